What follows belongs to an exercise in optimizing a design on an open flow for small area; a production flow would make more cautious choices.
At most, simulation tests tie the RTL to the original design; equivalence was not proved.
Runs are listed by start time; runs that overlapped did not see each other's results, and the first one shown may already differ from the original design.
Not every run is shown, and edits may drop behaviour that the tests do not exercise.
The RTL of runs 6 to 9 was laid out without a check of its function.
Power and IR drop assume default switching activity. The flow treats the clock pin as an ideal source, which a real chip does not have.

### flow/run.sh
#!/bin/bash
# synth_recipe.tcl (not shown) runs the flow's synth.tcl, then flattens the netlist and writes it again
# the make line also repeats each setting of config.mk as NAME=value (left out here)
make -C /OpenROAD-flow-scripts/flow DESIGN_CONFIG=/design/flow/config.mk WORK_HOME=/design/flow/orfs CLKGATE_MAP_FILE= SYNTH_SCRIPT=/design/flow/synth_recipe.tcl finish
### flow/design.v
`timescale 1ns / 1ps
module VGA(
    input wire CLK25,
    input wire rst,
    input wire rez_160x120,
    input wire rez_320x240,
    output reg hsync,
    output reg vsync,
    output wire nblank,
    output reg activeArea,
    output wire nsync,
    output wire [11:0] hcnt_out,
    output wire [11:0] vcnt_out
    );
    localparam HM = 799;
    localparam HD = 640;
    localparam HF = 16;
    localparam HB = 48;
    localparam HR = 96;
    localparam VM = 524;
    localparam VD = 480;
    localparam VF = 10;
    localparam VB = 33;
    localparam VR = 2;
    localparam POS_X = 240;
    localparam POS_Y = 180;
    localparam WIDTH = 160;
    localparam HEIGHT = 120;
    reg [9:0] Hcnt;
    reg [9:0] Vcnt;
    wire video;
    assign hcnt_out = {2'b00, Hcnt};
    assign vcnt_out = {2'b00, Vcnt};
    always @(posedge CLK25) begin
        if (rst) begin
            Hcnt <= 10'b0000000000;
            Vcnt <= 10'b1000001000;
        end
        else if (Hcnt == HM) begin
            Hcnt <= 10'b0000000000;
            if (Vcnt == VM)
                Vcnt <= 10'b0000000000;
            else
                Vcnt <= Vcnt + 1;
        end
        else begin
            Hcnt <= Hcnt + 1;
        end
        if ((Hcnt >= POS_X) && (Hcnt < POS_X + WIDTH) && (Vcnt >= POS_Y) && (Vcnt < POS_Y + HEIGHT))
            activeArea <= 1'b1;
        else
            activeArea <= 1'b0;
    end
    always @(posedge CLK25) begin
        if (rst)
            hsync <= 1'b0;
        else if (Hcnt >= (HD + HF) && Hcnt <= (HD + HF + HR - 1))
            hsync <= 1'b0;
        else
            hsync <= 1'b1;
    end
    always @(posedge CLK25) begin
        if (rst)
            vsync <= 1'b0;
        else if (Vcnt >= (VD + VF) && Vcnt <= (VD + VF + VR - 1))
            vsync <= 1'b0;
        else
            vsync <= 1'b1;
    end
    assign nsync = 1'b1;
    assign video = (Hcnt < HD) && (Vcnt < VD);
    assign nblank = video;
endmodule
`timescale 1ns / 1ps
module integral_image_display(
        input rst,
        input clk_vga,
        output vga_hsync,
        output vsync_out,
        output nblank,
        output nsync,
        output [11:0] rgb,
        output [14:0] rd_addr,
        input  [19:0] ii_rddata,
        output [11:0] hcnt_out,
        output [11:0] vcnt_out
    );
    localparam
    II_WIDTH = 160,
    II_HEIGHT = 120;
    reg [14:0] ii_address;  
    reg [3:0] ii_z_buff [II_WIDTH - 1 : 0];  
    integer i;
    reg [3:0] row_buff;
    reg [7:0] col_ctr;
    reg [3:0] bw_reg;
    wire active_area;
    wire vsync;
    reg vsync_z, vsync_z_z, vsync_z_z_z, active_area_z, active_area_z_z, active_area_z_z_z;
    assign rd_addr = ii_address;
    assign rgb = {bw_reg[3:0], bw_reg[3:0], bw_reg[3:0]};
    assign vsync_out = vsync_z_z;
    VGA u1_VGA(
        .rst(rst),
        .CLK25(clk_vga),
        .rez_160x120(1),
        .rez_320x240(0),
        .hsync(vga_hsync),
        .vsync(vsync),
        .nblank(nblank),
        .nsync(nsync),
        .activeArea(active_area),
        .hcnt_out(hcnt_out),
        .vcnt_out(vcnt_out)
    );
    always @(posedge clk_vga) begin
        if (rst) begin
            ii_address <= 0;
        end
        else begin
            if (vsync == 0) begin
                ii_address <= 0;
            end
            else if(active_area) begin
                ii_address <= ii_address + 1;
            end
            vsync_z <= vsync;
            vsync_z_z <= vsync_z;
            vsync_z_z_z <= vsync_z_z;
            active_area_z <= active_area;
            active_area_z_z <= active_area_z;
            active_area_z_z_z <= active_area_z_z;
        end
    end
    always @(posedge clk_vga) begin
        if (rst) begin
            for (i = 0 ; i < II_WIDTH ; i = i + 1) begin
                ii_z_buff[i] <= 0;
            end
            row_buff <= 0;
            col_ctr <= 0;
        end
        else begin
            if (vsync_z_z_z == 0) begin  
                for (i = 0 ; i < II_WIDTH ; i = i + 1) begin
                    ii_z_buff[i] <= 0;
                end
                row_buff <= 0;
                    col_ctr <= 0;
            end
            else if(active_area_z_z_z) begin
                if (col_ctr == II_WIDTH - 1) begin
                    row_buff <=  ii_rddata - ii_z_buff[II_WIDTH - 1];
                    bw_reg <= ii_rddata - ii_z_buff[II_WIDTH - 1] - row_buff;
                    for (i = II_WIDTH - 1; i > 0 ; i = i - 1) begin
                        ii_z_buff[i] <= ii_z_buff[i - 1];
                    end
                    ii_z_buff[0] <= ii_rddata;
                    col_ctr <= 0;
                end
                else begin
                    bw_reg <= ii_rddata - ii_z_buff[II_WIDTH - 1] - row_buff;  
                    row_buff <= ii_rddata - ii_z_buff[II_WIDTH - 1];  
                    for (i = II_WIDTH - 1; i > 0 ; i = i - 1) begin
                        ii_z_buff[i] <= ii_z_buff[i - 1];
                    end
                    ii_z_buff[0] <= ii_rddata;
                    col_ctr <= col_ctr + 1;
                end
            end
            else begin
                bw_reg <= 0;
            end
        end
    end
endmodule
`timescale 1ns / 1ps
module draw(
    input wire rst,
    input wire pclk,
    input wire [11:0] hcount_in,
    input wire hsync_in,
    input wire hblnk_in,
    input wire [11:0] vcount_in,
    input wire vsync_in,
    input wire vblnk_in,
    input wire [11:0] rgb_in,
    input wire detected_flag,
    input wire continuous,
    output reg [11:0] hcount_out,
    output reg hsync_out,
    output reg hblnk_out,
    output reg [11:0] vcount_out,
    output reg vsync_out,
    output reg vblnk_out,
    output reg [11:0] rgb_out,
    output reg nblank_out
    );
    reg [11:0] rgb_out_nxt;
    localparam RECTANGLE_X_POSITION = 100;
    localparam RECTANGLE_Y_POSITION = 100;
    localparam RECTANGLE_HEIGHT = 100;
    localparam RECTANGLE_WIDTH = 100;
    localparam RECTANGLE_COLOUR_NOT_CONTINUOUS = 12'hf_f_0;
    localparam RECTANGLE_COLOUR_CONTINUOUS = 12'h0_0_f;
    localparam CIRCLE_X_POSITION = 500;
    localparam CIRCLE_Y_POSITION = 150;
    localparam CIRCLE_RADIUS = 50;
    localparam CIRCLE_COLOUR_DETECTED = 12'h0_f_0;
    localparam CIRCLE_COLOUR_NOT_DETECTED = 12'hf_0_0;
    always @(posedge pclk) begin
        if (rst) begin
        hcount_out <= 0;
        hsync_out <= 0;
        hblnk_out <= 0;
        vcount_out <= 0;
        vsync_out <= 0;
        vblnk_out <= 0;
        rgb_out <= 0;
        nblank_out <= 0;
        end
        else begin
        hcount_out <= hcount_in;
        hsync_out <= hsync_in;
        hblnk_out <= hblnk_in;
        vcount_out <= vcount_in;
        vsync_out <= vsync_in;
        vblnk_out <= vblnk_in;
        rgb_out <= rgb_out_nxt;
        nblank_out <= !(hblnk_in || vblnk_in);
        end        
    end
    always @* begin
        if (hcount_in >= RECTANGLE_X_POSITION
            && hcount_in < (RECTANGLE_X_POSITION + RECTANGLE_WIDTH)
            && vcount_in >= RECTANGLE_Y_POSITION
            && vcount_in <= (RECTANGLE_Y_POSITION+RECTANGLE_HEIGHT)) begin 
            if (continuous) begin
                rgb_out_nxt = RECTANGLE_COLOUR_CONTINUOUS;         
            end
            else begin
                rgb_out_nxt = RECTANGLE_COLOUR_NOT_CONTINUOUS;
            end
        end
        else if ((hcount_in-CIRCLE_X_POSITION)*(hcount_in-CIRCLE_X_POSITION) + (vcount_in-CIRCLE_Y_POSITION)*(vcount_in-CIRCLE_Y_POSITION) <= CIRCLE_RADIUS) begin
            if (detected_flag) begin
                rgb_out_nxt = CIRCLE_COLOUR_DETECTED;
            end
            else begin
                rgb_out_nxt = CIRCLE_COLOUR_NOT_DETECTED;
            end
        end
        else begin
            rgb_out_nxt = rgb_in;  
        end
    end
endmodule
`timescale 1ns / 1ps
module facedet_display(
    input wire clk,
    input wire rst,
    output wire [14:0] rd_addr,
    input wire [19:0] ii_rddata,
    input wire detected_flag,
    input wire continuous,
    output wire vga_hsync,
    output wire vga_vsync,
    output wire [3:0] vga_r,
    output wire [3:0] vga_g,
    output wire [3:0] vga_b
    );
    wire [11:0] disp2draw_hcnt;
    wire disp2draw_nblank;
    wire [11:0] disp2draw_rgb;
    wire [11:0] disp2draw_vcnt;
    wire disp2draw_hsync;
    wire disp2draw_vsync;
    wire [11:0] draw2rgb_data;
    wire draw2RGB_nblank;
    integral_image_display u1_integral_image_display(
        .rst(rst),
        .clk_vga(clk),
        .vga_hsync(disp2draw_hsync),
        .vsync_out(disp2draw_vsync),
        .nblank(disp2draw_nblank),
        .nsync(),
        .rgb(disp2draw_rgb),
        .rd_addr(rd_addr),
        .ii_rddata(ii_rddata),
        .hcnt_out(disp2draw_hcnt),
        .vcnt_out(disp2draw_vcnt)
    );
    draw ul_draw(
        .rst(rst),
        .pclk(clk),
        .hcount_in(disp2draw_hcnt),
        .vcount_in(disp2draw_vcnt),
        .hsync_in(disp2draw_hsync),
        .vsync_in(disp2draw_vsync),
        .hblnk_in(!disp2draw_nblank),
        .vblnk_in(!disp2draw_nblank),
        .rgb_in(disp2draw_rgb),
        .hsync_out(vga_hsync),
        .vsync_out(vga_vsync),
        .rgb_out(draw2rgb_data),
        .nblank_out(draw2RGB_nblank),
        .detected_flag(detected_flag),
        .continuous(continuous),
        .hblnk_out(),
        .vblnk_out(),
        .vcount_out(),
        .hcount_out()
    );
    assign vga_r = draw2RGB_nblank ? draw2rgb_data[11:8] : 4'b0000;
    assign vga_g = draw2RGB_nblank ? draw2rgb_data[7:4] : 4'b0000;
    assign vga_b = draw2RGB_nblank ? draw2rgb_data[3:0] : 4'b0000;
endmodule
### flow/constraint.sdc
create_clock -name core_clock -period 12.0 [get_ports {clk}]
set_input_delay 2.4000 -clock core_clock [delete_from_list [all_inputs] [get_ports {clk}]]
set_output_delay 2.4000 -clock core_clock [all_outputs]
set_load 0.01 [all_outputs]
### flow/config.mk
export PLATFORM = sky130hd
export DESIGN_NAME = facedet_display
export DESIGN_NICKNAME = facedet_display
export VERILOG_FILES = /design/flow/design.v
export SDC_FILE = /design/flow/constraint.sdc
export NUM_CORES = 4
export LEC_CHECK = 0
export CAP_MARGIN = 20
export CORE_MARGIN = 2
export CORE_UTILIZATION = 45
export PLACE_DENSITY = 0.6
export SLEW_MARGIN = 20
==> Flow_metrics.wiki, run 1 <==
{| class="wikitable"
! Metric !! Value
|-
| Result of the run || timing/DRC/antenna clean
|-
| Share of synthesized registers carrying an async set or reset || 0%
|-
| Cell type group with the largest total delay on the critical path || adder cells
|-
| Multi-input gate area || roughly 26,000 sq um
|-
| Number of placement rows || about 110
|-
| CP Capture Type || flip-flop
|-
| GRT overflow || 0
|-
| Most instantiated cells after synthesis || nor2_1, dfxtp_1, mux2i_1
|-
| Required time worst endpoint || between 10,000 and 15,000 ps
|-
| WP data arrival || between 10,000 and 15,000 ps
|-
| Area growth from synthesis to layout || 10.1%
|-
| Number of pins exceeding their max-slew limit in the final report || 0
|-
| CP Launch Type || flip-flop
|-
| Area used by sequential logic in the layout || approximately 14,000 sq um
|-
| Maximum number of pins on one net before global-route repair || around 250
|-
| Sinks on the clock net || a little over 700
|-
| DRC Markers || 0
|-
| CTS tree || built
|-
| Fraction of the yosys area taken by sequential cells || 32.9%
|-
| Floorplan die area || approximately 99,000 sq um
|-
| Hold crit path type || reg -> reg
|-
| Final net count || roughly 5,000
|-
| Shortest period the worst path allows || 11,430 ps
|-
| Avg Inst Size Synth || 10.3 sq um
|-
| Most numerous cell in the Yosys netlist || nor2_1
|-
| Relative slew slack || 21.4%
|-
| Number of DRC violations after detailed-routing iteration 0 || around 1,600
|-
| Number of setup violations in the final report || 0
|-
| Number of synthesis warnings || 6
|-
| Register bank with the most flops || u1_integral_image_display.ii_z_buff
|-
| Actual slew at the worst max-slew pin || between 1000 and 1500 ps
|-
| Worst path most repeated cell || fa_1
|-
| First-pass GRT wire length || ~140,000 um
|-
| Count of vias placed by the detailed router || 26,694
|-
| Total I/O pin count || 53
|-
| Library cell contributing the largest single delay on the critical path || fa_2
|-
| Net count after synthesis || a little under 5,000
|-
| Antenna violations before repair || 0
|-
| Count of buffering cells on the critical path with inverters included || 10
|-
| Max reg flops || between 600 and 700
|-
| Routed Wire Length || roughly 83,000 um
|-
| Classification of the worst setup path || reg -> reg
|-
| Critical path fanouts, max || 12
|-
| Fin. Hold Viols || 0
|-
| Synthesized instance count || between 4,000 and 5,000
|-
| Final clock skew || ~45 ps
|-
| Layout cells sized above 1 || slightly above 5%
|-
| Detailed-router iteration count before antenna repair || 5
|-
| Setup repair after global routing missed its margin || false
|-
| Post-synthesis register bit count || around 710
|-
| Die X || between 300 and 400 um
|-
| Initial core utilization || roughly 45%
|-
| Chip height || between 300 and 400 um
|-
| Global-route total usage across every layer || between 10% and 20%
|-
| Largest stage delay on the critical path || 680 ps
|-
| Most instantiated flip-flop cell in the synthesis netlist || dfxtp_1
|-
| Final GP Congestion || slightly above 0.9
|-
| Via density per instance || 4.83
|-
| Detail Route Antenna Nets || 0
|-
| Biggest registers after layout || u1_integral_image_display.ii_z_buff x640, u1_integral_image_display.ii_address x15, ul_draw.rgb_out x12
|-
| Sum of negative setup slack || 0 ps
|-
| Maximum clock path buffer count || 3
|-
| CTS Hold Buffers Added || 0
|-
| Share of Yosys cell area claimed by the top area cell type || between 30% and 40%
|-
| Quantity of I/O buffers inserted on ports || 36
|-
| Worst-skew pair later-pin latency || 640 ps
|-
| Master cell of the clock root buffer || clkbuf_16
|-
| Final Cycle Share || between 90% and 100%
|-
| Number of buffers created by CTS || between 70 and 80
|-
| Top cells by area in the synthesized netlist || dfxtp_1, fa_1, mux2i_1
|-
| Core area || 95,200 sq um
|-
| Routed wirelength normalized by instance count || between 15 and 20 um
|-
| Number of flops mapped to enable cells by yosys || 10
|-
| Area of the mapped netlist || around 43,000 sq um
|-
| Detail Placement HPWL || about 62,000 um
|-
| Post-synthesis cell type with the largest combined area || dfxtp_1
|-
| Fill count || 8,781
|-
| Via count of the first global-routing pass || 26,381
|-
| Max-capacitance violation count || 0
|-
| CTS HTree Levels || 3
|-
| Clock-pin transition on the worst setup and hold timing paths || around 60 ps
|-
| Synth unique cells || slightly below 80
|-
| Highest achievable clock rate || slightly below 0.09 GHz
|}
## final cells by class
type,count,area share (%)
repair buffers,100,1.93
inverters,618,4.88
clock inverters,29,0.877
well taps,1265,3.32
clock buffers,110,4.53
diodes,1,0.00525
flip-flops and latches,707,29.9
multi-input cells,2692,54.5
## repair_timing
| action | in CTS | in global routing |
|---|---|---|
| gates resized for setup | 0 | 4 |
| setup buffers | 0 | 3 |
| setup endpoints to repair | 0 | 12 |
## routing by layer
metal	up-vias	track usage (%)	part of all wire, %
met5	-	0	0
met1	12944	25.2	48
met3	96	3.25	5.0
li1	13236	-	-
met2	418	26.4	45
met4	0	4.02	1.7
## logic make-up after synthesis
kind of cell	after synthesis	share of synthesized area (%)
AO/OA/AOI/OAI	187	2.99
flip-flops	707	32.9
AND/OR/NAND/NOR	996	9.35
XOR/XNOR	114	2.34
buffers and inverters	801	7.09
adder cells (fa/ha/maj)	743	30.2
multiplexers	652	15.1
## path summary, 6_finish.rpt
kind | from | endpoint | slack (ps) | cells after the start
worst min register to register | u1_integral_image_display.active_area_z_z | u1_integral_image_display.active_area_z_z_z | 420 | 0
worst max-delay path | u1_integral_image_display.u1_VGA.Vcnt[1] | ul_draw.rgb_out[2] | 570 | 38
worst min-delay path | u1_integral_image_display.active_area_z_z | u1_integral_image_display.active_area_z_z_z | 420 | 0
worst max register to register | u1_integral_image_display.u1_VGA.Vcnt[1] | ul_draw.rgb_out[2] | 570 | 38
## metrics by stage
step / instances / util (%) / hold WS [ps] / setup slack, ps / area, sq um
floorplan: 4200 / - / 400 / 1110 / 43300
global placement: 5377 / 47.2 / 406 / 655 / 45000
detailed placement: 5377 / 47.2 / 406 / 548 / 45000
CTS: 5516 / 50.0 / 417 / 512 / 47500
global route: 5521 / 50.1 / 422 / 63.0 / 47600
finish: 5522 / 50.1 / 417 / 573 / 47600
## worst register-to-register path: cells and delay by family (launching register included)
family	cells	cell delay, ps
adder cells (fa/ha/maj)	12	5910
AND/OR/NAND/NOR	9	2290
AO/OA/AOI/OAI	6	1370
flip-flops	1	310
buffers and inverters	10	1120
XOR/XNOR	1	300
## cell usage in the layout (no fill, tap or decap), drive strengths merged, types with 5 or more instances in the layout
master	n
buf	64
fa	503
clkdlybuf4s50	36
nand2	110
mux2i	651
a21o	22
o21a	9
a21oi	47
xor2	40
nand4	13
ha	240
clkinv	25
nor4	5
clkbuf	110
o21ai	42
and3	9
xnor2	73
o211ai	5
a31oi	13
nor3	15
or2	11
nand2b	11
dfxtp	697
nor2b	6
edfxtp	10
a211oi	9
inv	617
or3	10
and2	19
nor2	769
nand3	7
Power of run 1 is left out: the tool's default activity adds up to more than one toggle a clock period on the data nets, which glitch-free logic cannot reach.
==> inputs of run 2 (changes only) <==
==> flow/design.v (replaced) <==
`timescale 1ns / 1ps
module facedet_display(
    input wire clk,
    input wire rst,
    output wire [14:0] rd_addr,
    input wire [19:0] ii_rddata,
    input wire detected_flag,
    input wire continuous,
    output wire vga_hsync,
    output wire vga_vsync,
    output wire [3:0] vga_r,
    output wire [3:0] vga_g,
    output wire [3:0] vga_b
    );
    reg [9:0] hcnt;
    reg [9:0] vcnt;
    always @(posedge clk) begin
        if (rst) begin
            hcnt <= 10'd0;
            vcnt <= 10'd520;
        end else if (hcnt == 10'd799) begin
            hcnt <= 10'd0;
            vcnt <= (vcnt == 10'd524) ? 10'd0 : vcnt + 10'd1;
        end else begin
            hcnt <= hcnt + 10'd1;
        end
    end
    wire rows = (vcnt >= 10'd180) && (vcnt < 10'd300);
    wire addr_en = rows && (hcnt >= 10'd241) && (hcnt <= 10'd400);
    wire data_en = rows && (hcnt >= 10'd244) && (hcnt <= 10'd403);
    wire addr_clr = ((vcnt == 10'd490) && (hcnt != 10'd0)) || (vcnt >= 10'd491);
    reg [14:0] ii_address;
    always @(posedge clk) begin
        if (addr_clr)
            ii_address <= 15'd0;
        else if (addr_en)
            ii_address <= ii_address + 15'd1;
    end
    assign rd_addr = ii_address;
    reg [639:0] ring;
    wire [3:0] above = ring[639:636];
    wire [3:0] feed = data_en ? ii_rddata[3:0] : (vcnt[9] ? 4'd0 : above);
    always @(posedge clk)
        ring <= {ring[635:0], feed};
    wire [3:0] diff = ii_rddata[3:0] - above;
    reg [3:0] row_buff;
    reg [3:0] bw_reg;
    always @(posedge clk) begin
        if (vcnt[9])
            row_buff <= 4'd0;
        else if (data_en)
            row_buff <= diff;
        bw_reg <= data_en ? diff - row_buff : 4'd0;
    end
    wire rect = (hcnt >= 10'd100) && (hcnt < 10'd200) && (vcnt >= 10'd100) && (vcnt <= 10'd200);
    wire [9:0] dx = hcnt - 10'd500;
    wire [9:0] dy = vcnt - 10'd150;
    wire near = ((dx <= 10'd7) || (dx >= 10'd1017)) && ((dy <= 10'd7) || (dy >= 10'd1017));
    wire [2:0] ax = dx[9] ? 3'd0 - dx[2:0] : dx[2:0];
    wire [2:0] ay = dy[9] ? 3'd0 - dy[2:0] : dy[2:0];
    wire [6:0] r2 = ax * ax + ay * ay;
    wire dot = near && (r2 <= 7'd50);
    reg xr, xg, xb;
    reg [3:0] grey;
    reg hs, vs;
    always @(posedge clk) begin
        xr <= (rect && !continuous) || (!rect && dot && !detected_flag);
        xg <= (rect && !continuous) || (!rect && dot && detected_flag);
        xb <= rect && continuous;
        grey <= bw_reg;
        hs <= !((hcnt >= 10'd657) && (hcnt <= 10'd752));
        vs <= !((vcnt == 10'd491) || ((vcnt == 10'd490) && (hcnt >= 10'd3)) ||
                ((vcnt == 10'd492) && (hcnt < 10'd3)));
    end
    assign vga_hsync = hs;
    assign vga_vsync = vs;
    assign vga_r = {4{xr}} | grey;
    assign vga_g = {4{xg}} | grey;
    assign vga_b = {4{xb}} | grey;
endmodule
==> Flow_metrics.wiki, run 2 <==
{| class="wikitable"
! Metric !! Value
|-
| Maximum clock path buffer count || 3
|-
| Antenna violations before repair || 0
|-
| Power share of the combinational group || less than 1%
|-
| Number of placement rows || 70
|-
| Buffers inserted by post-CTS timing repair || 0
|-
| Number of DRC violations after detailed-routing iteration 0 || 351
|-
| Post-synthesis cell type with the largest combined area || dfxtp_1
|-
| Via count of the first global-routing pass || around 7,000
|-
| Fin. Hold Viols || 0
|-
| Routed Wire Length || approximately 20,000 um
|-
| Share of total power consumed by net switching || a little under 20%
|-
| Sw power || about 0.82 mW
|-
| Hold path startpoint || ring[464]
|-
| Most instantiated flip-flop cell in the synthesis netlist || dfxtp_1
|-
| Most used cells in the layout excluding fill and tap cells || dfxtp_1, clkbuf_16, nor2_1
|-
| Share of total power in sequential cells || about 54%
|-
| DRC Markers || 0
|-
| Synthesized instance count || 1,083
|-
| Number of flops mapped to enable cells by yosys || 0
|-
| Biggest registers after layout || ring x640, ii_address x15
|-
| Static leakage || approximately 7.7 nW
|-
| Power Dens Cells || about 220 nW/um^2
|-
| Sinks on the clock net || a little under 700
|-
| Fill count || a little under 3,000
|-
| Critical path fanouts, max || 16
|-
| Sum of negative setup slack || 0 ps
|-
| Quantity of I/O buffers inserted on ports || 36
|-
| Final Cycle Share || 35.1%
|-
| Share of synthesized registers carrying an async set or reset || 0%
|-
| Chip height || slightly below 200 um
|-
| CP Launch Type || flip-flop
|-
| Synth unique cells || 60
|-
| Max reg flops || 640
|-
| Max IR drop VDD || ~0.00013 V
|-
| Total I/O pin count || 53
|-
| Die X || about 200 um
|-
| Register bank with the most flops || ring
|-
| CTS HTree Levels || 2
|-
| Initial core utilization || between 40% and 50%
|-
| Detailed-router iteration count before antenna repair || 5
|-
| Setup repair after global routing missed its margin || false
|-
| Worst reg2reg endpoint || xg
|-
| Worst-skew pair later-pin latency || roughly 600 ps
|-
| Routed wirelength normalized by instance count || between 10 and 15 um
|-
| Classification of the worst setup path || reg -> reg
|-
| Instance count along the most critical hold path || 0
|-
| Share of Yosys cell area claimed by the top area cell type || between 80% and 90%
|-
| Shortest period the worst path allows || approximately 4200 ps
|-
| Antenna diode instance count || 0
|-
| Number of buffers created by CTS || 60
|-
| Net count after synthesis || 1,139
|-
| Compound-gate portion of the synthesized area || roughly 3.8%
|-
| Global-route total usage across every layer || 11.2%
|-
| Required time worst endpoint || around 13,000 ps
|-
| Area of the mapped netlist || ~16,000 sq um
|-
| Number of synthesis warnings || 1
|-
| CTS tree || built
|-
| Largest family of logic cells by synthesized area || simple AND/OR/NAND/NOR gates
|-
| Post-synthesis register bit count || ~690
|-
| Number of setup violations in the final report || 0
|-
| CTS Hold Buffers Added || 0
|-
| GRT overflow || 0
|-
| Maximum number of pins on one net before global-route repair || 26
|-
| Count of vias placed by the detailed router || around 7,200
|-
| Detail Placement HPWL || ~11,000 um
|-
| Internal power || between 3 and 4 mW
|-
| Clock-pin transition on the worst setup and hold timing paths || approximately 60 ps
|-
| Detail Route Antenna Nets || 0
|-
| Layout cells sized above 1 || between 10% and 20%
|-
| Core area || ~36,000 sq um
|-
| First-pass GRT wire length || ~35,000 um
|-
| Most numerous cell in the Yosys netlist || dfxtp_1
|-
| Relative slew slack || between 50% and 60%
|-
| Simple-gate portion of the synthesized area || 5.66%
|-
| Master cell of the clock root buffer || clkbuf_16
|-
| WP data arrival || roughly 4700 ps
|-
| Final GP Congestion || 0.788
|-
| Most instantiated cells after synthesis || dfxtp_1, nor2_1, inv_1
|-
| Reg2Reg Depth || 15
|-
| Max-capacitance violation count || 0
|-
| Worst hold path endpoint || ring[468]
|-
| Post-synthesis share of cell area spent on xor and xnor gates || roughly 1.7%
|-
| Result of the run || timing/DRC/antenna clean
|-
| RR Startpoint || hcnt[4]
|-
| Floorplan die area || between 30,000 and 40,000 sq um
|-
| Fraction of the yosys area taken by sequential cells || approximately 84%
|-
| Multiplexer share of the synthesized area || less than 1%
|-
| Avg Inst Size Synth || 15.2 sq um
|-
| Register-to-register setup slack || between 7000 and 8000 ps
|-
| CP Capture Type || flip-flop
|-
| Leading cell type in the layout, fill and taps excluded || dfxtp_1
|-
| Final clock skew || roughly 19 ps
|-
| Placed standard-cell area || ~17,000 sq um
|-
| Resized cells post-CTS || 0
|-
| Final net count || about 1,200
|-
| Number of pins exceeding their max-slew limit in the final report || 0
|-
| Actual slew at the worst max-slew pin || 650 ps
|-
| Clock share of power || about 45%
|-
| Fraction of the mapped netlist area in adder cells || between 2 and 3%
|-
| Area growth from synthesis to layout || 17.5%
|-
| Area of all placed cells without fillers || 19,300 sq um
|-
| Via density per instance || roughly 4.3
|-
| Highest achievable clock rate || 0.238 GHz
|-
| Hold crit path type || reg -> reg
|-
| Top cells by area in the synthesized netlist || dfxtp_1, ha_1, nor2_1
|}
[run 2: layout make-up]
cell class | count | area, sq um | area share (%)
inverters | 31 | 116 | 0.602
well taps | 468 | 586 | 3.03
multi-input cells | 336 | 2350 | 12.1
flip-flops and latches | 692 | 13900 | 71.7
repair buffers | 38 | 375 | 1.94
clock buffers | 88 | 1750 | 9.05
clock inverters | 24 | 297 | 1.53
[run 2: worst max-delay path by stage]
stage	slack, ps	startpoint	to
after floorplan	7810	ii_rddata[0]	bw_reg[3]
after global placement	7170	ii_rddata[0]	bw_reg[3]
after detailed placement	7200	ii_rddata[0]	bw_reg[3]
after CTS	7760	hcnt[4]	xg
after global routing	7400	hcnt[4]	xg
final	7790	hcnt[4]	xg
[run 2: cell families after synthesis]
logic type | Yosys count
and+or+nand+nor | 176
xor gates and xnor gates | 31
AOI/OAI and AO/OA | 88
buffers and inverters | 55
muxes | 9
adders and majority gates | 32
DFF | 692
[run 2: stage by stage]
step,cells,setup slack (ps),power [mW],util (%),hold slack (ps)
floorplan,1083,7810,2.38,-,310
global placement,1565,7170,2.38,47.7,311
detailed placement,1565,7200,2.38,47.7,312
CTS,1677,7760,4.31,53.3,309
global route,1677,7400,4.41,53.3,321
finish,1677,7790,4.25,53.3,308
[run 2: power groups by stage]
stage | combinational, mW | sequential [mW] | clock (mW)
after floorplan | 0.0254 | 2.35 | 0
after global placement | 0.0337 | 2.35 | 0
after detailed placement | 0.0341 | 2.35 | 0
after CTS | 0.0343 | 2.30 | 1.98
after global routing | 0.0405 | 2.30 | 2.07
final | 0.0337 | 2.30 | 1.92
[run 2: worst max-delay path, stage by stage, from the launching register on]
cell and delay (ps):
dfxtp_1 660, nand4_1 370, nor3b_1 310, xnor2_1 270, mux2i_1 310, inv_1 80, ha_1 180, inv_1 50
o31ai_1 80, fa_1 460, ha_1 240, fa_1 380, xor2_1 150, o211ai_1 140, nand4_1 130, o32ai_1 280
[run 2: metal layers]
layer	GRT usage (%)	wire length, um	vias up
met5	0	0	-
met1	16.5	10900	3290
li1	-	-	3684
met3	3.78	1090	50
met2	14.8	7780	137
met4	5.15	644	0
==> inputs of run 3 (changes only) <==
--- a/flow/config.mk
+++ b/flow/config.mk
@@ -8,5 +8,7 @@
 export CAP_MARGIN = 20
 export CORE_MARGIN = 2
-export CORE_UTILIZATION = 45
-export PLACE_DENSITY = 0.6
+export CORE_UTILIZATION = 70
+export CTS_BUF_LIST = sky130_fd_sc_hd__clkbuf_8
+export CTS_CLUSTER_SIZE = 30
+export PLACE_DENSITY = 0.8
 export SLEW_MARGIN = 20
==> Flow_metrics.wiki, run 3 <==
{| class="wikitable"
! Metric !! Value
|-
| Master cell of the clock root buffer || clkbuf_8
|-
| Synth unique cells || 60
|-
| Share of synthesized registers carrying an async set or reset || 0%
|-
| Initial core utilization || between 70 and 80%
|-
| Net count after synthesis || 1,139
|-
| Static leakage || 7.83 nW
|-
| Antenna violations before repair || 1
|-
| Largest stage delay on the critical path || 480 ps
|-
| Global-route total usage across every layer || between 20% and 30%
|-
| Most numerous cell in the Yosys netlist || dfxtp_1
|-
| Cell type group with the largest total delay on the critical path || adder cells
|-
| Area of the mapped netlist || around 16,000 sq um
|-
| Max reg flops || 640
|-
| Shortest period the worst path allows || about 4300 ps
|-
| Die X || 157 um
|-
| Power Dens Cells || 221 nW/um^2
|-
| Highest achievable clock rate || approximately 0.23 GHz
|-
| Register-to-register setup slack || just under 8000 ps
|-
| Power share of the combinational group || less than 1%
|-
| Reg2Reg Depth || 15
|-
| Max IR drop VDD || approximately 0.00015 V
|-
| Final net count || about 1,200
|-
| Number of cells on the critical path || 11
|-
| Synthesized instance count || ~1,100
|-
| Layout cells sized above 1 || about 14%
|-
| Via density per instance || between 4 and 5
|-
| RR Startpoint || hcnt[4]
|-
| CTS Hold Buffers Added || 0
|-
| Number of setup violations in the final report || 0
|-
| Relative slew slack || between 50% and 60%
|-
| Biggest registers after layout || ring x640, ii_address x15
|-
| Share of total power consumed by net switching || 20.5%
|-
| Share of Yosys cell area claimed by the top area cell type || a little over four fifths
|-
| Number of buffers created by CTS || between 90 and 100
|-
| Final Cycle Share || around 36%
|-
| Hold crit path type || reg -> reg
|-
| Area growth from synthesis to layout || 16.7%
|-
| Register bank with the most flops || ring
|-
| Internal power || 3.37 mW
|-
| Worst setup path start || ii_rddata[0]
|-
| Chip height || ~160 um
|-
| Actual slew at the worst max-slew pin || ~720 ps
|-
| Classification of the worst setup path || in -> reg
|-
| Number of flops mapped to enable cells by yosys || 0
|-
| Number of synthesis warnings || 1
|-
| GRT overflow || 0
|-
| Critical path fanouts, max || 3
|-
| Routed Wire Length || between 20,000 and 30,000 um
|-
| Post-synthesis cell type with the largest combined area || dfxtp_1
|-
| WP data arrival || 4780 ps
|-
| First-pass GRT wire length || 42,700 um
|-
| Top cells by area in the synthesized netlist || dfxtp_1, ha_1, nor2_1
|-
| Avg Inst Size Synth || roughly 15 sq um
|-
| Fin. Hold Viols || 0
|-
| Minimum setup slack after placement || a little over 7000 ps
|-
| Maximum number of pins on one net before global-route repair || 26
|-
| Quantity of I/O buffers inserted on ports || 36
|-
| Via count of the first global-routing pass || 8,284
|-
| Placed standard-cell area || 17,100 sq um
|-
| Clock share of power || around 45%
|-
| Worst reg2reg endpoint || xg
|-
| CP Launch Type || input pin
|-
| Area of all placed cells without fillers || roughly 19,000 sq um
|-
| CTS HTree Levels || 3
|-
| Share of total power in sequential cells || around 54%
|-
| Maximum clock path buffer count || 3
|-
| Sum of negative setup slack || 0 ps
|-
| Most instantiated cells after synthesis || dfxtp_1, nor2_1, inv_1
|-
| Library cell contributing the largest single delay on the critical path || fa_1
|-
| Min setup slack post-route || 7720 ps
|-
| Capture point of the worst path || bw_reg[3]
|-
| Max-capacitance violation count || 0
|-
| Routed wirelength normalized by instance count || 16.7 um
|-
| Count of vias placed by the detailed router || around 7,700
|-
| DRC Markers || 0
|-
| Sw power || 0.867 mW
|-
| Detail Placement HPWL || roughly 12,000 um
|-
| Post-synthesis register bit count || between 600 and 700
|-
| Sinks on the clock net || ~690
|-
| Fraction of the yosys area taken by sequential cells || between 80% and 90%
|-
| CTS tree || built
|-
| Buffers inserted by post-CTS timing repair || 0
|-
| Core area || between 20,000 and 25,000 sq um
|-
| Worst-skew pair later-pin latency || around 600 ps
|-
| Number of DRC violations after detailed-routing iteration 0 || approximately 480
|-
| Count of buffering cells on the critical path with inverters included || 3
|-
| Total I/O pin count || 53
|-
| Cell breakdown of the critical path || clkdlybuf4s50_1 > inv_1 > ha_1 > inv_1 > fa_1 > ha_1 > a21o_1 > a21oi_1 > xnor2_1 > xnor2_1 > nor2_1
|-
| Most used cells in the layout excluding fill and tap cells || dfxtp_1, clkbuf_8, inv_1, nor2_1, clkdlybuf4s50_1
|-
| Detail Route Antenna Nets || 0
|-
| Number of pins exceeding their max-slew limit in the final report || 0
|-
| Number of placement rows || 56
|-
| Hold Slack || ~320 ps
|-
| Most instantiated flip-flop cell in the synthesis netlist || dfxtp_1
|-
| Clock-pin transition on the worst setup and hold timing paths || approximately 70 ps
|-
| Required time worst endpoint || roughly 13,000 ps
|-
| Floorplan die area || between 20,000 and 25,000 sq um
|-
| CP Capture Type || flip-flop
|-
| Final clock skew || 19.5 ps
|-
| Result of the run || timing/DRC/antenna clean
|-
| Resized cells post-CTS || 0
|-
| Detailed-router iteration count before antenna repair || 5
|-
| Setup repair after global routing missed its margin || false
|-
| Leading cell type in the layout, fill and taps excluded || dfxtp_1
|-
| Final GP Congestion || roughly 0.84
|}
==> run 3: cell counts after synthesis <==
Identical to the previous run, type by type.
==> run 3: how the worst min path moves through the flow <==
stage | to | cells past startpoint | startpoint | slack [ps]
floorplan | grey[0] | 0 | bw_reg[0] | 310
global placement | ring[636] | 0 | ring[632] | 310
detailed placement | ring[238] | 0 | ring[234] | 310
CTS | ring[43] | 0 | ring[39] | 310
global route | ring[611] | 0 | ring[607] | 320
finish | ring[581] | 0 | ring[577] | 320
==> run 3: area by class of cell <==
class                   instances  area, sq um
clock inverters                46          354
repair buffers                 38          375
clock buffers                 126         1730
inverters                      31          116
well taps                     319          399
multi-input cells             336         2350
diodes                          1         2.50
fillers                      1123         4080
flip-flops and latches        692        13900
==> run 3: stage by stage <==
step                cells  power [mW]  util (%)
detailed placement   1416        2.38      73.5
finish               1589        4.23      82.5
global placement     1416        2.38      73.5
CTS                  1588        4.27      82.4
floorplan            1083        2.38         -
global route         1588        4.37      82.4
==> run 3: cell families after synthesis <==
group	count (synthesis)	share of synthesized area, %
AOI/OAI and AO/OA	88	3.77
adders and majority gates	32	2.62
DFF	692	84.2
xor gates and xnor gates	31	1.65
and+or+nand+nor	176	5.66
muxes	9	0.578
buffers and inverters	55	1.48
==> run 3: layer usage <==
layer,routed length [um],vias up,part of all wire [%],GRT usage (%)
met5,0,-,0,0
met4,952,0,3.6,11.8
met3,1090,78,4.1,5.15
met2,13000,207,49,37.2
met1,11400,3657,43,27.9
li1,-,3777,-,-
==> run 3: worst reg2reg max path, cell delays in order (launching register included) <==
cell	delay (ps)
dfxtp_1	670
nand4_1	410
nor3b_1	360
xnor2_1	260
mux2i_1	300
inv_1	80
ha_1	180
inv_1	50
o31ai_1	80
fa_1	470
ha_1	230
fa_1	370
xor2_1	150
o211ai_1	110
nand4_1	120
o32ai_1	300
==> run 3: power groups by stage <==
| stage | combinational, mW | clock, mW | sequential [mW] |
|---|---|---|---|
| 6_report | 0.0351 | 1.90 | 2.30 |
| 5_1_grt | 0.0398 | 2.04 | 2.30 |
| 4_1_cts | 0.0353 | 1.94 | 2.30 |
| 3_5_place_dp | 0.0342 | 0 | 2.35 |
| 3_3_place_gp | 0.0329 | 0 | 2.35 |
| 2_1_floorplan | 0.0254 | 0 | 2.35 |
==> inputs of run 4 (changes only) <==
--- a/flow/config.mk
+++ b/flow/config.mk
@@ -8,7 +8,7 @@
 export CAP_MARGIN = 20
 export CORE_MARGIN = 2
-export CORE_UTILIZATION = 70
-export CTS_BUF_LIST = sky130_fd_sc_hd__clkbuf_8
-export CTS_CLUSTER_SIZE = 30
-export PLACE_DENSITY = 0.8
+export CORE_UTILIZATION = 45
+export CTS_CLUSTER_DIAMETER = 50
+export CTS_CLUSTER_SIZE = 40
+export PLACE_DENSITY = 0.6
 export SLEW_MARGIN = 20
==> Flow_metrics.wiki, run 4 <==
{| class="wikitable"
! Metric !! Value
|-
| Result of the run || timing/DRC/antenna clean
|-
| Count of vias placed by the detailed router || 7,009
|-
| Post-synthesis register bit count || 692
|-
| CTS HTree Levels || 2
|-
| Routed Wire Length || 19,400 um
|-
| Actual slew at the worst max-slew pin || ~650 ps
|-
| Max-capacitance violation count || 0
|-
| Number of setup violations in the final report || 0
|-
| First-pass GRT wire length || 33,600 um
|-
| Relative slew slack || between 50% and 60%
|-
| Fin. Hold Viols || 0
|-
| Number of flops mapped to enable cells by yosys || 0
|-
| Resized cells post-CTS || 0
|-
| Maximum number of pins on one net before global-route repair || 39
|-
| Required time worst endpoint || between 10,000 and 15,000 ps
|-
| Register bank with the most flops || ring
|-
| CTS tree || built
|-
| Power Dens Cells || about 210 nW/um^2
|-
| Number of DRC violations after detailed-routing iteration 0 || a little under 400
|-
| Avg Inst Size Synth || ~15 sq um
|-
| Hold crit path type || reg -> reg
|-
| Synth unique cells || 60
|-
| Top cells by area in the synthesized netlist || dfxtp_1, ha_1, nor2_1
|-
| Floorplan die area || 38,100 sq um
|-
| Final Cycle Share || a little over a third
|-
| Buffers inserted by post-CTS timing repair || 0
|-
| Die X || 195 um
|-
| Detailed-router iteration count before antenna repair || 4
|-
| Library cell contributing the largest single delay on the critical path || fa_1
|-
| Classification of the worst setup path || in -> reg
|-
| Largest family of logic cells by synthesized area || simple AND/OR/NAND/NOR gates
|-
| Antenna diode instance count || 0
|-
| GRT overflow || 0
|-
| Initial core utilization || 45.3%
|-
| Number of synthesis warnings || 1
|-
| Master cell of the clock root buffer || clkbuf_16
|-
| Area growth from synthesis to layout || 15.4%
|-
| Hold path startpoint || ring[0]
|-
| Number of buffers created by CTS || 40
|-
| Post-synthesis share of cell area spent on xor and xnor gates || ~1.7%
|-
| Sum of negative setup slack || 0 ps
|-
| Final net count || roughly 1,200
|-
| Antenna violations before repair || 0
|-
| Multiplexer share of the synthesized area || less than 1%
|-
| Critical path fanouts, max || 3
|-
| Layout cells sized above 1 || 8.71%
|-
| Routed wirelength normalized by instance count || ~12 um
|-
| Setup repair after global routing missed its margin || false
|-
| Synthesized instance count || approximately 1,100
|-
| Chip height || slightly below 200 um
|-
| Fraction of the yosys area taken by sequential cells || 84.2%
|-
| CP Capture Type || flip-flop
|-
| Quantity of I/O buffers inserted on ports || 36
|-
| Net count after synthesis || ~1,100
|-
| Detail Placement HPWL || 10,900 um
|-
| Worst-skew pair later-pin latency || between 500 and 600 ps
|-
| Global-route total usage across every layer || around a tenth
|-
| Share of synthesized registers carrying an async set or reset || 0%
|-
| Maximum clock path buffer count || 3
|-
| CTS Hold Buffers Added || 0
|-
| Final clock skew || around 45 ps
|-
| Most instantiated flip-flop cell in the synthesis netlist || dfxtp_1
|-
| Number of placement rows || 70
|-
| Register-to-register setup slack || 7790 ps
|-
| Area of the mapped netlist || roughly 16,000 sq um
|-
| Most instantiated cells after synthesis || dfxtp_1, nor2_1, inv_1
|-
| Most used cells in the layout excluding fill and tap cells || dfxtp_1, nor2_1, clkbuf_16
|-
| Cell breakdown of the critical path || clkdlybuf4s50_1 > inv_1 > ha_1 > inv_1 > fa_1 > ha_1 > a21o_1 > a21oi_1 > xnor2_1 > xnor2_1 > nor2_1
|-
| Clock-pin transition on the worst setup and hold timing paths || around 120 ps
|-
| Largest stage delay on the critical path || approximately 470 ps
|-
| Leading cell type in the layout, fill and taps excluded || dfxtp_1
|-
| Reg2Reg Depth || 15
|-
| Biggest registers after layout || ring x640, ii_address x15
|-
| Final GP Congestion || 0.788
|-
| Highest achievable clock rate || around 0.24 GHz
|-
| Shortest period the worst path allows || about 4200 ps
|-
| RR Startpoint || hcnt[4]
|-
| Max reg flops || 640
|-
| Max IR drop VDD || 0.000102 V
|-
| Detail Route Antenna Nets || 0
|-
| Total I/O pin count || 53
|-
| Capture point of the worst path || bw_reg[3]
|-
| Simple-gate portion of the synthesized area || between 5 and 6%
|-
| Compound-gate portion of the synthesized area || roughly 3.8%
|-
| Static leakage || around 7.5 nW
|-
| PnR Total Power || ~4 mW
|-
| Post-synthesis cell type with the largest combined area || dfxtp_1
|-
| Number of pins exceeding their max-slew limit in the final report || 0
|-
| Worst setup path start || ii_rddata[0]
|-
| WP data arrival || 4670 ps
|-
| DRC Markers || 0
|-
| Worst reg2reg endpoint || xg
|-
| Share of Yosys cell area claimed by the top area cell type || about 84%
|-
| Fraction of the mapped netlist area in adder cells || under 10%
|-
| CP Launch Type || input pin
|-
| Most numerous cell in the Yosys netlist || dfxtp_1
|-
| Via density per instance || 4.28
|-
| Core area || approximately 36,000 sq um
|-
| Via count of the first global-routing pass || ~6,700
|-
| Sinks on the clock net || 692
|}
-- run 4: cell types whose count changed in the layout (fill, tap and decap cells not counted), moves of 3 or more --
| cell | before | now |
|---|---|---|
| inv_1 | 55 | 31 |
| clkinv_16 | 0 | 11 |
| inv_16 | 0 | 7 |
| clkbuf_8 | 126 | 0 |
| inv_6 | 0 | 4 |
| clkbuf_16 | 0 | 41 |
| bufinv_16 | 5 | 2 |
| inv_12 | 1 | 4 |
| clkinv_2 | 12 | 2 |
-- run 4: worst min path at each step --
stage / to / slack [ps] / cells past startpoint
final: ring[4] / 300 / 0
after global routing: ring[4] / 300 / 0
after CTS: ring[4] / 310 / 0
after detailed placement: ring[129] / 310 / 0
after global placement: ring[636] / 310 / 0
after floorplan: grey[0] / 310 / 0
-- run 4: report_power, final --
group	internal, mW	total [mW]	switching (mW)
clock network	0.779	1.68	0.900
registers	2.30	2.30	0.00143
logic	0.0152	0.0336	0.0184
total	3.09	4.01	0.920
-- run 4: worst max-delay path, delay by kind of cell --
kind / cells / cell delay [ps]
buffers and inverters: 3 / 590
XOR/XNOR: 2 / 300
AO/OA/AOI/OAI: 2 / 360
AND/OR/NAND/NOR: 1 / 50
adder cells (fa/ha/maj): 3 / 960
-- run 4: final cells by class --
class | instances | area [sq um]
Clock buffer | 41 | 1030
Fill cell | 2976 | 17300
Multi-Input combinational cell | 336 | 2350
Sequential cell | 692 | 13900
Tap cell | 468 | 586
Inverter | 31 | 116
Clock inverter | 33 | 672
Timing Repair Buffer | 38 | 375
-- run 4: cells by family (layout without fill, tap and decap cells) --
group                    Yosys count  after routing
flip-flops                       692            692
AND/OR/NAND/NOR                  176            176
AO/OA/AOI/OAI                     88             88
buffers and inverters             55            143
adder cells (fa/ha/maj)           32             32
XOR/XNOR                          31             31
multiplexers                       9              9
-- run 4: routing by layer --
| metal | routed length [um] | part of all wire (%) | global-route usage [%] | vias up |
|---|---|---|---|---|
| li1 | - | - | - | 3630 |
| met1 | 10700 | 55 | 16.3 | 3236 |
| met4 | 547 | 2.8 | 4.18 | 0 |
| met5 | 0 | 0 | 0 | - |
| met3 | 840 | 4.3 | 2.57 | 41 |
| met2 | 7290 | 38 | 14.0 | 102 |
-- run 4: through the flow --
step / hold WS, ps / instance area (sq um) / setup slack (ps) / std cells / utilization, %
2_1_floorplan: 310 / 16400 / 7810 / 1083 / -
3_3_place_gp: 311 / 17300 / 7170 / 1565 / 47.7
3_5_place_dp: 312 / 17300 / 7200 / 1565 / 47.7
4_1_cts: 306 / 19000 / 7770 / 1639 / 52.3
5_1_grt: 303 / 19000 / 7410 / 1639 / 52.3
6_report: 303 / 19000 / 7780 / 1639 / 52.3
==> inputs of run 5 (changes only) <==
--- a/flow/config.mk
+++ b/flow/config.mk
@@ -9,6 +9,6 @@
 export CORE_MARGIN = 2
 export CORE_UTILIZATION = 45
-export CTS_CLUSTER_DIAMETER = 50
-export CTS_CLUSTER_SIZE = 40
+export CTS_CLUSTER_DIAMETER = 100
+export CTS_CLUSTER_SIZE = 30
 export PLACE_DENSITY = 0.6
 export SLEW_MARGIN = 20
==> Flow_metrics.wiki, run 5 <==
{| class="wikitable"
! Metric !! Value
|-
| Capture point of the worst path || xg
|-
| Sinks on the clock net || slightly below 700
|-
| Detailed-router iteration count before antenna repair || 5
|-
| Leading cell type in the layout, fill and taps excluded || dfxtp_1
|-
| Global-route total usage across every layer || about a tenth
|-
| Hold crit path type || reg -> reg
|-
| CP Launch Type || flip-flop
|-
| Chip height || approximately 200 um
|-
| Worst setup path start || hcnt[4]
|-
| Post-synthesis register bit count || between 600 and 700
|-
| Top cells by area in the synthesized netlist || dfxtp_1, ha_1, nor2_1
|-
| Initial core utilization || ~45%
|-
| Core area || 36,300 sq um
|-
| Placed standard-cell area || approximately 17,000 sq um
|-
| Actual slew at the worst max-slew pin || about 640 ps
|-
| Number of buffers created by CTS || 27
|-
| RR Startpoint || hcnt[4]
|-
| Largest stage delay on the critical path || about 680 ps
|-
| Power Dens Cells || around 190 nW/um^2
|-
| Master cell of the clock root buffer || clkbuf_16
|-
| Final GP Congestion || about 0.79
|-
| CTS tree || built
|-
| Via density per instance || approximately 4.3
|-
| CTS HTree Levels || 1
|-
| Die X || 195 um
|-
| Number of DRC violations after detailed-routing iteration 0 || 414
|-
| Maximum number of pins on one net before global-route repair || 31
|-
| Most numerous cell in the Yosys netlist || dfxtp_1
|-
| Number of synthesis warnings || 1
|-
| Final net count || between 1,000 and 1,500
|-
| Buffers inserted by post-CTS timing repair || 0
|-
| Most instantiated cells after synthesis || dfxtp_1, nor2_1, inv_1
|-
| Floorplan die area || about 38,000 sq um
|-
| Max IR drop VDD || ~0.00011 V
|-
| Total I/O pin count || 53
|-
| Share of synthesized registers carrying an async set or reset || 0%
|-
| Hold Slack || ~320 ps
|-
| Min setup slack post-route || about 7800 ps
|-
| Share of Yosys cell area claimed by the top area cell type || about 84%
|-
| Shortest period the worst path allows || about 4200 ps
|-
| Layout cells sized above 1 || under 10%
|-
| Final Cycle Share || a little over a third
|-
| CTS Hold Buffers Added || 0
|-
| Number of setup violations in the final report || 0
|-
| Synth unique cells || 60
|-
| Final clock skew || around 10 ps
|-
| Highest achievable clock rate || roughly 0.24 GHz
|-
| Reg2Reg Depth || 15
|-
| Quantity of I/O buffers inserted on ports || 36
|-
| CP Capture Type || flip-flop
|-
| Detail Placement HPWL || roughly 11,000 um
|-
| Static leakage || around 7.0 nW
|-
| Net count after synthesis || between 1,000 and 1,500
|-
| Routed Wire Length || roughly 19,000 um
|-
| Maximum clock path buffer count || 3
|-
| Library cell contributing the largest single delay on the critical path || dfxtp_1
|-
| Post-synthesis cell type with the largest combined area || dfxtp_1
|-
| Count of vias placed by the detailed router || ~7,000
|-
| Register-to-register setup slack || around 8000 ps
|-
| Classification of the worst setup path || reg -> reg
|-
| Most used cells in the layout excluding fill and tap cells || dfxtp_1, nor2_1, clkdlybuf4s50_1
|-
| Number of flops mapped to enable cells by yosys || 0
|-
| Area growth from synthesis to layout || 9.53%
|-
| Area of all placed cells without fillers || 18,000 sq um
|-
| First-pass GRT wire length || approximately 33,000 um
|-
| Detail Route Antenna Nets || 0
|-
| Sum of negative setup slack || 0 ps
|-
| GRT overflow || 0
|-
| Most instantiated flip-flop cell in the synthesis netlist || dfxtp_1
|-
| Minimum setup slack after placement || approximately 7200 ps
|-
| DRC Markers || 0
|-
| Register bank with the most flops || ring
|-
| Number of pins exceeding their max-slew limit in the final report || 0
|-
| Avg Inst Size Synth || around 15 sq um
|-
| Fraction of the yosys area taken by sequential cells || between 80% and 90%
|-
| Resized cells post-CTS || 0
|-
| WP data arrival || around 4700 ps
|-
| Result of the run || timing/DRC/antenna clean
|-
| Area of the mapped netlist || 16,400 sq um
|-
| Worst-skew pair later-pin latency || approximately 570 ps
|-
| Cell breakdown of the critical path || nand4_1 > nor3b_1 > xnor2_1 > mux2i_1 > inv_1 > ha_1 > inv_1 > o31ai_1 > fa_1 > ha_1 > fa_1 > xor2_1 > o211ai_1 > nand4_1 > o32ai_1
|-
| Antenna violations before repair || 0
|-
| Relative slew slack || a little under three fifths
|-
| Max reg flops || 640
|-
| Required time worst endpoint || between 10,000 and 15,000 ps
|-
| Hold path startpoint || ring[344]
|-
| Setup repair after global routing missed its margin || false
|-
| Worst reg2reg endpoint || xg
|-
| Antenna diode instance count || 0
|-
| Routed wirelength normalized by instance count || 11.9 um
|-
| Critical path fanouts, max || 16
|-
| Fin. Hold Viols || 0
|-
| Number of placement rows || 70
|-
| Max-capacitance violation count || 0
|-
| Clock-pin transition on the worst setup and hold timing paths || approximately 110 ps
|-
| Synthesized instance count || ~1,100
|-
| Biggest registers after layout || ring x640, ii_address x15
|-
| Via count of the first global-routing pass || approximately 6,600
|}
run 5: cell types whose count changed in the layout (fill, tap and decap cells not counted), moves of 4 or more:
cell / change
clkbuf_16: -14
clkinv_16: -11
inv_16: -5
inv_12: -4
inv_6: -4
run 5: how the worst min path moves through the flow:
stage | endpoint | slack [ps] | depth (start not counted)
floorplan | grey[0] | 310 | 0
global placement | ring[636] | 310 | 0
detailed placement | ring[129] | 310 | 0
CTS | ring[348] | 320 | 0
global route | ring[308] | 320 | 0
finish | ring[348] | 320 | 0
run 5: cell type report:
class	instances	area, sq um
inverter	31	116
sequential	692	13900
fill	3070	18300
clock inverter	3	56.3
tap	468	586
clock buffer	27	676
timing repair buffer	38	375
multi-input combinational	336	2350
run 5: power by group:
part	leakage [nW]	total, mW	internal, mW	switching [mW]
clock	0.359	1.04	0.416	0.627
combinational	1.08	0.0336	0.0152	0.0183
sequential	5.58	2.30	2.30	0.00141
total	7.02	3.37	2.73	0.646
run 5: stage by stage:
step	util, %	total power, mW	cells
finish	49.7	3.37	1595
global route	49.7	3.51	1595
CTS	49.7	3.42	1595
detailed placement	47.7	2.38	1565
global placement	47.7	2.38	1565
floorplan	-	2.38	1083
run 5: metal layers:
layer,GRT usage [%],up-vias,wire [um]
met3,2.12,36,790
met1,16.3,3180,10500
li1,-,3574,-
met2,13.9,108,7150
met5,0,-,0
met4,3.31,0,448
run 5: kinds of logic after synthesis:
group / share of synthesized area, %
AO/OA/AOI/OAI: 3.77
multiplexers: 0.578
buffers and inverters: 1.48
adder cells (fa/ha/maj): 2.62
flip-flops: 84.2
XOR/XNOR: 1.65
AND/OR/NAND/NOR: 5.66
run 5: critical path: cells and delay by family (launching register included):
family / cells / cell delay (ps)
compound gates: 3 / 490
flops: 1 / 680
xor+xnor: 2 / 420
buf+inv: 2 / 130
simple gates: 3 / 810
fa+ha+maj: 4 / 1260
mux: 1 / 310
==> inputs of run 6 (changes only) <==
==> flow/design.v (replaced) <==
`timescale 1ns / 1ps
module facedet_display(
    input wire clk,
    input wire rst,
    output wire [14:0] rd_addr,
    input wire [19:0] ii_rddata,
    input wire detected_flag,
    input wire continuous,
    output wire vga_hsync,
    output wire vga_vsync,
    output wire [3:0] vga_r,
    output wire [3:0] vga_g,
    output wire [3:0] vga_b
    );
    reg [9:0] hpos;
    reg [9:0] vcnt;
    always @(posedge clk) begin
        if (rst) begin
            hpos <= 10'd15;
            vcnt <= 10'd520;
        end else if (hpos == 10'd814) begin
            hpos <= 10'd15;
            vcnt <= (vcnt == 10'd524) ? 10'd0 : vcnt + 10'd1;
        end else begin
            hpos <= hpos + 10'd1;
        end
    end
    wire rows = ((vcnt >= 10'd180) && (vcnt <= 10'd299));
    wire addr_en = rows && ((hpos >= 10'd256) && (hpos <= 10'd415));
    wire data_en = rows && ((hpos >= 10'd259) && (hpos <= 10'd418));
    wire addr_clr = ((vcnt == 10'd490) && (hpos != 10'd15)) || ((vcnt >= 10'd491) && (vcnt <= 10'd524));
    reg [9:0] addr_hi;
    always @(posedge clk) begin
        if (addr_clr)
            addr_hi <= 10'd0;
        else if (addr_en && (hpos[4:0] == 5'd31))
            addr_hi <= addr_hi + 10'd1;
    end
    assign rd_addr = {addr_hi, addr_en ? hpos[4:0] : 5'd0};
    reg [639:0] ring;
    wire [3:0] above = ring[639:636];
    wire [3:0] feed = data_en ? ii_rddata[3:0] : (addr_clr ? 4'd0 : above);
    always @(posedge clk)
        ring <= {ring[635:0], feed};
    wire [3:0] diff = ii_rddata[3:0] - above;
    reg [3:0] row_buff;
    reg [3:0] bw_reg;
    reg [3:0] grey;
    always @(posedge clk) begin
        if (addr_clr)
            row_buff <= 4'd0;
        else if (data_en)
            row_buff <= diff;
        bw_reg <= data_en ? diff - row_buff : 4'd0;
        grey <= bw_reg;
    end
    reg cont_q, det_q;
    always @(posedge clk) begin
        cont_q <= continuous;
        det_q <= detected_flag;
    end
    wire rect = ((hpos >= 10'd116) && (hpos <= 10'd215)) && ((vcnt >= 10'd100) && (vcnt <= 10'd200));
    wire dot =
        ((vcnt == 10'd143) && ((hpos >= 10'd515) && (hpos <= 10'd517))) ||
        ((vcnt == 10'd144) && ((hpos >= 10'd513) && (hpos <= 10'd519))) ||
        ((vcnt == 10'd145) && ((hpos >= 10'd511) && (hpos <= 10'd521))) ||
        ((vcnt == 10'd146) && ((hpos >= 10'd511) && (hpos <= 10'd521))) ||
        ((vcnt == 10'd147) && ((hpos >= 10'd510) && (hpos <= 10'd522))) ||
        ((vcnt == 10'd148) && ((hpos >= 10'd510) && (hpos <= 10'd522))) ||
        ((vcnt == 10'd149) && ((hpos >= 10'd509) && (hpos <= 10'd523))) ||
        ((vcnt == 10'd150) && ((hpos >= 10'd509) && (hpos <= 10'd523))) ||
        ((vcnt == 10'd151) && ((hpos >= 10'd509) && (hpos <= 10'd523))) ||
        ((vcnt == 10'd152) && ((hpos >= 10'd510) && (hpos <= 10'd522))) ||
        ((vcnt == 10'd153) && ((hpos >= 10'd510) && (hpos <= 10'd522))) ||
        ((vcnt == 10'd154) && ((hpos >= 10'd511) && (hpos <= 10'd521))) ||
        ((vcnt == 10'd155) && ((hpos >= 10'd511) && (hpos <= 10'd521))) ||
        ((vcnt == 10'd156) && ((hpos >= 10'd513) && (hpos <= 10'd519))) ||
        ((vcnt == 10'd157) && ((hpos >= 10'd515) && (hpos <= 10'd517)));
    wire xr = (rect && !cont_q) || (dot && !det_q);
    wire xg = (rect && !cont_q) || (dot && det_q);
    wire xb = rect && cont_q;
    assign vga_hsync = !((hpos >= 10'd673) && (hpos <= 10'd768));
    assign vga_vsync = !((vcnt == 10'd491) || ((vcnt == 10'd490) && ((hpos >= 10'd19) && (hpos <= 10'd814))) ||
                         ((vcnt == 10'd492) && ((hpos >= 10'd15) && (hpos <= 10'd18))));
    assign vga_r = {4{xr}} | grey;
    assign vga_g = {4{xg}} | grey;
    assign vga_b = {4{xb}} | grey;
endmodule
--- a/flow/config.mk
+++ b/flow/config.mk
@@ -9,5 +9,5 @@
 export CORE_MARGIN = 2
 export CORE_UTILIZATION = 45
-export CTS_CLUSTER_DIAMETER = 100
+export CTS_CLUSTER_DIAMETER = 200
 export CTS_CLUSTER_SIZE = 30
 export PLACE_DENSITY = 0.6
==> Flow_metrics.wiki, run 6 <==
{| class="wikitable"
! Metric !! Value
|-
| Leading cell type in the layout, fill and taps excluded || dfxtp_1
|-
| Layout cells sized above 1 || 4.64%
|-
| Max reg flops || 640
|-
| Relative slew slack || approximately a third
|-
| Floorplan die area || 36,600 sq um
|-
| Maximum number of pins on one net before global-route repair || 31
|-
| Sum of negative setup slack || 0 ps
|-
| Detail Placement HPWL || roughly 10,000 um
|-
| Share of total power consumed by net switching || a little under a fifth
|-
| Avg Inst Size Synth || approximately 16 sq um
|-
| Sinks on the clock net || 684
|-
| Synth unique cells || 60
|-
| Result of the run || timing/DRC/antenna clean
|-
| Number of setup violations in the final report || 0
|-
| Static leakage || roughly 6.7 nW
|-
| Fill count || approximately 3,000
|-
| Setup repair after global routing missed its margin || false
|-
| Fraction of the yosys area taken by sequential cells || between 80 and 90%
|-
| Area growth from synthesis to layout || 9.57%
|-
| Number of pins exceeding their max-slew limit in the final report || 0
|-
| DRC Markers || 0
|-
| Critical path fanouts, max || 8
|-
| Power Dens Cells || around 190 nW/um^2
|-
| Share of total power in sequential cells || 68.6%
|-
| Via density per instance || between 4 and 5
|-
| Net count after synthesis || about 1,100
|-
| PnR Total Power || 3.33 mW
|-
| Global-route total usage across every layer || about a tenth
|-
| Synthesized instance count || 1,010
|-
| CP Capture Type || primary output
|-
| Number of synthesis warnings || 1
|-
| Die X || 191 um
|-
| Share of synthesized registers carrying an async set or reset || 0%
|-
| Hold Slack || a little over 300 ps
|-
| Final net count || approximately 1,100
|-
| Multi-input gate area || 1930 sq um
|-
| CP Launch Type || flip-flop
|-
| Resized cells post-CTS || 0
|-
| CTS tree || built
|-
| Fin. Hold Viols || 0
|-
| Non-Filler Instances || between 1,500 and 2,000
|-
| Total I/O pin count || 53
|-
| CTS HTree Levels || 1
|-
| Final Cycle Share || between 40% and 50%
|-
| Share of Yosys cell area claimed by the top area cell type || around 87%
|-
| Most numerous cell in the Yosys netlist || dfxtp_1
|-
| Buffers inserted by post-CTS timing repair || 0
|-
| Antenna diode instance count || 0
|-
| Clock share of power || a little under a third
|-
| Count of vias placed by the detailed router || approximately 6,500
|-
| Area used by sequential logic in the layout || around 14,000 sq um
|-
| Internal power || 2.69 mW
|-
| Number of buffers created by CTS || 26
|-
| Required time worst endpoint || roughly 9600 ps
|-
| GRT overflow || 0
|-
| Final clock skew || 28.7 ps
|-
| Shortest period the worst path allows || slightly below 6000 ps
|-
| Post-synthesis cell type with the largest combined area || dfxtp_1
|-
| Classification of the worst setup path || reg -> out
|-
| Highest achievable clock rate || 0.173 GHz
|-
| Register bank with the most flops || ring
|-
| Quantity of I/O buffers inserted on ports || 36
|-
| Actual slew at the worst max-slew pin || between 1000 and 1500 ps
|-
| Most instantiated cells after synthesis || dfxtp_1, nand2_1, nor2_1
|-
| Fraction of the core area covered by cells at the end of the flow || between 50 and 60%
|-
| Number of placement rows || 68
|-
| First-pass GRT wire length || between 30,000 and 40,000 um
|-
| Detail Route Antenna Nets || 0
|-
| Chip height || between 150 and 200 um
|-
| Max IR drop VDD || 0.000125 V
|-
| Most used cells in the layout excluding fill and tap cells || dfxtp_1, nand2_1, clkdlybuf4s50_1
|-
| Master cell of the clock root buffer || clkbuf_16
|-
| Antenna violations before repair || 0
|-
| Final GP Congestion || roughly 0.86
|-
| Clock-pin transition on the worst setup and hold timing paths || between 100 and 150 ps
|-
| Max-capacitance violation count || 0
|-
| Power share of the combinational group || ~1.1%
|-
| Initial core utilization || between 40 and 50%
|-
| Core area || ~35,000 sq um
|-
| Maximum clock path buffer count || 3
|-
| Post-synthesis register bit count || 684
|-
| Number of flops mapped to enable cells by yosys || 0
|-
| Most instantiated flip-flop cell in the synthesis netlist || dfxtp_1
|-
| Cell Count Post-Placement || about 1,500
|-
| Sw power || ~0.63 mW
|-
| Routed wirelength normalized by instance count || approximately 12 um
|-
| Top cells by area in the synthesized netlist || dfxtp_1, ha_1, nand2_1
|-
| Worst-skew pair later-pin latency || approximately 570 ps
|-
| CTS Hold Buffers Added || 0
|-
| Number of DRC violations after detailed-routing iteration 0 || between 400 and 500
|-
| Routed Wire Length || roughly 18,000 um
|-
| Hold crit path type || reg -> reg
|-
| WP data arrival || roughly 3400 ps
|-
| Detailed-router iteration count before antenna repair || 5
|-
| Via count of the first global-routing pass || roughly 6,000
|-
| Area of the mapped netlist || about 16,000 sq um
|}
## run 6: cell count changes in the layout (fill, tap and decap cells not counted), sizes merged, moves of 5 or more
cell   previous run  this run
a21oi            26        13
dfxtp           692       684
ha               28        16
inv              33        23
nand2            21        39
nand3            15        10
nand4            11         6
nor2             55        38
o21ai            12        19
o31ai            12         4
or4              13         1
xor2             14         9
## run 6: worst paths after layout
| kind | slack, ps | endpoint | startpoint | depth (start not counted) |
|---|---|---|---|---|
| worst min register to register | 310 | ring[101] | ring[97] | 0 |
| worst max register to register | 9170 | row_buff[3] | vcnt[2] | 6 |
| worst min-delay path | 310 | ring[101] | ring[97] | 0 |
| worst max-delay path | 6210 | vga_r[3] | hpos[0] | 8 |
## run 6: metal layers
metal | routed length (um) | vias up | track usage [%]
met5 | 0 | - | 0
met4 | 527 | 0 | 3.49
met3 | 852 | 35 | 1.95
met1 | 10300 | 2976 | 16.5
met2 | 6710 | 117 | 13.1
li1 | - | 3323 | -
## run 6: per-stage QoR
stage	worst slack [ps]	cell area, sq um
after floorplan	7680	15800
after global placement	6860	16600
after detailed placement	6840	16600
after CTS	6180	17300
after global routing	5940	17300
final	6210	17300
## run 6: logic make-up (layout without fill, tap and decap cells)
| kind of cell | count (synthesis) | count (layout) | share of synthesized area (%) |
|---|---|---|---|
| AO/OA/AOI/OAI | 74 | 74 | 3.27 |
| XOR/XNOR | 24 | 24 | 1.33 |
| adder cells (fa/ha/maj) | 18 | 18 | 1.52 |
| buffers and inverters | 41 | 87 | 1.19 |
| flip-flops | 684 | 684 | 86.6 |
| multiplexers | 7 | 7 | 0.459 |
| AND/OR/NAND/NOR | 162 | 162 | 5.62 |
## run 6: power by group through the flow
stage	combinational [mW]	clock, mW	sequential [mW]
2_1_floorplan	0.0298	0	2.33
3_3_place_gp	0.0343	0	2.33
3_5_place_dp	0.0345	0	2.33
4_1_cts	0.0349	1.05	2.28
5_1_grt	0.0390	1.13	2.28
6_report	0.0355	1.01	2.28
## run 6: worst max-delay path: stages, from the launching register on
cell             delay (ps)
dfxtp_1                 500
ha_1                    330
or3_1                   160
nand4_1                 100
a2111oi_0               540
nor4_2                   90
a41oi_1                 410
or2_1                   160
clkdlybuf4s50_1         530
## run 6: cell type report
cell class | count | area share (%)
sequential | 684 | 79.1
clock inverter | 1 | 0.0506
multi-input combinational | 285 | 11.1
inverter | 23 | 0.498
clock buffer | 27 | 3.90
tap | 455 | 3.29
timing repair buffer | 36 | 2.08
==> inputs of run 7 (changes only) <==
--- a/flow/config.mk
+++ b/flow/config.mk
@@ -9,6 +9,6 @@
 export CORE_MARGIN = 2
 export CORE_UTILIZATION = 45
-export CTS_CLUSTER_DIAMETER = 200
-export CTS_CLUSTER_SIZE = 30
+export CTS_CLUSTER_DIAMETER = 100
+export CTS_CLUSTER_SIZE = 36
 export PLACE_DENSITY = 0.6
 export SLEW_MARGIN = 20
==> Flow_metrics.wiki, run 7 <==
{| class="wikitable"
! Metric !! Value
|-
| Result of the run || timing/DRC/antenna clean
|-
| Clock-pin transition on the worst setup and hold timing paths || ~130 ps
|-
| Most used cells in the layout excluding fill and tap cells || dfxtp_1, nand2_1, clkdlybuf4s50_1
|-
| Post-synthesis cell type with the largest combined area || dfxtp_1
|-
| Highest achievable clock rate || ~0.17 GHz
|-
| Master cell of the clock root buffer || clkbuf_16
|-
| GRT overflow || 0
|-
| Number of synthesis warnings || 1
|-
| Cell Count Post-Placement || between 1,000 and 1,500
|-
| Avg Inst Size Synth || between 15 and 20 sq um
|-
| WP data arrival || ~3400 ps
|-
| CTS HTree Levels || 1
|-
| Detail Placement HPWL || between 10,000 and 15,000 um
|-
| Largest stage delay on the critical path || approximately 550 ps
|-
| Fin. Hold Viols || 0
|-
| Area growth from synthesis to layout || 9.22%
|-
| CP Capture Type || primary output
|-
| Worst-skew pair later-pin latency || 560 ps
|-
| Initial core utilization || between 40% and 50%
|-
| Actual slew at the worst max-slew pin || roughly 1000 ps
|-
| Leading cell type in the layout, fill and taps excluded || dfxtp_1
|-
| Max IR drop VDD || approximately 0.00013 V
|-
| Number of pins exceeding their max-slew limit in the final report || 0
|-
| Fraction of the yosys area taken by sequential cells || 86.6%
|-
| Non-Filler Instances || roughly 1,500
|-
| Final net count || between 1,000 and 1,500
|-
| Cell breakdown of the critical path || ha_1 > or3_1 > nand4_1 > a2111oi_0 > nor4_2 > a41oi_1 > or2_1 > clkdlybuf4s50_1
|-
| Library cell contributing the largest single delay on the critical path || a2111oi_0
|-
| Detail Route Antenna Nets || 0
|-
| Fraction of the core area covered by cells at the end of the flow || roughly 50%
|-
| Critical path fanouts, max || 8
|-
| Final clock skew || roughly 18 ps
|-
| Number of buffers created by CTS || 23
|-
| Most instantiated cells after synthesis || dfxtp_1, nand2_1, nor2_1
|-
| Maximum number of pins on one net before global-route repair || 37
|-
| CTS tree || built
|-
| Hold Slack || between 300 and 400 ps
|-
| Sinks on the clock net || 684
|-
| Placed standard-cell area || ~17,000 sq um
|-
| Number of DRC violations after detailed-routing iteration 0 || ~360
|-
| Cell type group with the largest total delay on the critical path || compound AO/OA/AOI/OAI gates
|-
| Power Dens Cells || between 150 and 200 nW/um^2
|-
| Number of flops mapped to enable cells by yosys || 0
|-
| Via count of the first global-routing pass || 5,923
|-
| Shortest period the worst path allows || approximately 5800 ps
|-
| Minimum setup slack after placement || 6840 ps
|-
| Setup repair after global routing missed its margin || false
|-
| Relative slew slack || a little under a third
|-
| Number of placement rows || 68
|-
| Antenna violations before repair || 0
|-
| Die X || 191 um
|-
| Total I/O pin count || 53
|-
| Most numerous cell in the Yosys netlist || dfxtp_1
|-
| Post-synthesis register bit count || between 600 and 700
|-
| Count of vias placed by the detailed router || about 6,500
|-
| Synth unique cells || 60
|-
| Register bank with the most flops || ring
|-
| Count of buffering cells on the critical path with inverters included || 1
|-
| Detailed-router iteration count before antenna repair || 7
|-
| Number of setup violations in the final report || 0
|-
| Static leakage || about 6.7 nW
|-
| Max reg flops || 640
|-
| Layout cells sized above 1 || under 10%
|-
| Quantity of I/O buffers inserted on ports || 36
|-
| CP Launch Type || flip-flop
|-
| Max-capacitance violation count || 0
|-
| PnR Total Power || roughly 3.3 mW
|-
| Hold crit path type || reg -> reg
|-
| Share of Yosys cell area claimed by the top area cell type || 86.6%
|-
| Required time worst endpoint || around 9600 ps
|-
| Area of all placed cells without fillers || between 15,000 and 20,000 sq um
|-
| Share of synthesized registers carrying an async set or reset || 0%
|-
| Fill count || between 2,000 and 3,000
|-
| DRC Markers || 0
|-
| Synthesized instance count || approximately 1,000
|-
| Via density per instance || roughly 4.3
|-
| Top cells by area in the synthesized netlist || dfxtp_1, ha_1, nand2_1
|-
| Chip height || around 190 um
|-
| Floorplan die area || approximately 37,000 sq um
|-
| Area of the mapped netlist || roughly 16,000 sq um
|-
| Routed Wire Length || 18,300 um
|-
| Classification of the worst setup path || reg -> out
|-
| Routed wirelength normalized by instance count || 12.1 um
|-
| Core area || about 35,000 sq um
|-
| Global-route total usage across every layer || around 10%
|-
| CTS Hold Buffers Added || 0
|-
| Final GP Congestion || 0.861
|-
| Final Cycle Share || approximately half
|-
| Maximum clock path buffer count || 3
|-
| First-pass GRT wire length || slightly above 30,000 um
|-
| Most instantiated flip-flop cell in the synthesis netlist || dfxtp_1
|-
| Resized cells post-CTS || 0
|-
| Buffers inserted by post-CTS timing repair || 0
|-
| Min setup slack post-route || 6210 ps
|-
| Net count after synthesis || 1,052
|-
| Sum of negative setup slack || 0 ps
|-
| Antenna diode instance count || 0
|}
-- run 7: cell counts after synthesis --
Identical to the previous run, type by type.
-- run 7: final timing paths --
path	start	endpoint	slack (ps)	cells past startpoint
hold reg to reg	ring[260]	ring[264]	320	0
setup / recovery	hpos[0]	vga_r[3]	6210	8
hold / removal	ring[260]	ring[264]	320	0
setup reg to reg	vcnt[2]	row_buff[3]	9180	6
-- run 7: logic make-up after synthesis --
kind of cell | Yosys count | synth area share, %
adders and majority gates | 18 | 1.52
xor gates and xnor gates | 24 | 1.33
and+or+nand+nor | 162 | 5.62
AOI/OAI and AO/OA | 74 | 3.27
DFF | 684 | 86.6
buffers and inverters | 41 | 1.19
muxes | 7 | 0.459
-- run 7: routing by layer --
| layer | vias up | share of wire (%) | global-route usage (%) |
|---|---|---|---|
| met5 | - | 0 | 0 |
| met4 | 0 | 3.4 | 3.73 |
| met3 | 43 | 4.2 | 1.62 |
| met2 | 122 | 36 | 12.7 |
| met1 | 2983 | 57 | 16.5 |
| li1 | 3314 | - | - |
-- run 7: area by class of cell --
type / count / area [sq um] / area share (%)
sequential: 684 / 13700 / 79.3
multi-input combinational: 285 / 1930 / 11.2
clock buffer: 24 / 589 / 3.41
tap: 455 / 569 / 3.30
timing repair buffer: 36 / 360 / 2.09
inverter: 23 / 86.3 / 0.500
clock inverter: 3 / 40.0 / 0.232
-- run 7: where the power goes --
| part | switching (mW) | internal [mW] |
|---|---|---|
| combinational | 0.0219 | 0.0137 |
| sequential | 0.00977 | 2.27 |
| clock | 0.608 | 0.365 |
| total | 0.640 | 2.65 |
-- run 7: worst reg2reg max path, delay by kind of cell, from the launching register on --
kind               cells  cell delay (ps)
AOI/OAI and AO/OA      4             1820
DFF                    1              520
muxes                  1              300
and+or+nand+nor        1               40
==> inputs of run 8 (changes only) <==
--- a/flow/config.mk
+++ b/flow/config.mk
@@ -8,7 +8,7 @@
 export CAP_MARGIN = 20
 export CORE_MARGIN = 2
-export CORE_UTILIZATION = 45
-export CTS_CLUSTER_DIAMETER = 100
-export CTS_CLUSTER_SIZE = 36
-export PLACE_DENSITY = 0.6
+export CORE_UTILIZATION = 65
+export CTS_CLUSTER_DIAMETER = 60
+export CTS_CLUSTER_SIZE = 40
+export PLACE_DENSITY = 0.7
 export SLEW_MARGIN = 20
==> Flow_metrics.wiki, run 8 <==
{| class="wikitable"
! Metric !! Value
|-
| Number of setup violations in the final report || 0
|-
| Register bank with the most flops || ring
|-
| Share of total power in sequential cells || 63.2%
|-
| Area of the mapped netlist || 15,800 sq um
|-
| Result of the run || timing/DRC/antenna clean
|-
| Avg Inst Size Synth || approximately 16 sq um
|-
| Number of pins exceeding their max-slew limit in the final report || 0
|-
| Top cells by area in the synthesized netlist || dfxtp_1, ha_1, nand2_1
|-
| Highest achievable clock rate || 0.173 GHz
|-
| PnR Total Power || approximately 3.6 mW
|-
| Most instantiated flip-flop cell in the synthesis netlist || dfxtp_1
|-
| Non-Filler Instances || around 1,400
|-
| Detail Placement HPWL || a little over 10,000 um
|-
| Shortest period the worst path allows || 5770 ps
|-
| CTS tree || built
|-
| Relative slew slack || between 30% and 40%
|-
| Clock share of power || 35.9%
|-
| Static leakage || 6.91 nW
|-
| Net count after synthesis || 1,052
|-
| Number of DRC violations after detailed-routing iteration 0 || around 400
|-
| CTS Hold Buffers Added || 0
|-
| Sw power || just under 0.8 mW
|-
| Core area || around 24,000 sq um
|-
| Count of vias placed by the detailed router || 6,454
|-
| CTS HTree Levels || 1
|-
| Initial core utilization || approximately two thirds
|-
| Number of synthesis warnings || 1
|-
| CP Launch Type || flip-flop
|-
| Buffers inserted by post-CTS timing repair || 0
|-
| Classification of the worst setup path || reg -> out
|-
| Actual slew at the worst max-slew pin || 1040 ps
|-
| Fin. Hold Viols || 0
|-
| Multiplexer share of the synthesized area || less than 1%
|-
| Power share of the combinational group || around 1.0%
|-
| Total I/O pin count || 53
|-
| Routed Wire Length || about 19,000 um
|-
| Layout cells sized above 1 || 6.85%
|-
| Max reg flops || 640
|-
| Number of buffers created by CTS || 29
|-
| Fill count || ~1,500
|-
| Number of placement rows || 57
|-
| Maximum number of pins on one net before global-route repair || 41
|-
| Final clock skew || approximately 36 ps
|-
| Leading cell type in the layout, fill and taps excluded || dfxtp_1
|-
| Via count of the first global-routing pass || 6,115
|-
| Die X || 160 um
|-
| Antenna violations before repair || 0
|-
| Master cell of the clock root buffer || clkbuf_16
|-
| Post-synthesis share of cell area spent on xor and xnor gates || approximately 1.3%
|-
| Most instantiated cells after synthesis || dfxtp_1, nand2_1, nor2_1
|-
| GRT overflow || 0
|-
| Power Dens Cells || roughly 210 nW/um^2
|-
| First-pass GRT wire length || around 32,000 um
|-
| Final Cycle Share || ~48%
|-
| Sinks on the clock net || slightly below 700
|-
| Largest family of logic cells by synthesized area || simple AND/OR/NAND/NOR gates
|-
| Chip height || between 150 and 200 um
|-
| Number of flops mapped to enable cells by yosys || 0
|-
| Register-to-register setup slack || a little over 9000 ps
|-
| Share of Yosys cell area claimed by the top area cell type || between 80 and 90%
|-
| Worst-skew pair later-pin latency || about 600 ps
|-
| Setup repair after global routing missed its margin || false
|-
| CP Capture Type || primary output
|-
| WP data arrival || about 3400 ps
|-
| Hold crit path type || reg -> reg
|-
| Resized cells post-CTS || 0
|-
| Synthesized instance count || just over 1,000
|-
| Compound-gate portion of the synthesized area || approximately 3.3%
|-
| Fraction of the mapped netlist area in adder cells || roughly 1.5%
|-
| Clock-pin transition on the worst setup and hold timing paths || about 120 ps
|-
| Global-route total usage across every layer || 15.1%
|-
| Critical path fanouts, max || 8
|-
| Final net count || between 1,000 and 1,500
|-
| Most numerous cell in the Yosys netlist || dfxtp_1
|-
| Share of synthesized registers carrying an async set or reset || 0%
|-
| Floorplan die area || roughly 26,000 sq um
|-
| Fraction of the yosys area taken by sequential cells || between 80% and 90%
|-
| Post-synthesis cell type with the largest combined area || dfxtp_1
|-
| Post-synthesis register bit count || about 680
|-
| Sum of negative setup slack || 0 ps
|-
| Detail Route Antenna Nets || 0
|-
| Quantity of I/O buffers inserted on ports || 36
|-
| Max IR drop VDD || around 0.00015 V
|-
| Cell Count Post-Placement || 1,352
|-
| Simple-gate portion of the synthesized area || roughly 5.6%
|-
| Antenna diode instance count || 0
|-
| Internal power || ~2.8 mW
|-
| Most used cells in the layout excluding fill and tap cells || dfxtp_1, nand2_1, clkdlybuf4s50_1
|-
| DRC Markers || 0
|-
| Final GP Congestion || 0.853
|-
| Detailed-router iteration count before antenna repair || 4
|-
| Routed wirelength normalized by instance count || ~13 um
|-
| Share of total power consumed by net switching || between 20% and 30%
|-
| Required time worst endpoint || 9600 ps
|-
| Via density per instance || between 4 and 5
|-
| Area growth from synthesis to layout || 11.5%
|-
| Synth unique cells || 60
|-
| Max-capacitance violation count || 0
|-
| Maximum clock path buffer count || 3
|}
run 8: cell counts after synthesis:
Identical to the previous run, type by type.
run 8: cells by family (layout without fill, tap and decap cells):
| family | count (synthesis) | after routing |
|---|---|---|
| simple gates | 162 | 162 |
| compound gates | 74 | 74 |
| buf+inv | 41 | 112 |
| xor+xnor | 24 | 24 |
| mux | 7 | 7 |
| fa+ha+maj | 18 | 18 |
| flops | 684 | 684 |
run 8: layout make-up:
type / count / area, sq um / share of cell area [%]
flip-flops and latches: 684 / 13700 / 77.7
well taps: 324 / 405 / 2.30
repair buffers: 36 / 360 / 2.04
clock buffers: 29 / 726 / 4.12
multi-input cells: 285 / 1930 / 10.9
clock inverters: 24 / 430 / 2.44
inverters: 23 / 86.3 / 0.490
run 8: through the flow:
step	hold WS (ps)	area (sq um)	utilization [%]	setup WS (ps)
floorplan	310	15800	-	7680
CTS	329	17600	73.1	6220
detailed placement	312	16500	68.3	6890
global route	331	17600	73.1	5980
finish	327	17600	73.1	6230
global placement	311	16500	68.3	6890
run 8: worst paths after layout:
| check | startpoint | end | depth (start not counted) |
|---|---|---|---|
| max | hpos[0] | vga_r[0] | 8 |
| min | ring[125] | ring[129] | 0 |
| max reg2reg | vcnt[2] | row_buff[3] | 6 |
| min reg2reg | ring[125] | ring[129] | 0 |
run 8: power by group through the flow:
stage	registers (mW)	logic (mW)	clock network, mW
floorplan	2.33	0.0298	0
CTS	2.28	0.0352	1.33
global route	2.28	0.0395	1.41
detailed placement	2.33	0.0341	0
global placement	2.33	0.0336	0
finish	2.28	0.0354	1.30
run 8: metal layers:
metal	wire length, um	vias up	GRT usage (%)
li1	-	3349	-
met1	10300	2946	25.1
met2	7320	125	20.2
met3	886	34	2.55
met4	435	0	4.71
met5	0	-	0
run 8: critical path: stages, from the launching register on:
cell	delay, ps
dfxtp_1	500
ha_1	330
or3_1	160
nand4_1	100
a2111oi_0	550
nor4_2	90
a41oi_1	380
or2_1	160
clkdlybuf4s50_1	530
==> inputs of run 9 (changes only) <==
==> flow/flow/run.sh (new file) <==
#!/bin/bash
# Standard layout with three changes: logic cells shrunk to their smallest
# drive after floorplanning, port buffers of the smallest buffer cell, and
# clock tree synthesis without dummy loads and with larger sink clusters.
set -euo pipefail
here=$(pwd)
export POST_FLOORPLAN_TCL=$here/flow/downsize.tcl
export BUFFER_PORTS_ARGS="-buffer_cell sky130_fd_sc_hd__buf_1"
export CTS_ARGS="-sink_clustering_enable -repair_clock_nets -dont_use_dummy_load -sink_clustering_size 36 -sink_clustering_max_diameter 100"
bash standard.sh > $here/standard.log 2>&1
==> flow/flow/downsize.tcl (new file) <==
# Shrink each logic cell to the smallest drive strength of its family. The
# design has several ns of slack at its period; the resizer's later
# repair_design restores drive wherever a slew or load limit needs it.
set dont_use [split $::env(DONT_USE_CELLS)]
set n 0
set saved 0.0
foreach inst [get_cells *] {
  set master [get_property $inst ref_name]
  if { ![regexp {^(sky130_fd_sc_hd__[a-z0-9]+)_([0-9]+)$} $master -> base sz] } { continue }
  if { [regexp {^sky130_fd_sc_hd__(df|ed|sd|dl|tap|fill|decap|conb|clk|probe|lpflow)} $master] } { continue }
  set cur [lindex [get_lib_cells */$master] 0]
  set best $master
  set best_area [get_property $cur area]
  set area0 $best_area
  foreach lc [get_lib_cells */${base}_*] {
    set name [get_property $lc name]
    if { ![regexp "^${base}_\[0-9\]+\$" $name] } { continue }
    if { [lsearch -exact $dont_use $name] >= 0 } { continue }
    set a [get_property $lc area]
    if { $a < $best_area } {
      set best $name
      set best_area $a
    }
  }
  if { $best ne $master } {
    replace_cell $inst $best
    incr n
    set saved [expr {$saved + $area0 - $best_area}]
  }
}
puts "downsize.tcl: replaced $n cells, [format %.1f $saved] um2 less"
==> flow/standard.sh (new file) <==
#!/bin/bash
# synth_recipe.tcl (not shown) runs the flow's synth.tcl, then flattens the netlist and writes it again
# the make line also repeats each setting of config.mk as NAME=value (left out here)
make -C /OpenROAD-flow-scripts/flow DESIGN_CONFIG=/design/flow/config.mk WORK_HOME=/design/flow/orfs CLKGATE_MAP_FILE= SYNTH_SCRIPT=/design/flow/synth_recipe.tcl "${@:-finish}"
--- a/flow/config.mk
+++ b/flow/config.mk
@@ -8,7 +8,5 @@
 export CAP_MARGIN = 20
 export CORE_MARGIN = 2
-export CORE_UTILIZATION = 65
-export CTS_CLUSTER_DIAMETER = 60
-export CTS_CLUSTER_SIZE = 40
-export PLACE_DENSITY = 0.7
+export CORE_UTILIZATION = 45
+export PLACE_DENSITY = 0.6
 export SLEW_MARGIN = 20
removed: flow/run.sh
==> Flow_metrics.wiki, run 9 <==
{| class="wikitable"
! Metric !! Value
|-
| Result of the run || timing/DRC/antenna clean
|-
| CP Launch Type || flip-flop
|-
| Number of DRC violations after detailed-routing iteration 0 || ~340
|-
| Post-synthesis cell type with the largest combined area || dfxtp_1
|-
| Final GP Congestion || ~0.86
|-
| Detail Placement HPWL || approximately 9900 um
|-
| Number of synthesis warnings || 1
|-
| Core area || 34,500 sq um
|-
| Die X || 191 um
|-
| Max reg flops || 640
|-
| Library cell contributing the largest single delay on the critical path || nor3_1
|-
| Via density per instance || roughly 4.2
|-
| Sinks on the clock net || approximately 680
|-
| Relative slew slack || between 30% and 40%
|-
| Initial core utilization || a little under half
|-
| Actual slew at the worst max-slew pin || between 900 and 1000 ps
|-
| Resized cells post-CTS || 0
|-
| Detail Route Antenna Nets || 0
|-
| Number of pins exceeding their max-slew limit in the final report || 0
|-
| Max IR drop VDD || 0.000147 V
|-
| CTS Hold Buffers Added || 0
|-
| CP Capture Type || primary output
|-
| Net count after synthesis || roughly 1,100
|-
| Static leakage || 6.53 nW
|-
| Antenna violations before repair || 0
|-
| Buffers inserted by post-CTS timing repair || 0
|-
| Power Dens Cells || roughly 190 nW/um^2
|-
| Most numerous cell in the Yosys netlist || dfxtp_1
|-
| Via count of the first global-routing pass || around 6,100
|-
| Maximum clock path buffer count || 3
|-
| Largest stage delay on the critical path || approximately 670 ps
|-
| Critical path fanouts, max || 10
|-
| Cell breakdown of the critical path || nor3_1 > nand3_1 > a2111oi_0 > o21bai_1 > a41oi_1 > or2_1 > buf_1
|-
| Simple-gate portion of the synthesized area || 5.62%
|-
| First-pass GRT wire length || roughly 31,000 um
|-
| Master cell of the clock root buffer || clkbuf_16
|-
| Layout cells sized above 1 || 3.13%
|-
| Largest family of logic cells by synthesized area || simple AND/OR/NAND/NOR gates
|-
| Floorplan die area || 36,600 sq um
|-
| Multiplexer share of the synthesized area || 0.459%
|-
| Area of the mapped netlist || about 16,000 sq um
|-
| Number of placement rows || 68
|-
| Quantity of I/O buffers inserted on ports || 36
|-
| Avg Inst Size Synth || roughly 16 sq um
|-
| Global-route total usage across every layer || between 10% and 20%
|-
| CTS tree || built
|-
| Shortest period the worst path allows || roughly 5600 ps
|-
| Highest achievable clock rate || around 0.18 GHz
|-
| Final Cycle Share || between 40% and 50%
|-
| Area growth from synthesis to layout || 6.95%
|-
| WP data arrival || approximately 3200 ps
|-
| Register-to-register setup slack || approximately 9200 ps
|-
| Worst-skew pair later-pin latency || about 550 ps
|-
| Max-capacitance violation count || 0
|-
| Top cells by area in the synthesized netlist || dfxtp_1, ha_1, nand2_1
|-
| Routed Wire Length || roughly 18,000 um
|-
| Post-synthesis share of cell area spent on xor and xnor gates || ~1.3%
|-
| GRT overflow || 0
|-
| PnR Total Power || between 3 and 4 mW
|-
| Most used cells in the layout excluding fill and tap cells || dfxtp_1, nand2_1, nor2_1
|-
| Share of Yosys cell area claimed by the top area cell type || between 80% and 90%
|-
| Most instantiated flip-flop cell in the synthesis netlist || dfxtp_1
|-
| Detailed-router iteration count before antenna repair || 5
|-
| Final clock skew || between 40 and 50 ps
|-
| Most instantiated cells after synthesis || dfxtp_1, nand2_1, nor2_1
|-
| Chip height || 191 um
|-
| Number of flops mapped to enable cells by yosys || 0
|-
| Count of buffering cells on the critical path with inverters included || 1
|-
| Clock-pin transition on the worst setup and hold timing paths || ~120 ps
|-
| Antenna diode instance count || 0
|-
| Register bank with the most flops || ring
|-
| Count of vias placed by the detailed router || ~6,400
|-
| Required time worst endpoint || about 9600 ps
|-
| Fraction of the yosys area taken by sequential cells || slightly below 90%
|-
| Synth unique cells || 60
|-
| Compound-gate portion of the synthesized area || approximately 3.3%
|-
| Number of buffers created by CTS || 23
|-
| Synthesized instance count || 1,010
|-
| Sum of negative setup slack || 0 ps
|-
| CTS HTree Levels || 1
|-
| Share of synthesized registers carrying an async set or reset || 0%
|-
| Routed wirelength normalized by instance count || approximately 12 um
|-
| Final net count || ~1,100
|-
| Fraction of the mapped netlist area in adder cells || 1.52%
|-
| Hold crit path type || reg -> reg
|-
| Number of setup violations in the final report || 0
|-
| Maximum number of pins on one net before global-route repair || 37
|-
| Total I/O pin count || 53
|-
| Post-synthesis register bit count || ~680
|-
| Classification of the worst setup path || reg -> out
|-
| Setup repair after global routing missed its margin || false
|-
| Fin. Hold Viols || 0
|-
| DRC Markers || 0
|-
| Leading cell type in the layout, fill and taps excluded || dfxtp_1
|-
| Cell type group with the largest total delay on the critical path || simple AND/OR/NAND/NOR gates
|}
-- run 9: worst paths after layout --
path | startpoint | endpoint | depth (start not counted)
setup reg to reg | vcnt[3] | addr_hi[3] | 6
hold / removal | ring[312] | ring[316] | 0
setup / recovery | hpos[7] | vga_r[0] | 7
hold reg to reg | ring[312] | ring[316] | 0
-- run 9: where the power goes --
part / switching [mW] / internal [mW] / leakage [nW]
registers: 0.00977 / 2.27 / 5.51
clock network: 0.586 / 0.349 / 0.283
logic: 0.0206 / 0.0118 / 0.731
total: 0.617 / 2.63 / 6.53
-- run 9: final cells by class --
class	instances	area (sq um)
well taps	455	569
clock buffers	23	576
inverters	23	86.3
flip-flops and latches	684	13700
fillers	2980	17600
repair buffers	38	150
multi-input cells	285	1830
-- run 9: logic make-up after synthesis --
family,Yosys count
mux,7
flops,684
buf+inv,41
simple gates,162
compound gates,74
xor+xnor,24
fa+ha+maj,18
-- run 9: per-stage QoR --
stage	instances	setup WS (ps)	hold WS [ps]	cell area [sq um]	util, %
6_report	1508	6400	287	16900	48.9
5_1_grt	1508	6130	294	16900	48.9
4_1_cts	1508	6410	296	16900	48.9
3_5_place_dp	1485	7010	312	16300	47.3
3_3_place_gp	1485	7050	310	16300	47.3
2_1_floorplan	1010	7680	310	15800	-
-- run 9: metal layers --
metal  up-vias  GRT usage, %  part of all wire, %
li1       3314             -                    -
met1      2935          16.5                   57
met2       111          13.0                   36
met3        28          1.82                  4.5
met4         0          3.49                  2.8
met5         -             0                    0
==> inputs of run 10 (changes only) <==
==> flow/design.v (replaced) <==
`timescale 1ns / 1ps
module facedet_display(
    input wire clk,
    input wire rst,
    output wire [14:0] rd_addr,
    input wire [19:0] ii_rddata,
    input wire detected_flag,
    input wire continuous,
    output wire vga_hsync,
    output wire vga_vsync,
    output wire [3:0] vga_r,
    output wire [3:0] vga_g,
    output wire [3:0] vga_b
    );
    reg [9:0] hpos;
    reg [9:0] vcnt;
    always @(posedge clk) begin
        if (rst) begin
            hpos <= 10'd623;
            vcnt <= 10'd160;
        end else if (hpos == 10'd398) begin
            hpos <= 10'd623;
            vcnt <= (vcnt == 10'd164) ? 10'd664 : vcnt + 10'd1;
        end else begin
            hpos <= hpos + 10'd1;
        end
    end
    wire rows = ((vcnt >= 10'd844) && (vcnt <= 10'd963));
    wire addr_en = rows && ((hpos >= 10'd864));
    wire data_en = rows && ((hpos >= 10'd867) || (hpos <= 10'd2));
    wire addr_clr = ((vcnt == 10'd130) && (hpos != 10'd623)) || ((vcnt >= 10'd131) && (vcnt <= 10'd164));
    reg [9:0] addr_hi;
    always @(posedge clk) begin
        if (addr_clr)
            addr_hi <= 10'd0;
        else if (addr_en && (hpos[4:0] == 5'd31))
            addr_hi <= addr_hi + 10'd1;
    end
    assign rd_addr = {addr_hi, addr_en ? hpos[4:0] : 5'd0};
    reg [639:0] ring;
    wire [3:0] above = ring[639:636];
    wire [3:0] feed = data_en ? ii_rddata[3:0] : (addr_clr ? 4'd0 : above);
    always @(posedge clk)
        ring <= {ring[635:0], feed};
    wire [3:0] diff = ii_rddata[3:0] - above;
    reg [3:0] row_buff;
    reg [3:0] bw_reg;
    reg [3:0] grey;
    always @(posedge clk) begin
        if (addr_clr)
            row_buff <= 4'd0;
        else if (data_en)
            row_buff <= diff;
        bw_reg <= data_en ? diff - row_buff : 4'd0;
        grey <= bw_reg;
    end
    reg cont_q, det_q;
    always @(posedge clk) begin
        cont_q <= continuous;
        det_q <= detected_flag;
    end
    wire rect = ((hpos >= 10'd724) && (hpos <= 10'd823)) && ((vcnt >= 10'd764) && (vcnt <= 10'd864));
    wire dot =
        ((vcnt == 10'd807) && ((hpos >= 10'd99) && (hpos <= 10'd101))) ||
        ((vcnt == 10'd808) && ((hpos >= 10'd97) && (hpos <= 10'd103))) ||
        ((vcnt == 10'd809) && ((hpos >= 10'd95) && (hpos <= 10'd105))) ||
        ((vcnt == 10'd810) && ((hpos >= 10'd95) && (hpos <= 10'd105))) ||
        ((vcnt == 10'd811) && ((hpos >= 10'd94) && (hpos <= 10'd106))) ||
        ((vcnt == 10'd812) && ((hpos >= 10'd94) && (hpos <= 10'd106))) ||
        ((vcnt == 10'd813) && ((hpos >= 10'd93) && (hpos <= 10'd107))) ||
        ((vcnt == 10'd814) && ((hpos >= 10'd93) && (hpos <= 10'd107))) ||
        ((vcnt == 10'd815) && ((hpos >= 10'd93) && (hpos <= 10'd107))) ||
        ((vcnt == 10'd816) && ((hpos >= 10'd94) && (hpos <= 10'd106))) ||
        ((vcnt == 10'd817) && ((hpos >= 10'd94) && (hpos <= 10'd106))) ||
        ((vcnt == 10'd818) && ((hpos >= 10'd95) && (hpos <= 10'd105))) ||
        ((vcnt == 10'd819) && ((hpos >= 10'd95) && (hpos <= 10'd105))) ||
        ((vcnt == 10'd820) && ((hpos >= 10'd97) && (hpos <= 10'd103))) ||
        ((vcnt == 10'd821) && ((hpos >= 10'd99) && (hpos <= 10'd101)));
    wire xr = (rect && !cont_q) || (dot && !det_q);
    wire xg = (rect && !cont_q) || (dot && det_q);
    wire xb = rect && cont_q;
    assign vga_hsync = !((hpos >= 10'd257) && (hpos <= 10'd352));
    assign vga_vsync = !((vcnt == 10'd131) || ((vcnt == 10'd130) && ((hpos >= 10'd627) || (hpos <= 10'd398))) ||
                         ((vcnt == 10'd132) && ((hpos >= 10'd623) && (hpos <= 10'd626))));
    assign vga_r = {4{xr}} | grey;
    assign vga_g = {4{xg}} | grey;
    assign vga_b = {4{xb}} | grey;
endmodule
==> Flow_metrics.wiki, run 10 <==
{| class="wikitable"
! Metric !! Value
|-
| Number of setup violations in the final report || 0
|-
| Sinks on the clock net || ~680
|-
| Highest achievable clock rate || between 0.15 and 0.2 GHz
|-
| Resized cells post-CTS || 0
|-
| Global routing usage on met1 || ~16%
|-
| Detail Route Antenna Nets || 0
|-
| Number of placement rows || just under 70
|-
| CP Capture Type || primary output
|-
| Detail Placement HPWL || slightly below 10,000 um
|-
| Critical path fanouts, max || 13
|-
| Post-synthesis register bit count || slightly below 700
|-
| Fin. Hold Viols || 0
|-
| Via density per instance || 4.22
|-
| Met2 track demand over resource in global routing || around 13%
|-
| Required time worst endpoint || ~9600 ps
|-
| Avg Inst Size Synth || approximately 16 sq um
|-
| Cell type group with the largest total delay on the critical path || simple AND/OR/NAND/NOR gates
|-
| Core area || ~34,000 sq um
|-
| Number of DRC violations after detailed-routing iteration 0 || a little over 300
|-
| CTS tree || built
|-
| Max-capacitance violation count || 0
|-
| Buffers inserted by post-CTS timing repair || 0
|-
| Most used cells in the layout excluding fill and tap cells || dfxtp_1, nor2_1, buf_1
|-
| CTS Hold Buffers Added || 0
|-
| Worst-skew pair later-pin latency || around 550 ps
|-
| Final Cycle Share || around 44%
|-
| Final GP Congestion || a little under 0.9
|-
| CP Launch Type || flip-flop
|-
| Total I/O pin count || 53
|-
| Actual slew at the worst max-slew pin || just under 800 ps
|-
| PnR Total Power || around 3.3 mW
|-
| Number of flops mapped to enable cells by yosys || 0
|-
| Maximum number of pins on one net before global-route repair || 37
|-
| Synth unique cells || 56
|-
| Area used by sequential logic in the layout || 13,700 sq um
|-
| Largest stage delay on the critical path || 640 ps
|-
| Initial core utilization || a little under half
|-
| Number of pins exceeding their max-slew limit in the final report || 0
|-
| Fraction of the yosys area taken by sequential cells || between 80% and 90%
|-
| Post-synthesis cell type with the largest combined area || dfxtp_1
|-
| Synthesized instance count || ~990
|-
| Master cell of the clock root buffer || clkbuf_16
|-
| Count of vias placed by the detailed router || 6,265
|-
| GRT Max-Usage Layer || met1
|-
| Power Dens Cells || 194 nW/um^2
|-
| Classification of the worst setup path || reg -> out
|-
| WP data arrival || 2930 ps
|-
| Cell breakdown of the critical path || nand4_1 > or3_1 > o21ai_0 > nor4bb_1 > and3b_1 > or3_1 > buf_1
|-
| Number of synthesis warnings || 1
|-
| Most instantiated flip-flop cell in the synthesis netlist || dfxtp_1
|-
| Share of Yosys cell area claimed by the top area cell type || between 80% and 90%
|-
| Quantity of I/O buffers inserted on ports || 36
|-
| Area of the mapped netlist || between 15,000 and 20,000 sq um
|-
| Worst path most repeated cell || or3_1
|-
| Library cell contributing the largest single delay on the critical path || dfxtp_1
|-
| Non-Filler Instances || around 1,500
|-
| Final net count || 1,074
|-
| Antenna diode instance count || 0
|-
| Chip height || 190 um
|-
| Detailed-router iteration count before antenna repair || 5
|-
| Clock-pin transition on the worst setup and hold timing paths || about 120 ps
|-
| Floorplan die area || ~36,000 sq um
|-
| Net count after synthesis || between 1,000 and 1,500
|-
| CTS HTree Levels || 1
|-
| Final clock skew || roughly 48 ps
|-
| First-pass GRT wire length || 29,400 um
|-
| GRT overflow || 0
|-
| Most instantiated cells after synthesis || dfxtp_1, nor2_1, nand2_1
|-
| Via count of the first global-routing pass || between 5,000 and 6,000
|-
| Register bank with the most flops || ring
|-
| Max reg flops || 640
|-
| Global-route total usage across every layer || 9.76%
|-
| Routed Wire Length || 17,500 um
|-
| Fill count || 2,909
|-
| Global-route met3 utilization || ~2%
|-
| Maximum clock path buffer count || 3
|-
| Most numerous cell in the Yosys netlist || dfxtp_1
|-
| Setup repair after global routing missed its margin || false
|-
| Share of synthesized registers carrying an async set or reset || 0%
|-
| Number of buffers created by CTS || 23
|-
| Hold crit path type || reg -> reg
|-
| Sum of negative setup slack || 0 ps
|-
| Layout cells sized above 1 || 2.81%
|-
| DRC Markers || 0
|-
| Multi-input gate area || ~1700 sq um
|-
| Count of buffering cells on the critical path with inverters included || 1
|-
| Die X || 190 um
|-
| Relative slew slack || between 40% and 50%
|-
| Antenna violations before repair || 0
|-
| Top cells by area in the synthesized netlist || dfxtp_1, ha_1, xor2_1
|-
| Area growth from synthesis to layout || 7.38%
|-
| Max IR drop VDD || approximately 0.00013 V
|-
| Fraction of the core area covered by cells at the end of the flow || between 40% and 50%
|-
| Routed wirelength normalized by instance count || 11.8 um
|-
| Cell Count Post-Placement || 1,463
|-
| Static leakage || about 6.5 nW
|-
| Shortest period the worst path allows || 5330 ps
|-
| Leading cell type in the layout, fill and taps excluded || dfxtp_1
|-
| Result of the run || timing/DRC/antenna clean
|}
run 10: report_power, final:
group / switching (mW) / total [mW] / internal, mW
Combinational: 0.0202 / 0.0347 / 0.0145
Clock: 0.583 / 0.932 / 0.349
Sequential: 0.0113 / 2.29 / 2.28
Total: 0.615 / 3.25 / 2.64
run 10: per-layer routing:
layer,share of wire (%),wire length [um]
met5,0,0
met4,3.1,546
met3,4.2,733
met2,36,6370
met1,56,9870
run 10: cells by family (layout without fill, tap and decap cells):
kind of cell	Yosys count	after routing	share of synthesized area [%]
flip-flops	684	684	87.6
adder cells (fa/ha/maj)	17	17	1.46
buffers and inverters	42	81	1.22
XOR/XNOR	25	25	1.40
AO/OA/AOI/OAI	62	62	2.56
multiplexers	4	4	0.256
AND/OR/NAND/NOR	158	158	5.46
run 10: worst paths after layout:
path | from | to | slack, ps | cells after the start
setup reg to reg | vcnt[4] | addr_hi[9] | 9090 | 6
hold reg to reg | ring[356] | ring[360] | 270 | 0
setup / recovery | vcnt[4] | vga_g[3] | 6670 | 7
hold / removal | ring[356] | ring[360] | 270 | 0
run 10: stage by stage:
stage / hold slack [ps] / instance area, sq um / setup WS [ps]
floorplan: 310 / 15600 / 7740
detailed placement: 312 / 16200 / 7280
finish: 273 / 16800 / 6670
global route: 276 / 16800 / 6410
CTS: 279 / 16800 / 6650
global placement: 311 / 16200 / 7320
run 10: cell type report:
type,instances,share of cell area (%)
sequential,684,81.6
clock buffer,23,3.43
multi-input combinational,266,10.2
tap,455,3.39
inverter,20,0.447
timing repair buffer,38,0.895
==> inputs of run 11 (changes only) <==
==> flow/design.v (replaced) <==
`timescale 1ns / 1ps
module facedet_display(
    input wire clk,
    input wire rst,
    output wire [14:0] rd_addr,
    input wire [19:0] ii_rddata,
    input wire detected_flag,
    input wire continuous,
    output wire vga_hsync,
    output wire vga_vsync,
    output wire [3:0] vga_r,
    output wire [3:0] vga_g,
    output wire [3:0] vga_b
    );
    reg [9:0] hpos;
    reg [9:0] vcnt;
    always @(posedge clk) begin
        if (rst) begin
            hpos <= 10'd623;
            vcnt <= 10'd730;
        end else if (hpos == 10'd398) begin
            hpos <= 10'd623;
            vcnt <= (vcnt == 10'd734) ? 10'd210 : vcnt + 10'd1;
        end else begin
            hpos <= hpos + 10'd1;
        end
    end
    wire rows = ((vcnt >= 10'd390) && (vcnt <= 10'd509));
    wire addr_en = rows && ((hpos >= 10'd864));
    wire data_en = rows && ((hpos >= 10'd867) || (hpos <= 10'd2));
    wire addr_clr = ((vcnt == 10'd700) && (hpos != 10'd623)) || ((vcnt >= 10'd701) && (vcnt <= 10'd734));
    reg [9:0] addr_hi;
    always @(posedge clk) begin
        if (addr_clr)
            addr_hi <= 10'd0;
        else if (addr_en && (hpos[4:0] == 5'd31))
            addr_hi <= addr_hi + 10'd1;
    end
    assign rd_addr = {addr_hi, addr_en ? hpos[4:0] : 5'd0};
    reg [639:0] ring;
    wire [3:0] above = ring[639:636];
    wire [3:0] feed = data_en ? ii_rddata[3:0] : (addr_clr ? 4'd0 : above);
    always @(posedge clk)
        ring <= {ring[635:0], feed};
    wire [3:0] diff = ii_rddata[3:0] - above;
    reg [3:0] row_buff;
    reg [3:0] bw_reg;
    reg [3:0] grey;
    always @(posedge clk) begin
        if (addr_clr)
            row_buff <= 4'd0;
        else if (data_en)
            row_buff <= diff;
        bw_reg <= data_en ? diff - row_buff : 4'd0;
        grey <= bw_reg;
    end
    reg cont_q, det_q;
    always @(posedge clk) begin
        cont_q <= continuous;
        det_q <= detected_flag;
    end
    wire rect = ((hpos >= 10'd724) && (hpos <= 10'd823)) && ((vcnt >= 10'd310) && (vcnt <= 10'd410));
    wire vwin = (vcnt[9:4] == 6'd22) && (vcnt[3:0] != 4'd0);
    wire [2:0] ady = vcnt[3] ? vcnt[2:0] : 3'd0 - vcnt[2:0];
    wire hin_a = (hpos[9:5] == 5'd3) && (hpos[4:0] <= 5'd11);
    wire hin_b = (hpos[9:5] == 5'd2) && (hpos[4:0] >= 5'd29);
    wire [2:0] adx = (hin_a && (hpos[4:2] != 3'd0)) ? hpos[2:0] - 3'd4 : 3'd4 - hpos[2:0];
    reg dot_t;
    always @* begin
        case ({adx, ady})
            6'd0: dot_t = 1'b1;
            6'd1: dot_t = 1'b1;
            6'd2: dot_t = 1'b1;
            6'd3: dot_t = 1'b1;
            6'd4: dot_t = 1'b1;
            6'd5: dot_t = 1'b1;
            6'd6: dot_t = 1'b1;
            6'd7: dot_t = 1'b1;
            6'd8: dot_t = 1'b1;
            6'd9: dot_t = 1'b1;
            6'd10: dot_t = 1'b1;
            6'd11: dot_t = 1'b1;
            6'd12: dot_t = 1'b1;
            6'd13: dot_t = 1'b1;
            6'd14: dot_t = 1'b1;
            6'd15: dot_t = 1'b1;
            6'd16: dot_t = 1'b1;
            6'd17: dot_t = 1'b1;
            6'd18: dot_t = 1'b1;
            6'd19: dot_t = 1'b1;
            6'd20: dot_t = 1'b1;
            6'd21: dot_t = 1'b1;
            6'd22: dot_t = 1'b1;
            6'd24: dot_t = 1'b1;
            6'd25: dot_t = 1'b1;
            6'd26: dot_t = 1'b1;
            6'd27: dot_t = 1'b1;
            6'd28: dot_t = 1'b1;
            6'd29: dot_t = 1'b1;
            6'd30: dot_t = 1'b1;
            6'd32: dot_t = 1'b1;
            6'd33: dot_t = 1'b1;
            6'd34: dot_t = 1'b1;
            6'd35: dot_t = 1'b1;
            6'd36: dot_t = 1'b1;
            6'd37: dot_t = 1'b1;
            6'd40: dot_t = 1'b1;
            6'd41: dot_t = 1'b1;
            6'd42: dot_t = 1'b1;
            6'd43: dot_t = 1'b1;
            6'd44: dot_t = 1'b1;
            6'd45: dot_t = 1'b1;
            6'd48: dot_t = 1'b1;
            6'd49: dot_t = 1'b1;
            6'd50: dot_t = 1'b1;
            6'd51: dot_t = 1'b1;
            6'd56: dot_t = 1'b1;
            6'd57: dot_t = 1'b1;
            default: dot_t = 1'b0;
        endcase
    end
    wire dot = vwin && (hin_a || hin_b) && dot_t;
    wire xr = (rect && !cont_q) || (dot && !det_q);
    wire xg = (rect && !cont_q) || (dot && det_q);
    wire xb = rect && cont_q;
    assign vga_hsync = !((hpos >= 10'd257) && (hpos <= 10'd352));
    assign vga_vsync = !((vcnt == 10'd701) || ((vcnt == 10'd700) && ((hpos >= 10'd627) || (hpos <= 10'd398))) ||
                         ((vcnt == 10'd702) && ((hpos >= 10'd623) && (hpos <= 10'd626))));
    assign vga_r = {4{xr}} | grey;
    assign vga_g = {4{xg}} | grey;
    assign vga_b = {4{xb}} | grey;
endmodule
==> Flow_metrics.wiki, run 11 <==
{| class="wikitable"
! Metric !! Value
|-
| Result of the run || timing/DRC/antenna clean
|-
| Actual slew at the worst max-slew pin || 835 ps
|-
| Routed Wire Length || 17,200 um
|-
| Classification of the worst setup path || reg -> out
|-
| Via density per instance || 4.18
|-
| Floorplan die area || 36,100 sq um
|-
| Share of Yosys cell area claimed by the top area cell type || roughly 88%
|-
| Static leakage || between 6 and 7 nW
|-
| Share of synthesized registers carrying an async set or reset || 0%
|-
| Final Cycle Share || 45.6%
|-
| Synth unique cells || 62
|-
| Fin. Hold Viols || 0
|-
| Number of DRC violations after detailed-routing iteration 0 || around 330
|-
| Detailed-router iteration count before antenna repair || 5
|-
| Antenna diode instance count || 0
|-
| Detail Route Antenna Nets || 0
|-
| GRT overflow || 0
|-
| Avg Inst Size Synth || between 15 and 20 sq um
|-
| Number of pins exceeding their max-slew limit in the final report || 0
|-
| CP Launch Type || flip-flop
|-
| Synthesized instance count || 982
|-
| Placed standard-cell area || ~16,000 sq um
|-
| Chip height || 190 um
|-
| Antenna violations before repair || 0
|-
| CP Capture Type || primary output
|-
| Relative slew slack || between 40% and 50%
|-
| Worst-skew pair later-pin latency || around 550 ps
|-
| CTS tree || built
|-
| Number of setup violations in the final report || 0
|-
| Final GP Congestion || a little over 0.8
|-
| Hold Slack || between 200 and 300 ps
|-
| DRC Markers || 0
|-
| Routed wirelength normalized by instance count || 11.6 um
|-
| Area of all placed cells without fillers || ~17,000 sq um
|-
| First-pass GRT wire length || 28,900 um
|-
| Detail Placement HPWL || 9330 um
|-
| Setup repair after global routing missed its margin || false
|-
| Layout cells sized above 1 || under 10%
|-
| Post-synthesis cell type with the largest combined area || dfxtp_1
|-
| Most instantiated cells after synthesis || dfxtp_1, nor2_1, nand2_1
|-
| Clock-pin transition on the worst setup and hold timing paths || 120 ps
|-
| Fraction of the yosys area taken by sequential cells || around 88%
|-
| Maximum number of pins on one net before global-route repair || 37
|-
| Highest achievable clock rate || approximately 0.18 GHz
|-
| Post-synthesis register bit count || 684
|-
| Sinks on the clock net || a little under 700
|-
| Die X || 190 um
|-
| Max IR drop VDD || 0.000106 V
|-
| Sum of negative setup slack || 0 ps
|-
| Global-route total usage across every layer || 9.56%
|-
| Area of the mapped netlist || 15,600 sq um
|-
| Required time worst endpoint || 9600 ps
|-
| WP data arrival || about 3100 ps
|-
| Top cells by area in the synthesized netlist || dfxtp_1, ha_1, nor2_1
|-
| Buffers inserted by post-CTS timing repair || 0
|-
| Max-capacitance violation count || 0
|-
| Resized cells post-CTS || 0
|-
| PnR Total Power || ~3.3 mW
|-
| Most numerous cell in the Yosys netlist || dfxtp_1
|-
| Initial core utilization || 45.5%
|-
| Final net count || about 1,100
|-
| Quantity of I/O buffers inserted on ports || 36
|-
| Hold crit path type || reg -> reg
|-
| Number of synthesis warnings || 1
|-
| Leading cell type in the layout, fill and taps excluded || dfxtp_1
|-
| Critical path fanouts, max || 7
|-
| CTS Hold Buffers Added || 0
|-
| Net count after synthesis || about 1,000
|-
| Maximum clock path buffer count || 3
|-
| Max reg flops || 640
|-
| Register bank with the most flops || ring
|-
| Count of vias placed by the detailed router || roughly 6,200
|-
| Final clock skew || ~43 ps
|-
| Core area || roughly 34,000 sq um
|-
| Power Dens Cells || 195 nW/um^2
|-
| CTS HTree Levels || 1
|-
| Number of placement rows || slightly below 70
|-
| Number of flops mapped to enable cells by yosys || 0
|-
| Via count of the first global-routing pass || roughly 5,800
|-
| Area growth from synthesis to layout || 7.59%
|-
| Most used cells in the layout excluding fill and tap cells || dfxtp_1, nor2_1, buf_1
|-
| Most instantiated flip-flop cell in the synthesis netlist || dfxtp_1
|-
| Total I/O pin count || 53
|-
| Master cell of the clock root buffer || clkbuf_16
|-
| Shortest period the worst path allows || 5470 ps
|-
| Number of buffers created by CTS || 23
|}
## run 11: logic make-up (layout without fill, tap and decap cells)
| group | count (synthesis) | count (layout) | synth area share, % |
|---|---|---|---|
| flops | 684 | 684 | 87.8 |
| buf+inv | 36 | 79 | 0.987 |
| xor+xnor | 26 | 26 | 1.46 |
| fa+ha+maj | 17 | 17 | 1.46 |
| simple gates | 159 | 159 | 5.41 |
| mux | 5 | 5 | 0.321 |
| compound gates | 55 | 55 | 2.51 |
## run 11: critical path, stage by stage, from the launching register on
cell and delay, ps:
dfxtp_1 490, inv_1 150, ha_1 360, or4b_2 620, a31oi_1 200, mux2i_1 130, o211ai_1 330, nand2_1 100
buf_1 130
## run 11: cell type report
| class | count | area [sq um] |
|---|---|---|
| fill | 2921 | 17500 |
| sequential | 684 | 13700 |
| multi-input combinational | 262 | 1720 |
| clock buffer | 23 | 576 |
| tap | 455 | 569 |
| timing repair buffer | 38 | 150 |
| inverter | 18 | 67.6 |
## run 11: per-stage QoR
stage / instances / worst slack, ps / util (%)
after detailed placement: 1457 / 7130 / 47.2
after global placement: 1457 / 7190 / 47.2
after CTS: 1480 / 6530 / 48.9
after global routing: 1480 / 6280 / 48.9
after floorplan: 982 / 7420 / -
final: 1480 / 6530 / 48.9
## run 11: path summary, 6_finish.rpt
check / endpoint / slack [ps] / from / depth (start not counted)
worst max-delay path: vga_r[1] / 6530 / vcnt[0] / 8
worst min-delay path: ring[456] / 290 / ring[452] / 0
worst max register to register: ring[0] / 9280 / vcnt[0] / 8
worst min register to register: ring[456] / 290 / ring[452] / 0
## run 11: layer usage
layer	wire, um	GRT usage [%]	vias up
li1	-	-	3210
met1	9770	15.6	2821
met3	757	1.72	39
met4	564	3.43	0
met2	6100	12.4	120
met5	0	0	-
## run 11: where the power goes
| part | total (mW) | internal (mW) | switching (mW) | leakage (nW) |
|---|---|---|---|---|
| clock network | 0.933 | 0.349 | 0.584 | 0.283 |
| logic | 0.0432 | 0.0193 | 0.0239 | 0.821 |
| registers | 2.29 | 2.27 | 0.0119 | 5.51 |
==> inputs of run 12 (changes only) <==
--- a/flow/flow/run.sh
+++ b/flow/flow/run.sh
@@ -7,4 +7,4 @@
 export POST_FLOORPLAN_TCL=$here/flow/downsize.tcl
 export BUFFER_PORTS_ARGS="-buffer_cell sky130_fd_sc_hd__buf_1"
-export CTS_ARGS="-sink_clustering_enable -repair_clock_nets -dont_use_dummy_load -sink_clustering_size 36 -sink_clustering_max_diameter 100"
+export CTS_ARGS="-sink_clustering_enable -repair_clock_nets -dont_use_dummy_load -sink_clustering_size 38 -sink_clustering_max_diameter 60"
 bash standard.sh > $here/standard.log 2>&1
--- a/flow/config.mk
+++ b/flow/config.mk
@@ -8,5 +8,5 @@
 export CAP_MARGIN = 20
 export CORE_MARGIN = 2
-export CORE_UTILIZATION = 45
-export PLACE_DENSITY = 0.6
+export CORE_UTILIZATION = 65
+export PLACE_DENSITY = 0.75
 export SLEW_MARGIN = 20
==> Flow_metrics.wiki, run 12 <==
{| class="wikitable"
! Metric !! Value
|-
| Result of the run || timing/DRC/antenna clean
|-
| Share of synthesized registers carrying an async set or reset || 0%
|-
| Synthesized instance count || 982
|-
| Classification of the worst setup path || reg -> out
|-
| Net count after synthesis || 1,023
|-
| Antenna diode instance count || 0
|-
| Most used cells in the layout excluding fill and tap cells || dfxtp_1, nor2_1, buf_1
|-
| Final clock skew || between 70 and 80 ps
|-
| Detail Route Antenna Nets || 0
|-
| Antenna violations before repair || 0
|-
| CP Capture Type || primary output
|-
| Quantity of I/O buffers inserted on ports || 36
|-
| CTS HTree Levels || 1
|-
| Fin. Hold Viols || 0
|-
| Register bank with the most flops || ring
|-
| Relative slew slack || 48.9%
|-
| WP data arrival || just over 3000 ps
|-
| Simple-gate portion of the synthesized area || 5.41%
|-
| Hold path startpoint || ring[381]
|-
| CP Launch Type || flip-flop
|-
| Static leakage || approximately 6.7 nW
|-
| Max reg flops || 640
|-
| Power Dens Cells || around 200 nW/um^2
|-
| Largest stage delay on the critical path || about 620 ps
|-
| Maximum clock path buffer count || 3
|-
| Die X || 159 um
|-
| Most instantiated cells after synthesis || dfxtp_1, nor2_1, nand2_1
|-
| Hold crit path type || reg -> reg
|-
| Number of placement rows || 56
|-
| Max IR drop VDD || between 0.0001 and 0.00015 V
|-
| Share of Yosys cell area claimed by the top area cell type || 87.8%
|-
| Cell type group with the largest total delay on the critical path || simple AND/OR/NAND/NOR gates
|-
| Most numerous cell in the Yosys netlist || dfxtp_1
|-
| Via density per instance || about 4.6
|-
| Cell breakdown of the critical path || inv_1 > ha_1 > or4b_2 > a31oi_1 > mux2i_1 > o211ai_1 > nand2_1 > buf_1
|-
| Fill count || 1,490
|-
| Core area || roughly 23,000 sq um
|-
| CTS tree || built
|-
| Number of pins exceeding their max-slew limit in the final report || 0
|-
| Final net count || 1,073
|-
| Final Cycle Share || roughly 45%
|-
| Required time worst endpoint || ~9600 ps
|-
| Compound-gate portion of the synthesized area || under 10%
|-
| Largest family of logic cells by synthesized area || simple AND/OR/NAND/NOR gates
|-
| Master cell of the clock root buffer || clkbuf_16
|-
| Post-synthesis share of cell area spent on xor and xnor gates || 1.46%
|-
| Register-to-register setup slack || 9300 ps
|-
| Leading cell type in the layout, fill and taps excluded || dfxtp_1
|-
| Setup repair after global routing missed its margin || false
|-
| Number of flops mapped to enable cells by yosys || 0
|-
| Reg2Reg Depth || 8
|-
| Critical path fanouts, max || 10
|-
| Buffers inserted by post-CTS timing repair || 0
|-
| Floorplan die area || 25,200 sq um
|-
| Sum of negative setup slack || 0 ps
|-
| Actual slew at the worst max-slew pin || 755 ps
|-
| Most instantiated flip-flop cell in the synthesis netlist || dfxtp_1
|-
| Routed Wire Length || ~20,000 um
|-
| Highest achievable clock rate || 0.184 GHz
|-
| Clock-pin transition on the worst setup and hold timing paths || around 120 ps
|-
| Hold Slack || 249 ps
|-
| Shortest period the worst path allows || approximately 5400 ps
|-
| Count of vias placed by the detailed router || ~6,200
|-
| Worst hold path endpoint || ring[385]
|-
| Initial core utilization || about two thirds
|-
| Maximum number of pins on one net before global-route repair || 39
|-
| Top cells by area in the synthesized netlist || dfxtp_1, ha_1, nor2_1
|-
| Multiplexer share of the synthesized area || less than 1%
|-
| Global-route total usage across every layer || roughly 16%
|-
| Detail Placement HPWL || between 10,000 and 15,000 um
|-
| First-pass GRT wire length || ~32,000 um
|-
| Fraction of the yosys area taken by sequential cells || between 80 and 90%
|-
| Post-synthesis cell type with the largest combined area || dfxtp_1
|-
| Fraction of the mapped netlist area in adder cells || about 1.5%
|-
| Max-capacitance violation count || 0
|-
| Number of DRC violations after detailed-routing iteration 0 || approximately 340
|-
| Final GP Congestion || roughly 0.84
|-
| Via count of the first global-routing pass || around 6,200
|-
| RR Startpoint || vcnt[1]
|-
| Layout cells sized above 1 || 3.40%
|-
| Count of buffering cells on the critical path with inverters included || 2
|-
| DRC Markers || 0
|-
| GRT overflow || 0
|-
| Sinks on the clock net || between 600 and 700
|-
| Post-synthesis register bit count || between 600 and 700
|-
| Number of buffers created by CTS || 28
|-
| Worst-skew pair later-pin latency || around 590 ps
|-
| Instance count along the most critical hold path || 0
|-
| Worst reg2reg endpoint || ring[0]
|-
| Area of the mapped netlist || around 16,000 sq um
|-
| Area growth from synthesis to layout || 7.30%
|-
| Chip height || approximately 160 um
|-
| Detailed-router iteration count before antenna repair || 4
|-
| Synth unique cells || 62
|-
| Total I/O pin count || 53
|-
| Routed wirelength normalized by instance count || approximately 14 um
|-
| Resized cells post-CTS || 0
|-
| Number of synthesis warnings || 1
|-
| CTS Hold Buffers Added || 0
|-
| Avg Inst Size Synth || between 15 and 20 sq um
|-
| Library cell contributing the largest single delay on the critical path || or4b_2
|-
| Number of setup violations in the final report || 0
|}
-- run 12: cell count changes in the layout (fill, tap and decap cells not counted), sizes merged --
cell	before	now
clkbuf	23	28
-- run 12: worst max path at each step --
stage	cells after the start	startpoint	to
2_1_floorplan	8	vcnt[1]	vga_r[3]
3_3_place_gp	8	vcnt[1]	vga_r[2]
3_5_place_dp	8	vcnt[1]	vga_g[0]
4_1_cts	8	vcnt[1]	vga_r[3]
5_1_grt	8	vcnt[1]	vga_g[0]
6_report	8	vcnt[1]	vga_r[3]
-- run 12: final cells by class --
class / instances / area (sq um) / share of cell area [%]
clock buffers: 28 / 701 / 4.19
inverters: 18 / 67.6 / 0.404
multi-input cells: 262 / 1720 / 10.3
flip-flops and latches: 684 / 13700 / 81.9
well taps: 319 / 399 / 2.39
repair buffers: 38 / 150 / 0.898
-- run 12: where the power goes --
group | total, mW | internal (mW) | switching, mW | leakage (nW)
sequential | 2.29 | 2.27 | 0.0118 | 5.51
combinational | 0.0432 | 0.0194 | 0.0238 | 0.821
clock | 1.03 | 0.418 | 0.612 | 0.345
total | 3.36 | 2.71 | 0.648 | 6.67
-- run 12: metrics by stage --
step	area (sq um)	worst slack, ps	instances	power [mW]	utilization (%)
detailed placement	16000	7180	1321	2.38	68.3
floorplan	15600	7420	982	2.37	-
CTS	16700	6550	1349	3.38	71.3
global placement	16000	7240	1321	2.38	68.3
global route	16700	6350	1349	3.47	71.3
finish	16700	6570	1349	3.36	71.3
-- run 12: routing by layer --
layer	vias to the layer above	GRT usage, %	wire, um
met5	-	0	0
met2	97	23.4	8100
li1	3209	-	-
met3	33	2.59	664
met1	2880	24.0	10300
met4	0	4.09	448
-- run 12: cell families after synthesis --
| group | after synthesis |
|---|---|
| buf+inv | 36 |
| mux | 5 |
| compound gates | 55 |
| fa+ha+maj | 17 |
| xor+xnor | 26 |
| flops | 684 |
| simple gates | 159 |
==> inputs of run 13 (changes only) <==
==> flow/flow/run.sh (replaced) <==
#!/bin/bash
# Standard layout with four changes: ABC maps the logic with an area-oriented
# script (the flip-flops and their names are those of the standard
# synthesis), logic cells are shrunk to their smallest drive after
# floorplanning, port buffers use the smallest buffer cell, and clock tree
# synthesis runs without dummy loads and with larger sink clusters.
set -euo pipefail
here=$(pwd)
cp -r "$FLOW_HOME/scripts" "$here/scripts"
cp "$here/flow/abc_area.script" "$here/scripts/abc_speed.script"
export SCRIPTS_DIR=$here/scripts
export POST_FLOORPLAN_TCL=$here/flow/downsize.tcl
export BUFFER_PORTS_ARGS="-buffer_cell sky130_fd_sc_hd__buf_1"
export CTS_ARGS="-sink_clustering_enable -repair_clock_nets -dont_use_dummy_load -sink_clustering_size 36 -sink_clustering_max_diameter 100"
bash standard.sh > $here/standard.log 2>&1
==> flow/flow/abc_area.script (new file) <==
&get -n
&st
&dch
&nf -p
&st
&syn2
&dch
&nf -p
&st
&syn2
&dch
&nf -p
&st
&syn2
&dch
&nf -p
&st
&dch
&nf -R 1000 -p
&put
--- a/flow/config.mk
+++ b/flow/config.mk
@@ -8,5 +8,5 @@
 export CAP_MARGIN = 20
 export CORE_MARGIN = 2
-export CORE_UTILIZATION = 65
-export PLACE_DENSITY = 0.75
+export CORE_UTILIZATION = 45
+export PLACE_DENSITY = 0.6
 export SLEW_MARGIN = 20
==> Flow_metrics.wiki, run 13 <==
{| class="wikitable"
! Metric !! Value
|-
| Result of the run || timing/DRC/antenna clean
|-
| Clock-pin transition on the worst setup and hold timing paths || 120 ps
|-
| CTS tree || built
|-
| Top cells by area in the synthesized netlist || dfxtp_1, ha_1, nand2_1
|-
| Multiplexer share of the synthesized area || 0.130%
|-
| Maximum number of pins on one net before global-route repair || 37
|-
| Buffers inserted by post-CTS timing repair || 0
|-
| Area growth from synthesis to layout || 8.38%
|-
| Floorplan die area || about 36,000 sq um
|-
| Die X || 189 um
|-
| Leading cell type in the layout, fill and taps excluded || dfxtp_1
|-
| Worst-skew pair later-pin latency || around 550 ps
|-
| Synth unique cells || 42
|-
| Resized cells post-CTS || 0
|-
| Fin. Hold Viols || 0
|-
| Antenna diode instance count || 0
|-
| Master cell of the clock root buffer || clkbuf_16
|-
| Number of synthesis warnings || 1
|-
| Via count of the first global-routing pass || ~5,700
|-
| DRC Markers || 0
|-
| GRT overflow || 0
|-
| Most used cells in the layout excluding fill and tap cells || dfxtp_1, nand2_1, buf_1
|-
| CP Launch Type || flip-flop
|-
| Fraction of the mapped netlist area in adder cells || 1.48%
|-
| Chip height || around 190 um
|-
| Non-Filler Instances || about 1,500
|-
| Fraction of the yosys area taken by sequential cells || between 80% and 90%
|-
| Met2 track demand over resource in global routing || between 10% and 20%
|-
| Register-to-register setup slack || a little over 9000 ps
|-
| Post-synthesis share of cell area spent on xor and xnor gates || less than 1%
|-
| Core area || between 30,000 and 40,000 sq um
|-
| Instance count along the most critical hold path || 0
|-
| Hold path startpoint || ring[422]
|-
| Number of pins exceeding their max-slew limit in the final report || 0
|-
| Number of setup violations in the final report || 0
|-
| Placed standard-cell area || 16,100 sq um
|-
| Share of Yosys cell area claimed by the top area cell type || between 80 and 90%
|-
| WP data arrival || ~3200 ps
|-
| Fill count || between 2,000 and 3,000
|-
| Global routing usage on met1 || between 10% and 20%
|-
| Critical path fanouts, max || 8
|-
| Max IR drop VDD || between 0.0001 and 0.00015 V
|-
| Multi-input gate area || around 1600 sq um
|-
| Maximum clock path buffer count || 3
|-
| Final net count || 1,062
|-
| Detail Route Antenna Nets || 0
|-
| CTS HTree Levels || 1
|-
| Most numerous cell in the Yosys netlist || dfxtp_1
|-
| Reg2Reg Depth || 11
|-
| Sinks on the clock net || a little under 700
|-
| Hold crit path type || reg -> reg
|-
| Actual slew at the worst max-slew pin || ~900 ps
|-
| Final Cycle Share || 46.6%
|-
| Share of synthesized registers carrying an async set or reset || 0%
|-
| Total I/O pin count || 53
|-
| Area used by sequential logic in the layout || ~14,000 sq um
|-
| Detailed-router iteration count before antenna repair || 4
|-
| CTS Hold Buffers Added || 0
|-
| Post-synthesis register bit count || 684
|-
| Routed Wire Length || 17,200 um
|-
| Power Dens Cells || about 200 nW/um^2
|-
| Via density per instance || between 4 and 5
|-
| Global-route met3 utilization || between 1.5 and 2%
|-
| Quantity of I/O buffers inserted on ports || 36
|-
| Post-synthesis cell type with the largest combined area || dfxtp_1
|-
| Count of vias placed by the detailed router || between 6,000 and 7,000
|-
| Layout cells sized above 1 || ~2.5%
|-
| Most instantiated cells after synthesis || dfxtp_1, nand2_1, nor2_1
|-
| Number of flops mapped to enable cells by yosys || 0
|-
| First-pass GRT wire length || 28,900 um
|-
| GRT Max-Usage Layer || met1
|-
| Most instantiated flip-flop cell in the synthesis netlist || dfxtp_1
|-
| Number of buffers created by CTS || 23
|-
| Area of all placed cells without fillers || about 17,000 sq um
|-
| Antenna violations before repair || 0
|-
| Largest family of logic cells by synthesized area || simple AND/OR/NAND/NOR gates
|-
| Final GP Congestion || 0.850
|-
| Register bank with the most flops || ring
|-
| Required time worst endpoint || ~9600 ps
|-
| Simple-gate portion of the synthesized area || approximately 4.7%
|-
| Initial core utilization || roughly 46%
|-
| Number of placement rows || 67
|-
| Classification of the worst setup path || reg -> out
|-
| Relative slew slack || about 40%
|-
| Detail Placement HPWL || between 9000 and 10,000 um
|-
| Avg Inst Size Synth || roughly 16 sq um
|-
| Minimum setup slack after placement || 7000 ps
|-
| Routed wirelength normalized by instance count || ~12 um
|-
| Cell Count Post-Placement || 1,444
|-
| Synthesized instance count || around 960
|-
| Number of DRC violations after detailed-routing iteration 0 || 323
|-
| Net count after synthesis || between 900 and 1,000
|-
| Shortest period the worst path allows || between 5000 and 6000 ps
|-
| Global-route total usage across every layer || 9.73%
|-
| CP Capture Type || primary output
|-
| Highest achievable clock rate || 0.179 GHz
|-
| RR Startpoint || vcnt[0]
|-
| Compound-gate portion of the synthesized area || 3.22%
|-
| Setup repair after global routing missed its margin || false
|-
| Max-capacitance violation count || 0
|-
| Area of the mapped netlist || ~15,000 sq um
|-
| Min setup slack post-route || ~6400 ps
|-
| Max reg flops || 640
|-
| Final clock skew || 54.3 ps
|-
| Fraction of the core area covered by cells at the end of the flow || 49.6%
|-
| Worst hold path endpoint || ring[426]
|-
| Sum of negative setup slack || 0 ps
|-
| Static leakage || 6.48 nW
|-
| Worst reg2reg endpoint || addr_hi[4]
|}
[run 13: metal layers]
layer | wire, um | part of all wire, %
met1 | 9770 | 57
met2 | 6200 | 36
met3 | 720 | 4.2
met4 | 507 | 2.9
met5 | 0 | 0
[run 13: critical path, stage by stage, from the launching register on]
cell	delay (ps)
dfxtp_1	490
and2_0	330
nand4_1	130
a21oi_1	280
nand2_1	110
mux2i_1	250
clkinv_1	150
o211ai_1	250
nand3_1	100
o21bai_1	240
or2_0	160
buf_1	160
[run 13: logic make-up (layout without fill, tap and decap cells)]
kind of cell             count (synthesis)  count (layout)
adder cells (fa/ha/maj)                 17              17
multiplexers                             2               2
AND/OR/NAND/NOR                        148             148
buffers and inverters                   16              77
AO/OA/AOI/OAI                           77              77
XOR/XNOR                                14              14
flip-flops                             684             684
[run 13: where the power goes]
group,leakage (nW),switching [mW],internal [mW]
clock network,0.283,0.585,0.349
logic,0.679,0.0211,0.0161
registers,5.52,0.0126,2.28
[run 13: through the flow]
step                      power [mW]  hold WS [ps]
after floorplan                 2.36           310
after global placement          2.38           311
after detailed placement        2.38           312
after CTS                       3.30           312
after global routing            3.38           311
final                           3.26           309
[run 13: how the worst max path moves through the flow]
stage                     startpoint       end  slack [ps]  cells after the start
after floorplan              hpos[0]  vga_r[0]        7630                     10
after global placement       hpos[6]  vga_r[2]        7010                     11
after detailed placement     hpos[6]  vga_r[2]        7000                     11
after CTS                    hpos[6]  vga_r[2]        6390                     11
after global routing         hpos[6]  vga_r[2]        6070                     11
final                        hpos[6]  vga_r[2]        6410                     11
[run 13: layout make-up]
| class | instances | share of cell area (%) |
|---|---|---|
| Clock buffer | 23 | 3.46 |
| Inverter | 16 | 0.361 |
| Multi-Input combinational cell | 258 | 9.57 |
| Sequential cell | 684 | 82.3 |
| Tap cell | 448 | 3.37 |
| Timing Repair Buffer | 38 | 0.903 |
==> inputs of run 14 (changes only) <==
--- a/flow/flow/run.sh
+++ b/flow/flow/run.sh
@@ -12,4 +12,4 @@
 export POST_FLOORPLAN_TCL=$here/flow/downsize.tcl
 export BUFFER_PORTS_ARGS="-buffer_cell sky130_fd_sc_hd__buf_1"
-export CTS_ARGS="-sink_clustering_enable -repair_clock_nets -dont_use_dummy_load -sink_clustering_size 36 -sink_clustering_max_diameter 100"
+export CTS_ARGS="-sink_clustering_enable -repair_clock_nets -dont_use_dummy_load -sink_clustering_size 40 -sink_clustering_max_diameter 50"
 bash standard.sh > $here/standard.log 2>&1
--- a/flow/config.mk
+++ b/flow/config.mk
@@ -8,5 +8,5 @@
 export CAP_MARGIN = 20
 export CORE_MARGIN = 2
-export CORE_UTILIZATION = 45
-export PLACE_DENSITY = 0.6
+export CORE_UTILIZATION = 70
+export PLACE_DENSITY = 0.85
 export SLEW_MARGIN = 20
==> Flow_metrics.wiki, run 14 <==
{| class="wikitable"
! Metric !! Value
|-
| Classification of the worst setup path || reg -> out
|-
| Initial core utilization || between 70% and 80%
|-
| Synth unique cells || 42
|-
| RR Startpoint || vcnt[0]
|-
| Maximum clock path buffer count || 3
|-
| Number of flops mapped to enable cells by yosys || 0
|-
| Instance count along the most critical hold path || 0
|-
| Synthesized instance count || approximately 960
|-
| Buffers inserted by post-CTS timing repair || 0
|-
| Post-synthesis cell type with the largest combined area || dfxtp_1
|-
| Worst hold path endpoint || ring[124]
|-
| DRC Markers || 0
|-
| Number of placement rows || 54
|-
| Die X || 152 um
|-
| Largest stage delay on the critical path || about 520 ps
|-
| Number of DRC violations after detailed-routing iteration 0 || 467
|-
| Worst reg2reg endpoint || addr_hi[6]
|-
| Final GP Congestion || 0.902
|-
| Count of vias placed by the detailed router || 6,501
|-
| Sinks on the clock net || roughly 680
|-
| Critical path fanouts, max || 8
|-
| Global-route total usage across every layer || between 20 and 25%
|-
| Share of Yosys cell area claimed by the top area cell type || 89.2%
|-
| Final clock skew || a little under 80 ps
|-
| Share of synthesized registers carrying an async set or reset || 0%
|-
| Placed standard-cell area || 15,800 sq um
|-
| Final net count || around 1,100
|-
| Leading cell type in the layout, fill and taps excluded || dfxtp_1
|-
| CTS tree || built
|-
| Routed wirelength normalized by instance count || around 18 um
|-
| Static leakage || around 6.6 nW
|-
| Sum of negative setup slack || 0 ps
|-
| Fraction of the yosys area taken by sequential cells || between 80% and 90%
|-
| Shortest period the worst path allows || roughly 5700 ps
|-
| CP Launch Type || flip-flop
|-
| Net count after synthesis || ~1,000
|-
| Reg2Reg Depth || 11
|-
| Floorplan die area || between 20,000 and 25,000 sq um
|-
| Fin. Hold Viols || 0
|-
| Layout cells sized above 1 || approximately 3.5%
|-
| Number of buffers created by CTS || 34
|-
| WP data arrival || 3280 ps
|-
| First-pass GRT wire length || 36,600 um
|-
| Minimum setup slack after placement || approximately 7000 ps
|-
| Area of the mapped netlist || ~15,000 sq um
|-
| Detail Route Antenna Nets || 0
|-
| Detail Placement HPWL || around 12,000 um
|-
| Hold Slack || around 290 ps
|-
| Maximum number of pins on one net before global-route repair || 38
|-
| Most instantiated cells after synthesis || dfxtp_1, nand2_1, nor2_1
|-
| Required time worst endpoint || roughly 9600 ps
|-
| Via count of the first global-routing pass || 6,626
|-
| Max reg flops || between 600 and 700
|-
| Post-synthesis register bit count || roughly 680
|-
| Library cell contributing the largest single delay on the critical path || dfxtp_1
|-
| CTS HTree Levels || 2
|-
| Via density per instance || around 5.0
|-
| Max-capacitance violation count || 0
|-
| Number of setup violations in the final report || 0
|-
| Quantity of I/O buffers inserted on ports || 36
|-
| Number of pins exceeding their max-slew limit in the final report || 0
|-
| Actual slew at the worst max-slew pin || around 900 ps
|-
| CP Capture Type || primary output
|-
| Power Dens Cells || around 210 nW/um^2
|-
| Detailed-router iteration count before antenna repair || 6
|-
| Number of synthesis warnings || 1
|-
| Result of the run || timing/DRC/antenna clean
|-
| Antenna violations before repair || 0
|-
| Fraction of the core area covered by cells at the end of the flow || about 77%
|-
| GRT overflow || 0
|-
| Final Cycle Share || approximately 47%
|-
| Chip height || approximately 150 um
|-
| Hold crit path type || reg -> reg
|-
| Most instantiated flip-flop cell in the synthesis netlist || dfxtp_1
|-
| Cell breakdown of the critical path || and2_0 > nand4_1 > a21oi_1 > nand2_1 > mux2i_1 > clkinv_1 > o211ai_1 > nand3_1 > o21bai_1 > or2_0 > buf_1
|-
| Relative slew slack || just under 40%
|-
| Highest achievable clock rate || 0.176 GHz
|-
| Resized cells post-CTS || 0
|-
| Cell Count Post-Placement || around 1,300
|-
| Max IR drop VDD || roughly 0.00016 V
|-
| Area growth from synthesis to layout || 8.81%
|-
| Non-Filler Instances || between 1,000 and 1,500
|-
| Master cell of the clock root buffer || clkbuf_16
|-
| Cell type group with the largest total delay on the critical path || simple AND/OR/NAND/NOR gates
|-
| Min setup slack post-route || about 6300 ps
|-
| Routed Wire Length || ~23,000 um
|-
| Worst-skew pair later-pin latency || 540 ps
|-
| Antenna diode instance count || 0
|-
| Top cells by area in the synthesized netlist || dfxtp_1, ha_1, nand2_1
|-
| Core area || between 20,000 and 25,000 sq um
|-
| Register bank with the most flops || ring
|-
| Register-to-register setup slack || 8930 ps
|-
| Most used cells in the layout excluding fill and tap cells || dfxtp_1, nand2_1, buf_1
|-
| Total I/O pin count || 53
|-
| CTS Hold Buffers Added || 0
|-
| Setup repair after global routing missed its margin || false
|-
| Area of all placed cells without fillers || 16,700 sq um
|-
| Avg Inst Size Synth || roughly 16 sq um
|-
| Hold path startpoint || ring[120]
|-
| Count of buffering cells on the critical path with inverters included || 2
|-
| Clock-pin transition on the worst setup and hold timing paths || roughly 110 ps
|-
| PnR Total Power || between 3 and 4 mW
|-
| Most numerous cell in the Yosys netlist || dfxtp_1
|-
| Fill count || approximately 1,100
|}
[run 14: area by class of cell]
type / count / area [sq um] / share of cell area [%]
clock buffers: 34 / 851 / 5.10
flip-flops and latches: 684 / 13700 / 82.0
repair buffers: 38 / 150 / 0.899
multi-input cells: 258 / 1590 / 9.53
inverters: 16 / 60.1 / 0.360
well taps: 280 / 350 / 2.10
[run 14: worst max path at each step]
stage            start  endpoint  slack, ps  cells after the start
4_1_cts        hpos[6]  vga_r[2]       6380                     11
5_1_grt        hpos[6]  vga_r[3]       6050                     11
3_3_place_gp   hpos[1]  vga_r[1]       7100                     11
3_5_place_dp   hpos[6]  vga_r[2]       7000                     11
6_report       hpos[6]  vga_r[2]       6320                     11
2_1_floorplan  hpos[0]  vga_r[0]       7630                     10
[run 14: kinds of logic (layout without fill, tap and decap cells)]
family / after synthesis / after routing / synth area share [%]
AO/OA/AOI/OAI: 77 / 77 / 3.22
XOR/XNOR: 14 / 14 / 0.799
adder cells (fa/ha/maj): 17 / 17 / 1.48
buffers and inverters: 16 / 88 / 0.391
flip-flops: 684 / 684 / 89.2
multiplexers: 2 / 2 / 0.130
AND/OR/NAND/NOR: 148 / 148 / 4.74
[run 14: power breakdown]
part           switching [mW]  internal (mW)
Combinational          0.0245         0.0165
Sequential             0.0133           2.27
Clock                   0.635          0.509
[run 14: per-layer routing]
layer,global-route usage (%),up-vias,part of all wire [%]
li1,-,3218,-
met1,27.9,3068,45
met2,33.5,166,48
met3,3.42,49,4.1
met4,5.83,0,2.4
met5,0,-,0
==> inputs of run 15 (changes only) <==
--- a/flow/design.v
+++ b/flow/design.v
@@ -18,16 +18,16 @@
         if (rst) begin
             hpos <= 10'd623;
-            vcnt <= 10'd730;
+            vcnt <= 10'd234;
         end else if (hpos == 10'd398) begin
             hpos <= 10'd623;
-            vcnt <= (vcnt == 10'd734) ? 10'd210 : vcnt + 10'd1;
+            vcnt <= (vcnt == 10'd238) ? 10'd738 : vcnt + 10'd1;
         end else begin
             hpos <= hpos + 10'd1;
         end
     end
-    wire rows = ((vcnt >= 10'd390) && (vcnt <= 10'd509));
+    wire rows = ((vcnt >= 10'd918) || (vcnt <= 10'd13));
     wire addr_en = rows && ((hpos >= 10'd864));
     wire data_en = rows && ((hpos >= 10'd867) || (hpos <= 10'd2));
-    wire addr_clr = ((vcnt == 10'd700) && (hpos != 10'd623)) || ((vcnt >= 10'd701) && (vcnt <= 10'd734));
+    wire addr_clr = ((vcnt == 10'd204) && (hpos != 10'd623)) || ((vcnt >= 10'd205) && (vcnt <= 10'd238));
     reg [9:0] addr_hi;
     always @(posedge clk) begin
@@ -60,6 +60,6 @@
         det_q <= detected_flag;
     end
-    wire rect = ((hpos >= 10'd724) && (hpos <= 10'd823)) && ((vcnt >= 10'd310) && (vcnt <= 10'd410));
-    wire vwin = (vcnt[9:4] == 6'd22) && (vcnt[3:0] != 4'd0);
+    wire rect = ((hpos >= 10'd724) && (hpos <= 10'd823)) && ((vcnt >= 10'd838) && (vcnt <= 10'd938));
+    wire vwin = (vcnt[9:4] == 6'd55) && (vcnt[3:0] != 4'd0);
     wire [2:0] ady = vcnt[3] ? vcnt[2:0] : 3'd0 - vcnt[2:0];
     wire hin_a = (hpos[9:5] == 5'd3) && (hpos[4:0] <= 5'd11);
@@ -125,6 +125,6 @@
     wire xb = rect && cont_q;
     assign vga_hsync = !((hpos >= 10'd257) && (hpos <= 10'd352));
-    assign vga_vsync = !((vcnt == 10'd701) || ((vcnt == 10'd700) && ((hpos >= 10'd627) || (hpos <= 10'd398))) ||
-                         ((vcnt == 10'd702) && ((hpos >= 10'd623) && (hpos <= 10'd626))));
+    assign vga_vsync = !((vcnt == 10'd205) || ((vcnt == 10'd204) && ((hpos >= 10'd627) || (hpos <= 10'd398))) ||
+                         ((vcnt == 10'd206) && ((hpos >= 10'd623) && (hpos <= 10'd626))));
     assign vga_r = {4{xr}} | grey;
     assign vga_g = {4{xg}} | grey;
--- a/flow/flow/run.sh
+++ b/flow/flow/run.sh
@@ -12,4 +12,4 @@
 export POST_FLOORPLAN_TCL=$here/flow/downsize.tcl
 export BUFFER_PORTS_ARGS="-buffer_cell sky130_fd_sc_hd__buf_1"
-export CTS_ARGS="-sink_clustering_enable -repair_clock_nets -dont_use_dummy_load -sink_clustering_size 40 -sink_clustering_max_diameter 50"
+export CTS_ARGS="-sink_clustering_enable -repair_clock_nets -dont_use_dummy_load -sink_clustering_size 20 -sink_clustering_max_diameter 100 -buf_list sky130_fd_sc_hd__clkbuf_8 -root_buf sky130_fd_sc_hd__clkbuf_16"
 bash standard.sh > $here/standard.log 2>&1
--- a/flow/config.mk
+++ b/flow/config.mk
@@ -8,5 +8,5 @@
 export CAP_MARGIN = 20
 export CORE_MARGIN = 2
-export CORE_UTILIZATION = 70
-export PLACE_DENSITY = 0.85
+export CORE_UTILIZATION = 45
+export PLACE_DENSITY = 0.6
 export SLEW_MARGIN = 20
==> Flow_metrics.wiki, run 15 <==
{| class="wikitable"
! Metric !! Value
|-
| Core area || roughly 34,000 sq um
|-
| CP Capture Type || primary output
|-
| Count of vias placed by the detailed router || 6,281
|-
| Net count after synthesis || ~990
|-
| Buffers inserted by post-CTS timing repair || 0
|-
| Largest stage delay on the critical path || roughly 570 ps
|-
| Maximum number of pins on one net before global-route repair || 21
|-
| Die X || roughly 190 um
|-
| Detail Route Antenna Nets || 0
|-
| Max-capacitance violation count || 0
|-
| Total I/O pin count || 53
|-
| Number of buffers created by CTS || 40
|-
| DRC Markers || 0
|-
| WP data arrival || about 3200 ps
|-
| Critical path fanouts, max || 11
|-
| Setup repair after global routing missed its margin || false
|-
| Required time worst endpoint || between 9000 and 10,000 ps
|-
| Detail Placement HPWL || a little under 10,000 um
|-
| Fill count || about 2,900
|-
| Clock-pin transition on the worst setup and hold timing paths || approximately 110 ps
|-
| Relative slew slack || 34.8%
|-
| Register bank with the most flops || ring
|-
| Sum of negative setup slack || 0 ps
|-
| Multi-input gate area || 1560 sq um
|-
| Classification of the worst setup path || reg -> out
|-
| Highest achievable clock rate || 0.180 GHz
|-
| Synthesized instance count || around 950
|-
| First-pass GRT wire length || 30,000 um
|-
| Static leakage || between 6 and 7 nW
|-
| Share of synthesized registers carrying an async set or reset || 0%
|-
| Hold crit path type || reg -> reg
|-
| Master cell of the clock root buffer || clkbuf_16
|-
| Most instantiated cells after synthesis || dfxtp_1, nor2_1, nand2_1
|-
| Shortest period the worst path allows || around 5600 ps
|-
| Post-synthesis cell type with the largest combined area || dfxtp_1
|-
| Leading cell type in the layout, fill and taps excluded || dfxtp_1
|-
| Library cell contributing the largest single delay on the critical path || dfxtp_1
|-
| Fin. Hold Viols || 0
|-
| Initial core utilization || a little under half
|-
| Antenna diode instance count || 0
|-
| Fraction of the yosys area taken by sequential cells || 89.4%
|-
| Final clock skew || 58.4 ps
|-
| Cell breakdown of the critical path || ha_1 > nand4b_1 > nand4_1 > nor2_1 > a21oi_1 > a31oi_1 > o2111ai_1 > nand4_1 > clkinv_1 > a21oi_1 > nand2b_1 > buf_1
|-
| Final net count || between 1,000 and 1,500
|-
| Final Cycle Share || approximately 46%
|-
| Global-route total usage across every layer || 10.1%
|-
| Number of pins exceeding their max-slew limit in the final report || 0
|-
| Via density per instance || ~4.3
|-
| Synth unique cells || 43
|-
| Quantity of I/O buffers inserted on ports || 36
|-
| Post-synthesis register bit count || 684
|-
| Avg Inst Size Synth || 16.2 sq um
|-
| Maximum clock path buffer count || 3
|-
| Area growth from synthesis to layout || 8.65%
|-
| Most used cells in the layout excluding fill and tap cells || dfxtp_1, buf_1, clkbuf_8
|-
| Layout cells sized above 1 || ~4.2%
|-
| Routed Wire Length || roughly 18,000 um
|-
| Actual slew at the worst max-slew pin || ~970 ps
|-
| CP Launch Type || flip-flop
|-
| CTS HTree Levels || 2
|-
| Most numerous cell in the Yosys netlist || dfxtp_1
|-
| Number of DRC violations after detailed-routing iteration 0 || 273
|-
| Number of synthesis warnings || 1
|-
| Number of setup violations in the final report || 0
|-
| Floorplan die area || around 36,000 sq um
|-
| Resized cells post-CTS || 0
|-
| Number of flops mapped to enable cells by yosys || 0
|-
| Chip height || between 150 and 200 um
|-
| Sinks on the clock net || about 680
|-
| Most instantiated flip-flop cell in the synthesis netlist || dfxtp_1
|-
| CTS Hold Buffers Added || 0
|-
| Worst-skew pair later-pin latency || 510 ps
|-
| CTS tree || built
|-
| Power Dens Cells || ~200 nW/um^2
|-
| Area used by sequential logic in the layout || around 14,000 sq um
|-
| Result of the run || timing/DRC/antenna clean
|-
| Routed wirelength normalized by instance count || around 12 um
|-
| Detailed-router iteration count before antenna repair || 4
|-
| Fraction of the core area covered by cells at the end of the flow || roughly half
|-
| GRT overflow || 0
|-
| Max reg flops || 640
|-
| Share of Yosys cell area claimed by the top area cell type || about nine tenths
|-
| Final GP Congestion || roughly 0.82
|-
| Top cells by area in the synthesized netlist || dfxtp_1, ha_1, a21oi_1
|-
| Max IR drop VDD || 0.000110 V
|-
| Area of the mapped netlist || around 15,000 sq um
|-
| Via count of the first global-routing pass || between 5,000 and 6,000
|-
| Number of placement rows || 67
|-
| Antenna violations before repair || 0
|}
run 15: routing by layer:
| metal | GRT usage, % | routed length [um] |
|---|---|---|
| met5 | 0 | 0 |
| met4 | 3.67 | 441 |
| met3 | 2.46 | 799 |
| met2 | 13.1 | 6390 |
| met1 | 16.0 | 10000 |
run 15: final cells by class:
class,count,share of cell area (%)
timing repair buffer,39,0.948
multi-input combinational,248,9.37
clock buffer,40,3.65
sequential,684,82.3
inverter,16,0.361
tap,448,3.37
run 15: final timing paths:
path,from,end,slack (ps),cells after the start
setup / recovery,hpos[0],vga_g[0],6440,12
hold / removal,ring[268],ring[272],260,0
setup reg to reg,vcnt[1],addr_hi[9],8970,9
hold reg to reg,ring[268],ring[272],260,0
run 15: where the power goes:
part,total [mW],leakage (nW),switching [mW],internal [mW]
Clock,0.939,0.313,0.598,0.341
Combinational,0.0351,0.678,0.0210,0.0141
Sequential,2.29,5.52,0.0117,2.27
Total,3.26,6.51,0.630,2.63
run 15: critical path, delay by kind of cell (launching register included):
| family | cells | cell delay, ps |
|---|---|---|
| simple gates | 5 | 770 |
| compound gates | 4 | 760 |
| flops | 1 | 570 |
| fa+ha+maj | 1 | 340 |
| buf+inv | 2 | 210 |
run 15: through the flow:
stage | total power [mW] | area [sq um] | setup WS, ps | hold slack [ps] | instances
floorplan | 2.36 | 15300 | 7490 | 310 | 948
global placement | 2.37 | 16000 | 7060 | 312 | 1435
detailed placement | 2.37 | 16000 | 7020 | 312 | 1435
CTS | 3.30 | 16600 | 6470 | 257 | 1475
global route | 3.39 | 16600 | 6120 | 265 | 1475
finish | 3.26 | 16600 | 6440 | 258 | 1475
run 15: logic make-up (layout without fill, tap and decap cells):
logic type,Yosys count,in the layout,share of synthesized area [%]
multiplexers,2,2,0.131
adder cells (fa/ha/maj),17,17,1.49
XOR/XNOR,10,10,0.572
AO/OA/AOI/OAI,81,81,3.29
AND/OR/NAND/NOR,138,138,4.70
buffers and inverters,16,95,0.392
flip-flops,684,684,89.4
==> inputs of run 16 (changes only) <==
--- a/flow/flow/run.sh
+++ b/flow/flow/run.sh
@@ -12,4 +12,4 @@
 export POST_FLOORPLAN_TCL=$here/flow/downsize.tcl
 export BUFFER_PORTS_ARGS="-buffer_cell sky130_fd_sc_hd__buf_1"
-export CTS_ARGS="-sink_clustering_enable -repair_clock_nets -dont_use_dummy_load -sink_clustering_size 20 -sink_clustering_max_diameter 100 -buf_list sky130_fd_sc_hd__clkbuf_8 -root_buf sky130_fd_sc_hd__clkbuf_16"
+export CTS_ARGS="-sink_clustering_enable -repair_clock_nets -dont_use_dummy_load -sink_clustering_size 36 -sink_clustering_max_diameter 100"
 bash standard.sh > $here/standard.log 2>&1
==> Flow_metrics.wiki, run 16 <==
{| class="wikitable"
! Metric !! Value
|-
| Final net count || 1,053
|-
| Clock share of power || between 20% and 30%
|-
| Sw power || approximately 0.62 mW
|-
| Number of setup violations in the final report || 0
|-
| Antenna diode instance count || 0
|-
| Minimum setup slack after placement || around 7000 ps
|-
| Relative slew slack || between 30 and 40%
|-
| Register bank with the most flops || ring
|-
| First-pass GRT wire length || about 30,000 um
|-
| CTS tree || built
|-
| Synth unique cells || between 40 and 50
|-
| Share of Yosys cell area claimed by the top area cell type || approximately 89%
|-
| Required time worst endpoint || between 9000 and 10,000 ps
|-
| Post-synthesis cell type with the largest combined area || dfxtp_1
|-
| Maximum number of pins on one net before global-route repair || 37
|-
| Leading cell type in the layout, fill and taps excluded || dfxtp_1
|-
| Avg Inst Size Synth || 16.2 sq um
|-
| Fraction of the yosys area taken by sequential cells || between 80% and 90%
|-
| Floorplan die area || 35,500 sq um
|-
| Result of the run || timing/DRC/antenna clean
|-
| Master cell of the clock root buffer || clkbuf_16
|-
| Most used cells in the layout excluding fill and tap cells || dfxtp_1, buf_1, nor2_1
|-
| Die X || around 190 um
|-
| Detailed-router iteration count before antenna repair || 4
|-
| Power share of the combinational group || under 10%
|-
| Most instantiated cells after synthesis || dfxtp_1, nor2_1, nand2_1
|-
| Core area || ~34,000 sq um
|-
| Reg2Reg Depth || 8
|-
| Final GP Congestion || 0.822
|-
| CP Launch Type || flip-flop
|-
| Number of flops mapped to enable cells by yosys || 0
|-
| GRT overflow || 0
|-
| DRC Markers || 0
|-
| Number of synthesis warnings || 1
|-
| Highest achievable clock rate || around 0.18 GHz
|-
| Number of DRC violations after detailed-routing iteration 0 || roughly 300
|-
| Fraction of the core area covered by cells at the end of the flow || roughly 50%
|-
| Area of the mapped netlist || 15,300 sq um
|-
| Initial core utilization || ~46%
|-
| Chip height || about 190 um
|-
| Most numerous cell in the Yosys netlist || dfxtp_1
|-
| Sum of negative setup slack || 0 ps
|-
| Share of total power consumed by net switching || approximately a fifth
|-
| Max IR drop VDD || 0.000100 V
|-
| Register-to-register setup slack || ~9000 ps
|-
| Routed wirelength normalized by instance count || approximately 12 um
|-
| Worst reg2reg endpoint || addr_hi[9]
|-
| Buffers inserted by post-CTS timing repair || 0
|-
| Critical path fanouts, max || 11
|-
| Final clock skew || roughly 48 ps
|-
| Worst setup path start || hpos[0]
|-
| Detail Placement HPWL || between 9000 and 10,000 um
|-
| Share of synthesized registers carrying an async set or reset || 0%
|-
| Quantity of I/O buffers inserted on ports || 36
|-
| Power Dens Cells || around 200 nW/um^2
|-
| CP Capture Type || primary output
|-
| Actual slew at the worst max-slew pin || between 900 and 1000 ps
|-
| Shortest period the worst path allows || approximately 5600 ps
|-
| Internal power || 2.64 mW
|-
| Detail Route Antenna Nets || 0
|-
| Number of placement rows || 67
|-
| Placed standard-cell area || 16,000 sq um
|-
| Resized cells post-CTS || 0
|-
| Hold crit path type || reg -> reg
|-
| Share of total power in sequential cells || 70.2%
|-
| Most instantiated flip-flop cell in the synthesis netlist || dfxtp_1
|-
| Via count of the first global-routing pass || slightly below 6,000
|-
| Capture point of the worst path || vga_g[0]
|-
| Static leakage || 6.48 nW
|-
| WP data arrival || 3200 ps
|-
| Area growth from synthesis to layout || 8.45%
|-
| Max-capacitance violation count || 0
|-
| Post-synthesis register bit count || 684
|-
| Net count after synthesis || between 900 and 1,000
|-
| Area of all placed cells without fillers || between 15,000 and 20,000 sq um
|-
| Number of buffers created by CTS || 23
|-
| Setup repair after global routing missed its margin || false
|-
| Clock-pin transition on the worst setup and hold timing paths || between 100 and 150 ps
|-
| Final Cycle Share || 46.7%
|-
| Fin. Hold Viols || 0
|-
| Maximum clock path buffer count || 3
|-
| RR Startpoint || vcnt[0]
|-
| Number of pins exceeding their max-slew limit in the final report || 0
|-
| Total I/O pin count || 53
|-
| Global-route total usage across every layer || approximately a tenth
|-
| Max reg flops || 640
|-
| CTS HTree Levels || 1
|-
| Via density per instance || 4.27
|-
| Top cells by area in the synthesized netlist || dfxtp_1, ha_1, a21oi_1
|-
| Sinks on the clock net || roughly 680
|-
| Routed Wire Length || around 17,000 um
|-
| Count of vias placed by the detailed router || approximately 6,200
|-
| Antenna violations before repair || 0
|-
| Worst-skew pair later-pin latency || between 500 and 600 ps
|-
| CTS Hold Buffers Added || 0
|-
| Classification of the worst setup path || reg -> out
|-
| Min setup slack post-route || between 6000 and 7000 ps
|-
| Synthesized instance count || about 950
|-
| Layout cells sized above 1 || ~2.6%
|}
run 16: worst max-delay path: stages, from the launching register on:
cell and delay, ps:
dfxtp_1 580, ha_1 350, nand4b_1 140, nand4_1 120, nor2_1 240, a21oi_1 100, a31oi_1 210, o2111ai_1 150
nand4_1 170, clkinv_1 80, a21oi_1 300, nand2b_1 100, buf_1 130
run 16: stage by stage:
step	hold WS (ps)	power [mW]	instances
after CTS	275	3.29	1458
after global placement	312	2.37	1435
after floorplan	310	2.36	948
after detailed placement	312	2.37	1435
after global routing	272	3.38	1458
final	278	3.26	1458
run 16: worst min path at each step:
stage | start | endpoint | slack, ps | depth (start not counted)
CTS | ring[272] | ring[276] | 270 | 0
finish | ring[272] | ring[276] | 280 | 0
global route | ring[284] | ring[288] | 270 | 0
detailed placement | ring[150] | ring[154] | 310 | 0
global placement | ring[135] | ring[139] | 310 | 0
floorplan | bw_reg[0] | grey[0] | 310 | 0
run 16: layer usage:
layer  part of all wire (%)  vias to the layer above  wire, um  track usage (%)
met4                    2.8                        0       492             3.13
met1                     57                     2881      9910             16.0
met3                    3.9                       38       684             1.83
met5                      0                        -         0                0
met2                     36                      111      6350             13.1
li1                       -                     3198         -                -
run 16: layout make-up:
cell class | instances | area (sq um)
multi-input cells | 248 | 1560
flip-flops and latches | 684 | 13700
repair buffers | 39 | 158
inverters | 16 | 60.1
well taps | 448 | 561
fillers | 2859 | 16900
clock buffers | 23 | 576
run 16: kinds of logic after synthesis:
logic type,share of synthesized area (%)
flops,89.4
xor+xnor,0.572
mux,0.131
buf+inv,0.392
compound gates,3.29
simple gates,4.70
fa+ha+maj,1.49
run 16: power groups by stage:
| stage | Combinational (mW) | Clock [mW] | Sequential [mW] |
|---|---|---|---|
| after global routing | 0.0399 | 1.05 | 2.29 |
| after global placement | 0.0345 | 0 | 2.34 |
| final | 0.0350 | 0.937 | 2.29 |
| after detailed placement | 0.0347 | 0 | 2.34 |
| after floorplan | 0.0267 | 0 | 2.33 |
| after CTS | 0.0350 | 0.972 | 2.29 |
==> inputs of run 17 (changes only) <==
--- a/flow/flow/run.sh
+++ b/flow/flow/run.sh
@@ -12,4 +12,4 @@
 export POST_FLOORPLAN_TCL=$here/flow/downsize.tcl
 export BUFFER_PORTS_ARGS="-buffer_cell sky130_fd_sc_hd__buf_1"
-export CTS_ARGS="-sink_clustering_enable -repair_clock_nets -dont_use_dummy_load -sink_clustering_size 36 -sink_clustering_max_diameter 100"
+export CTS_ARGS="-sink_clustering_enable -repair_clock_nets -dont_use_dummy_load -sink_clustering_size 36 -sink_clustering_max_diameter 100 -sink_clustering_buffer sky130_fd_sc_hd__clkbuf_16 -buf_list sky130_fd_sc_hd__clkbuf_4 -root_buf sky130_fd_sc_hd__clkbuf_8"
 bash standard.sh > $here/standard.log 2>&1
==> Flow_metrics.wiki, run 17 <==
{| class="wikitable"
! Metric !! Value
|-
| Result of the run || timing/DRC/antenna clean
|-
| Max reg flops || 640
|-
| Antenna violations before repair || 0
|-
| Chip height || about 190 um
|-
| Share of Yosys cell area claimed by the top area cell type || around nine tenths
|-
| Final clock skew || between 40 and 50 ps
|-
| Fill count || 2,863
|-
| Detail Route Antenna Nets || 0
|-
| Share of synthesized registers carrying an async set or reset || 0%
|-
| Detailed-router iteration count before antenna repair || 4
|-
| Avg Inst Size Synth || ~16 sq um
|-
| Sum of negative setup slack || 0 ps
|-
| Leading cell type in the layout, fill and taps excluded || dfxtp_1
|-
| Count of vias placed by the detailed router || approximately 6,200
|-
| Wire length on met1 || 9820 um
|-
| Most instantiated flip-flop cell in the synthesis netlist || dfxtp_1
|-
| Largest family of logic cells by synthesized area || simple AND/OR/NAND/NOR gates
|-
| Worst-skew pair later-pin latency || between 600 and 700 ps
|-
| Actual slew at the worst max-slew pin || a little under 1000 ps
|-
| Uppermost layer routed || met4
|-
| Hold Slack || 278 ps
|-
| Number of pins exceeding their max-slew limit in the final report || 0
|-
| Library cell contributing the largest single delay on the critical path || dfxtp_1
|-
| Largest stage delay on the critical path || between 500 and 600 ps
|-
| CP Capture Type || primary output
|-
| Classification of the worst setup path || reg -> out
|-
| Number of placement rows || 67
|-
| Number of DRC violations after detailed-routing iteration 0 || about 350
|-
| GRT overflow || 0
|-
| Highest achievable clock rate || 0.177 GHz
|-
| Shortest period the worst path allows || between 5000 and 6000 ps
|-
| Floorplan die area || around 36,000 sq um
|-
| Most used cells in the layout excluding fill and tap cells || dfxtp_1, buf_1, nor2_1
|-
| Multiplexer share of the synthesized area || less than 1%
|-
| Top cells by area in the synthesized netlist || dfxtp_1, ha_1, a21oi_1
|-
| Routed wirelength normalized by instance count || ~12 um
|-
| Final net count || roughly 1,100
|-
| Fraction of the yosys area taken by sequential cells || a little under 90%
|-
| Hold crit path type || reg -> reg
|-
| Register bank with the most flops || ring
|-
| CP Launch Type || flip-flop
|-
| Die X || around 190 um
|-
| Quantity of I/O buffers inserted on ports || 36
|-
| Via count of the first global-routing pass || between 5,000 and 6,000
|-
| Buffers inserted by post-CTS timing repair || 0
|-
| Post-synthesis cell type with the largest combined area || dfxtp_1
|-
| CTS Hold Buffers Added || 0
|-
| Setup repair after global routing missed its margin || false
|-
| Maximum clock path buffer count || 3
|-
| Most instantiated cells after synthesis || dfxtp_1, nor2_1, nand2_1
|-
| CTS HTree Levels || 1
|-
| Master cell of the clock root buffer || clkbuf_8
|-
| Global-route total usage across every layer || roughly 10%
|-
| Critical path fanouts, max || 11
|-
| Core area || ~34,000 sq um
|-
| Final GP Congestion || around 0.8
|-
| Resized cells post-CTS || 0
|-
| Max-capacitance violation count || 0
|-
| Fin. Hold Viols || 0
|-
| Most numerous cell in the Yosys netlist || dfxtp_1
|-
| Static leakage || roughly 6.5 nW
|-
| Net count after synthesis || a little under 1,000
|-
| Number of setup violations in the final report || 0
|-
| Via density per instance || ~4.3
|-
| Required time worst endpoint || ~9600 ps
|-
| Number of synthesis warnings || 1
|-
| Compound-gate portion of the synthesized area || 3.29%
|-
| Final Cycle Share || 47.2%
|-
| Met3 WL || between 600 and 700 um
|-
| Sinks on the clock net || slightly below 700
|-
| WP data arrival || between 3000 and 4000 ps
|-
| Relative slew slack || 34.6%
|-
| Clock-pin transition on the worst setup and hold timing paths || 110 ps
|-
| Total I/O pin count || 53
|-
| Simple-gate portion of the synthesized area || about 4.7%
|-
| DRC Markers || 0
|-
| Maximum number of pins on one net before global-route repair || 37
|-
| Area of the mapped netlist || approximately 15,000 sq um
|-
| Routed Wire Length || 17,400 um
|-
| Synthesized instance count || 948
|-
| Post-synthesis register bit count || between 600 and 700
|-
| Post-synthesis share of cell area spent on xor and xnor gates || 0.572%
|-
| Max IR drop VDD || between 0.00009 and 0.0001 V
|-
| Initial core utilization || between 40% and 50%
|-
| Number of flops mapped to enable cells by yosys || 0
|-
| First-pass GRT wire length || around 30,000 um
|-
| Area growth from synthesis to layout || 8.23%
|-
| Antenna diode instance count || 0
|-
| Synth unique cells || 43
|-
| Detail Route met2 WL || 6380 um
|-
| Power Dens Cells || 195 nW/um^2
|-
| Cell breakdown of the critical path || ha_1 > nand4b_1 > nand4_1 > nor2_1 > a21oi_1 > a31oi_1 > o2111ai_1 > nand4_1 > clkinv_1 > a21oi_1 > nand2b_1 > buf_1
|-
| Detail Placement HPWL || 9630 um
|-
| Number of buffers created by CTS || 23
|-
| Layout cells sized above 1 || roughly 2.6%
|-
| CTS tree || built
|-
| Fraction of the mapped netlist area in adder cells || between 1 and 1.5%
|}
==> run 17: cell counts after synthesis <==
Identical to the previous run, type by type.
==> run 17: where the power goes <==
part / internal [mW] / switching [mW] / leakage, nW
Sequential: 2.28 / 0.0116 / 5.52
Clock: 0.323 / 0.585 / 0.268
Combinational: 0.0141 / 0.0210 / 0.678
==> run 17: cell families after synthesis <==
logic type | after synthesis
xor+xnor | 10
fa+ha+maj | 17
simple gates | 138
compound gates | 81
buf+inv | 16
flops | 684
mux | 2
==> run 17: cell type report <==
| type | instances | area [sq um] | share of cell area [%] |
|---|---|---|---|
| repair buffers | 39 | 158 | 0.951 |
| clock buffers | 23 | 542 | 3.27 |
| multi-input cells | 248 | 1560 | 9.41 |
| well taps | 448 | 561 | 3.38 |
| flip-flops and latches | 684 | 13700 | 82.6 |
| inverters | 16 | 60.1 | 0.362 |
==> run 17: final timing paths <==
path                     end  startpoint  cells after the start  slack [ps]
hold / removal     ring[276]   ring[272]                      0         280
hold reg to reg    ring[276]   ring[272]                      0         280
setup / recovery    vga_g[0]     hpos[0]                     12        6340
setup reg to reg  addr_hi[9]     vcnt[0]                      8        8950
==> run 17: routing by layer <==
layer,vias to the layer above,global-route usage (%)
met4,0,3.22
met2,105,13.1
met5,-,0
li1,3193,-
met1,2886,16.0
met3,41,1.84
==> run 17: through the flow <==
step	setup WS [ps]	util, %	total power, mW	std cells	area [sq um]
floorplan	7490	-	2.36	948	15300
global placement	7060	47.8	2.37	1435	16000
detailed placement	7020	47.8	2.37	1435	16000
CTS	6330	49.4	3.27	1458	16600
global route	5990	49.4	3.35	1458	16600
finish	6340	49.4	3.23	1458	16600
==> run 17: critical path: cells and delay by family (launching register included) <==
| kind | cells | cell delay, ps |
|---|---|---|
| DFF | 1 | 570 |
| and+or+nand+nor | 5 | 760 |
| AOI/OAI and AO/OA | 4 | 760 |
| buffers and inverters | 2 | 210 |
| adders and majority gates | 1 | 350 |
==> inputs of run 18 (changes only) <==
--- a/flow/config.mk
+++ b/flow/config.mk
@@ -9,4 +9,5 @@
 export CORE_MARGIN = 2
 export CORE_UTILIZATION = 45
+export GPL_TIMING_DRIVEN = 0
 export PLACE_DENSITY = 0.6
 export SLEW_MARGIN = 20
==> Flow_metrics.wiki, run 18 <==
{| class="wikitable"
! Metric !! Value
|-
| Antenna diode instance count || 0
|-
| Synthesized instance count || ~950
|-
| Max IR drop VDD || 0.0000912 V
|-
| Post-synthesis cell type with the largest combined area || dfxtp_1
|-
| Quantity of I/O buffers inserted on ports || 36
|-
| Layout cells sized above 1 || under 10%
|-
| Reg2Reg Depth || 9
|-
| Critical path fanouts, max || 11
|-
| Most numerous cell in the Yosys netlist || dfxtp_1
|-
| Largest family of logic cells by synthesized area || simple AND/OR/NAND/NOR gates
|-
| Share of synthesized registers carrying an async set or reset || 0%
|-
| Most instantiated cells after synthesis || dfxtp_1, nor2_1, nand2_1
|-
| Total I/O pin count || between 50 and 60
|-
| Detailed-router iteration count before antenna repair || 7
|-
| Final Cycle Share || 47.0%
|-
| Global-route total usage across every layer || 9.64%
|-
| Post-synthesis share of cell area spent on xor and xnor gates || 0.572%
|-
| CTS Hold Buffers Added || 0
|-
| Number of setup violations in the final report || 0
|-
| Die X || around 190 um
|-
| Most instantiated flip-flop cell in the synthesis netlist || dfxtp_1
|-
| Area used by sequential logic in the layout || 13,700 sq um
|-
| Initial core utilization || 45.7%
|-
| Final clock skew || approximately 60 ps
|-
| Floorplan die area || between 30,000 and 40,000 sq um
|-
| Avg Inst Size Synth || 16.2 sq um
|-
| Leading cell type in the layout, fill and taps excluded || dfxtp_1
|-
| Master cell of the clock root buffer || clkbuf_8
|-
| Multi-input gate area || approximately 1600 sq um
|-
| WP data arrival || 3240 ps
|-
| Setup repair after global routing missed its margin || false
|-
| Actual slew at the worst max-slew pin || just over 800 ps
|-
| Post-synthesis register bit count || 684
|-
| CP Capture Type || primary output
|-
| GRT overflow || 0
|-
| Fraction of the yosys area taken by sequential cells || around nine tenths
|-
| Share of Yosys cell area claimed by the top area cell type || approximately 90%
|-
| Buffers inserted by post-CTS timing repair || 0
|-
| Final net count || approximately 1,100
|-
| Number of synthesis warnings || 1
|-
| Shortest period the worst path allows || about 5600 ps
|-
| First-pass GRT wire length || 28,700 um
|-
| Via count of the first global-routing pass || 5,697
|-
| Clock-pin transition on the worst setup and hold timing paths || between 100 and 150 ps
|-
| Static leakage || ~6.4 nW
|-
| Register bank with the most flops || ring
|-
| Worst-skew pair later-pin latency || about 630 ps
|-
| Number of placement rows || 67
|-
| Relative slew slack || 44.7%
|-
| Hold crit path type || reg -> reg
|-
| Resized cells post-CTS || 0
|-
| Required time worst endpoint || about 9600 ps
|-
| CTS HTree Levels || 1
|-
| Via density per instance || 4.24
|-
| Final GP Congestion || around 0.8
|-
| Net count after synthesis || 989
|-
| Max-capacitance violation count || 0
|-
| Detail Placement HPWL || between 9000 and 10,000 um
|-
| Count of vias placed by the detailed router || 6,170
|-
| DRC Markers || 0
|-
| Instance count along the most critical hold path || 0
|-
| Number of pins exceeding their max-slew limit in the final report || 0
|-
| Hold Slack || just under 300 ps
|-
| Synth unique cells || 43
|-
| Fill count || between 2,000 and 3,000
|-
| Compound-gate portion of the synthesized area || approximately 3.3%
|-
| Highest achievable clock rate || about 0.18 GHz
|-
| CTS tree || built
|-
| Area growth from synthesis to layout || 8.11%
|-
| Number of buffers created by CTS || 22
|-
| CP Launch Type || flip-flop
|-
| Maximum clock path buffer count || 3
|-
| Number of DRC violations after detailed-routing iteration 0 || roughly 310
|-
| Multiplexer share of the synthesized area || less than 1%
|-
| Routed Wire Length || between 15,000 and 20,000 um
|-
| Max reg flops || 640
|-
| Fin. Hold Viols || 0
|-
| Detail Route Antenna Nets || 0
|-
| Number of flops mapped to enable cells by yosys || 0
|-
| Maximum number of pins on one net before global-route repair || 37
|-
| Sinks on the clock net || 684
|-
| Fraction of the mapped netlist area in adder cells || around 1.5%
|-
| Classification of the worst setup path || reg -> out
|-
| Routed wirelength normalized by instance count || about 12 um
|-
| Simple-gate portion of the synthesized area || 4.70%
|-
| Most used cells in the layout excluding fill and tap cells || dfxtp_1, buf_1, nor2_1
|-
| Chip height || 188 um
|-
| Core area || about 34,000 sq um
|-
| Result of the run || timing/DRC/antenna clean
|-
| Power Dens Cells || about 190 nW/um^2
|-
| Sum of negative setup slack || 0 ps
|-
| Top cells by area in the synthesized netlist || dfxtp_1, ha_1, a21oi_1
|-
| Antenna violations before repair || 0
|-
| Area of the mapped netlist || roughly 15,000 sq um
|}
-- run 18: cell counts after synthesis --
No cell type changed its count.
-- run 18: through the flow --
step,setup WS (ps),utilization [%],std cells,power (mW),cell area [sq um]
after floorplan,7490,-,948,2.36,15300
after global placement,7060,47.7,1432,2.37,16000
after detailed placement,7010,47.8,1434,2.37,16000
after CTS,6330,49.4,1456,3.24,16600
after global routing,5980,49.4,1456,3.33,16600
final,6360,49.4,1456,3.21,16600
-- run 18: area by class of cell --
class                           count  share of cell area (%)
Inverter                           16                   0.363
Sequential cell                   684                    82.7
Clock buffer                       22                    3.12
Tap cell                          448                    3.39
Timing Repair Buffer               38                   0.915
Multi-Input combinational cell    248                    9.50
-- run 18: kinds of logic (layout without fill, tap and decap cells) --
family,count (synthesis),in the layout
xor gates and xnor gates,10,10
and+or+nand+nor,138,138
buffers and inverters,16,76
AOI/OAI and AO/OA,81,81
muxes,2,2
adders and majority gates,17,17
DFF,684,684
-- run 18: worst max-delay path, stage by stage (launching register included) --
cell       delay [ps]
dfxtp_1           590
ha_1              350
nand4b_1          140
nand4_1           120
nor2_1            230
a21oi_1           100
a31oi_1           220
o2111ai_1         150
nand4_1           180
clkinv_1           90
a21oi_1           280
nand2b_1           80
buf_1             130
-- run 18: worst paths after layout --
| check | start | endpoint | slack (ps) |
|---|---|---|---|
| setup / recovery | hpos[0] | vga_g[3] | 6360 |
| hold / removal | ring[484] | ring[488] | 290 |
| setup reg to reg | vcnt[1] | addr_hi[9] | 9070 |
| hold reg to reg | ring[484] | ring[488] | 290 |
-- run 18: routing by layer --
| metal | global-route usage (%) | wire [um] | vias up |
|---|---|---|---|
| met2 | 12.5 | 6140 | 126 |
| met3 | 1.88 | 784 | 29 |
| met4 | 2.85 | 400 | 0 |
| met1 | 15.9 | 9750 | 2821 |
| met5 | 0 | 0 | - |
| li1 | - | - | 3194 |
-- run 18: power breakdown --
part           internal, mW  switching (mW)
sequential             2.28          0.0117
combinational        0.0141          0.0212
clock                 0.310           0.576
==> inputs of run 19 (changes only) <==
--- a/flow/flow/run.sh
+++ b/flow/flow/run.sh
@@ -12,4 +12,4 @@
 export POST_FLOORPLAN_TCL=$here/flow/downsize.tcl
 export BUFFER_PORTS_ARGS="-buffer_cell sky130_fd_sc_hd__buf_1"
-export CTS_ARGS="-sink_clustering_enable -repair_clock_nets -dont_use_dummy_load -sink_clustering_size 36 -sink_clustering_max_diameter 100 -sink_clustering_buffer sky130_fd_sc_hd__clkbuf_16 -buf_list sky130_fd_sc_hd__clkbuf_4 -root_buf sky130_fd_sc_hd__clkbuf_8"
+export CTS_ARGS="-sink_clustering_enable -repair_clock_nets -dont_use_dummy_load -sink_clustering_size 36 -sink_clustering_max_diameter 80 -sink_clustering_buffer sky130_fd_sc_hd__clkbuf_16 -buf_list sky130_fd_sc_hd__clkbuf_4 -root_buf sky130_fd_sc_hd__clkbuf_8"
 bash standard.sh > $here/standard.log 2>&1
==> Flow_metrics.wiki, run 19 <==
{| class="wikitable"
! Metric !! Value
|-
| Most used cells in the layout excluding fill and tap cells || dfxtp_1, buf_1, nor2_1
|-
| Via density per instance || between 4 and 5
|-
| Floorplan die area || about 36,000 sq um
|-
| Net count after synthesis || 989
|-
| Final net count || 1,052
|-
| CP Launch Type || flip-flop
|-
| Core area || about 34,000 sq um
|-
| Final Cycle Share || a little under half
|-
| Power share of the combinational group || under 10%
|-
| Routed Wire Length || roughly 17,000 um
|-
| Number of buffers created by CTS || 23
|-
| Final clock skew || roughly 48 ps
|-
| GRT overflow || 0
|-
| Sum of negative setup slack || 0 ps
|-
| Detailed-router iteration count before antenna repair || 5
|-
| Area used by sequential logic in the layout || between 10,000 and 15,000 sq um
|-
| Maximum clock path buffer count || 3
|-
| First-pass GRT wire length || 28,700 um
|-
| Number of DRC violations after detailed-routing iteration 0 || between 300 and 400
|-
| Synthesized instance count || between 900 and 1,000
|-
| Fill count || between 2,000 and 3,000
|-
| Result of the run || timing/DRC/antenna clean
|-
| Max reg flops || 640
|-
| Register bank with the most flops || ring
|-
| Max-capacitance violation count || 0
|-
| Classification of the worst setup path || reg -> out
|-
| Number of pins exceeding their max-slew limit in the final report || 0
|-
| Worst-skew pair later-pin latency || around 630 ps
|-
| Most instantiated flip-flop cell in the synthesis netlist || dfxtp_1
|-
| Total I/O pin count || 53
|-
| Quantity of I/O buffers inserted on ports || 36
|-
| WP data arrival || ~3300 ps
|-
| Sw power || ~0.6 mW
|-
| Multi-input gate area || roughly 1600 sq um
|-
| Number of synthesis warnings || 1
|-
| CP Capture Type || primary output
|-
| Clock share of power || roughly 28%
|-
| Maximum number of pins on one net before global-route repair || 37
|-
| Count of buffering cells on the critical path with inverters included || 2
|-
| Most numerous cell in the Yosys netlist || dfxtp_1
|-
| Synth unique cells || 43
|-
| Share of Yosys cell area claimed by the top area cell type || 89.4%
|-
| Number of flops mapped to enable cells by yosys || 0
|-
| DRC Markers || 0
|-
| Post-synthesis register bit count || just under 700
|-
| Chip height || ~190 um
|-
| Relative slew slack || between 40% and 50%
|-
| Final GP Congestion || about 0.81
|-
| Highest achievable clock rate || between 0.15 and 0.2 GHz
|-
| Fraction of the yosys area taken by sequential cells || between 80% and 90%
|-
| Cell breakdown of the critical path || ha_1 > nand4b_1 > nand4_1 > nor2_1 > a21oi_1 > a31oi_1 > o2111ai_1 > nand4_1 > clkinv_1 > a21oi_1 > nand2b_1 > buf_1
|-
| Layout cells sized above 1 || 2.78%
|-
| CTS Hold Buffers Added || 0
|-
| Master cell of the clock root buffer || clkbuf_8
|-
| Power Dens Cells || around 190 nW/um^2
|-
| Avg Inst Size Synth || 16.2 sq um
|-
| Shortest period the worst path allows || 5690 ps
|-
| Die X || between 150 and 200 um
|-
| Actual slew at the worst max-slew pin || 812 ps
|-
| Share of total power in sequential cells || between 70% and 80%
|-
| Setup repair after global routing missed its margin || false
|-
| Library cell contributing the largest single delay on the critical path || dfxtp_1
|-
| Routed wirelength normalized by instance count || between 10 and 15 um
|-
| Detail Route Antenna Nets || 0
|-
| Critical path fanouts, max || 11
|-
| Detail Placement HPWL || about 9400 um
|-
| CTS tree || built
|-
| Resized cells post-CTS || 0
|-
| Max IR drop VDD || ~0.00009 V
|-
| CTS HTree Levels || 1
|-
| Initial core utilization || 45.7%
|-
| Antenna violations before repair || 0
|-
| Area of the mapped netlist || between 15,000 and 20,000 sq um
|-
| Cell type group with the largest total delay on the critical path || simple AND/OR/NAND/NOR gates
|-
| Number of setup violations in the final report || 0
|-
| Antenna diode instance count || 0
|-
| Clock-pin transition on the worst setup and hold timing paths || 120 ps
|-
| Hold crit path type || reg -> reg
|-
| Placed standard-cell area || 16,000 sq um
|-
| Share of synthesized registers carrying an async set or reset || 0%
|-
| Internal power || ~2.6 mW
|-
| Count of vias placed by the detailed router || between 6,000 and 7,000
|-
| Top cells by area in the synthesized netlist || dfxtp_1, ha_1, a21oi_1
|-
| Buffers inserted by post-CTS timing repair || 0
|-
| Share of total power consumed by net switching || about a fifth
|-
| Hold Slack || 273 ps
|-
| PnR Total Power || about 3.2 mW
|-
| Via count of the first global-routing pass || between 5,000 and 6,000
|-
| Required time worst endpoint || between 9000 and 10,000 ps
|-
| Fin. Hold Viols || 0
|-
| Largest stage delay on the critical path || ~590 ps
|-
| Global-route total usage across every layer || about a tenth
|-
| Leading cell type in the layout, fill and taps excluded || dfxtp_1
|-
| Number of placement rows || between 60 and 70
|-
| Sinks on the clock net || just under 700
|-
| Area of all placed cells without fillers || around 17,000 sq um
|-
| Static leakage || 6.46 nW
|-
| Most instantiated cells after synthesis || dfxtp_1, nor2_1, nand2_1
|-
| Post-synthesis cell type with the largest combined area || dfxtp_1
|-
| Area growth from synthesis to layout || 8.28%
|}
[run 19: cell count changes in the layout (fill, tap and decap cells not counted)]
cell,previous run,this run
clkbuf_16,19,20
[run 19: path summary, 6_finish.rpt]
check | start | end | slack (ps) | cells after the start
setup / recovery | hpos[0] | vga_g[3] | 6310 | 12
hold / removal | ring[244] | ring[248] | 270 | 0
setup reg to reg | vcnt[0] | addr_hi[9] | 9090 | 9
hold reg to reg | ring[244] | ring[248] | 270 | 0
[run 19: metal layers]
layer  vias up  part of all wire (%)  track usage, %
li1       3193                     -               -
met1      2803                    58            16.0
met2       117                    35            12.4
met3        38                   4.5            1.94
met4         0                   2.6            3.00
met5         -                     0               0
[run 19: kinds of logic (layout without fill, tap and decap cells)]
logic type,after synthesis,count (layout),synth area share (%)
buf+inv,16,77,0.392
fa+ha+maj,17,17,1.49
mux,2,2,0.131
xor+xnor,10,10,0.572
compound gates,81,81,3.29
simple gates,138,138,4.70
flops,684,684,89.4
[run 19: layout make-up]
type / count / area share, %
flip-flops and latches: 684 / 82.6
inverters: 16 / 0.362
repair buffers: 38 / 0.913
multi-input cells: 248 / 9.49
clock buffers: 23 / 3.27
well taps: 448 / 3.38
[run 19: metrics by stage]
stage | setup WS, ps | cells | utilization (%)
5_1_grt | 5960 | 1457 | 49.4
6_report | 6310 | 1457 | 49.4
3_3_place_gp | 7060 | 1432 | 47.7
2_1_floorplan | 7490 | 948 | -
3_5_place_dp | 7010 | 1434 | 47.8
4_1_cts | 6320 | 1457 | 49.4
[run 19: power groups by stage]
stage / Sequential, mW / Combinational [mW] / Clock, mW
after floorplan: 2.33 / 0.0267 / 0
after global placement: 2.34 / 0.0345 / 0
after detailed placement: 2.34 / 0.0348 / 0
after CTS: 2.29 / 0.0351 / 0.939
after global routing: 2.29 / 0.0396 / 1.02
final: 2.29 / 0.0353 / 0.906
==> inputs of run 20 (changes only) <==
--- a/flow/flow/run.sh
+++ b/flow/flow/run.sh
@@ -12,4 +12,4 @@
 export POST_FLOORPLAN_TCL=$here/flow/downsize.tcl
 export BUFFER_PORTS_ARGS="-buffer_cell sky130_fd_sc_hd__buf_1"
-export CTS_ARGS="-sink_clustering_enable -repair_clock_nets -dont_use_dummy_load -sink_clustering_size 36 -sink_clustering_max_diameter 80 -sink_clustering_buffer sky130_fd_sc_hd__clkbuf_16 -buf_list sky130_fd_sc_hd__clkbuf_4 -root_buf sky130_fd_sc_hd__clkbuf_8"
+export CTS_ARGS="-sink_clustering_enable -repair_clock_nets -dont_use_dummy_load -sink_clustering_size 36 -sink_clustering_max_diameter 100 -sink_clustering_buffer sky130_fd_sc_hd__clkbuf_16 -buf_list sky130_fd_sc_hd__clkbuf_4 -root_buf sky130_fd_sc_hd__clkbuf_8"
 bash standard.sh > $here/standard.log 2>&1
--- a/flow/config.mk
+++ b/flow/config.mk
@@ -8,6 +8,6 @@
 export CAP_MARGIN = 20
 export CORE_MARGIN = 2
-export CORE_UTILIZATION = 45
+export CORE_UTILIZATION = 50
 export GPL_TIMING_DRIVEN = 0
-export PLACE_DENSITY = 0.6
+export PLACE_DENSITY = 0.65
 export SLEW_MARGIN = 20
==> Flow_metrics.wiki, run 20 <==
{| class="wikitable"
! Metric !! Value
|-
| Floorplan die area || between 30,000 and 40,000 sq um
|-
| Share of Yosys cell area claimed by the top area cell type || roughly nine tenths
|-
| Sinks on the clock net || a little under 700
|-
| Final GP Congestion || ~0.9
|-
| Share of synthesized registers carrying an async set or reset || 0%
|-
| Fill count || about 2,400
|-
| Number of buffers created by CTS || 22
|-
| Highest achievable clock rate || 0.175 GHz
|-
| Min setup slack post-route || ~6300 ps
|-
| Met2 track demand over resource in global routing || between 10% and 20%
|-
| Most used cells in the layout excluding fill and tap cells || dfxtp_1, buf_1, nor2_1
|-
| Number of synthesis warnings || 1
|-
| Buffers inserted by post-CTS timing repair || 0
|-
| Chip height || approximately 180 um
|-
| WP data arrival || ~3300 ps
|-
| Resized cells post-CTS || 0
|-
| CP Capture Type || primary output
|-
| Total I/O pin count || 53
|-
| Final Cycle Share || roughly 48%
|-
| CP Launch Type || flip-flop
|-
| Shortest period the worst path allows || about 5700 ps
|-
| Max reg flops || 640
|-
| Maximum number of pins on one net before global-route repair || 37
|-
| Power Dens Cells || between 150 and 200 nW/um^2
|-
| Synth unique cells || 43
|-
| Setup repair after global routing missed its margin || false
|-
| Master cell of the clock root buffer || clkbuf_8
|-
| Minimum setup slack after placement || around 7000 ps
|-
| Post-synthesis register bit count || ~680
|-
| Worst-skew pair later-pin latency || approximately 640 ps
|-
| Max-capacitance violation count || 0
|-
| Detailed-router iteration count before antenna repair || 5
|-
| Most instantiated flip-flop cell in the synthesis netlist || dfxtp_1
|-
| Area growth from synthesis to layout || 7.71%
|-
| DRC Markers || 0
|-
| CTS HTree Levels || 1
|-
| Global routing usage on met1 || between 10% and 20%
|-
| GRT overflow || 0
|-
| Top cells by area in the synthesized netlist || dfxtp_1, ha_1, a21oi_1
|-
| Actual slew at the worst max-slew pin || roughly 1000 ps
|-
| Routed wirelength normalized by instance count || between 10 and 15 um
|-
| Maximum clock path buffer count || 3
|-
| Core area || between 30,000 and 40,000 sq um
|-
| GRT Max-Usage Layer || met1
|-
| Global-route met3 utilization || 1.93%
|-
| Via density per instance || around 4.4
|-
| Result of the run || timing/DRC/antenna clean
|-
| Fraction of the yosys area taken by sequential cells || approximately 89%
|-
| Final net count || ~1,100
|-
| Library cell contributing the largest single delay on the critical path || dfxtp_1
|-
| Via count of the first global-routing pass || ~5,700
|-
| Net count after synthesis || 989
|-
| Quantity of I/O buffers inserted on ports || 36
|-
| Most numerous cell in the Yosys netlist || dfxtp_1
|-
| Die X || between 150 and 200 um
|-
| Antenna diode instance count || 0
|-
| Sum of negative setup slack || 0 ps
|-
| Fin. Hold Viols || 0
|-
| Register bank with the most flops || ring
|-
| Relative slew slack || roughly 30%
|-
| Number of setup violations in the final report || 0
|-
| Routed Wire Length || about 17,000 um
|-
| CTS Hold Buffers Added || 0
|-
| Number of flops mapped to enable cells by yosys || 0
|-
| Critical path fanouts, max || 11
|-
| Static leakage || approximately 6.4 nW
|-
| Layout cells sized above 1 || 2.68%
|-
| Initial core utilization || 50.5%
|-
| Hold Slack || roughly 290 ps
|-
| Number of DRC violations after detailed-routing iteration 0 || 379
|-
| Largest stage delay on the critical path || ~600 ps
|-
| Multi-input gate area || 1570 sq um
|-
| Final clock skew || between 60 and 70 ps
|-
| Clock-pin transition on the worst setup and hold timing paths || roughly 120 ps
|-
| Number of pins exceeding their max-slew limit in the final report || 0
|-
| Count of vias placed by the detailed router || about 6,100
|-
| Avg Inst Size Synth || 16.2 sq um
|-
| Required time worst endpoint || about 9600 ps
|-
| Antenna violations before repair || 0
|-
| Number of placement rows || 64
|-
| Classification of the worst setup path || reg -> out
|-
| Area of the mapped netlist || ~15,000 sq um
|-
| Most instantiated cells after synthesis || dfxtp_1, nor2_1, nand2_1
|-
| Hold crit path type || reg -> reg
|-
| Area used by sequential logic in the layout || 13,700 sq um
|-
| Detail Placement HPWL || a little under 10,000 um
|-
| Max IR drop VDD || a little under 0.0001 V
|-
| Synthesized instance count || 948
|-
| First-pass GRT wire length || 28,500 um
|-
| Post-synthesis cell type with the largest combined area || dfxtp_1
|-
| Cell breakdown of the critical path || ha_1 > nand4b_1 > nand4_1 > nor2_1 > a21oi_1 > a31oi_1 > o2111ai_1 > nand4_1 > clkinv_1 > a21oi_1 > nand2b_1 > buf_1
|-
| Detail Route Antenna Nets || 0
|-
| CTS tree || built
|-
| Global-route total usage across every layer || 11.0%
|-
| Leading cell type in the layout, fill and taps excluded || dfxtp_1
|}
[run 20: area by class of cell]
cell class	instances	area share, %
repair buffers	38	0.933
multi-input cells	248	9.54
flip-flops and latches	684	83.0
well taps	396	3.00
inverters	16	0.364
clock buffers	22	3.13
[run 20: logic make-up after synthesis]
| group | synth area share [%] |
|---|---|
| muxes | 0.131 |
| DFF | 89.4 |
| AOI/OAI and AO/OA | 3.29 |
| buffers and inverters | 0.392 |
| xor gates and xnor gates | 0.572 |
| adders and majority gates | 1.49 |
| and+or+nand+nor | 4.70 |
[run 20: critical path: cells and delay by family, from the launching register on]
| family | cells | cell delay [ps] |
|---|---|---|
| compound gates | 4 | 790 |
| fa+ha+maj | 1 | 330 |
| buf+inv | 2 | 210 |
| flops | 1 | 600 |
| simple gates | 5 | 790 |
[run 20: final timing paths]
check / endpoint / slack [ps] / startpoint / depth (start not counted)
max reg2reg: addr_hi[9] / 8810 / vcnt[1] / 9
min: ring[538] / 290 / ring[534] / 0
min reg2reg: ring[538] / 290 / ring[534] / 0
max: vga_g[1] / 6290 / hpos[0] / 12
[run 20: per-layer routing]
metal	wire length, um	share of wire, %	vias up
met2	6360	37	108
li1	-	-	3205
met5	0	0	-
met4	433	2.5	0
met1	9690	56	2786
met3	772	4.5	33
[run 20: where the power goes]
part           leakage (nW)  switching (mW)  total (mW)  internal, mW
logic                 0.675          0.0210      0.0351        0.0141
clock network         0.256           0.578       0.888         0.309
registers              5.52          0.0118        2.29          2.28
[run 20: through the flow]
step	util (%)	total power, mW	std cells	instance area, sq um
floorplan	-	2.36	948	15300
global placement	52.5	2.37	1380	15900
detailed placement	52.6	2.37	1382	16000
CTS	54.3	3.24	1404	16500
global route	54.3	3.32	1404	16500
finish	54.3	3.21	1404	16500
==> inputs of run 21 (changes only) <==
--- a/flow/flow/run.sh
+++ b/flow/flow/run.sh
@@ -12,4 +12,4 @@
 export POST_FLOORPLAN_TCL=$here/flow/downsize.tcl
 export BUFFER_PORTS_ARGS="-buffer_cell sky130_fd_sc_hd__buf_1"
-export CTS_ARGS="-sink_clustering_enable -repair_clock_nets -dont_use_dummy_load -sink_clustering_size 36 -sink_clustering_max_diameter 100 -sink_clustering_buffer sky130_fd_sc_hd__clkbuf_16 -buf_list sky130_fd_sc_hd__clkbuf_4 -root_buf sky130_fd_sc_hd__clkbuf_8"
+export CTS_ARGS="-sink_clustering_enable -repair_clock_nets -dont_use_dummy_load -sink_clustering_size 35 -sink_clustering_max_diameter 100 -sink_clustering_buffer sky130_fd_sc_hd__clkbuf_16 -buf_list sky130_fd_sc_hd__clkbuf_4 -root_buf sky130_fd_sc_hd__clkbuf_8"
 bash standard.sh > $here/standard.log 2>&1
--- a/flow/config.mk
+++ b/flow/config.mk
@@ -8,6 +8,6 @@
 export CAP_MARGIN = 20
 export CORE_MARGIN = 2
-export CORE_UTILIZATION = 50
+export CORE_UTILIZATION = 45
 export GPL_TIMING_DRIVEN = 0
-export PLACE_DENSITY = 0.65
+export PLACE_DENSITY = 0.6
 export SLEW_MARGIN = 20
==> Flow_metrics.wiki, run 21 <==
{| class="wikitable"
! Metric !! Value
|-
| Result of the run || timing/DRC/antenna clean
|-
| Core area || ~34,000 sq um
|-
| CTS tree || built
|-
| Reg2Reg Depth || 9
|-
| Non-Filler Instances || ~1,500
|-
| Quantity of I/O buffers inserted on ports || 36
|-
| Number of flops mapped to enable cells by yosys || 0
|-
| Area of the mapped netlist || around 15,000 sq um
|-
| Shortest period the worst path allows || around 5700 ps
|-
| Sum of negative setup slack || 0 ps
|-
| Maximum number of pins on one net before global-route repair || 36
|-
| Worst hold path endpoint || ring[24]
|-
| Highest achievable clock rate || about 0.18 GHz
|-
| Number of synthesis warnings || 1
|-
| Final GP Congestion || 0.810
|-
| Synthesized instance count || between 900 and 1,000
|-
| Master cell of the clock root buffer || clkbuf_8
|-
| RR Startpoint || vcnt[1]
|-
| Via density per instance || between 4 and 5
|-
| Resized cells post-CTS || 0
|-
| Initial core utilization || around 46%
|-
| Setup repair after global routing missed its margin || false
|-
| Post-synthesis cell type with the largest combined area || dfxtp_1
|-
| Number of DRC violations after detailed-routing iteration 0 || 340
|-
| Clock-pin transition on the worst setup and hold timing paths || 120 ps
|-
| Floorplan die area || 35,500 sq um
|-
| CTS HTree Levels || 1
|-
| Detailed-router iteration count before antenna repair || 4
|-
| Instance count along the most critical hold path || 0
|-
| CP Capture Type || primary output
|-
| Top cells by area in the synthesized netlist || dfxtp_1, ha_1, a21oi_1
|-
| Global-route met3 utilization || ~1.8%
|-
| Hold path startpoint || ring[20]
|-
| Final clock skew || slightly below 40 ps
|-
| DRC Markers || 0
|-
| Routed Wire Length || approximately 17,000 um
|-
| Area growth from synthesis to layout || 8.28%
|-
| Power Dens Cells || ~200 nW/um^2
|-
| Antenna violations before repair || 0
|-
| Most instantiated cells after synthesis || dfxtp_1, nor2_1, nand2_1
|-
| Share of Yosys cell area claimed by the top area cell type || slightly below 90%
|-
| Met2 track demand over resource in global routing || about 12%
|-
| Worst-skew pair later-pin latency || 630 ps
|-
| Detail Placement HPWL || between 9000 and 10,000 um
|-
| CP Launch Type || flip-flop
|-
| Max reg flops || 640
|-
| Die X || 188 um
|-
| Leading cell type in the layout, fill and taps excluded || dfxtp_1
|-
| Net count after synthesis || a little under 1,000
|-
| Chip height || ~190 um
|-
| Maximum clock path buffer count || 3
|-
| Classification of the worst setup path || reg -> out
|-
| GRT Max-Usage Layer || met1
|-
| Register-to-register setup slack || 9070 ps
|-
| Share of synthesized registers carrying an async set or reset || 0%
|-
| Final Cycle Share || 47.1%
|-
| Total I/O pin count || 53
|-
| Via count of the first global-routing pass || around 5,700
|-
| Worst reg2reg endpoint || addr_hi[9]
|-
| Number of buffers created by CTS || 23
|-
| Antenna diode instance count || 0
|-
| Layout cells sized above 1 || under 10%
|-
| Global routing usage on met1 || between 15 and 20%
|-
| First-pass GRT wire length || around 29,000 um
|-
| Global-route total usage across every layer || 9.62%
|-
| Max-capacitance violation count || 0
|-
| Count of vias placed by the detailed router || between 6,000 and 7,000
|-
| Required time worst endpoint || ~9600 ps
|-
| Register bank with the most flops || ring
|-
| Post-synthesis register bit count || ~700
|-
| Most used cells in the layout excluding fill and tap cells || dfxtp_1, buf_1, nor2_1
|-
| Relative slew slack || 43.7%
|-
| Most numerous cell in the Yosys netlist || dfxtp_1
|-
| Number of placement rows || 67
|-
| WP data arrival || between 3000 and 4000 ps
|-
| Detail Route Antenna Nets || 0
|-
| Avg Inst Size Synth || about 16 sq um
|-
| Number of pins exceeding their max-slew limit in the final report || 0
|-
| CTS Hold Buffers Added || 0
|-
| Buffers inserted by post-CTS timing repair || 0
|-
| Number of setup violations in the final report || 0
|-
| Hold crit path type || reg -> reg
|-
| PnR Total Power || between 3 and 4 mW
|-
| Critical path fanouts, max || 11
|-
| Max IR drop VDD || ~0.000092 V
|-
| Static leakage || ~6.5 nW
|-
| Fraction of the yosys area taken by sequential cells || approximately nine tenths
|-
| Synth unique cells || 43
|-
| Cell Count Post-Placement || 1,434
|-
| GRT overflow || 0
|-
| Actual slew at the worst max-slew pin || 833 ps
|-
| Final net count || 1,052
|-
| Sinks on the clock net || around 680
|-
| Most instantiated flip-flop cell in the synthesis netlist || dfxtp_1
|-
| Routed wirelength normalized by instance count || about 12 um
|-
| Fin. Hold Viols || 0
|}
==> run 21: cell counts after synthesis <==
Identical to the previous run, type by type.
==> run 21: logic make-up (layout without fill, tap and decap cells) <==
kind of cell,Yosys count,count (layout),share of synthesized area [%]
adder cells (fa/ha/maj),17,17,1.49
flip-flops,684,684,89.4
multiplexers,2,2,0.131
AO/OA/AOI/OAI,81,81,3.29
XOR/XNOR,10,10,0.572
AND/OR/NAND/NOR,138,138,4.70
buffers and inverters,16,77,0.392
==> run 21: how the worst max path moves through the flow <==
stage	to	depth (start not counted)	start	slack, ps
CTS	vga_g[3]	12	hpos[0]	6320
detailed placement	vga_g[3]	12	hpos[0]	7010
floorplan	vga_g[0]	11	hpos[0]	7490
global placement	vga_g[0]	12	hpos[0]	7060
global route	vga_g[2]	12	hpos[0]	5970
finish	vga_g[3]	12	hpos[0]	6350
==> run 21: layout make-up <==
class	count	area (sq um)
repair buffers	38	151
inverters	16	60.1
well taps	448	561
flip-flops and latches	684	13700
fillers	2867	17000
clock buffers	23	542
multi-input cells	248	1570
==> run 21: critical path, stage by stage, from the launching register on <==
cell,delay [ps]
dfxtp_1,590
ha_1,350
nand4b_1,140
nand4_1,120
nor2_1,240
a21oi_1,100
a31oi_1,210
o2111ai_1,150
nand4_1,180
clkinv_1,90
a21oi_1,280
nand2b_1,80
buf_1,130
==> run 21: stage by stage <==
step           util, %  setup WS [ps]  instance area [sq um]  hold slack, ps
2_1_floorplan        -           7490                  15300             310
3_3_place_gp      47.7           7060                  16000             312
3_5_place_dp      47.8           7010                  16000             312
4_1_cts           49.4           6320                  16600             303
5_1_grt           49.4           5970                  16600             310
6_report          49.4           6350                  16600             305
==> run 21: routing by layer <==
layer  routed length [um]  part of all wire (%)  vias to the layer above
met4                  479                   2.8                        0
met1                 9850                    58                     2798
met3                  745                   4.4                       35
met2                 5960                    35                      123
met5                    0                     0                        -
li1                     -                     -                     3192
==> run 21: power breakdown <==
part	switching, mW	leakage, nW	internal, mW
clock network	0.583	0.268	0.323
registers	0.0116	5.52	2.27
logic	0.0211	0.675	0.0141
total	0.615	6.46	2.61
==> inputs of run 22 (changes only) <==
--- a/flow/flow/run.sh
+++ b/flow/flow/run.sh
@@ -12,4 +12,4 @@
 export POST_FLOORPLAN_TCL=$here/flow/downsize.tcl
 export BUFFER_PORTS_ARGS="-buffer_cell sky130_fd_sc_hd__buf_1"
-export CTS_ARGS="-sink_clustering_enable -repair_clock_nets -dont_use_dummy_load -sink_clustering_size 35 -sink_clustering_max_diameter 100 -sink_clustering_buffer sky130_fd_sc_hd__clkbuf_16 -buf_list sky130_fd_sc_hd__clkbuf_4 -root_buf sky130_fd_sc_hd__clkbuf_8"
+export CTS_ARGS="-sink_clustering_enable -repair_clock_nets -dont_use_dummy_load -sink_clustering_size 36 -sink_clustering_max_diameter 90 -sink_clustering_buffer sky130_fd_sc_hd__clkbuf_16 -buf_list sky130_fd_sc_hd__clkbuf_4 -root_buf sky130_fd_sc_hd__clkbuf_8"
 bash standard.sh > $here/standard.log 2>&1
==> Flow_metrics.wiki, run 22 <==
{| class="wikitable"
! Metric !! Value
|-
| Result of the run || timing/DRC/antenna clean
|-
| Via density per instance || 4.19
|-
| Area used by sequential logic in the layout || 13,700 sq um
|-
| Detail Placement HPWL || ~9400 um
|-
| Number of placement rows || 67
|-
| Antenna violations before repair || 0
|-
| CP Launch Type || flip-flop
|-
| Fraction of the yosys area taken by sequential cells || between 80% and 90%
|-
| Classification of the worst setup path || reg -> out
|-
| Multi-input gate area || between 1500 and 2000 sq um
|-
| Resized cells post-CTS || 0
|-
| Number of flops mapped to enable cells by yosys || 0
|-
| Max IR drop VDD || between 0.0001 and 0.00015 V
|-
| Number of DRC violations after detailed-routing iteration 0 || around 310
|-
| Highest achievable clock rate || roughly 0.18 GHz
|-
| Floorplan die area || between 30,000 and 40,000 sq um
|-
| DRC Markers || 0
|-
| Maximum clock path buffer count || 3
|-
| Hold Slack || approximately 270 ps
|-
| Quantity of I/O buffers inserted on ports || 36
|-
| Total I/O pin count || between 50 and 60
|-
| Sinks on the clock net || 684
|-
| Most used cells in the layout excluding fill and tap cells || dfxtp_1, buf_1, nor2_1
|-
| Buffers inserted by post-CTS timing repair || 0
|-
| Compound-gate portion of the synthesized area || about 3.3%
|-
| Number of setup violations in the final report || 0
|-
| Routed wirelength normalized by instance count || ~12 um
|-
| Required time worst endpoint || 9600 ps
|-
| CP Capture Type || primary output
|-
| Antenna diode instance count || 0
|-
| Leading cell type in the layout, fill and taps excluded || dfxtp_1
|-
| Top cells by area in the synthesized netlist || dfxtp_1, ha_1, a21oi_1
|-
| Most numerous cell in the Yosys netlist || dfxtp_1
|-
| Share of synthesized registers carrying an async set or reset || 0%
|-
| Share of Yosys cell area claimed by the top area cell type || about nine tenths
|-
| Largest stage delay on the critical path || approximately 580 ps
|-
| Sum of negative setup slack || 0 ps
|-
| Clock-pin transition on the worst setup and hold timing paths || about 120 ps
|-
| Area growth from synthesis to layout || 8.28%
|-
| Final GP Congestion || about 0.8
|-
| Library cell contributing the largest single delay on the critical path || dfxtp_1
|-
| Max-capacitance violation count || 0
|-
| Fraction of the core area covered by cells at the end of the flow || 49.4%
|-
| Maximum number of pins on one net before global-route repair || 37
|-
| Synthesized instance count || around 950
|-
| Setup repair after global routing missed its margin || false
|-
| Final clock skew || ~50 ps
|-
| Layout cells sized above 1 || 2.78%
|-
| Detailed-router iteration count before antenna repair || 5
|-
| Hold crit path type || reg -> reg
|-
| Number of pins exceeding their max-slew limit in the final report || 0
|-
| Critical path fanouts, max || 11
|-
| Cell breakdown of the critical path || ha_1 > nand4b_1 > nand4_1 > nor2_1 > a21oi_1 > a31oi_1 > o2111ai_1 > nand4_1 > clkinv_1 > a21oi_1 > nand2b_1 > buf_1
|-
| Net count after synthesis || between 900 and 1,000
|-
| First-pass GRT wire length || approximately 29,000 um
|-
| Power Dens Cells || a little under 200 nW/um^2
|-
| Number of synthesis warnings || 1
|-
| Max reg flops || 640
|-
| Final net count || around 1,100
|-
| Die X || approximately 190 um
|-
| Most instantiated cells after synthesis || dfxtp_1, nor2_1, nand2_1
|-
| Fill count || between 2,000 and 3,000
|-
| Core area || roughly 34,000 sq um
|-
| Fin. Hold Viols || 0
|-
| Register bank with the most flops || ring
|-
| GRT overflow || 0
|-
| WP data arrival || 3270 ps
|-
| Most instantiated flip-flop cell in the synthesis netlist || dfxtp_1
|-
| Number of buffers created by CTS || 23
|-
| Count of vias placed by the detailed router || between 6,000 and 7,000
|-
| Routed Wire Length || roughly 17,000 um
|-
| Simple-gate portion of the synthesized area || 4.70%
|-
| Post-synthesis share of cell area spent on xor and xnor gates || less than 1%
|-
| Global-route total usage across every layer || under 10%
|-
| Avg Inst Size Synth || between 15 and 20 sq um
|-
| Initial core utilization || 45.7%
|-
| Final Cycle Share || ~47%
|-
| Post-synthesis cell type with the largest combined area || dfxtp_1
|-
| Chip height || ~190 um
|-
| Static leakage || between 6 and 7 nW
|-
| Fraction of the mapped netlist area in adder cells || between 1 and 1.5%
|-
| Worst-skew pair later-pin latency || 630 ps
|-
| Actual slew at the worst max-slew pin || between 800 and 900 ps
|-
| Master cell of the clock root buffer || clkbuf_8
|-
| Minimum setup slack after placement || approximately 7000 ps
|-
| CTS tree || built
|-
| Area of the mapped netlist || about 15,000 sq um
|-
| Multiplexer share of the synthesized area || less than 1%
|-
| Post-synthesis register bit count || between 600 and 700
|-
| Largest family of logic cells by synthesized area || simple AND/OR/NAND/NOR gates
|-
| CTS Hold Buffers Added || 0
|-
| Shortest period the worst path allows || ~5700 ps
|-
| Via count of the first global-routing pass || between 5,000 and 6,000
|-
| Relative slew slack || ~44%
|-
| Detail Route Antenna Nets || 0
|-
| Synth unique cells || 43
|-
| CTS HTree Levels || 1
|-
| Min setup slack post-route || about 6300 ps
|}
## run 22: cell counts in the layout (fill, tap and decap cells not counted)
Identical to the previous run, type by type.
## run 22: area by class of cell
class / count / share of cell area [%]
clock buffer: 23 / 3.27
inverter: 16 / 0.362
multi-input combinational: 248 / 9.49
sequential: 684 / 82.6
tap: 448 / 3.38
timing repair buffer: 38 / 0.913
## run 22: per-layer routing
layer	vias to the layer above	routed length (um)	track usage [%]
li1	3200	-	-
met1	2775	9810	15.8
met2	106	6080	12.6
met3	27	707	1.77
met4	0	429	2.91
met5	-	0	0
## run 22: where the power goes
part | leakage, nW | internal [mW] | switching, mW
combinational | 0.675 | 0.0141 | 0.0212
clock | 0.268 | 0.323 | 0.580
sequential | 5.52 | 2.28 | 0.0115
total | 6.46 | 2.61 | 0.613
## run 22: cells by family (layout without fill, tap and decap cells)
logic type | Yosys count | in the layout
flip-flops | 684 | 684
buffers and inverters | 16 | 77
AND/OR/NAND/NOR | 138 | 138
XOR/XNOR | 10 | 10
adder cells (fa/ha/maj) | 17 | 17
multiplexers | 2 | 2
AO/OA/AOI/OAI | 81 | 81
## run 22: path summary, 6_finish.rpt
kind,cells past startpoint,slack [ps],start,to
max,12,6330,hpos[0],vga_g[3]
min,0,270,ring[220],ring[224]
max reg2reg,9,9090,vcnt[0],addr_hi[9]
min reg2reg,0,270,ring[220],ring[224]
## run 22: worst max-delay path, delay by kind of cell (launching register included)
family                     cells  cell delay [ps]
and+or+nand+nor                5              760
buffers and inverters          2              220
AOI/OAI and AO/OA              4              740
DFF                            1              580
adders and majority gates      1              350
## run 22: through the flow
stage / power [mW] / std cells / area (sq um)
global route: 3.35 / 1457 / 16600
floorplan: 2.36 / 948 / 15300
global placement: 2.37 / 1432 / 16000
finish: 3.23 / 1457 / 16600
detailed placement: 2.37 / 1434 / 16000
CTS: 3.26 / 1457 / 16600
==> inputs of run 23 (changes only) <==
==> flow/flow/run.sh (replaced) <==
#!/bin/bash
# Standard layout with four changes: ABC maps the logic with an area-oriented
# script (the flip-flops and their names are those of the standard
# synthesis), logic cells are shrunk to their smallest drive after
# floorplanning, port buffers use the smallest buffer cell, and clock tree
# synthesis runs without dummy loads, with larger sink clusters and with
# smaller buffers above the leaf level.
set -euo pipefail
here=$(pwd)
cp -r "$FLOW_HOME/scripts" "$here/scripts"
cp "$here/flow/abc_area.script" "$here/scripts/abc_speed.script"
export SCRIPTS_DIR=$here/scripts
export POST_FLOORPLAN_TCL=$here/flow/downsize.tcl
export BUFFER_PORTS_ARGS="-buffer_cell sky130_fd_sc_hd__buf_1"
export CTS_ARGS="-sink_clustering_enable -repair_clock_nets -dont_use_dummy_load -sink_clustering_size 36 -sink_clustering_max_diameter 100 -sink_clustering_buffer sky130_fd_sc_hd__clkbuf_16 -buf_list sky130_fd_sc_hd__clkbuf_4 -root_buf sky130_fd_sc_hd__clkbuf_8"
bash standard.sh > $here/standard.log 2>&1
==> Flow_metrics.wiki, run 23 <==
{| class="wikitable"
! Metric !! Value
|-
| Result of the run || timing/DRC/antenna clean
|-
| Number of flops mapped to enable cells by yosys || 0
|-
| Max reg flops || 640
|-
| Number of placement rows || 67
|-
| Most instantiated flip-flop cell in the synthesis netlist || dfxtp_1
|-
| Worst-skew pair later-pin latency || 630 ps
|-
| Share of Yosys cell area claimed by the top area cell type || between 80% and 90%
|-
| Number of setup violations in the final report || 0
|-
| Detail Route Antenna Nets || 0
|-
| Power share of the combinational group || under 10%
|-
| CTS HTree Levels || 1
|-
| Initial core utilization || a little under half
|-
| Max IR drop VDD || between 0.00009 and 0.0001 V
|-
| Hold Slack || ~290 ps
|-
| Share of total power consumed by net switching || a little under a fifth
|-
| CTS Hold Buffers Added || 0
|-
| Leading cell type in the layout, fill and taps excluded || dfxtp_1
|-
| Most instantiated cells after synthesis || dfxtp_1, nor2_1, nand2_1
|-
| Number of pins exceeding their max-slew limit in the final report || 0
|-
| Clock-pin transition on the worst setup and hold timing paths || 120 ps
|-
| Routed wirelength normalized by instance count || between 10 and 15 um
|-
| Cell breakdown of the critical path || ha_1 > nand4b_1 > nand4_1 > nor2_1 > a21oi_1 > a31oi_1 > o2111ai_1 > nand4_1 > clkinv_1 > a21oi_1 > nand2b_1 > buf_1
|-
| Detailed-router iteration count before antenna repair || 7
|-
| Avg Inst Size Synth || 16.2 sq um
|-
| Largest stage delay on the critical path || slightly below 600 ps
|-
| Library cell contributing the largest single delay on the critical path || dfxtp_1
|-
| Synth unique cells || 43
|-
| Final Cycle Share || 47.0%
|-
| Critical path fanouts, max || 11
|-
| Final GP Congestion || approximately 0.81
|-
| Area of the mapped netlist || around 15,000 sq um
|-
| Core area || about 34,000 sq um
|-
| Fin. Hold Viols || 0
|-
| Synthesized instance count || roughly 950
|-
| Number of DRC violations after detailed-routing iteration 0 || around 310
|-
| Area of all placed cells without fillers || around 17,000 sq um
|-
| Via density per instance || 4.24
|-
| Fill count || 2,869
|-
| First-pass GRT wire length || ~29,000 um
|-
| Fraction of the yosys area taken by sequential cells || 89.4%
|-
| Shortest period the worst path allows || between 5000 and 6000 ps
|-
| Area growth from synthesis to layout || 8.11%
|-
| Master cell of the clock root buffer || clkbuf_8
|-
| GRT overflow || 0
|-
| Power Dens Cells || between 150 and 200 nW/um^2
|-
| Via count of the first global-routing pass || about 5,700
|-
| Maximum number of pins on one net before global-route repair || 37
|-
| Static leakage || around 6.4 nW
|-
| Register bank with the most flops || ring
|-
| CP Capture Type || primary output
|-
| Max-capacitance violation count || 0
|-
| Chip height || 188 um
|-
| Maximum clock path buffer count || 3
|-
| Fraction of the core area covered by cells at the end of the flow || between 40% and 50%
|-
| Detail Placement HPWL || 9380 um
|-
| Post-synthesis register bit count || between 600 and 700
|-
| Most used cells in the layout excluding fill and tap cells || dfxtp_1, buf_1, nor2_1
|-
| Sw power || just over 0.6 mW
|-
| Hold crit path type || reg -> reg
|-
| Antenna diode instance count || 0
|-
| Placed standard-cell area || about 16,000 sq um
|-
| Antenna violations before repair || 0
|-
| Floorplan die area || roughly 36,000 sq um
|-
| WP data arrival || about 3200 ps
|-
| Layout cells sized above 1 || about 2.7%
|-
| Required time worst endpoint || roughly 9600 ps
|-
| Internal power || approximately 2.6 mW
|-
| Post-synthesis cell type with the largest combined area || dfxtp_1
|-
| Actual slew at the worst max-slew pin || around 800 ps
|-
| Relative slew slack || about 45%
|-
| Sinks on the clock net || just under 700
|-
| Quantity of I/O buffers inserted on ports || 36
|-
| CTS tree || built
|-
| Classification of the worst setup path || reg -> out
|-
| Setup repair after global routing missed its margin || false
|-
| Net count after synthesis || just under 1,000
|-
| CP Launch Type || flip-flop
|-
| Count of vias placed by the detailed router || 6,170
|-
| Final net count || 1,051
|-
| Buffers inserted by post-CTS timing repair || 0
|-
| Resized cells post-CTS || 0
|-
| Die X || 188 um
|-
| Most numerous cell in the Yosys netlist || dfxtp_1
|-
| Share of synthesized registers carrying an async set or reset || 0%
|-
| Clock share of power || between 20% and 30%
|-
| Global-route total usage across every layer || 9.64%
|-
| Share of total power in sequential cells || a little over 70%
|-
| Final clock skew || between 50 and 60 ps
|-
| Number of synthesis warnings || 1
|-
| Sum of negative setup slack || 0 ps
|-
| Highest achievable clock rate || ~0.18 GHz
|-
| Total I/O pin count || 53
|-
| Number of buffers created by CTS || 22
|-
| Top cells by area in the synthesized netlist || dfxtp_1, ha_1, a21oi_1
|-
| DRC Markers || 0
|-
| Routed Wire Length || approximately 17,000 um
|}
[run 23: cell types whose count changed in the layout (fill, tap and decap cells not counted), sizes merged]
cell,change
clkbuf,-1
[run 23: layer usage]
| metal | part of all wire [%] | track usage, % | vias up |
|---|---|---|---|
| met1 | 57 | 15.9 | 2821 |
| li1 | - | - | 3194 |
| met2 | 36 | 12.5 | 126 |
| met3 | 4.6 | 1.88 | 29 |
| met5 | 0 | 0 | - |
| met4 | 2.3 | 2.85 | 0 |
[run 23: logic make-up (layout without fill, tap and decap cells)]
group / count (synthesis) / count (layout) / share of synthesized area (%)
DFF: 684 / 684 / 89.4
and+or+nand+nor: 138 / 138 / 4.70
AOI/OAI and AO/OA: 81 / 81 / 3.29
adders and majority gates: 17 / 17 / 1.49
buffers and inverters: 16 / 76 / 0.392
xor gates and xnor gates: 10 / 10 / 0.572
muxes: 2 / 2 / 0.131
[run 23: power by group through the flow]
| stage | Clock (mW) | Combinational, mW | Sequential, mW |
|---|---|---|---|
| finish | 0.885 | 0.0353 | 2.29 |
| global route | 1.00 | 0.0396 | 2.29 |
| CTS | 0.923 | 0.0351 | 2.29 |
| detailed placement | 0 | 0.0348 | 2.34 |
| global placement | 0 | 0.0345 | 2.34 |
| floorplan | 0 | 0.0267 | 2.33 |
[run 23: cell type report]
type                       count  area (sq um)  area share, %
timing repair buffer          38           151          0.915
clock buffer                  22           517           3.12
sequential                   684         13700           82.7
multi-input combinational    248          1570           9.50
tap                          448           561           3.39
inverter                      16          60.1          0.363
[run 23: stage by stage]
stage                     power [mW]  setup slack, ps  std cells
after floorplan                 2.36             7490        948
after global placement          2.37             7060       1432
after detailed placement        2.37             7010       1434
after CTS                       3.24             6330       1456
after global routing            3.33             5980       1456
final                           3.21             6360       1456
[run 23: critical path, delay by kind of cell, from the launching register on]
kind,cells,cell delay [ps]
flip-flops,1,590
AO/OA/AOI/OAI,4,750
adder cells (fa/ha/maj),1,350
AND/OR/NAND/NOR,5,750
buffers and inverters,2,220
[run 23: worst paths after layout]
kind                                 from    endpoint  depth (start not counted)  slack [ps]
worst max-delay path              hpos[0]    vga_g[3]                         12        6360
worst min-delay path            ring[484]   ring[488]                          0         290
worst max register to register    vcnt[1]  addr_hi[9]                          9        9070
worst min register to register  ring[484]   ring[488]                          0         290
==> inputs of run 24 (changes only) <==
--- a/flow/design.v
+++ b/flow/design.v
@@ -15,19 +15,21 @@
     reg [9:0] hpos;
     reg [9:0] vcnt;
+    wire line_end = ((!hpos[9] && !hpos[8] && !hpos[7] && hpos[3] && hpos[2] && hpos[1]));      
+    wire frame_end = ((vcnt[9] && vcnt[3] && vcnt[2] && vcnt[1]));     
     always @(posedge clk) begin
         if (rst) begin
-            hpos <= 10'd623;
-            vcnt <= 10'd234;
-        end else if (hpos == 10'd398) begin
-            hpos <= 10'd623;
-            vcnt <= (vcnt == 10'd238) ? 10'd738 : vcnt + 10'd1;
+            hpos <= 10'd239;
+            vcnt <= 10'd522;
+        end else if (line_end) begin
+            hpos <= 10'd239;
+            vcnt <= frame_end ? 10'd2 : vcnt + 10'd1;
         end else begin
             hpos <= hpos + 10'd1;
         end
     end
-    wire rows = ((vcnt >= 10'd918) || (vcnt <= 10'd13));
-    wire addr_en = rows && ((hpos >= 10'd864));
-    wire data_en = rows && ((hpos >= 10'd867) || (hpos <= 10'd2));
-    wire addr_clr = ((vcnt == 10'd204) && (hpos != 10'd623)) || ((vcnt >= 10'd205) && (vcnt <= 10'd238));
+    wire rows = ((vcnt[8] && !vcnt[7] && !vcnt[6] && !vcnt[5]) || (vcnt[8] && !vcnt[7] && !vcnt[6] && !vcnt[4] && !vcnt[3]) || (vcnt[8] && !vcnt[7] && !vcnt[6] && !vcnt[4] && !vcnt[2]) || (vcnt[8] && !vcnt[7] && !vcnt[6] && !vcnt[4] && !vcnt[1]) || (!vcnt[8] && vcnt[7] && vcnt[5] && vcnt[4] && vcnt[2] && vcnt[1]) || (!vcnt[8] && vcnt[7] && vcnt[5] && vcnt[4] && vcnt[3]) || (!vcnt[8] && vcnt[7] && vcnt[6]));
+    wire addr_en = rows && ((hpos[9] && !hpos[8] && !hpos[7]) || (!hpos[9] && hpos[8] && hpos[7] && hpos[6] && hpos[5]));
+    wire data_en = rows && ((hpos[9] && !hpos[8] && !hpos[7]) || (!hpos[9] && hpos[8] && hpos[7] && hpos[6] && hpos[5] && hpos[4]) || (!hpos[9] && hpos[8] && hpos[7] && hpos[6] && hpos[5] && hpos[3]) || (!hpos[9] && hpos[8] && hpos[7] && hpos[6] && hpos[5] && hpos[2]) || (!hpos[8] && hpos[7] && !hpos[6] && !hpos[5] && !hpos[4] && !hpos[3] && !hpos[2] && !hpos[0]) || (!hpos[9] && hpos[8] && hpos[7] && hpos[6] && hpos[5] && hpos[1] && hpos[0]) || (!hpos[8] && hpos[7] && !hpos[6] && !hpos[5] && !hpos[4] && !hpos[3] && !hpos[2] && !hpos[1]));
+    wire addr_clr = (((vcnt[8] && vcnt[7] && vcnt[6] && vcnt[5] && !vcnt[4] && vcnt[3] && vcnt[2] && !vcnt[1] && !vcnt[0])) && !((!hpos[9] && !hpos[8] && hpos[7] && !hpos[4]))) || ((vcnt[9]) || (vcnt[8] && vcnt[7] && vcnt[6] && vcnt[5] && vcnt[3] && vcnt[2] && vcnt[0]) || (vcnt[8] && vcnt[7] && vcnt[6] && vcnt[5] && vcnt[3] && vcnt[2] && vcnt[1]) || (vcnt[8] && vcnt[7] && vcnt[6] && vcnt[5] && vcnt[4]));
     reg [9:0] addr_hi;
     always @(posedge clk) begin
@@ -60,10 +62,9 @@
         det_q <= detected_flag;
     end
-    wire rect = ((hpos >= 10'd724) && (hpos <= 10'd823)) && ((vcnt >= 10'd838) && (vcnt <= 10'd938));
-    wire vwin = (vcnt[9:4] == 6'd55) && (vcnt[3:0] != 4'd0);
+    wire rect = ((!hpos[9] && !hpos[7] && hpos[6] && hpos[4] && hpos[2]) || (!hpos[9] && !hpos[7] && hpos[6] && hpos[4] && hpos[3]) || (!hpos[9] && !hpos[7] && hpos[6] && hpos[5]) || (!hpos[9] && hpos[7] && !hpos[6] && !hpos[5]) || (!hpos[9] && hpos[7] && !hpos[6] && !hpos[4]) || (!hpos[9] && hpos[7] && !hpos[6] && !hpos[3])) && ((!vcnt[8] && !vcnt[7] && vcnt[6] && vcnt[5] && vcnt[2] && vcnt[1]) || (!vcnt[8] && !vcnt[7] && vcnt[6] && vcnt[5] && vcnt[3]) || (!vcnt[8] && !vcnt[7] && vcnt[6] && vcnt[5] && vcnt[4]) || (!vcnt[8] && vcnt[7] && !vcnt[6]) || (!vcnt[8] && vcnt[7] && !vcnt[5] && !vcnt[4] && !vcnt[3]) || (!vcnt[8] && vcnt[7] && !vcnt[5] && !vcnt[4] && !vcnt[2] && !vcnt[1]) || (!vcnt[8] && vcnt[7] && !vcnt[5] && !vcnt[4] && !vcnt[2] && !vcnt[0]));
+    wire vwin = ((!vcnt[8] && vcnt[7] && !vcnt[6] && !vcnt[5] && vcnt[4] && vcnt[0]) || (!vcnt[8] && vcnt[7] && !vcnt[6] && !vcnt[5] && vcnt[4] && vcnt[1]) || (!vcnt[8] && vcnt[7] && !vcnt[6] && !vcnt[5] && vcnt[4] && vcnt[2]) || (!vcnt[8] && vcnt[7] && !vcnt[6] && !vcnt[5] && vcnt[4] && vcnt[3]));
+    wire hwin = ((!hpos[8] && hpos[7] && hpos[6] && hpos[5] && !hpos[4] && !hpos[3]) || (!hpos[8] && hpos[7] && hpos[6] && hpos[5] && !hpos[4] && !hpos[2]) || (!hpos[8] && hpos[7] && hpos[6] && !hpos[5] && hpos[4] && hpos[3] && hpos[2] && hpos[0]) || (!hpos[8] && hpos[7] && hpos[6] && !hpos[5] && hpos[4] && hpos[3] && hpos[2] && hpos[1]));
     wire [2:0] ady = vcnt[3] ? vcnt[2:0] : 3'd0 - vcnt[2:0];
-    wire hin_a = (hpos[9:5] == 5'd3) && (hpos[4:0] <= 5'd11);
-    wire hin_b = (hpos[9:5] == 5'd2) && (hpos[4:0] >= 5'd29);
-    wire [2:0] adx = (hin_a && (hpos[4:2] != 3'd0)) ? hpos[2:0] - 3'd4 : 3'd4 - hpos[2:0];
+    wire [2:0] adx = (!hpos[4] && (hpos[3] || hpos[2])) ? hpos[2:0] - 3'd4 : 3'd4 - hpos[2:0];
     reg dot_t;
     always @* begin
@@ -120,11 +121,11 @@
         endcase
     end
-    wire dot = vwin && (hin_a || hin_b) && dot_t;
+    wire dot = vwin && hwin && dot_t;
     wire xr = (rect && !cont_q) || (dot && !det_q);
     wire xg = (rect && !cont_q) || (dot && det_q);
     wire xb = rect && cont_q;
-    assign vga_hsync = !((hpos >= 10'd257) && (hpos <= 10'd352));
-    assign vga_vsync = !((vcnt == 10'd205) || ((vcnt == 10'd204) && ((hpos >= 10'd627) || (hpos <= 10'd398))) ||
-                         ((vcnt == 10'd206) && ((hpos >= 10'd623) && (hpos <= 10'd626))));
+    assign vga_hsync = !((hpos[9] && hpos[8] && hpos[7] && !hpos[5] && hpos[2]) || (hpos[9] && hpos[8] && hpos[7] && !hpos[6] && hpos[5]) || (hpos[9] && hpos[8] && hpos[7] && !hpos[5] && hpos[1]) || (hpos[9] && hpos[8] && hpos[7] && !hpos[5] && hpos[4]) || (hpos[9] && hpos[8] && hpos[7] && hpos[6] && !hpos[5]) || (hpos[9] && hpos[8] && hpos[7] && !hpos[6] && hpos[3]) || (hpos[9] && hpos[8] && hpos[7] && !hpos[5] && hpos[0]) || (hpos[9] && hpos[8] && hpos[7] && hpos[6] && !hpos[4] && !hpos[3] && !hpos[2] && !hpos[1] && !hpos[0]));
+    assign vga_vsync = !(((vcnt[8] && vcnt[7] && vcnt[6] && vcnt[5] && !vcnt[4] && vcnt[3] && vcnt[2] && !vcnt[1] && vcnt[0])) || (((vcnt[8] && vcnt[7] && vcnt[6] && vcnt[5] && !vcnt[4] && vcnt[3] && vcnt[2] && !vcnt[1] && !vcnt[0])) && !((!hpos[9] && !hpos[8] && hpos[7] && !hpos[3] && !hpos[2] && !hpos[1]) || (!hpos[9] && !hpos[8] && hpos[7] && !hpos[4]) || (!hpos[9] && !hpos[8] && hpos[7] && !hpos[3] && !hpos[2] && !hpos[0]))) ||
+                         (((vcnt[8] && vcnt[7] && vcnt[6] && vcnt[5] && !vcnt[4] && vcnt[3] && vcnt[2] && vcnt[1] && !vcnt[0])) && ((!hpos[9] && !hpos[8] && hpos[7] && !hpos[3] && !hpos[2] && !hpos[1]) || (!hpos[9] && !hpos[8] && hpos[7] && !hpos[4]) || (!hpos[9] && !hpos[8] && hpos[7] && !hpos[3] && !hpos[2] && !hpos[0]))));
     assign vga_r = {4{xr}} | grey;
     assign vga_g = {4{xg}} | grey;
==> Flow_metrics.wiki, run 24 <==
{| class="wikitable"
! Metric !! Value
|-
| Result of the run || timing/DRC/antenna clean
|-
| Worst-skew pair later-pin latency || ~640 ps
|-
| Number of buffers created by CTS || 22
|-
| Power Dens Cells || about 200 nW/um^2
|-
| Share of total power in sequential cells || 70.5%
|-
| Max-capacitance violation count || 0
|-
| Largest stage delay on the critical path || ~490 ps
|-
| Maximum clock path buffer count || 3
|-
| Post-synthesis cell type with the largest combined area || dfxtp_1
|-
| Power share of the combinational group || 2.5%
|-
| Floorplan die area || between 30,000 and 40,000 sq um
|-
| Hold Slack || 282 ps
|-
| Routed Wire Length || 16,300 um
|-
| CTS Hold Buffers Added || 0
|-
| Master cell of the clock root buffer || clkbuf_8
|-
| Relative slew slack || between 40% and 50%
|-
| Fin. Hold Viols || 0
|-
| Sw power || between 0.6 and 0.7 mW
|-
| WP data arrival || roughly 3100 ps
|-
| Cell breakdown of the critical path || clkinv_1 > ha_1 > mux2i_1 > nor2_1 > or3b_1 > nor3b_1 > nor4_1 > or3_1 > buf_1
|-
| Leading cell type in the layout, fill and taps excluded || dfxtp_1
|-
| Detail Route Antenna Nets || 0
|-
| Most instantiated flip-flop cell in the synthesis netlist || dfxtp_1
|-
| Number of pins exceeding their max-slew limit in the final report || 0
|-
| Fill count || ~2,900
|-
| Die X || 188 um
|-
| Final clock skew || between 50 and 60 ps
|-
| Cell type group with the largest total delay on the critical path || simple AND/OR/NAND/NOR gates
|-
| Setup repair after global routing missed its margin || false
|-
| Most numerous cell in the Yosys netlist || dfxtp_1
|-
| CTS tree || built
|-
| Hold crit path type || reg -> reg
|-
| Fraction of the yosys area taken by sequential cells || 90.3%
|-
| Count of vias placed by the detailed router || 5,969
|-
| CP Capture Type || primary output
|-
| Static leakage || around 6.4 nW
|-
| Shortest period the worst path allows || roughly 5500 ps
|-
| Resized cells post-CTS || 0
|-
| Number of placement rows || 67
|-
| Via density per instance || between 4 and 5
|-
| Clock-pin transition on the worst setup and hold timing paths || 120 ps
|-
| Classification of the worst setup path || reg -> out
|-
| Multi-input gate area || ~1400 sq um
|-
| Routed wirelength normalized by instance count || roughly 11 um
|-
| Library cell contributing the largest single delay on the critical path || dfxtp_1
|-
| Net count after synthesis || 970
|-
| CP Launch Type || flip-flop
|-
| Core area || between 30,000 and 40,000 sq um
|-
| Reg2Reg Depth || 10
|-
| Quantity of I/O buffers inserted on ports || 36
|-
| Number of setup violations in the final report || 0
|-
| Number of flops mapped to enable cells by yosys || 0
|-
| Initial core utilization || between 40% and 50%
|-
| Area growth from synthesis to layout || 8.11%
|-
| Top cells by area in the synthesized netlist || dfxtp_1, ha_1, nor2_1
|-
| Most used cells in the layout excluding fill and tap cells || dfxtp_1, buf_1, nor2_1
|-
| Required time worst endpoint || between 9000 and 10,000 ps
|-
| Sinks on the clock net || just under 700
|-
| Antenna violations before repair || 0
|-
| Register bank with the most flops || ring
|-
| Worst reg2reg endpoint || addr_hi[9]
|-
| Number of synthesis warnings || 1
|-
| Via count of the first global-routing pass || around 5,500
|-
| Avg Inst Size Synth || around 16 sq um
|-
| GRT overflow || 0
|-
| First-pass GRT wire length || ~27,000 um
|-
| Max reg flops || 640
|-
| Area of the mapped netlist || around 15,000 sq um
|-
| Chip height || roughly 190 um
|-
| CTS HTree Levels || 1
|-
| Final GP Congestion || ~0.8
|-
| Share of Yosys cell area claimed by the top area cell type || 90.3%
|-
| Actual slew at the worst max-slew pin || between 800 and 900 ps
|-
| Share of total power consumed by net switching || 19.8%
|-
| Instance count along the most critical hold path || 0
|-
| Total I/O pin count || 53
|-
| Worst hold path endpoint || ring[586]
|-
| Most instantiated cells after synthesis || dfxtp_1, nor2_1, nand2_1
|-
| RR Startpoint || vcnt[3]
|-
| Highest achievable clock rate || about 0.18 GHz
|-
| Clock share of power || 27.1%
|-
| Critical path fanouts, max || 8
|-
| Max IR drop VDD || between 0.00009 and 0.0001 V
|-
| Detail Placement HPWL || 9070 um
|-
| Sum of negative setup slack || 0 ps
|-
| Register-to-register setup slack || 9070 ps
|-
| Area used by sequential logic in the layout || around 14,000 sq um
|-
| Number of DRC violations after detailed-routing iteration 0 || ~320
|-
| Synth unique cells || 38
|-
| Post-synthesis register bit count || approximately 680
|-
| Hold path startpoint || ring[582]
|-
| Maximum number of pins on one net before global-route repair || 37
|-
| Buffers inserted by post-CTS timing repair || 0
|-
| DRC Markers || 0
|-
| Global-route total usage across every layer || roughly 9%
|-
| Synthesized instance count || a little over 900
|-
| Detailed-router iteration count before antenna repair || 4
|-
| Share of synthesized registers carrying an async set or reset || 0%
|-
| Final net count || roughly 1,000
|-
| Final Cycle Share || ~46%
|-
| Antenna diode instance count || 0
|-
| Layout cells sized above 1 || 2.52%
|-
| Internal power || about 2.6 mW
|-
| Count of buffering cells on the critical path with inverters included || 2
|}
-- run 24: changes by cell type after synthesis, moves of 4 or more --
cell     delta
and3_1      -5
a21oi_1     -4
nor2b_1     +6
o21ai_0     -5
nor2_1      +4
-- run 24: worst reg2reg max path, stage by stage (launching register included) --
cell	delay, ps
dfxtp_1	550
a21o_1	170
a31oi_1	90
o21ai_0	280
o21ai_0	390
nor2b_1	440
nand4_1	170
nor2b_1	220
and3_1	280
and3_1	180
nor3_1	40
-- run 24: metal layers --
metal  GRT usage [%]  vias to the layer above  routed length (um)
li1                -                     3099                   -
met2            11.9                       89                5770
met5               0                        -                   0
met1            15.1                     2748                9370
met4            2.73                        0                 435
met3            1.95                       33                 710
-- run 24: worst max-delay path by stage --
stage / depth (start not counted) / startpoint / slack [ps] / to
floorplan: 8 / vcnt[1] / 7510 / vga_r[0]
global placement: 9 / vcnt[1] / 7190 / vga_r[2]
detailed placement: 9 / vcnt[1] / 7120 / vga_r[0]
CTS: 9 / vcnt[1] / 6420 / vga_r[0]
global route: 10 / vcnt[1] / 6250 / vga_g[0]
finish: 9 / vcnt[1] / 6470 / vga_r[0]
-- run 24: per-stage QoR --
step / utilization (%) / setup slack (ps) / std cells / cell area [sq um] / power, mW
4_1_cts: 49.1 / 6420 / 1439 / 16400 / 3.31
5_1_grt: 49.1 / 6250 / 1439 / 16400 / 3.40
3_3_place_gp: 47.5 / 7190 / 1416 / 15900 / 2.43
3_5_place_dp: 47.6 / 7120 / 1417 / 15900 / 2.44
2_1_floorplan: - / 7510 / 932 / 15200 / 2.41
6_report: 49.1 / 6470 / 1439 / 16400 / 3.27
-- run 24: cell families (layout without fill, tap and decap cells) --
group	Yosys count	after routing	share of synthesized area, %
DFF	684	684	90.3
and+or+nand+nor	140	140	4.62
xor gates and xnor gates	12	12	0.693
buffers and inverters	15	74	0.371
muxes	1	1	0.0660
adders and majority gates	14	14	1.25
AOI/OAI and AO/OA	66	66	2.69
-- run 24: power groups by stage --
stage	clock, mW	combinational (mW)	sequential [mW]
2_1_floorplan	0	0.0632	2.35
4_1_cts	0.928	0.0797	2.31
3_5_place_dp	0	0.0790	2.36
6_report	0.885	0.0801	2.31
5_1_grt	1.00	0.0910	2.31
3_3_place_gp	0	0.0775	2.36
-- run 24: layout make-up --
cell class,count,share of cell area (%)
sequential,684,83.5
inverter,15,0.343
clock buffer,22,3.15
multi-input combinational,233,8.69
tap,448,3.42
timing repair buffer,37,0.870
==> inputs of run 25 (changes only) <==
--- a/flow/flow/run.sh
+++ b/flow/flow/run.sh
@@ -4,6 +4,5 @@
 # synthesis), logic cells are shrunk to their smallest drive after
 # floorplanning, port buffers use the smallest buffer cell, and clock tree
-# synthesis runs without dummy loads, with larger sink clusters and with
-# smaller buffers above the leaf level.
+# synthesis runs without dummy loads and with larger sink clusters.
 set -euo pipefail
 here=$(pwd)
--- a/flow/config.mk
+++ b/flow/config.mk
@@ -9,5 +9,4 @@
 export CORE_MARGIN = 2
 export CORE_UTILIZATION = 45
-export GPL_TIMING_DRIVEN = 0
 export PLACE_DENSITY = 0.6
 export SLEW_MARGIN = 20
==> Flow_metrics.wiki, run 25 <==
{| class="wikitable"
! Metric !! Value
|-
| Result of the run || timing/DRC/antenna clean
|-
| Via density per instance || between 4 and 5
|-
| GRT Max-Usage Layer || met1
|-
| Number of setup violations in the final report || 0
|-
| Synth unique cells || 38
|-
| Net count after synthesis || 970
|-
| Hold crit path type || reg -> reg
|-
| WP data arrival || 3200 ps
|-
| Routed wirelength normalized by instance count || around 12 um
|-
| Antenna diode instance count || 0
|-
| Via count of the first global-routing pass || between 5,000 and 6,000
|-
| Most instantiated cells after synthesis || dfxtp_1, nor2_1, nand2_1
|-
| Share of Yosys cell area claimed by the top area cell type || approximately 90%
|-
| Post-synthesis cell type with the largest combined area || dfxtp_1
|-
| Met2 track demand over resource in global routing || between 10% and 20%
|-
| Max-capacitance violation count || 0
|-
| Leading cell type in the layout, fill and taps excluded || dfxtp_1
|-
| Max reg flops || 640
|-
| Fraction of the core area covered by cells at the end of the flow || approximately 49%
|-
| Layout cells sized above 1 || under 10%
|-
| Detail Route Antenna Nets || 0
|-
| Number of DRC violations after detailed-routing iteration 0 || 351
|-
| Fill count || approximately 2,900
|-
| Reg2Reg Depth || 10
|-
| Synthesized instance count || 932
|-
| Fraction of the yosys area taken by sequential cells || between 90% and 100%
|-
| Instance count along the most critical hold path || 0
|-
| Avg Inst Size Synth || approximately 16 sq um
|-
| Shortest period the worst path allows || about 5600 ps
|-
| Maximum clock path buffer count || 3
|-
| Sinks on the clock net || 684
|-
| Setup repair after global routing missed its margin || false
|-
| Register-to-register setup slack || 9180 ps
|-
| Quantity of I/O buffers inserted on ports || 36
|-
| Number of synthesis warnings || 1
|-
| Worst reg2reg endpoint || addr_hi[9]
|-
| Number of placement rows || 67
|-
| Hold path startpoint || ring[154]
|-
| Final clock skew || approximately 28 ps
|-
| Critical path fanouts, max || 8
|-
| Count of vias placed by the detailed router || between 5,000 and 6,000
|-
| Fin. Hold Viols || 0
|-
| RR Startpoint || vcnt[3]
|-
| GRT overflow || 0
|-
| Core area || approximately 33,000 sq um
|-
| Routed Wire Length || about 17,000 um
|-
| CP Capture Type || primary output
|-
| Initial core utilization || a little under half
|-
| Master cell of the clock root buffer || clkbuf_8
|-
| Global-route total usage across every layer || a little under a tenth
|-
| CTS Hold Buffers Added || 0
|-
| Max IR drop VDD || roughly 0.00011 V
|-
| Multi-input gate area || roughly 1400 sq um
|-
| Most instantiated flip-flop cell in the synthesis netlist || dfxtp_1
|-
| Buffers inserted by post-CTS timing repair || 0
|-
| Clock-pin transition on the worst setup and hold timing paths || roughly 120 ps
|-
| Antenna violations before repair || 1
|-
| Power Dens Cells || around 200 nW/um^2
|-
| Detailed-router iteration count before antenna repair || 4
|-
| Highest achievable clock rate || 0.179 GHz
|-
| DRC Markers || 0
|-
| Global-route met3 utilization || between 2 and 2.5%
|-
| Chip height || between 150 and 200 um
|-
| Area growth from synthesis to layout || 8.09%
|-
| Classification of the worst setup path || reg -> out
|-
| CTS tree || built
|-
| Maximum number of pins on one net before global-route repair || 37
|-
| Top cells by area in the synthesized netlist || dfxtp_1, ha_1, nor2_1
|-
| Number of buffers created by CTS || 22
|-
| Sum of negative setup slack || 0 ps
|-
| Number of pins exceeding their max-slew limit in the final report || 0
|-
| Relative slew slack || approximately half
|-
| Worst-skew pair later-pin latency || 630 ps
|-
| First-pass GRT wire length || 28,100 um
|-
| Most numerous cell in the Yosys netlist || dfxtp_1
|-
| Actual slew at the worst max-slew pin || ~770 ps
|-
| Number of flops mapped to enable cells by yosys || 0
|-
| Post-synthesis register bit count || 684
|-
| Final net count || between 1,000 and 1,500
|-
| CTS HTree Levels || 1
|-
| Register bank with the most flops || ring
|-
| Area used by sequential logic in the layout || 13,700 sq um
|-
| Detail Placement HPWL || between 8000 and 9000 um
|-
| Global routing usage on met1 || between 15 and 20%
|-
| Final Cycle Share || a little under half
|-
| Area of the mapped netlist || 15,200 sq um
|-
| Worst hold path endpoint || ring[158]
|-
| Most used cells in the layout excluding fill and tap cells || dfxtp_1, buf_1, nor2_1
|-
| Final GP Congestion || between 0.8 and 0.9
|-
| Required time worst endpoint || 9600 ps
|-
| Share of synthesized registers carrying an async set or reset || 0%
|-
| Total I/O pin count || 53
|-
| Static leakage || between 6 and 7 nW
|-
| Die X || 188 um
|-
| Floorplan die area || 35,200 sq um
|-
| CP Launch Type || flip-flop
|-
| Resized cells post-CTS || 0
|}
==> run 25: cell counts after synthesis <==
Identical to the previous run, type by type.
==> run 25: final cells by class <==
class / count / area share (%)
multi-input cells: 233 / 8.63
clock buffers: 22 / 3.15
well taps: 448 / 3.42
inverters: 15 / 0.344
flip-flops and latches: 684 / 83.5
repair buffers: 38 / 0.916
==> run 25: critical path: stages (launching register included) <==
cell and delay, ps:
dfxtp_1 500, clkinv_1 190, ha_1 370, mux2i_1 200
nor2_1 60, or3b_1 340, nor3b_1 160, nor4_1 440
or3_1 180, buf_1 150
==> run 25: logic make-up (layout without fill, tap and decap cells) <==
kind of cell               Yosys count  after routing  share of synthesized area [%]
AOI/OAI and AO/OA                   66             66                           2.69
buffers and inverters               15             75                          0.371
and+or+nand+nor                    140            140                           4.62
adders and majority gates           14             14                           1.25
muxes                                1              1                         0.0660
xor gates and xnor gates            12             12                          0.693
DFF                                684            684                           90.3
==> run 25: power by group <==
part	switching [mW]	internal [mW]
Clock	0.584	0.309
Combinational	0.0477	0.0334
Sequential	0.0243	2.28
==> run 25: worst max-delay path by stage <==
stage                     startpoint  endpoint  depth (start not counted)
after global placement       vcnt[1]  vga_r[0]                          9
after detailed placement     vcnt[1]  vga_r[0]                          9
after global routing         vcnt[1]  vga_r[2]                          9
final                        vcnt[1]  vga_r[0]                          9
after CTS                    vcnt[1]  vga_r[0]                          9
after floorplan              vcnt[1]  vga_r[0]                          8
==> run 25: per-stage QoR <==
stage / std cells / power, mW / setup slack [ps] / hold slack, ps / area (sq um)
after floorplan: 932 / 2.41 / 7510 / 310 / 15200
after global placement: 1418 / 2.44 / 7180 / 312 / 15900
after detailed placement: 1418 / 2.44 / 7090 / 312 / 15900
after CTS: 1440 / 3.32 / 6380 / 321 / 16400
after global routing: 1440 / 3.40 / 6180 / 332 / 16400
final: 1440 / 3.28 / 6400 / 320 / 16400
==> run 25: layer usage <==
layer	routed length, um	part of all wire [%]
met1	9690	58
met3	726	4.4
met2	5710	34
met4	440	2.7
met5	12	0.072
==> inputs of run 26 (changes only) <==
--- a/flow/flow/run.sh
+++ b/flow/flow/run.sh
@@ -4,5 +4,6 @@
 # synthesis), logic cells are shrunk to their smallest drive after
 # floorplanning, port buffers use the smallest buffer cell, and clock tree
-# synthesis runs without dummy loads and with larger sink clusters.
+# synthesis runs without dummy loads, with larger sink clusters and with
+# smaller buffers above the leaf level.
 set -euo pipefail
 here=$(pwd)
==> Flow_metrics.wiki, run 26 <==
{| class="wikitable"
! Metric !! Value
|-
| Area used by sequential logic in the layout || approximately 14,000 sq um
|-
| Synthesized instance count || 932
|-
| Worst-skew pair later-pin latency || approximately 630 ps
|-
| Most used cells in the layout excluding fill and tap cells || dfxtp_1, buf_1, nor2_1
|-
| Internal power || approximately 2.6 mW
|-
| WP data arrival || roughly 3200 ps
|-
| Final GP Congestion || ~0.82
|-
| Share of total power consumed by net switching || 20.0%
|-
| Detail Route Antenna Nets || 0
|-
| Synth unique cells || 38
|-
| Chip height || approximately 190 um
|-
| Post-synthesis register bit count || around 680
|-
| Count of buffering cells on the critical path with inverters included || 2
|-
| Number of setup violations in the final report || 0
|-
| Most numerous cell in the Yosys netlist || dfxtp_1
|-
| Number of flops mapped to enable cells by yosys || 0
|-
| Layout cells sized above 1 || 2.42%
|-
| Library cell contributing the largest single delay on the critical path || dfxtp_1
|-
| Fraction of the yosys area taken by sequential cells || between 90% and 100%
|-
| Cell type group with the largest total delay on the critical path || simple AND/OR/NAND/NOR gates
|-
| Floorplan die area || 35,200 sq um
|-
| Placed standard-cell area || approximately 16,000 sq um
|-
| Area growth from synthesis to layout || 8.09%
|-
| Register-to-register setup slack || a little over 9000 ps
|-
| Via density per instance || slightly above 4
|-
| Avg Inst Size Synth || between 15 and 20 sq um
|-
| Static leakage || about 6.4 nW
|-
| Cell Count Post-Placement || 1,418
|-
| Power Dens Cells || 200 nW/um^2
|-
| Shortest period the worst path allows || between 5000 and 6000 ps
|-
| Number of synthesis warnings || 1
|-
| Number of DRC violations after detailed-routing iteration 0 || ~350
|-
| Relative slew slack || between 40% and 50%
|-
| Highest achievable clock rate || between 0.15 and 0.2 GHz
|-
| Final net count || between 1,000 and 1,500
|-
| CTS Hold Buffers Added || 0
|-
| Max-capacitance violation count || 0
|-
| Number of pins exceeding their max-slew limit in the final report || 0
|-
| Non-Filler Instances || approximately 1,400
|-
| Largest stage delay on the critical path || 500 ps
|-
| Count of vias placed by the detailed router || approximately 6,000
|-
| Die X || about 190 um
|-
| Max IR drop VDD || 0.000108 V
|-
| Detailed-router iteration count before antenna repair || 4
|-
| Area of the mapped netlist || between 15,000 and 20,000 sq um
|-
| Final clock skew || roughly 28 ps
|-
| Detail Placement HPWL || slightly below 9000 um
|-
| Global-route total usage across every layer || a little under a tenth
|-
| Maximum clock path buffer count || 3
|-
| Register bank with the most flops || ring
|-
| Total I/O pin count || 53
|-
| Critical path fanouts, max || 8
|-
| Fin. Hold Viols || 0
|-
| Post-synthesis cell type with the largest combined area || dfxtp_1
|-
| Area of all placed cells without fillers || approximately 16,000 sq um
|-
| Maximum number of pins on one net before global-route repair || 37
|-
| CTS HTree Levels || 1
|-
| Setup repair after global routing missed its margin || false
|-
| Number of buffers created by CTS || 22
|-
| Leading cell type in the layout, fill and taps excluded || dfxtp_1
|-
| Final Cycle Share || between 40 and 50%
|-
| Max reg flops || between 600 and 700
|-
| Sw power || around 0.66 mW
|-
| Initial core utilization || between 40% and 50%
|-
| Sum of negative setup slack || 0 ps
|-
| Fill count || around 2,900
|-
| Antenna diode instance count || 0
|-
| Clock share of power || 27.2%
|-
| Hold crit path type || reg -> reg
|-
| Share of total power in sequential cells || a little over two thirds
|-
| DRC Markers || 0
|-
| Classification of the worst setup path || reg -> out
|-
| Routed wirelength normalized by instance count || approximately 12 um
|-
| Clock-pin transition on the worst setup and hold timing paths || 120 ps
|-
| First-pass GRT wire length || 28,100 um
|-
| GRT overflow || 0
|-
| CP Capture Type || primary output
|-
| Multi-input gate area || 1410 sq um
|-
| CP Launch Type || flip-flop
|-
| Top cells by area in the synthesized netlist || dfxtp_1, ha_1, nor2_1
|-
| Net count after synthesis || 970
|-
| Master cell of the clock root buffer || clkbuf_8
|-
| Via count of the first global-routing pass || around 5,700
|-
| CTS tree || built
|-
| Required time worst endpoint || roughly 9600 ps
|-
| Number of placement rows || 67
|-
| Sinks on the clock net || about 680
|-
| Cell breakdown of the critical path || clkinv_1 > ha_1 > mux2i_1 > nor2_1 > or3b_1 > nor3b_1 > nor4_1 > or3_1 > buf_1
|-
| Power share of the combinational group || between 2 and 3%
|-
| Result of the run || timing/DRC/antenna clean
|-
| Share of synthesized registers carrying an async set or reset || 0%
|-
| Most instantiated cells after synthesis || dfxtp_1, nor2_1, nand2_1
|-
| Resized cells post-CTS || 0
|-
| Antenna violations before repair || 1
|-
| Actual slew at the worst max-slew pin || just under 800 ps
|-
| Buffers inserted by post-CTS timing repair || 0
|-
| Most instantiated flip-flop cell in the synthesis netlist || dfxtp_1
|-
| Core area || between 30,000 and 40,000 sq um
|-
| Quantity of I/O buffers inserted on ports || 36
|-
| Routed Wire Length || between 15,000 and 20,000 um
|-
| Share of Yosys cell area claimed by the top area cell type || between 90 and 100%
|}
## run 26: cell counts in the layout (fill, tap and decap cells not counted)
Identical to the previous run, type by type.
## run 26: kinds of logic after synthesis
| kind of cell | count (synthesis) | share of synthesized area [%] |
|---|---|---|
| compound gates | 66 | 2.69 |
| xor+xnor | 12 | 0.693 |
| fa+ha+maj | 14 | 1.25 |
| buf+inv | 15 | 0.371 |
| flops | 684 | 90.3 |
| mux | 1 | 0.0660 |
| simple gates | 140 | 4.62 |
## run 26: routing by layer
layer  GRT usage [%]  part of all wire [%]  up-vias
li1                -                     -     3103
met1            15.8                    58     2712
met2            12.3                    34       87
met3            2.04                   4.4       31
met4            2.63                   2.7        2
met5               0                 0.072        -
## run 26: cell type report
class                   count  area share [%]
multi-input cells         233            8.63
clock buffers              22            3.15
repair buffers             38           0.916
well taps                 448            3.42
flip-flops and latches    684            83.5
inverters                  15           0.344
## run 26: power by group through the flow
stage	clock (mW)	sequential, mW	combinational [mW]
final	0.893	2.31	0.0811
after global routing	1.00	2.31	0.0916
after CTS	0.930	2.31	0.0809
after detailed placement	0	2.36	0.0804
after global placement	0	2.36	0.0787
after floorplan	0	2.35	0.0632
## run 26: through the flow
step | utilization, % | hold WS (ps) | worst slack [ps] | total power [mW]
2_1_floorplan | - | 310 | 7510 | 2.41
3_3_place_gp | 47.6 | 312 | 7180 | 2.44
3_5_place_dp | 47.6 | 312 | 7090 | 2.44
4_1_cts | 49.1 | 321 | 6380 | 3.32
5_1_grt | 49.1 | 332 | 6180 | 3.40
6_report | 49.1 | 320 | 6400 | 3.28
## run 26: final timing paths
path                                 from  cells after the start         end
worst max register to register    vcnt[3]                     10  addr_hi[9]
worst max-delay path              vcnt[1]                      9    vga_r[0]
worst min-delay path            ring[154]                      0   ring[158]
worst min register to register  ring[154]                      0   ring[158]
==> inputs of run 27 (changes only) <==
--- a/flow/flow/run.sh
+++ b/flow/flow/run.sh
@@ -13,4 +13,4 @@
 export POST_FLOORPLAN_TCL=$here/flow/downsize.tcl
 export BUFFER_PORTS_ARGS="-buffer_cell sky130_fd_sc_hd__buf_1"
-export CTS_ARGS="-sink_clustering_enable -repair_clock_nets -dont_use_dummy_load -sink_clustering_size 36 -sink_clustering_max_diameter 100 -sink_clustering_buffer sky130_fd_sc_hd__clkbuf_16 -buf_list sky130_fd_sc_hd__clkbuf_4 -root_buf sky130_fd_sc_hd__clkbuf_8"
+export CTS_ARGS="-sink_clustering_enable -repair_clock_nets -dont_use_dummy_load -sink_clustering_size 37 -sink_clustering_max_diameter 100 -sink_clustering_buffer sky130_fd_sc_hd__clkbuf_16 -buf_list sky130_fd_sc_hd__clkbuf_4 -root_buf sky130_fd_sc_hd__clkbuf_8"
 bash standard.sh > $here/standard.log 2>&1
==> Flow_metrics.wiki, run 27 <==
{| class="wikitable"
! Metric !! Value
|-
| Result of the run || timing/DRC/antenna clean
|-
| Shortest period the worst path allows || 5560 ps
|-
| Required time worst endpoint || ~9600 ps
|-
| Area used by sequential logic in the layout || 13,700 sq um
|-
| Total I/O pin count || 53
|-
| Antenna violations before repair || 1
|-
| Largest stage delay on the critical path || ~490 ps
|-
| Leading cell type in the layout, fill and taps excluded || dfxtp_1
|-
| Final GP Congestion || roughly 0.82
|-
| First-pass GRT wire length || about 28,000 um
|-
| Hold crit path type || reg -> reg
|-
| Fin. Hold Viols || 0
|-
| Most numerous cell in the Yosys netlist || dfxtp_1
|-
| Cell type group with the largest total delay on the critical path || simple AND/OR/NAND/NOR gates
|-
| Final clock skew || 62.8 ps
|-
| Hold path startpoint || ring[554]
|-
| CTS HTree Levels || 1
|-
| Fill count || around 2,900
|-
| Number of synthesis warnings || 1
|-
| Synth unique cells || 38
|-
| Final net count || 1,032
|-
| PnR Total Power || ~3.3 mW
|-
| Critical path fanouts, max || 8
|-
| Maximum clock path buffer count || 3
|-
| Post-synthesis cell type with the largest combined area || dfxtp_1
|-
| RR Startpoint || vcnt[3]
|-
| Number of buffers created by CTS || 22
|-
| Area growth from synthesis to layout || 8.09%
|-
| Buffers inserted by post-CTS timing repair || 0
|-
| Number of DRC violations after detailed-routing iteration 0 || approximately 400
|-
| Share of synthesized registers carrying an async set or reset || 0%
|-
| Quantity of I/O buffers inserted on ports || 36
|-
| CTS Hold Buffers Added || 0
|-
| Instance count along the most critical hold path || 0
|-
| GRT overflow || 0
|-
| Synthesized instance count || just over 900
|-
| Count of buffering cells on the critical path with inverters included || 2
|-
| Die X || between 150 and 200 um
|-
| Floorplan die area || ~35,000 sq um
|-
| Global-route total usage across every layer || 9.45%
|-
| Core area || between 30,000 and 40,000 sq um
|-
| Net count after synthesis || 970
|-
| Number of flops mapped to enable cells by yosys || 0
|-
| Setup repair after global routing missed its margin || false
|-
| Relative slew slack || a little under 50%
|-
| CTS tree || built
|-
| Max IR drop VDD || 0.0000918 V
|-
| Max reg flops || 640
|-
| Routed Wire Length || ~16,000 um
|-
| Routed wirelength normalized by instance count || roughly 11 um
|-
| Chip height || roughly 190 um
|-
| Sinks on the clock net || between 600 and 700
|-
| Resized cells post-CTS || 0
|-
| WP data arrival || about 3200 ps
|-
| Antenna diode instance count || 0
|-
| Most used cells in the layout excluding fill and tap cells || dfxtp_1, buf_1, nor2_1
|-
| Clock-pin transition on the worst setup and hold timing paths || 120 ps
|-
| Worst-skew pair later-pin latency || 640 ps
|-
| Post-synthesis register bit count || between 600 and 700
|-
| Number of cells on the critical path || 9
|-
| DRC Markers || 0
|-
| Share of Yosys cell area claimed by the top area cell type || 90.3%
|-
| Library cell contributing the largest single delay on the critical path || dfxtp_1
|-
| Avg Inst Size Synth || 16.3 sq um
|-
| Number of pins exceeding their max-slew limit in the final report || 0
|-
| Actual slew at the worst max-slew pin || between 700 and 800 ps
|-
| Fraction of the yosys area taken by sequential cells || roughly 90%
|-
| Count of vias placed by the detailed router || ~5,900
|-
| Layout cells sized above 1 || roughly 2.4%
|-
| Via density per instance || between 4 and 5
|-
| Most instantiated cells after synthesis || dfxtp_1, nor2_1, nand2_1
|-
| Cell breakdown of the critical path || clkinv_1 > ha_1 > mux2i_1 > nor2_1 > or3b_1 > nor3b_1 > nor4_1 > or3_1 > buf_1
|-
| CP Launch Type || flip-flop
|-
| Detail Route Antenna Nets || 0
|-
| Detail Placement HPWL || between 8000 and 9000 um
|-
| Initial core utilization || a little under half
|-
| Classification of the worst setup path || reg -> out
|-
| Master cell of the clock root buffer || clkbuf_8
|-
| Via count of the first global-routing pass || around 5,600
|-
| Power Dens Cells || around 200 nW/um^2
|-
| Most instantiated flip-flop cell in the synthesis netlist || dfxtp_1
|-
| Sum of negative setup slack || 0 ps
|-
| Worst setup path start || vcnt[1]
|-
| Number of setup violations in the final report || 0
|-
| Detailed-router iteration count before antenna repair || 5
|-
| Static leakage || between 6 and 7 nW
|-
| Maximum number of pins on one net before global-route repair || 38
|-
| Area of the mapped netlist || about 15,000 sq um
|-
| Highest achievable clock rate || ~0.18 GHz
|-
| CP Capture Type || primary output
|-
| Top cells by area in the synthesized netlist || dfxtp_1, ha_1, nor2_1
|-
| Final Cycle Share || around 46%
|-
| Register bank with the most flops || ring
|-
| Reg2Reg Depth || 10
|-
| Multi-input gate area || ~1400 sq um
|-
| Max-capacitance violation count || 0
|-
| Number of placement rows || 67
|}
run 27: where the power goes:
| group | total [mW] | switching (mW) | internal [mW] |
|---|---|---|---|
| clock network | 0.886 | 0.576 | 0.310 |
| logic | 0.0809 | 0.0474 | 0.0334 |
| registers | 2.31 | 0.0244 | 2.28 |
| total | 3.27 | 0.648 | 2.62 |
run 27: path summary, 6_finish.rpt:
check                    end  slack (ps)
setup / recovery    vga_r[0]        6440
hold / removal     ring[558]         280
setup reg to reg  addr_hi[9]        9200
hold reg to reg    ring[558]         280
run 27: cell type report:
type                       instances  area share (%)
clock buffer                      22            3.15
timing repair buffer              38           0.916
inverter                          15           0.344
sequential                       684            83.5
tap                              448            3.42
multi-input combinational        233            8.63
run 27: cell families after synthesis:
logic type	count (synthesis)	share of synthesized area, %
compound gates	66	2.69
xor+xnor	12	0.693
fa+ha+maj	14	1.25
buf+inv	15	0.371
flops	684	90.3
mux	1	0.0660
simple gates	140	4.62
run 27: routing by layer:
layer	wire length, um	global-route usage (%)	part of all wire (%)	vias to the layer above
li1	-	-	-	3107
met1	9640	15.7	59	2700
met2	5690	12.2	35	92
met3	634	1.85	3.9	27
met4	381	2.67	2.3	2
met5	12	0	0.073	-
run 27: worst register-to-register path, cell delays in order, from the launching register on:
cell and delay [ps]:
dfxtp_1 550, a21o_1 180, a31oi_1 90, o21ai_0 240
o21ai_0 340, nor2b_1 440, nand4_1 160, nor2b_1 200
and3_1 270, and3_1 180, nor3_1 40
run 27: through the flow:
step	util [%]	hold WS [ps]	cells	setup WS [ps]	instance area, sq um
after global routing	49.1	288	1440	6210	16400
after detailed placement	47.6	312	1418	7090	15900
after CTS	49.1	286	1440	6410	16400
after global placement	47.6	312	1418	7180	15900
final	49.1	283	1440	6440	16400
after floorplan	-	310	932	7510	15200
==> inputs of run 28 (changes only) <==
--- a/flow/flow/run.sh
+++ b/flow/flow/run.sh
@@ -13,4 +13,4 @@
 export POST_FLOORPLAN_TCL=$here/flow/downsize.tcl
 export BUFFER_PORTS_ARGS="-buffer_cell sky130_fd_sc_hd__buf_1"
-export CTS_ARGS="-sink_clustering_enable -repair_clock_nets -dont_use_dummy_load -sink_clustering_size 37 -sink_clustering_max_diameter 100 -sink_clustering_buffer sky130_fd_sc_hd__clkbuf_16 -buf_list sky130_fd_sc_hd__clkbuf_4 -root_buf sky130_fd_sc_hd__clkbuf_8"
+export CTS_ARGS="-sink_clustering_enable -repair_clock_nets -dont_use_dummy_load -sink_clustering_size 36 -apply_ndr full -sink_clustering_max_diameter 100 -sink_clustering_buffer sky130_fd_sc_hd__clkbuf_16 -buf_list sky130_fd_sc_hd__clkbuf_4 -root_buf sky130_fd_sc_hd__clkbuf_8"
 bash standard.sh > $here/standard.log 2>&1
==> Flow_metrics.wiki, run 28 <==
{| class="wikitable"
! Metric !! Value
|-
| Result of the run || timing/DRC/antenna clean
|-
| Min setup slack post-route || around 6400 ps
|-
| Cell type group with the largest total delay on the critical path || simple AND/OR/NAND/NOR gates
|-
| Global-route total usage across every layer || roughly a tenth
|-
| Leading cell type in the layout, fill and taps excluded || dfxtp_1
|-
| Resized cells post-CTS || 0
|-
| Final Cycle Share || a little under half
|-
| CP Capture Type || primary output
|-
| GRT overflow || 0
|-
| Register bank with the most flops || ring
|-
| Buffers inserted by post-CTS timing repair || 0
|-
| Share of Yosys cell area claimed by the top area cell type || around nine tenths
|-
| Cell breakdown of the critical path || clkinv_1 > ha_1 > mux2i_1 > nor2_1 > or3b_1 > nor3b_1 > nor4_1 > or3_1 > buf_1
|-
| Number of DRC violations after detailed-routing iteration 0 || 351
|-
| Static leakage || 6.42 nW
|-
| Number of buffers created by CTS || 22
|-
| Via density per instance || about 4
|-
| Sum of negative setup slack || 0 ps
|-
| Largest stage delay on the critical path || 500 ps
|-
| Number of setup violations in the final report || 0
|-
| CTS Hold Buffers Added || 0
|-
| First-pass GRT wire length || around 28,000 um
|-
| Synthesized instance count || 932
|-
| Worst-skew pair later-pin latency || roughly 630 ps
|-
| Most used cells in the layout excluding fill and tap cells || dfxtp_1, buf_1, nor2_1
|-
| Routed wirelength normalized by instance count || roughly 12 um
|-
| Required time worst endpoint || 9600 ps
|-
| Quantity of I/O buffers inserted on ports || 36
|-
| Sw power || roughly 0.66 mW
|-
| Highest achievable clock rate || 0.179 GHz
|-
| CP Launch Type || flip-flop
|-
| Final GP Congestion || slightly above 0.8
|-
| Fin. Hold Viols || 0
|-
| Detail Placement HPWL || 8940 um
|-
| Maximum clock path buffer count || 3
|-
| Power share of the combinational group || 2.5%
|-
| Antenna violations before repair || 1
|-
| Maximum number of pins on one net before global-route repair || 37
|-
| Max IR drop VDD || approximately 0.00011 V
|-
| DRC Markers || 0
|-
| Via count of the first global-routing pass || 5,660
|-
| Internal power || between 2 and 3 mW
|-
| Met2 track demand over resource in global routing || 12.3%
|-
| Total I/O pin count || 53
|-
| Relative slew slack || between 40% and 50%
|-
| Actual slew at the worst max-slew pin || around 770 ps
|-
| Sinks on the clock net || 684
|-
| Routed Wire Length || 16,600 um
|-
| Most numerous cell in the Yosys netlist || dfxtp_1
|-
| Core area || ~33,000 sq um
|-
| Final net count || 1,032
|-
| Antenna diode instance count || 0
|-
| Fraction of the core area covered by cells at the end of the flow || roughly half
|-
| Top cells by area in the synthesized netlist || dfxtp_1, ha_1, nor2_1
|-
| Hold crit path type || reg -> reg
|-
| Floorplan die area || 35,200 sq um
|-
| Fill count || roughly 2,900
|-
| Detail Route Antenna Nets || 0
|-
| Global routing usage on met1 || between 10% and 20%
|-
| Library cell contributing the largest single delay on the critical path || dfxtp_1
|-
| Post-synthesis register bit count || about 680
|-
| Area growth from synthesis to layout || 8.09%
|-
| Most instantiated cells after synthesis || dfxtp_1, nor2_1, nand2_1
|-
| Count of vias placed by the detailed router || just under 6,000
|-
| Minimum setup slack after placement || just over 7000 ps
|-
| Classification of the worst setup path || reg -> out
|-
| Max reg flops || 640
|-
| Power Dens Cells || 200 nW/um^2
|-
| Clock-pin transition on the worst setup and hold timing paths || approximately 120 ps
|-
| Max-capacitance violation count || 0
|-
| Area of the mapped netlist || 15,200 sq um
|-
| Count of buffering cells on the critical path with inverters included || 2
|-
| Setup repair after global routing missed its margin || false
|-
| Number of synthesis warnings || 1
|-
| Fraction of the yosys area taken by sequential cells || 90.3%
|-
| Share of total power consumed by net switching || 20.0%
|-
| Number of placement rows || 67
|-
| Initial core utilization || a little under half
|-
| Detailed-router iteration count before antenna repair || 4
|-
| Synth unique cells || 38
|-
| Shortest period the worst path allows || ~5600 ps
|-
| GRT Max-Usage Layer || met1
|-
| Layout cells sized above 1 || under 10%
|-
| Chip height || roughly 190 um
|-
| Final clock skew || ~28 ps
|-
| CTS tree || built
|-
| Post-synthesis cell type with the largest combined area || dfxtp_1
|-
| Master cell of the clock root buffer || clkbuf_8
|-
| Critical path fanouts, max || 8
|-
| WP data arrival || between 3000 and 4000 ps
|-
| Net count after synthesis || 970
|-
| Avg Inst Size Synth || ~16 sq um
|-
| PnR Total Power || approximately 3.3 mW
|-
| Number of pins exceeding their max-slew limit in the final report || 0
|-
| Most instantiated flip-flop cell in the synthesis netlist || dfxtp_1
|-
| Hold Slack || ~320 ps
|-
| CTS HTree Levels || 1
|-
| Share of total power in sequential cells || a little over two thirds
|-
| Clock share of power || 27.2%
|-
| Die X || 188 um
|-
| Share of synthesized registers carrying an async set or reset || 0%
|-
| Number of flops mapped to enable cells by yosys || 0
|-
| Global-route met3 utilization || 2.04%
|}
## run 28: cell counts in the layout (fill, tap and decap cells not counted)
No cell type changed its count.
## run 28: layout make-up
cell class | count | area (sq um) | area share [%]
sequential | 684 | 13700 | 83.5
multi-input combinational | 233 | 1410 | 8.63
tap | 448 | 561 | 3.42
clock buffer | 22 | 517 | 3.15
timing repair buffer | 38 | 150 | 0.916
inverter | 15 | 56.3 | 0.344
## run 28: worst paths after layout
check | startpoint | endpoint | slack, ps | depth (start not counted)
worst max-delay path | vcnt[1] | vga_r[0] | 6400 | 9
worst min-delay path | ring[154] | ring[158] | 320 | 0
worst max register to register | vcnt[3] | addr_hi[9] | 9180 | 10
worst min register to register | ring[154] | ring[158] | 320 | 0
## run 28: power by group through the flow
stage	sequential [mW]	combinational (mW)	clock, mW
after CTS	2.31	0.0809	0.930
after global placement	2.36	0.0787	0
final	2.31	0.0811	0.893
after detailed placement	2.36	0.0804	0
after floorplan	2.35	0.0632	0
after global routing	2.31	0.0916	1.00
## run 28: kinds of logic (layout without fill, tap and decap cells)
logic type,Yosys count,in the layout,share of synthesized area (%)
AO/OA/AOI/OAI,66,66,2.69
buffers and inverters,15,75,0.371
XOR/XNOR,12,12,0.693
adder cells (fa/ha/maj),14,14,1.25
AND/OR/NAND/NOR,140,140,4.62
multiplexers,1,1,0.0660
flip-flops,684,684,90.3
## run 28: worst reg2reg max path, stage by stage, from the launching register on
cell,delay (ps)
dfxtp_1,550
a21o_1,180
a31oi_1,90
o21ai_0,240
o21ai_0,340
nor2b_1,440
nand4_1,160
nor2b_1,200
and3_1,270
and3_1,180
nor3_1,40
## run 28: per-stage QoR
| stage | instances | area, sq um |
|---|---|---|
| after floorplan | 932 | 15200 |
| after global placement | 1418 | 15900 |
| after detailed placement | 1418 | 15900 |
| after CTS | 1440 | 16400 |
| after global routing | 1440 | 16400 |
| final | 1440 | 16400 |
## run 28: per-layer routing
layer  wire length [um]  vias up
met3                726       31
met2               5710       87
met1               9690     2712
met4                440        2
met5                 12        -
li1                   -     3103
==> inputs of run 29 (changes only) <==
==> flow/flow/run.sh (replaced) <==
#!/bin/bash
# Standard layout with these changes: ABC maps all the logic, adders
# included, with an area-oriented script (the flip-flops and their names are
# those of the standard synthesis), logic cells are shrunk to their smallest drive after
# floorplanning, port buffers use the smallest buffer cell, and clock tree
# synthesis runs without dummy loads, with larger sink clusters and with
# smaller buffers above the leaf level.
set -euo pipefail
here=$(pwd)
cp -r "$FLOW_HOME/scripts" "$here/scripts"
cp "$here/flow/abc_area.script" "$here/scripts/abc_speed.script"
export SCRIPTS_DIR=$here/scripts
export ADDER_MAP_FILE=
export POST_FLOORPLAN_TCL=$here/flow/downsize.tcl
export BUFFER_PORTS_ARGS="-buffer_cell sky130_fd_sc_hd__buf_1"
export CTS_ARGS="-sink_clustering_enable -repair_clock_nets -dont_use_dummy_load -sink_clustering_size 36 -sink_clustering_max_diameter 100 -sink_clustering_buffer sky130_fd_sc_hd__clkbuf_16 -buf_list sky130_fd_sc_hd__clkbuf_4 -root_buf sky130_fd_sc_hd__clkbuf_8"
bash standard.sh > $here/standard.log 2>&1
==> flow/flow/abc_area.script (replaced) <==
&get -n
&st
&dch
&nf -p
&st
&syn2
&dch
&nf -p
&st
&dch
&nf -R 1000 -p
&put
==> Flow_metrics.wiki, run 29 <==
{| class="wikitable"
! Metric !! Value
|-
| Register-to-register setup slack || approximately 9000 ps
|-
| Layout cells sized above 1 || about 2.3%
|-
| Detail Placement HPWL || 8410 um
|-
| Max reg flops || 640
|-
| Routed Wire Length || 15,700 um
|-
| Highest achievable clock rate || approximately 0.18 GHz
|-
| Clock-pin transition on the worst setup and hold timing paths || 120 ps
|-
| Classification of the worst setup path || reg -> out
|-
| Fill count || 2,763
|-
| Sinks on the clock net || approximately 680
|-
| Number of synthesis warnings || 1
|-
| CP Capture Type || primary output
|-
| Share of synthesized registers carrying an async set or reset || 0%
|-
| Capture point of the worst path || vga_g[0]
|-
| Max IR drop VDD || approximately 0.00011 V
|-
| Die X || between 150 and 200 um
|-
| Detail Route Antenna Nets || 0
|-
| Final clock skew || between 20 and 30 ps
|-
| RR Startpoint || vcnt[2]
|-
| Register bank with the most flops || ring
|-
| Routed wirelength normalized by instance count || about 11 um
|-
| Count of vias placed by the detailed router || between 5,000 and 6,000
|-
| Via count of the first global-routing pass || ~5,400
|-
| Final GP Congestion || about 0.85
|-
| Fraction of the core area covered by cells at the end of the flow || 49.5%
|-
| Post-synthesis register bit count || ~680
|-
| Non-Filler Instances || about 1,400
|-
| Number of flops mapped to enable cells by yosys || 0
|-
| Most numerous cell in the Yosys netlist || dfxtp_1
|-
| Buffers inserted by post-CTS timing repair || 0
|-
| Initial core utilization || about 46%
|-
| Resized cells post-CTS || 0
|-
| Antenna diode instance count || 0
|-
| Result of the run || timing/DRC/antenna clean
|-
| Number of placement rows || 66
|-
| Share of Yosys cell area claimed by the top area cell type || roughly nine tenths
|-
| CP Launch Type || flip-flop
|-
| Most used cells in the layout excluding fill and tap cells || dfxtp_1, buf_1, nor2_1
|-
| WP data arrival || approximately 3000 ps
|-
| Sum of negative setup slack || 0 ps
|-
| Maximum clock path buffer count || 3
|-
| Max-capacitance violation count || 0
|-
| Master cell of the clock root buffer || clkbuf_8
|-
| Worst-skew pair later-pin latency || ~620 ps
|-
| Critical path fanouts, max || 7
|-
| Area of the mapped netlist || 15,000 sq um
|-
| Required time worst endpoint || 9600 ps
|-
| GRT overflow || 0
|-
| Post-synthesis cell type with the largest combined area || dfxtp_1
|-
| Core area || between 30,000 and 40,000 sq um
|-
| Area of all placed cells without fillers || approximately 16,000 sq um
|-
| Hold crit path type || reg -> reg
|-
| Fin. Hold Viols || 0
|-
| Leading cell type in the layout, fill and taps excluded || dfxtp_1
|-
| Number of buffers created by CTS || 22
|-
| Global-route total usage across every layer || 9.02%
|-
| Placed standard-cell area || 15,700 sq um
|-
| Static leakage || 6.26 nW
|-
| Synth unique cells || 33
|-
| Worst setup path start || vcnt[0]
|-
| Most instantiated cells after synthesis || dfxtp_1, nor2_1, a21oi_1
|-
| Final Cycle Share || 45.2%
|-
| CTS Hold Buffers Added || 0
|-
| CTS HTree Levels || 1
|-
| Cell Count Post-Placement || about 1,400
|-
| Hold Slack || ~320 ps
|-
| Quantity of I/O buffers inserted on ports || 36
|-
| Shortest period the worst path allows || about 5400 ps
|-
| Antenna violations before repair || 0
|-
| Setup repair after global routing missed its margin || false
|-
| Maximum number of pins on one net before global-route repair || 37
|-
| Worst reg2reg endpoint || ring[2]
|-
| Synthesized instance count || just over 900
|-
| Number of DRC violations after detailed-routing iteration 0 || approximately 320
|-
| Chip height || 187 um
|-
| Top cells by area in the synthesized netlist || dfxtp_1, a21oi_1, nor2_1
|-
| Floorplan die area || around 35,000 sq um
|-
| Power Dens Cells || roughly 200 nW/um^2
|-
| Via density per instance || just over 4
|-
| Net count after synthesis || 940
|-
| Area growth from synthesis to layout || 8.04%
|-
| Avg Inst Size Synth || ~16 sq um
|-
| Number of pins exceeding their max-slew limit in the final report || 0
|-
| Actual slew at the worst max-slew pin || 872 ps
|-
| First-pass GRT wire length || ~27,000 um
|-
| Reg2Reg Depth || 8
|-
| Fraction of the yosys area taken by sequential cells || between 90 and 100%
|-
| CTS tree || built
|-
| Total I/O pin count || 53
|-
| Relative slew slack || about two fifths
|-
| Final net count || approximately 1,000
|-
| Detailed-router iteration count before antenna repair || 4
|-
| Number of setup violations in the final report || 0
|-
| Hold path startpoint || ring[207]
|-
| DRC Markers || 0
|-
| Most instantiated flip-flop cell in the synthesis netlist || dfxtp_1
|}
==> run 29: changes by cell type in the layout (fill, tap and decap cells not counted), sizes merged, moves of 4 or more <==
cell	change
o21ai	+10
o31ai	-4
a21oi	+6
nor2b	+4
or2	+10
clkinv	-10
ha	-12
or3	-4
nor3	-7
nand2	-6
==> run 29: worst max-delay path, cell delays in order, from the launching register on <==
cell and delay [ps]:
dfxtp_1 390, nor2_1 270, nor2_1 100, a211oi_1 230
a21oi_1 60, o311ai_0 120, a21oi_1 80, or4_1 540
o21ai_0 330, or2_0 160, buf_1 150
==> run 29: cell families after synthesis <==
group           count (synthesis)  share of synthesized area (%)
fa+ha+maj                       1                         0.0668
buf+inv                         5                          0.125
xor+xnor                       12                          0.701
flops                         684                           91.3
simple gates                  138                           4.81
compound gates                 76                           2.98
==> run 29: worst min path at each step <==
stage | endpoint | slack [ps] | cells past startpoint
6_report | ring[211] | 320 | 0
5_1_grt | ring[211] | 310 | 0
4_1_cts | ring[211] | 310 | 0
3_5_place_dp | ring[117] | 310 | 0
3_3_place_gp | ring[639] | 310 | 0
2_1_floorplan | grey[0] | 310 | 0
==> run 29: layout make-up <==
type	count	area (sq um)	area share, %
Sequential cell	684	13700	84.5
Multi-Input combinational cell	227	1280	7.92
Tap cell	442	553	3.41
Clock buffer	22	517	3.19
Timing Repair Buffer	36	135	0.834
Inverter	5	18.8	0.116
==> run 29: where the power goes <==
group          switching (mW)  leakage (nW)  internal [mW]  total (mW)
combinational          0.0200         0.500         0.0158      0.0358
clock                   0.576         0.256          0.309       0.886
sequential             0.0132          5.51           2.28        2.29
==> run 29: per-layer routing <==
metal / up-vias / track usage [%] / share of wire (%)
met2: 81 / 11.5 / 34
met4: 0 / 2.59 / 2.4
met1: 2632 / 14.9 / 60
met3: 26 / 1.97 / 4.3
li1: 3041 / - / -
met5: - / 0 / 0
==> run 29: metrics by stage <==
stage	worst slack (ps)	power, mW
floorplan	7620	2.36
global placement	7270	2.37
detailed placement	7190	2.37
CTS	6510	3.25
global route	6270	3.33
finish	6580	3.21
==> inputs of run 30 (changes only) <==
--- a/flow/flow/run.sh
+++ b/flow/flow/run.sh
@@ -14,4 +14,4 @@
 export POST_FLOORPLAN_TCL=$here/flow/downsize.tcl
 export BUFFER_PORTS_ARGS="-buffer_cell sky130_fd_sc_hd__buf_1"
-export CTS_ARGS="-sink_clustering_enable -repair_clock_nets -dont_use_dummy_load -sink_clustering_size 36 -sink_clustering_max_diameter 100 -sink_clustering_buffer sky130_fd_sc_hd__clkbuf_16 -buf_list sky130_fd_sc_hd__clkbuf_4 -root_buf sky130_fd_sc_hd__clkbuf_8"
+export CTS_ARGS="-sink_clustering_enable -repair_clock_nets -dont_use_dummy_load -sink_clustering_size 37 -sink_clustering_max_diameter 100 -sink_clustering_buffer sky130_fd_sc_hd__clkbuf_16 -buf_list sky130_fd_sc_hd__clkbuf_4 -root_buf sky130_fd_sc_hd__clkbuf_8"
 bash standard.sh > $here/standard.log 2>&1
==> Flow_metrics.wiki, run 30 <==
{| class="wikitable"
! Metric !! Value
|-
| Setup repair after global routing missed its margin || false
|-
| Area used by sequential logic in the layout || 13,700 sq um
|-
| Placed standard-cell area || between 15,000 and 20,000 sq um
|-
| Number of synthesis warnings || 1
|-
| First-pass GRT wire length || approximately 27,000 um
|-
| Worst setup path start || vcnt[0]
|-
| GRT overflow || 0
|-
| Share of synthesized registers carrying an async set or reset || 0%
|-
| Actual slew at the worst max-slew pin || around 860 ps
|-
| Largest family of logic cells by synthesized area || simple AND/OR/NAND/NOR gates
|-
| CTS tree || built
|-
| Synthesized instance count || 916
|-
| Via density per instance || 4.09
|-
| Multi-input gate area || about 1300 sq um
|-
| Multiplexer share of the synthesized area || 0%
|-
| Initial core utilization || between 40% and 50%
|-
| Die X || ~190 um
|-
| Hold Slack || about 280 ps
|-
| Result of the run || timing/DRC/antenna clean
|-
| Leading cell type in the layout, fill and taps excluded || dfxtp_1
|-
| Master cell of the clock root buffer || clkbuf_8
|-
| Global-route total usage across every layer || a little under a tenth
|-
| Final Cycle Share || 45.3%
|-
| Fraction of the yosys area taken by sequential cells || between 90% and 100%
|-
| Worst-skew pair later-pin latency || 620 ps
|-
| Fill count || 2,762
|-
| Quantity of I/O buffers inserted on ports || 36
|-
| Static leakage || 6.26 nW
|-
| Post-synthesis register bit count || 684
|-
| Clock-pin transition on the worst setup and hold timing paths || approximately 120 ps
|-
| Fraction of the mapped netlist area in adder cells || 0.0668%
|-
| Post-synthesis share of cell area spent on xor and xnor gates || less than 1%
|-
| Detail Route Antenna Nets || 0
|-
| Critical path fanouts, max || 7
|-
| Detail Placement HPWL || roughly 8400 um
|-
| Hold crit path type || reg -> reg
|-
| Number of flops mapped to enable cells by yosys || 0
|-
| Number of DRC violations after detailed-routing iteration 0 || about 340
|-
| Chip height || ~190 um
|-
| Area growth from synthesis to layout || 8.04%
|-
| CP Capture Type || primary output
|-
| CP Launch Type || flip-flop
|-
| Via count of the first global-routing pass || about 5,400
|-
| Top cells by area in the synthesized netlist || dfxtp_1, a21oi_1, nor2_1
|-
| Number of buffers created by CTS || 22
|-
| Simple-gate portion of the synthesized area || 4.81%
|-
| Final net count || about 1,000
|-
| CTS Hold Buffers Added || 0
|-
| Shortest period the worst path allows || ~5400 ps
|-
| Final GP Congestion || around 0.85
|-
| Antenna violations before repair || 0
|-
| Maximum number of pins on one net before global-route repair || 38
|-
| Detailed-router iteration count before antenna repair || 4
|-
| Post-synthesis cell type with the largest combined area || dfxtp_1
|-
| Required time worst endpoint || 9600 ps
|-
| Number of placement rows || 66
|-
| Classification of the worst setup path || reg -> out
|-
| Avg Inst Size Synth || roughly 16 sq um
|-
| RR Startpoint || vcnt[2]
|-
| Net count after synthesis || 940
|-
| Area of the mapped netlist || about 15,000 sq um
|-
| Resized cells post-CTS || 0
|-
| Most numerous cell in the Yosys netlist || dfxtp_1
|-
| Final clock skew || about 42 ps
|-
| Most used cells in the layout excluding fill and tap cells || dfxtp_1, buf_1, nor2_1
|-
| WP data arrival || between 3000 and 4000 ps
|-
| Number of setup violations in the final report || 0
|-
| Hold path startpoint || ring[120]
|-
| Max reg flops || 640
|-
| CTS HTree Levels || 1
|-
| Register bank with the most flops || ring
|-
| Most instantiated cells after synthesis || dfxtp_1, nor2_1, a21oi_1
|-
| Maximum clock path buffer count || 3
|-
| Buffers inserted by post-CTS timing repair || 0
|-
| Synth unique cells || 33
|-
| Total I/O pin count || 53
|-
| Compound-gate portion of the synthesized area || under 10%
|-
| Antenna diode instance count || 0
|-
| Most instantiated flip-flop cell in the synthesis netlist || dfxtp_1
|-
| Layout cells sized above 1 || about 2.3%
|-
| Routed wirelength normalized by instance count || about 11 um
|-
| Area of all placed cells without fillers || around 16,000 sq um
|-
| Floorplan die area || roughly 35,000 sq um
|-
| Max-capacitance violation count || 0
|-
| Core area || around 33,000 sq um
|-
| Count of vias placed by the detailed router || 5,787
|-
| PnR Total Power || 3.21 mW
|-
| Max IR drop VDD || approximately 0.00011 V
|-
| Highest achievable clock rate || 0.184 GHz
|-
| Sum of negative setup slack || 0 ps
|-
| Sinks on the clock net || 684
|-
| Number of pins exceeding their max-slew limit in the final report || 0
|-
| Power Dens Cells || between 150 and 200 nW/um^2
|-
| Routed Wire Length || 15,700 um
|-
| DRC Markers || 0
|-
| Share of Yosys cell area claimed by the top area cell type || between 90 and 100%
|-
| Fin. Hold Viols || 0
|-
| Relative slew slack || a little over two fifths
|}
run 30: worst paths after layout:
path	to	slack, ps	depth (start not counted)
worst min register to register	ring[124]	280	0
worst min-delay path	ring[124]	280	0
worst max register to register	ring[3]	9030	8
worst max-delay path	vga_g[0]	6570	10
run 30: cells by family (layout without fill, tap and decap cells):
kind of cell,after synthesis,after routing
buffers and inverters,5,63
flip-flops,684,684
AO/OA/AOI/OAI,76,76
AND/OR/NAND/NOR,138,138
adder cells (fa/ha/maj),1,1
XOR/XNOR,12,12
run 30: power by group:
part	switching [mW]	internal, mW	total, mW
Combinational	0.0200	0.0158	0.0358
Clock	0.575	0.310	0.884
Sequential	0.0129	2.28	2.29
run 30: stage by stage:
step / std cells / util, % / setup WS (ps)
final: 1416 / 49.5 / 6570
after global routing: 1416 / 49.5 / 6260
after CTS: 1416 / 49.5 / 6520
after detailed placement: 1394 / 48.0 / 7190
after global placement: 1394 / 48.0 / 7270
after floorplan: 916 / - / 7620
run 30: area by class of cell:
type	instances	area share [%]
repair buffers	36	0.834
flip-flops and latches	684	84.5
well taps	442	3.41
multi-input cells	227	7.92
clock buffers	22	3.19
inverters	5	0.116
run 30: critical path, cell delays in order, from the launching register on:
cell and delay, ps:
dfxtp_1 390, nor2_1 270, nor2_1 100, a211oi_1 230, a21oi_1 60, o311ai_0 120
a21oi_1 80, or4_1 540, o21ai_0 330, or2_0 160, buf_1 150
run 30: routing by layer:
| metal | up-vias | global-route usage [%] | wire length, um |
|---|---|---|---|
| met4 | 0 | 2.66 | 392 |
| li1 | 3041 | - | - |
| met2 | 96 | 11.4 | 5320 |
| met3 | 26 | 1.82 | 690 |
| met1 | 2624 | 15.2 | 9310 |
| met5 | - | 0 | 0 |
==> inputs of run 31 (changes only) <==
--- a/flow/flow/run.sh
+++ b/flow/flow/run.sh
@@ -14,4 +14,4 @@
 export POST_FLOORPLAN_TCL=$here/flow/downsize.tcl
 export BUFFER_PORTS_ARGS="-buffer_cell sky130_fd_sc_hd__buf_1"
-export CTS_ARGS="-sink_clustering_enable -repair_clock_nets -dont_use_dummy_load -sink_clustering_size 37 -sink_clustering_max_diameter 100 -sink_clustering_buffer sky130_fd_sc_hd__clkbuf_16 -buf_list sky130_fd_sc_hd__clkbuf_4 -root_buf sky130_fd_sc_hd__clkbuf_8"
+export CTS_ARGS="-sink_clustering_enable -repair_clock_nets -dont_use_dummy_load -sink_clustering_size 38 -sink_clustering_max_diameter 100 -sink_clustering_buffer sky130_fd_sc_hd__clkbuf_16 -buf_list sky130_fd_sc_hd__clkbuf_4 -root_buf sky130_fd_sc_hd__clkbuf_8"
 bash standard.sh > $here/standard.log 2>&1
==> Flow_metrics.wiki, run 31 <==
{| class="wikitable"
! Metric !! Value
|-
| Required time worst endpoint || approximately 9600 ps
|-
| Relative slew slack || around two fifths
|-
| CTS Hold Buffers Added || 0
|-
| Post-synthesis register bit count || between 600 and 700
|-
| Most used cells in the layout excluding fill and tap cells || dfxtp_1, buf_1, nor2_1
|-
| Static leakage || around 6.3 nW
|-
| Net count after synthesis || 940
|-
| Highest achievable clock rate || 0.185 GHz
|-
| Final clock skew || 49.2 ps
|-
| Fraction of the yosys area taken by sequential cells || about nine tenths
|-
| First-pass GRT wire length || 26,600 um
|-
| Critical path fanouts, max || 7
|-
| Floorplan die area || about 35,000 sq um
|-
| Fraction of the core area covered by cells at the end of the flow || 49.5%
|-
| Final net count || roughly 1,000
|-
| Via density per instance || 4.07
|-
| Layout cells sized above 1 || around 2.2%
|-
| Routed wirelength normalized by instance count || around 11 um
|-
| Number of synthesis warnings || 1
|-
| Final GP Congestion || roughly 0.85
|-
| Classification of the worst setup path || reg -> out
|-
| Routed Wire Length || 15,700 um
|-
| CTS HTree Levels || 1
|-
| Resized cells post-CTS || 0
|-
| Min setup slack post-route || roughly 6600 ps
|-
| Fin. Hold Viols || 0
|-
| PnR Total Power || approximately 3.2 mW
|-
| Share of Yosys cell area claimed by the top area cell type || 91.3%
|-
| Post-synthesis cell type with the largest combined area || dfxtp_1
|-
| Number of buffers created by CTS || 21
|-
| Most instantiated flip-flop cell in the synthesis netlist || dfxtp_1
|-
| Max IR drop VDD || 0.0000929 V
|-
| Minimum setup slack after placement || 7190 ps
|-
| Max-capacitance violation count || 0
|-
| Global-route total usage across every layer || a little under a tenth
|-
| CP Capture Type || primary output
|-
| Number of setup violations in the final report || 0
|-
| Power Dens Cells || 198 nW/um^2
|-
| Total I/O pin count || 53
|-
| Max reg flops || 640
|-
| Leading cell type in the layout, fill and taps excluded || dfxtp_1
|-
| Worst-skew pair later-pin latency || ~620 ps
|-
| Number of pins exceeding their max-slew limit in the final report || 0
|-
| DRC Markers || 0
|-
| Quantity of I/O buffers inserted on ports || 36
|-
| Maximum number of pins on one net before global-route repair || 39
|-
| Via count of the first global-routing pass || approximately 5,400
|-
| Core area || 32,700 sq um
|-
| Detail Placement HPWL || 8410 um
|-
| Antenna diode instance count || 0
|-
| Sum of negative setup slack || 0 ps
|-
| Area growth from synthesis to layout || 7.87%
|-
| Clock-pin transition on the worst setup and hold timing paths || around 120 ps
|-
| WP data arrival || 3010 ps
|-
| Register bank with the most flops || ring
|-
| Shortest period the worst path allows || 5410 ps
|-
| Final Cycle Share || approximately 45%
|-
| Number of DRC violations after detailed-routing iteration 0 || about 350
|-
| Most instantiated cells after synthesis || dfxtp_1, nor2_1, a21oi_1
|-
| Setup repair after global routing missed its margin || false
|-
| Detail Route Antenna Nets || 0
|-
| CP Launch Type || flip-flop
|-
| Top cells by area in the synthesized netlist || dfxtp_1, a21oi_1, nor2_1
|-
| Detailed-router iteration count before antenna repair || 4
|-
| Hold crit path type || reg -> reg
|-
| Cell Count Post-Placement || roughly 1,400
|-
| Buffers inserted by post-CTS timing repair || 0
|-
| Number of placement rows || 66
|-
| Synth unique cells || 33
|-
| CTS tree || built
|-
| Die X || about 190 um
|-
| Result of the run || timing/DRC/antenna clean
|-
| Most numerous cell in the Yosys netlist || dfxtp_1
|-
| Master cell of the clock root buffer || clkbuf_8
|-
| Chip height || 187 um
|-
| Actual slew at the worst max-slew pin || 876 ps
|-
| Area of the mapped netlist || 15,000 sq um
|-
| Share of synthesized registers carrying an async set or reset || 0%
|-
| Sinks on the clock net || 684
|-
| Non-Filler Instances || 1,415
|-
| Count of vias placed by the detailed router || 5,757
|-
| Register-to-register setup slack || around 9000 ps
|-
| GRT overflow || 0
|-
| Initial core utilization || 45.9%
|-
| Maximum clock path buffer count || 3
|-
| Number of flops mapped to enable cells by yosys || 0
|-
| Avg Inst Size Synth || ~16 sq um
|-
| Synthesized instance count || roughly 920
|-
| Antenna violations before repair || 0
|}
[run 31: area by class of cell]
class	count	area (sq um)
clock buffers	21	492
fillers	2765	16500
inverters	5	18.8
repair buffers	36	135
well taps	442	553
flip-flops and latches	684	13700
multi-input cells	227	1280
[run 31: critical path: stages (launching register included)]
cell and delay, ps:
dfxtp_1 390, nor2_1 270, nor2_1 100, a211oi_1 230
a21oi_1 60, o311ai_0 120, a21oi_1 80, or4_1 540
o21ai_0 330, or2_0 160, buf_1 150
[run 31: logic make-up after synthesis]
logic type / share of synthesized area, %
AO/OA/AOI/OAI: 2.98
XOR/XNOR: 0.701
adder cells (fa/ha/maj): 0.0668
buffers and inverters: 0.125
flip-flops: 91.3
AND/OR/NAND/NOR: 4.81
[run 31: final timing paths]
kind	to	cells after the start	startpoint
worst max-delay path	vga_g[0]	10	vcnt[0]
worst min-delay path	ring[211]	0	ring[207]
worst max register to register	ring[3]	8	vcnt[2]
worst min register to register	ring[211]	0	ring[207]
[run 31: through the flow]
stage               hold slack, ps  cell area (sq um)
finish                         299              16200
global route                   286              16200
CTS                            287              16200
detailed placement             312              15700
global placement               312              15700
floorplan                      310              15000
[run 31: metal layers]
| metal | part of all wire (%) | global-route usage [%] |
|---|---|---|
| met5 | 0 | 0 |
| met4 | 2.5 | 2.63 |
| met3 | 4.1 | 1.84 |
| met2 | 33 | 11.4 |
| met1 | 60 | 15.1 |
[run 31: power by group]
part / switching [mW] / internal, mW / leakage, nW / total [mW]
combinational: 0.0200 / 0.0158 / 0.500 / 0.0358
sequential: 0.0130 / 2.28 / 5.51 / 2.29
clock: 0.578 / 0.296 / 0.243 / 0.874
total: 0.611 / 2.59 / 6.25 / 3.20

## port drivers added, routing unchanged
How much do the figures lean on ideal ports? The routed layouts below were timed once more, with nothing changed but the port constraints. Step 1, drivers: a clkbuf_16 drives clk and a buf_2 each remaining input, both assumed. Step 2, shift: input delay + t, output delay - t, t = (earliest + latest rising clock arrival at the registers) / 2. This alone moves slack from input paths to output paths. Three values: ideal ports, drivers, drivers and shift; two values: the first two.
run | t, ns | setup WS [ns] | worst hold slack (ns) | latest minus earliest clock arrival (ns) | worst register clock-pin slew, ns
run 1 | 0.684 | 0.573 / 0.573 / 0.573 | 0.417 / 0.417 / 0.417 | 0.048 / 0.049 | 0.06 / 0.06
run 2 | 0.645 | 7.793 / 7.793 / 7.193 | 0.308 / 0.308 / 0.308 | 0.026 / 0.026 | 0.07 / 0.07
run 3 | 0.642 | 7.718 / 7.736 / 7.094 | 0.316 / 0.316 / 0.316 | 0.019 / 0.020 | 0.08 / 0.08
run 4 | 0.599 | 7.777 / 7.789 / 7.199 | 0.303 / 0.303 / 0.303 | 0.049 / 0.049 | 0.12 / 0.12
run 5 | 0.618 | 7.784 / 7.784 / 7.207 | 0.321 / 0.321 / 0.321 | 0.017 / 0.018 | 0.11 / 0.11
run 6 | 0.602 | 6.207 / 6.159 / 6.761 | 0.308 / 0.308 / 0.308 | 0.032 / 0.032 | 0.13 / 0.13
run 7 | 0.591 | 6.205 / 6.158 / 6.749 | 0.321 / 0.321 / 0.321 | 0.026 / 0.025 | 0.13 / 0.13
run 8 | 0.628 | 6.230 / 6.182 / 6.810 | 0.327 / 0.327 / 0.327 | 0.040 / 0.040 | 0.13 / 0.13
run 9 | 0.579 | 6.401 / 6.352 / 6.931 | 0.287 / 0.287 / 0.287 | 0.046 / 0.046 | 0.12 / 0.12
run 10 | 0.573 | 6.674 / 6.624 / 7.197 | 0.273 / 0.273 / 0.273 | 0.048 / 0.048 | 0.12 / 0.12
run 11 | 0.577 | 6.531 / 6.484 / 7.061 | 0.287 / 0.287 / 0.287 | 0.043 / 0.044 | 0.12 / 0.12
run 12 | 0.591 | 6.568 / 6.522 / 7.112 | 0.249 / 0.249 / 0.249 | 0.121 / 0.121 | 0.12 / 0.12
run 13 | 0.579 | 6.414 / 6.363 / 6.941 | 0.309 / 0.309 / 0.309 | 0.069 / 0.069 | 0.12 / 0.12
run 14 | 0.549 | 6.325 / 6.279 / 6.828 | 0.286 / 0.286 / 0.286 | 0.079 / 0.079 | 0.12 / 0.12
run 15 | 0.524 | 6.439 / 6.395 / 6.920 | 0.258 / 0.258 / 0.258 | 0.059 / 0.059 | 0.12 / 0.12
run 16 | 0.575 | 6.401 / 6.355 / 6.930 | 0.278 / 0.278 / 0.278 | 0.048 / 0.048 | 0.12 / 0.12
run 17 | 0.649 | 6.339 / 6.298 / 6.946 | 0.278 / 0.278 / 0.278 | 0.059 / 0.059 | 0.12 / 0.12
run 18 | 0.645 | 6.364 / 6.320 / 6.965 | 0.289 / 0.289 / 0.289 | 0.068 / 0.068 | 0.12 / 0.12
run 19 | 0.651 | 6.315 / 6.272 / 6.922 | 0.273 / 0.273 / 0.273 | 0.059 / 0.059 | 0.12 / 0.12
run 20 | 0.646 | 6.290 / 6.251 / 6.897 | 0.286 / 0.286 / 0.286 | 0.066 / 0.066 | 0.13 / 0.13
run 21 | 0.649 | 6.346 / 6.306 / 6.954 | 0.305 / 0.305 / 0.305 | 0.053 / 0.053 | 0.12 / 0.12
run 22 | 0.642 | 6.327 / 6.286 / 6.928 | 0.268 / 0.268 / 0.268 | 0.056 / 0.056 | 0.12 / 0.12
run 23 | 0.645 | 6.364 / 6.320 / 6.965 | 0.289 / 0.289 / 0.289 | 0.068 / 0.068 | 0.12 / 0.12
run 24 | 0.648 | 6.472 / 6.433 / 7.081 | 0.282 / 0.282 / 0.282 | 0.062 / 0.062 | 0.12 / 0.12
run 25 | 0.657 | 6.398 / 6.355 / 7.012 | 0.320 / 0.320 / 0.320 | 0.032 / 0.031 | 0.12 / 0.12
run 26 | 0.657 | 6.398 / 6.355 / 7.012 | 0.320 / 0.320 / 0.320 | 0.032 / 0.031 | 0.12 / 0.12
run 27 | 0.635 | 6.441 / 6.400 / 7.035 | 0.283 / 0.283 / 0.283 | 0.086 / 0.086 | 0.12 / 0.12
run 28 | 0.657 | 6.398 / 6.355 / 7.012 | 0.320 / 0.320 / 0.320 | 0.032 / 0.031 | 0.12 / 0.12
run 29 | 0.647 | 6.577 / 6.534 / 7.182 | 0.315 / 0.315 / 0.315 | 0.033 / 0.033 | 0.12 / 0.12
run 30 | 0.641 | 6.570 / 6.527 / 7.168 | 0.281 / 0.281 / 0.281 | 0.044 / 0.043 | 0.12 / 0.12
run 31 | 0.643 | 6.586 / 6.544 / 7.186 | 0.299 / 0.299 / 0.299 | 0.059 / 0.059 | 0.12 / 0.12
After both steps every run listed still meets setup and hold. For run 3, which loses most, drivers alone change the setup slack by +0.018 ns; drivers and shift together by -0.624 ns.
